This is an optimization exercise on Yosys and OpenROAD, whose aim is small area, not a production implementation. RTL that was checked went through simulation tests only; none was proved equivalent to the original. Order is by start time. A run may have started before the one above it ended, and the first run may already hold edits. The series may have gaps, and a smaller design here may also do less where the tests do not look. Function not checked in runs 7, 8, 10, 11, 16, 17 and 39: the RTL went through the layout flow alone. The flow treats the clock pin as an ideal source, which a real chip does not have.

### design/flow/config.mk
export PLATFORM = sky130hd
export DESIGN_NAME = canny_top
export DESIGN_NICKNAME = canny_top
export VERILOG_FILES = /design/flow/design.v
export SDC_FILE = /design/flow/constraint.sdc
export NUM_CORES = 8
export LEC_CHECK = 0
export CAP_MARGIN = 60
export CORE_MARGIN = 2
export CORE_UTILIZATION = 40
export SLEW_MARGIN = 60
### design/flow/constraint.sdc
create_clock -name core_clock -period 12.0 [get_ports {clk}]
set_input_delay 2.4000 -clock core_clock [delete_from_list [all_inputs] [get_ports {clk}]]
set_output_delay 2.4000 -clock core_clock [all_outputs]
set_load 0.01 [all_outputs]
### design/flow/design.v
`timescale 1ns / 1ps
module canny_top #(
    parameter IMG_W = 256
)(
    input  wire        clk,
    input  wire        rst,
    input  wire [7:0]  pixel_in,
    output wire        out_valid,
    output wire [7:0]  pixel_out
);
    reg  [7:0] col;
    reg  [2:0] row;
    wire [10:0] cnt = {row, col};
    always @(posedge clk) begin
        if (rst) begin
            col <= 8'd0;
            row <= 3'd0;
        end else begin
            col <= col + 8'd1;
            if (col == 8'd255 && row != 3'd7)
                row <= row + 3'd1;
        end
    end
    reg [8*513-1:0] xc;
    always @(posedge clk)
        xc <= {xc[8*512-1:0], pixel_in};
    wire [7:0] x_bot = xc[7:0];
    wire [7:0] x_mid = xc[8*257-1 -: 8];
    wire [7:0] x_top = (cnt <= 11'd512) ? 8'd0 : xc[8*513-1 -: 8];
    wire [9:0]        a_new = {2'b0, x_top} + {1'b0, x_mid, 1'b0} + {2'b0, x_bot};
    wire [8:0] b_new = {1'b0, x_bot} - {1'b0, x_top};    
    reg [9:0]        a1, a2;
    reg [8:0]        b1, b2;
    always @(posedge clk) begin
        a1 <= a_new; a2 <= a1;
        b1 <= b_new; b2 <= b1;
    end
    wire [10:0] fx = {1'b0, a_new} - {1'b0, a2};
    wire [10:0] fy = {{2{b2[8]}}, b2} + {b1[8], b1, 1'b0} + {{2{b_new[8]}}, b_new};
    wire [9:0]  ax = fx[10] ? -fx[9:0] : fx[9:0];
    wire [9:0]  ay = fy[10] ? -fy[9:0] : fy[9:0];
    wire [10:0] mag = {1'b0, ax} + {1'b0, ay};
    wire        quad = fx[10] ^ fy[10];
    wire [9:0]  tan22 = (ax >> 2) + (ax >> 3) + (ax >> 5) + (ax >> 7);
    wire [10:0] tan67 = {1'b0, ax} + {1'b0, tan22};
    localparam [2:0] C_NONE = 3'd0,    
                     C_H    = 3'd1,    
                     C_D    = 3'd2,    
                     C_V    = 3'd3,    
                     C_W    = 3'd4;    
    wire [2:0] cls = (ay < tan22)             ? C_H :
                     ({1'b0, ay} < tan67)     ? (quad ? C_V : C_D) :
                                                C_W;
    wire valid_s = (cnt >= 11'd514) && (col >= 8'd2);
    reg [10:0] ms;       
    reg [2:0]  zc;       
    reg [2:0]  zc_d;
    always @(posedge clk) begin
        if (rst) begin
            ms <= 11'd0;
            zc <= C_NONE;
        end else if (valid_s) begin
            ms <= mag;
            zc <= cls;
        end
        zc_d <= zc;
    end
    reg [11*257-1:0] mc;
    always @(posedge clk)
        mc <= {mc[11*256-1:0], ms};
    wire [10:0] mc1   = mc[10:0];
    wire [10:0] mc255 = mc[11*255-1 -: 11];
    wire [10:0] mc256 = mc[11*256-1 -: 11];
    wire [10:0] mc257 = mc[11*257-1 -: 11];
    wire ge1   = ms >= mc1;      
    wire le1   = mc1 >= ms;      
    wire le255 = mc255 >= ms;    
    wire ge256 = ms >= mc256;    
    wire le256 = mc256 >= ms;    
    wire ge257 = ms >= mc257;    
    wire le257 = mc257 >= ms;    
    localparam [1:0] P_NONE = 2'd0, P_DL = 2'd1, P_D = 2'd2, P_DR = 2'd3;
    reg [3:0] st0;
    always @* begin
        case (zc_d)
            C_H:     st0 = {1'b1, ge1,   P_NONE};
            C_W:     st0 = {1'b1, 1'b1,  P_DL};
            C_V:     st0 = {1'b0, ge256, P_D};
            C_D:     st0 = {1'b0, ge257, P_DR};
            default: st0 = {1'b0, 1'b1,  P_NONE};
        endcase
    end
    reg [3:0]         st1;
    reg [3*256-1:0]   st;     
    wire       st1_alive = st1[2] & (~st1[3] | le1);
    wire [2:0] st255 = st[3*254-1 -: 3];
    wire [2:0] st256 = st[3*255-1 -: 3];
    wire [2:0] st257 = st[3*256-1 -: 3];
    wire st255_alive = st255[2] & ~(st255[1:0] == P_DL & ~le255);
    wire st256_alive = st256[2] & ~(st256[1:0] == P_D  & ~le256);
    wire st257_alive = st257[2] & ~(st257[1:0] == P_DR & ~le257);
    always @(posedge clk) begin
        st1 <= st0;
        st  <= {st256_alive, st256[1:0],
                st255_alive, st255[1:0],
                st[3*253-1:0],
                st1_alive, st1[1:0]};
    end
    wire       valid_n = (col != 8'd254) && (col != 8'd255);
    wire [7:0] clip257 = (mc257[10:8] != 3'd0) ? 8'hFF : mc257[7:0];
    wire [7:0] ns_new  = (valid_n && st257_alive) ? clip257 : 8'd0;
    reg [7:0] ns;
    always @(posedge clk)
        ns <= ns_new;
    reg [8*257-1:0] nc_a;       
    reg [8*255-1:0] nc_b;       
    always @(posedge clk) begin
        nc_a <= {nc_a[8*256-1:0], ns};
        nc_b <= {nc_b[8*254-1:0], nc_a[8*257-1 -: 8]};
    end
    wire [7:0] n_bot = (cnt >= 11'd768)  ? ns : 8'd0;
    wire [7:0] n_mid = (cnt >= 11'd1024) ? nc_a[8*256-1 -: 8] : 8'd0;
    wire [7:0] n_top = (cnt >= 11'd1280) ? nc_b[8*255-1 -: 8] : 8'd0;
    wire [7:0] din   = (cnt >= 11'd1024) ? nc_a[8*257-1 -: 8] : 8'd0;
    wire [9:0] s_new = {2'b0, n_top} + {2'b0, n_mid} + {2'b0, n_bot};
    reg  [9:0] s1, s2;
    always @(posedge clk) begin
        s1 <= s_new;
        s2 <= s1;
    end
    wire [11:0] sum9 = {2'b0, s_new} + {2'b0, s1} + {2'b0, s2};
    reg  [11:0] s_prev;
    wire [11:0] din9   = {din, 3'b000} + {4'b0, din} + 12'd8;
    wire        ge_mean = (s_prev <= din9);
    wire        is_strong  = (din >= 8'd155) && ge_mean;
    wire        is_weak    = (din >= 8'd130) && ge_mean;    
    wire valid_l = (col != 8'd252) && (col != 8'd253) && (cnt >= 11'd510);
    reg [259:0] hc;             
    reg [7:0]   hcol;
    reg         wrapped;
    reg         connected;
    reg         dout;
    wire r_col  = (col < 8'd252)  ? hc[257] : hc[259];
    wire r_col1 = (col == 8'd254) ? hc[258] : hc[256];
    wire e_new  = is_strong | (is_weak & connected);
    always @(posedge clk) begin
        hc <= {hc[258:0], e_new};
        if (valid_l)
            s_prev <= sum9;
        if (rst) begin
            hcol    <= 8'd0;
            wrapped <= 1'b0;
        end else if (valid_l) begin
            connected <= ((hcol != 8'd0) & dout) |
                         (wrapped & r_col) |
                         (wrapped & (hcol != 8'd255) & r_col1);
            dout <= e_new;
            hcol <= hcol + 8'd1;
            if (hcol == 8'd255)
                wrapped <= 1'b1;
        end
    end
    reg [5:0] od;
    reg       ov;
    always @(posedge clk) begin
        od <= {od[4:0], dout};
        if (rst)
            ov <= 1'b0;
        else
            ov <= (cnt >= 11'd514) && (col != 8'd2) && (col != 8'd3);
    end
    assign out_valid = ov;
    assign pixel_out = {8{od[5]}};
endmodule
### design/flow/run.sh
#!/bin/bash
# synth_recipe.tcl (not shown) runs the flow's synth.tcl, then flattens the netlist and writes it again
# the make line also repeats each setting of config.mk as NAME=value (left out here)
make -C /OpenROAD-flow-scripts/flow DESIGN_CONFIG=/design/flow/config.mk WORK_HOME=/design/flow/orfs CLKGATE_MAP_FILE= SYNTH_SCRIPT=/design/flow/synth_recipe.tcl finish
==> metrics.yaml, run 1 <==
floorplan:
  fp-row-count: 291
  initial_core_util_pct: 40.2
  pin_count: 19
  coreArea_um2: 628000
  die_area_um2: 637000
  die_x_um: 798
  die_h_um: 798
placed_design:
  portBuffers: 18
  gp_congestion: 0.684
  hpwlAfterDp_um: 119000
detailed_routing:
  wl_per_cell_um: 11.1
  drc: 0
  first_iter_violations: 3128
  postRouteAntennaNets: 0
  vias: 85100
  avgViaCountPerCell: 3.60
  drt-pass1-iter-count: 4
  routed_wl_um: 263000
worst_setup_path:
  worstSetupStartpointType: "flop"
  slowest_stage: "dfxtp_1"
  slowest_delay_ns: 0.54
  worstPathArrival_ns: 11.30
  cp-end-kind: "flop"
  critPathMaxFanout: 11
  cp_common_cell: "ha_1"
  path_class: "reg -> reg"
  worstPathRequired_ns: 13.06
  reg2reg_depth: 45
clocking:
  numCtsBuffers: 1177
  clk_path_buf_depth: 5
  holdBufCountCts: 0
  cts.sinks: 12200
  insertion_delay_ns: 1.15
  root_buffer: "clkbuf_16"
  clk_pin_slew_worst_paths_ns: 0.06
  cts_setup_buffers: 0
  ctsResizeCount: 0
  htreeDepth: 7
  cts_tree: "built"
synth:
  ys_types: 75
  syn-cell-area_um2: 252000
  synth_edf_count: 14
  synth_warnings: 1
  syn_nets: 13500
  syn-mean-instance-area_um2: 19.0
  syn_inst: 13300
  ys.flop_type: "dfxtp_1"
  synthArstFlopShare_pct: 0
  ys_seq_area_share_pct: 96.7
  yosys_register_bits: 12200
sta:
  hold_viol: 0
  slew_headroom_pct: 62.7
  drv_slew: 0
  clock.fmax_ghz: 0.0977
  tightest_slew_ns: 0.554
  worst_clock_skew_ns: 0.0803
  post-route-period-util_pct: 85.3
  setup_violations: 0
  post-route-min-period_ns: 10.23
  finalSetupTns_ns: 0
  rsz0062_at_grt: "no"
final_layout:
  synthToLayoutAreaGrowth_pct: 19.4
  nNetsFinal: 14700
  drive_gt1_share_pct: 11.8
  n_fill_cell: 51900
global_routing:
  grt_max_degree: 38
  antenna_found_initial: 7
  grt_pass1_vias: 86400
  overflow: 0
  grt_use_total_pct: 8.53
  grt_first_pass_wirelength_um: 442000
worst_hold_path:
  hold_class: "reg -> reg"
  holdPathStages: 0
outcome:
  outcome: "complete, no violations"
job:
  drv_cap: 0
area by class of cell:
type	instances	area, um^2	area share (%)
multi-input combinational	895	7430	2.47
clock buffer	1658	34100	11.3
clock inverter	335	4180	1.39
antenna	12	30.0	0.00997
tap	8350	10400	3.47
sequential	12200	244000	81.0
timing repair buffer	31	278	0.0922
inverter	190	713	0.237
state kept, by name, summed over array words and instances, names as in the netlist, 3 cells and up:
name    cells
ns          8
s_prev     12
st1         4
row         3
od          6
nc_a     2056
s2         10
a2          9
nc_b     2040
xc       4104
zc          3
zc_d        3
mc       2827
b2          9
b1          9
a1          9
ms         11
s1         10
hc        260
hcol        8
col         8
st        768
cell families (layout without fill, tap and decap cells):
| logic type | after synthesis | count (layout) | share of synthesized area [%] |
|---|---|---|---|
| DFF | 12200 | 12200 | 96.7 |
| and+or+nand+nor | 289 | 289 | 0.554 |
| AOI/OAI and AO/OA | 256 | 256 | 0.678 |
| adders and majority gates | 228 | 228 | 1.26 |
| buffers and inverters | 214 | 2214 | 0.334 |
| xor gates and xnor gates | 116 | 116 | 0.412 |
| muxes | 6 | 6 | 0.0243 |
| other | 0 | 12 | 0 |
final timing paths:
kind / start / endpoint / slack (ns)
worst min register to register: xc[92] / xc[100] / 0.24
worst max-delay path: col[1] / zc[0] / 1.77
worst min-delay path: xc[92] / xc[100] / 0.24
worst max register to register: col[1] / zc[0] / 1.77
through the flow:
step / instances / area (um^2) / setup WS, ns / util, % / hold slack [ns]
after floorplan: 13300 / 252000 / 3.00 / - / 0.310
after global placement: 21600 / 263000 / 1.30 / 41.8 / 0.310
after detailed placement: 21600 / 263000 / 1.67 / 41.9 / 0.312
after CTS: 23600 / 301000 / 1.58 / 48.0 / 0.244
after global routing: 23600 / 301000 / 0.962 / 48.0 / 0.257
final: 23700 / 301000 / 1.77 / 48.0 / 0.244
cell usage in the layout (no fill, tap or decap), types with 7 or more instances in the layout:
| master | count |
|---|---|
| a211oi_1 | 9 |
| a21o_1 | 30 |
| a21oi_1 | 76 |
| and2_1 | 22 |
| buf_4 | 13 |
| bufinv_16 | 88 |
| clkbuf_1 | 227 |
| clkbuf_16 | 1207 |
| clkbuf_8 | 224 |
| clkdlybuf4s50_1 | 18 |
| clkinv_2 | 175 |
| clkinv_8 | 8 |
| clkinvlp_4 | 32 |
| dfxtp_1 | 12200 |
| diode_2 | 12 |
| edfxtp_1 | 14 |
| fa_1 | 45 |
| ha_1 | 175 |
| inv_1 | 189 |
| inv_6 | 22 |
| maj3_1 | 7 |
| nand2_1 | 73 |
| nand2b_1 | 19 |
| nand3_1 | 16 |
| nand4_1 | 14 |
| nor2_1 | 84 |
| nor2b_1 | 17 |
| nor3_1 | 16 |
| o21a_1 | 32 |
| o21ai_0 | 34 |
| o21bai_1 | 21 |
| xnor2_1 | 68 |
| xor2_1 | 42 |
synth_stat cells (3+ instances only):
| cell | instances | area share [%] |
|---|---|---|
| and3_1 | 6 | 0.015 |
| edfxtp_1 | 14 | 0.17 |
| nor2b_1 | 17 | 0.042 |
| nor4_1 | 3 | 0.0074 |
| nor2_1 | 84 | 0.13 |
| a21boi_0 | 3 | 0.0089 |
| xor2_1 | 43 | 0.15 |
| or3_1 | 4 | 0.0099 |
| clkbuf_1 | 12 | 0.018 |
| or2_2 | 3 | 0.0074 |
| nand2_1 | 73 | 0.11 |
| a211oi_1 | 9 | 0.027 |
| ha_1 | 175 | 0.87 |
| a21oi_1 | 78 | 0.15 |
| and2_1 | 22 | 0.055 |
| maj3_1 | 7 | 0.028 |
| mux2i_1 | 5 | 0.020 |
| nand4_1 | 14 | 0.035 |
| dfxtp_1 | 12200 | 97 |
| xnor2_1 | 70 | 0.24 |
| a31oi_1 | 6 | 0.015 |
| nand3_1 | 16 | 0.032 |
| buf_4 | 8 | 0.024 |
| fa_1 | 45 | 0.36 |
| o211ai_1 | 4 | 0.012 |
| nor3b_1 | 3 | 0.0089 |
| a211o_1 | 3 | 0.010 |
| o31ai_1 | 3 | 0.0089 |
| o21a_1 | 32 | 0.095 |
| o21ai_0 | 34 | 0.067 |
| nand2b_1 | 19 | 0.047 |
| o21bai_1 | 21 | 0.063 |
| a21o_1 | 31 | 0.092 |
| nor3_1 | 16 | 0.032 |
| inv_1 | 189 | 0.28 |
critical path, delay by kind of cell (launching register included):
| kind | cells | cell delay (ns) |
|---|---|---|
| fa+ha+maj | 12 | 3.88 |
| simple gates | 10 | 1.53 |
| compound gates | 18 | 3.54 |
| buf+inv | 2 | 0.17 |
| xor+xnor | 3 | 0.46 |
| flops | 1 | 0.54 |
metal layers:
layer	up-vias	track usage, %	part of all wire (%)
met5	-	0	0
met4	0	4.64	3.7
met1	39000	12.9	56
met2	1415	10.0	34
met3	866	3.40	6.1
li1	43800	-	-
Power of run 1 is not shown: the default activity estimate is doubtful for this run.
==> run 2: changes to the inputs <==
--- a/design/flow/design.v
+++ b/design/flow/design.v
@@ -24,8 +24,8 @@
     reg [8*513-1:0] xc;
     always @(posedge clk)
-        xc <= {xc[8*512-1:0], pixel_in};
+        xc <= {xc[8*512-1:0], rst ? 8'd0 : pixel_in};    
     wire [7:0] x_bot = xc[7:0];
     wire [7:0] x_mid = xc[8*257-1 -: 8];
-    wire [7:0] x_top = (cnt <= 11'd512) ? 8'd0 : xc[8*513-1 -: 8];
+    wire [7:0] x_top = xc[8*513-1 -: 8];
     wire [9:0]        a_new = {2'b0, x_top} + {1'b0, x_mid, 1'b0} + {2'b0, x_bot};
     wire [8:0] b_new = {1'b0, x_bot} - {1'b0, x_top};    
@@ -44,24 +44,22 @@
     wire [9:0]  tan22 = (ax >> 2) + (ax >> 3) + (ax >> 5) + (ax >> 7);
     wire [10:0] tan67 = {1'b0, ax} + {1'b0, tan22};
-    localparam [2:0] C_NONE = 3'd0,    
-                     C_H    = 3'd1,    
-                     C_D    = 3'd2,    
-                     C_V    = 3'd3,    
-                     C_W    = 3'd4;    
-    wire [2:0] cls = (ay < tan22)             ? C_H :
+    localparam [1:0] C_H    = 2'd0,    
+                     C_D    = 2'd1,    
+                     C_V    = 2'd2,    
+                     C_W    = 2'd3;    
+    wire [1:0] cls = (ay < tan22)             ? C_H :
                      ({1'b0, ay} < tan67)     ? (quad ? C_V : C_D) :
                                                 C_W;
     wire valid_s = (cnt >= 11'd514) && (col >= 8'd2);
     reg [10:0] ms;       
-    reg [2:0]  zc;       
-    reg [2:0]  zc_d;
+    reg [1:0]  zc;       
+    reg [1:0]  zc_d;
     always @(posedge clk) begin
-        if (rst) begin
+        if (rst)
             ms <= 11'd0;
-            zc <= C_NONE;
-        end else if (valid_s) begin
+        else if (valid_s)
             ms <= mag;
+        if (valid_s)
             zc <= cls;
-        end
         zc_d <= zc;
     end
@@ -83,10 +81,11 @@
     reg [3:0] st0;
     always @* begin
-        case (zc_d)
+        if (cnt == 11'd515)
+            st0 = {1'b0, 1'b1, P_NONE};
+        else case (zc_d)
             C_H:     st0 = {1'b1, ge1,   P_NONE};
             C_W:     st0 = {1'b1, 1'b1,  P_DL};
             C_V:     st0 = {1'b0, ge256, P_D};
-            C_D:     st0 = {1'b0, ge257, P_DR};
-            default: st0 = {1'b0, 1'b1,  P_NONE};
+            default: st0 = {1'b0, ge257, P_DR};
         endcase
     end
@@ -107,20 +106,17 @@
                 st1_alive, st1[1:0]};
     end
-    wire       valid_n = (col != 8'd254) && (col != 8'd255);
+    wire       valid_n = (col != 8'd254) && (col != 8'd255) && (cnt >= 11'd772);
     wire [7:0] clip257 = (mc257[10:8] != 3'd0) ? 8'hFF : mc257[7:0];
     wire [7:0] ns_new  = (valid_n && st257_alive) ? clip257 : 8'd0;
-    reg [7:0] ns;
-    always @(posedge clk)
-        ns <= ns_new;
     reg [8*257-1:0] nc_a;       
     reg [8*255-1:0] nc_b;       
     always @(posedge clk) begin
-        nc_a <= {nc_a[8*256-1:0], ns};
+        nc_a <= {nc_a[8*256-1:0], ns_new};
         nc_b <= {nc_b[8*254-1:0], nc_a[8*257-1 -: 8]};
     end
-    wire [7:0] n_bot = (cnt >= 11'd768)  ? ns : 8'd0;
-    wire [7:0] n_mid = (cnt >= 11'd1024) ? nc_a[8*256-1 -: 8] : 8'd0;
-    wire [7:0] n_top = (cnt >= 11'd1280) ? nc_b[8*255-1 -: 8] : 8'd0;
-    wire [7:0] din   = (cnt >= 11'd1024) ? nc_a[8*257-1 -: 8] : 8'd0;
+    wire [7:0] n_bot = ns_new;
+    wire [7:0] n_mid = nc_a[8*256-1 -: 8];
+    wire [7:0] n_top = nc_b[8*255-1 -: 8];
+    wire [7:0] din   = nc_a[8*257-1 -: 8];
     wire [9:0] s_new = {2'b0, n_top} + {2'b0, n_mid} + {2'b0, n_bot};
     reg  [9:0] s1, s2;
@@ -135,5 +131,5 @@
     wire        is_strong  = (din >= 8'd155) && ge_mean;
     wire        is_weak    = (din >= 8'd130) && ge_mean;    
-    wire valid_l = (col != 8'd252) && (col != 8'd253) && (cnt >= 11'd510);
+    wire valid_l = (col != 8'd251) && (col != 8'd252) && (cnt >= 11'd509);
     reg [259:0] hc;             
     reg [7:0]   hcol;
@@ -141,6 +137,6 @@
     reg         connected;
     reg         dout;
-    wire r_col  = (col < 8'd252)  ? hc[257] : hc[259];
-    wire r_col1 = (col == 8'd254) ? hc[258] : hc[256];
+    wire r_col  = (col == 8'd253 || col == 8'd254) ? hc[259] : hc[257];
+    wire r_col1 = (col == 8'd253) ? hc[258] : hc[256];
     wire e_new  = is_strong | (is_weak & connected);
     always @(posedge clk) begin
@@ -161,8 +157,8 @@
         end
     end
-    reg [5:0] od;
+    reg [6:0] od;
     reg       ov;
     always @(posedge clk) begin
-        od <= {od[4:0], dout};
+        od <= {od[5:0], dout};
         if (rst)
             ov <= 1'b0;
@@ -171,4 +167,4 @@
     end
     assign out_valid = ov;
-    assign pixel_out = {8{od[5]}};
+    assign pixel_out = {8{od[6]}};
 endmodule
--- a/design/flow/config.mk
+++ b/design/flow/config.mk
@@ -9,3 +9,5 @@
 export CORE_MARGIN = 2
 export CORE_UTILIZATION = 40
+export CTS_CLUSTER_DIAMETER = 80
+export CTS_CLUSTER_SIZE = 30
 export SLEW_MARGIN = 60
==> run 2 against run 1 <==
  * Largest cell class unchanged
  * Clock skew decreased by 0.018 ns
  * Final cell count decreased by 6.2%
  * Critical path depth decreased by 1
  * Flip-flop and latch count decreased by 9
  * Still clean on timing, DRC and antenna
  * Worst hold slack improved by 0.034 ns
  * Final area decreased by 8.2%
  * Synthesized cell count decreased by 0.28%
  * Register-to-register slack improved by 0.76 ns
  * Die area about the same
  * Area after synthesis about the same
  * Non-clock buffer count decreased by 7
==> metrics.yaml, run 2 <==
synth:
  synthArstFlopShare_pct: 0  # unchanged
  syn_inst: 13300  # -0.28%
  synth_edf_count: 16  # +2
  syn-mean-instance-area_um2: 19.0  # +0.22%
  synth_mux_area_share_pct: 0.0288  # +0.0045 points
  synth.largest_area_cell: "dfxtp_1"
  synth-simple-area-share_pct: 0.495  # -0.059 points
  ys_types: 80  # +6.7%
  synth_warnings: 1  # unchanged
  yosysTopAreaCellShare_pct: 96.5  # about the same
  ys_seq_area_share_pct: 96.7  # about the same
  synth-compound-area-share_pct: 0.698  # +0.020 points
  synth-xor-area-share_pct: 0.410  # -0.0017 points
  syn-cell-area_um2: 252000  # about the same
  synth_top_family_by_area: "adder cells"
  yosysMostFrequentCell: "dfxtp_1"
  ys_top_cells_by_area: "dfxtp_1 97%, ha_1 0.89%, fa_1 0.36%, inv_1 0.29%, xnor2_1 0.24%"
  yosys_register_bits: 12200  # -0.074%
  synthAdderAreaFrac_pct: 1.28  # +0.021 points
  yosys-top-cells-count: "12200 x dfxtp_1, 198 x inv_1, 179 x ha_1"
  syn_nets: 13500  # -0.24%
  ys.flop_type: "dfxtp_1"
detailed_routing:
  vias: 79500  # -6.6%
  drt-pass1-iter-count: 6  # +2
  postRouteAntennaNets: 0  # unchanged
  first_iter_violations: 3802  # +22%
  drc: 0  # unchanged
  avgViaCountPerCell: 3.58  # -0.41%
  wl_per_cell_um: 11.0  # -1.2%
  routed_wl_um: 244000  # -7.3%
floorplan:
  fp-row-count: 291  # unchanged
  coreArea_um2: 628000  # unchanged
  initial_core_util_pct: 40.1  # about the same
  die_h_um: 798  # about the same
  die_x_um: 798  # about the same
  die_area_um2: 637000  # about the same
  pin_count: 19  # unchanged
clocking:
  cts.sinks: 12200  # -0.074%
  htreeDepth: 5  # -2
  insertion_delay_ns: 1.05  # -0.10 ns
  cts_setup_buffers: 0  # unchanged
  root_buffer: "clkbuf_16"
  cts_tree: "built"
  ctsResizeCount: 0  # unchanged
  holdBufCountCts: 0  # unchanged
  clk_path_buf_depth: 4  # -1
  clk_pin_slew_worst_paths_ns: 0.10  # +0.04 ns
  numCtsBuffers: 472  # -60%
sta:
  worst_hold_slack_ns: 0.278  # +0.0336 ns
  tightest_slew_ns: 0.554  # +0.0000929 ns
  setup_ws_ns: 2.53  # +0.759 ns
  setup_violations: 0  # unchanged
  clock.fmax_ghz: 0.106  # +8.0%
  slew_headroom_pct: 62.8  # +0.16 points
  rsz0062_at_grt: "no"
  worst_clock_skew_ns: 0.0621  # -0.0182 ns
  post-route-min-period_ns: 9.47  # -0.759 ns
  post-route-period-util_pct: 78.9  # -6.3 points
  drv_slew: 0  # unchanged
  finalSetupTns_ns: 0  # unchanged
  hold_viol: 0  # unchanged
placed_design:
  portBuffers: 18  # unchanged
  dp_slack_ns: 2.41  # +0.746 ns
  hpwlAfterDp_um: 120000  # +0.80%
  gp_congestion: 0.702  # +2.6%
worst_setup_path:
  crit_buf_inv: 4  # +2
  path_class: "reg -> reg"
  slowest_stage: "fa_1"
  slowest_delay_ns: 0.53  # about the same
  worstSetupStartpointType: "flop"
  path_delay_family: "compound AO/OA/AOI/OAI gates"
  worstPathRequired_ns: 12.85  # -0.21 ns
  cp_common_cell: "a21oi_1"
  worstPathArrival_ns: 10.32  # -0.98 ns
  critPathMaxFanout: 9  # -2
  cp-end-kind: "flop"
final_layout:
  drive_gt1_share_pct: 4.54  # -7.2 points
  reg_top3: "xc x4104, mc x2827, nc_a x2056"
  n_fill_cell: 53800  # +3.7%
  regMostFlops: "xc"
  mostFrequentLayoutCells: "12200 x dfxtp_1, 474 x clkbuf_16, 197 x inv_1"
  nNetsFinal: 14000  # -5.0%
  largest_register_ffs: 4104  # unchanged
  synthToLayoutAreaGrowth_pct: 9.73
  layout_commonest_cell: "dfxtp_1"
global_routing:
  grt_max_degree: 44  # +16%
  grt_pass1_vias: 77300  # -11%
  grt_use_total_pct: 7.58  # -0.95 points
  antenna_found_initial: 8  # +1
  overflow: 0  # unchanged
  grt_first_pass_wirelength_um: 405000  # -8.3%
job:
  drv_cap: 0  # unchanged
worst_hold_path:
  hold_class: "reg -> reg"
outcome:
  outcome: "complete, no violations"
==> run 2: final timing paths <==
check | startpoint | end | slack, ns | cells after the start
setup / recovery | xc[1] | zc[0] | 2.53 | 44
hold / removal | xc[1570] | xc[1578] | 0.28 | 0
setup reg to reg | xc[1] | zc[0] | 2.53 | 44
hold reg to reg | xc[1570] | xc[1578] | 0.28 | 0
==> run 2: final cells by class <==
class	count	area, um^2	area share (%)
diodes	5	12.5	0.00452
inverters	199	747	0.270
well taps	8350	10400	3.78
clock buffers	491	12000	4.34
flip-flops and latches	12200	244000	88.2
multi-input cells	861	7490	2.71
clock inverters	88	1840	0.665
repair buffers	24	219	0.0792
==> run 2: metrics by stage <==
| step | std cells | instance area (um^2) | util (%) |
|---|---|---|---|
| 5_1_grt | 22200 | 277000 | 44.0 |
| 2_1_floorplan | 13300 | 252000 | - |
| 3_5_place_dp | 21600 | 263000 | 41.8 |
| 6_report | 22200 | 277000 | 44.0 |
| 4_1_cts | 22200 | 277000 | 44.0 |
| 3_3_place_gp | 21600 | 263000 | 41.8 |
==> run 2: logic make-up after synthesis <==
kind of cell / after synthesis
flops: 12200
compound gates: 260
simple gates: 253
fa+ha+maj: 232
buf+inv: 220
xor+xnor: 109
mux: 7
==> run 2: routing by layer <==
metal | track usage, % | up-vias | wire, um
met5 | 0 | - | 0
met4 | 2.40 | 0 | 7260
met2 | 9.43 | 641 | 81800
met1 | 12.6 | 36900 | 145000
met3 | 1.73 | 511 | 10200
li1 | - | 41500 | -
Power of run 2 is not shown: the default activity estimate is doubtful for this run.
==> run 3: changes to the inputs <==
--- a/design/flow/config.mk
+++ b/design/flow/config.mk
@@ -6,7 +6,8 @@
 export NUM_CORES = 8
 export LEC_CHECK = 0
+export ABC_AREA = 1
 export CAP_MARGIN = 60
 export CORE_MARGIN = 2
-export CORE_UTILIZATION = 40
+export CORE_UTILIZATION = 55
 export CTS_CLUSTER_DIAMETER = 80
 export CTS_CLUSTER_SIZE = 30
==> run 3 against run 2 <==
  * Core utilization increased by 16 points
  * Via count is 1.4% higher
  * Clock skew decreased by 0.0044 ns
  * Final area down 1.5%
  * Register-to-register slack better by 0.76 ns
  * Critical path type unchanged
  * Critical endpoint is now zc[1]
==> metrics.yaml, run 3 <==
worst_setup_path:
  worstPathArrival_ns: 9.46  # -0.86 ns
  cp-end-kind: "flop"
  critPathMaxFanout: 15  # +6
  slowest_delay_ns: 0.54  # about the same
  slowest_stage: "fa_1"
  worstSetupStartpointType: "flop"
  path_class: "reg -> reg"
  worstPathRequired_ns: 12.74  # -0.11 ns
  cp_common_cell: "nand2_1"
synth:
  ys.flop_type: "dfxtp_1"
  synth-xor-area-share_pct: 0.263  # -0.15 points
  yosys-top-cells-count: "12200 x dfxtp_1, 309 x inv_1, 225 x nand2_1"
  syn_inst: 13500  # +1.8%
  ys_seq_area_share_pct: 96.6  # -0.11 points
  synth_mux_area_share_pct: 0  # -0.029 points
  synth_edf_count: 16  # unchanged
  yosys_register_bits: 12200  # unchanged
  ys_top_cells_by_area: "dfxtp_1 96%, ha_1 0.89%, inv_1 0.46%, fa_1 0.36%, nand2_1 0.33%"
  synth_warnings: 1  # unchanged
  synthArstFlopShare_pct: 0  # unchanged
  synth_top_family_by_area: "adder cells"
  ys_types: 55  # -31%
  syn_nets: 13700  # +1.7%
  synth-simple-area-share_pct: 0.809  # +0.31 points
  syn-cell-area_um2: 252000  # +0.11%
  yosysMostFrequentCell: "dfxtp_1"
  syn-mean-instance-area_um2: 18.7  # -1.6%
  synth.largest_area_cell: "dfxtp_1"
  yosysTopAreaCellShare_pct: 96.4  # -0.11 points
  synthAdderAreaFrac_pct: 1.24  # -0.034 points
  synth-compound-area-share_pct: 0.533  # -0.17 points
detailed_routing:
  vias: 80700  # +1.4%
  wl_per_cell_um: 13.0  # +18%
  routed_wl_um: 262000  # +7.3%
  postRouteAntennaNets: 0  # unchanged
  drt-pass1-iter-count: 5  # -1
  first_iter_violations: 3406  # -10%
  drc: 0  # unchanged
  avgViaCountPerCell: 4.00  # +12%
global_routing:
  grt_use_total_pct: 11.3  # +3.7 points
  overflow: 0  # unchanged
  grt_first_pass_wirelength_um: 431000  # +6.5%
  antenna_found_initial: 17  # +9
  grt_max_degree: 32  # -27%
  grt_pass1_vias: 82100  # +6.3%
final_layout:
  layout_commonest_cell: "dfxtp_1"
  drive_gt1_share_pct: 4.18  # -0.36 points
  nNetsFinal: 14200  # +1.6%
  utilization_pct: 59.7  # +16 points
  n_fill_cell: 33000  # -39%
  reg_top3: "xc x4104, mc x2827, nc_a x2056"
  multi_input_area_um2: 7260  # -3.1%
  regArea_um2: 244000  # unchanged
  largest_register_ffs: 4104  # unchanged
  synthToLayoutAreaGrowth_pct: 8.01
  mostFrequentLayoutCells: "12200 x dfxtp_1, 460 x clkbuf_16, 308 x inv_1"
  regMostFlops: "xc"
sta:
  hold_viol: 0  # unchanged
  worst_clock_skew_ns: 0.0577  # -0.00440 ns
  tightest_slew_ns: 0.560  # +0.00570 ns
  post-route-period-util_pct: 72.6  # -6.4 points
  post-route-min-period_ns: 8.71  # -0.763 ns
  setup_violations: 0  # unchanged
  slew_headroom_pct: 62.6  # -0.21 points
  setup_ws_ns: 3.29  # +0.763 ns
  drv_slew: 0  # unchanged
  clock.fmax_ghz: 0.115  # +8.8%
  finalSetupTns_ns: 0  # unchanged
  rsz0062_at_grt: "no"
job:
  drv_cap: 0  # unchanged
clocking:
  ctsResizeCount: 0  # unchanged
  htreeDepth: 5  # unchanged
  insertion_delay_ns: 0.99  # -0.06 ns
  root_buffer: "clkbuf_16"
  cts_tree: "built"
  clk_path_buf_depth: 4  # unchanged
  clk_pin_slew_worst_paths_ns: 0.11  # about the same
  cts.sinks: 12200  # unchanged
  cts_setup_buffers: 0  # unchanged
  holdBufCountCts: 0  # unchanged
  numCtsBuffers: 453  # -4.0%
placed_design:
  portBuffers: 18  # unchanged
  hpwlAfterDp_um: 138000  # +15%
  dp_slack_ns: 3.04  # +0.625 ns
  gp_congestion: 0.729  # +3.9%
floorplan:
  pin_count: 19  # unchanged
  initial_core_util_pct: 55.3  # +15 points
  die_x_um: 681  # -15%
  coreArea_um2: 456000  # -27%
  fp-row-count: 248  # -15%
  die_area_um2: 464000  # -27%
  die_h_um: 681  # -15%
worst_hold_path:
  hold_class: "reg -> reg"
outcome:
  outcome: "complete, no violations"
==> run 3: cell count changes after synthesis, sizes merged, moves of 9 or more <==
cell,delta
inv,+118
a21o,-27
nor3,-9
o21a,-25
a21oi,+60
nand2,+198
xor2,+12
nor2b,-26
nand2b,-12
xnor2,-49
nand3,+59
==> run 3: worst paths after layout <==
path	startpoint	to	slack [ns]	depth (start not counted)
worst max-delay path	xc[1]	zc[1]	3.29	45
worst min-delay path	xc[99]	xc[107]	0.30	0
worst max register to register	xc[1]	zc[1]	3.29	45
worst min register to register	xc[99]	xc[107]	0.30	0
==> run 3: per-stage QoR <==
| stage | cells | area (um^2) | hold slack [ns] |
|---|---|---|---|
| after detailed placement | 19600 | 260000 | 0.312 |
| after CTS | 20100 | 273000 | 0.281 |
| after global placement | 19600 | 260000 | 0.309 |
| final | 20100 | 273000 | 0.297 |
| after floorplan | 13500 | 252000 | 0.310 |
| after global routing | 20100 | 273000 | 0.289 |
==> run 3: per-layer routing <==
layer / GRT usage [%] / vias to the layer above / share of wire, %
met5: 0 / - / 0.012
met4: 3.47 / 4 / 2.9
met3: 1.82 / 508 / 3.1
met2: 15.1 / 604 / 37
met1: 18.4 / 37600 / 57
li1: - / 42000 / -
==> run 3: cell families after synthesis <==
family                   count (synthesis)
AO/OA/AOI/OAI                          235
XOR/XNOR                                72
buffers and inverters                  334
adder cells (fa/ha/maj)                224
AND/OR/NAND/NOR                        450
flip-flops                           12200
==> run 3: critical path, delay by kind of cell (launching register included) <==
kind,cells,cell delay (ns)
AO/OA/AOI/OAI,10,1.68
XOR/XNOR,4,0.78
adder cells (fa/ha/maj),10,3.38
buffers and inverters,6,0.80
flip-flops,1,0.42
AND/OR/NAND/NOR,15,1.40
==> run 3: layout make-up <==
type | instances | share of cell area [%]
clock buffers | 468 | 4.24
clock inverters | 44 | 0.283
repair buffers | 27 | 0.0900
multi-input cells | 981 | 2.66
flip-flops and latches | 12200 | 89.5
well taps | 6125 | 2.81
diodes | 15 | 0.0138
inverters | 317 | 0.438
Power of run 3 is not shown: the default activity estimate is doubtful for this run.
==> run 4: changes to the inputs <==
--- a/design/flow/config.mk
+++ b/design/flow/config.mk
@@ -9,5 +9,5 @@
 export CAP_MARGIN = 60
 export CORE_MARGIN = 2
-export CORE_UTILIZATION = 55
+export CORE_UTILIZATION = 75
 export CTS_CLUSTER_DIAMETER = 80
 export CTS_CLUSTER_SIZE = 30
==> run 4 against run 3 <==
  * The flow now stops in 3_5_place_dp
  * Area after synthesis is the same
  * Synthesized cell count is the same
==> metrics.yaml, run 4 <==
outcome:
  outcome: "did not finish"
  haltStage: "3_5_place_dp"
  first-error: "[ERROR DPL-0033] detailed placement checks failed during check placement."
synth:
  syn-cell-area_um2: 252000  # unchanged
  syn_nets: 13700  # unchanged
  synth_top_family_by_area: "adder cells"
  yosysMostFrequentCell: "dfxtp_1"
  ys_types: 55  # unchanged
  yosysTopAreaCellShare_pct: 96.4  # unchanged
  synth-xor-area-share_pct: 0.263  # unchanged
  syn_inst: 13500  # unchanged
  synth_mux_area_share_pct: 0  # unchanged
  synth.largest_area_cell: "dfxtp_1"
  synthAdderAreaFrac_pct: 1.24  # unchanged
  syn-mean-instance-area_um2: 18.7  # unchanged
  synth-simple-area-share_pct: 0.809  # unchanged
  ys.flop_type: "dfxtp_1"
  synth_warnings: 1  # unchanged
  yosys-top-cells-count: "12200 x dfxtp_1, 309 x inv_1, 225 x nand2_1"
  synth_edf_count: 16  # unchanged
  yosys_register_bits: 12200  # unchanged
  ys_seq_area_share_pct: 96.6  # unchanged
  synthArstFlopShare_pct: 0  # unchanged
  ys_top_cells_by_area: "dfxtp_1 96%, ha_1 0.89%, inv_1 0.46%, fa_1 0.36%, nand2_1 0.33%"
  synth-compound-area-share_pct: 0.533  # unchanged
floorplan:
  initial_core_util_pct: 75.5  # +20 points
  die_x_um: 584  # -14%
  pin_count: 19  # unchanged
  die_h_um: 584  # -14%
  fp-row-count: 212  # -15%
placed_design:
  hpwlAfterDp_um: 272000  # +98%
  portBuffers: 18  # unchanged
  gp_congestion: 0.750  # +2.8%
==> run 4: cell counts after synthesis <==
Identical to the previous run, type by type.
==> run 4: kinds of logic after synthesis <==
group,count (synthesis)
AOI/OAI and AO/OA,235
and+or+nand+nor,450
xor gates and xnor gates,72
adders and majority gates,224
buffers and inverters,334
DFF,12200
==> run 4: worst max path at each step <==
stage                   endpoint  start
after floorplan            zc[1]  xc[1]
after global placement     zc[1]  xc[1]
==> run 4: through the flow <==
step           cell area (um^2)  hold slack (ns)  setup WS, ns
2_1_floorplan            252000            0.310          4.60
3_3_place_gp             258000            0.309          2.38
==> run 5: changes to the inputs <==
--- a/design/flow/config.mk
+++ b/design/flow/config.mk
@@ -9,5 +9,5 @@
 export CAP_MARGIN = 60
 export CORE_MARGIN = 2
-export CORE_UTILIZATION = 75
+export CORE_UTILIZATION = 70
 export CTS_CLUSTER_DIAMETER = 80
 export CTS_CLUSTER_SIZE = 30
==> run 5 against run 4 <==
  * The flow again stops in 3_5_place_dp
  * Synthesized cell count stayed put
  * Area after synthesis stayed put
==> metrics.yaml, run 5 <==
outcome:
  outcome: "did not finish"
  haltStage: "3_5_place_dp"
  first-error: "[ERROR DPL-0033] detailed placement checks failed during check placement."
synth:
  synthArstFlopShare_pct: 0  # unchanged
  yosys_register_bits: 12200  # unchanged
  ys_types: 55  # unchanged
  synth_warnings: 1  # unchanged
  syn_nets: 13700  # unchanged
  yosysMostFrequentCell: "dfxtp_1"
  syn-mean-instance-area_um2: 18.7  # unchanged
  synth.largest_area_cell: "dfxtp_1"
  syn_inst: 13500  # unchanged
  yosysTopAreaCellShare_pct: 96.4  # unchanged
  ys.flop_type: "dfxtp_1"
  ys_seq_area_share_pct: 96.6  # unchanged
  synth_edf_count: 16  # unchanged
  syn-cell-area_um2: 252000  # unchanged
  ys_top_cells_by_area: "dfxtp_1 96%, ha_1 0.89%, inv_1 0.46%, fa_1 0.36%, nand2_1 0.33%"
  yosys-top-cells-count: "12200 x dfxtp_1, 309 x inv_1, 225 x nand2_1"
placed_design:
  gp_congestion: 0.735  # -2.0%
  hpwlAfterDp_um: 183000  # -33%
  portBuffers: 18  # unchanged
floorplan:
  die_x_um: 604  # +3.5%
  pin_count: 19  # unchanged
  die_h_um: 604  # +3.5%
  initial_core_util_pct: 70.3  # -5.2 points
  fp-row-count: 220  # +3.8%
run 5: cell counts after synthesis:
Identical to the previous run, type by type.
run 5: worst max-delay path by stage:
stage / startpoint / endpoint / slack [ns] / cells past startpoint
after global placement: xc[1] / zc[1] / 2.35 / 44
after floorplan: xc[1] / zc[1] / 4.60 / 47
run 5: logic make-up after synthesis:
logic type,synth area share (%)
compound gates,0.533
xor+xnor,0.263
fa+ha+maj,1.24
buf+inv,0.524
flops,96.6
simple gates,0.809
run 5: through the flow:
step	cells	cell area (um^2)	setup slack [ns]
after global placement	18300	258000	2.35
after floorplan	13500	252000	4.60
==> run 6: changes to the inputs <==
--- a/design/flow/config.mk
+++ b/design/flow/config.mk
@@ -9,5 +9,5 @@
 export CAP_MARGIN = 60
 export CORE_MARGIN = 2
-export CORE_UTILIZATION = 70
+export CORE_UTILIZATION = 65
 export CTS_CLUSTER_DIAMETER = 80
 export CTS_CLUSTER_SIZE = 30
==> run 6 against run 5 <==
  * The run now finishes clean
  * Synthesized cell count did not move
  * Area after synthesis did not move
==> metrics.yaml, run 6 <==
clocking:
  root_buffer: "clkbuf_16"
  numCtsBuffers: 449
  cts.sinks: 12200
  cts_tree: "built"
  clk_path_buf_depth: 4
  htreeDepth: 5
  cts_setup_buffers: 0
  clk_pin_slew_worst_paths_ns: 0.11
  holdBufCountCts: 0
  ctsResizeCount: 0
  insertion_delay_ns: 1.00
sta:
  drv_slew: 0
  finalSetupTns_ns: 0
  worst_clock_skew_ns: 0.0874
  rsz0062_at_grt: "no"
  setup_violations: 0
  post-route-period-util_pct: 72.5
  slew_headroom_pct: 64.6
  tightest_slew_ns: 0.528
  setup_ws_ns: 3.30
  clock.fmax_ghz: 0.115
  hold_viol: 0
  post-route-min-period_ns: 8.70
detailed_routing:
  drc: 0
  avgViaCountPerCell: 4.20
  routed_wl_um: 279000
  vias: 80500
  first_iter_violations: 3762
  postRouteAntennaNets: 0
  drt-pass1-iter-count: 5
  wl_per_cell_um: 14.5
final_layout:
  synthToLayoutAreaGrowth_pct: 7.42
  nNetsFinal: 14200
  largest_register_ffs: 4104
  mostFrequentLayoutCells: "12200 x dfxtp_1, 456 x clkbuf_16, 308 x inv_1"
  n_fill_cell: 23100
  drive_gt1_share_pct: 4.03
  reg_top3: "xc x4104, mc x2827, nc_a x2056"
  regMostFlops: "xc"
  layout_commonest_cell: "dfxtp_1"
worst_setup_path:
  path_class: "reg -> reg"
  path_delay_family: "adder cells"
  critPathMaxFanout: 15
  worstPathRequired_ns: 12.71
  slowest_delay_ns: 0.55
  worstSetupStartpointType: "flop"
  slowest_stage: "fa_1"
  cp-end-kind: "flop"
  worstPathArrival_ns: 9.41
  crit_buf_inv: 6
floorplan:
  initial_core_util_pct: 65.4  # -4.9 points
  die_area_um2: 393000
  pin_count: 19  # unchanged
  die_x_um: 627  # +3.7%
  die_h_um: 627  # +3.7%
  fp-row-count: 228  # +3.6%
  coreArea_um2: 386000
global_routing:
  overflow: 0
  antenna_found_initial: 15
  grt_use_total_pct: 14.2
  grt_pass1_vias: 83700
  grt_max_degree: 32
  grt_first_pass_wirelength_um: 451000
synth:
  synth_warnings: 1  # unchanged
  yosysTopAreaCellShare_pct: 96.4  # unchanged
  yosysMostFrequentCell: "dfxtp_1"
  synth.largest_area_cell: "dfxtp_1"
  yosys_register_bits: 12200  # unchanged
  syn-cell-area_um2: 252000  # unchanged
  synth_edf_count: 16  # unchanged
  ys_types: 55  # unchanged
  ys_top_cells_by_area: "dfxtp_1 96%, ha_1 0.89%, inv_1 0.46%, fa_1 0.36%, nand2_1 0.33%"
  syn_nets: 13700  # unchanged
  yosys-top-cells-count: "12200 x dfxtp_1, 309 x inv_1, 225 x nand2_1"
  ys_seq_area_share_pct: 96.6  # unchanged
  syn-mean-instance-area_um2: 18.7  # unchanged
  ys.flop_type: "dfxtp_1"
  synthArstFlopShare_pct: 0  # unchanged
  syn_inst: 13500  # unchanged
placed_design:
  portBuffers: 18  # unchanged
  hpwlAfterDp_um: 137000  # -25%
  gp_congestion: 0.731  # -0.45%
  dp_slack_ns: 3.10
worst_hold_path:
  hold_class: "reg -> reg"
job:
  drv_cap: 0
outcome:
  outcome: "complete, no violations"
-- run 6: path summary, 6_finish.rpt --
kind | startpoint | endpoint | slack (ns) | depth (start not counted)
hold / removal | nc_b[1899] | nc_b[1907] | 0.27 | 0
setup / recovery | xc[1] | zc[1] | 3.30 | 45
hold reg to reg | nc_b[1899] | nc_b[1907] | 0.27 | 0
setup reg to reg | xc[1] | zc[1] | 3.30 | 45
-- run 6: final cells by class --
class,instances,area [um^2],share of cell area [%]
timing repair buffer,24,223,0.0822
sequential,12200,244000,90.0
antenna,3,7.51,0.00277
inverter,317,1190,0.441
clock inverter,34,623,0.230
tap,5175,6470,2.39
multi-input combinational,981,7260,2.68
clock buffer,462,11400,4.22
-- run 6: through the flow --
step | instances | instance area, um^2 | util (%) | hold slack, ns
floorplan | 13500 | 252000 | - | 0.310
global placement | 18700 | 259000 | 67.1 | 0.309
detailed placement | 18700 | 259000 | 67.1 | 0.312
CTS | 19200 | 271000 | 70.2 | 0.271
global route | 19200 | 271000 | 70.2 | 0.282
finish | 19200 | 271000 | 70.2 | 0.270
-- run 6: layer usage --
metal  wire [um]  track usage, %
met3        7970            2.06
met5           0               0
met4        7030            3.89
met2      113000            20.7
met1      151000            22.3
-- run 6: logic make-up (layout without fill, tap and decap cells) --
group,count (synthesis),count (layout),synth area share [%]
other cells,0,3,0
flops,12200,12200,96.6
compound gates,235,235,0.533
simple gates,450,450,0.809
xor+xnor,72,72,0.263
buf+inv,334,837,0.524
fa+ha+maj,224,224,1.24
-- run 6: worst reg2reg max path: cells and delay by family (launching register included) --
family | cells | cell delay [ns]
simple gates | 16 | 1.72
buf+inv | 6 | 0.62
fa+ha+maj | 10 | 3.38
compound gates | 9 | 1.34
flops | 1 | 0.44
xor+xnor | 4 | 0.97
Power of run 6 is not shown: the default activity estimate is doubtful for this run.
==> run 7: changes to the inputs <==
--- a/design/flow/design.v
+++ b/design/flow/design.v
@@ -14,5 +14,5 @@
     always @(posedge clk) begin
         if (rst) begin
-            col <= 8'd0;
+            col <= 8'd1;
             row <= 3'd0;
         end else begin
@@ -22,10 +22,10 @@
         end
     end
-    reg [8*513-1:0] xc;
+    reg [8*512-1:0] xc;
     always @(posedge clk)
-        xc <= {xc[8*512-1:0], rst ? 8'd0 : pixel_in};    
-    wire [7:0] x_bot = xc[7:0];
-    wire [7:0] x_mid = xc[8*257-1 -: 8];
-    wire [7:0] x_top = xc[8*513-1 -: 8];
+        xc <= {xc[8*511-1:0], rst ? 8'd0 : pixel_in};    
+    wire [7:0] x_bot = pixel_in;
+    wire [7:0] x_mid = xc[8*256-1 -: 8];
+    wire [7:0] x_top = xc[8*512-1 -: 8];
     wire [9:0]        a_new = {2'b0, x_top} + {1'b0, x_mid, 1'b0} + {2'b0, x_bot};
     wire [8:0] b_new = {1'b0, x_bot} - {1'b0, x_top};    
@@ -43,11 +43,11 @@
     wire        quad = fx[10] ^ fy[10];
     wire [9:0]  tan22 = (ax >> 2) + (ax >> 3) + (ax >> 5) + (ax >> 7);
-    wire [10:0] tan67 = {1'b0, ax} + {1'b0, tan22};
+    wire [10:0] d22   = {1'b0, ay} - {1'b0, tan22};    
     localparam [1:0] C_H    = 2'd0,    
                      C_D    = 2'd1,    
                      C_V    = 2'd2,    
                      C_W    = 2'd3;    
-    wire [1:0] cls = (ay < tan22)             ? C_H :
-                     ({1'b0, ay} < tan67)     ? (quad ? C_V : C_D) :
+    wire [1:0] cls = d22[10]                  ? C_H :
+                     (d22[9:0] < ax)          ? (quad ? C_V : C_D) :
                                                 C_W;
     wire valid_s = (cnt >= 11'd514) && (col >= 8'd2);
@@ -126,7 +126,8 @@
     end
     wire [11:0] sum9 = {2'b0, s_new} + {2'b0, s1} + {2'b0, s2};
-    reg  [11:0] s_prev;
-    wire [11:0] din9   = {din, 3'b000} + {4'b0, din} + 12'd8;
-    wire        ge_mean = (s_prev <= din9);
+    wire [7:0]  din_nx  = (col == 8'd250) ? nc_a[8*254-1 -: 8] : n_mid;
+    wire [11:0] din9_nx = {1'b0, din_nx, 3'b000} + {4'b0, din_nx} + 12'd8;
+    wire        ge_nx   = (sum9 <= din9_nx);
+    reg         ge_mean;
     wire        is_strong  = (din >= 8'd155) && ge_mean;
     wire        is_weak    = (din >= 8'd130) && ge_mean;    
@@ -143,5 +144,5 @@
         hc <= {hc[258:0], e_new};
         if (valid_l)
-            s_prev <= sum9;
+            ge_mean <= ge_nx;
         if (rst) begin
             hcol    <= 8'd0;
@@ -157,14 +158,14 @@
         end
     end
-    reg [6:0] od;
+    reg [7:0] od;
     reg       ov;
     always @(posedge clk) begin
-        od <= {od[5:0], dout};
+        od <= {od[6:0], dout};
         if (rst)
             ov <= 1'b0;
         else
-            ov <= (cnt >= 11'd514) && (col != 8'd2) && (col != 8'd3);
+            ov <= (cnt >= 11'd515) && (col != 8'd3) && (col != 8'd4);
     end
     assign out_valid = ov;
-    assign pixel_out = {8{od[6]}};
+    assign pixel_out = {8{od[7]}};
 endmodule
==> design/flow/flow/run.sh (new file) <==
#!/bin/bash
# Standard layout (standard.sh), with clock tree synthesis told not to
# add dummy balancing loads and to cluster up to 32 flip-flops per leaf buffer.
set -euo pipefail
export CTS_ARGS="-sink_clustering_enable -repair_clock_nets -dont_use_dummy_load -sink_clustering_size 32 -sink_clustering_max_diameter 80"
bash standard.sh > standard.log 2>&1
==> design/flow/standard.sh (new file) <==
#!/bin/bash
# synth_recipe.tcl (not shown) runs the flow's synth.tcl, then flattens the netlist and writes it again
# the make line also repeats each setting of config.mk as NAME=value (left out here)
make -C /OpenROAD-flow-scripts/flow DESIGN_CONFIG=/design/flow/config.mk WORK_HOME=/design/flow/orfs CLKGATE_MAP_FILE= SYNTH_SCRIPT=/design/flow/synth_recipe.tcl "${@:-finish}"
--- a/design/flow/config.mk
+++ b/design/flow/config.mk
@@ -10,5 +10,3 @@
 export CORE_MARGIN = 2
 export CORE_UTILIZATION = 65
-export CTS_CLUSTER_DIAMETER = 80
-export CTS_CLUSTER_SIZE = 30
 export SLEW_MARGIN = 60
removed: design/flow/run.sh
==> run 7 against run 6 <==
  * Still clean
  * Sequential share of layout area grew 0.61 points
  * Worst setup slack got worse by 1.7 ns
  * Worst hold slack about the same
  * Largest cell class unchanged
==> metrics.yaml, run 7 <==
global_routing:
  grt_pass1_vias: 80100  # -4.3%
  grt_max_degree: 33  # +3.1%
  grt_use_total_pct: 13.2  # -1.0 points
  grt_first_pass_wirelength_um: 426000  # -5.6%
  antenna_found_initial: 3  # -12
  overflow: 0  # unchanged
final_layout:
  nNetsFinal: 14100  # -0.79%
  regArea_um2: 243000  # -0.19%
  reg_top3: "xc x4096, mc x2827, nc_a x2056"
  synthToLayoutAreaGrowth_pct: 6.85
  largest_register_ffs: 4096  # -0.19%
  final_cell_area_um2: 269000  # -0.87%
  n_fill_cell: 23900  # +3.2%
  mostFrequentLayoutCells: "12100 x dfxtp_1, 422 x clkbuf_16, 315 x inv_1"
  multi_input_area_um2: 6840  # -5.8%
  stdcell_count: 19000  # -0.83%
  layout_commonest_cell: "dfxtp_1"
  drive_gt1_share_pct: 3.37  # -0.66 points
  regMostFlops: "xc"
placed_design:
  placed_cell_area_um2: 258000  # -0.33%
  hpwlAfterDp_um: 126000  # -8.4%
  gp_congestion: 0.773  # +5.6%
  dp.cells: 18600  # -0.46%
  portBuffers: 18  # unchanged
floorplan:
  die_h_um: 626  # -0.17%
  initial_core_util_pct: 65.3  # -0.13 points
  die_area_um2: 392000  # -0.34%
  pin_count: 19  # unchanged
  die_x_um: 626  # -0.17%
  fp-row-count: 228  # unchanged
  coreArea_um2: 385000  # -0.15%
worst_setup_path:
  r2r_slack_ns: 3.26  # -0.04 ns
  crit_buf_inv: 9  # +3
  slowest_delay_ns: 0.52  # -0.03 ns
  path_class: "in -> reg"
  cp_common_cell: "inv_1"
  critPathMaxFanout: 9  # -6
  worstSetupStartpointType: "primary input"
  worstPathRequired_ns: 12.61  # -0.10 ns
  cp-end-kind: "flop"
  worstPathArrival_ns: 11.03  # +1.62 ns
  path_delay_family: "adder cells"
  slowest_stage: "fa_1"
synth:
  synth.largest_area_cell: "dfxtp_1"
  yosysMostFrequentCell: "dfxtp_1"
  yosys-top-cells-count: "12100 x dfxtp_1, 316 x inv_1, 204 x nand2_1"
  ys_types: 49  # -11%
  synth_edf_count: 5  # -11
  syn_nets: 13600  # -0.63%
  syn-mean-instance-area_um2: 18.8  # +0.31%
  ys_seq_area_share_pct: 96.8  # +0.14 points
  synthArstFlopShare_pct: 0  # unchanged
  synth_warnings: 1  # unchanged
  syn_inst: 13400  # -0.65%
  syn-cell-area_um2: 251000  # -0.34%
  yosysTopAreaCellShare_pct: 96.7  # +0.27 points
  ys.flop_type: "dfxtp_1"
  yosys_register_bits: 12200  # -0.15%
  ys_top_cells_by_area: "dfxtp_1 97%, ha_1 0.84%, inv_1 0.47%, fa_1 0.45%, nand2_1 0.30%"
job:
  drv_cap: 0  # unchanged
sta:
  post-route-period-util_pct: 86.8  # +14 points
  finalSetupTns_ns: 0  # unchanged
  tightest_slew_ns: 0.611  # +0.0830 ns
  clock.fmax_ghz: 0.0960  # -16%
  hold_viol: 0  # unchanged
  rsz0062_at_grt: "no"
  setup_violations: 0  # unchanged
  post-route-min-period_ns: 10.42  # +1.72 ns
  drv_slew: 0  # unchanged
  slew_headroom_pct: 59.0  # -5.6 points
  worst_clock_skew_ns: 0.0930  # +0.00558 ns
clocking:
  clk_path_buf_depth: 4  # unchanged
  cts_setup_buffers: 0  # unchanged
  holdBufCountCts: 0  # unchanged
  numCtsBuffers: 422  # -6.0%
  htreeDepth: 5  # unchanged
  ctsResizeCount: 0  # unchanged
  root_buffer: "clkbuf_16"
  cts_tree: "built"
  cts.sinks: 12200  # -0.15%
  insertion_delay_ns: 0.92  # -0.08 ns
  clk_pin_slew_worst_paths_ns: 0.10  # about the same
detailed_routing:
  avgViaCountPerCell: 4.15  # -1.1%
  drc: 0  # unchanged
  vias: 79000  # -1.9%
  wl_per_cell_um: 13.6  # -6.4%
  routed_wl_um: 259000  # -7.1%
  postRouteAntennaNets: 0  # unchanged
  first_iter_violations: 3825  # +1.7%
  drt-pass1-iter-count: 5  # unchanged
worst_hold_path:
  hold_class: "reg -> reg"
outcome:
  outcome: "complete, no violations"
[run 7: stage by stage]
stage	hold slack (ns)	setup WS, ns	utilization, %
global route	0.280	0.926	69.7
floorplan	0.310	2.59	-
detailed placement	0.312	0.585	67.0
CTS	0.276	1.56	69.7
global placement	0.309	0.400	67.0
finish	0.271	1.58	69.7
[run 7: final timing paths]
check,startpoint,to,cells past startpoint
setup / recovery,pixel_in[1],zc[0],45
hold reg to reg,xc[231],xc[239],0
hold / removal,xc[231],xc[239],0
setup reg to reg,xc[2040],zc[0],44
[run 7: cells by family after synthesis]
group	count (synthesis)	synth area share, %
compound gates	226	0.504
xor+xnor	63	0.236
fa+ha+maj	224	1.28
buf+inv	342	0.525
flops	12200	96.8
mux	2	0.00895
simple gates	389	0.674
[run 7: area by class of cell]
cell class / count / share of cell area, %
Inverter: 326 / 0.456
Sequential cell: 12200 / 90.6
Multi-Input combinational cell: 904 / 2.55
Antenna cell: 2 / 0.00186
Clock buffer: 422 / 3.93
Timing Repair Buffer: 25 / 0.0866
Tap cell: 5175 / 2.41
[run 7: layer usage]
layer	GRT usage [%]	vias to the layer above	part of all wire, %
met5	0	-	0
met4	3.97	0	2.8
met3	1.83	506	2.8
met2	18.2	647	38
met1	21.6	36300	57
li1	-	41500	-
Power of run 7 is not shown: the default activity estimate is doubtful for this run.
==> run 8: changes to the inputs <==
==> design/flow/flow/run.sh (replaced) <==
#!/bin/bash
# Standard layout (standard.sh), with clock tree synthesis told not to
# add dummy balancing loads and to cluster up to 30 flip-flops per leaf buffer.
set -euo pipefail
export CTS_ARGS="-sink_clustering_enable -repair_clock_nets -dont_use_dummy_load -sink_clustering_size 30 -sink_clustering_max_diameter 80"
bash standard.sh > standard.log 2>&1
==> run 8 against run 7 <==
  * Still clean on timing, DRC and antenna
  * Final cell count grew 0.13%
  * Maximum frequency rose by 0.51%
  * First-iteration DRC count is 0.47% lower
  * Global-route usage rose by 0.11 points
  * Area after synthesis did not move
  * Clock skew is 0.014 ns lower
  * Via count up 0.23%
  * Core utilization rose by 0.17 points
  * Sequential share of layout area is 0.22 points lower
  * Worst setup slack improved by 0.053 ns
  * Largest cell class unchanged
==> metrics.yaml, run 8 <==
sta:
  slew_headroom_pct: 61.2  # +2.3 points
  worst_hold_slack_ns: 0.262  # -0.00899 ns
  setup_ws_ns: 1.63  # +0.0527 ns
  finalSetupTns_ns: 0  # unchanged
  post-route-period-util_pct: 86.4  # -0.44 points
  worst_clock_skew_ns: 0.0786  # -0.0145 ns
  post-route-min-period_ns: 10.37  # -0.0527 ns
  hold_viol: 0  # unchanged
  setup_violations: 0  # unchanged
  clock.fmax_ghz: 0.0965  # +0.51%
  drv_slew: 0  # unchanged
  tightest_slew_ns: 0.577  # -0.0339 ns
  rsz0062_at_grt: "no"
final_layout:
  reg_top3: "xc x4096, mc x2827, nc_a x2056"
  nNetsFinal: 14100  # +0.18%
  synthToLayoutAreaGrowth_pct: 7.10
  layout_commonest_cell: "dfxtp_1"
  mostFrequentLayoutCells: "12100 x dfxtp_1, 448 x clkbuf_16, 315 x inv_1"
  drive_gt1_share_pct: 3.55  # +0.18 points
  final_cell_area_um2: 269000  # +0.24%
  largest_register_ffs: 4096  # unchanged
  regMostFlops: "xc"
global_routing:
  grt_use_total_pct: 13.3  # +0.11 points
  antenna_found_initial: 4  # +1
  grt_max_degree: 31  # -6.1%
  overflow: 0  # unchanged
  grt_pass1_vias: 80700  # +0.80%
  grt_first_pass_wirelength_um: 429000  # +0.67%
synth:
  syn_inst: 13400  # unchanged
  yosysMostFrequentCell: "dfxtp_1"
  ys_top_cells_by_area: "dfxtp_1 97%, ha_1 0.84%, inv_1 0.47%, fa_1 0.45%, nand2_1 0.30%"
  syn-mean-instance-area_um2: 18.8  # unchanged
  ys_types: 49  # unchanged
  yosys-top-cells-count: "12100 x dfxtp_1, 316 x inv_1, 204 x nand2_1"
  syn-cell-area_um2: 251000  # unchanged
  yosys_register_bits: 12200  # unchanged
  synth.largest_area_cell: "dfxtp_1"
  ys.flop_type: "dfxtp_1"
  synth_warnings: 1  # unchanged
  synthArstFlopShare_pct: 0  # unchanged
  syn_nets: 13600  # unchanged
  yosysTopAreaCellShare_pct: 96.7  # unchanged
  synth_edf_count: 5  # unchanged
  ys_seq_area_share_pct: 96.8  # unchanged
worst_hold_path:
  hold_class: "reg -> reg"
  holdPathStages: 0  # unchanged
floorplan:
  pin_count: 19  # unchanged
  coreArea_um2: 385000  # unchanged
  die_area_um2: 392000  # unchanged
  initial_core_util_pct: 65.3  # unchanged
  die_x_um: 626  # unchanged
  die_h_um: 626  # unchanged
  fp-row-count: 228  # unchanged
placed_design:
  gp_congestion: 0.773  # unchanged
  portBuffers: 18  # unchanged
  placed_cell_area_um2: 258000  # unchanged
  dp_slack_ns: 0.585  # unchanged
  hpwlAfterDp_um: 126000  # unchanged
clocking:
  cts.sinks: 12200  # unchanged
  cts_setup_buffers: 0  # unchanged
  clk_path_buf_depth: 4  # unchanged
  numCtsBuffers: 448  # +6.2%
  insertion_delay_ns: 0.94  # +0.02 ns
  clk_pin_slew_worst_paths_ns: 0.10  # about the same
  root_buffer: "clkbuf_16"
  ctsResizeCount: 0  # unchanged
  holdBufCountCts: 0  # unchanged
  htreeDepth: 5  # unchanged
  cts_tree: "built"
worst_setup_path:
  worstPathArrival_ns: 11.01  # -0.02 ns
  worstPathRequired_ns: 12.65  # +0.04 ns
  path_depth: 45  # unchanged
  reg2reg_depth: 44  # unchanged
  path_delay_family: "adder cells"
  cp-end-kind: "flop"
  r2r_slack_ns: 3.30  # +0.04 ns
  worstSetupStartpointType: "primary input"
  crit_buf_inv: 9  # unchanged
  path_class: "in -> reg"
  cp_common_cell: "inv_1"
  slowest_stage: "fa_1"
  critPathMaxFanout: 9  # unchanged
  slowest_delay_ns: 0.52  # about the same
outcome:
  outcome: "complete, no violations"
detailed_routing:
  postRouteAntennaNets: 0  # unchanged
  wl_per_cell_um: 13.7  # +0.35%
  avgViaCountPerCell: 4.16  # +0.10%
  routed_wl_um: 260000  # +0.48%
  first_iter_violations: 3807  # -0.47%
  drc: 0  # unchanged
  drt-pass1-iter-count: 5  # unchanged
  vias: 79200  # +0.23%
job:
  drv_cap: 0  # unchanged
==> run 8: final cells by class <==
cell class	instances	area, um^2
Antenna cell	1	2.50
Clock buffer	448	11200
Fill cell	23800	116000
Inverter	326	1230
Multi-Input combinational cell	904	6840
Sequential cell	12200	243000
Tap cell	5175	6470
Timing Repair Buffer	25	233
==> run 8: layer usage <==
| layer | vias up | wire length [um] | track usage, % |
|---|---|---|---|
| li1 | 41500 | - | - |
| met1 | 36400 | 147000 | 21.7 |
| met2 | 674 | 98100 | 18.3 |
| met3 | 515 | 7520 | 1.95 |
| met4 | 0 | 7500 | 4.07 |
| met5 | - | 0 | 0 |
==> run 8: worst paths after layout <==
kind	from	to
worst max register to register	xc[2040]	zc[0]
worst min register to register	nc_a[2034]	nc_a[2042]
worst max-delay path	pixel_in[1]	zc[0]
worst min-delay path	nc_a[2034]	nc_a[2042]
==> run 8: metrics by stage <==
step | utilization (%) | std cells
finish | 69.9 | 19000
global route | 69.9 | 19000
CTS | 69.9 | 19000
detailed placement | 67.0 | 18600
global placement | 67.0 | 18600
floorplan | - | 13400
==> run 8: worst reg2reg max path, delay by kind of cell (launching register included) <==
family	cells	cell delay (ns)
AND/OR/NAND/NOR	12	1.34
buffers and inverters	8	0.66
AO/OA/AOI/OAI	13	2.24
XOR/XNOR	2	0.45
adder cells (fa/ha/maj)	9	3.35
flip-flops	1	0.37
==> run 8: kinds of logic (layout without fill, tap and decap cells) <==
kind of cell | count (synthesis) | after routing | synth area share [%]
xor gates and xnor gates | 63 | 63 | 0.236
buffers and inverters | 342 | 799 | 0.525
and+or+nand+nor | 389 | 389 | 0.674
muxes | 2 | 2 | 0.00895
DFF | 12200 | 12200 | 96.8
AOI/OAI and AO/OA | 226 | 226 | 0.504
other | 0 | 1 | 0
adders and majority gates | 224 | 224 | 1.28
Power of run 8 is not shown: the default activity estimate is doubtful for this run.
==> run 9: changes to the inputs <==
--- a/design/flow/design.v
+++ b/design/flow/design.v
@@ -31,14 +31,17 @@
     wire [8:0] b_new = {1'b0, x_bot} - {1'b0, x_top};    
     reg [9:0]        a1, a2;
-    reg [8:0]        b1, b2;
+    reg [8:1]        b1h, b2h;
     always @(posedge clk) begin
         a1 <= a_new; a2 <= a1;
-        b1 <= b_new; b2 <= b1;
+        b1h <= b_new[8:1]; b2h <= b1h;
     end
+    wire [8:0] b1 = {b1h, a1[0]};
+    wire [8:0] b2 = {b2h, a2[0]};
     wire [10:0] fx = {1'b0, a_new} - {1'b0, a2};
     wire [10:0] fy = {{2{b2[8]}}, b2} + {b1[8], b1, 1'b0} + {{2{b_new[8]}}, b_new};
     wire [9:0]  ax = fx[10] ? -fx[9:0] : fx[9:0];
     wire [9:0]  ay = fy[10] ? -fy[9:0] : fy[9:0];
-    wire [10:0] mag = {1'b0, ax} + {1'b0, ay};
+    wire [10:0] mag = {1'b0, ax} + {1'b0, ay};    
+    wire [9:0]  mh  = mag[10:1];
     wire        quad = fx[10] ^ fy[10];
     wire [9:0]  tan22 = (ax >> 2) + (ax >> 3) + (ax >> 5) + (ax >> 7);
@@ -52,23 +55,23 @@
                                                 C_W;
     wire valid_s = (cnt >= 11'd514) && (col >= 8'd2);
-    reg [10:0] ms;       
+    reg [9:0]  ms;       
     reg [1:0]  zc;       
     reg [1:0]  zc_d;
     always @(posedge clk) begin
         if (rst)
-            ms <= 11'd0;
+            ms <= 10'd0;
         else if (valid_s)
-            ms <= mag;
+            ms <= mh;
         if (valid_s)
             zc <= cls;
         zc_d <= zc;
     end
-    reg [11*257-1:0] mc;
+    reg [10*257-1:0] mc;
     always @(posedge clk)
-        mc <= {mc[11*256-1:0], ms};
-    wire [10:0] mc1   = mc[10:0];
-    wire [10:0] mc255 = mc[11*255-1 -: 11];
-    wire [10:0] mc256 = mc[11*256-1 -: 11];
-    wire [10:0] mc257 = mc[11*257-1 -: 11];
+        mc <= {mc[10*256-1:0], ms};
+    wire [9:0] mc1   = mc[9:0];
+    wire [9:0] mc255 = mc[10*255-1 -: 10];
+    wire [9:0] mc256 = mc[10*256-1 -: 10];
+    wire [9:0] mc257 = mc[10*257-1 -: 10];
     wire ge1   = ms >= mc1;      
     wire le1   = mc1 >= ms;      
@@ -107,5 +110,5 @@
     end
     wire       valid_n = (col != 8'd254) && (col != 8'd255) && (cnt >= 11'd772);
-    wire [7:0] clip257 = (mc257[10:8] != 3'd0) ? 8'hFF : mc257[7:0];
+    wire [7:0] clip257 = (mc257[9:7] != 3'd0) ? 8'hFF : {mc257[6:0], 1'b0};
     wire [7:0] ns_new  = (valid_n && st257_alive) ? clip257 : 8'd0;
     reg [8*257-1:0] nc_a;       
==> design/flow/flow/run.sh (replaced) <==
#!/bin/bash
# Standard layout (standard.sh), with clock tree synthesis told not to
# add dummy balancing loads and to cluster up to 32 flip-flops per leaf buffer.
set -euo pipefail
export CTS_ARGS="-sink_clustering_enable -repair_clock_nets -dont_use_dummy_load -sink_clustering_size 32 -sink_clustering_max_diameter 80"
bash standard.sh > standard.log 2>&1
==> run 9 against run 8 <==
  * Clock skew grew 0.025 ns
  * Sequential share of layout area increased by 0.18 points
  * Flip-flop and latch count shrank 258
  * Final cell count decreased by 2.4%
  * Maximum frequency increased by 2.1%
  * Worst hold slack got worse by 0.029 ns
  * Wire length is 2.6% lower
  * Largest cell class unchanged
  * Highest routed layer unchanged
  * Register-to-register slack improved by 0.22 ns
  * Non-clock buffer count rose by 9
==> metrics.yaml, run 9 <==
outcome:
  outcome: "complete, no violations"
synth:
  synthArstFlopShare_pct: 0  # unchanged
  yosysMostFrequentCell: "dfxtp_1"
  ys_seq_area_share_pct: 96.7  # about the same
  syn-mean-instance-area_um2: 18.8  # about the same
  syn_inst: 13100  # -2.1%
  synth_edf_count: 5  # unchanged
  yosys_register_bits: 11900  # -2.1%
  yosysTopAreaCellShare_pct: 96.7  # about the same
  yosys-top-cells-count: "11900 x dfxtp_1, 314 x inv_1, 207 x nand2_1"
  ys.flop_type: "dfxtp_1"
  ys_top_cells_by_area: "dfxtp_1 97%, ha_1 0.82%, inv_1 0.48%, fa_1 0.45%, nand2_1 0.32%"
  synth.largest_area_cell: "dfxtp_1"
  syn-cell-area_um2: 246000  # -2.1%
  ys_types: 53  # +8.2%
  synth_warnings: 1  # unchanged
  syn_nets: 13300  # -2.1%
worst_setup_path:
  worstSetupStartpointType: "primary input"
  cp-end-kind: "flop"
  startpoint: "pixel_in[1]"
  path_class: "in -> reg"
  r2r_end: "zc[0]"
  reg2reg_from: "xc[2040]"
  worstPathArrival_ns: 10.82  # -0.19 ns
  reg2reg_depth: 43  # -2.3%
  cp_common_cell: "nand2_1"
  slowest_delay_ns: 0.57  # +0.05 ns
  critPathMaxFanout: 4  # -5
  slowest_stage: "fa_1"
  worstPathRequired_ns: 12.67  # +0.02 ns
  r2r_slack_ns: 3.52  # +0.22 ns
sta:
  rsz0062_at_grt: "no"
  tightest_slew_ns: 0.505  # -0.0717 ns
  hold_viol: 0  # unchanged
  setup_ws_ns: 1.85  # +0.212 ns
  post-route-min-period_ns: 10.15  # -0.212 ns
  setup_violations: 0  # unchanged
  slew_headroom_pct: 66.1  # +4.8 points
  post-route-period-util_pct: 84.6  # -1.8 points
  clock.fmax_ghz: 0.0985  # +2.1%
  finalSetupTns_ns: 0  # unchanged
  drv_slew: 0  # unchanged
  worst_clock_skew_ns: 0.103  # +0.0247 ns
placed_design:
  portBuffers: 18  # unchanged
  placed_cell_area_um2: 253000  # -2.1%
  dp_slack_ns: 0.789  # +0.204 ns
  gp_congestion: 0.736  # -4.7%
  hpwlAfterDp_um: 128000  # +1.7%
clocking:
  clk_path_buf_depth: 4  # unchanged
  root_buffer: "clkbuf_16"
  insertion_delay_ns: 0.94  # about the same
  htreeDepth: 5  # unchanged
  holdBufCountCts: 0  # unchanged
  cts.sinks: 11900  # -2.1%
  clk_pin_slew_worst_paths_ns: 0.10  # about the same
  cts_setup_buffers: 0  # unchanged
  numCtsBuffers: 414  # -7.6%
  cts_tree: "built"
  ctsResizeCount: 0  # unchanged
global_routing:
  grt_pass1_vias: 79200  # -1.9%
  met1_usage_pct: 21.5  # -0.13 points
  overflow: 0  # unchanged
  grt_first_pass_wirelength_um: 416000  # -3.1%
  grt_max_degree: 33  # +6.5%
  grt_use_total_pct: 13.2  # -0.12 points
  grt_use_met2_pct: 18.1  # -0.18 points
  grt_util_met3_pct: 1.82  # -0.12 points
  top_usage_layer: "met1"
  antenna_found_initial: 5  # +1
final_layout:
  nNetsFinal: 13800  # -2.2%
  layout_commonest_cell: "dfxtp_1"
  synthToLayoutAreaGrowth_pct: 6.86
  mostFrequentLayoutCells: "11900 x dfxtp_1, 414 x clkbuf_16, 313 x inv_1"
  reg_top3: "xc x4096, mc x2570, nc_a x2056"
  largest_register_ffs: 4096  # unchanged
  regMostFlops: "xc"
  drive_gt1_share_pct: 3.49  # -0.061 points
  final_cell_area_um2: 263000  # -2.3%
detailed_routing:
  first_iter_violations: 3552  # -6.7%
  drc: 0  # unchanged
  avgViaCountPerCell: 4.16  # about the same
  drt-pass1-iter-count: 5  # unchanged
  routed_wl_um: 253000  # -2.6%
  postRouteAntennaNets: 0  # unchanged
  vias: 77300  # -2.4%
  wl_per_cell_um: 13.6  # -0.19%
floorplan:
  coreArea_um2: 378000  # -1.9%
  fp-row-count: 226  # -0.88%
  die_area_um2: 384000  # -2.1%
  pin_count: 19  # unchanged
  initial_core_util_pct: 65.1  # -0.13 points
  die_h_um: 619  # -1.0%
  die_x_um: 619  # -1.0%
job:
  drv_cap: 0  # unchanged
worst_hold_path:
  hold_class: "reg -> reg"
  hp-start: "mc[96]"
  holdPathStages: 0  # unchanged
  holdPathEnd: "mc[106]"
## run 9: cell type report
| class | instances | area (um^2) |
|---|---|---|
| diodes | 1 | 2.50 |
| multi-input cells | 891 | 6770 |
| well taps | 5016 | 6280 |
| flip-flops and latches | 11900 | 238000 |
| fillers | 23500 | 115000 |
| repair buffers | 34 | 304 |
| inverters | 318 | 1200 |
| clock buffers | 414 | 10400 |
## run 9: kinds of logic after synthesis
kind of cell / Yosys count / synth area share, %
simple gates: 389 / 0.720
flops: 11900 / 96.7
compound gates: 216 / 0.497
xor+xnor: 69 / 0.245
fa+ha+maj: 216 / 1.27
buf+inv: 334 / 0.527
mux: 1 / 0.00457
## run 9: worst max-delay path by stage
stage / cells past startpoint / slack (ns) / to
after floorplan: 43 / 2.20 / zc[0]
after global placement: 44 / 0.72 / zc[0]
after detailed placement: 38 / 0.79 / zc[0]
after CTS: 38 / 1.75 / zc[0]
after global routing: 38 / 1.22 / zc[0]
final: 44 / 1.85 / zc[0]
## run 9: per-layer routing
layer | vias to the layer above | share of wire, % | wire length [um]
met5 | - | 0 | 0
met4 | 0 | 2.9 | 7380
met3 | 484 | 2.8 | 7000
met2 | 577 | 38 | 95000
met1 | 35500 | 57 | 144000
li1 | 40700 | - | -
## run 9: critical path, delay by kind of cell
family          cells  cell delay (ns)
fa+ha+maj           9             3.43
xor+xnor            3             0.72
simple gates       16             1.57
buf+inv             8             0.91
compound gates      8             1.76
## run 9: through the flow
step           std cells  utilization, %  hold slack, ns
6_report           18600            69.6           0.233
5_1_grt            18600            69.6           0.229
4_1_cts            18600            69.6           0.245
3_5_place_dp       18200            66.9           0.312
3_3_place_gp       18200            66.8           0.310
2_1_floorplan      13100               -           0.310
Power of run 9 is not shown: the default activity estimate is doubtful for this run.
==> run 10: changes to the inputs <==
--- a/design/flow/design.v
+++ b/design/flow/design.v
@@ -9,4 +9,17 @@
     output wire [7:0]  pixel_out
 );
+    function [11:0] rca;
+        input [11:0] a, b;
+        input        cin;
+        integer i;
+        reg c;
+        begin
+            c = cin;
+            for (i = 0; i < 12; i = i + 1) begin
+                rca[i] = a[i] ^ b[i] ^ c;
+                c = (a[i] & b[i]) | (a[i] & c) | (b[i] & c);
+            end
+        end
+    endfunction
     reg  [7:0] col;
     reg  [2:0] row;
@@ -28,6 +41,9 @@
     wire [7:0] x_mid = xc[8*256-1 -: 8];
     wire [7:0] x_top = xc[8*512-1 -: 8];
-    wire [9:0]        a_new = {2'b0, x_top} + {1'b0, x_mid, 1'b0} + {2'b0, x_bot};
-    wire [8:0] b_new = {1'b0, x_bot} - {1'b0, x_top};    
+    wire [11:0] tb_w  = rca({4'b0, x_top}, {4'b0, x_bot}, 1'b0);
+    wire [11:0] an_w  = rca(tb_w, {3'b0, x_mid, 1'b0}, 1'b0);
+    wire [9:0]  a_new = an_w[9:0];
+    wire [11:0] bn_w  = rca({4'b0, x_bot}, ~{4'b0, x_top}, 1'b1);
+    wire [8:0]  b_new = bn_w[8:0];    
     reg [9:0]        a1, a2;
     reg [8:1]        b1h, b2h;
@@ -38,9 +54,13 @@
     wire [8:0] b1 = {b1h, a1[0]};
     wire [8:0] b2 = {b2h, a2[0]};
-    wire [10:0] fx = {1'b0, a_new} - {1'b0, a2};
-    wire [10:0] fy = {{2{b2[8]}}, b2} + {b1[8], b1, 1'b0} + {{2{b_new[8]}}, b_new};
+    wire [11:0] fx_w = rca({2'b0, a_new}, ~{2'b0, a2}, 1'b1);
+    wire [10:0] fx = fx_w[10:0];
+    wire [11:0] fy_1 = rca({{3{b2[8]}}, b2}, {{3{b_new[8]}}, b_new}, 1'b0);
+    wire [11:0] fy_w = rca(fy_1, {{2{b1[8]}}, b1, 1'b0}, 1'b0);
+    wire [10:0] fy = fy_w[10:0];
     wire [9:0]  ax = fx[10] ? -fx[9:0] : fx[9:0];
     wire [9:0]  ay = fy[10] ? -fy[9:0] : fy[9:0];
-    wire [10:0] mag = {1'b0, ax} + {1'b0, ay};    
+    wire [11:0] mag_w = rca({2'b0, ax}, {2'b0, ay}, 1'b0);
+    wire [10:0] mag = mag_w[10:0];    
     wire [9:0]  mh  = mag[10:1];
     wire        quad = fx[10] ^ fy[10];
@@ -122,5 +142,7 @@
     wire [7:0] n_top = nc_b[8*255-1 -: 8];
     wire [7:0] din   = nc_a[8*257-1 -: 8];
-    wire [9:0] s_new = {2'b0, n_top} + {2'b0, n_mid} + {2'b0, n_bot};
+    wire [11:0] s_1 = rca({4'b0, n_top}, {4'b0, n_mid}, 1'b0);
+    wire [11:0] s_w = rca(s_1, {4'b0, n_bot}, 1'b0);
+    wire [9:0] s_new = s_w[9:0];
     reg  [9:0] s1, s2;
     always @(posedge clk) begin
@@ -128,7 +150,8 @@
         s2 <= s1;
     end
-    wire [11:0] sum9 = {2'b0, s_new} + {2'b0, s1} + {2'b0, s2};
+    wire [11:0] sum_1 = rca({2'b0, s_new}, {2'b0, s1}, 1'b0);
+    wire [11:0] sum9 = rca(sum_1, {2'b0, s2}, 1'b0);
     wire [7:0]  din_nx  = (col == 8'd250) ? nc_a[8*254-1 -: 8] : n_mid;
-    wire [11:0] din9_nx = {1'b0, din_nx, 3'b000} + {4'b0, din_nx} + 12'd8;
+    wire [11:0] din9_nx = rca({1'b0, din_nx, 3'b000}, {4'b0, din_nx}, 1'b0) + 12'd8;
     wire        ge_nx   = (sum9 <= din9_nx);
     reg         ge_mean;
==> run 10 against run 9 <==
  * Die area decreased by 0.45%
  * First-iteration DRC count increased by 3.9%
  * Final area decreased by 0.41%
  * Register-to-register slack got worse by 1.5 ns
  * Core utilization increased by 0.18 points
  * Count of clock-buffer cells in the layout decreased by 2
  * Maximum frequency decreased by 12%
  * Worst setup slack got worse by 1.4 ns
  * Global-route usage decreased by 0.86 points
  * Flip-flop and latch count unchanged
==> metrics.yaml, run 10 <==
outcome:
  outcome: "complete, no violations"
final_layout:
  n_fill_cell: 23700  # +1.1%
  mostFrequentLayoutCells: "11900 x dfxtp_1, 412 x clkbuf_16, 197 x inv_1"
  reg_top3: "xc x4096, mc x2570, nc_a x2056"
  synthToLayoutAreaGrowth_pct: 6.90  # about the same
  regArea_um2: 238000  # about the same
  drive_gt1_share_pct: 3.73  # +0.24 points
  layout_commonest_cell: "dfxtp_1"
  nNetsFinal: 13500  # -2.0%
  regMostFlops: "xc"
  largest_register_ffs: 4096  # unchanged
  multi_input_area_um2: 6000  # -11%
global_routing:
  grt_max_degree: 33  # unchanged
  grt_first_pass_wirelength_um: 393000  # -5.6%
  grt_use_total_pct: 12.3  # -0.86 points
  antenna_found_initial: 4  # -1
  grt_pass1_vias: 76200  # -3.8%
  overflow: 0  # unchanged
sta:
  post-route-min-period_ns: 11.56  # +1.41 ns
  slew_headroom_pct: 62.6  # -3.4 points
  post-route-period-util_pct: 96.4  # +12 points
  drv_slew: 0  # unchanged
  hold_viol: 0  # unchanged
  setup_ws_ns: 0.437  # -1.41 ns
  setup_violations: 0  # unchanged
  tightest_slew_ns: 0.556  # +0.0511 ns
  rsz0062_at_grt: "no"
  worst_clock_skew_ns: 0.0954  # -0.00783 ns
  clock.fmax_ghz: 0.0865  # -12%
synth:
  synth-xor-area-share_pct: 0.125  # -0.12 points
  syn-cell-area_um2: 245000  # -0.45%
  synthAdderAreaFrac_pct: 1.44  # +0.17 points
  synth_mux_area_share_pct: 0  # -0.0046 points
  syn-mean-instance-area_um2: 19.1  # +1.8%
  synth-simple-area-share_pct: 0.614  # -0.11 points
  synth_top_family_by_area: "adder cells"
  yosysMostFrequentCell: "dfxtp_1"
  yosys_register_bits: 11900  # unchanged
  ys_types: 42  # -21%
  synthArstFlopShare_pct: 0  # unchanged
  yosys-top-cells-count: "11900 x dfxtp_1, 198 x inv_1, 147 x nand2_1"
  synth.largest_area_cell: "dfxtp_1"
  synth_warnings: 1  # unchanged
  synth_edf_count: 5  # unchanged
  ys_top_cells_by_area: "dfxtp_1 97%, fa_1 0.89%, ha_1 0.55%, inv_1 0.30%, nand2_1 0.23%"
  yosysTopAreaCellShare_pct: 97.1  # +0.44 points
  ys_seq_area_share_pct: 97.2  # +0.44 points
  synth-compound-area-share_pct: 0.265  # -0.23 points
  syn_inst: 12800  # -2.2%
  syn_nets: 13100  # -2.2%
  ys.flop_type: "dfxtp_1"
detailed_routing:
  avgViaCountPerCell: 4.13  # -0.69%
  drc: 0  # unchanged
  routed_wl_um: 236000  # -6.9%
  vias: 75500  # -2.3%
  first_iter_violations: 3689  # +3.9%
  postRouteAntennaNets: 0  # unchanged
  drt-pass1-iter-count: 5  # unchanged
  wl_per_cell_um: 12.9  # -5.4%
floorplan:
  die_area_um2: 382000  # -0.45%
  fp-row-count: 225  # -0.44%
  die_h_um: 618  # -0.22%
  die_x_um: 618  # -0.22%
  pin_count: 19  # unchanged
  initial_core_util_pct: 65.3  # +0.14 points
  coreArea_um2: 376000  # -0.67%
clocking:
  clk_path_buf_depth: 4  # unchanged
  insertion_delay_ns: 0.96  # +0.02 ns
  cts.sinks: 11900  # unchanged
  cts_tree: "built"
  holdBufCountCts: 0  # unchanged
  cts_setup_buffers: 0  # unchanged
  root_buffer: "clkbuf_16"
  numCtsBuffers: 412  # -0.48%
  htreeDepth: 5  # unchanged
  clk_pin_slew_worst_paths_ns: 0.11  # about the same
worst_setup_path:
  worstPathArrival_ns: 12.19  # +1.37 ns
  worstPathRequired_ns: 12.63  # -0.04 ns
  cp-end-kind: "flop"
  cp_common_cell: "fa_1"
  slowest_stage: "fa_1"
  worstSetupStartpointType: "primary input"
  slowest_delay_ns: 0.56  # about the same
  critPathMaxFanout: 7  # +3
  path_class: "in -> reg"
job:
  drv_cap: 0  # unchanged
placed_design:
  gp_congestion: 0.802  # +8.9%
  dp_slack_ns: -0.519  # -1.31 ns
  portBuffers: 18  # unchanged
  hpwlAfterDp_um: 114000  # -11%
worst_hold_path:
  hold_class: "reg -> reg"
==> run 10: cell types whose count changed after synthesis, sizes merged, moves of 13 or more <==
cell,delta
nor2,+36
inv,-108
nand3,-16
fa,+54
o21bai,-13
a21oi,-60
nand2,-61
xor2,-21
o21ai,-22
ha,-54
xnor2,-13
==> run 10: through the flow <==
stage / cell area [um^2] / hold slack (ns) / cells / TNS, ns / util [%]
after floorplan: 245000 / 0.310 / 12800 / 0 / -
after global placement: 252000 / 0.309 / 17900 / -1.55 / 67.0
after detailed placement: 252000 / 0.312 / 17900 / -1.42 / 67.0
after CTS: 262000 / 0.240 / 18300 / 0 / 69.8
after global routing: 262000 / 0.238 / 18300 / 0 / 69.8
final: 262000 / 0.246 / 18300 / 0 / 69.8
==> run 10: critical path, delay by kind of cell <==
kind	cells	cell delay, ns
AO/OA/AOI/OAI	1	0.13
XOR/XNOR	2	0.47
AND/OR/NAND/NOR	10	1.18
buffers and inverters	8	1.09
adder cells (fa/ha/maj)	17	6.90
==> run 10: logic make-up after synthesis <==
group                      after synthesis
AOI/OAI and AO/OA                      111
xor gates and xnor gates                35
adders and majority gates              216
and+or+nand+nor                        340
DFF                                  11900
buffers and inverters                  228
==> run 10: worst paths after layout <==
check | from | to | slack, ns | depth (start not counted)
max | pixel_in[0] | zc[0] | 0.44 | 38
min | nc_a[2032] | nc_a[2040] | 0.25 | 0
max reg2reg | xc[4088] | zc[0] | 2.05 | 37
min reg2reg | nc_a[2032] | nc_a[2040] | 0.25 | 0
==> run 10: timing repair <==
item / in CTS / in global routing
hold endpoints to repair: 0 / 0
endpoints found under the setup margin: 0 / 1
gates resized for setup: 0 / 1
==> run 10: area by class of cell <==
type	instances	share of cell area (%)
repair buffers	55	0.174
well taps	4994	2.38
clock buffers	412	3.93
flip-flops and latches	11900	90.9
diodes	1	0.000955
inverters	212	0.309
multi-input cells	702	2.29
==> run 10: per-layer routing <==
metal | wire length (um) | up-vias | track usage [%]
li1 | - | 39700 | -
met1 | 137000 | 34700 | 20.8
met2 | 84400 | 618 | 16.0
met3 | 7030 | 495 | 1.91
met4 | 7210 | 0 | 4.01
met5 | 0 | - | 0
Power of run 10 is not shown: the default activity estimate is doubtful for this run.
==> run 11: changes to the inputs <==
--- a/design/flow/design.v
+++ b/design/flow/design.v
@@ -41,9 +41,6 @@
     wire [7:0] x_mid = xc[8*256-1 -: 8];
     wire [7:0] x_top = xc[8*512-1 -: 8];
-    wire [11:0] tb_w  = rca({4'b0, x_top}, {4'b0, x_bot}, 1'b0);
-    wire [11:0] an_w  = rca(tb_w, {3'b0, x_mid, 1'b0}, 1'b0);
-    wire [9:0]  a_new = an_w[9:0];
-    wire [11:0] bn_w  = rca({4'b0, x_bot}, ~{4'b0, x_top}, 1'b1);
-    wire [8:0]  b_new = bn_w[8:0];    
+    wire [9:0]  a_new = {2'b0, x_top} + {1'b0, x_mid, 1'b0} + {2'b0, x_bot};
+    wire [8:0]  b_new = {1'b0, x_bot} - {1'b0, x_top};    
     reg [9:0]        a1, a2;
     reg [8:1]        b1h, b2h;
@@ -163,5 +160,5 @@
     reg         wrapped;
     reg         connected;
-    reg         dout;
+    wire dout = (col == 8'd253) ? hc[2] : hc[0];
     wire r_col  = (col == 8'd253 || col == 8'd254) ? hc[259] : hc[257];
     wire r_col1 = (col == 8'd253) ? hc[258] : hc[256];
@@ -178,5 +175,4 @@
                          (wrapped & r_col) |
                          (wrapped & (hcol != 8'd255) & r_col1);
-            dout <= e_new;
             hcol <= hcol + 8'd1;
             if (hcol == 8'd255)
@@ -184,14 +180,5 @@
         end
     end
-    reg [7:0] od;
-    reg       ov;
-    always @(posedge clk) begin
-        od <= {od[6:0], dout};
-        if (rst)
-            ov <= 1'b0;
-        else
-            ov <= (cnt >= 11'd515) && (col != 8'd3) && (col != 8'd4);
-    end
-    assign out_valid = ov;
-    assign pixel_out = {8{od[7]}};
+    assign out_valid = (cnt >= 11'd516) && (col != 8'd4) && (col != 8'd5);
+    assign pixel_out = {8{hc[8]}};
 endmodule
==> run 11 against run 10 <==
  * Core utilization is 0.080 points higher
  * Worst hold slack better by 0.017 ns
  * Count of clock-buffer cells in the layout is 5 higher
  * Register-to-register slack better by 0.21 ns
  * Maximum frequency is 0.13% higher
  * First-iteration DRC count is 3.2% lower
  * Sequential share of layout area is 0.18 points lower
  * Final cell count is 0.45% higher
  * Wire length is 10% higher
  * Area after synthesis hardly changed
  * Clock skew is 0.043 ns higher
  * Highest routed layer unchanged
==> metrics.yaml, run 11 <==
outcome:
  outcome: "complete, no violations"
synth:
  synth_warnings: 1  # unchanged
  syn-cell-area_um2: 245000  # about the same
  ys_seq_area_share_pct: 97.1  # about the same
  synth.largest_area_cell: "dfxtp_1"
  ys_types: 45  # +7.1%
  ys_top_cells_by_area: "dfxtp_1 97%, fa_1 0.79%, ha_1 0.62%, inv_1 0.31%, nand2_1 0.24%"
  yosysTopAreaCellShare_pct: 97.1  # about the same
  syn_inst: 12900  # +0.32%
  yosys_register_bits: 11900  # -0.084%
  synthArstFlopShare_pct: 0  # unchanged
  syn-mean-instance-area_um2: 19.0  # -0.35%
  yosysMostFrequentCell: "dfxtp_1"
  synth_edf_count: 4  # -1
  yosys-top-cells-count: "11900 x dfxtp_1, 205 x inv_1, 158 x nand2_1"
  syn_nets: 13100  # +0.33%
  ys.flop_type: "dfxtp_1"
sta:
  worst_clock_skew_ns: 0.139  # +0.0435 ns
  hold_viol: 0  # unchanged
  clock.fmax_ghz: 0.0866  # +0.13%
  finalSetupTns_ns: 0  # unchanged
  tightest_slew_ns: 0.538  # -0.0188 ns
  setup_ws_ns: 0.451  # +0.0145 ns
  rsz0062_at_grt: "no"
  setup_violations: 0  # unchanged
  slew_headroom_pct: 63.9  # +1.2 points
  drv_slew: 0  # unchanged
  post-route-period-util_pct: 96.2  # -0.12 points
  worst_hold_slack_ns: 0.263  # +0.0167 ns
  post-route-min-period_ns: 11.55  # -0.0145 ns
worst_setup_path:
  worstPathArrival_ns: 12.40  # +0.21 ns
  reg2reg_depth: 30  # -19%
  r2r_end: "ms[8]"
  path_class: "in -> reg"
  worstSetupStartpointType: "primary input"
  slowest_stage: "clkdlybuf4s50_1"
  cp_common_cell: "fa_1"
  worstPathRequired_ns: 12.85  # +0.22 ns
  slowest_delay_ns: 0.51  # -0.05 ns
  reg2reg_from: "xc[4088]"
  critPathMaxFanout: 4  # -3
  cp-end-kind: "flop"
  r2r_slack_ns: 2.26  # +0.21 ns
placed_design:
  portBuffers: 18  # unchanged
  dp_slack_ns: -0.629  # -0.110 ns
  gp_congestion: 0.766  # -4.5%
  hpwlAfterDp_um: 134000  # +18%
global_routing:
  grt_use_total_pct: 13.6  # +1.3 points
  overflow: 0  # unchanged
  grt_max_degree: 33  # unchanged
  antenna_found_initial: 7  # +3
  grt_pass1_vias: 79700  # +4.6%
  grt_first_pass_wirelength_um: 424000  # +7.9%
clocking:
  cts.sinks: 11900  # -0.084%
  htreeDepth: 5  # unchanged
  clk_pin_slew_worst_paths_ns: 0.11  # about the same
  holdBufCountCts: 0  # unchanged
  numCtsBuffers: 417  # +1.2%
  insertion_delay_ns: 0.95  # about the same
  root_buffer: "clkbuf_16"
  ctsResizeCount: 0  # unchanged
  clk_path_buf_depth: 4  # unchanged
  cts_setup_buffers: 0  # unchanged
  cts_tree: "built"
job:
  drv_cap: 0  # unchanged
final_layout:
  nNetsFinal: 13600  # +0.57%
  drive_gt1_share_pct: 3.75  # +0.024 points
  layout_commonest_cell: "dfxtp_1"
  reg_top3: "xc x4096, mc x2570, nc_a x2056"
  regMostFlops: "xc"
  mostFrequentLayoutCells: "11900 x dfxtp_1, 417 x clkbuf_16, 204 x inv_1"
  largest_register_ffs: 4096  # unchanged
  synthToLayoutAreaGrowth_pct: 7.05
worst_hold_path:
  holdPathStages: 0  # unchanged
  hold_class: "reg -> reg"
  hp-start: "mc[2391]"
  holdPathEnd: "mc[2401]"
detailed_routing:
  drc: 0  # unchanged
  first_iter_violations: 3572  # -3.2%
  routed_wl_um: 260000  # +10%
  vias: 77000  # +2.0%
  avgViaCountPerCell: 4.19  # +1.5%
  drt-pass1-iter-count: 5  # unchanged
  wl_per_cell_um: 14.2  # +9.9%
  postRouteAntennaNets: 0  # unchanged
floorplan:
  die_x_um: 618  # about the same
  die_area_um2: 382000  # about the same
  initial_core_util_pct: 65.3  # about the same
  die_h_um: 618  # about the same
  fp-row-count: 225  # unchanged
  pin_count: 19  # unchanged
  coreArea_um2: 376000  # unchanged
-- run 11: changes by cell type after synthesis, moves of 4 or more --
cell     before    now
nand2_2      11      1
o21ai_0      19     42
fa_1        109     97
xnor2_1       4      8
inv_2        11      1
nor2_1       97    105
o21ai_1       8      1
a21oi_1      53     63
nand2_1     147    158
dfxtp_1   11891  11882
ha_1        107    121
xor2_1       31     37
inv_1       198    205
a31oi_1       2      9
-- run 11: per-stage QoR --
stage | instance area (um^2) | std cells | utilization (%)
6_report | 262000 | 18400 | 69.9
5_1_grt | 262000 | 18300 | 69.8
4_1_cts | 262000 | 18300 | 69.8
3_5_place_dp | 252000 | 17900 | 67.1
3_3_place_gp | 252000 | 17900 | 67.1
2_1_floorplan | 245000 | 12900 | -
-- run 11: cell type report --
class	instances	area [um^2]
Inverter	208	782
Fill cell	23100	113000
Clock buffer	417	10400
Timing Repair Buffer	81	653
Multi-Input combinational cell	760	6200
Tap cell	4994	6250
Sequential cell	11900	238000
Antenna cell	8	20.0
-- run 11: worst max path at each step --
stage | startpoint | end | slack [ns]
global placement | pixel_in[0] | ms[8] | -0.66
finish | pixel_in[0] | ms[8] | 0.45
global route | pixel_in[0] | ms[8] | 0.05
detailed placement | pixel_in[0] | ms[8] | -0.63
CTS | pixel_in[0] | ms[8] | 0.41
floorplan | pixel_in[0] | ms[8] | 0.58
-- run 11: critical path: cells and delay by family --
kind,cells,cell delay (ns)
compound gates,1,0.17
buf+inv,4,0.74
simple gates,6,0.60
fa+ha+maj,21,8.50
-- run 11: cell families after synthesis --
kind of cell / Yosys count / share of synthesized area (%)
DFF: 11900 / 97.1
and+or+nand+nor: 357 / 0.634
buffers and inverters: 221 / 0.357
adders and majority gates: 218 / 1.41
AOI/OAI and AO/OA: 139 / 0.314
xor gates and xnor gates: 45 / 0.161
muxes: 1 / 0.00460
-- run 11: per-layer routing --
layer  track usage, %  wire length [um]  vias up
met2             19.6            104000      654
met3             2.32              8530      431
met4             3.30              5800        0
li1                 -                 -    40000
met5                0                 0        -
met1             21.4            142000    35900
Power of run 11 is not shown: the default activity estimate is doubtful for this run.
==> run 12: changes to the inputs <==
--- a/design/flow/design.v
+++ b/design/flow/design.v
@@ -41,6 +41,9 @@
     wire [7:0] x_mid = xc[8*256-1 -: 8];
     wire [7:0] x_top = xc[8*512-1 -: 8];
-    wire [9:0]  a_new = {2'b0, x_top} + {1'b0, x_mid, 1'b0} + {2'b0, x_bot};
-    wire [8:0]  b_new = {1'b0, x_bot} - {1'b0, x_top};    
+    wire [11:0] tb_w  = rca({4'b0, x_top}, {4'b0, x_bot}, 1'b0);
+    wire [11:0] an_w  = rca(tb_w, {3'b0, x_mid, 1'b0}, 1'b0);
+    wire [9:0]  a_new = an_w[9:0];
+    wire [11:0] bn_w  = rca({4'b0, x_bot}, ~{4'b0, x_top}, 1'b1);
+    wire [8:0]  b_new = bn_w[8:0];    
     reg [9:0]        a1, a2;
     reg [8:1]        b1h, b2h;
==> run 12 against run 11 <==
  * Still clean
  * Via count fell by 0.50%
  * Final area fell by 0.20%
  * Clock skew fell by 0.054 ns
  * Die area shrank 0.12%
  * Final cell count fell by 0.49%
  * Global-route usage fell by 0.55 points
==> metrics.yaml, run 12 <==
outcome:
  outcome: "complete, no violations"
global_routing:
  grt_pass1_vias: 78800  # -1.2%
  grt_max_degree: 33  # unchanged
  grt_first_pass_wirelength_um: 412000  # -2.8%
  overflow: 0  # unchanged
  grt_use_total_pct: 13.0  # -0.55 points
  antenna_found_initial: 2  # -5
floorplan:
  pin_count: 19  # unchanged
  fp-row-count: 225  # unchanged
  die_area_um2: 381000  # -0.12%
  initial_core_util_pct: 65.2  # about the same
  coreArea_um2: 375000  # about the same
  die_x_um: 618  # about the same
  die_h_um: 618  # about the same
sta:
  post-route-period-util_pct: 96.1  # -0.17 points
  drv_slew: 0  # unchanged
  slew_headroom_pct: 67.8  # +4.0 points
  rsz0062_at_grt: "no"
  clock.fmax_ghz: 0.0867  # +0.17%
  setup_ws_ns: 0.471  # +0.0201 ns
  hold_viol: 0  # unchanged
  setup_violations: 0  # unchanged
  worst_hold_slack_ns: 0.275  # +0.0117 ns
  worst_clock_skew_ns: 0.0851  # -0.0538 ns
  tightest_slew_ns: 0.477  # -0.0603 ns
  post-route-min-period_ns: 11.53  # -0.0201 ns
final_layout:
  layout_commonest_cell: "dfxtp_1"
  regMostFlops: "xc"
  drive_gt1_share_pct: 3.61  # -0.14 points
  mostFrequentLayoutCells: "11900 x dfxtp_1, 413 x clkbuf_16, 216 x inv_1"
  largest_register_ffs: 4096  # unchanged
  utilization_pct: 69.8  # -0.086 points
  n_fill_cell: 23500  # +1.5%
  nNetsFinal: 13500  # -0.66%
  synthToLayoutAreaGrowth_pct: 6.96  # about the same
  reg_top3: "xc x4096, mc x2570, nc_a x2056"
synth:
  synth.largest_area_cell: "dfxtp_1"
  synthArstFlopShare_pct: 0  # unchanged
  syn-cell-area_um2: 245000  # -0.12%
  ys_top_cells_by_area: "dfxtp_1 97%, fa_1 0.89%, ha_1 0.55%, inv_1 0.33%, nand2_1 0.22%"
  synth-compound-area-share_pct: 0.270  # -0.043 points
  synth_warnings: 1  # unchanged
  syn-mean-instance-area_um2: 19.1  # +0.37%
  syn_nets: 13000  # -0.49%
  ys_seq_area_share_pct: 97.2  # +0.11 points
  synth_top_family_by_area: "adder cells"
  synth-xor-area-share_pct: 0.129  # -0.032 points
  ys.flop_type: "dfxtp_1"
  synth-simple-area-share_pct: 0.552  # -0.082 points
  synth_edf_count: 4  # unchanged
  synth_mux_area_share_pct: 0.00460  # +0.0000054 points
  yosysTopAreaCellShare_pct: 97.2  # +0.11 points
  ys_types: 37  # -18%
  synthAdderAreaFrac_pct: 1.44  # +0.028 points
  yosys-top-cells-count: "11900 x dfxtp_1, 217 x inv_1, 141 x nand2_1"
  yosys_register_bits: 11900  # unchanged
  yosysMostFrequentCell: "dfxtp_1"
  syn_inst: 12800  # -0.48%
clocking:
  cts_tree: "built"
  clk_pin_slew_worst_paths_ns: 0.11  # about the same
  cts.sinks: 11900  # unchanged
  numCtsBuffers: 413  # -0.96%
  clk_path_buf_depth: 4  # unchanged
  insertion_delay_ns: 0.96  # about the same
  root_buffer: "clkbuf_16"
  htreeDepth: 5  # unchanged
  holdBufCountCts: 0  # unchanged
job:
  drv_cap: 0  # unchanged
worst_setup_path:
  path_delay_family: "adder cells"
  slowest_delay_ns: 0.55  # +0.04 ns
  critPathMaxFanout: 5  # +1
  crit_buf_inv: 7  # +3
  path_class: "in -> reg"
  worstPathRequired_ns: 12.62  # -0.23 ns
  worstPathArrival_ns: 12.15  # -0.25 ns
  cp_common_cell: "fa_1"
  worstSetupStartpointType: "primary input"
  cp-end-kind: "flop"
  slowest_stage: "fa_1"
worst_hold_path:
  hold_class: "reg -> reg"
detailed_routing:
  drt-pass1-iter-count: 4  # -1
  avgViaCountPerCell: 4.19  # about the same
  drc: 0  # unchanged
  vias: 76600  # -0.50%
  first_iter_violations: 3584  # +0.34%
  routed_wl_um: 248000  # -4.9%
  postRouteAntennaNets: 0  # unchanged
  wl_per_cell_um: 13.6  # -4.4%
placed_design:
  portBuffers: 18  # unchanged
  dp_slack_ns: -0.502  # +0.128 ns
  gp_congestion: 0.764  # -0.21%
  hpwlAfterDp_um: 123000  # -8.2%
## run 12: kinds of logic (layout without fill, tap and decap cells)
family,Yosys count,after routing
DFF,11900,11900
and+or+nand+nor,313,313
buffers and inverters,234,693
adders and majority gates,216,216
AOI/OAI and AO/OA,119,119
xor gates and xnor gates,36,36
muxes,1,1
other,0,6
## run 12: final cells by class
type / count / area, um^2 / share of cell area [%]
Inverter: 220 / 826 / 0.315
Clock buffer: 413 / 10300 / 3.95
Timing Repair Buffer: 60 / 495 / 0.189
Sequential cell: 11900 / 238000 / 90.9
Tap cell: 4994 / 6250 / 2.39
Multi-Input combinational cell: 685 / 5890 / 2.25
Antenna cell: 6 / 15.0 / 0.00574
## run 12: worst paths after layout
check,from,to,slack [ns],cells past startpoint
max,pixel_in[0],zc[0],0.47,37
min,nc_a[5],nc_a[13],0.27,0
max reg2reg,xc[4088],zc[0],2.16,36
min reg2reg,nc_a[5],nc_a[13],0.27,0
## run 12: timing repair
action / in CTS / in global routing
setup endpoints to repair: 0 / 1
setup buffers: 0 / 0
hold endpoints to repair: 0 / 0
resized for setup: 0 / 1
## run 12: worst reg2reg max path: cells and delay by family (launching register included)
family                   cells  cell delay [ns]
AND/OR/NAND/NOR              7             0.91
adder cells (fa/ha/maj)     17             6.60
buffers and inverters        6             0.52
AO/OA/AOI/OAI                5             0.91
flip-flops                   1             0.35
XOR/XNOR                     1             0.32
## run 12: metrics by stage
stage	area (um^2)	TNS, ns	cells
final	262000	0	18300
after global routing	262000	0	18300
after CTS	262000	0	18300
after detailed placement	251000	-1.42	17800
after global placement	251000	-1.75	17800
after floorplan	245000	0	12800
## run 12: routing by layer
metal	global-route usage, %	up-vias	routed length (um)
li1	-	39700	-
met1	20.8	35800	136000
met2	18.4	600	96700
met3	1.89	499	7100
met4	4.09	0	7290
met5	0	-	0
Power of run 12 is not shown: the default activity estimate is doubtful for this run.
==> run 13: changes to the inputs <==
==> design/flow/design.v (replaced) <==
`timescale 1ns / 1ps
module sobel_unit (
    input  wire       clk,
    input  wire [7:0] x_top,
    input  wire [7:0] x_mid,
    input  wire [7:0] x_bot,
    output wire [9:0] mh,
    output wire [1:0] cls
);
    function [11:0] rca;
        input [11:0] a, b;
        input        cin;
        integer i;
        reg c;
        begin
            c = cin;
            for (i = 0; i < 12; i = i + 1) begin
                rca[i] = a[i] ^ b[i] ^ c;
                c = (a[i] & b[i]) | (a[i] & c) | (b[i] & c);
            end
        end
    endfunction
    wire [11:0] tb_w  = rca({4'b0, x_top}, {4'b0, x_bot}, 1'b0);
    wire [11:0] an_w  = rca(tb_w, {3'b0, x_mid, 1'b0}, 1'b0);
    wire [9:0]  a_new = an_w[9:0];
    wire [11:0] bn_w  = rca({4'b0, x_bot}, ~{4'b0, x_top}, 1'b1);
    wire [8:0]  b_new = bn_w[8:0];    
    reg [9:0] a1, a2;
    reg [8:1] b1h, b2h;
    always @(posedge clk) begin
        a1 <= a_new; a2 <= a1;
        b1h <= b_new[8:1]; b2h <= b1h;
    end
    wire [8:0] b1 = {b1h, a1[0]};
    wire [8:0] b2 = {b2h, a2[0]};
    wire [11:0] fx_w = rca({2'b0, a_new}, ~{2'b0, a2}, 1'b1);
    wire [10:0] fx   = fx_w[10:0];
    wire [11:0] fy_1 = rca({{3{b2[8]}}, b2}, {{3{b_new[8]}}, b_new}, 1'b0);
    wire [11:0] fy_w = rca(fy_1, {{2{b1[8]}}, b1, 1'b0}, 1'b0);
    wire [10:0] fy   = fy_w[10:0];
    wire [9:0]  ax   = fx[10] ? -fx[9:0] : fx[9:0];
    wire [9:0]  ay   = fy[10] ? -fy[9:0] : fy[9:0];
    wire [11:0] mag_w = rca({2'b0, ax}, {2'b0, ay}, 1'b0);
    assign mh = mag_w[10:1];
    wire        quad = fx[10] ^ fy[10];
    wire [9:0]  tan22 = (ax >> 2) + (ax >> 3) + (ax >> 5) + (ax >> 7);
    wire [10:0] d22   = {1'b0, ay} - {1'b0, tan22};    
    assign cls = d22[10]         ? 2'd0 :
                 (d22[9:0] < ax) ? (quad ? 2'd2 : 2'd1) :
                                   2'd3;
endmodule
`timescale 1ns / 1ps
module canny_top #(
    parameter IMG_W = 256
)(
    input  wire        clk,
    input  wire        rst,
    input  wire [7:0]  pixel_in,
    output wire        out_valid,
    output wire [7:0]  pixel_out
);
    function [11:0] rca;
        input [11:0] a, b;
        input        cin;
        integer i;
        reg c;
        begin
            c = cin;
            for (i = 0; i < 12; i = i + 1) begin
                rca[i] = a[i] ^ b[i] ^ c;
                c = (a[i] & b[i]) | (a[i] & c) | (b[i] & c);
            end
        end
    endfunction
    reg  [7:0] col;
    reg  [2:0] row;
    wire [10:0] cnt = {row, col};
    always @(posedge clk) begin
        if (rst) begin
            col <= 8'd1;
            row <= 3'd0;
        end else begin
            col <= col + 8'd1;
            if (col == 8'd255 && row != 3'd7)
                row <= row + 3'd1;
        end
    end
    reg [8*767-1:0] xc;
    always @(posedge clk)
        xc <= {xc[8*766-1:0], rst ? 8'd0 : pixel_in};    
    localparam [1:0] C_H = 2'd0,    
                     C_D = 2'd1,    
                     C_V = 2'd2,    
                     C_W = 2'd3;    
    wire [9:0] mh_l;
    wire [1:0] cls_l;
    sobel_unit sob_l (
        .clk(clk),
        .x_top(xc[8*512-1 -: 8]), .x_mid(xc[8*256-1 -: 8]), .x_bot(pixel_in),
        .mh(mh_l), .cls(cls_l)
    );
    wire [9:0] mh_u;
    wire [1:0] cls_u;
    sobel_unit sob_u (
        .clk(clk),
        .x_top(xc[8*767-1 -: 8]), .x_mid(xc[8*511-1 -: 8]), .x_bot(xc[8*255-1 -: 8]),
        .mh(mh_u), .cls(cls_u)
    );
    wire valid_l_s = (cnt >= 11'd514) && (col != 8'd0) && (col != 8'd1);
    wire valid_u_s = (cnt >= 11'd769) && (col != 8'd255) && (col != 8'd0);
    reg [9:0] hl0, hl1, hl2;
    reg [9:0] hu0, hu1, hu2, hu3;
    reg [1:0] zl0, zl1;
    reg [1:0] zu0, zu1, zu2, zu3;
    always @(posedge clk) begin
        if (rst)
            hl0 <= 10'd0;
        else if (valid_l_s)
            hl0 <= mh_l;
        if (rst)
            hu0 <= 10'd0;
        else if (valid_u_s)
            hu0 <= mh_u;
        if (valid_l_s)
            zl0 <= cls_l;
        if (valid_u_s)
            zu0 <= cls_u;
        hl1 <= hl0; hl2 <= hl1;
        hu1 <= hu0; hu2 <= hu1; hu3 <= hu2;
        zl1 <= zl0;
        zu1 <= zu0; zu2 <= zu1; zu3 <= zu2;
    end
    wire up_chk = (zl1 == C_V) ? (hl0 >= hu1) :
                  (zl1 == C_D) ? (hl0 >= hu2) : 1'b1;
    reg [256:0] up_ok;          
    always @(posedge clk)
        up_ok <= {up_ok[255:0], up_chk};
    wire [9:0] hq = hu2;        
    reg  [9:0] nb1;             
    always @* begin
        case (zu3)              
            C_H:     nb1 = hu3;    
            C_W:     nb1 = hl2;    
            C_V:     nb1 = hl1;    
            default: nb1 = hl0;    
        endcase
    end
    wire chk2  = (zu3 == C_H || zu3 == C_W) ? (hq >= hu1) : up_ok[256];
    wire alive = (cnt == 11'd772) || ((hq >= nb1) && chk2);
    wire       valid_n = (col != 8'd254) && (col != 8'd255) && (cnt >= 11'd772);
    wire [7:0] clip_q  = (hq[9:7] != 3'd0) ? 8'hFF : {hq[6:0], 1'b0};
    wire [7:0] ns_new  = (valid_n && alive) ? clip_q : 8'd0;
    reg [8*257-1:0] nc_a;       
    reg [8*255-1:0] nc_b;       
    always @(posedge clk) begin
        nc_a <= {nc_a[8*256-1:0], ns_new};
        nc_b <= {nc_b[8*254-1:0], nc_a[8*257-1 -: 8]};
    end
    wire [7:0] n_bot = ns_new;
    wire [7:0] n_mid = nc_a[8*256-1 -: 8];
    wire [7:0] n_top = nc_b[8*255-1 -: 8];
    wire [7:0] din   = nc_a[8*257-1 -: 8];
    wire [11:0] s_1 = rca({4'b0, n_top}, {4'b0, n_mid}, 1'b0);
    wire [11:0] s_w = rca(s_1, {4'b0, n_bot}, 1'b0);
    wire [9:0] s_new = s_w[9:0];
    reg  [9:0] s1, s2;
    always @(posedge clk) begin
        s1 <= s_new;
        s2 <= s1;
    end
    wire [11:0] sum_1 = rca({2'b0, s_new}, {2'b0, s1}, 1'b0);
    wire [11:0] sum9 = rca(sum_1, {2'b0, s2}, 1'b0);
    wire [7:0]  din_nx  = (col == 8'd250) ? nc_a[8*254-1 -: 8] : n_mid;
    wire [11:0] din9_nx = rca({1'b0, din_nx, 3'b000}, {4'b0, din_nx}, 1'b0) + 12'd8;
    wire        ge_nx   = (sum9 <= din9_nx);
    reg         ge_mean;
    wire        is_strong  = (din >= 8'd155) && ge_mean;
    wire        is_weak    = (din >= 8'd130) && ge_mean;    
    wire valid_l = (col != 8'd251) && (col != 8'd252) && (cnt >= 11'd509);
    reg [259:0] hc;             
    reg [7:0]   hcol;
    reg         wrapped;
    reg         connected;
    wire dout = (col == 8'd253) ? hc[2] : hc[0];
    wire r_col  = (col == 8'd253 || col == 8'd254) ? hc[259] : hc[257];
    wire r_col1 = (col == 8'd253) ? hc[258] : hc[256];
    wire e_new  = is_strong | (is_weak & connected);
    always @(posedge clk) begin
        hc <= {hc[258:0], e_new};
        if (valid_l)
            ge_mean <= ge_nx;
        if (rst) begin
            hcol    <= 8'd0;
            wrapped <= 1'b0;
        end else if (valid_l) begin
            connected <= ((hcol != 8'd0) & dout) |
                         (wrapped & r_col) |
                         (wrapped & (hcol != 8'd255) & r_col1);
            hcol <= hcol + 8'd1;
            if (hcol == 8'd255)
                wrapped <= 1'b1;
        end
    end
    assign out_valid = (cnt >= 11'd516) && (col != 8'd4) && (col != 8'd5);
    assign pixel_out = {8{hc[8]}};
endmodule
==> run 13 against run 12 <==
  * Sequential share of layout area down 2.1 points
  * Wire length increased by 3.4%
  * Flip-flop and latch count down 941
  * Worst setup slack better by 0.076 ns
  * First-iteration DRC count up 10%
  * Final cell count down 3.2%
  * Die area shrank 6.0%
  * Synthesized cell count down 2.8%
  * Count of clock-buffer cells in the layout fell by 27
  * Maximum frequency grew 0.66%
  * Critical path type unchanged
  * Still clean on timing, DRC and antenna
  * Final area down 5.8%
  * Critical path depth rose by 8
==> metrics.yaml, run 13 <==
outcome:
  outcome: "complete, no violations"
sta:
  tightest_slew_ns: 0.586  # +0.109 ns
  worst_clock_skew_ns: 0.127  # +0.0424 ns
  rsz0062_at_grt: "yes"
  post-route-period-util_pct: 95.4  # -0.63 points
  finalSetupTns_ns: 0  # unchanged
  setup_violations: 0  # unchanged
  drv_slew: 0  # unchanged
  post-route-min-period_ns: 11.45  # -0.0757 ns
  clock.fmax_ghz: 0.0873  # +0.66%
  slew_headroom_pct: 60.9  # -6.9 points
  hold_viol: 0  # unchanged
job:
  drv_cap: 0  # unchanged
placed_design:
  portBuffers: 18  # unchanged
  gp_congestion: 0.730  # -4.4%
  hpwlAfterDp_um: 132000  # +7.0%
synth:
  syn-mean-instance-area_um2: 18.5  # -3.4%
  yosys-top-cells-count: "10900 x dfxtp_1, 344 x inv_1, 277 x nand2_1"
  synth_warnings: 2  # +1
  ys_seq_area_share_pct: 95.3  # -1.9 points
  syn_inst: 12400  # -2.8%
  ys.flop_type: "dfxtp_1"
  syn_nets: 12800  # -2.0%
  synthArstFlopShare_pct: 0  # unchanged
  syn-cell-area_um2: 230000  # -6.1%
  yosys_register_bits: 10900  # -7.9%
  synth.largest_area_cell: "dfxtp_1"
  yosysTopAreaCellShare_pct: 95.2  # -1.9 points
  ys_top_cells_by_area: "dfxtp_1 95%, fa_1 1.3%, ha_1 0.87%, inv_1 0.56%, nand2_1 0.45%"
  yosysMostFrequentCell: "dfxtp_1"
  ys_types: 55  # +49%
  synth_edf_count: 6  # +2
final_layout:
  drive_gt1_share_pct: 4.73  # +1.1 points
  regArea_um2: 219000  # -7.9%
  regMostFlops: "xc"
  synthToLayoutAreaGrowth_pct: 7.30
  mostFrequentLayoutCells: "10900 x dfxtp_1, 386 x clkbuf_16, 340 x inv_1"
  n_fill_cell: 21600  # -8.2%
  nNetsFinal: 13300  # -1.7%
  largest_register_ffs: 6136  # +50%
  multi_input_area_um2: 9610  # +63%
  reg_top3: "xc x6136, nc_a x2056, nc_b x2040"
  layout_commonest_cell: "dfxtp_1"
clocking:
  cts.sinks: 10900  # -7.9%
  root_buffer: "clkbuf_16"
  numCtsBuffers: 386  # -6.5%
  clk_path_buf_depth: 4  # unchanged
  clk_pin_slew_worst_paths_ns: 0.11  # about the same
  cts_tree: "built"
  htreeDepth: 5  # unchanged
  insertion_delay_ns: 0.94  # -0.02 ns
worst_setup_path:
  worstPathArrival_ns: 12.08  # -0.07 ns
  worstSetupStartpointType: "primary input"
  cp-end-kind: "flop"
  cp_common_cell: "fa_2"
  startpoint: "pixel_in[0]"
  slowest_stage: "fa_2"
  slowest_delay_ns: 0.58  # +0.03 ns
  r2r_slack_ns: 0.81  # -1.35 ns
  worstPathRequired_ns: 12.63  # about the same
  reg2reg_from: "xc[2032]"
  path_class: "in -> reg"
  critPathMaxFanout: 11  # +6
detailed_routing:
  wl_per_cell_um: 14.5  # +6.8%
  postRouteAntennaNets: 0  # unchanged
  drt-pass1-iter-count: 6  # +2
  drc: 0  # unchanged
  routed_wl_um: 256000  # +3.4%
  avgViaCountPerCell: 4.20  # +0.13%
  vias: 74200  # -3.1%
  first_iter_violations: 3950  # +10%
global_routing:
  grt_pass1_vias: 77000  # -2.2%
  overflow: 0  # unchanged
  grt_first_pass_wirelength_um: 414000  # +0.59%
  grt_max_degree: 36  # +9.1%
  antenna_found_initial: 8  # +6
  grt_use_total_pct: 14.3  # +1.3 points
floorplan:
  fp-row-count: 218  # -3.1%
  die_h_um: 599  # -3.1%
  die_x_um: 599  # -3.1%
  die_area_um2: 359000  # -6.0%
  coreArea_um2: 352000  # -6.1%
  initial_core_util_pct: 65.2  # about the same
  pin_count: 19  # unchanged
worst_hold_path:
  hold_class: "reg -> reg"
  hp-start: "xc[5912]"
==> run 13: per-stage QoR <==
step	instances	setup slack (ns)	cell area (um^2)	hold slack (ns)	util, %
2_1_floorplan	12400	0.473	230000	0.310	-
3_3_place_gp	17300	-1.10	237000	0.309	67.2
3_5_place_dp	17300	-0.895	237000	0.312	67.2
4_1_cts	17700	0.0763	246000	0.224	69.9
5_1_grt	17700	-0.0131	247000	0.218	70.0
6_report	17700	0.547	247000	0.230	70.0
==> run 13: path summary, 6_finish.rpt <==
kind / end / cells after the start
max: zl0[1] / 45
min: xc[5920] / 0
max reg2reg: zu0[0] / 48
min reg2reg: xc[5920] / 0
==> run 13: critical path, delay by kind of cell <==
kind / cells / cell delay, ns
buffers and inverters: 9 / 1.03
AO/OA/AOI/OAI: 9 / 1.25
AND/OR/NAND/NOR: 7 / 0.67
adder cells (fa/ha/maj): 19 / 6.62
XOR/XNOR: 1 / 0.12
==> run 13: cell type report <==
| class | instances | share of cell area [%] |
|---|---|---|
| flip-flops and latches | 10900 | 88.8 |
| multi-input cells | 1126 | 3.90 |
| well taps | 4730 | 2.40 |
| repair buffers | 128 | 0.405 |
| clock buffers | 386 | 3.92 |
| inverters | 356 | 0.545 |
| diodes | 6 | 0.00609 |
==> run 13: logic make-up (layout without fill, tap and decap cells) <==
group	count (synthesis)	in the layout	share of synthesized area (%)
AOI/OAI and AO/OA	222	222	0.562
and+or+nand+nor	521	521	1.02
muxes	1	1	0.00490
adders and majority gates	310	310	2.18
other	0	6	0
DFF	10900	10900	95.3
buffers and inverters	378	870	0.638
xor gates and xnor gates	72	72	0.274
==> run 13: per-layer routing <==
layer	track usage (%)	up-vias	wire [um]
li1	-	38800	-
met1	22.4	34500	138000
met2	21.0	564	104000
met3	1.97	460	6900
met4	4.08	0	6810
met5	0	-	0
==> run 13: timing repair <==
action                                  4_1_cts  5_1_grt
buffers inserted                              0        8
endpoints found under the setup margin        0        4
hold buffers                                  0        0
resized for setup                             0       51
Power of run 13 is not shown: the default activity estimate is doubtful for this run.
==> run 14: changes to the inputs <==
--- a/design/flow/config.mk
+++ b/design/flow/config.mk
@@ -7,6 +7,6 @@
 export LEC_CHECK = 0
 export ABC_AREA = 1
-export CAP_MARGIN = 60
+export CAP_MARGIN = 5
 export CORE_MARGIN = 2
 export CORE_UTILIZATION = 65
-export SLEW_MARGIN = 60
+export SLEW_MARGIN = 5
==> run 14 against run 13 <==
  * Still clean
  * Flip-flop and latch count did not move
  * Via count barely moved
  * Global-route usage barely moved
  * Sequential share of layout area rose by 0.079 points
  * Critical path type unchanged
  * Critical endpoint unchanged
  * Highest routed layer unchanged
==> metrics.yaml, run 14 <==
synth:
  syn-mean-instance-area_um2: 18.5  # unchanged
  syn-cell-area_um2: 230000  # unchanged
  ys_seq_area_share_pct: 95.3  # unchanged
  synthArstFlopShare_pct: 0  # unchanged
  ys_types: 55  # unchanged
  yosys-top-cells-count: "10900 x dfxtp_1, 344 x inv_1, 277 x nand2_1"
  synth.largest_area_cell: "dfxtp_1"
  ys_top_cells_by_area: "dfxtp_1 95%, fa_1 1.3%, ha_1 0.87%, inv_1 0.56%, nand2_1 0.45%"
  synth_warnings: 2  # unchanged
  syn_inst: 12400  # unchanged
  yosys_register_bits: 10900  # unchanged
  syn_nets: 12800  # unchanged
  ys.flop_type: "dfxtp_1"
  yosysTopAreaCellShare_pct: 95.2  # unchanged
  synth_edf_count: 6  # unchanged
  yosysMostFrequentCell: "dfxtp_1"
placed_design:
  portBuffers: 18  # unchanged
  gp_congestion: 0.730  # unchanged
  dp_slack_ns: -0.985  # -0.0905 ns
  placed_cell_area_um2: 237000  # about the same
  dp.cells: 17300  # -0.012%
  hpwlAfterDp_um: 132000  # +0.25%
worst_setup_path:
  path_class: "in -> reg"
  cp-end-kind: "flop"
  worstPathRequired_ns: 12.64  # about the same
  slowest_delay_ns: 0.54  # -0.04 ns
  worstSetupStartpointType: "primary input"
  crit_buf_inv: 12  # +3
  worstPathArrival_ns: 12.20  # +0.12 ns
  path_delay_family: "adder cells"
  slowest_stage: "fa_2"
  critPathMaxFanout: 11  # unchanged
clocking:
  cts_tree: "built"
  holdBufCountCts: 0  # unchanged
  numCtsBuffers: 386  # unchanged
  htreeDepth: 5  # unchanged
  cts.sinks: 10900  # unchanged
  clk_path_buf_depth: 4  # unchanged
  insertion_delay_ns: 0.96  # +0.02 ns
  root_buffer: "clkbuf_16"
  clk_pin_slew_worst_paths_ns: 0.10  # about the same
sta:
  post-route-min-period_ns: 11.56  # +0.104 ns
  tightest_slew_ns: 1.04  # +0.458 ns
  worst_hold_slack_ns: 0.254  # +0.0242 ns
  hold_viol: 0  # unchanged
  drv_slew: 0  # unchanged
  setup_ws_ns: 0.443  # -0.104 ns
  clock.fmax_ghz: 0.0865  # -0.90%
  slew_headroom_pct: 30.3  # -31 points
  setup_violations: 0  # unchanged
  worst_clock_skew_ns: 0.116  # -0.0116 ns
  post-route-period-util_pct: 96.3  # +0.87 points
detailed_routing:
  wl_per_cell_um: 14.6  # +0.58%
  drc: 0  # unchanged
  postRouteAntennaNets: 0  # unchanged
  drt-pass1-iter-count: 5  # -1
  avgViaCountPerCell: 4.20  # about the same
  first_iter_violations: 3681  # -6.8%
  routed_wl_um: 257000  # +0.52%
  vias: 74200  # -0.066%
floorplan:
  die_x_um: 599  # unchanged
  pin_count: 19  # unchanged
  die_area_um2: 359000  # unchanged
  fp-row-count: 218  # unchanged
  initial_core_util_pct: 65.2  # unchanged
  die_h_um: 599  # unchanged
  coreArea_um2: 352000  # unchanged
final_layout:
  drive_gt1_share_pct: 4.45  # -0.28 points
  layout_commonest_cell: "dfxtp_1"
  synthToLayoutAreaGrowth_pct: 7.21  # about the same
  final_cell_area_um2: 246000  # about the same
  largest_register_ffs: 6136  # unchanged
  nNetsFinal: 13300  # -0.060%
  mostFrequentLayoutCells: "10900 x dfxtp_1, 386 x clkbuf_16, 341 x inv_1"
  reg_top3: "xc x6136, nc_a x2056, nc_b x2040"
  stdcell_count: 17700  # -0.062%
  regMostFlops: "xc"
global_routing:
  overflow: 0  # unchanged
  antenna_found_initial: 10  # +2
  grt_first_pass_wirelength_um: 414000  # about the same
  grt_max_degree: 36  # unchanged
  grt_use_total_pct: 14.3  # +0.028 points
  grt_pass1_vias: 76400  # -0.77%
job:
  drv_cap: 0  # unchanged
worst_hold_path:
  hold_class: "reg -> reg"
outcome:
  outcome: "complete, no violations"
run 14: what timing repair did:
item | 4_1_cts | 5_1_grt
setup buffers | 0 | 2
endpoints found under the hold margin | 0 | 0
resized for setup | 0 | 39
endpoints found under the setup margin | 0 | 2
run 14: final timing paths:
kind                    start  endpoint  slack, ns  cells after the start
setup / recovery  pixel_in[1]    zl0[1]       0.44                     49
hold / removal       xc[2126]  xc[2134]       0.25                      0
setup reg to reg     xc[2032]    zu0[0]       0.81                     48
hold reg to reg      xc[2126]  xc[2134]       0.25                      0
run 14: final cells by class:
class | count | area [um^2]
clock buffers | 386 | 9660
diodes | 3 | 7.51
fillers | 21600 | 106000
inverters | 356 | 1340
repair buffers | 120 | 948
multi-input cells | 1126 | 9460
flip-flops and latches | 10900 | 219000
well taps | 4730 | 5920
run 14: cell families after synthesis:
group	Yosys count	share of synthesized area [%]
buf+inv	378	0.638
simple gates	521	1.02
mux	1	0.00490
xor+xnor	72	0.274
compound gates	222	0.562
flops	10900	95.3
fa+ha+maj	310	2.18
run 14: layer usage:
layer  part of all wire, %  vias up  GRT usage [%]
li1                      -    38700              -
met5                     0        -              0
met2                    41      577           21.0
met1                    54    34500           22.5
met3                   2.6      430           1.85
met4                   2.5        0           3.96
run 14: metrics by stage:
step / TNS [ns] / utilization, %
finish: 0 / 69.9
global route: -0.0146 / 69.9
CTS: 0 / 69.9
detailed placement: -1.96 / 67.2
global placement: -2.19 / 67.2
floorplan: 0 / -
Power of run 14 is not shown: the default activity estimate is doubtful for this run.
==> run 15: changes to the inputs <==
--- a/design/flow/config.mk
+++ b/design/flow/config.mk
@@ -7,6 +7,6 @@
 export LEC_CHECK = 0
 export ABC_AREA = 1
-export CAP_MARGIN = 5
+export CAP_MARGIN = 20
 export CORE_MARGIN = 2
 export CORE_UTILIZATION = 65
-export SLEW_MARGIN = 5
+export SLEW_MARGIN = 20
==> run 15 against run 14 <==
  * First-iteration DRC count stayed put
  * Synthesized cell count stayed put
  * Core utilization stayed put
  * Critical path depth stayed put
  * Non-clock buffer count stayed put
  * Critical path type unchanged
  * Critical endpoint unchanged
==> metrics.yaml, run 15 <==
final_layout:
  drive_gt1_share_pct: 4.45  # unchanged
  regMostFlops: "xc"
  largest_register_ffs: 6136  # unchanged
  nNetsFinal: 13300  # unchanged
  reg_top3: "xc x6136, nc_a x2056, nc_b x2040"
  synthToLayoutAreaGrowth_pct: 7.21  # unchanged
  mostFrequentLayoutCells: "10900 x dfxtp_1, 386 x clkbuf_16, 341 x inv_1"
  utilization_pct: 69.9  # unchanged
  layout_commonest_cell: "dfxtp_1"
detailed_routing:
  vias: 74200  # unchanged
  wl_per_cell_um: 14.6  # unchanged
  routed_wl_um: 257000  # unchanged
  first_iter_violations: 3681  # unchanged
  avgViaCountPerCell: 4.20  # unchanged
  drt-pass1-iter-count: 5  # unchanged
  postRouteAntennaNets: 0  # unchanged
  drc: 0  # unchanged
synth:
  syn_nets: 12800  # unchanged
  synth_edf_count: 6  # unchanged
  yosys_register_bits: 10900  # unchanged
  syn-mean-instance-area_um2: 18.5  # unchanged
  synth_warnings: 2  # unchanged
  yosys-top-cells-count: "10900 x dfxtp_1, 344 x inv_1, 277 x nand2_1"
  ys_seq_area_share_pct: 95.3  # unchanged
  synth.largest_area_cell: "dfxtp_1"
  syn_inst: 12400  # unchanged
  yosysMostFrequentCell: "dfxtp_1"
  ys_top_cells_by_area: "dfxtp_1 95%, fa_1 1.3%, ha_1 0.87%, inv_1 0.56%, nand2_1 0.45%"
  yosysTopAreaCellShare_pct: 95.2  # unchanged
  syn-cell-area_um2: 230000  # unchanged
  ys.flop_type: "dfxtp_1"
  synthArstFlopShare_pct: 0  # unchanged
  ys_types: 55  # unchanged
worst_setup_path:
  crit_buf_inv: 12  # unchanged
  worstPathArrival_ns: 12.20  # about the same
  worstSetupStartpointType: "primary input"
  cp-end-kind: "flop"
  path_delay_family: "adder cells"
  slowest_delay_ns: 0.54  # about the same
  path_class: "in -> reg"
  critPathMaxFanout: 11  # unchanged
  slowest_stage: "fa_2"
  worstPathRequired_ns: 12.64  # about the same
clocking:
  htreeDepth: 5  # unchanged
  holdBufCountCts: 0  # unchanged
  insertion_delay_ns: 0.96  # about the same
  cts_tree: "built"
  cts.sinks: 10900  # unchanged
  numCtsBuffers: 386  # unchanged
  clk_path_buf_depth: 4  # unchanged
  root_buffer: "clkbuf_16"
  clk_pin_slew_worst_paths_ns: 0.10  # about the same
floorplan:
  die_h_um: 599  # unchanged
  fp-row-count: 218  # unchanged
  initial_core_util_pct: 65.2  # unchanged
  die_area_um2: 359000  # unchanged
  coreArea_um2: 352000  # unchanged
  die_x_um: 599  # unchanged
  pin_count: 19  # unchanged
global_routing:
  top_usage_layer: "met1"
  grt_use_total_pct: 14.3  # unchanged
  grt_pass1_vias: 76400  # unchanged
  overflow: 0  # unchanged
  grt_max_degree: 36  # unchanged
  grt_util_met3_pct: 1.85  # unchanged
  antenna_found_initial: 10  # unchanged
  grt_use_met2_pct: 21.0  # unchanged
  grt_first_pass_wirelength_um: 414000  # unchanged
  met1_usage_pct: 22.5  # unchanged
sta:
  post-route-min-period_ns: 11.56  # unchanged
  drv_slew: 0  # unchanged
  worst_clock_skew_ns: 0.116  # unchanged
  hold_viol: 0  # unchanged
  slew_headroom_pct: 30.3  # unchanged
  tightest_slew_ns: 1.04  # unchanged
  post-route-period-util_pct: 96.3  # unchanged
  worst_hold_slack_ns: 0.254  # unchanged
  finalSetupTns_ns: 0  # unchanged
  setup_violations: 0  # unchanged
  clock.fmax_ghz: 0.0865  # unchanged
placed_design:
  hpwlAfterDp_um: 132000  # unchanged
  gp_congestion: 0.730  # unchanged
  portBuffers: 18  # unchanged
outcome:
  outcome: "complete, no violations"
worst_hold_path:
  hold_class: "reg -> reg"
job:
  drv_cap: 0  # unchanged
-- run 15: kinds of logic after synthesis --
kind of cell	Yosys count	synth area share, %
buffers and inverters	378	0.638
AOI/OAI and AO/OA	222	0.562
xor gates and xnor gates	72	0.274
DFF	10900	95.3
and+or+nand+nor	521	1.02
muxes	1	0.00490
adders and majority gates	310	2.18
-- run 15: final cells by class --
cell class	count	area, um^2
inverter	356	1340
antenna	3	7.51
fill	21600	106000
multi-input combinational	1126	9460
tap	4730	5920
timing repair buffer	120	948
clock buffer	386	9660
sequential	10900	219000
-- run 15: what timing repair did --
item / in CTS / in global routing
setup buffers: 0 / 2
endpoints found under the setup margin: 0 / 2
gates resized for setup: 0 / 39
-- run 15: layer usage --
metal	vias up	part of all wire [%]
li1	38700	-
met1	34500	54
met2	577	41
met3	430	2.6
met4	0	2.5
met5	-	0
-- run 15: path summary, 6_finish.rpt --
path                    start        to  slack [ns]  depth (start not counted)
hold / removal       xc[2126]  xc[2134]        0.25                          0
setup / recovery  pixel_in[1]    zl0[1]        0.44                         49
hold reg to reg      xc[2126]  xc[2134]        0.25                          0
setup reg to reg     xc[2032]    zu0[0]        0.81                         48
-- run 15: stage by stage --
stage                     setup WS [ns]  std cells  area [um^2]
after floorplan                   0.473      12400       230000
after global placement            -1.10      17300       237000
after detailed placement         -0.985      17300       237000
after CTS                        0.0214      17700       246000
after global routing           -0.00736      17700       246000
final                             0.443      17700       246000
-- run 15: worst register-to-register path, delay by kind of cell (launching register included) --
family / cells / cell delay, ns
AO/OA/AOI/OAI: 7 / 1.27
XOR/XNOR: 3 / 0.52
adder cells (fa/ha/maj): 18 / 7.01
buffers and inverters: 11 / 0.86
flip-flops: 1 / 0.37
AND/OR/NAND/NOR: 9 / 0.94
Power of run 15 is not shown: the default activity estimate is doubtful for this run.
==> run 16: changes to the inputs <==
--- a/design/flow/design.v
+++ b/design/flow/design.v
@@ -109,6 +109,6 @@
     wire valid_l_s = (cnt >= 11'd514) && (col != 8'd0) && (col != 8'd1);
     wire valid_u_s = (cnt >= 11'd769) && (col != 8'd255) && (col != 8'd0);
-    reg [9:0] hl0, hl1, hl2;
-    reg [9:0] hu0, hu1, hu2, hu3;
+    reg [9:0] hl0;
+    reg [9:0] hu0, hu1, hu2;
     reg [1:0] zl0, zl1;
     reg [1:0] zu0, zu1, zu2, zu3;
@@ -126,26 +126,41 @@
         if (valid_u_s)
             zu0 <= cls_u;
-        hl1 <= hl0; hl2 <= hl1;
-        hu1 <= hu0; hu2 <= hu1; hu3 <= hu2;
+        hu1 <= hu0; hu2 <= hu1;
         zl1 <= zl0;
         zu1 <= zu0; zu2 <= zu1; zu3 <= zu2;
     end
-    wire up_chk = (zl1 == C_V) ? (hl0 >= hu1) :
-                  (zl1 == C_D) ? (hl0 >= hu2) : 1'b1;
+    wire l_ge_u1 = hl0 >= hu1;      
+    wire u1_ge_l = hu1 >= hl0;
+    wire l_ge_u2 = hl0 >= hu2;      
+    wire u2_ge_l = hu2 >= hl0;
+    wire u0_ge_l = hu0 >= hl0;      
+    wire u0_ge_u1 = hu0 >= hu1;     
+    wire u1_ge_u0 = hu1 >= hu0;
+    reg [1:0] dl_ok;     
+    reg       dn_ok;     
+    reg       rt_ok;     
+    reg [1:0] lt_ok;     
+    always @(posedge clk) begin
+        dl_ok <= {dl_ok[0], u0_ge_l};
+        dn_ok <= u1_ge_l;
+        rt_ok <= u1_ge_u0;
+        lt_ok <= {lt_ok[0], u0_ge_u1};
+    end
+    wire up_chk = (zl1 == C_V) ? l_ge_u1 :
+                  (zl1 == C_D) ? l_ge_u2 : 1'b1;
     reg [256:0] up_ok;          
     always @(posedge clk)
         up_ok <= {up_ok[255:0], up_chk};
     wire [9:0] hq = hu2;        
-    reg  [9:0] nb1;             
+    reg        chk;
     always @* begin
         case (zu3)              
-            C_H:     nb1 = hu3;    
-            C_W:     nb1 = hl2;    
-            C_V:     nb1 = hl1;    
-            default: nb1 = hl0;    
+            C_H:     chk = lt_ok[1] & rt_ok;       
+            C_W:     chk = rt_ok & dl_ok[1];       
+            C_V:     chk = up_ok[256] & dn_ok;     
+            default: chk = up_ok[256] & u2_ge_l;   
         endcase
     end
-    wire chk2  = (zu3 == C_H || zu3 == C_W) ? (hq >= hu1) : up_ok[256];
-    wire alive = (cnt == 11'd772) || ((hq >= nb1) && chk2);
+    wire alive = (cnt == 11'd772) || chk;
     wire       valid_n = (col != 8'd254) && (col != 8'd255) && (cnt >= 11'd772);
     wire [7:0] clip_q  = (hq[9:7] != 3'd0) ? 8'hFF : {hq[6:0], 1'b0};
--- a/design/flow/config.mk
+++ b/design/flow/config.mk
@@ -7,6 +7,6 @@
 export LEC_CHECK = 0
 export ABC_AREA = 1
-export CAP_MARGIN = 20
+export CAP_MARGIN = 60
 export CORE_MARGIN = 2
 export CORE_UTILIZATION = 65
-export SLEW_MARGIN = 20
+export SLEW_MARGIN = 60
==> run 16 against run 15 <==
  * Non-clock buffer count fell by 5
  * Area after synthesis fell by 0.35%
  * Largest cell class unchanged
  * Die area fell by 0.34%
  * Maximum frequency rose by 0.87%
  * Highest routed layer unchanged
  * Final cell count fell by 1.0%
  * Synthesized cell count fell by 0.55%
  * Wire length fell by 5.6%
  * Flip-flop and latch count fell by 24
  * Global-route usage fell by 0.71 points
  * Worst hold slack got worse by 0.066 ns
==> metrics.yaml, run 16 <==
final_layout:
  utilization_pct: 69.8  # -0.14 points
  n_fill_cell: 21700  # +0.25%
  largest_register_ffs: 6136  # unchanged
  regMostFlops: "xc"
  mostFrequentLayoutCells: "10900 x dfxtp_1, 388 x clkbuf_16, 347 x inv_1"
  layout_commonest_cell: "dfxtp_1"
  nNetsFinal: 13200  # -0.51%
  synthToLayoutAreaGrowth_pct: 7.20  # about the same
  stdcell_count: 17500  # -1.0%
  reg_top3: "xc x6136, nc_a x2056, nc_b x2040"
  drive_gt1_share_pct: 4.49  # +0.038 points
worst_hold_path:
  holdPathStages: 0  # unchanged
  hp-start: "xc[2367]"
  holdPathEnd: "xc[2375]"
  hold_class: "reg -> reg"
clocking:
  numCtsBuffers: 388  # +0.52%
  insertion_delay_ns: 0.96  # about the same
  cts_setup_buffers: 0  # unchanged
  cts_tree: "built"
  cts.sinks: 10900  # -0.22%
  root_buffer: "clkbuf_16"
  clk_path_buf_depth: 4  # unchanged
  clk_pin_slew_worst_paths_ns: 0.11  # about the same
  htreeDepth: 5  # unchanged
  holdBufCountCts: 0  # unchanged
synth:
  ys.flop_type: "dfxtp_1"
  yosys-top-cells-count: "10900 x dfxtp_1, 351 x inv_1, 240 x nand2_1"
  synth_edf_count: 6  # unchanged
  synthArstFlopShare_pct: 0  # unchanged
  yosysTopAreaCellShare_pct: 95.4  # +0.12 points
  syn-cell-area_um2: 229000  # -0.35%
  ys_top_cells_by_area: "dfxtp_1 95%, fa_1 1.3%, ha_1 0.86%, inv_1 0.58%, nand2_1 0.39%"
  syn_nets: 12700  # -0.55%
  syn-mean-instance-area_um2: 18.5  # +0.20%
  syn_inst: 12400  # -0.55%
  yosys_register_bits: 10900  # -0.22%
  ys_seq_area_share_pct: 95.4  # +0.12 points
  yosysMostFrequentCell: "dfxtp_1"
  synth.largest_area_cell: "dfxtp_1"
  ys_types: 49  # -11%
  synth_warnings: 2  # unchanged
sta:
  post-route-period-util_pct: 95.5  # -0.83 points
  drv_slew: 0  # unchanged
  tightest_slew_ns: 0.557  # -0.488 ns
  setup_ws_ns: 0.542  # +0.0993 ns
  slew_headroom_pct: 62.7  # +32 points
  setup_violations: 0  # unchanged
  clock.fmax_ghz: 0.0873  # +0.87%
  hold_viol: 0  # unchanged
  finalSetupTns_ns: 0  # unchanged
  post-route-min-period_ns: 11.46  # -0.0993 ns
  worst_clock_skew_ns: 0.127  # +0.0114 ns
  rsz0062_at_grt: "no"
floorplan:
  die_area_um2: 357000  # -0.34%
  initial_core_util_pct: 65.1  # -0.13 points
  fp-row-count: 218  # unchanged
  die_x_um: 598  # -0.17%
  coreArea_um2: 352000  # -0.15%
  die_h_um: 598  # -0.17%
  pin_count: 19  # unchanged
worst_setup_path:
  worstSetupStartpointType: "primary input"
  r2r_slack_ns: 0.85  # +0.04 ns
  path_class: "in -> reg"
  reg2reg_from: "xc[2032]"
  critPathMaxFanout: 11  # unchanged
  r2r_end: "zu0[0]"
  worstPathArrival_ns: 12.06  # -0.14 ns
  reg2reg_depth: 50  # +4.2%
  worstPathRequired_ns: 12.60  # -0.04 ns
  slowest_delay_ns: 0.57  # +0.03 ns
  cp-end-kind: "flop"
  slowest_stage: "fa_1"
detailed_routing:
  avgViaCountPerCell: 4.20  # about the same
  wl_per_cell_um: 13.9  # -4.6%
  routed_wl_um: 243000  # -5.6%
  first_iter_violations: 3746  # +1.8%
  postRouteAntennaNets: 0  # unchanged
  vias: 73500  # -0.97%
  drt-pass1-iter-count: 5  # unchanged
  drc: 0  # unchanged
placed_design:
  gp_congestion: 0.728  # -0.31%
  dp.cells: 17100  # -1.0%
  dp_slack_ns: -1.12  # -0.139 ns
  hpwlAfterDp_um: 124000  # -6.2%
  portBuffers: 18  # unchanged
global_routing:
  antenna_found_initial: 11  # +1
  grt_first_pass_wirelength_um: 398000  # -3.9%
  grt_pass1_vias: 75000  # -1.8%
  grt_max_degree: 33  # -8.3%
  overflow: 0  # unchanged
  grt_use_total_pct: 13.6  # -0.71 points
job:
  drv_cap: 0  # unchanged
outcome:
  outcome: "complete, no violations"
## run 16: changes by cell type in the layout (fill, tap and decap cells not counted), sizes merged, moves of 6 or more
cell,delta
nand2,-40
dfxtp,-24
a21oi,+15
o21ai,+10
o22ai,-10
a22o,-9
nor3,+7
inv,+6
## run 16: worst max path at each step
stage / from / to / slack [ns] / cells past startpoint
global route: pixel_in[0] / zl0[0] / 0.03 / 53
global placement: pixel_in[0] / zl0[0] / -1.15 / 53
floorplan: pixel_in[0] / zl0[0] / 0.48 / 52
detailed placement: pixel_in[0] / zl0[0] / -1.12 / 53
CTS: pixel_in[0] / zl0[0] / 0.03 / 54
finish: pixel_in[0] / zl0[0] / 0.54 / 53
## run 16: critical path: cells and delay by family
kind,cells,cell delay (ns)
adders and majority gates,18,6.03
and+or+nand+nor,15,1.23
xor gates and xnor gates,2,0.29
AOI/OAI and AO/OA,5,0.61
buffers and inverters,13,1.43
## run 16: cells by family (layout without fill, tap and decap cells)
family	after synthesis	count (layout)	synth area share (%)
compound gates	216	216	0.519
xor+xnor	74	74	0.283
fa+ha+maj	308	308	2.17
buf+inv	379	865	0.638
flops	10900	10900	95.4
mux	1	1	0.00491
other cells	0	2	0
simple gates	482	482	0.939
## run 16: layer usage
metal  up-vias  GRT usage (%)  wire length (um)  share of wire, %
li1      38500              -                 -                 -
met1     34000           22.0            135000                56
met2       567           19.1             94000                39
met3       444           1.88              6680               2.8
met4         0           4.20              6970               2.9
met5         -              0                 0                 0
## run 16: area by class of cell
class | instances | area [um^2] | share of cell area [%]
timing repair buffer | 115 | 910 | 0.370
multi-input combinational | 1081 | 9170 | 3.73
inverter | 362 | 1370 | 0.556
tap | 4620 | 5780 | 2.35
clock buffer | 388 | 9710 | 3.95
antenna | 2 | 5.00 | 0.00204
sequential | 10900 | 219000 | 89.0
## run 16: what timing repair did
| action | in CTS | in global routing |
|---|---|---|
| setup endpoints to repair | 2 | 2 |
| pin swaps | 0 | 12 |
| resized for setup | 5 | 36 |
## run 16: metrics by stage
stage               hold WS, ns  area, um^2
CTS                       0.177      245000
floorplan                 0.310      229000
detailed placement        0.312      236000
global placement          0.309      236000
global route              0.187      246000
finish                    0.188      246000
Power of run 16 is not shown: the default activity estimate is doubtful for this run.
==> run 17: changes to the inputs <==
--- a/design/flow/config.mk
+++ b/design/flow/config.mk
@@ -7,6 +7,7 @@
 export LEC_CHECK = 0
 export ABC_AREA = 1
-export CAP_MARGIN = 60
+export CAP_MARGIN = 20
 export CORE_MARGIN = 2
 export CORE_UTILIZATION = 65
-export SLEW_MARGIN = 60
+export GPL_TIMING_DRIVEN = 0
+export SLEW_MARGIN = 20
==> run 17 against run 16 <==
  * Still clean on timing, DRC and antenna
  * Non-clock buffer count shrank 67
  * Global-route usage grew 0.80 points
  * Worst hold slack improved by 0.061 ns
  * Highest routed layer unchanged
==> metrics.yaml, run 17 <==
outcome:
  outcome: "complete, no violations"
detailed_routing:
  drc: 0  # unchanged
  routed_wl_um: 256000  # +5.3%
  avgViaCountPerCell: 4.23  # +0.61%
  first_iter_violations: 3753  # +0.19%
  drt-pass1-iter-count: 8  # +3
  wl_per_cell_um: 14.7  # +5.7%
  vias: 73600  # +0.22%
  postRouteAntennaNets: 0  # unchanged
worst_setup_path:
  worstPathRequired_ns: 12.61  # about the same
  slowest_delay_ns: 0.61  # +0.04 ns
  slowest_stage: "fa_2"
  cp-end-kind: "flop"
  cp_common_cell: "fa_2"
  critPathMaxFanout: 10  # -1
  worstSetupStartpointType: "primary input"
  worstPathArrival_ns: 12.28  # +0.22 ns
  path_class: "in -> reg"
clocking:
  holdBufCountCts: 0  # unchanged
  cts.sinks: 10900  # unchanged
  cts_tree: "built"
  root_buffer: "clkbuf_16"
  clk_pin_slew_worst_paths_ns: 0.10  # about the same
  numCtsBuffers: 388  # unchanged
  clk_path_buf_depth: 4  # unchanged
  insertion_delay_ns: 0.94  # -0.02 ns
  htreeDepth: 5  # unchanged
floorplan:
  die_area_um2: 357000  # unchanged
  die_x_um: 598  # unchanged
  initial_core_util_pct: 65.1  # unchanged
  coreArea_um2: 352000  # unchanged
  die_h_um: 598  # unchanged
  pin_count: 19  # unchanged
  fp-row-count: 218  # unchanged
final_layout:
  final_cell_area_um2: 245000  # -0.14%
  reg_top3: "xc x6136, nc_a x2056, nc_b x2040"
  layout_commonest_cell: "dfxtp_1"
  regMostFlops: "xc"
  mostFrequentLayoutCells: "10900 x dfxtp_1, 388 x clkbuf_16, 340 x inv_1"
  nNetsFinal: 13100  # -0.51%
  utilization_pct: 69.7  # -0.094 points
  drive_gt1_share_pct: 4.22  # -0.27 points
  synthToLayoutAreaGrowth_pct: 7.06
  largest_register_ffs: 6136  # unchanged
sta:
  hold_viol: 0  # unchanged
  clock.fmax_ghz: 0.0857  # -1.8%
  worst_clock_skew_ns: 0.127  # -0.000690 ns
  tightest_slew_ns: 0.908  # +0.351 ns
  slew_headroom_pct: 39.3  # -23 points
  post-route-period-util_pct: 97.2  # +1.7 points
  drv_slew: 0  # unchanged
  post-route-min-period_ns: 11.67  # +0.209 ns
  setup_violations: 0  # unchanged
global_routing:
  antenna_found_initial: 8  # -3
  grt_first_pass_wirelength_um: 417000  # +4.7%
  grt_pass1_vias: 77400  # +3.1%
  grt_max_degree: 33  # unchanged
  overflow: 0  # unchanged
  grt_use_total_pct: 14.4  # +0.80 points
synth:
  yosys_register_bits: 10900  # unchanged
  ys.flop_type: "dfxtp_1"
  ys_top_cells_by_area: "dfxtp_1 95%, fa_1 1.3%, ha_1 0.86%, inv_1 0.58%, nand2_1 0.39%"
  yosysTopAreaCellShare_pct: 95.4  # unchanged
  synthArstFlopShare_pct: 0  # unchanged
  yosys-top-cells-count: "10900 x dfxtp_1, 351 x inv_1, 240 x nand2_1"
  syn-mean-instance-area_um2: 18.5  # unchanged
  synthAdderAreaFrac_pct: 2.17  # unchanged
  syn-cell-area_um2: 229000  # unchanged
  synth-compound-area-share_pct: 0.519  # unchanged
  ys_seq_area_share_pct: 95.4  # unchanged
  syn_nets: 12700  # unchanged
  synth-xor-area-share_pct: 0.283  # unchanged
  synth_mux_area_share_pct: 0.00491  # unchanged
  syn_inst: 12400  # unchanged
  synth-simple-area-share_pct: 0.939  # unchanged
  synth_top_family_by_area: "adder cells"
  synth_warnings: 2  # unchanged
  synth.largest_area_cell: "dfxtp_1"
  yosysMostFrequentCell: "dfxtp_1"
  ys_types: 49  # unchanged
  synth_edf_count: 6  # unchanged
worst_hold_path:
  hold_class: "reg -> reg"
placed_design:
  hpwlAfterDp_um: 131000  # +5.7%
  gp_congestion: 0.734  # +0.85%
  portBuffers: 18  # unchanged
  placed_cell_area_um2: 235000  # -0.29%
job:
  drv_cap: 0  # unchanged
## run 17: stage by stage
step | std cells | worst slack, ns | hold WS (ns) | setup TNS [ns]
after global placement | 17000 | -1.61 | 0.309 | -3.21
after detailed placement | 17000 | -1.62 | 0.312 | -3.23
after floorplan | 12400 | 0.483 | 0.310 | 0
after global routing | 17400 | -0.0377 | 0.245 | -0.0404
final | 17400 | 0.333 | 0.249 | 0
after CTS | 17400 | 0.0327 | 0.245 | 0
## run 17: layout make-up
| cell class | count | area (um^2) |
|---|---|---|
| flip-flops and latches | 10900 | 219000 |
| fillers | 21300 | 107000 |
| clock buffers | 388 | 9710 |
| inverters | 362 | 1370 |
| well taps | 4620 | 5780 |
| plain buffers | 16 | 100 |
| multi-input cells | 1081 | 9350 |
| repair buffers | 32 | 288 |
| diodes | 2 | 5.00 |
## run 17: per-layer routing
metal,wire length [um],track usage [%]
met1,138000,22.4
met2,105000,21.4
met3,6740,1.90
met4,6450,3.93
met5,0,0
## run 17: kinds of logic (layout without fill, tap and decap cells)
group / count (synthesis) / after routing
xor gates and xnor gates: 74 / 74
and+or+nand+nor: 482 / 482
muxes: 1 / 1
AOI/OAI and AO/OA: 216 / 216
buffers and inverters: 379 / 798
DFF: 10900 / 10900
other: 0 / 2
adders and majority gates: 308 / 308
## run 17: what timing repair did
action,CTS,global route
pin swaps,7,43
gates cloned,0,0
gates resized for setup,29,70
endpoints found under the hold margin,0,0
endpoints found under the setup margin,4,4
setup buffers,3,11
## run 17: worst paths after layout
check / to / slack (ns) / startpoint / cells after the start
max: zl0[0] / 0.33 / pixel_in[1] / 51
min: nc_a[8] / 0.25 / nc_a[0] / 0
max reg2reg: zu0[1] / 0.94 / xc[2032] / 50
min reg2reg: nc_a[8] / 0.25 / nc_a[0] / 0
## run 17: critical path, delay by kind of cell
family	cells	cell delay, ns
buffers and inverters	13	1.39
XOR/XNOR	2	0.48
AO/OA/AOI/OAI	5	0.81
adder cells (fa/ha/maj)	17	6.03
AND/OR/NAND/NOR	14	1.15
Power of run 17 is not shown: the default activity estimate is doubtful for this run.
==> run 18: changes to the inputs <==
--- a/design/flow/design.v
+++ b/design/flow/design.v
@@ -166,14 +166,30 @@
     wire [7:0] clip_q  = (hq[9:7] != 3'd0) ? 8'hFF : {hq[6:0], 1'b0};
     wire [7:0] ns_new  = (valid_n && alive) ? clip_q : 8'd0;
-    reg [8*257-1:0] nc_a;       
-    reg [8*255-1:0] nc_b;       
-    always @(posedge clk) begin
-        nc_a <= {nc_a[8*256-1:0], ns_new};
-        nc_b <= {nc_b[8*254-1:0], nc_a[8*257-1 -: 8]};
-    end
-    wire [7:0] n_bot = ns_new;
-    wire [7:0] n_mid = nc_a[8*256-1 -: 8];
-    wire [7:0] n_top = nc_b[8*255-1 -: 8];
-    wire [7:0] din   = nc_a[8*257-1 -: 8];
+    function [14:0] pair_code;
+        input [7:0] m, t;
+        begin
+            if (m[0])
+                pair_code = {2'b11, 5'b0, t};
+            else if (t[0])
+                pair_code = {2'b10, 6'b0, m[7:1]};
+            else
+                pair_code = {1'b0, m[7:1], t[7:1]};
+        end
+    endfunction
+    function [7:0] pair_mid;
+        input [14:0] c;
+        pair_mid = c[14] ? (c[13] ? 8'hFF : {c[6:0], 1'b0}) : {c[13:7], 1'b0};
+    endfunction
+    function [7:0] pair_top;
+        input [14:0] c;
+        pair_top = c[14] ? (c[13] ? c[7:0] : 8'hFF) : {c[6:0], 1'b0};
+    endfunction
+    reg [15*256-1:0] ncc;       
+    wire [14:0] code_j = ncc[15*256-1 -: 15];
+    wire [7:0]  n_mid  = pair_mid(code_j);       
+    wire [7:0]  n_top  = pair_top(code_j);       
+    wire [7:0]  n_bot  = ns_new;                 
+    always @(posedge clk)
+        ncc <= {ncc[15*255-1:0], pair_code(n_bot, n_mid)};
     wire [11:0] s_1 = rca({4'b0, n_top}, {4'b0, n_mid}, 1'b0);
     wire [11:0] s_w = rca(s_1, {4'b0, n_bot}, 1'b0);
@@ -186,10 +202,8 @@
     wire [11:0] sum_1 = rca({2'b0, s_new}, {2'b0, s1}, 1'b0);
     wire [11:0] sum9 = rca(sum_1, {2'b0, s2}, 1'b0);
-    wire [7:0]  din_nx  = (col == 8'd250) ? nc_a[8*254-1 -: 8] : n_mid;
+    wire [7:0]  din_nx  = (col == 8'd250) ? pair_mid(ncc[15*254-1 -: 15]) : n_mid;
     wire [11:0] din9_nx = rca({1'b0, din_nx, 3'b000}, {4'b0, din_nx}, 1'b0) + 12'd8;
     wire        ge_nx   = (sum9 <= din9_nx);
-    reg         ge_mean;
-    wire        is_strong  = (din >= 8'd155) && ge_mean;
-    wire        is_weak    = (din >= 8'd130) && ge_mean;    
+    reg         is_strong, is_weak;     
     wire valid_l = (col != 8'd251) && (col != 8'd252) && (cnt >= 11'd509);
     reg [259:0] hc;             
@@ -203,6 +217,11 @@
     always @(posedge clk) begin
         hc <= {hc[258:0], e_new};
-        if (valid_l)
-            ge_mean <= ge_nx;
+        if (rst) begin
+            is_strong <= 1'b0;
+            is_weak   <= 1'b0;
+        end else if (valid_l) begin
+            is_strong <= (din_nx >= 8'd155) && ge_nx;
+            is_weak   <= (din_nx >= 8'd130) && ge_nx;
+        end
         if (rst) begin
             hcol    <= 8'd0;
==> run 18 against run 17 <==
  * Clock skew rose by 0.0048 ns
  * Register-to-register slack worse by 0.12 ns
  * Flip-flop and latch count is 255 lower
  * Synthesized cell count is 1.5% lower
  * Sequential share of layout area is 0.25 points lower
  * Die area shrank 2.0%
  * Final cell count shrank 1.5%
  * First-iteration DRC count fell by 4.7%
  * Critical path depth decreased by 1
  * Critical endpoint unchanged
==> metrics.yaml, run 18 <==
synth:
  ys_types: 63  # +29%
  ys_seq_area_share_pct: 95.1  # -0.35 points
  yosys-top-cells-count: "10700 x dfxtp_1, 346 x inv_1, 247 x nand2_1"
  synthArstFlopShare_pct: 0  # unchanged
  ys.flop_type: "dfxtp_1"
  yosys_register_bits: 10700  # -2.3%
  syn_inst: 12200  # -1.5%
  ys_top_cells_by_area: "dfxtp_1 95%, fa_1 1.3%, ha_1 0.88%, inv_1 0.58%, nand2_1 0.41%"
  syn_nets: 12500  # -1.5%
  yosysMostFrequentCell: "dfxtp_1"
  syn-mean-instance-area_um2: 18.4  # -0.46%
  synth_warnings: 2  # unchanged
  synth_edf_count: 5  # -1
  synth.largest_area_cell: "dfxtp_1"
  yosysTopAreaCellShare_pct: 95.0  # -0.34 points
  syn-cell-area_um2: 225000  # -2.0%
sta:
  hold_viol: 0  # unchanged
  clock.fmax_ghz: 0.0864  # +0.84%
  post-route-period-util_pct: 96.4  # -0.81 points
  slew_headroom_pct: 39.6  # +0.33 points
  worst_clock_skew_ns: 0.131  # +0.00484 ns
  tightest_slew_ns: 0.899  # -0.00876 ns
  rsz0062_at_grt: "no"
  setup_violations: 0  # unchanged
  post-route-min-period_ns: 11.57  # -0.0977 ns
  drv_slew: 0  # unchanged
placed_design:
  hpwlAfterDp_um: 126000  # -3.4%
  gp_congestion: 0.732  # -0.33%
  dp.cells: 16800  # -1.5%
  portBuffers: 17  # -1
floorplan:
  coreArea_um2: 344000  # -2.4%
  initial_core_util_pct: 65.4  # +0.26 points
  die_h_um: 592  # -0.99%
  die_area_um2: 350000  # -2.0%
  fp-row-count: 215  # -1.4%
  die_x_um: 592  # -0.99%
  pin_count: 19  # unchanged
final_layout:
  drive_gt1_share_pct: 4.29  # +0.070 points
  stdcell_count: 17200  # -1.5%
  layout_commonest_cell: "dfxtp_1"
  synthToLayoutAreaGrowth_pct: 6.96  # about the same
  largest_register_ffs: 6136  # unchanged
  reg_top3: "xc x6136, ncc x3840, hc x260"
  mostFrequentLayoutCells: "10700 x dfxtp_1, 379 x clkbuf_16, 342 x inv_1"
  utilization_pct: 69.9  # +0.22 points
  nNetsFinal: 12900  # -1.6%
  regMostFlops: "xc"
detailed_routing:
  wl_per_cell_um: 14.0  # -4.4%
  drt-pass1-iter-count: 5  # -3
  postRouteAntennaNets: 0  # unchanged
  drc: 0  # unchanged
  first_iter_violations: 3576  # -4.7%
  vias: 72800  # -1.1%
  avgViaCountPerCell: 4.25  # +0.47%
  routed_wl_um: 241000  # -5.9%
worst_setup_path:
  critPathMaxFanout: 10  # unchanged
  worstPathRequired_ns: 12.58  # -0.03 ns
  cp_common_cell: "fa_2"
  slowest_stage: "fa_1"
  worstPathArrival_ns: 12.15  # -0.13 ns
  slowest_delay_ns: 0.58  # -0.03 ns
  path_class: "in -> reg"
  cp-end-kind: "flop"
  worstSetupStartpointType: "primary input"
clocking:
  numCtsBuffers: 379  # -2.3%
  root_buffer: "clkbuf_16"
  clk_pin_slew_worst_paths_ns: 0.11  # about the same
  clk_path_buf_depth: 4  # unchanged
  cts_tree: "built"
  insertion_delay_ns: 0.94  # about the same
  htreeDepth: 5  # unchanged
  cts.sinks: 10700  # -2.3%
outcome:
  outcome: "complete, no violations"
global_routing:
  grt_use_total_pct: 13.8  # -0.64 points
  overflow: 0  # unchanged
  grt_pass1_vias: 74800  # -3.3%
  grt_first_pass_wirelength_um: 394000  # -5.6%
  grt_max_degree: 33  # unchanged
  antenna_found_initial: 12  # +4
job:
  drv_cap: 0  # unchanged
worst_hold_path:
  hold_class: "reg -> reg"
-- run 18: worst paths after layout --
kind	start	endpoint	slack (ns)	depth (start not counted)
setup reg to reg	xc[2032]	zu0[1]	0.82	49
hold / removal	xc[6009]	xc[6017]	0.25	0
hold reg to reg	xc[6009]	xc[6017]	0.25	0
setup / recovery	pixel_in[0]	zl0[0]	0.43	50
-- run 18: repair_timing --
item | CTS | global route
resized for setup | 23 | 43
setup buffers | 1 | 3
endpoints found under the setup margin | 2 | 4
hold buffers | 0 | 0
pin swaps | 4 | 18
-- run 18: logic make-up (layout without fill, tap and decap cells) --
family          Yosys count  count (layout)  synth area share [%]
buf+inv                 393             793                 0.688
other cells               0               5                     0
compound gates          246             246                 0.644
flops                 10700           10700                  95.1
xor+xnor                 78              78                 0.304
fa+ha+maj               308             308                  2.22
simple gates            500             500                  1.05
mux                       1               1               0.00501
-- run 18: worst max-delay path: cells and delay by family --
family / cells / cell delay, ns
adders and majority gates: 18 / 6.39
AOI/OAI and AO/OA: 4 / 0.68
xor gates and xnor gates: 3 / 0.59
and+or+nand+nor: 12 / 1.03
buffers and inverters: 13 / 1.04
-- run 18: metrics by stage --
stage	instance area, um^2	setup TNS (ns)	hold WS, ns	worst slack, ns
after global placement	230000	-2.94	0.309	-1.47
after detailed placement	230000	-3.14	0.312	-1.58
final	240000	0	0.254	0.431
after CTS	240000	0	0.248	0.0151
after global routing	240000	0	0.261	0.00453
after floorplan	225000	0	0.310	0.485
-- run 18: cell type report --
type / count / area (um^2)
Tap cell: 4557 / 5700
Inverter: 367 / 1380
Multi-Input combinational cell: 1133 / 9710
Antenna cell: 5 / 12.5
Clock buffer: 379 / 9480
Fill cell: 21200 / 103000
Sequential cell: 10700 / 214000
Timing Repair Buffer: 21 / 203
Buffer: 26 / 169
-- run 18: routing by layer --
layer / GRT usage (%) / routed length [um]
met1: 21.9 / 132000
met2: 19.7 / 95000
met3: 2.32 / 8340
met4: 3.50 / 5430
met5: 0 / 0
Power of run 18 is not shown: the default activity estimate is doubtful for this run.
==> run 19: changes to the inputs <==
--- a/design/flow/config.mk
+++ b/design/flow/config.mk
@@ -7,7 +7,6 @@
 export LEC_CHECK = 0
 export ABC_AREA = 1
-export CAP_MARGIN = 20
+export CAP_MARGIN = 60
 export CORE_MARGIN = 2
 export CORE_UTILIZATION = 65
-export GPL_TIMING_DRIVEN = 0
-export SLEW_MARGIN = 20
+export SLEW_MARGIN = 60
==> run 19 against run 18 <==
  * Still clean on timing, DRC and antenna
  * Maximum frequency rose by 3.6%
  * Die area did not move
  * Area after synthesis did not move
  * Synthesized cell count did not move
  * Non-clock buffer count rose by 72
  * Worst setup slack improved by 0.40 ns
  * Critical path depth fell by 1
  * Final area rose by 0.25%
  * Clock skew fell by 0.0062 ns
  * Register-to-register slack improved by 0.21 ns
  * Flip-flop and latch count did not move
  * Critical path type unchanged
  * Largest cell class unchanged
==> metrics.yaml, run 19 <==
clocking:
  cts.sinks: 10700  # unchanged
  clk_path_buf_depth: 4  # unchanged
  cts_tree: "built"
  numCtsBuffers: 379  # unchanged
  holdBufCountCts: 0  # unchanged
  insertion_delay_ns: 0.94  # about the same
  clk_pin_slew_worst_paths_ns: 0.10  # about the same
  htreeDepth: 5  # unchanged
  root_buffer: "clkbuf_16"
synth:
  ys_types: 63  # unchanged
  synth_warnings: 2  # unchanged
  ys_seq_area_share_pct: 95.1  # unchanged
  yosysMostFrequentCell: "dfxtp_1"
  synth.largest_area_cell: "dfxtp_1"
  yosys_register_bits: 10700  # unchanged
  ys.flop_type: "dfxtp_1"
  synth_edf_count: 5  # unchanged
  yosysTopAreaCellShare_pct: 95.0  # unchanged
  syn_nets: 12500  # unchanged
  syn_inst: 12200  # unchanged
  syn-mean-instance-area_um2: 18.4  # unchanged
  yosys-top-cells-count: "10700 x dfxtp_1, 346 x inv_1, 247 x nand2_1"
  syn-cell-area_um2: 225000  # unchanged
  ys_top_cells_by_area: "dfxtp_1 95%, fa_1 1.3%, ha_1 0.88%, inv_1 0.58%, nand2_1 0.41%"
  synthArstFlopShare_pct: 0  # unchanged
worst_setup_path:
  cp_common_cell: "fa_2"
  slowest_delay_ns: 0.55  # -0.03 ns
  worstPathArrival_ns: 11.77  # -0.38 ns
  cp-end-kind: "flop"
  slowest_stage: "fa_1"
  r2r_slack_ns: 1.03  # +0.21 ns
  path_class: "in -> reg"
  worstPathRequired_ns: 12.61  # +0.03 ns
  worstSetupStartpointType: "primary input"
  critPathMaxFanout: 6  # -4
final_layout:
  synthToLayoutAreaGrowth_pct: 7.24
  nNetsFinal: 13000  # +0.56%
  largest_register_ffs: 6136  # unchanged
  final_cell_area_um2: 241000  # +0.25%
  drive_gt1_share_pct: 4.86  # +0.58 points
  layout_commonest_cell: "dfxtp_1"
  mostFrequentLayoutCells: "10700 x dfxtp_1, 379 x clkbuf_16, 344 x inv_1"
  n_fill_cell: 20500  # -3.2%
  regMostFlops: "xc"
  reg_top3: "xc x6136, ncc x3840, hc x260"
global_routing:
  met1_usage_pct: 22.8  # +0.88 points
  top_usage_layer: "met2"
  grt_use_met2_pct: 23.0  # +3.3 points
  overflow: 0  # unchanged
  grt_first_pass_wirelength_um: 423000  # +7.4%
  grt_max_degree: 33  # unchanged
  antenna_found_initial: 5  # -7
  grt_use_total_pct: 15.0  # +1.2 points
  grt_pass1_vias: 77500  # +3.6%
  grt_util_met3_pct: 2.02  # -0.31 points
detailed_routing:
  postRouteAntennaNets: 0  # unchanged
  routed_wl_um: 261000  # +8.3%
  drt-pass1-iter-count: 4  # -1
  first_iter_violations: 3567  # -0.25%
  vias: 73100  # +0.39%
  drc: 0  # unchanged
  wl_per_cell_um: 15.1  # +7.8%
  avgViaCountPerCell: 4.25  # about the same
job:
  drv_cap: 0  # unchanged
placed_design:
  portBuffers: 18  # +1
  hpwlAfterDp_um: 127000  # +0.86%
  placed_cell_area_um2: 231000  # +0.31%
  gp_congestion: 0.733  # +0.19%
sta:
  worst_hold_slack_ns: 0.246  # -0.00794 ns
  post-route-period-util_pct: 93.0  # -3.4 points
  worst_clock_skew_ns: 0.125  # -0.00619 ns
  setup_violations: 0  # unchanged
  hold_viol: 0  # unchanged
  post-route-min-period_ns: 11.17  # -0.403 ns
  clock.fmax_ghz: 0.0896  # +3.6%
  drv_slew: 0  # unchanged
  rsz0062_at_grt: "no"
  tightest_slew_ns: 0.512  # -0.387 ns
  slew_headroom_pct: 65.4  # +26 points
floorplan:
  initial_core_util_pct: 65.4  # unchanged
  die_h_um: 592  # unchanged
  coreArea_um2: 344000  # unchanged
  die_x_um: 592  # unchanged
  pin_count: 19  # unchanged
  fp-row-count: 215  # unchanged
  die_area_um2: 350000  # unchanged
outcome:
  outcome: "complete, no violations"
worst_hold_path:
  hold_class: "reg -> reg"
-- run 19: worst max-delay path: cells and delay by family --
family                     cells  cell delay [ns]
and+or+nand+nor               12             0.98
xor gates and xnor gates       3             0.47
buffers and inverters         10             0.65
adders and majority gates     18             6.20
AOI/OAI and AO/OA              6             1.03
-- run 19: area by class of cell --
type	count	area, um^2	share of cell area, %
Antenna cell	4	10.0	0.00416
Clock buffer	379	9480	3.94
Inverter	367	1380	0.575
Multi-Input combinational cell	1133	9720	4.03
Sequential cell	10700	214000	88.7
Tap cell	4557	5700	2.37
Timing Repair Buffer	119	977	0.406
-- run 19: cell families (layout without fill, tap and decap cells) --
| family | Yosys count | in the layout | synth area share [%] |
|---|---|---|---|
| multiplexers | 1 | 1 | 0.00501 |
| AO/OA/AOI/OAI | 246 | 246 | 0.644 |
| XOR/XNOR | 78 | 78 | 0.304 |
| buffers and inverters | 393 | 865 | 0.688 |
| AND/OR/NAND/NOR | 500 | 500 | 1.05 |
| adder cells (fa/ha/maj) | 308 | 308 | 2.22 |
| flip-flops | 10700 | 10700 | 95.1 |
| other | 0 | 4 | 0 |
-- run 19: metrics by stage --
stage | std cells | setup TNS, ns | setup WS (ns) | utilization, %
2_1_floorplan | 12200 | 0 | 0.485 | -
3_3_place_gp | 16800 | -2.47 | -1.26 | 67.2
3_5_place_dp | 16800 | -2.21 | -1.12 | 67.3
4_1_cts | 17200 | 0 | 0.00188 | 70.1
5_1_grt | 17200 | 0 | 0.177 | 70.1
6_report | 17200 | 0 | 0.834 | 70.1
-- run 19: path summary, 6_finish.rpt --
kind | from | to | depth (start not counted)
max | pixel_in[0] | zl0[0] | 49
min | ncc[506] | ncc[521] | 0
min reg2reg | ncc[506] | ncc[521] | 0
max reg2reg | xc[6128] | zu0[0] | 48
-- run 19: what timing repair did --
item / 4_1_cts / 5_1_grt
setup endpoints to repair: 2 / 3
pin swaps: 1 / 15
setup buffers: 0 / 2
gates resized for setup: 4 / 41
-- run 19: per-layer routing --
layer | wire length [um] | vias to the layer above
met4 | 6230 | 0
met5 | 0 | -
li1 | - | 38000
met1 | 136000 | 34200
met2 | 111000 | 554
met3 | 7470 | 403
Power of run 19 is not shown: the default activity estimate is doubtful for this run.
==> run 20: changes to the inputs <==
--- a/design/flow/design.v
+++ b/design/flow/design.v
@@ -78,5 +78,5 @@
     always @(posedge clk) begin
         if (rst) begin
-            col <= 8'd1;
+            col <= 8'd0;
             row <= 3'd0;
         end else begin
@@ -86,7 +86,7 @@
         end
     end
-    reg [8*767-1:0] xc;
+    reg [8*768-1:0] xc;
     always @(posedge clk)
-        xc <= {xc[8*766-1:0], rst ? 8'd0 : pixel_in};    
+        xc <= {xc[8*767-1:0], rst ? 8'd0 : pixel_in};    
     localparam [1:0] C_H = 2'd0,    
                      C_D = 2'd1,    
@@ -97,5 +97,5 @@
     sobel_unit sob_l (
         .clk(clk),
-        .x_top(xc[8*512-1 -: 8]), .x_mid(xc[8*256-1 -: 8]), .x_bot(pixel_in),
+        .x_top(xc[8*513-1 -: 8]), .x_mid(xc[8*257-1 -: 8]), .x_bot(xc[7:0]),
         .mh(mh_l), .cls(cls_l)
     );
@@ -104,5 +104,5 @@
     sobel_unit sob_u (
         .clk(clk),
-        .x_top(xc[8*767-1 -: 8]), .x_mid(xc[8*511-1 -: 8]), .x_bot(xc[8*255-1 -: 8]),
+        .x_top(xc[8*768-1 -: 8]), .x_mid(xc[8*512-1 -: 8]), .x_bot(xc[8*256-1 -: 8]),
         .mh(mh_u), .cls(cls_u)
     );
@@ -236,5 +236,5 @@
         end
     end
-    assign out_valid = (cnt >= 11'd516) && (col != 8'd4) && (col != 8'd5);
-    assign pixel_out = {8{hc[8]}};
+    assign out_valid = (cnt >= 11'd515) && (col != 8'd3) && (col != 8'd4);
+    assign pixel_out = {8{hc[7]}};
 endmodule
--- a/design/flow/config.mk
+++ b/design/flow/config.mk
@@ -7,6 +7,7 @@
 export LEC_CHECK = 0
 export ABC_AREA = 1
-export CAP_MARGIN = 60
+export CAP_MARGIN = 20
 export CORE_MARGIN = 2
 export CORE_UTILIZATION = 65
-export SLEW_MARGIN = 60
+export GPL_TIMING_DRIVEN = 0
+export SLEW_MARGIN = 20
==> run 20 against run 19 <==
  * Synthesized cell count is essentially flat
  * Clock skew shrank 0.0072 ns
  * Highest routed layer unchanged
  * Wire length shrank 9.0%
  * Final cell count shrank 0.38%
==> metrics.yaml, run 20 <==
outcome:
  outcome: "complete, no violations"
final_layout:
  synthToLayoutAreaGrowth_pct: 6.90
  nNetsFinal: 12900  # -0.52%
  mostFrequentLayoutCells: "10700 x dfxtp_1, 381 x clkbuf_16, 349 x inv_1"
  reg_top3: "xc x6144, ncc x3840, hc x260"
  regMostFlops: "xc"
  largest_register_ffs: 6144  # +0.13%
  drive_gt1_share_pct: 3.83  # -1.0 points
  layout_commonest_cell: "dfxtp_1"
floorplan:
  coreArea_um2: 344000  # unchanged
  die_area_um2: 350000  # about the same
  initial_core_util_pct: 65.4  # about the same
  fp-row-count: 215  # unchanged
  die_h_um: 592  # about the same
  die_x_um: 592  # about the same
  pin_count: 19  # unchanged
sta:
  drv_slew: 0  # unchanged
  slew_headroom_pct: 42.0  # -23 points
  setup_violations: 0  # unchanged
  finalSetupTns_ns: 0  # unchanged
  tightest_slew_ns: 0.863  # +0.351 ns
  hold_viol: 0  # unchanged
  post-route-period-util_pct: 92.5  # -0.59 points
  post-route-min-period_ns: 11.10  # -0.0707 ns
  worst_clock_skew_ns: 0.118  # -0.00722 ns
  clock.fmax_ghz: 0.0901  # +0.64%
synth:
  synth_edf_count: 5  # unchanged
  ys_seq_area_share_pct: 95.1  # about the same
  yosysTopAreaCellShare_pct: 95.1  # about the same
  syn_inst: 12200  # +0.025%
  syn-mean-instance-area_um2: 18.4  # about the same
  synthArstFlopShare_pct: 0  # unchanged
  yosysMostFrequentCell: "dfxtp_1"
  ys_types: 54  # -14%
  syn_nets: 12500  # +0.024%
  synth_warnings: 2  # unchanged
  ys_top_cells_by_area: "dfxtp_1 95%, fa_1 1.3%, ha_1 0.88%, inv_1 0.58%, nand2_1 0.43%"
  yosys-top-cells-count: "10700 x dfxtp_1, 349 x inv_1, 255 x nand2_1"
  syn-cell-area_um2: 225000  # about the same
  yosys_register_bits: 10700  # +0.075%
  synth.largest_area_cell: "dfxtp_1"
  ys.flop_type: "dfxtp_1"
worst_hold_path:
  hp-start: "up_ok[232]"
  hold_class: "reg -> reg"
clocking:
  htreeDepth: 5  # unchanged
  cts_tree: "built"
  clk_path_buf_depth: 4  # unchanged
  insertion_delay_ns: 0.94  # about the same
  numCtsBuffers: 381  # +0.53%
  holdBufCountCts: 0  # unchanged
  root_buffer: "clkbuf_16"
  clk_pin_slew_worst_paths_ns: 0.10  # about the same
  cts.sinks: 10700  # +0.075%
worst_setup_path:
  cp-end-kind: "flop"
  critPathMaxFanout: 10  # +4
  slowest_delay_ns: 0.56  # about the same
  startpoint: "xc[6137]"
  slowest_stage: "fa_1"
  path_class: "reg -> reg"
  reg2reg_from: "xc[6137]"
  cp_common_cell: "fa_1"
  r2r_slack_ns: 0.90  # -0.13 ns
  crit_end: "zu0[0]"
  worstPathRequired_ns: 12.63  # +0.02 ns
  r2r_end: "zu0[0]"
  reg2reg_depth: 48  # unchanged
  worstPathArrival_ns: 11.73  # -0.04 ns
  worstSetupStartpointType: "flop"
global_routing:
  grt_pass1_vias: 74400  # -4.0%
  grt_use_total_pct: 13.6  # -1.4 points
  grt_max_degree: 33  # unchanged
  overflow: 0  # unchanged
  antenna_found_initial: 9  # +4
  grt_first_pass_wirelength_um: 389000  # -8.0%
detailed_routing:
  first_iter_violations: 3933  # +10%
  drt-pass1-iter-count: 5  # +1
  drc: 0  # unchanged
  routed_wl_um: 237000  # -9.0%
  vias: 72800  # -0.41%
  wl_per_cell_um: 13.8  # -8.7%
  postRouteAntennaNets: 0  # unchanged
  avgViaCountPerCell: 4.24  # about the same
placed_design:
  portBuffers: 18  # unchanged
  hpwlAfterDp_um: 126000  # -1.0%
  gp_congestion: 0.757  # +3.3%
job:
  drv_cap: 0  # unchanged
## run 20: cell count changes after synthesis, moves of 3 or more
cell / before / now
a211oi_1: 2 / 6
buf_2: 9 / 6
dfxtp_1: 10661 / 10669
inv_1: 346 / 349
inv_2: 19 / 15
nand2_1: 247 / 255
nand3_1: 73 / 68
nor2_1: 79 / 83
nor3_1: 17 / 12
o211ai_1: 10 / 5
o21ai_2: 4 / 1
## run 20: worst min path at each step
stage | slack (ns) | to | depth (start not counted)
after floorplan | 0.31 | dl_ok[1] | 0
final | 0.23 | up_ok[233] | 0
after global placement | 0.31 | ncc[828] | 0
after detailed placement | 0.31 | hc[236] | 0
after CTS | 0.23 | up_ok[233] | 0
after global routing | 0.23 | up_ok[233] | 0
## run 20: metrics by stage
step | worst slack [ns] | util (%) | instances | hold slack [ns] | area [um^2]
finish | 0.905 | 69.9 | 17200 | 0.233 | 240000
global route | -0.000572 | 69.9 | 17200 | 0.228 | 240000
detailed placement | 0.405 | 67.1 | 16800 | 0.312 | 231000
global placement | 0.433 | 67.1 | 16800 | 0.309 | 231000
floorplan | 1.80 | - | 12200 | 0.310 | 225000
CTS | 0.334 | 69.9 | 17200 | 0.229 | 240000
## run 20: logic make-up (layout without fill, tap and decap cells)
family                     after synthesis  count (layout)  share of synthesized area, %
buffers and inverters                  389             790                         0.670
and+or+nand+nor                        499             499                          1.02
adders and majority gates              308             308                          2.22
xor gates and xnor gates                77              77                         0.300
AOI/OAI and AO/OA                      246             246                         0.628
DFF                                  10700           10700                          95.1
other                                    0               6                             0
muxes                                    2               2                        0.0100
## run 20: critical path: cells and delay by family (launching register included)
family,cells,cell delay (ns)
flops,1,0.54
buf+inv,12,0.98
fa+ha+maj,17,6.86
simple gates,9,0.79
xor+xnor,3,0.56
compound gates,7,1.08
## run 20: final cells by class
type,instances,area [um^2]
antenna,6,15.0
buffer,24,135
clock buffer,381,9530
fill,21300,103000
inverter,365,1370
multi-input combinational,1132,9440
sequential,10700,214000
tap,4557,5700
timing repair buffer,20,199
## run 20: metal layers
layer / global-route usage, % / up-vias / wire [um] / part of all wire [%]
li1: - / 37800 / - / -
met4: 3.94 / 0 / 6430 / 2.7
met3: 2.06 / 441 / 7530 / 3.2
met2: 19.4 / 607 / 92600 / 39
met5: 0 / - / 0 / 0
met1: 21.5 / 34000 / 131000 / 55
## run 20: repair_timing
action,4_1_cts,5_1_grt
endpoints found under the setup margin,0,2
gates resized for setup,0,11
buffers inserted,0,1
Power of run 20 is not shown: the default activity estimate is doubtful for this run.
==> run 21: changes to the inputs <==
--- a/design/flow/design.v
+++ b/design/flow/design.v
@@ -44,8 +44,11 @@
     assign mh = mag_w[10:1];
     wire        quad = fx[10] ^ fy[10];
-    wire [9:0]  tan22 = (ax >> 2) + (ax >> 3) + (ax >> 5) + (ax >> 7);
-    wire [10:0] d22   = {1'b0, ay} - {1'b0, tan22};    
-    assign cls = d22[10]         ? 2'd0 :
-                 (d22[9:0] < ax) ? (quad ? 2'd2 : 2'd1) :
+    wire [11:0] t1 = rca({4'b0, ax[9:2]}, {5'b0, ax[9:3]}, 1'b0);
+    wire [11:0] t2 = rca({7'b0, ax[9:5]}, {9'b0, ax[9:7]}, 1'b0);
+    wire [11:0] t3 = rca(t1, t2, 1'b0);
+    wire [11:0] d22w = rca({2'b0, ay}, ~t3, 1'b1);            
+    wire [11:0] d67w = rca(d22w, ~{2'b0, ax}, 1'b1);          
+    assign cls = d22w[11]         ? 2'd0 :
+                 d67w[11] ? (quad ? 2'd2 : 2'd1) :
                                    2'd3;
 endmodule
==> run 21 against run 20 <==
  * Die area down 0.29%
  * Synthesized cell count down 0.73%
  * First-iteration DRC count down 14%
  * Critical path depth down 7
  * Flip-flop and latch count unchanged
  * Non-clock buffer count down 1
  * Count of clock-buffer cells in the layout down 1
  * Final area down 0.25%
  * Clock skew up 0.0079 ns
  * Global-route usage up 0.28 points
  * Sequential share of layout area up 0.22 points
  * Maximum frequency down 3.6%
==> metrics.yaml, run 21 <==
sta:
  tightest_slew_ns: 0.897  # +0.0335 ns
  post-route-period-util_pct: 95.9  # +3.4 points
  worst_hold_slack_ns: 0.221  # -0.0120 ns
  worst_clock_skew_ns: 0.126  # +0.00789 ns
  drv_slew: 0  # unchanged
  post-route-min-period_ns: 11.51  # +0.412 ns
  clock.fmax_ghz: 0.0869  # -3.6%
  setup_violations: 0  # unchanged
  hold_viol: 0  # unchanged
  rsz0062_at_grt: "no"
  slew_headroom_pct: 40.2  # -1.8 points
worst_setup_path:
  worstPathArrival_ns: 12.08  # +0.35 ns
  critPathMaxFanout: 4  # -6
  path_class: "reg -> reg"
  cp-end-kind: "flop"
  cp_common_cell: "fa_1"
  worstSetupStartpointType: "flop"
  slowest_stage: "fa_2"
  slowest_delay_ns: 0.57  # about the same
  worstPathRequired_ns: 12.57  # -0.06 ns
placed_design:
  hpwlAfterDp_um: 126000  # -0.42%
  gp_congestion: 0.748  # -1.2%
  portBuffers: 17  # -1
  placed_cell_area_um2: 230000  # -0.28%
outcome:
  outcome: "complete, no violations"
final_layout:
  nNetsFinal: 12800  # -0.89%
  regMostFlops: "xc"
  layout_commonest_cell: "dfxtp_1"
  synthToLayoutAreaGrowth_pct: 6.95  # about the same
  largest_register_ffs: 6144  # unchanged
  mostFrequentLayoutCells: "10700 x dfxtp_1, 380 x clkbuf_16, 320 x inv_1"
  reg_top3: "xc x6144, ncc x3840, hc x260"
  n_fill_cell: 21000  # -1.4%
  drive_gt1_share_pct: 4.05  # +0.22 points
  final_cell_area_um2: 240000  # -0.25%
global_routing:
  grt_first_pass_wirelength_um: 394000  # +1.2%
  grt_max_degree: 33  # unchanged
  antenna_found_initial: 5  # -4
  grt_use_total_pct: 13.8  # +0.28 points
  overflow: 0  # unchanged
  grt_pass1_vias: 74100  # -0.38%
synth:
  yosys-top-cells-count: "10700 x dfxtp_1, 321 x inv_1, 318 x nand2_1"
  yosysMostFrequentCell: "dfxtp_1"
  syn_nets: 12400  # -0.92%
  synth.largest_area_cell: "dfxtp_1"
  yosys_register_bits: 10700  # unchanged
  ys.flop_type: "dfxtp_1"
  yosysTopAreaCellShare_pct: 95.4  # +0.28 points
  syn-mean-instance-area_um2: 18.5  # +0.44%
  ys_types: 56  # +3.7%
  ys_seq_area_share_pct: 95.4  # +0.28 points
  synth_edf_count: 5  # unchanged
  ys_top_cells_by_area: "dfxtp_1 95%, fa_1 1.5%, ha_1 0.64%, inv_1 0.54%, nand2_1 0.53%"
  synthArstFlopShare_pct: 0  # unchanged
  syn_inst: 12100  # -0.73%
  syn-cell-area_um2: 224000  # -0.29%
  synth_warnings: 2  # unchanged
detailed_routing:
  drc: 0  # unchanged
  avgViaCountPerCell: 4.23  # -0.32%
  vias: 72200  # -0.85%
  drt-pass1-iter-count: 5  # unchanged
  postRouteAntennaNets: 0  # unchanged
  routed_wl_um: 241000  # +1.4%
  first_iter_violations: 3387  # -14%
  wl_per_cell_um: 14.1  # +2.0%
clocking:
  holdBufCountCts: 0  # unchanged
  root_buffer: "clkbuf_16"
  cts_tree: "built"
  clk_path_buf_depth: 4  # unchanged
  numCtsBuffers: 380  # -0.26%
  cts.sinks: 10700  # unchanged
  htreeDepth: 5  # unchanged
  insertion_delay_ns: 0.95  # about the same
  clk_pin_slew_worst_paths_ns: 0.10  # about the same
floorplan:
  pin_count: 19  # unchanged
  coreArea_um2: 343000  # -0.16%
  die_h_um: 591  # -0.14%
  die_x_um: 591  # -0.14%
  fp-row-count: 215  # unchanged
  initial_core_util_pct: 65.3  # -0.087 points
  die_area_um2: 349000  # -0.29%
worst_hold_path:
  hold_class: "reg -> reg"
job:
  drv_cap: 0  # unchanged
run 21: repair_timing:
item,4_1_cts,5_1_grt
gates resized for setup,13,27
setup endpoints to repair,4,4
gates cloned,0,0
endpoints found under the hold margin,0,0
setup buffers,2,1
pin swaps,1,4
run 21: cell type report:
cell class,count,area [um^2],area share [%]
buffer,22,139,0.0580
tap,4557,5700,2.38
clock buffer,380,9510,3.97
inverter,339,1270,0.532
timing repair buffer,21,216,0.0904
multi-input combinational,1071,8940,3.73
sequential,10700,214000,89.2
antenna,4,10.0,0.00418
run 21: worst paths after layout:
path / start / endpoint / slack (ns) / depth (start not counted)
setup / recovery: xc[6136] / zu0[1] / 0.49 / 41
hold reg to reg: xc[597] / xc[605] / 0.22 / 0
setup reg to reg: xc[6136] / zu0[1] / 0.49 / 41
hold / removal: xc[597] / xc[605] / 0.22 / 0
run 21: kinds of logic after synthesis:
group / share of synthesized area (%)
compound gates: 0.485
buf+inv: 0.631
flops: 95.4
fa+ha+maj: 2.14
xor+xnor: 0.234
simple gates: 1.09
run 21: per-stage QoR:
step	setup WS [ns]	setup TNS [ns]	cells	util, %
floorplan	0.892	0	12100	-
global placement	-0.370	-1.17	16700	67.0
detailed placement	-0.310	-0.883	16700	67.0
CTS	0.0147	0	17100	69.8
global route	0.00815	0	17100	69.8
finish	0.493	0	17100	69.8
run 21: layer usage:
layer | vias to the layer above | wire (um) | global-route usage, %
li1 | 37400 | - | -
met1 | 33800 | 131000 | 21.9
met2 | 557 | 96000 | 19.9
met3 | 425 | 7030 | 2.00
met4 | 0 | 6220 | 4.06
met5 | - | 0 | 0
run 21: worst max-delay path: cells and delay by family, from the launching register on:
family / cells / cell delay, ns
AND/OR/NAND/NOR: 6 / 0.42
buffers and inverters: 10 / 0.73
flip-flops: 1 / 0.38
adder cells (fa/ha/maj): 24 / 9.36
XOR/XNOR: 1 / 0.22
Power of run 21 is not shown: the default activity estimate is doubtful for this run.
==> run 22: changes to the inputs <==
--- a/design/flow/config.mk
+++ b/design/flow/config.mk
@@ -9,5 +9,5 @@
 export CAP_MARGIN = 20
 export CORE_MARGIN = 2
-export CORE_UTILIZATION = 65
+export CORE_UTILIZATION = 72
 export GPL_TIMING_DRIVEN = 0
 export SLEW_MARGIN = 20
==> run 22 against run 21 <==
  * The run now fails in 3_5_place_dp
  * Synthesized cell count unchanged
  * Area after synthesis unchanged
==> metrics.yaml, run 22 <==
placed_design:
  gp_congestion: 0.785  # +5.0%
  portBuffers: 17  # unchanged
  hpwlAfterDp_um: 183000  # +46%
synth:
  ys.flop_type: "dfxtp_1"
  syn_inst: 12100  # unchanged
  syn_nets: 12400  # unchanged
  synth.largest_area_cell: "dfxtp_1"
  ys_top_cells_by_area: "dfxtp_1 95%, fa_1 1.5%, ha_1 0.64%, inv_1 0.54%, nand2_1 0.53%"
  syn-mean-instance-area_um2: 18.5  # unchanged
  yosys_register_bits: 10700  # unchanged
  yosys-top-cells-count: "10700 x dfxtp_1, 321 x inv_1, 318 x nand2_1"
  ys_seq_area_share_pct: 95.4  # unchanged
  syn-cell-area_um2: 224000  # unchanged
  yosysMostFrequentCell: "dfxtp_1"
  synthArstFlopShare_pct: 0  # unchanged
  synth_edf_count: 5  # unchanged
  synth_warnings: 2  # unchanged
  yosysTopAreaCellShare_pct: 95.4  # unchanged
  ys_types: 56  # unchanged
outcome:
  haltStage: "3_5_place_dp"
  outcome: "did not finish"
  first-error: "[ERROR DPL-0033] detailed placement checks failed during check placement."
floorplan:
  die_x_um: 562  # -5.0%
  pin_count: 19  # unchanged
  initial_core_util_pct: 72.5  # +7.2 points
  die_h_um: 562  # -5.0%
  fp-row-count: 204  # -5.1%
run 22: cell counts after synthesis:
No cell type changed its count.
run 22: how the worst max path moves through the flow:
stage | to | slack [ns] | cells after the start
after global placement | zl0[1] | -0.28 | 43
after floorplan | zl0[0] | 0.89 | 43
run 22: logic make-up after synthesis:
logic type,share of synthesized area (%)
flops,95.4
simple gates,1.09
buf+inv,0.631
fa+ha+maj,2.14
compound gates,0.485
xor+xnor,0.234
run 22: stage by stage:
| stage | setup slack [ns] | area (um^2) | instances | TNS (ns) | hold slack, ns |
|---|---|---|---|---|---|
| after floorplan | 0.892 | 224000 | 12100 | 0 | 0.310 |
| after global placement | -0.284 | 229000 | 16200 | -0.842 | 0.310 |
==> run 23: changes to the inputs <==
==> design/flow/flow/run.sh (replaced) <==
#!/bin/bash
# Standard layout (standard.sh), with clock tree synthesis told not to
# add dummy balancing loads and to cluster up to 34 flip-flops per leaf buffer,
# and the port buffers made with the smallest buffer cell.
set -euo pipefail
export CTS_ARGS="-sink_clustering_enable -repair_clock_nets -dont_use_dummy_load -sink_clustering_size 34 -sink_clustering_max_diameter 80"
export BUFFER_PORTS_ARGS="-buffer_cell sky130_fd_sc_hd__buf_1"
bash standard.sh > standard.log 2>&1
--- a/design/flow/config.mk
+++ b/design/flow/config.mk
@@ -9,5 +9,5 @@
 export CAP_MARGIN = 20
 export CORE_MARGIN = 2
-export CORE_UTILIZATION = 72
+export CORE_UTILIZATION = 65
 export GPL_TIMING_DRIVEN = 0
 export SLEW_MARGIN = 20
==> run 23 against run 22 <==
  * The run now finishes clean
  * Area after synthesis stayed put
  * Synthesized cell count unchanged
==> metrics.yaml, run 23 <==
clocking:
  clk_path_buf_depth: 4
  cts.sinks: 10700
  root_buffer: "clkbuf_16"
  numCtsBuffers: 362
  clk_pin_slew_worst_paths_ns: 0.11
  cts_tree: "built"
  insertion_delay_ns: 0.94
  holdBufCountCts: 0
  htreeDepth: 5
job:
  drv_cap: 0
synth:
  syn_nets: 12400  # unchanged
  ys_types: 56  # unchanged
  ys_seq_area_share_pct: 95.4  # unchanged
  syn-mean-instance-area_um2: 18.5  # unchanged
  synth_edf_count: 5  # unchanged
  yosysMostFrequentCell: "dfxtp_1"
  yosys_register_bits: 10700  # unchanged
  yosysTopAreaCellShare_pct: 95.4  # unchanged
  yosys-top-cells-count: "10700 x dfxtp_1, 321 x inv_1, 318 x nand2_1"
  ys_top_cells_by_area: "dfxtp_1 95%, fa_1 1.5%, ha_1 0.64%, inv_1 0.54%, nand2_1 0.53%"
  syn_inst: 12100  # unchanged
  synthArstFlopShare_pct: 0  # unchanged
  syn-cell-area_um2: 224000  # unchanged
  ys.flop_type: "dfxtp_1"
  synth_warnings: 2  # unchanged
  synth.largest_area_cell: "dfxtp_1"
global_routing:
  antenna_found_initial: 10
  grt_pass1_vias: 75300
  overflow: 0
  grt_first_pass_wirelength_um: 402000
  grt_use_total_pct: 14.2
  grt_max_degree: 35
floorplan:
  fp-row-count: 215  # +5.4%
  coreArea_um2: 343000
  pin_count: 19  # unchanged
  initial_core_util_pct: 65.3  # -7.2 points
  die_h_um: 591  # +5.2%
  die_x_um: 591  # +5.2%
  die_area_um2: 349000
final_layout:
  layout_commonest_cell: "dfxtp_1"
  synthToLayoutAreaGrowth_pct: 6.70
  nNetsFinal: 12800
  mostFrequentLayoutCells: "10700 x dfxtp_1, 362 x clkbuf_16, 319 x inv_1"
  reg_top3: "xc x6144, ncc x3840, hc x260"
  drive_gt1_share_pct: 3.96
  regMostFlops: "xc"
  final_cell_area_um2: 239000
  largest_register_ffs: 6144
worst_setup_path:
  cp-end-kind: "flop"
  slowest_delay_ns: 0.56
  cp_common_cell: "fa_1"
  r2r_end: "zl0[0]"
  r2r_slack_ns: 0.47
  worstPathArrival_ns: 12.14
  path_class: "reg -> reg"
  worstSetupStartpointType: "flop"
  slowest_stage: "fa_1"
  worstPathRequired_ns: 12.61
  reg2reg_from: "xc[0]"
  reg2reg_depth: 42
  crit_end: "zl0[0]"
  startpoint: "xc[0]"
  critPathMaxFanout: 10
outcome:
  outcome: "complete, no violations"
sta:
  tightest_slew_ns: 1.01
  hold_viol: 0
  drv_slew: 0
  setup_violations: 0
  worst_clock_skew_ns: 0.124
  post-route-min-period_ns: 11.53
  clock.fmax_ghz: 0.0867
  post-route-period-util_pct: 96.1
  slew_headroom_pct: 32.2
detailed_routing:
  first_iter_violations: 3508
  vias: 72400
  wl_per_cell_um: 14.5
  routed_wl_um: 247000
  avgViaCountPerCell: 4.25
  drc: 0
  drt-pass1-iter-count: 5
  postRouteAntennaNets: 0
placed_design:
  portBuffers: 17  # unchanged
  placed_cell_area_um2: 230000
  hpwlAfterDp_um: 128000  # -30%
  gp_congestion: 0.759  # -3.3%
worst_hold_path:
  hp-start: "xc[3867]"
  hold_class: "reg -> reg"
  holdPathStages: 0
run 23: cell counts after synthesis:
No cell type changed its count.
run 23: layout make-up:
class                      count  area [um^2]
timing repair buffer          22          101
buffer                        22          139
antenna                        5         12.5
multi-input combinational   1071         8950
fill                       20900       104000
tap                         4557         5700
inverter                     339         1280
clock buffer                 362         9060
sequential                 10700       214000
run 23: per-layer routing:
metal	GRT usage, %	vias up	routed length [um]
met4	4.18	0	6630
met5	0	-	0
met2	21.0	565	101000
met3	1.99	430	7150
li1	-	37400	-
met1	22.1	34000	132000
run 23: worst min path at each step:
stage / endpoint / slack, ns
after global placement: xc[4937] / 0.31
after detailed placement: ncc[192] / 0.31
after global routing: xc[1921] / 0.26
final: xc[3875] / 0.25
after CTS: xc[3859] / 0.25
after floorplan: dl_ok[1] / 0.31
run 23: logic make-up after synthesis:
kind of cell	count (synthesis)	synth area share, %
AO/OA/AOI/OAI	188	0.485
buffers and inverters	361	0.631
AND/OR/NAND/NOR	543	1.09
adder cells (fa/ha/maj)	282	2.14
flip-flops	10700	95.4
XOR/XNOR	58	0.234
run 23: through the flow:
step	setup TNS, ns	utilization (%)	hold WS, ns	instances	setup WS [ns]
detailed placement	-0.788	67.0	0.312	16700	-0.305
finish	0	69.7	0.251	17100	0.469
global route	-0.000725	69.7	0.262	17000	-0.000725
CTS	0	69.6	0.254	17000	0.000399
floorplan	0	-	0.310	12100	0.892
global placement	-0.792	67.0	0.309	16700	-0.243
run 23: what timing repair did:
item,4_1_cts,5_1_grt
setup endpoints to repair,4,4
pin swaps,0,4
buffers inserted,0,5
resized for setup,15,32
run 23: critical path: cells and delay by family (launching register included):
| kind | cells | cell delay (ns) |
|---|---|---|
| and+or+nand+nor | 7 | 0.52 |
| DFF | 1 | 0.38 |
| buffers and inverters | 10 | 0.80 |
| adders and majority gates | 23 | 9.30 |
| AOI/OAI and AO/OA | 1 | 0.08 |
| xor gates and xnor gates | 1 | 0.15 |
Power of run 23 is not shown: the default activity estimate is doubtful for this run.
==> run 24: changes to the inputs <==
--- a/design/flow/design.v
+++ b/design/flow/design.v
@@ -152,7 +152,4 @@
     wire up_chk = (zl1 == C_V) ? l_ge_u1 :
                   (zl1 == C_D) ? l_ge_u2 : 1'b1;
-    reg [256:0] up_ok;          
-    always @(posedge clk)
-        up_ok <= {up_ok[255:0], up_chk};
     wire [9:0] hq = hu2;        
     reg        chk;
@@ -161,6 +158,6 @@
             C_H:     chk = lt_ok[1] & rt_ok;       
             C_W:     chk = rt_ok & dl_ok[1];       
-            C_V:     chk = up_ok[256] & dn_ok;     
-            default: chk = up_ok[256] & u2_ge_l;   
+            C_V:     chk = up_ok & dn_ok;          
+            default: chk = up_ok & u2_ge_l;        
         endcase
     end
@@ -169,30 +166,49 @@
     wire [7:0] clip_q  = (hq[9:7] != 3'd0) ? 8'hFF : {hq[6:0], 1'b0};
     wire [7:0] ns_new  = (valid_n && alive) ? clip_q : 8'd0;
-    function [14:0] pair_code;
+    function [15:0] nc_code;
         input [7:0] m, t;
+        input       e, u;
+        reg   [7:0] te;
+        reg         eh;
         begin
+            eh = e & t[7] & (t[6:1] != 6'd0);      
+            if (t[0])
+                te = eh ? 8'hFF : 8'h80;
+            else
+                te = eh ? {1'b1, t[6:0]} : {1'b0, t[7:1]};
             if (m[0])
-                pair_code = {2'b11, 5'b0, t};
-            else if (t[0])
-                pair_code = {2'b10, 6'b0, m[7:1]};
+                nc_code = {te, 6'b100000, u, 1'b1};
             else
-                pair_code = {1'b0, m[7:1], t[7:1]};
-        end
-    endfunction
-    function [7:0] pair_mid;
-        input [14:0] c;
-        pair_mid = c[14] ? (c[13] ? 8'hFF : {c[6:0], 1'b0}) : {c[13:7], 1'b0};
-    endfunction
-    function [7:0] pair_top;
-        input [14:0] c;
-        pair_top = c[14] ? (c[13] ? c[7:0] : 8'hFF) : {c[6:0], 1'b0};
-    endfunction
-    reg [15*256-1:0] ncc;       
-    wire [14:0] code_j = ncc[15*256-1 -: 15];
-    wire [7:0]  n_mid  = pair_mid(code_j);       
-    wire [7:0]  n_top  = pair_top(code_j);       
-    wire [7:0]  n_bot  = ns_new;                 
-    always @(posedge clk)
-        ncc <= {ncc[15*255-1:0], pair_code(n_bot, n_mid)};
+                nc_code = {u, m[7:1], te};
+        end
+    endfunction
+    function nc_sp;                  
+        input [15:0] c;
+        nc_sp = c[7] & c[0] & (c[6:2] == 5'd0);
+    endfunction
+    function [7:0] nc_mid;
+        input [15:0] c;
+        nc_mid = nc_sp(c) ? 8'hFF : {c[14:8], 1'b0};
+    endfunction
+    reg [7:0] m_r, t_r;
+    reg       u_r;
+    reg  [16*255-1:0] ncj;
+    wire [15:0] ent  = ncj[16*255-1 -: 16];       
+    wire        sp   = nc_sp(ent);
+    wire [7:0]  te_j = sp ? ent[15:8] : ent[7:0];
+    wire [7:0]  n_mid = nc_mid(ent);              
+    wire [7:0]  n_top = te_j[7] ? (((te_j[6:0] == 7'd0) || (te_j[6:0] == 7'h7F)) ?
+                                   8'hFF : {1'b1, te_j[6:0]}) :
+                                  {te_j[6:0], 1'b0};    
+    wire        e_j   = te_j[7] & (te_j[6:0] != 7'd0);  
+    wire        u_j   = sp ? ent[1] : ent[15];          
+    wire [7:0]  n_bot = ns_new;                         
+    reg         up_ok;           
+    always @(posedge clk) begin
+        m_r <= n_bot;
+        t_r <= n_mid;
+        u_r <= up_chk;
+        up_ok <= u_j;
+    end
     wire [11:0] s_1 = rca({4'b0, n_top}, {4'b0, n_mid}, 1'b0);
     wire [11:0] s_w = rca(s_1, {4'b0, n_bot}, 1'b0);
@@ -205,19 +221,22 @@
     wire [11:0] sum_1 = rca({2'b0, s_new}, {2'b0, s1}, 1'b0);
     wire [11:0] sum9 = rca(sum_1, {2'b0, s2}, 1'b0);
-    wire [7:0]  din_nx  = (col == 8'd250) ? pair_mid(ncc[15*254-1 -: 15]) : n_mid;
+    wire [7:0]  din_nx  = (col == 8'd250) ? nc_mid(ncj[16*253-1 -: 16]) : n_mid;
     wire [11:0] din9_nx = rca({1'b0, din_nx, 3'b000}, {4'b0, din_nx}, 1'b0) + 12'd8;
     wire        ge_nx   = (sum9 <= din9_nx);
     reg         is_strong, is_weak;     
     wire valid_l = (col != 8'd251) && (col != 8'd252) && (cnt >= 11'd509);
-    reg [259:0] hc;             
+    reg [7:0]   hc;             
+    reg [4:0]   hd;             
     reg [7:0]   hcol;
     reg         wrapped;
     reg         connected;
     wire dout = (col == 8'd253) ? hc[2] : hc[0];
-    wire r_col  = (col == 8'd253 || col == 8'd254) ? hc[259] : hc[257];
-    wire r_col1 = (col == 8'd253) ? hc[258] : hc[256];
+    wire r_col  = (col == 8'd253 || col == 8'd254) ? hd[4] : hd[2];
+    wire r_col1 = (col == 8'd253) ? hd[3] : hd[1];
     wire e_new  = is_strong | (is_weak & connected);
     always @(posedge clk) begin
-        hc <= {hc[258:0], e_new};
+        hc <= {hc[6:0], e_new};
+        hd <= {hd[3:0], e_j};
+        ncj <= {ncj[16*254-1:0], nc_code(m_r, t_r, e_new, u_r)};
         if (rst) begin
             is_strong <= 1'b0;
==> design/flow/flow/run.sh (replaced) <==
#!/bin/bash
# Standard layout (standard.sh), with clock tree synthesis told not to
# add dummy balancing loads and to cluster up to 32 flip-flops per leaf buffer,
# and the port buffers made with the smallest buffer cell.
set -euo pipefail
export CTS_ARGS="-sink_clustering_enable -repair_clock_nets -dont_use_dummy_load -sink_clustering_size 32 -sink_clustering_max_diameter 80"
export BUFFER_PORTS_ARGS="-buffer_cell sky130_fd_sc_hd__buf_1"
bash standard.sh > standard.log 2>&1
==> run 24 against run 23 <==
  * Final cell count fell by 1.4%
  * Count of clock-buffer cells in the layout rose by 10
  * Global-route usage fell by 0.90 points
  * Non-clock buffer count fell by 1
  * Die area fell by 2.1%
  * Critical endpoint is now zu0[0]
  * Worst setup slack improved by 0.14 ns
  * Area after synthesis fell by 2.2%
  * Still clean
  * Critical path type unchanged
  * Final area fell by 1.9%
  * Core utilization rose by 0.055 points
  * First-iteration DRC count fell by 8.4%
  * Flip-flop and latch count fell by 246
  * Maximum frequency rose by 1.2%
==> metrics.yaml, run 24 <==
sta:
  post-route-min-period_ns: 11.39  # -0.140 ns
  slew_headroom_pct: 35.7  # +3.4 points
  setup_violations: 0  # unchanged
  tightest_slew_ns: 0.965  # -0.0440 ns
  post-route-period-util_pct: 94.9  # -1.2 points
  hold_viol: 0  # unchanged
  drv_slew: 0  # unchanged
  worst_clock_skew_ns: 0.145  # +0.0215 ns
  rsz0062_at_grt: "no"
  finalSetupTns_ns: 0  # unchanged
  setup_ws_ns: 0.610  # +0.140 ns
  clock.fmax_ghz: 0.0878  # +1.2%
synth:
  syn-mean-instance-area_um2: 18.4  # -0.48%
  syn-cell-area_um2: 219000  # -2.2%
  ys_top_cells_by_area: "dfxtp_1 95%, fa_1 1.5%, ha_1 0.65%, inv_1 0.58%, nand2_1 0.53%"
  syn_nets: 12200  # -1.6%
  ys_types: 59  # +5.4%
  yosysTopAreaCellShare_pct: 95.2  # -0.15 points
  yosys-top-cells-count: "10400 x dfxtp_1, 340 x inv_1, 309 x nand2_1"
  synth_edf_count: 5  # unchanged
  yosys_register_bits: 10400  # -2.3%
  synthArstFlopShare_pct: 0  # unchanged
  ys.flop_type: "dfxtp_1"
  synth_warnings: 2  # unchanged
  synth.largest_area_cell: "dfxtp_1"
  syn_inst: 11900  # -1.7%
  ys_seq_area_share_pct: 95.3  # -0.15 points
  yosysMostFrequentCell: "dfxtp_1"
clocking:
  clk_pin_slew_worst_paths_ns: 0.11  # about the same
  cts_tree: "built"
  holdBufCountCts: 0  # unchanged
  cts.sinks: 10400  # -2.3%
  clk_path_buf_depth: 4  # unchanged
  numCtsBuffers: 372  # +2.8%
  root_buffer: "clkbuf_16"
  insertion_delay_ns: 0.96  # +0.02 ns
  htreeDepth: 5  # unchanged
worst_setup_path:
  worstPathArrival_ns: 12.00  # -0.14 ns
  slowest_delay_ns: 0.56  # about the same
  path_delay_family: "adder cells"
  cp_common_cell: "fa_1"
  critPathMaxFanout: 10  # unchanged
  crit_buf_inv: 10  # unchanged
  worstPathRequired_ns: 12.61  # about the same
  slowest_stage: "fa_2"
  path_class: "reg -> reg"
  cp-end-kind: "flop"
  worstSetupStartpointType: "flop"
final_layout:
  n_fill_cell: 21000  # +0.70%
  synthToLayoutAreaGrowth_pct: 6.93
  mostFrequentLayoutCells: "10400 x dfxtp_1, 372 x clkbuf_16, 339 x inv_1"
  final_cell_area_um2: 234000  # -1.9%
  layout_commonest_cell: "dfxtp_1"
  multi_input_area_um2: 9030  # +0.84%
  largest_register_ffs: 6144  # unchanged
  stdcell_count: 16800  # -1.4%
  reg_top3: "xc x6144, ncj x4080"
  drive_gt1_share_pct: 3.90  # -0.051 points
  regArea_um2: 209000  # -2.3%
  nNetsFinal: 12600  # -1.5%
  regMostFlops: "xc"
global_routing:
  antenna_found_initial: 10  # unchanged
  grt_use_total_pct: 13.3  # -0.90 points
  grt_pass1_vias: 71900  # -4.5%
  overflow: 0  # unchanged
  grt_max_degree: 33  # -5.7%
  grt_first_pass_wirelength_um: 375000  # -6.9%
detailed_routing:
  postRouteAntennaNets: 0  # unchanged
  first_iter_violations: 3215  # -8.4%
  avgViaCountPerCell: 4.22  # -0.61%
  drt-pass1-iter-count: 5  # unchanged
  vias: 71000  # -2.0%
  drc: 0  # unchanged
  routed_wl_um: 228000  # -7.7%
  wl_per_cell_um: 13.5  # -6.4%
placed_design:
  gp_congestion: 0.734  # -3.3%
  portBuffers: 18  # +1
  hpwlAfterDp_um: 120000  # -6.2%
  dp.cells: 16400  # -1.5%
  placed_cell_area_um2: 225000  # -2.1%
  dp_slack_ns: -0.213  # +0.0914 ns
floorplan:
  initial_core_util_pct: 65.2  # -0.088 points
  die_h_um: 585  # -1.1%
  pin_count: 19  # unchanged
  die_x_um: 585  # -1.1%
  coreArea_um2: 336000  # -2.0%
  die_area_um2: 342000  # -2.1%
  fp-row-count: 213  # -0.93%
worst_hold_path:
  hold_class: "reg -> reg"
outcome:
  outcome: "complete, no violations"
job:
  drv_cap: 0  # unchanged
-- run 24: final cells by class --
type | count | share of cell area, %
diodes | 4 | 0.00427
plain buffers | 22 | 0.0561
clock buffers | 372 | 3.97
inverters | 350 | 0.562
multi-input cells | 1103 | 3.85
flip-flops and latches | 10400 | 89.1
well taps | 4515 | 2.41
repair buffers | 21 | 0.0384
-- run 24: path summary, 6_finish.rpt --
check                           endpoint  cells after the start      from  slack, ns
worst max-delay path              zu0[0]                     42  xc[2040]       0.61
worst min-delay path            xc[2327]                      0  xc[2319]       0.25
worst max register to register    zu0[0]                     42  xc[2040]       0.61
worst min register to register  xc[2327]                      0  xc[2319]       0.25
-- run 24: layer usage --
layer | global-route usage [%] | wire (um) | up-vias
met5 | 0 | 0 | -
met4 | 4.16 | 6520 | 0
met3 | 1.95 | 6830 | 418
met2 | 18.6 | 88100 | 560
met1 | 21.4 | 126000 | 33200
li1 | - | - | 36800
-- run 24: logic make-up (layout without fill, tap and decap cells) --
| group | after synthesis | count (layout) | share of synthesized area [%] |
|---|---|---|---|
| DFF | 10400 | 10400 | 95.3 |
| and+or+nand+nor | 566 | 566 | 1.13 |
| buffers and inverters | 372 | 765 | 0.658 |
| adders and majority gates | 282 | 282 | 2.19 |
| AOI/OAI and AO/OA | 196 | 196 | 0.503 |
| xor gates and xnor gates | 59 | 59 | 0.248 |
| other | 0 | 4 | 0 |
-- run 24: worst register-to-register path, delay by kind of cell (launching register included) --
family / cells / cell delay (ns)
compound gates: 1 / 0.07
xor+xnor: 1 / 0.16
simple gates: 7 / 0.53
fa+ha+maj: 23 / 9.18
buf+inv: 10 / 0.80
flops: 1 / 0.37
-- run 24: repair_timing --
item / 4_1_cts / 5_1_grt
gates resized for setup: 8 / 38
setup buffers: 2 / 1
pin swaps: 2 / 3
setup endpoints to repair: 4 / 4
-- run 24: metrics by stage --
step / hold slack (ns) / util [%]
after floorplan: 0.310 / -
after global placement: 0.310 / 66.9
after detailed placement: 0.312 / 66.9
after CTS: 0.240 / 69.7
after global routing: 0.237 / 69.7
final: 0.249 / 69.7
Power of run 24 is not shown: the default activity estimate is doubtful for this run.
==> run 25: changes to the inputs <==
==> design/flow/flow/run.sh (replaced) <==
#!/bin/bash
# Standard layout (standard.sh), with clock tree synthesis told not to
# add dummy balancing loads and to cluster up to 34 flip-flops per leaf buffer,
# and the port buffers made with the smallest buffer cell.
set -euo pipefail
export CTS_ARGS="-sink_clustering_enable -repair_clock_nets -dont_use_dummy_load -sink_clustering_size 34 -sink_clustering_max_diameter 80"
export BUFFER_PORTS_ARGS="-buffer_cell sky130_fd_sc_hd__buf_1"
bash standard.sh > standard.log 2>&1
==> run 25 against run 24 <==
  * Synthesized cell count unchanged
  * Count of clock-buffer cells in the layout down 19
  * Global-route usage about the same
  * Final cell count down 0.11%
  * Area after synthesis unchanged
  * Core utilization down 0.14 points
  * Sequential share of layout area up 0.18 points
  * Critical path depth unchanged
  * Non-clock buffer count unchanged
  * Register-to-register slack about the same
  * Largest cell class unchanged
==> metrics.yaml, run 25 <==
synth:
  ys_types: 59  # unchanged
  synth_warnings: 2  # unchanged
  yosysTopAreaCellShare_pct: 95.2  # unchanged
  yosysMostFrequentCell: "dfxtp_1"
  synth_edf_count: 5  # unchanged
  syn_nets: 12200  # unchanged
  ys_top_cells_by_area: "dfxtp_1 95%, fa_1 1.5%, ha_1 0.65%, inv_1 0.58%, nand2_1 0.53%"
  syn-mean-instance-area_um2: 18.4  # unchanged
  yosys-top-cells-count: "10400 x dfxtp_1, 340 x inv_1, 309 x nand2_1"
  syn_inst: 11900  # unchanged
  synthArstFlopShare_pct: 0  # unchanged
  syn-cell-area_um2: 219000  # unchanged
  ys_seq_area_share_pct: 95.3  # unchanged
  yosys_register_bits: 10400  # unchanged
  ys.flop_type: "dfxtp_1"
  synth.largest_area_cell: "dfxtp_1"
worst_setup_path:
  cp-end-kind: "flop"
  worstPathRequired_ns: 12.59  # -0.02 ns
  path_class: "reg -> reg"
  slowest_delay_ns: 0.56  # about the same
  critPathMaxFanout: 10  # unchanged
  cp_common_cell: "fa_1"
  worstSetupStartpointType: "flop"
  crit_buf_inv: 10  # unchanged
  worstPathArrival_ns: 11.99  # about the same
  path_delay_family: "adder cells"
  slowest_stage: "fa_2"
detailed_routing:
  first_iter_violations: 3273  # +1.8%
  routed_wl_um: 227000  # -0.18%
  drc: 0  # unchanged
  wl_per_cell_um: 13.5  # about the same
  drt-pass1-iter-count: 5  # unchanged
  avgViaCountPerCell: 4.22  # -0.11%
  vias: 70800  # -0.21%
  postRouteAntennaNets: 0  # unchanged
clocking:
  cts_tree: "built"
  root_buffer: "clkbuf_16"
  numCtsBuffers: 353  # -5.1%
  cts.sinks: 10400  # unchanged
  clk_path_buf_depth: 4  # unchanged
  insertion_delay_ns: 0.95  # about the same
  htreeDepth: 5  # unchanged
  clk_pin_slew_worst_paths_ns: 0.12  # about the same
worst_hold_path:
  hold_class: "reg -> reg"
final_layout:
  reg_top3: "xc x6144, ncj x4080"
  layout_commonest_cell: "dfxtp_1"
  regMostFlops: "xc"
  utilization_pct: 69.6  # -0.14 points
  nNetsFinal: 12600  # -0.15%
  largest_register_ffs: 6144  # unchanged
  synthToLayoutAreaGrowth_pct: 6.72
  drive_gt1_share_pct: 3.78  # -0.12 points
  mostFrequentLayoutCells: "10400 x dfxtp_1, 353 x clkbuf_16, 339 x inv_1"
floorplan:
  initial_core_util_pct: 65.2  # unchanged
  die_h_um: 585  # unchanged
  die_area_um2: 342000  # unchanged
  pin_count: 19  # unchanged
  coreArea_um2: 336000  # unchanged
  fp-row-count: 213  # unchanged
  die_x_um: 585  # unchanged
sta:
  post-route-min-period_ns: 11.39  # +0.00373 ns
  setup_ws_ns: 0.606  # -0.00373 ns
  hold_viol: 0  # unchanged
  setup_violations: 0  # unchanged
  tightest_slew_ns: 0.953  # -0.0117 ns
  post-route-period-util_pct: 95.0  # about the same
  slew_headroom_pct: 36.4  # +0.78 points
  worst_hold_slack_ns: 0.272  # +0.0231 ns
  drv_slew: 0  # unchanged
  finalSetupTns_ns: 0  # unchanged
  worst_clock_skew_ns: 0.142  # -0.00252 ns
  clock.fmax_ghz: 0.0878  # about the same
placed_design:
  dp_slack_ns: -0.213  # unchanged
  hpwlAfterDp_um: 120000  # unchanged
  portBuffers: 18  # unchanged
  gp_congestion: 0.734  # unchanged
global_routing:
  grt_pass1_vias: 71600  # -0.39%
  antenna_found_initial: 10  # unchanged
  overflow: 0  # unchanged
  grt_max_degree: 35  # +6.1%
  grt_use_total_pct: 13.3  # -0.044 points
  grt_first_pass_wirelength_um: 374000  # -0.24%
outcome:
  outcome: "complete, no violations"
job:
  drv_cap: 0  # unchanged
-- run 25: cell count changes in the layout (fill, tap and decap cells not counted) --
cell | before | now
clkbuf_16 | 372 | 353
diode_2 | 4 | 5
fa_1 | 143 | 141
fa_2 | 25 | 27
xor2_1 | 41 | 40
xor2_2 | 0 | 1
-- run 25: layout make-up --
type                    count  area [um^2]
plain buffers              22          131
fillers                 21100       102000
diodes                      5         12.5
repair buffers             21         90.1
well taps                4515         5650
clock buffers             353         8830
flip-flops and latches  10400       209000
multi-input cells        1103         9040
inverters                 350         1320
-- run 25: stage by stage --
stage,std cells,cell area (um^2)
2_1_floorplan,11900,219000
5_1_grt,16800,234000
6_report,16800,234000
3_5_place_dp,16400,225000
4_1_cts,16800,234000
3_3_place_gp,16400,225000
-- run 25: kinds of logic (layout without fill, tap and decap cells) --
| logic type | Yosys count | after routing | share of synthesized area [%] |
|---|---|---|---|
| buf+inv | 372 | 746 | 0.658 |
| simple gates | 566 | 566 | 1.13 |
| fa+ha+maj | 282 | 282 | 2.19 |
| xor+xnor | 59 | 59 | 0.248 |
| flops | 10400 | 10400 | 95.3 |
| other cells | 0 | 5 | 0 |
| compound gates | 196 | 196 | 0.503 |
-- run 25: final timing paths --
check | startpoint | end | slack, ns | depth (start not counted)
hold / removal | ncj[12] | ncj[28] | 0.27 | 0
setup reg to reg | xc[2040] | zu0[0] | 0.61 | 42
hold reg to reg | ncj[12] | ncj[28] | 0.27 | 0
setup / recovery | xc[2040] | zu0[0] | 0.61 | 42
-- run 25: routing by layer --
metal | track usage (%) | part of all wire (%)
met5 | 0 | 0
met4 | 4.18 | 3.0
met3 | 1.88 | 2.8
met2 | 18.5 | 38
met1 | 21.4 | 56
-- run 25: timing repair --
item	4_1_cts	5_1_grt
resized for setup	9	40
setup buffers	2	1
endpoints found under the setup margin	4	4
pin swaps	2	3
hold buffers	0	0
Power of run 25 is not shown: the default activity estimate is doubtful for this run.
==> run 26: changes to the inputs <==
==> design/flow/flow/run.sh (replaced) <==
#!/bin/bash
# Standard layout (standard.sh), with clock tree synthesis told not to
# add dummy balancing loads and to cluster up to 36 flip-flops per leaf buffer,
# and the port buffers made with the smallest buffer cell.
set -euo pipefail
export CTS_ARGS="-sink_clustering_enable -repair_clock_nets -dont_use_dummy_load -sink_clustering_size 36 -sink_clustering_max_diameter 80"
export BUFFER_PORTS_ARGS="-buffer_cell sky130_fd_sc_hd__buf_1"
bash standard.sh > standard.log 2>&1
==> run 26 against run 25 <==
  * Worst hold slack lost 0.041 ns
  * Wire length shrank 0.39%
  * Non-clock buffer count is the same
  * Via count is essentially flat
  * Clock skew grew 0.0019 ns
  * Count of clock-buffer cells in the layout shrank 17
  * Synthesized cell count is the same
  * Maximum frequency shrank 0.10%
  * Global-route usage shrank 0.055 points
  * Final cell count shrank 0.10%
  * Critical path depth is the same
  * Die area is the same
==> metrics.yaml, run 26 <==
placed_design:
  hpwlAfterDp_um: 120000  # unchanged
  dp.cells: 16400  # unchanged
  portBuffers: 18  # unchanged
  dp_slack_ns: -0.213  # unchanged
  gp_congestion: 0.734  # unchanged
synth:
  syn_inst: 11900  # unchanged
  ys_top_cells_by_area: "dfxtp_1 95%, fa_1 1.5%, ha_1 0.65%, inv_1 0.58%, nand2_1 0.53%"
  ys_seq_area_share_pct: 95.3  # unchanged
  yosys-top-cells-count: "10400 x dfxtp_1, 340 x inv_1, 309 x nand2_1"
  yosys_register_bits: 10400  # unchanged
  syn_nets: 12200  # unchanged
  yosysTopAreaCellShare_pct: 95.2  # unchanged
  syn-cell-area_um2: 219000  # unchanged
  synth_warnings: 2  # unchanged
  synthArstFlopShare_pct: 0  # unchanged
  synth_edf_count: 5  # unchanged
  ys_types: 59  # unchanged
  yosysMostFrequentCell: "dfxtp_1"
  ys.flop_type: "dfxtp_1"
  syn-mean-instance-area_um2: 18.4  # unchanged
  synth.largest_area_cell: "dfxtp_1"
final_layout:
  nNetsFinal: 12600  # -0.14%
  reg_top3: "xc x6144, ncj x4080"
  synthToLayoutAreaGrowth_pct: 6.52
  mostFrequentLayoutCells: "10400 x dfxtp_1, 339 x inv_1, 336 x clkbuf_16"
  largest_register_ffs: 6144  # unchanged
  layout_commonest_cell: "dfxtp_1"
  n_fill_cell: 21200  # +0.35%
  drive_gt1_share_pct: 3.62  # -0.16 points
  stdcell_count: 16800  # -0.10%
  regMostFlops: "xc"
worst_setup_path:
  slowest_delay_ns: 0.61  # +0.05 ns
  cp-end-kind: "flop"
  slowest_stage: "fa_2"
  worstPathRequired_ns: 12.57  # -0.02 ns
  worstPathArrival_ns: 11.98  # about the same
  cp_common_cell: "fa_1"
  worstSetupStartpointType: "flop"
  critPathMaxFanout: 10  # unchanged
  path_class: "reg -> reg"
global_routing:
  grt_use_total_pct: 13.2  # -0.055 points
  grt_pass1_vias: 71400  # -0.35%
  grt_max_degree: 37  # +5.7%
  overflow: 0  # unchanged
  grt_first_pass_wirelength_um: 372000  # -0.46%
  antenna_found_initial: 9  # -1
floorplan:
  die_h_um: 585  # unchanged
  fp-row-count: 213  # unchanged
  die_x_um: 585  # unchanged
  initial_core_util_pct: 65.2  # unchanged
  die_area_um2: 342000  # unchanged
  pin_count: 19  # unchanged
  coreArea_um2: 336000  # unchanged
clocking:
  cts.sinks: 10400  # unchanged
  htreeDepth: 5  # unchanged
  root_buffer: "clkbuf_16"
  numCtsBuffers: 336  # -4.8%
  clk_pin_slew_worst_paths_ns: 0.12  # about the same
  cts_tree: "built"
  insertion_delay_ns: 0.94  # about the same
  clk_path_buf_depth: 4  # unchanged
worst_hold_path:
  hold_class: "reg -> reg"
sta:
  drv_slew: 0  # unchanged
  post-route-min-period_ns: 11.41  # +0.0118 ns
  clock.fmax_ghz: 0.0877  # -0.10%
  worst_clock_skew_ns: 0.144  # +0.00190 ns
  post-route-period-util_pct: 95.0  # +0.098 points
  setup_violations: 0  # unchanged
  slew_headroom_pct: 36.0  # -0.44 points
  hold_viol: 0  # unchanged
  tightest_slew_ns: 0.960  # +0.00657 ns
  setup_ws_ns: 0.594  # -0.0118 ns
job:
  drv_cap: 0  # unchanged
detailed_routing:
  first_iter_violations: 3303  # +0.92%
  vias: 70800  # +0.044%
  wl_per_cell_um: 13.5  # -0.29%
  drt-pass1-iter-count: 5  # unchanged
  drc: 0  # unchanged
  avgViaCountPerCell: 4.22  # +0.15%
  postRouteAntennaNets: 0  # unchanged
  routed_wl_um: 226000  # -0.39%
outcome:
  outcome: "complete, no violations"
==> run 26: cell counts after synthesis <==
No cell type changed its count.
==> run 26: routing by layer <==
metal	global-route usage (%)	vias up	share of wire [%]
met5	0	-	0
met4	4.01	0	2.8
met3	1.94	390	3.2
met2	18.4	543	38
met1	21.4	33200	56
li1	-	36700	-
==> run 26: final cells by class <==
class	instances	area (um^2)	area share [%]
well taps	4515	5650	2.42
multi-input cells	1103	9030	3.87
diodes	5	12.5	0.00536
plain buffers	22	131	0.0563
inverters	350	1320	0.564
clock buffers	336	8410	3.60
flip-flops and latches	10400	209000	89.4
repair buffers	21	90.1	0.0386
==> run 26: worst max-delay path: cells and delay by family, from the launching register on <==
family | cells | cell delay (ns)
AO/OA/AOI/OAI | 1 | 0.06
buffers and inverters | 11 | 0.82
XOR/XNOR | 1 | 0.17
adder cells (fa/ha/maj) | 23 | 9.13
AND/OR/NAND/NOR | 6 | 0.47
flip-flops | 1 | 0.40
==> run 26: timing repair <==
item / in CTS / in global routing
setup buffers: 2 / 1
resized for setup: 10 / 36
hold buffers: 0 / 0
endpoints found under the setup margin: 4 / 4
pin swaps: 2 / 3
==> run 26: kinds of logic after synthesis <==
family | count (synthesis) | share of synthesized area (%)
fa+ha+maj | 282 | 2.19
xor+xnor | 59 | 0.248
buf+inv | 372 | 0.658
compound gates | 196 | 0.503
simple gates | 566 | 1.13
flops | 10400 | 95.3
==> run 26: final timing paths <==
kind              startpoint       to  slack, ns  depth (start not counted)
setup / recovery       xc[0]   zl0[1]       0.59                         42
hold / removal       ncj[12]  ncj[28]       0.23                          0
setup reg to reg       xc[0]   zl0[1]       0.59                         42
hold reg to reg      ncj[12]  ncj[28]       0.23                          0
==> run 26: per-stage QoR <==
stage	hold slack, ns	setup TNS (ns)	area [um^2]	utilization [%]
floorplan	0.310	0	219000	-
global placement	0.310	-0.333	225000	66.9
detailed placement	0.312	-0.427	225000	66.9
CTS	0.231	0	233000	69.4
global route	0.234	-0.0170	233000	69.5
finish	0.231	0	233000	69.5
Power of run 26 is not shown: the default activity estimate is doubtful for this run.
==> run 27: changes to the inputs <==
--- a/design/flow/config.mk
+++ b/design/flow/config.mk
@@ -9,5 +9,5 @@
 export CAP_MARGIN = 20
 export CORE_MARGIN = 2
-export CORE_UTILIZATION = 65
+export CORE_UTILIZATION = 60
 export GPL_TIMING_DRIVEN = 0
 export SLEW_MARGIN = 20
==> run 27 against run 26 <==
  * Still clean on timing, DRC and antenna
  * Maximum frequency down 0.56%
  * Count of clock-buffer cells in the layout rose by 3
  * Wire length fell by 2.0%
  * Largest cell class unchanged
  * Highest routed layer unchanged
==> metrics.yaml, run 27 <==
sta:
  hold_viol: 0  # unchanged
  tightest_slew_ns: 1.02  # +0.0601 ns
  drv_slew: 0  # unchanged
  rsz0062_at_grt: "no"
  setup_violations: 0  # unchanged
  setup_ws_ns: 0.530  # -0.0642 ns
  worst_clock_skew_ns: 0.145  # +0.000205 ns
  post-route-period-util_pct: 95.6  # +0.54 points
  slew_headroom_pct: 32.0  # -4.0 points
  clock.fmax_ghz: 0.0872  # -0.56%
  post-route-min-period_ns: 11.47  # +0.0642 ns
worst_setup_path:
  critPathMaxFanout: 10  # unchanged
  r2r_slack_ns: 0.53  # -0.06 ns
  cp-end-kind: "flop"
  r2r_end: "zl0[0]"
  slowest_delay_ns: 0.59  # -0.02 ns
  cp_common_cell: "fa_2"
  startpoint: "xc[4096]"
  reg2reg_depth: 43  # +2.4%
  worstSetupStartpointType: "flop"
  slowest_stage: "fa_2"
  reg2reg_from: "xc[4096]"
  path_class: "reg -> reg"
  worstPathArrival_ns: 12.05  # +0.07 ns
  worstPathRequired_ns: 12.58  # about the same
clocking:
  numCtsBuffers: 339  # +0.89%
  root_buffer: "clkbuf_16"
  cts_tree: "built"
  clk_pin_slew_worst_paths_ns: 0.12  # about the same
  htreeDepth: 5  # unchanged
  insertion_delay_ns: 0.93  # about the same
  clk_path_buf_depth: 4  # unchanged
  cts.sinks: 10400  # unchanged
synth:
  yosys-top-cells-count: "10400 x dfxtp_1, 340 x inv_1, 309 x nand2_1"
  ys_seq_area_share_pct: 95.3  # unchanged
  ys.flop_type: "dfxtp_1"
  yosysTopAreaCellShare_pct: 95.2  # unchanged
  synthArstFlopShare_pct: 0  # unchanged
  syn_nets: 12200  # unchanged
  yosys_register_bits: 10400  # unchanged
  yosysMostFrequentCell: "dfxtp_1"
  syn-cell-area_um2: 219000  # unchanged
  ys_types: 59  # unchanged
  synth_warnings: 2  # unchanged
  syn-mean-instance-area_um2: 18.4  # unchanged
  synth_edf_count: 5  # unchanged
  ys_top_cells_by_area: "dfxtp_1 95%, fa_1 1.5%, ha_1 0.65%, inv_1 0.58%, nand2_1 0.53%"
  syn_inst: 11900  # unchanged
  synth.largest_area_cell: "dfxtp_1"
global_routing:
  grt_pass1_vias: 71000  # -0.52%
  grt_max_degree: 37  # unchanged
  antenna_found_initial: 11  # +2
  grt_first_pass_wirelength_um: 370000  # -0.64%
  overflow: 0  # unchanged
  grt_use_total_pct: 12.0  # -1.2 points
job:
  drv_cap: 0  # unchanged
detailed_routing:
  postRouteAntennaNets: 0  # unchanged
  avgViaCountPerCell: 4.13  # -2.2%
  first_iter_violations: 3296  # -0.21%
  drc: 0  # unchanged
  vias: 70500  # -0.50%
  routed_wl_um: 222000  # -2.0%
  drt-pass1-iter-count: 5  # unchanged
  wl_per_cell_um: 13.0  # -3.6%
placed_design:
  dp_slack_ns: -0.260  # -0.0464 ns
  portBuffers: 18  # unchanged
  hpwlAfterDp_um: 118000  # -1.5%
  gp_congestion: 0.722  # -1.6%
floorplan:
  die_area_um2: 370000  # +8.3%
  coreArea_um2: 363000  # +8.0%
  die_h_um: 608  # +4.1%
  die_x_um: 608  # +4.1%
  fp-row-count: 221  # +3.8%
  pin_count: 19  # unchanged
  initial_core_util_pct: 60.4  # -4.8 points
worst_hold_path:
  holdPathEnd: "ncj[3966]"
  hold_class: "reg -> reg"
  holdPathStages: 0  # unchanged
  hp-start: "ncj[3950]"
final_layout:
  nNetsFinal: 12600  # +0.040%
  reg_top3: "xc x6144, ncj x4080"
  drive_gt1_share_pct: 3.71  # +0.088 points
  synthToLayoutAreaGrowth_pct: 6.74
  regMostFlops: "xc"
  mostFrequentLayoutCells: "10400 x dfxtp_1, 339 x clkbuf_16, 338 x inv_1"
  layout_commonest_cell: "dfxtp_1"
  largest_register_ffs: 6144  # unchanged
outcome:
  outcome: "complete, no violations"
## run 27: worst max path at each step
| stage | endpoint | slack [ns] |
|---|---|---|
| after detailed placement | zl0[0] | -0.26 |
| after global placement | zl0[0] | -0.25 |
| final | zl0[0] | 0.53 |
| after CTS | zl0[0] | 0.002 |
| after floorplan | zl0[0] | 0.87 |
| after global routing | zl0[0] | 0.01 |
## run 27: timing repair
action | CTS | global route
buffers inserted | 2 | 3
pin swaps | 2 | 4
gates resized for setup | 17 | 37
endpoints found under the setup margin | 4 | 4
hold buffers | 0 | 0
cloned | 0 | 0
## run 27: cell type report
class,instances,area [um^2]
antenna,6,15.0
buffer,22,131
clock buffer,339,8480
fill,25000,129000
inverter,350,1320
multi-input combinational,1103,9060
sequential,10400,209000
tap,4794,6000
timing repair buffer,23,105
## run 27: cells by family after synthesis
family / Yosys count / share of synthesized area (%)
buffers and inverters: 372 / 0.658
adder cells (fa/ha/maj): 282 / 2.19
flip-flops: 10400 / 95.3
AO/OA/AOI/OAI: 196 / 0.503
AND/OR/NAND/NOR: 566 / 1.13
XOR/XNOR: 59 / 0.248
## run 27: worst max-delay path: cells and delay by family, from the launching register on
family	cells	cell delay, ns
buffers and inverters	12	0.89
AND/OR/NAND/NOR	6	0.50
AO/OA/AOI/OAI	1	0.06
flip-flops	1	0.37
adder cells (fa/ha/maj)	24	9.29
## run 27: layer usage
layer / track usage [%] / vias up / part of all wire, %
met5: 0 / - / 0
met4: 3.84 / 0 / 3.0
met3: 1.83 / 423 / 3.0
met2: 16.2 / 523 / 37
met1: 19.6 / 32800 / 57
li1: - / 36700 / -
## run 27: metrics by stage
stage | area, um^2 | util [%] | TNS [ns] | hold slack, ns | cells
after floorplan | 219000 | - | 0 | 0.310 | 11900
after global placement | 225000 | 62.0 | -0.605 | 0.310 | 16700
after detailed placement | 225000 | 62.0 | -0.682 | 0.312 | 16700
after CTS | 234000 | 64.4 | 0 | 0.267 | 17100
after global routing | 234000 | 64.4 | 0 | 0.260 | 17100
final | 234000 | 64.4 | 0 | 0.266 | 17100
Power of run 27 is not shown: the default activity estimate is doubtful for this run.
==> run 28: changes to the inputs <==
==> design/flow/flow/run.sh (replaced) <==
#!/bin/bash
# Standard layout (standard.sh), with clock tree synthesis told not to
# add dummy balancing loads and to cluster up to 38 flip-flops per leaf buffer,
# and the port buffers made with the smallest buffer cell.
set -euo pipefail
export CTS_ARGS="-sink_clustering_enable -repair_clock_nets -dont_use_dummy_load -sink_clustering_size 38 -sink_clustering_max_diameter 80"
export BUFFER_PORTS_ARGS="-buffer_cell sky130_fd_sc_hd__buf_1"
bash standard.sh > standard.log 2>&1
--- a/design/flow/config.mk
+++ b/design/flow/config.mk
@@ -9,5 +9,5 @@
 export CAP_MARGIN = 20
 export CORE_MARGIN = 2
-export CORE_UTILIZATION = 60
+export CORE_UTILIZATION = 65
 export GPL_TIMING_DRIVEN = 0
 export SLEW_MARGIN = 20
==> run 28 against run 27 <==
  * Still clean
  * Area after synthesis is the same
  * Register-to-register slack better by 0.098 ns
  * Maximum frequency up 0.86%
  * Worst hold slack worse by 0.023 ns
  * Flip-flop and latch count unchanged
  * Sequential share of layout area up 0.31 points
  * First-iteration DRC count is 1.8% lower
  * Critical path type unchanged
==> metrics.yaml, run 28 <==
floorplan:
  die_h_um: 585  # -3.9%
  fp-row-count: 213  # -3.6%
  die_area_um2: 342000  # -7.6%
  die_x_um: 585  # -3.9%
  initial_core_util_pct: 65.2  # +4.8 points
  pin_count: 19  # unchanged
  coreArea_um2: 336000  # -7.4%
synth:
  ys_top_cells_by_area: "dfxtp_1 95%, fa_1 1.5%, ha_1 0.65%, inv_1 0.58%, nand2_1 0.53%"
  ys.flop_type: "dfxtp_1"
  synth_warnings: 2  # unchanged
  syn_inst: 11900  # unchanged
  syn-cell-area_um2: 219000  # unchanged
  syn_nets: 12200  # unchanged
  yosys_register_bits: 10400  # unchanged
  synth.largest_area_cell: "dfxtp_1"
  yosysMostFrequentCell: "dfxtp_1"
  ys_types: 59  # unchanged
  ys_seq_area_share_pct: 95.3  # unchanged
  yosysTopAreaCellShare_pct: 95.2  # unchanged
  syn-mean-instance-area_um2: 18.4  # unchanged
  synth_edf_count: 5  # unchanged
  synthArstFlopShare_pct: 0  # unchanged
  yosys-top-cells-count: "10400 x dfxtp_1, 340 x inv_1, 309 x nand2_1"
sta:
  clock.fmax_ghz: 0.0879  # +0.86%
  post-route-period-util_pct: 94.8  # -0.81 points
  drv_slew: 0  # unchanged
  finalSetupTns_ns: 0  # unchanged
  worst_clock_skew_ns: 0.155  # +0.0105 ns
  slew_headroom_pct: 34.9  # +2.9 points
  post-route-min-period_ns: 11.37  # -0.0975 ns
  setup_violations: 0  # unchanged
  hold_viol: 0  # unchanged
  tightest_slew_ns: 0.977  # -0.0429 ns
  rsz0062_at_grt: "no"
detailed_routing:
  postRouteAntennaNets: 0  # unchanged
  avgViaCountPerCell: 4.21  # +1.8%
  routed_wl_um: 226000  # +1.6%
  first_iter_violations: 3237  # -1.8%
  wl_per_cell_um: 13.5  # +3.4%
  drt-pass1-iter-count: 5  # unchanged
  drc: 0  # unchanged
  vias: 70500  # +0.014%
clocking:
  cts_tree: "built"
  root_buffer: "clkbuf_16"
  numCtsBuffers: 322  # -5.0%
  htreeDepth: 5  # unchanged
  holdBufCountCts: 0  # unchanged
  insertion_delay_ns: 0.95  # +0.02 ns
  cts.sinks: 10400  # unchanged
  clk_pin_slew_worst_paths_ns: 0.12  # about the same
  clk_path_buf_depth: 4  # unchanged
worst_setup_path:
  worstSetupStartpointType: "flop"
  path_delay_family: "adder cells"
  critPathMaxFanout: 10  # unchanged
  slowest_stage: "fa_2"
  cp-end-kind: "flop"
  cp_common_cell: "fa_1"
  crit_buf_inv: 10  # -2
  path_class: "reg -> reg"
  worstPathRequired_ns: 12.59  # about the same
  worstPathArrival_ns: 11.97  # -0.08 ns
  slowest_delay_ns: 0.57  # -0.02 ns
final_layout:
  n_fill_cell: 21200  # -15%
  regMostFlops: "xc"
  layout_commonest_cell: "dfxtp_1"
  reg_top3: "xc x6144, ncj x4080"
  synthToLayoutAreaGrowth_pct: 6.36
  largest_register_ffs: 6144  # unchanged
  mostFrequentLayoutCells: "10400 x dfxtp_1, 339 x inv_1, 322 x clkbuf_16"
  nNetsFinal: 12500  # -0.15%
  drive_gt1_share_pct: 3.54  # -0.17 points
global_routing:
  overflow: 0  # unchanged
  grt_pass1_vias: 70900  # -0.11%
  antenna_found_initial: 10  # -1
  grt_first_pass_wirelength_um: 370000  # about the same
  grt_max_degree: 39  # +5.4%
  grt_use_total_pct: 13.1  # +1.1 points
placed_design:
  portBuffers: 18  # unchanged
  hpwlAfterDp_um: 120000  # +1.5%
  gp_congestion: 0.734  # +1.6%
worst_hold_path:
  hold_class: "reg -> reg"
outcome:
  outcome: "complete, no violations"
job:
  drv_cap: 0  # unchanged
run 28: layout make-up:
cell class                      instances  area [um^2]  share of cell area [%]
Antenna cell                            2         5.00                 0.00215
Buffer                                 22          131                  0.0564
Clock buffer                          322         8060                    3.46
Inverter                              350         1320                   0.565
Multi-Input combinational cell       1103         9040                    3.88
Sequential cell                     10400       209000                    89.6
Tap cell                             4515         5650                    2.42
Timing Repair Buffer                   21         90.1                  0.0386
run 28: through the flow:
| stage | instance area, um^2 | std cells | worst slack, ns | util (%) | hold slack (ns) |
|---|---|---|---|---|---|
| floorplan | 219000 | 11900 | 0.873 | - | 0.310 |
| global placement | 225000 | 16400 | -0.130 | 66.9 | 0.310 |
| detailed placement | 225000 | 16400 | -0.213 | 66.9 | 0.312 |
| CTS | 233000 | 16800 | 0.00426 | 69.3 | 0.249 |
| global route | 233000 | 16800 | 0.00751 | 69.4 | 0.250 |
| finish | 233000 | 16800 | 0.627 | 69.4 | 0.242 |
run 28: timing repair:
| action | in CTS | in global routing |
|---|---|---|
| setup endpoints to repair | 4 | 4 |
| pin swaps | 2 | 3 |
| setup buffers | 2 | 1 |
| resized for setup | 8 | 42 |
run 28: worst paths after layout:
path	to	cells past startpoint	startpoint	slack (ns)
max	zu0[0]	42	xc[2040]	0.63
min	ncj[28]	0	ncj[12]	0.24
max reg2reg	zu0[0]	42	xc[2040]	0.63
min reg2reg	ncj[28]	0	ncj[12]	0.24
run 28: per-layer routing:
layer  wire [um]  share of wire, %  track usage, %
met5           0                 0               0
met1      127000                56            21.4
met3        6620               2.9            1.93
met4        6050               2.7            3.87
met2       85900                38            18.2
run 28: cells by family after synthesis:
| logic type | synth area share, % |
|---|---|
| simple gates | 1.13 |
| fa+ha+maj | 2.19 |
| xor+xnor | 0.248 |
| buf+inv | 0.658 |
| flops | 95.3 |
| compound gates | 0.503 |
Power of run 28 is not shown: the default activity estimate is doubtful for this run.
==> run 29: changes to the inputs <==
--- a/design/flow/design.v
+++ b/design/flow/design.v
@@ -110,5 +110,5 @@
         .mh(mh_u), .cls(cls_u)
     );
-    wire valid_l_s = (cnt >= 11'd514) && (col != 8'd0) && (col != 8'd1);
+    wire valid_l_s = (col != 8'd0) && (col != 8'd1);
     wire valid_u_s = (cnt >= 11'd769) && (col != 8'd255) && (col != 8'd0);
     reg [9:0] hl0;
@@ -117,7 +117,5 @@
     reg [1:0] zu0, zu1, zu2, zu3;
     always @(posedge clk) begin
-        if (rst)
-            hl0 <= 10'd0;
-        else if (valid_l_s)
+        if (valid_l_s)
             hl0 <= mh_l;
         if (rst)
==> design/flow/flow/run.sh (replaced) <==
#!/bin/bash
# Standard layout (standard.sh), with clock tree synthesis told not to
# add dummy balancing loads and to cluster up to 36 flip-flops per leaf buffer,
# and the port buffers made with the smallest buffer cell.
set -euo pipefail
export CTS_ARGS="-sink_clustering_enable -repair_clock_nets -dont_use_dummy_load -sink_clustering_size 36 -sink_clustering_max_diameter 80"
export BUFFER_PORTS_ARGS="-buffer_cell sky130_fd_sc_hd__buf_1"
bash standard.sh > standard.log 2>&1
==> run 29 against run 28 <==
  * Clock skew fell by 0.034 ns
  * Core utilization rose by 0.10 points
  * Maximum frequency fell by 1.3%
  * Area after synthesis barely moved
  * Worst setup slack got worse by 0.15 ns
  * Global-route usage rose by 0.38 points
  * Worst hold slack improved by 0.0052 ns
  * Via count rose by 0.80%
  * Count of clock-buffer cells in the layout rose by 15
  * Register-to-register slack got worse by 0.15 ns
  * Largest cell class unchanged
==> metrics.yaml, run 29 <==
floorplan:
  initial_core_util_pct: 65.2  # about the same
  die_area_um2: 342000  # about the same
  die_x_um: 585  # about the same
  pin_count: 19  # unchanged
  fp-row-count: 213  # unchanged
  coreArea_um2: 336000  # unchanged
  die_h_um: 585  # about the same
final_layout:
  nNetsFinal: 12500  # -0.096%
  reg_top3: "xc x6144, ncj x4080"
  layout_commonest_cell: "dfxtp_1"
  mostFrequentLayoutCells: "10400 x dfxtp_1, 346 x inv_1, 337 x clkbuf_16"
  synthToLayoutAreaGrowth_pct: 6.57
  largest_register_ffs: 6144  # unchanged
  stdcell_count: 16800  # -0.036%
  regMostFlops: "xc"
  drive_gt1_share_pct: 3.74  # +0.20 points
  utilization_pct: 69.5  # +0.10 points
  n_fill_cell: 20900  # -1.3%
sta:
  worst_clock_skew_ns: 0.121  # -0.0339 ns
  setup_violations: 0  # unchanged
  drv_slew: 0  # unchanged
  post-route-min-period_ns: 11.53  # +0.154 ns
  tightest_slew_ns: 1.03  # +0.0549 ns
  rsz0062_at_grt: "no"
  hold_viol: 0  # unchanged
  clock.fmax_ghz: 0.0868  # -1.3%
  post-route-period-util_pct: 96.1  # +1.3 points
  finalSetupTns_ns: 0  # unchanged
  slew_headroom_pct: 31.2  # -3.7 points
clocking:
  cts_tree: "built"
  numCtsBuffers: 337  # +4.7%
  htreeDepth: 5  # unchanged
  clk_pin_slew_worst_paths_ns: 0.12  # about the same
  root_buffer: "clkbuf_16"
  clk_path_buf_depth: 4  # unchanged
  cts.sinks: 10400  # unchanged
  insertion_delay_ns: 0.92  # -0.03 ns
  holdBufCountCts: 0  # unchanged
detailed_routing:
  postRouteAntennaNets: 0  # unchanged
  wl_per_cell_um: 13.8  # +2.5%
  avgViaCountPerCell: 4.24  # +0.84%
  vias: 71100  # +0.80%
  routed_wl_um: 231000  # +2.4%
  drc: 0  # unchanged
  first_iter_violations: 2990  # -7.6%
  drt-pass1-iter-count: 5  # unchanged
synth:
  syn_nets: 12200  # -0.25%
  ys_top_cells_by_area: "dfxtp_1 95%, fa_1 1.5%, ha_1 0.65%, inv_1 0.60%, nand2_1 0.52%"
  yosysTopAreaCellShare_pct: 95.2  # about the same
  synth.largest_area_cell: "dfxtp_1"
  syn-cell-area_um2: 219000  # about the same
  ys.flop_type: "dfxtp_1"
  ys_seq_area_share_pct: 95.4  # about the same
  synth_warnings: 2  # unchanged
  yosysMostFrequentCell: "dfxtp_1"
  yosys_register_bits: 10400  # unchanged
  ys_types: 54  # -8.5%
  yosys-top-cells-count: "10400 x dfxtp_1, 348 x inv_1, 302 x nand2_1"
  syn-mean-instance-area_um2: 18.4  # +0.20%
  synthArstFlopShare_pct: 0  # unchanged
  synth_edf_count: 15  # +10
  syn_inst: 11900  # -0.25%
worst_setup_path:
  cp-end-kind: "flop"
  cp_common_cell: "fa_1"
  path_class: "reg -> reg"
  critPathMaxFanout: 10  # unchanged
  worstSetupStartpointType: "flop"
  slowest_stage: "fa_1"
  worstPathRequired_ns: 12.61  # +0.02 ns
  worstPathArrival_ns: 12.14  # +0.17 ns
  slowest_delay_ns: 0.57  # about the same
global_routing:
  grt_use_total_pct: 13.5  # +0.38 points
  grt_first_pass_wirelength_um: 378000  # +2.2%
  overflow: 0  # unchanged
  antenna_found_initial: 13  # +3
  grt_pass1_vias: 72000  # +1.5%
  grt_max_degree: 37  # -5.1%
placed_design:
  gp_congestion: 0.791  # +7.7%
  portBuffers: 17  # -1
  dp.cells: 16400  # -0.18%
  hpwlAfterDp_um: 123000  # +2.5%
job:
  drv_cap: 0  # unchanged
worst_hold_path:
  hold_class: "reg -> reg"
outcome:
  outcome: "complete, no violations"
run 29: logic make-up after synthesis:
kind of cell	synth area share, %
XOR/XNOR	0.235
AND/OR/NAND/NOR	1.09
AO/OA/AOI/OAI	0.448
buffers and inverters	0.667
flip-flops	95.4
adder cells (fa/ha/maj)	2.19
run 29: per-stage QoR:
step / hold slack (ns) / setup slack [ns] / instance area, um^2
final: 0.248 / 0.474 / 233000
after global routing: 0.249 / 0.00613 / 233000
after CTS: 0.254 / 0.00220 / 233000
after detailed placement: 0.312 / -0.849 / 225000
after global placement: 0.309 / -0.994 / 225000
after floorplan: 0.310 / 0.781 / 219000
run 29: critical path, delay by kind of cell (launching register included):
kind            cells  cell delay [ns]
fa+ha+maj          23             9.24
buf+inv            11             0.83
simple gates        6             0.53
flops               1             0.38
xor+xnor            1             0.15
compound gates      1             0.07
run 29: timing repair:
action,4_1_cts,5_1_grt
pin swaps,2,6
endpoints found under the setup margin,4,4
resized for setup,25,37
buffers inserted,3,2
endpoints found under the hold margin,0,0
run 29: routing by layer:
metal	vias to the layer above	global-route usage (%)	part of all wire, %
met5	-	0	0
met4	0	3.23	2.2
met3	357	2.48	3.7
met2	609	19.4	40
met1	33500	21.3	54
li1	36600	-	-
run 29: area by class of cell:
type,instances,area [um^2],area share (%)
flip-flops and latches,10400,209000,89.5
multi-input cells,1068,8840,3.79
clock buffers,337,8430,3.61
well taps,4515,5650,2.42
inverters,356,1340,0.575
plain buffers,21,125,0.0536
repair buffers,24,116,0.0498
diodes,8,20.0,0.00858
run 29: worst paths after layout:
kind / endpoint / cells after the start / slack, ns / startpoint
min: xc[6067] / 0 / 0.25 / xc[6059]
max reg2reg: zl0[0] / 42 / 0.47 / xc[4096]
max: zl0[0] / 42 / 0.47 / xc[4096]
min reg2reg: xc[6067] / 0 / 0.25 / xc[6059]
Power of run 29 is not shown: the default activity estimate is doubtful for this run.
==> run 30: changes to the inputs <==
--- a/design/flow/design.v
+++ b/design/flow/design.v
@@ -110,5 +110,5 @@
         .mh(mh_u), .cls(cls_u)
     );
-    wire valid_l_s = (col != 8'd0) && (col != 8'd1);
+    wire valid_l_s = (cnt >= 11'd514) && (col != 8'd0) && (col != 8'd1);
     wire valid_u_s = (cnt >= 11'd769) && (col != 8'd255) && (col != 8'd0);
     reg [9:0] hl0;
@@ -117,5 +117,7 @@
     reg [1:0] zu0, zu1, zu2, zu3;
     always @(posedge clk) begin
-        if (valid_l_s)
+        if (rst)
+            hl0 <= 10'd0;
+        else if (valid_l_s)
             hl0 <= mh_l;
         if (rst)
==> design/flow/flow/run.sh (replaced) <==
#!/bin/bash
# Standard layout (standard.sh), with clock tree synthesis told not to
# add dummy balancing loads and to cluster up to 37 flip-flops per leaf buffer,
# and the port buffers made with the smallest buffer cell.
set -euo pipefail
export CTS_ARGS="-sink_clustering_enable -repair_clock_nets -dont_use_dummy_load -sink_clustering_size 37 -sink_clustering_max_diameter 80"
export BUFFER_PORTS_ARGS="-buffer_cell sky130_fd_sc_hd__buf_1"
bash standard.sh > standard.log 2>&1
==> run 30 against run 29 <==
  * Count of clock-buffer cells in the layout down 9
  * Non-clock buffer count decreased by 2
  * Still clean on timing, DRC and antenna
  * Largest cell class unchanged
  * Sequential share of layout area about the same
  * Via count shrank 0.58%
  * Clock skew up 0.017 ns
  * First-iteration DRC count rose by 2.9%
==> metrics.yaml, run 30 <==
synth:
  synth_warnings: 2  # unchanged
  syn_nets: 12200  # +0.25%
  yosys_register_bits: 10400  # unchanged
  yosys-top-cells-count: "10400 x dfxtp_1, 340 x inv_1, 309 x nand2_1"
  synthArstFlopShare_pct: 0  # unchanged
  synthAdderAreaFrac_pct: 2.19  # about the same
  synth-xor-area-share_pct: 0.248  # +0.012 points
  ys.flop_type: "dfxtp_1"
  synth_edf_count: 5  # -10
  syn-mean-instance-area_um2: 18.4  # -0.20%
  ys_types: 59  # +9.3%
  synth_top_family_by_area: "adder cells"
  synth_mux_area_share_pct: 0  # unchanged
  yosysTopAreaCellShare_pct: 95.2  # about the same
  ys_seq_area_share_pct: 95.3  # about the same
  ys_top_cells_by_area: "dfxtp_1 95%, fa_1 1.5%, ha_1 0.65%, inv_1 0.58%, nand2_1 0.53%"
  syn_inst: 11900  # +0.25%
  yosysMostFrequentCell: "dfxtp_1"
  synth.largest_area_cell: "dfxtp_1"
  syn-cell-area_um2: 219000  # about the same
  synth-simple-area-share_pct: 1.13  # +0.037 points
  synth-compound-area-share_pct: 0.503  # +0.055 points
sta:
  rsz0062_at_grt: "no"
  drv_slew: 0  # unchanged
  worst_clock_skew_ns: 0.138  # +0.0169 ns
  slew_headroom_pct: 37.0  # +5.8 points
  tightest_slew_ns: 0.945  # -0.0868 ns
  hold_viol: 0  # unchanged
  post-route-min-period_ns: 11.39  # -0.137 ns
  finalSetupTns_ns: 0  # unchanged
  setup_violations: 0  # unchanged
  clock.fmax_ghz: 0.0878  # +1.2%
  post-route-period-util_pct: 94.9  # -1.1 points
final_layout:
  largest_register_ffs: 6144  # unchanged
  mostFrequentLayoutCells: "10400 x dfxtp_1, 339 x inv_1, 328 x clkbuf_16"
  n_fill_cell: 21200  # +1.1%
  synthToLayoutAreaGrowth_pct: 6.43
  layout_commonest_cell: "dfxtp_1"
  reg_top3: "xc x6144, ncj x4080"
  drive_gt1_share_pct: 3.59  # -0.15 points
  regMostFlops: "xc"
  nNetsFinal: 12500  # +0.14%
detailed_routing:
  wl_met1_um: 126000  # +0.48%
  drt-pass1-iter-count: 5  # unchanged
  met2_wirelength_um: 86500  # -6.2%
  highest_layer: "met4"
  drc: 0  # unchanged
  routed-wl-met3_um: 6860  # -19%
  routed_wl_um: 225000  # -2.4%
  avgViaCountPerCell: 4.21  # -0.65%
  first_iter_violations: 3078  # +2.9%
  postRouteAntennaNets: 0  # unchanged
  vias: 70700  # -0.58%
  wl_per_cell_um: 13.4  # -2.5%
placed_design:
  portBuffers: 18  # +1
  gp_congestion: 0.734  # -7.1%
  hpwlAfterDp_um: 120000  # -2.5%
global_routing:
  grt_pass1_vias: 71100  # -1.3%
  grt_first_pass_wirelength_um: 371000  # -1.8%
  grt_max_degree: 38  # +2.7%
  overflow: 0  # unchanged
  antenna_found_initial: 10  # -3
  grt_use_total_pct: 13.2  # -0.33 points
clocking:
  clk_path_buf_depth: 4  # unchanged
  cts_tree: "built"
  holdBufCountCts: 0  # unchanged
  cts.sinks: 10400  # unchanged
  numCtsBuffers: 328  # -2.7%
  clk_pin_slew_worst_paths_ns: 0.12  # about the same
  htreeDepth: 5  # unchanged
  insertion_delay_ns: 0.95  # +0.03 ns
  root_buffer: "clkbuf_16"
floorplan:
  die_area_um2: 342000  # about the same
  coreArea_um2: 336000  # unchanged
  die_h_um: 585  # about the same
  pin_count: 19  # unchanged
  fp-row-count: 213  # unchanged
  initial_core_util_pct: 65.2  # about the same
  die_x_um: 585  # about the same
outcome:
  outcome: "complete, no violations"
worst_setup_path:
  cp-end-kind: "flop"
  slowest_stage: "fa_2"
  worstPathRequired_ns: 12.59  # -0.02 ns
  worstSetupStartpointType: "flop"
  critPathMaxFanout: 10  # unchanged
  path_class: "reg -> reg"
  worstPathArrival_ns: 11.98  # -0.16 ns
  path_delay_family: "adder cells"
  slowest_delay_ns: 0.57  # about the same
  cp_common_cell: "fa_1"
  crit_buf_inv: 10  # -1
  r2r_slack_ns: 0.61  # +0.14 ns
job:
  drv_cap: 0  # unchanged
worst_hold_path:
  hold_class: "reg -> reg"
==> run 30: changes by cell type after synthesis, moves of 3 or more <==
cell,change
inv_1,-8
nand3_1,-7
nand2_2,+6
edfxtp_1,-10
o21ai_0,+12
a211oi_1,+3
dfxtp_1,+10
nand2_1,+7
nor3b_1,+3
o21ai_1,+3
==> run 30: stage by stage <==
step                      worst slack (ns)  instance area, um^2  utilization [%]  std cells  hold slack (ns)
after floorplan                      0.873               219000                -      11900            0.310
after global placement              -0.130               225000             66.9      16400            0.310
after detailed placement            -0.213               225000             66.9      16400            0.312
after CTS                          0.00873               233000             69.4      16800            0.268
after global routing               0.00645               233000             69.4      16800            0.268
final                                0.611               233000             69.4      16800            0.263
==> run 30: routing by layer <==
metal / vias to the layer above / track usage [%]
met4: 0 / 3.98
met1: 33100 / 21.4
met5: - / 0
li1: 36700 / -
met3: 383 / 1.87
met2: 513 / 18.3
==> run 30: final timing paths <==
path,from,end,cells after the start
setup / recovery,xc[2040],zu0[0],42
setup reg to reg,xc[2040],zu0[0],42
hold reg to reg,ncj[239],ncj[255],0
hold / removal,ncj[239],ncj[255],0
==> run 30: cell families after synthesis <==
| group | Yosys count |
|---|---|
| AND/OR/NAND/NOR | 566 |
| buffers and inverters | 372 |
| adder cells (fa/ha/maj) | 282 |
| XOR/XNOR | 59 |
| AO/OA/AOI/OAI | 196 |
| flip-flops | 10400 |
==> run 30: what timing repair did <==
| action | CTS | global route |
|---|---|---|
| setup endpoints to repair | 4 | 4 |
| pin swaps | 2 | 3 |
| buffers inserted | 2 | 1 |
| cloned | 0 | 0 |
| resized for setup | 10 | 40 |
==> run 30: cell type report <==
| type | count | area, um^2 | share of cell area, % |
|---|---|---|---|
| antenna | 3 | 7.51 | 0.00322 |
| buffer | 22 | 131 | 0.0563 |
| clock buffer | 328 | 8210 | 3.52 |
| inverter | 350 | 1320 | 0.564 |
| multi-input combinational | 1103 | 9040 | 3.88 |
| sequential | 10400 | 209000 | 89.5 |
| tap | 4515 | 5650 | 2.42 |
| timing repair buffer | 21 | 90.1 | 0.0386 |
Power of run 30 is not shown: the default activity estimate is doubtful for this run.
==> run 31: changes to the inputs <==
==> design/flow/flow/run.sh (replaced) <==
#!/bin/bash
# Standard layout (standard.sh), with clock tree synthesis told not to
# add dummy balancing loads and to cluster up to 36 flip-flops per leaf buffer,
# and the port buffers made with the smallest buffer cell.
set -euo pipefail
export CTS_ARGS="-sink_clustering_enable -repair_clock_nets -dont_use_dummy_load -sink_clustering_size 36 -sink_clustering_max_diameter 80"
export BUFFER_PORTS_ARGS="-buffer_cell sky130_fd_sc_hd__buf_1"
bash standard.sh > standard.log 2>&1
--- a/design/flow/config.mk
+++ b/design/flow/config.mk
@@ -6,5 +6,5 @@
 export NUM_CORES = 8
 export LEC_CHECK = 0
-export ABC_AREA = 1
+export ABC_AREA = 0
 export CAP_MARGIN = 20
 export CORE_MARGIN = 2
==> run 31 against run 30 <==
  * Maximum frequency shrank 1.2%
  * Via count shrank 0.80%
  * Sequential share of layout area shrank 0.098 points
  * Worst setup slack lost 0.14 ns
  * Clock skew shrank 0.016 ns
  * Count of clock-buffer cells in the layout grew 11
  * Register-to-register slack lost 0.14 ns
  * Worst hold slack lost 0.029 ns
  * Critical path depth shrank 3
  * Critical endpoint is now zl0[0]
==> metrics.yaml, run 31 <==
detailed_routing:
  routed_wl_um: 228000  # +0.98%
  vias: 70100  # -0.80%
  drt-pass1-iter-count: 6  # +1
  postRouteAntennaNets: 0  # unchanged
  drc: 0  # unchanged
  avgViaCountPerCell: 4.27  # +1.4%
  wl_per_cell_um: 13.9  # +3.2%
  first_iter_violations: 3142  # +2.1%
placed_design:
  portBuffers: 17  # -1
  hpwlAfterDp_um: 120000  # about the same
  gp_congestion: 0.755  # +2.9%
sta:
  tightest_slew_ns: 0.830  # -0.115 ns
  post-route-min-period_ns: 11.53  # +0.138 ns
  worst_clock_skew_ns: 0.122  # -0.0164 ns
  drv_slew: 0  # unchanged
  clock.fmax_ghz: 0.0868  # -1.2%
  setup_violations: 0  # unchanged
  hold_viol: 0  # unchanged
  finalSetupTns_ns: 0  # unchanged
  post-route-period-util_pct: 96.1  # +1.2 points
  slew_headroom_pct: 44.7  # +7.7 points
synth:
  ys.flop_type: "dfxtp_1"
  yosys_register_bits: 10400  # unchanged
  yosysTopAreaCellShare_pct: 95.3  # +0.13 points
  synth-xor-area-share_pct: 0.417  # +0.17 points
  synth_edf_count: 5  # unchanged
  yosysMostFrequentCell: "dfxtp_1"
  yosys-top-cells-count: "10400 x dfxtp_1, 223 x inv_1, 168 x fa_1"
  ys_top_cells_by_area: "dfxtp_1 95%, fa_1 1.5%, ha_1 0.65%, inv_1 0.38%, xnor2_1 0.27%"
  syn-cell-area_um2: 219000  # -0.13%
  ys_types: 80  # +36%
  syn_nets: 11900  # -2.4%
  synth_mux_area_share_pct: 0.118  # +0.12 points
  synth-compound-area-share_pct: 0.697  # +0.19 points
  synth_top_family_by_area: "adder cells"
  synthArstFlopShare_pct: 0  # unchanged
  syn_inst: 11600  # -2.5%
  synth.largest_area_cell: "dfxtp_1"
  synth-simple-area-share_pct: 0.616  # -0.51 points
  synth_warnings: 2  # unchanged
  ys_seq_area_share_pct: 95.4  # +0.13 points
  synthAdderAreaFrac_pct: 2.26  # +0.075 points
  syn-mean-instance-area_um2: 18.9  # +2.4%
global_routing:
  grt_first_pass_wirelength_um: 374000  # +0.79%
  antenna_found_initial: 9  # -1
  grt_use_total_pct: 13.3  # +0.15 points
  overflow: 0  # unchanged
  grt_pass1_vias: 71200  # +0.094%
  grt_max_degree: 37  # -2.6%
floorplan:
  die_x_um: 584  # about the same
  die_area_um2: 341000  # -0.13%
  initial_core_util_pct: 65.2  # about the same
  pin_count: 19  # unchanged
  fp-row-count: 213  # unchanged
  die_h_um: 584  # about the same
  coreArea_um2: 336000  # about the same
worst_hold_path:
  hold_class: "reg -> reg"
worst_setup_path:
  critPathMaxFanout: 10  # unchanged
  worstSetupStartpointType: "flop"
  worstPathArrival_ns: 12.10  # +0.12 ns
  slowest_stage: "fa_2"
  path_class: "reg -> reg"
  cp-end-kind: "flop"
  slowest_delay_ns: 0.59  # +0.02 ns
  cp_common_cell: "fa_2"
  worstPathRequired_ns: 12.57  # -0.02 ns
clocking:
  htreeDepth: 5  # unchanged
  cts.sinks: 10400  # unchanged
  clk_pin_slew_worst_paths_ns: 0.12  # about the same
  cts_tree: "built"
  holdBufCountCts: 0  # unchanged
  root_buffer: "clkbuf_16"
  clk_path_buf_depth: 4  # unchanged
  numCtsBuffers: 339  # +3.4%
  insertion_delay_ns: 0.93  # -0.02 ns
final_layout:
  regMostFlops: "xc"
  mostFrequentLayoutCells: "10400 x dfxtp_1, 339 x clkbuf_16, 222 x inv_1"
  nNetsFinal: 12300  # -2.1%
  reg_top3: "xc x6144, ncj x4080"
  utilization_pct: 69.5  # +0.13 points
  drive_gt1_share_pct: 4.24  # +0.65 points
  layout_commonest_cell: "dfxtp_1"
  synthToLayoutAreaGrowth_pct: 6.69
  largest_register_ffs: 6144  # unchanged
job:
  drv_cap: 0  # unchanged
outcome:
  outcome: "complete, no violations"
-- run 31: changes by cell type after synthesis, sizes merged, moves of 19 or more --
| cell | before | now |
|---|---|---|
| nor2b | 0 | 24 |
| xnor2 | 16 | 73 |
| nand3 | 59 | 18 |
| nand2 | 320 | 42 |
| nor2 | 124 | 94 |
| o21ai | 95 | 39 |
| inv | 349 | 225 |
| o21a | 2 | 21 |
-- run 31: routing by layer --
| layer | part of all wire, % | track usage, % | vias up |
|---|---|---|---|
| met5 | 0 | 0 | - |
| li1 | - | - | 36100 |
| met3 | 3.9 | 2.50 | 399 |
| met2 | 39 | 19.0 | 575 |
| met1 | 54 | 21.0 | 33000 |
| met4 | 2.4 | 3.45 | 0 |
-- run 31: final cells by class --
class | instances | area (um^2)
sequential | 10400 | 209000
fill | 21000 | 102000
multi-input combinational | 916 | 9300
clock buffer | 339 | 8480
tap | 4407 | 5510
inverter | 226 | 848
buffer | 39 | 283
timing repair buffer | 44 | 267
antenna | 3 | 7.51
-- run 31: cell families after synthesis --
family          count (synthesis)
fa+ha+maj                     297
simple gates                  267
compound gates                227
mux                            25
buf+inv                       265
flops                       10400
xor+xnor                      100
-- run 31: final timing paths --
path	cells after the start	startpoint	to	slack (ns)
setup reg to reg	39	xc[0]	zl0[0]	0.47
hold / removal	0	xc[2144]	xc[2152]	0.23
setup / recovery	39	xc[0]	zl0[0]	0.47
hold reg to reg	0	xc[2144]	xc[2152]	0.23
-- run 31: critical path, delay by kind of cell, from the launching register on --
kind / cells / cell delay, ns
fa+ha+maj: 23 / 8.67
buf+inv: 8 / 0.79
compound gates: 5 / 0.75
xor+xnor: 2 / 0.45
flops: 1 / 0.39
simple gates: 1 / 0.07
-- run 31: through the flow --
stage	worst slack [ns]	area [um^2]	instances	hold slack, ns
6_report	0.473	234000	16400	0.234
5_1_grt	-0.00380	234000	16400	0.239
4_1_cts	0.00170	233000	16400	0.243
3_5_place_dp	-1.23	224000	16000	0.312
3_3_place_gp	-1.32	224000	16000	0.310
2_1_floorplan	0.278	219000	11600	0.310
-- run 31: what timing repair did --
| item | 4_1_cts | 5_1_grt |
|---|---|---|
| setup buffers | 23 | 4 |
| gates resized for setup | 65 | 37 |
| pin swaps | 19 | 14 |
| setup endpoints to repair | 4 | 4 |
| endpoints found under the hold margin | 0 | 0 |
Power of run 31 is not shown: the default activity estimate is doubtful for this run.
==> run 32: changes to the inputs <==
--- a/design/flow/config.mk
+++ b/design/flow/config.mk
@@ -6,8 +6,9 @@
 export NUM_CORES = 8
 export LEC_CHECK = 0
-export ABC_AREA = 0
+export ABC_AREA = 1
 export CAP_MARGIN = 20
 export CORE_MARGIN = 2
 export CORE_UTILIZATION = 65
+export GPL_ROUTABILITY_DRIVEN = 0
 export GPL_TIMING_DRIVEN = 0
 export SLEW_MARGIN = 20
==> run 32 against run 31 <==
  * Still clean on timing, DRC and antenna
  * Final area hardly changed
  * Non-clock buffer count fell by 42
  * Final cell count is 2.3% higher
  * Clock skew down 0.011 ns
  * Core utilization shrank 0.12 points
  * Flip-flop and latch count is the same
  * Count of clock-buffer cells in the layout shrank 6
  * Worst setup slack got worse by 0.018 ns
  * Critical path depth up 3
  * Die area up 0.13%
  * Critical endpoint is now zu0[1]
==> metrics.yaml, run 32 <==
global_routing:
  overflow: 0  # unchanged
  grt_pass1_vias: 70800  # -0.52%
  grt_first_pass_wirelength_um: 357000  # -4.5%
  grt_use_total_pct: 12.5  # -0.80 points
  antenna_found_initial: 11  # +2
  grt_max_degree: 37  # unchanged
worst_setup_path:
  cp_common_cell: "fa_1"
  cp-end-kind: "flop"
  slowest_stage: "fa_2"
  worstPathArrival_ns: 12.17  # +0.07 ns
  slowest_delay_ns: 0.58  # about the same
  worstSetupStartpointType: "flop"
  path_class: "reg -> reg"
  crit_buf_inv: 10  # +2
  path_delay_family: "adder cells"
  startpoint: "xc[6136]"
  worstPathRequired_ns: 12.63  # +0.06 ns
  critPathMaxFanout: 10  # unchanged
  reg2reg_from: "xc[6136]"
sta:
  hold_viol: 0  # unchanged
  worst_clock_skew_ns: 0.111  # -0.0106 ns
  slew_headroom_pct: 44.3  # -0.33 points
  clock.fmax_ghz: 0.0866  # -0.16%
  post-route-min-period_ns: 11.55  # +0.0181 ns
  post-route-period-util_pct: 96.2  # +0.15 points
  setup_violations: 0  # unchanged
  worst_hold_slack_ns: 0.248  # +0.0144 ns
  drv_slew: 0  # unchanged
  tightest_slew_ns: 0.835  # +0.00493 ns
floorplan:
  die_h_um: 585  # about the same
  initial_core_util_pct: 65.2  # about the same
  die_x_um: 585  # about the same
  coreArea_um2: 336000  # about the same
  pin_count: 19  # unchanged
  fp-row-count: 213  # unchanged
  die_area_um2: 342000  # +0.13%
synth:
  synthArstFlopShare_pct: 0  # unchanged
  yosys-top-cells-count: "10400 x dfxtp_1, 340 x inv_1, 309 x nand2_1"
  yosys_register_bits: 10400  # unchanged
  ys_types: 59  # -26%
  yosysMostFrequentCell: "dfxtp_1"
  syn_nets: 12200  # +2.5%
  ys_seq_area_share_pct: 95.3  # -0.13 points
  yosysTopAreaCellShare_pct: 95.2  # -0.13 points
  syn-cell-area_um2: 219000  # +0.13%
  syn_inst: 11900  # +2.5%
  syn-mean-instance-area_um2: 18.4  # -2.3%
  synth.largest_area_cell: "dfxtp_1"
  synth_warnings: 2  # unchanged
  ys_top_cells_by_area: "dfxtp_1 95%, fa_1 1.5%, ha_1 0.65%, inv_1 0.58%, nand2_1 0.53%"
  synth_edf_count: 5  # unchanged
  ys.flop_type: "dfxtp_1"
clocking:
  cts.sinks: 10400  # unchanged
  clk_pin_slew_worst_paths_ns: 0.12  # about the same
  htreeDepth: 5  # unchanged
  root_buffer: "clkbuf_16"
  clk_path_buf_depth: 4  # unchanged
  cts_tree: "built"
  insertion_delay_ns: 0.93  # about the same
  numCtsBuffers: 333  # -1.8%
detailed_routing:
  drc: 0  # unchanged
  avgViaCountPerCell: 4.25  # -0.65%
  postRouteAntennaNets: 0  # unchanged
  routed_wl_um: 215000  # -5.5%
  wl_per_cell_um: 12.8  # -7.6%
  vias: 71200  # +1.6%
  drt-pass1-iter-count: 5  # -1
  first_iter_violations: 3551  # +13%
placed_design:
  placed_cell_area_um2: 225000  # +0.19%
  portBuffers: 18  # +1
  hpwlAfterDp_um: 114000  # -5.2%
final_layout:
  utilization_pct: 69.4  # -0.12 points
  layout_commonest_cell: "dfxtp_1"
  final_cell_area_um2: 233000  # about the same
  n_fill_cell: 21600  # +2.7%
  regMostFlops: "xc"
  largest_register_ffs: 6144  # unchanged
  synthToLayoutAreaGrowth_pct: 6.45
  mostFrequentLayoutCells: "10400 x dfxtp_1, 339 x inv_1, 333 x clkbuf_16"
  reg_top3: "xc x6144, ncj x4080"
  nNetsFinal: 12500  # +2.1%
  drive_gt1_share_pct: 3.48  # -0.77 points
worst_hold_path:
  hp-start: "xc[2270]"
  hold_class: "reg -> reg"
job:
  drv_cap: 0  # unchanged
outcome:
  outcome: "complete, no violations"
-- run 32: final cells by class --
| type | count | area (um^2) | area share, % |
|---|---|---|---|
| tap | 4515 | 5650 | 2.42 |
| clock buffer | 333 | 8330 | 3.57 |
| sequential | 10400 | 209000 | 89.5 |
| antenna | 2 | 5.00 | 0.00215 |
| timing repair buffer | 19 | 75.1 | 0.0322 |
| multi-input combinational | 1103 | 8970 | 3.85 |
| inverter | 350 | 1320 | 0.564 |
| buffer | 22 | 131 | 0.0563 |
-- run 32: through the flow --
stage                      TNS, ns  instances  setup WS, ns
after floorplan                  0      11900         0.873
after global placement           0      16400         0.138
after detailed placement         0      16400        0.0533
after CTS                        0      16800        0.0264
after global routing      -0.00120      16800      -0.00120
final                            0      16800         0.455
-- run 32: cell families after synthesis --
kind of cell | count (synthesis) | synth area share (%)
and+or+nand+nor | 566 | 1.13
xor gates and xnor gates | 59 | 0.248
DFF | 10400 | 95.3
buffers and inverters | 372 | 0.658
adders and majority gates | 282 | 2.19
AOI/OAI and AO/OA | 196 | 0.503
-- run 32: worst paths after layout --
| kind | cells after the start | endpoint | slack (ns) |
|---|---|---|---|
| hold / removal | 0 | xc[2278] | 0.25 |
| setup / recovery | 42 | zu0[1] | 0.45 |
| setup reg to reg | 42 | zu0[1] | 0.45 |
| hold reg to reg | 0 | xc[2278] | 0.25 |
-- run 32: timing repair --
action,in CTS,in global routing
resized for setup,1,28
pin swaps,0,2
hold buffers,0,0
setup endpoints to repair,1,4
setup buffers,0,1
-- run 32: routing by layer --
layer,up-vias,track usage [%],part of all wire (%),routed length [um]
li1,36700,-,-,-
met1,33400,20.4,56,121000
met2,678,17.0,37,80100
met3,468,1.90,3.2,6870
met4,0,4.22,3.1,6730
met5,-,0,0,0
Power of run 32 is not shown: the default activity estimate is doubtful for this run.
==> run 33: changes to the inputs <==
==> design/flow/flow/run.sh (replaced) <==
#!/bin/bash
# Standard layout (standard.sh), with clock tree synthesis told not to
# add dummy balancing loads and to cluster up to 37 flip-flops per leaf buffer,
# and the port buffers made with the smallest buffer cell.
set -euo pipefail
export CTS_ARGS="-sink_clustering_enable -repair_clock_nets -dont_use_dummy_load -sink_clustering_size 37 -sink_clustering_max_diameter 80"
export BUFFER_PORTS_ARGS="-buffer_cell sky130_fd_sc_hd__buf_1"
bash standard.sh > standard.log 2>&1
==> run 33 against run 32 <==
  * Non-clock buffer count did not move
  * Global-route usage barely moved
  * Final cell count about the same
  * Maximum frequency up 0.41%
  * Clock skew fell by 0.0060 ns
  * Area after synthesis unchanged
==> metrics.yaml, run 33 <==
worst_setup_path:
  crit_buf_inv: 10  # unchanged
  cp-end-kind: "flop"
  worstPathRequired_ns: 12.63  # about the same
  worstPathArrival_ns: 12.13  # -0.04 ns
  reg2reg_from: "xc[6136]"
  reg2reg_depth: 42  # unchanged
  path_class: "reg -> reg"
  slowest_delay_ns: 0.55  # -0.03 ns
  cp_common_cell: "fa_1"
  slowest_stage: "fa_1"
  path_delay_family: "adder cells"
  critPathMaxFanout: 10  # unchanged
  r2r_end: "zu0[1]"
  path_depth: 42  # unchanged
  worstSetupStartpointType: "flop"
  r2r_slack_ns: 0.50  # +0.05 ns
worst_hold_path:
  holdPathEnd: "xc[2064]"
  hp-start: "xc[2056]"
  hold_class: "reg -> reg"
  holdPathStages: 0  # unchanged
synth:
  ys_seq_area_share_pct: 95.3  # unchanged
  synth-xor-area-share_pct: 0.248  # unchanged
  syn_nets: 12200  # unchanged
  synthAdderAreaFrac_pct: 2.19  # unchanged
  syn_inst: 11900  # unchanged
  yosys_register_bits: 10400  # unchanged
  ys.flop_type: "dfxtp_1"
  synth.largest_area_cell: "dfxtp_1"
  synth_top_family_by_area: "adder cells"
  synth-simple-area-share_pct: 1.13  # unchanged
  syn-mean-instance-area_um2: 18.4  # unchanged
  syn-cell-area_um2: 219000  # unchanged
  ys_types: 59  # unchanged
  synth_mux_area_share_pct: 0  # unchanged
  synth-compound-area-share_pct: 0.503  # unchanged
  ys_top_cells_by_area: "dfxtp_1 95%, fa_1 1.5%, ha_1 0.65%, inv_1 0.58%, nand2_1 0.53%"
  synthArstFlopShare_pct: 0  # unchanged
  synth_warnings: 2  # unchanged
  synth_edf_count: 5  # unchanged
  yosysTopAreaCellShare_pct: 95.2  # unchanged
  yosysMostFrequentCell: "dfxtp_1"
  yosys-top-cells-count: "10400 x dfxtp_1, 340 x inv_1, 309 x nand2_1"
detailed_routing:
  wl_per_cell_um: 12.8  # -0.37%
  drt-pass1-iter-count: 5  # unchanged
  vias: 71100  # -0.088%
  first_iter_violations: 3376  # -4.9%
  postRouteAntennaNets: 0  # unchanged
  routed_wl_um: 214000  # -0.41%
  avgViaCountPerCell: 4.24  # about the same
  drc: 0  # unchanged
final_layout:
  drive_gt1_share_pct: 3.44  # -0.039 points
  utilization_pct: 69.4  # about the same
  largest_register_ffs: 6144  # unchanged
  nNetsFinal: 12500  # -0.064%
  layout_commonest_cell: "dfxtp_1"
  n_fill_cell: 21600  # -0.056%
  multi_input_area_um2: 8980  # about the same
  mostFrequentLayoutCells: "10400 x dfxtp_1, 339 x inv_1, 325 x clkbuf_16"
  regArea_um2: 209000  # about the same
  final_cell_area_um2: 233000  # about the same
  regMostFlops: "xc"
  reg_top3: "xc x6144, ncj x4080"
  synthToLayoutAreaGrowth_pct: 6.36  # about the same
clocking:
  numCtsBuffers: 325  # -2.4%
  holdBufCountCts: 0  # unchanged
  cts.sinks: 10400  # unchanged
  root_buffer: "clkbuf_16"
  clk_pin_slew_worst_paths_ns: 0.12  # about the same
  htreeDepth: 5  # unchanged
  clk_path_buf_depth: 4  # unchanged
  insertion_delay_ns: 0.93  # about the same
  cts_tree: "built"
outcome:
  outcome: "complete, no violations"
floorplan:
  fp-row-count: 213  # unchanged
  pin_count: 19  # unchanged
  die_area_um2: 342000  # unchanged
  coreArea_um2: 336000  # unchanged
  initial_core_util_pct: 65.2  # unchanged
  die_x_um: 585  # unchanged
  die_h_um: 585  # unchanged
sta:
  clock.fmax_ghz: 0.0870  # +0.41%
  slew_headroom_pct: 46.4  # +2.1 points
  finalSetupTns_ns: 0  # unchanged
  drv_slew: 0  # unchanged
  post-route-period-util_pct: 95.8  # -0.40 points
  hold_viol: 0  # unchanged
  tightest_slew_ns: 0.804  # -0.0311 ns
  setup_violations: 0  # unchanged
  worst_clock_skew_ns: 0.105  # -0.00599 ns
  post-route-min-period_ns: 11.50  # -0.0476 ns
  rsz0062_at_grt: "no"
  worst_hold_slack_ns: 0.243  # -0.00528 ns
global_routing:
  grt_use_total_pct: 12.5  # -0.039 points
  grt_pass1_vias: 70600  # -0.24%
  grt_first_pass_wirelength_um: 356000  # -0.31%
  grt_max_degree: 38  # +2.7%
  antenna_found_initial: 11  # unchanged
  overflow: 0  # unchanged
placed_design:
  placed_cell_area_um2: 225000  # unchanged
  hpwlAfterDp_um: 114000  # unchanged
  portBuffers: 18  # unchanged
job:
  drv_cap: 0  # unchanged
run 33: changes by cell type in the layout (fill, tap and decap cells not counted):
cell and delta:
dfxtp_2 +1, clkbuf_16 -8, fa_1 -2, dfxtp_1 -1, diode_2 +2, fa_2 +2
run 33: worst max-delay path by stage:
stage	start	end	slack (ns)
after floorplan	xc[0]	zl0[0]	0.87
after global placement	xc[0]	zl0[0]	0.14
after detailed placement	xc[0]	zl0[0]	0.05
after CTS	xc[6136]	zu0[1]	0.03
after global routing	xc[0]	zl0[1]	0.03
final	xc[6136]	zu0[1]	0.50
run 33: repair_timing:
action / in CTS / in global routing
setup endpoints to repair: 2 / 4
resized for setup: 1 / 31
buffers inserted: 0 / 1
pin swaps: 0 / 2
hold endpoints to repair: 0 / 0
run 33: cell families after synthesis:
family	Yosys count
and+or+nand+nor	566
DFF	10400
xor gates and xnor gates	59
adders and majority gates	282
buffers and inverters	372
AOI/OAI and AO/OA	196
run 33: area by class of cell:
type | instances | share of cell area, %
sequential | 10400 | 89.6
timing repair buffer | 19 | 0.0322
multi-input combinational | 1103 | 3.85
inverter | 350 | 0.565
antenna | 4 | 0.00429
buffer | 22 | 0.0564
tap | 4515 | 2.42
clock buffer | 325 | 3.49
run 33: metal layers:
layer / vias to the layer above / track usage (%) / wire length (um)
li1: 36700 / - / -
met2: 663 / 16.9 / 79900
met1: 33400 / 20.4 / 121000
met5: - / 0 / 0
met3: 430 / 1.93 / 7180
met4: 0 / 4.10 / 6360
run 33: metrics by stage:
step           std cells  setup WS [ns]
5_1_grt            16800         0.0300
4_1_cts            16800         0.0310
6_report           16800          0.503
3_3_place_gp       16400          0.138
2_1_floorplan      11900          0.873
3_5_place_dp       16400         0.0533
Power of run 33 is not shown: the default activity estimate is doubtful for this run.
==> run 34: changes to the inputs <==
==> design/flow/flow/run.sh (replaced) <==
#!/bin/bash
# Standard layout (standard.sh), with clock tree synthesis told not to
# add dummy balancing loads and to cluster up to 38 flip-flops per leaf buffer,
# and the port buffers made with the smallest buffer cell.
set -euo pipefail
export CTS_ARGS="-sink_clustering_enable -repair_clock_nets -dont_use_dummy_load -sink_clustering_size 38 -sink_clustering_max_diameter 80"
export BUFFER_PORTS_ARGS="-buffer_cell sky130_fd_sc_hd__buf_1"
bash standard.sh > standard.log 2>&1
==> run 34 against run 33 <==
  * Core utilization is 0.055 points lower
  * First-iteration DRC count fell by 2.5%
  * Critical endpoint unchanged
  * Worst setup slack worse by 0.032 ns
  * Critical path type unchanged
  * Synthesized cell count did not move
==> metrics.yaml, run 34 <==
outcome:
  outcome: "complete, no violations"
synth:
  yosys-top-cells-count: "10400 x dfxtp_1, 340 x inv_1, 309 x nand2_1"
  synth_warnings: 2  # unchanged
  yosysTopAreaCellShare_pct: 95.2  # unchanged
  yosys_register_bits: 10400  # unchanged
  synth-xor-area-share_pct: 0.248  # unchanged
  syn-mean-instance-area_um2: 18.4  # unchanged
  syn_nets: 12200  # unchanged
  yosysMostFrequentCell: "dfxtp_1"
  syn_inst: 11900  # unchanged
  ys_seq_area_share_pct: 95.3  # unchanged
  synth_mux_area_share_pct: 0  # unchanged
  synthAdderAreaFrac_pct: 2.19  # unchanged
  ys_top_cells_by_area: "dfxtp_1 95%, fa_1 1.5%, ha_1 0.65%, inv_1 0.58%, nand2_1 0.53%"
  synth.largest_area_cell: "dfxtp_1"
  syn-cell-area_um2: 219000  # unchanged
  ys_types: 59  # unchanged
  synth_edf_count: 5  # unchanged
  synth_top_family_by_area: "adder cells"
  ys.flop_type: "dfxtp_1"
  synth-compound-area-share_pct: 0.503  # unchanged
  synthArstFlopShare_pct: 0  # unchanged
  synth-simple-area-share_pct: 1.13  # unchanged
worst_setup_path:
  reg2reg_depth: 42  # unchanged
  r2r_slack_ns: 0.47  # -0.03 ns
  critPathMaxFanout: 10  # unchanged
  path_delay_family: "adder cells"
  worstPathArrival_ns: 12.16  # +0.03 ns
  worstSetupStartpointType: "flop"
  cp_common_cell: "fa_1"
  reg2reg_from: "xc[2040]"
  worstPathRequired_ns: 12.63  # about the same
  slowest_stage: "fa_2"
  path_class: "reg -> reg"
  cp-end-kind: "flop"
  slowest_delay_ns: 0.58  # +0.03 ns
  r2r_end: "zu0[1]"
  crit_buf_inv: 10  # unchanged
clocking:
  numCtsBuffers: 318  # -2.2%
  root_buffer: "clkbuf_16"
  holdBufCountCts: 0  # unchanged
  htreeDepth: 5  # unchanged
  clk_path_buf_depth: 4  # unchanged
  cts.sinks: 10400  # unchanged
  clk_pin_slew_worst_paths_ns: 0.12  # about the same
  insertion_delay_ns: 0.93  # about the same
  cts_tree: "built"
sta:
  rsz0062_at_grt: "no"
  drv_slew: 0  # unchanged
  tightest_slew_ns: 0.851  # +0.0472 ns
  worst_clock_skew_ns: 0.105  # +0.000157 ns
  clock.fmax_ghz: 0.0867  # -0.27%
  post-route-min-period_ns: 11.53  # +0.0316 ns
  setup_violations: 0  # unchanged
  hold_viol: 0  # unchanged
  finalSetupTns_ns: 0  # unchanged
  post-route-period-util_pct: 96.1  # +0.26 points
  slew_headroom_pct: 43.3  # -3.1 points
global_routing:
  grt_util_met3_pct: 1.86  # -0.069 points
  grt_first_pass_wirelength_um: 356000  # +0.11%
  top_usage_layer: "met1"
  grt_use_total_pct: 12.5  # +0.025 points
  grt_max_degree: 39  # +2.6%
  grt_pass1_vias: 70600  # -0.013%
  antenna_found_initial: 13  # +2
  overflow: 0  # unchanged
  grt_use_met2_pct: 17.0  # +0.037 points
  met1_usage_pct: 20.4  # +0.032 points
detailed_routing:
  drc: 0  # unchanged
  avgViaCountPerCell: 4.24  # -0.16%
  wl_per_cell_um: 12.8  # +0.36%
  routed_wl_um: 215000  # +0.32%
  drt-pass1-iter-count: 5  # unchanged
  postRouteAntennaNets: 0  # unchanged
  first_iter_violations: 3291  # -2.5%
  vias: 71000  # -0.21%
job:
  drv_cap: 0  # unchanged
worst_hold_path:
  holdPathEnd: "xc[2080]"
  hold_class: "reg -> reg"
  holdPathStages: 0  # unchanged
  hp-start: "xc[2072]"
floorplan:
  die_h_um: 585  # unchanged
  die_area_um2: 342000  # unchanged
  pin_count: 19  # unchanged
  die_x_um: 585  # unchanged
  coreArea_um2: 336000  # unchanged
  initial_core_util_pct: 65.2  # unchanged
  fp-row-count: 213  # unchanged
final_layout:
  layout_commonest_cell: "dfxtp_1"
  mostFrequentLayoutCells: "10400 x dfxtp_1, 339 x inv_1, 318 x clkbuf_16"
  largest_register_ffs: 6144  # unchanged
  synthToLayoutAreaGrowth_pct: 6.28  # about the same
  reg_top3: "xc x6144, ncj x4080"
  drive_gt1_share_pct: 3.36  # -0.080 points
  regMostFlops: "xc"
  nNetsFinal: 12500  # -0.056%
placed_design:
  hpwlAfterDp_um: 114000  # unchanged
  portBuffers: 18  # unchanged
[run 34: cell counts after synthesis]
Identical to the previous run, type by type.
[run 34: worst max-delay path by stage]
stage | from | to | slack [ns] | cells past startpoint
final | xc[2040] | zu0[1] | 0.47 | 42
after global placement | xc[0] | zl0[0] | 0.14 | 43
after floorplan | xc[0] | zl0[0] | 0.87 | 42
after global routing | xc[2040] | zu0[1] | 0.004 | 43
after detailed placement | xc[0] | zl0[0] | 0.05 | 43
after CTS | xc[0] | zl0[0] | 0.02 | 43
[run 34: kinds of logic (layout without fill, tap and decap cells)]
logic type / count (synthesis) / in the layout
xor+xnor: 59 / 59
buf+inv: 372 / 709
fa+ha+maj: 282 / 282
simple gates: 566 / 566
flops: 10400 / 10400
compound gates: 196 / 196
other cells: 0 / 3
[run 34: metrics by stage]
stage	util (%)	hold WS, ns	cells	area [um^2]	setup WS (ns)
after floorplan	-	0.310	11900	219000	0.873
after global placement	66.9	0.309	16400	225000	0.138
after detailed placement	66.9	0.312	16400	225000	0.0533
after CTS	69.3	0.246	16800	233000	0.0212
after global routing	69.3	0.249	16800	233000	0.00436
final	69.3	0.245	16800	233000	0.471
[run 34: repair_timing]
action	CTS	global route
setup endpoints to repair	1	4
resized for setup	1	28
pin swaps	0	2
setup buffers	0	1
[run 34: layer usage]
| metal | share of wire, % | vias to the layer above | wire length, um |
|---|---|---|---|
| met5 | 0 | - | 0 |
| met4 | 3.2 | 0 | 6790 |
| met3 | 3.2 | 446 | 6880 |
| met2 | 37 | 670 | 79600 |
| met1 | 57 | 33200 | 122000 |
| li1 | - | 36700 | - |
[run 34: area by class of cell]
| type | instances | area (um^2) |
|---|---|---|
| Antenna cell | 3 | 7.51 |
| Sequential cell | 10400 | 209000 |
| Inverter | 350 | 1320 |
| Buffer | 22 | 131 |
| Tap cell | 4515 | 5650 |
| Clock buffer | 318 | 7960 |
| Timing Repair Buffer | 19 | 75.1 |
| Fill cell | 21600 | 103000 |
| Multi-Input combinational cell | 1103 | 8970 |
Power of run 34 is not shown: the default activity estimate is doubtful for this run.
==> run 35: changes to the inputs <==
--- a/design/flow/design.v
+++ b/design/flow/design.v
@@ -110,5 +110,5 @@
         .mh(mh_u), .cls(cls_u)
     );
-    wire valid_l_s = (cnt >= 11'd514) && (col != 8'd0) && (col != 8'd1);
+    wire valid_l_s = (col != 8'd0) && (col != 8'd1);
     wire valid_u_s = (cnt >= 11'd769) && (col != 8'd255) && (col != 8'd0);
     reg [9:0] hl0;
@@ -117,7 +117,5 @@
     reg [1:0] zu0, zu1, zu2, zu3;
     always @(posedge clk) begin
-        if (rst)
-            hl0 <= 10'd0;
-        else if (valid_l_s)
+        if (valid_l_s)
             hl0 <= mh_l;
         if (rst)
==> run 35 against run 34 <==
  * Worst setup slack worse by 0.017 ns
  * Die area hardly changed
  * Final cell count is 0.14% lower
  * Global-route usage is 0.10 points higher
  * Count of clock-buffer cells in the layout stayed put
  * Wire length is 0.68% higher
  * Sequential share of layout area is 0.061 points higher
  * Largest cell class unchanged
  * Core utilization hardly changed
==> metrics.yaml, run 35 <==
floorplan:
  die_x_um: 585  # about the same
  initial_core_util_pct: 65.2  # about the same
  coreArea_um2: 336000  # unchanged
  die_h_um: 585  # about the same
  die_area_um2: 342000  # about the same
  pin_count: 19  # unchanged
  fp-row-count: 213  # unchanged
synth:
  ys_top_cells_by_area: "dfxtp_1 95%, fa_1 1.5%, ha_1 0.65%, inv_1 0.60%, nand2_1 0.52%"
  synthArstFlopShare_pct: 0  # unchanged
  syn-cell-area_um2: 219000  # about the same
  yosysMostFrequentCell: "dfxtp_1"
  ys_seq_area_share_pct: 95.4  # about the same
  ys_types: 54  # -8.5%
  yosysTopAreaCellShare_pct: 95.2  # about the same
  syn_nets: 12200  # -0.25%
  syn_inst: 11900  # -0.25%
  syn-mean-instance-area_um2: 18.4  # +0.20%
  synth.largest_area_cell: "dfxtp_1"
  yosys-top-cells-count: "10400 x dfxtp_1, 348 x inv_1, 302 x nand2_1"
  synth_warnings: 2  # unchanged
  ys.flop_type: "dfxtp_1"
  synth_edf_count: 15  # +10
  yosys_register_bits: 10400  # unchanged
sta:
  tightest_slew_ns: 0.937  # +0.0860 ns
  finalSetupTns_ns: 0  # unchanged
  worst_clock_skew_ns: 0.0784  # -0.0269 ns
  clock.fmax_ghz: 0.0866  # -0.14%
  post-route-min-period_ns: 11.55  # +0.0165 ns
  hold_viol: 0  # unchanged
  setup_violations: 0  # unchanged
  drv_slew: 0  # unchanged
  post-route-period-util_pct: 96.2  # +0.14 points
  setup_ws_ns: 0.454  # -0.0165 ns
  slew_headroom_pct: 37.5  # -5.7 points
outcome:
  outcome: "complete, no violations"
final_layout:
  synthToLayoutAreaGrowth_pct: 6.31  # about the same
  multi_input_area_um2: 8790  # -2.1%
  n_fill_cell: 21800  # +0.72%
  layout_commonest_cell: "dfxtp_1"
  largest_register_ffs: 6144  # unchanged
  regMostFlops: "xc"
  nNetsFinal: 12500  # -0.23%
  regArea_um2: 209000  # about the same
  drive_gt1_share_pct: 3.45  # +0.090 points
  final_cell_area_um2: 233000  # about the same
  mostFrequentLayoutCells: "10400 x dfxtp_1, 347 x inv_1, 318 x clkbuf_16"
  reg_top3: "xc x6144, ncj x4080"
global_routing:
  grt_first_pass_wirelength_um: 359000  # +0.73%
  grt_use_total_pct: 12.6  # +0.10 points
  grt_pass1_vias: 71400  # +1.1%
  grt_max_degree: 39  # unchanged
  overflow: 0  # unchanged
  antenna_found_initial: 11  # -2
clocking:
  root_buffer: "clkbuf_16"
  insertion_delay_ns: 0.94  # about the same
  holdBufCountCts: 0  # unchanged
  numCtsBuffers: 318  # unchanged
  cts.sinks: 10400  # unchanged
  clk_pin_slew_worst_paths_ns: 0.12  # about the same
  cts_tree: "built"
  htreeDepth: 5  # unchanged
  clk_path_buf_depth: 4  # unchanged
detailed_routing:
  routed_wl_um: 216000  # +0.68%
  avgViaCountPerCell: 4.27  # +0.78%
  drc: 0  # unchanged
  drt-pass1-iter-count: 6  # +1
  wl_per_cell_um: 12.9  # +0.83%
  first_iter_violations: 3250  # -1.2%
  postRouteAntennaNets: 0  # unchanged
  vias: 71400  # +0.64%
placed_design:
  hpwlAfterDp_um: 116000  # +2.4%
  portBuffers: 17  # -1
  dp_slack_ns: -0.272  # -0.326 ns
  placed_cell_area_um2: 225000  # about the same
worst_setup_path:
  cp-end-kind: "flop"
  worstSetupStartpointType: "flop"
  critPathMaxFanout: 10  # unchanged
  path_class: "reg -> reg"
  worstPathArrival_ns: 12.22  # +0.06 ns
  cp_common_cell: "fa_1"
  worstPathRequired_ns: 12.68  # +0.05 ns
  slowest_delay_ns: 0.58  # about the same
  slowest_stage: "fa_2"
worst_hold_path:
  hold_class: "reg -> reg"
job:
  drv_cap: 0  # unchanged
-- run 35: worst paths after layout --
| check | slack, ns | cells after the start | start | endpoint |
|---|---|---|---|---|
| max | 0.45 | 43 | xc[4096] | zl0[0] |
| min | 0.28 | 0 | xc[6098] | xc[6106] |
| max reg2reg | 0.45 | 43 | xc[4096] | zl0[0] |
| min reg2reg | 0.28 | 0 | xc[6098] | xc[6106] |
-- run 35: timing repair --
item,CTS,global route
setup buffers,1,1
pin swaps,1,4
resized for setup,14,33
endpoints found under the setup margin,4,4
cloned,0,0
-- run 35: logic make-up (layout without fill, tap and decap cells) --
kind of cell               Yosys count  count (layout)  share of synthesized area [%]
buffers and inverters              377             715                          0.667
xor gates and xnor gates            58              58                          0.235
AOI/OAI and AO/OA                  175             175                          0.448
DFF                              10400           10400                           95.4
other                                0               8                              0
and+or+nand+nor                    553             553                           1.09
adders and majority gates          282             282                           2.19
-- run 35: metal layers --
metal	up-vias	global-route usage (%)	share of wire (%)
li1	36600	-	-
met1	33800	20.3	55
met2	685	17.4	38
met3	429	1.99	3.5
met4	0	4.11	3.0
met5	-	0	0
-- run 35: cell type report --
| cell class | count | area share, % |
|---|---|---|
| sequential | 10400 | 89.7 |
| multi-input combinational | 1068 | 3.77 |
| clock buffer | 318 | 3.42 |
| tap | 4515 | 2.43 |
| inverter | 356 | 0.575 |
| buffer | 21 | 0.0537 |
| timing repair buffer | 20 | 0.0371 |
| antenna | 8 | 0.00860 |
-- run 35: critical path: cells and delay by family, from the launching register on --
family	cells	cell delay, ns
adders and majority gates	24	9.30
buffers and inverters	12	0.92
and+or+nand+nor	6	0.59
DFF	1	0.38
AOI/OAI and AO/OA	1	0.07
-- run 35: per-stage QoR --
step,hold slack [ns],cells,utilization (%)
2_1_floorplan,0.310,11900,-
3_3_place_gp,0.309,16400,66.9
3_5_place_dp,0.312,16400,66.9
4_1_cts,0.280,16700,69.3
5_1_grt,0.279,16700,69.3
6_report,0.280,16700,69.3
Power of run 35 is not shown: the default activity estimate is doubtful for this run.
==> run 36: changes to the inputs <==
==> design/flow/flow/run.sh (replaced) <==
#!/bin/bash
# Standard layout (standard.sh), with clock tree synthesis told not to
# add dummy balancing loads and to cluster up to 36 flip-flops per leaf buffer,
# and the port buffers made with the smallest buffer cell.
set -euo pipefail
export CTS_ARGS="-sink_clustering_enable -repair_clock_nets -dont_use_dummy_load -sink_clustering_size 36 -sink_clustering_max_diameter 80"
export BUFFER_PORTS_ARGS="-buffer_cell sky130_fd_sc_hd__buf_1"
bash standard.sh > standard.log 2>&1
==> run 36 against run 35 <==
  * Clock skew down 0.011 ns
  * First-iteration DRC count grew 5.7%
  * Final cell count barely moved
  * Area after synthesis is the same
  * Final area is 0.15% higher
  * Global-route usage about the same
==> metrics.yaml, run 36 <==
outcome:
  outcome: "complete, no violations"
worst_setup_path:
  reg2reg_from: "xc[0]"
  critPathMaxFanout: 10  # unchanged
  worstPathRequired_ns: 12.69  # about the same
  path_class: "reg -> reg"
  slowest_delay_ns: 0.58  # about the same
  worstSetupStartpointType: "flop"
  slowest_stage: "fa_2"
  cp_common_cell: "fa_1"
  r2r_end: "zl0[0]"
  cp-end-kind: "flop"
  worstPathArrival_ns: 12.26  # +0.04 ns
  r2r_slack_ns: 0.43  # -0.02 ns
  reg2reg_depth: 43  # unchanged
final_layout:
  drive_gt1_share_pct: 3.53  # +0.086 points
  largest_register_ffs: 6144  # unchanged
  utilization_pct: 69.4  # +0.10 points
  regMostFlops: "xc"
  mostFrequentLayoutCells: "10400 x dfxtp_1, 347 x inv_1, 332 x clkbuf_16"
  nNetsFinal: 12500  # +0.11%
  n_fill_cell: 21700  # -0.37%
  layout_commonest_cell: "dfxtp_1"
  reg_top3: "xc x6144, ncj x4080"
  synthToLayoutAreaGrowth_pct: 6.47
synth:
  synth-compound-area-share_pct: 0.448  # unchanged
  synth_top_family_by_area: "adder cells"
  syn_nets: 12200  # unchanged
  synth_edf_count: 15  # unchanged
  yosys_register_bits: 10400  # unchanged
  yosysTopAreaCellShare_pct: 95.2  # unchanged
  synthArstFlopShare_pct: 0  # unchanged
  ys.flop_type: "dfxtp_1"
  synth_mux_area_share_pct: 0  # unchanged
  syn-cell-area_um2: 219000  # unchanged
  synth.largest_area_cell: "dfxtp_1"
  ys_top_cells_by_area: "dfxtp_1 95%, fa_1 1.5%, ha_1 0.65%, inv_1 0.60%, nand2_1 0.52%"
  yosysMostFrequentCell: "dfxtp_1"
  syn_inst: 11900  # unchanged
  yosys-top-cells-count: "10400 x dfxtp_1, 348 x inv_1, 302 x nand2_1"
  ys_types: 54  # unchanged
  synth-simple-area-share_pct: 1.09  # unchanged
  synthAdderAreaFrac_pct: 2.19  # unchanged
  syn-mean-instance-area_um2: 18.4  # unchanged
  synth-xor-area-share_pct: 0.235  # unchanged
  ys_seq_area_share_pct: 95.4  # unchanged
  synth_warnings: 2  # unchanged
worst_hold_path:
  hold_class: "reg -> reg"
  holdPathEnd: "xc[175]"
  hp-start: "xc[167]"
  holdPathStages: 0  # unchanged
global_routing:
  grt_pass1_vias: 71500  # +0.19%
  antenna_found_initial: 13  # +2
  overflow: 0  # unchanged
  grt_max_degree: 37  # -5.1%
  grt_use_total_pct: 12.6  # +0.030 points
  grt_first_pass_wirelength_um: 360000  # +0.24%
floorplan:
  fp-row-count: 213  # unchanged
  pin_count: 19  # unchanged
  die_area_um2: 342000  # unchanged
  die_h_um: 585  # unchanged
  initial_core_util_pct: 65.2  # unchanged
  die_x_um: 585  # unchanged
  coreArea_um2: 336000  # unchanged
job:
  drv_cap: 0  # unchanged
clocking:
  holdBufCountCts: 0  # unchanged
  root_buffer: "clkbuf_16"
  clk_path_buf_depth: 4  # unchanged
  htreeDepth: 5  # unchanged
  cts.sinks: 10400  # unchanged
  cts_tree: "built"
  clk_pin_slew_worst_paths_ns: 0.12  # about the same
  numCtsBuffers: 332  # +4.4%
  insertion_delay_ns: 0.92  # -0.02 ns
detailed_routing:
  drc: 0  # unchanged
  drt-pass1-iter-count: 6  # unchanged
  vias: 71600  # +0.15%
  postRouteAntennaNets: 0  # unchanged
  first_iter_violations: 3434  # +5.7%
  avgViaCountPerCell: 4.27  # about the same
  routed_wl_um: 216000  # about the same
  wl_per_cell_um: 12.9  # -0.19%
sta:
  worst_clock_skew_ns: 0.0674  # -0.0110 ns
  finalSetupTns_ns: 0  # unchanged
  setup_violations: 0  # unchanged
  tightest_slew_ns: 0.945  # +0.00736 ns
  clock.fmax_ghz: 0.0865  # -0.17%
  slew_headroom_pct: 37.0  # -0.49 points
  hold_viol: 0  # unchanged
  drv_slew: 0  # unchanged
  post-route-period-util_pct: 96.4  # +0.16 points
  rsz0062_at_grt: "no"
  post-route-min-period_ns: 11.57  # +0.0195 ns
placed_design:
  hpwlAfterDp_um: 116000  # unchanged
  portBuffers: 17  # unchanged
## run 36: changes by cell type in the layout (fill, tap and decap cells not counted), sizes merged
cell / previous run / this run
clkbuf: 325 / 339
diode: 8 / 9
## run 36: logic make-up (layout without fill, tap and decap cells)
family,count (synthesis),count (layout)
simple gates,553,553
fa+ha+maj,282,282
compound gates,175,175
flops,10400,10400
buf+inv,377,729
xor+xnor,58,58
other cells,0,9
## run 36: area by class of cell
cell class	instances	area, um^2	share of cell area (%)
Sequential cell	10400	209000	89.6
Inverter	356	1340	0.574
Multi-Input combinational cell	1068	8780	3.76
Clock buffer	332	8310	3.56
Timing Repair Buffer	20	86.3	0.0370
Antenna cell	9	22.5	0.00966
Tap cell	4515	5650	2.42
Buffer	21	125	0.0536
## run 36: timing repair
action / CTS / global route
setup buffers: 1 / 1
endpoints found under the setup margin: 4 / 4
gates resized for setup: 10 / 34
pin swaps: 1 / 4
## run 36: worst max path at each step
stage,from,to,depth (start not counted)
floorplan,xc[2040],zu0[0],42
global placement,xc[2040],zu0[0],44
detailed placement,xc[2040],zu0[0],44
CTS,xc[0],zl0[0],43
global route,xc[0],zl0[0],42
finish,xc[0],zl0[0],43
## run 36: worst max-delay path: cells and delay by family (launching register included)
family,cells,cell delay [ns]
buf+inv,12,0.92
simple gates,6,0.59
flops,1,0.38
compound gates,1,0.07
fa+ha+maj,24,9.36
## run 36: routing by layer
metal | wire length (um) | global-route usage [%]
met5 | 0 | 0
met2 | 83600 | 17.6
met1 | 118000 | 20.2
met4 | 6600 | 4.13
met3 | 7660 | 1.99
## run 36: stage by stage
step / cells / worst slack (ns) / hold slack (ns) / area, um^2
floorplan: 11900 / 0.781 / 0.310 / 219000
global placement: 16400 / -0.0144 / 0.309 / 225000
detailed placement: 16400 / -0.272 / 0.312 / 225000
CTS: 16700 / 0.00816 / 0.267 / 233000
global route: 16700 / 0.000434 / 0.259 / 233000
finish: 16700 / 0.435 / 0.262 / 233000
Power of run 36 is not shown: the default activity estimate is doubtful for this run.
==> run 37: changes to the inputs <==
--- a/design/flow/design.v
+++ b/design/flow/design.v
@@ -6,5 +6,6 @@
     input  wire [7:0] x_bot,
     output wire [9:0] mh,
-    output wire [1:0] cls
+    output wire [1:0] cls,
+    output wire       quad
 );
     function [11:0] rca;
@@ -43,5 +44,5 @@
     wire [11:0] mag_w = rca({2'b0, ax}, {2'b0, ay}, 1'b0);
     assign mh = mag_w[10:1];
-    wire        quad = fx[10] ^ fy[10];
+    assign quad = fx[10] ^ fy[10];
     wire [11:0] t1 = rca({4'b0, ax[9:2]}, {5'b0, ax[9:3]}, 1'b0);
     wire [11:0] t2 = rca({7'b0, ax[9:5]}, {9'b0, ax[9:7]}, 1'b0);
@@ -97,9 +98,9 @@
                      C_W = 2'd3;    
     wire [9:0] mh_l;
-    wire [1:0] cls_l;
+    wire       quad_l;
     sobel_unit sob_l (
         .clk(clk),
         .x_top(xc[8*513-1 -: 8]), .x_mid(xc[8*257-1 -: 8]), .x_bot(xc[7:0]),
-        .mh(mh_l), .cls(cls_l)
+        .mh(mh_l), .cls(), .quad(quad_l)
     );
     wire [9:0] mh_u;
@@ -108,5 +109,5 @@
         .clk(clk),
         .x_top(xc[8*768-1 -: 8]), .x_mid(xc[8*512-1 -: 8]), .x_bot(xc[8*256-1 -: 8]),
-        .mh(mh_u), .cls(cls_u)
+        .mh(mh_u), .cls(cls_u), .quad()
     );
     wire valid_l_s = (col != 8'd0) && (col != 8'd1);
@@ -114,5 +115,5 @@
     reg [9:0] hl0;
     reg [9:0] hu0, hu1, hu2;
-    reg [1:0] zl0, zl1;
+    reg       ql0, ql1;
     reg [1:0] zu0, zu1, zu2, zu3;
     always @(posedge clk) begin
@@ -124,9 +125,9 @@
             hu0 <= mh_u;
         if (valid_l_s)
-            zl0 <= cls_l;
+            ql0 <= quad_l;
         if (valid_u_s)
             zu0 <= cls_u;
         hu1 <= hu0; hu2 <= hu1;
-        zl1 <= zl0;
+        ql1 <= ql0;
         zu1 <= zu0; zu2 <= zu1; zu3 <= zu2;
     end
@@ -148,6 +149,5 @@
         lt_ok <= {lt_ok[0], u0_ge_u1};
     end
-    wire up_chk = (zl1 == C_V) ? l_ge_u1 :
-                  (zl1 == C_D) ? l_ge_u2 : 1'b1;
+    wire up_chk = ql1 ? l_ge_u1 : l_ge_u2;
     wire [9:0] hq = hu2;        
     reg        chk;
==> design/flow/flow/run.sh (replaced) <==
#!/bin/bash
# Standard layout (standard.sh), with clock tree synthesis told not to
# add dummy balancing loads and to cluster up to 38 flip-flops per leaf buffer,
# and the port buffers made with the smallest buffer cell.
set -euo pipefail
export CTS_ARGS="-sink_clustering_enable -repair_clock_nets -dont_use_dummy_load -sink_clustering_size 38 -sink_clustering_max_diameter 80"
export BUFFER_PORTS_ARGS="-buffer_cell sky130_fd_sc_hd__buf_1"
bash standard.sh > standard.log 2>&1
==> run 37 against run 36 <==
  * Clock skew rose by 0.0094 ns
  * Wire length fell by 2.3%
  * Area after synthesis fell by 0.51%
  * Worst hold slack got worse by 0.0024 ns
  * Via count fell by 2.8%
  * Global-route usage fell by 0.30 points
  * First-iteration DRC count rose by 0.84%
  * Largest cell class unchanged
  * Register-to-register slack improved by 0.06 ns
  * Critical endpoint is now zu0[0]
  * Core utilization barely moved
  * Critical path depth fell by 1
==> metrics.yaml, run 37 <==
outcome:
  outcome: "complete, no violations"
final_layout:
  mostFrequentLayoutCells: "10400 x dfxtp_1, 316 x clkbuf_16, 299 x inv_1"
  synthToLayoutAreaGrowth_pct: 6.23
  nNetsFinal: 12300  # -2.0%
  utilization_pct: 69.4  # about the same
  regMostFlops: "xc"
  layout_commonest_cell: "dfxtp_1"
  reg_top3: "xc x6144, ncj x4080"
  largest_register_ffs: 6144  # unchanged
  drive_gt1_share_pct: 3.22  # -0.32 points
sta:
  worst_clock_skew_ns: 0.0768  # +0.00941 ns
  finalSetupTns_ns: 0  # unchanged
  tightest_slew_ns: 0.801  # -0.144 ns
  post-route-min-period_ns: 11.50  # -0.0606 ns
  hold_viol: 0  # unchanged
  rsz0062_at_grt: "no"
  slew_headroom_pct: 46.6  # +9.6 points
  drv_slew: 0  # unchanged
  clock.fmax_ghz: 0.0869  # +0.53%
  setup_violations: 0  # unchanged
  post-route-period-util_pct: 95.9  # -0.51 points
worst_setup_path:
  worstPathArrival_ns: 12.12  # -0.14 ns
  critPathMaxFanout: 10  # unchanged
  cp_common_cell: "fa_1"
  worstPathRequired_ns: 12.61  # -0.08 ns
  slowest_delay_ns: 0.58  # about the same
  cp-end-kind: "flop"
  worstSetupStartpointType: "flop"
  slowest_stage: "fa_2"
  path_class: "reg -> reg"
detailed_routing:
  drt-pass1-iter-count: 6  # unchanged
  first_iter_violations: 3463  # +0.84%
  avgViaCountPerCell: 4.24  # -0.70%
  routed_wl_um: 211000  # -2.3%
  postRouteAntennaNets: 0  # unchanged
  wl_per_cell_um: 12.9  # -0.22%
  vias: 69500  # -2.8%
  drc: 0  # unchanged
global_routing:
  grt_pass1_vias: 68800  # -3.8%
  overflow: 0  # unchanged
  grt_first_pass_wirelength_um: 349000  # -2.8%
  antenna_found_initial: 8  # -5
  grt_max_degree: 39  # +5.4%
  grt_use_total_pct: 12.3  # -0.30 points
synth:
  yosys_register_bits: 10400  # -0.019%
  synth_edf_count: 14  # -1
  syn-mean-instance-area_um2: 18.7  # +1.3%
  ys.flop_type: "dfxtp_1"
  ys_seq_area_share_pct: 95.8  # +0.47 points
  yosysTopAreaCellShare_pct: 95.6  # +0.48 points
  yosys-top-cells-count: "10400 x dfxtp_1, 299 x inv_1, 210 x nand2_1"
  syn-cell-area_um2: 218000  # -0.51%
  synth.largest_area_cell: "dfxtp_1"
  synth_warnings: 2  # unchanged
  synthArstFlopShare_pct: 0  # unchanged
  syn_inst: 11700  # -1.8%
  syn_nets: 11900  # -1.9%
  yosysMostFrequentCell: "dfxtp_1"
  ys_types: 56  # +3.7%
  ys_top_cells_by_area: "dfxtp_1 96%, fa_1 1.5%, ha_1 0.60%, inv_1 0.52%, nand2_1 0.36%"
floorplan:
  die_area_um2: 340000  # -0.51%
  fp-row-count: 212  # -0.47%
  die_h_um: 583  # -0.26%
  pin_count: 19  # unchanged
  die_x_um: 583  # -0.26%
  coreArea_um2: 334000  # -0.71%
  initial_core_util_pct: 65.3  # +0.13 points
clocking:
  insertion_delay_ns: 0.93  # about the same
  holdBufCountCts: 0  # unchanged
  clk_pin_slew_worst_paths_ns: 0.12  # about the same
  root_buffer: "clkbuf_16"
  clk_path_buf_depth: 4  # unchanged
  htreeDepth: 5  # unchanged
  numCtsBuffers: 316  # -4.8%
  cts.sinks: 10400  # -0.019%
  cts_tree: "built"
placed_design:
  portBuffers: 18  # +1
  hpwlAfterDp_um: 111000  # -5.1%
worst_hold_path:
  hold_class: "reg -> reg"
job:
  drv_cap: 0  # unchanged
run 37: cell count changes after synthesis, sizes merged, moves of 4 or more:
| cell | before | now |
|---|---|---|
| nand2 | 307 | 217 |
| inv | 355 | 308 |
| nor2 | 123 | 96 |
| nand3 | 65 | 54 |
| ha | 114 | 104 |
| fa | 168 | 159 |
| o21ai | 79 | 71 |
| nand4 | 18 | 11 |
| or2 | 14 | 9 |
| xor2 | 40 | 36 |
run 37: final timing paths:
check | slack (ns) | start | to | depth (start not counted)
max | 0.50 | xc[2040] | zu0[0] | 42
min | 0.26 | xc[2153] | xc[2161] | 0
max reg2reg | 0.50 | xc[2040] | zu0[0] | 42
min reg2reg | 0.26 | xc[2153] | xc[2161] | 0
run 37: cells by family (layout without fill, tap and decap cells):
family | count (synthesis) | in the layout | synth area share (%)
xor gates and xnor gates | 54 | 54 | 0.220
other | 0 | 14 | 0
AOI/OAI and AO/OA | 172 | 172 | 0.452
buffers and inverters | 328 | 664 | 0.588
and+or+nand+nor | 415 | 415 | 0.842
adders and majority gates | 263 | 263 | 2.06
DFF | 10400 | 10400 | 95.8
run 37: area by class of cell:
type / instances / area (um^2)
Timing Repair Buffer: 20 / 82.6
Antenna cell: 14 / 35.0
Fill cell: 21500 / 102000
Multi-Input combinational cell: 904 / 7840
Buffer: 20 / 129
Clock buffer: 316 / 7910
Inverter: 308 / 1160
Tap cell: 4387 / 5490
Sequential cell: 10400 / 209000
run 37: metal layers:
| layer | GRT usage, % | part of all wire [%] | vias up | routed length (um) |
|---|---|---|---|---|
| li1 | - | - | 36000 | - |
| met4 | 4.05 | 3.0 | 0 | 6370 |
| met2 | 16.6 | 37 | 603 | 77700 |
| met5 | 0 | 0 | - | 0 |
| met1 | 20.3 | 57 | 32600 | 120000 |
| met3 | 1.88 | 3.3 | 432 | 7020 |
run 37: worst max-delay path: cells and delay by family, from the launching register on:
| kind | cells | cell delay [ns] |
|---|---|---|
| AOI/OAI and AO/OA | 1 | 0.08 |
| DFF | 1 | 0.37 |
| xor gates and xnor gates | 1 | 0.15 |
| adders and majority gates | 23 | 9.31 |
| and+or+nand+nor | 6 | 0.48 |
| buffers and inverters | 11 | 0.79 |
run 37: timing repair:
| action | in CTS | in global routing |
|---|---|---|
| hold endpoints to repair | 0 | 0 |
| setup endpoints to repair | 2 | 2 |
| buffers inserted | 0 | 1 |
| resized for setup | 2 | 13 |
| pin swaps | 0 | 3 |
run 37: metrics by stage:
stage / hold WS [ns] / instance area (um^2) / setup WS (ns) / cells
final: 0.260 / 231000 / 0.496 / 16400
after global placement: 0.309 / 223000 / 0.0959 / 16100
after CTS: 0.263 / 231000 / 0.0619 / 16400
after global routing: 0.258 / 231000 / 0.0348 / 16400
after floorplan: 0.310 / 218000 / 0.831 / 11700
after detailed placement: 0.312 / 224000 / 0.0200 / 16100
Power of run 37 is not shown: the default activity estimate is doubtful for this run.
==> run 38: changes to the inputs <==
==> design/flow/flow/run.sh (replaced) <==
#!/bin/bash
# Standard layout (standard.sh), with clock tree synthesis told not to
# add dummy balancing loads and to cluster up to 36 flip-flops per leaf buffer,
# and the port buffers made with the smallest buffer cell.
set -euo pipefail
export CTS_ARGS="-sink_clustering_enable -repair_clock_nets -dont_use_dummy_load -sink_clustering_size 36 -sink_clustering_max_diameter 80"
export BUFFER_PORTS_ARGS="-buffer_cell sky130_fd_sc_hd__buf_1"
bash standard.sh > standard.log 2>&1
==> run 38 against run 37 <==
  * Still clean
  * Die area stayed put
  * Count of clock-buffer cells in the layout is 15 higher
  * Flip-flop and latch count stayed put
  * Worst setup slack improved by 0.0017 ns
  * Critical endpoint is now zu0[1]
==> metrics.yaml, run 38 <==
sta:
  tightest_slew_ns: 0.807  # +0.00639 ns
  worst_clock_skew_ns: 0.0781  # +0.00125 ns
  setup_violations: 0  # unchanged
  worst_hold_slack_ns: 0.254  # -0.00598 ns
  rsz0062_at_grt: "no"
  hold_viol: 0  # unchanged
  slew_headroom_pct: 46.2  # -0.43 points
  clock.fmax_ghz: 0.0869  # about the same
  drv_slew: 0  # unchanged
  post-route-min-period_ns: 11.50  # -0.00174 ns
  finalSetupTns_ns: 0  # unchanged
  post-route-period-util_pct: 95.9  # about the same
synth:
  ys.flop_type: "dfxtp_1"
  yosys-top-cells-count: "10400 x dfxtp_1, 299 x inv_1, 210 x nand2_1"
  syn-mean-instance-area_um2: 18.7  # unchanged
  yosysMostFrequentCell: "dfxtp_1"
  synth.largest_area_cell: "dfxtp_1"
  ys_top_cells_by_area: "dfxtp_1 96%, fa_1 1.5%, ha_1 0.60%, inv_1 0.52%, nand2_1 0.36%"
  ys_types: 56  # unchanged
  syn_inst: 11700  # unchanged
  synth_edf_count: 14  # unchanged
  synthArstFlopShare_pct: 0  # unchanged
  synth_warnings: 2  # unchanged
  ys_seq_area_share_pct: 95.8  # unchanged
  syn_nets: 11900  # unchanged
  syn-cell-area_um2: 218000  # unchanged
  yosys_register_bits: 10400  # unchanged
  yosysTopAreaCellShare_pct: 95.6  # unchanged
detailed_routing:
  first_iter_violations: 3253  # -6.1%
  drc: 0  # unchanged
  wl_per_cell_um: 12.9  # about the same
  postRouteAntennaNets: 0  # unchanged
  avgViaCountPerCell: 4.25  # +0.10%
  routed_wl_um: 212000  # +0.17%
  drt-pass1-iter-count: 8  # +2
  vias: 69700  # +0.18%
global_routing:
  antenna_found_initial: 7  # -1
  grt_max_degree: 37  # -5.1%
  overflow: 0  # unchanged
  grt_pass1_vias: 69100  # +0.42%
  grt_use_total_pct: 12.4  # +0.042 points
  grt_first_pass_wirelength_um: 350000  # +0.28%
placed_design:
  portBuffers: 18  # unchanged
  hpwlAfterDp_um: 111000  # unchanged
floorplan:
  die_area_um2: 340000  # unchanged
  die_h_um: 583  # unchanged
  fp-row-count: 212  # unchanged
  coreArea_um2: 334000  # unchanged
  initial_core_util_pct: 65.3  # unchanged
  die_x_um: 583  # unchanged
  pin_count: 19  # unchanged
clocking:
  clk_path_buf_depth: 4  # unchanged
  clk_pin_slew_worst_paths_ns: 0.12  # about the same
  cts.sinks: 10400  # unchanged
  htreeDepth: 5  # unchanged
  insertion_delay_ns: 0.93  # about the same
  numCtsBuffers: 331  # +4.7%
  cts_tree: "built"
  root_buffer: "clkbuf_16"
worst_setup_path:
  reg2reg_from: "xc[2040]"
  slowest_delay_ns: 0.58  # about the same
  reg2reg_depth: 42  # unchanged
  path_class: "reg -> reg"
  worstPathArrival_ns: 12.12  # about the same
  cp_common_cell: "fa_1"
  worstSetupStartpointType: "flop"
  r2r_end: "zu0[1]"
  r2r_slack_ns: 0.50  # about the same
  critPathMaxFanout: 10  # unchanged
  cp-end-kind: "flop"
  slowest_stage: "fa_2"
  worstPathRequired_ns: 12.61  # about the same
final_layout:
  reg_top3: "xc x6144, ncj x4080"
  regMostFlops: "xc"
  layout_commonest_cell: "dfxtp_1"
  largest_register_ffs: 6144  # unchanged
  mostFrequentLayoutCells: "10400 x dfxtp_1, 331 x clkbuf_16, 299 x inv_1"
  drive_gt1_share_pct: 3.34  # +0.12 points
  synthToLayoutAreaGrowth_pct: 6.40
  nNetsFinal: 12300  # +0.12%
worst_hold_path:
  holdPathEnd: "xc[2161]"
  hold_class: "reg -> reg"
  holdPathStages: 0  # unchanged
  hp-start: "xc[2153]"
outcome:
  outcome: "complete, no violations"
job:
  drv_cap: 0  # unchanged
[run 38: per-layer routing]
| metal | vias to the layer above | track usage (%) | wire length, um |
|---|---|---|---|
| met3 | 431 | 1.88 | 6710 |
| met1 | 32600 | 20.3 | 120000 |
| met5 | - | 0 | 0 |
| li1 | 36000 | - | - |
| met4 | 0 | 4.19 | 6620 |
| met2 | 634 | 16.6 | 78100 |
[run 38: area by class of cell]
type | instances | area [um^2]
Sequential cell | 10400 | 209000
Multi-Input combinational cell | 904 | 7840
Buffer | 20 | 129
Tap cell | 4387 | 5490
Inverter | 308 | 1160
Clock buffer | 331 | 8280
Antenna cell | 12 | 30.0
Timing Repair Buffer | 20 | 82.6
Fill cell | 21500 | 102000
[run 38: cell families (layout without fill, tap and decap cells)]
logic type                 Yosys count  in the layout  synth area share, %
DFF                              10400          10400                 95.8
and+or+nand+nor                    415            415                0.842
buffers and inverters              328            679                0.588
AOI/OAI and AO/OA                  172            172                0.452
xor gates and xnor gates            54             54                0.220
adders and majority gates          263            263                 2.06
other                                0             12                    0
[run 38: repair_timing]
| action | 4_1_cts | 5_1_grt |
|---|---|---|
| hold buffers | 0 | 0 |
| resized for setup | 2 | 13 |
| endpoints found under the setup margin | 2 | 2 |
| pin swaps | 0 | 3 |
| setup buffers | 0 | 1 |
[run 38: stage by stage]
step                cells  instance area, um^2  worst slack [ns]  util [%]
global route        16400               232000            0.0316      69.5
global placement    16100               223000            0.0959      67.0
floorplan           11700               218000             0.831         -
detailed placement  16100               224000            0.0200      67.0
CTS                 16400               232000            0.0589      69.5
finish              16400               232000             0.497      69.5
[run 38: worst max path at each step]
stage              from      to  slack [ns]  cells after the start
2_1_floorplan  xc[2040]  zu0[0]        0.83                     42
3_3_place_gp   xc[2040]  zu0[0]         0.1                     40
3_5_place_dp   xc[2040]  zu0[1]        0.02                     40
4_1_cts        xc[2040]  zu0[1]        0.06                     42
5_1_grt        xc[2040]  zu0[1]        0.03                     42
6_report       xc[2040]  zu0[1]        0.50                     42
[run 38: worst max-delay path: cells and delay by family (launching register included)]
kind	cells	cell delay, ns
adder cells (fa/ha/maj)	23	9.31
AO/OA/AOI/OAI	1	0.08
buffers and inverters	11	0.79
XOR/XNOR	1	0.15
flip-flops	1	0.37
AND/OR/NAND/NOR	6	0.49
Power of run 38 is not shown: the default activity estimate is doubtful for this run.
==> run 39: changes to the inputs <==
--- a/design/flow/design.v
+++ b/design/flow/design.v
@@ -82,5 +82,5 @@
     always @(posedge clk) begin
         if (rst) begin
-            col <= 8'd0;
+            col <= 8'd1;
             row <= 3'd0;
         end else begin
@@ -90,7 +90,7 @@
         end
     end
-    reg [8*768-1:0] xc;
+    reg [8*767-1:0] xc;
     always @(posedge clk)
-        xc <= {xc[8*767-1:0], rst ? 8'd0 : pixel_in};    
+        xc <= {xc[8*766-1:0], rst ? 8'd0 : pixel_in};    
     localparam [1:0] C_H = 2'd0,    
                      C_D = 2'd1,    
@@ -101,5 +101,5 @@
     sobel_unit sob_l (
         .clk(clk),
-        .x_top(xc[8*513-1 -: 8]), .x_mid(xc[8*257-1 -: 8]), .x_bot(xc[7:0]),
+        .x_top(xc[8*512-1 -: 8]), .x_mid(xc[8*256-1 -: 8]), .x_bot(pixel_in),
         .mh(mh_l), .cls(), .quad(quad_l)
     );
@@ -108,5 +108,5 @@
     sobel_unit sob_u (
         .clk(clk),
-        .x_top(xc[8*768-1 -: 8]), .x_mid(xc[8*512-1 -: 8]), .x_bot(xc[8*256-1 -: 8]),
+        .x_top(xc[8*767-1 -: 8]), .x_mid(xc[8*511-1 -: 8]), .x_bot(xc[8*255-1 -: 8]),
         .mh(mh_u), .cls(cls_u), .quad()
     );
@@ -224,5 +224,5 @@
     reg         is_strong, is_weak;     
     wire valid_l = (col != 8'd251) && (col != 8'd252) && (cnt >= 11'd509);
-    reg [7:0]   hc;             
+    reg [8:0]   hc;             
     reg [4:0]   hd;             
     reg [7:0]   hcol;
@@ -234,5 +234,5 @@
     wire e_new  = is_strong | (is_weak & connected);
     always @(posedge clk) begin
-        hc <= {hc[6:0], e_new};
+        hc <= {hc[7:0], e_new};
         hd <= {hd[3:0], e_j};
         ncj <= {ncj[16*254-1:0], nc_code(m_r, t_r, e_new, u_r)};
@@ -256,5 +256,5 @@
         end
     end
-    assign out_valid = (cnt >= 11'd515) && (col != 8'd3) && (col != 8'd4);
-    assign pixel_out = {8{hc[7]}};
+    assign out_valid = (cnt >= 11'd516) && (col != 8'd4) && (col != 8'd5);
+    assign pixel_out = {8{hc[8]}};
 endmodule
==> design/flow/flow/run.sh (replaced) <==
#!/bin/bash
# Standard layout (standard.sh), with clock tree synthesis told not to
# add dummy balancing loads and to cluster up to 38 flip-flops per leaf buffer,
# and the port buffers made with the smallest buffer cell.
set -euo pipefail
export CTS_ARGS="-sink_clustering_enable -repair_clock_nets -dont_use_dummy_load -sink_clustering_size 38 -sink_clustering_max_diameter 80"
export BUFFER_PORTS_ARGS="-buffer_cell sky130_fd_sc_hd__buf_1"
bash standard.sh > standard.log 2>&1
==> run 39 against run 38 <==
  * Clock skew down 0.0055 ns
  * Area after synthesis about the same
  * Maximum frequency down 0.55%
  * Via count up 0.60%
  * Worst setup slack worse by 0.063 ns
  * Count of clock-buffer cells in the layout down 15
  * Critical path depth down 13
  * Non-clock buffer count down 2
  * Wire length up 2.1%
==> metrics.yaml, run 39 <==
global_routing:
  overflow: 0  # unchanged
  grt_first_pass_wirelength_um: 356000  # +1.6%
  antenna_found_initial: 17  # +10
  grt_pass1_vias: 69600  # +0.66%
  grt_use_total_pct: 12.7  # +0.31 points
  grt_max_degree: 39  # +5.4%
worst_hold_path:
  hp-start: "ncj[1248]"
  holdPathEnd: "ncj[1264]"
  holdPathStages: 0  # unchanged
  hold_class: "reg -> reg"
final_layout:
  largest_register_ffs: 6136  # -0.13%
  stdcell_count: 16400  # +0.049%
  nNetsFinal: 12300  # +0.090%
  drive_gt1_share_pct: 3.19  # -0.14 points
  regMostFlops: "xc"
  mostFrequentLayoutCells: "10400 x dfxtp_1, 322 x inv_1, 316 x clkbuf_16"
  synthToLayoutAreaGrowth_pct: 6.22
  reg_top3: "xc x6136, ncj x4080"
  layout_commonest_cell: "dfxtp_1"
clocking:
  clk_path_buf_depth: 4  # unchanged
  numCtsBuffers: 316  # -4.5%
  insertion_delay_ns: 0.95  # +0.02 ns
  root_buffer: "clkbuf_16"
  cts.sinks: 10400  # -0.067%
  cts_tree: "built"
  holdBufCountCts: 0  # unchanged
  htreeDepth: 5  # unchanged
  clk_pin_slew_worst_paths_ns: 0.12  # about the same
synth:
  ys_seq_area_share_pct: 95.8  # about the same
  synth_edf_count: 14  # unchanged
  synthArstFlopShare_pct: 0  # unchanged
  syn-cell-area_um2: 218000  # about the same
  ys_top_cells_by_area: "dfxtp_1 96%, fa_1 1.5%, ha_1 0.60%, inv_1 0.56%, nand2_1 0.35%"
  yosysTopAreaCellShare_pct: 95.6  # about the same
  ys_types: 52  # -7.1%
  syn_inst: 11700  # +0.23%
  ys.flop_type: "dfxtp_1"
  synth.largest_area_cell: "dfxtp_1"
  syn_nets: 12000  # +0.23%
  yosysMostFrequentCell: "dfxtp_1"
  yosys-top-cells-count: "10400 x dfxtp_1, 323 x inv_1, 203 x nand2_1"
  synth_warnings: 2  # unchanged
  syn-mean-instance-area_um2: 18.6  # -0.25%
  yosys_register_bits: 10400  # -0.067%
sta:
  hold_viol: 0  # unchanged
  post-route-period-util_pct: 96.4  # +0.53 points
  clock.fmax_ghz: 0.0865  # -0.55%
  worst_clock_skew_ns: 0.0726  # -0.00549 ns
  slew_headroom_pct: 41.6  # -4.6 points
  post-route-min-period_ns: 11.57  # +0.0634 ns
  setup_violations: 0  # unchanged
  drv_slew: 0  # unchanged
  tightest_slew_ns: 0.876  # +0.0688 ns
worst_setup_path:
  path_class: "in -> reg"
  slowest_stage: "fa_1"
  critPathMaxFanout: 9  # -1
  r2r_end: "zu0[0]"
  worstPathRequired_ns: 12.63  # +0.02 ns
  worstPathArrival_ns: 12.20  # +0.08 ns
  reg2reg_from: "xc[2032]"
  worstSetupStartpointType: "primary input"
  slowest_delay_ns: 0.56  # -0.02 ns
  reg2reg_depth: 42  # unchanged
  cp-end-kind: "flop"
  r2r_slack_ns: 0.48  # -0.02 ns
  cp_common_cell: "fa_1"
detailed_routing:
  first_iter_violations: 3404  # +4.6%
  postRouteAntennaNets: 0  # unchanged
  routed_wl_um: 216000  # +2.1%
  drt-pass1-iter-count: 5  # -3
  wl_per_cell_um: 13.2  # +2.0%
  vias: 70100  # +0.60%
  avgViaCountPerCell: 4.27  # +0.55%
  drc: 0  # unchanged
placed_design:
  portBuffers: 17  # -1
  hpwlAfterDp_um: 117000  # +5.5%
  dp.cells: 16100  # +0.16%
floorplan:
  initial_core_util_pct: 65.3  # about the same
  pin_count: 19  # unchanged
  die_h_um: 583  # about the same
  fp-row-count: 212  # unchanged
  coreArea_um2: 333000  # about the same
  die_x_um: 583  # about the same
  die_area_um2: 340000  # about the same
job:
  drv_cap: 0  # unchanged
outcome:
  outcome: "complete, no violations"
-- run 39: layout make-up --
cell class	instances	area, um^2
fill	21500	102000
clock buffer	316	7910
inverter	330	1240
sequential	10400	209000
multi-input combinational	917	7850
buffer	19	120
antenna	9	22.5
timing repair buffer	19	78.8
tap	4387	5490
-- run 39: layer usage --
metal  wire, um  part of all wire [%]  global-route usage [%]
met1     120000                    56                    20.6
met2      82900                    38                    17.5
met3       6950                   3.2                    2.06
met4       6210                   2.9                    3.74
met5          0                     0                       0
-- run 39: logic make-up after synthesis --
logic type      share of synthesized area [%]
fa+ha+maj                                2.06
buf+inv                                 0.623
xor+xnor                                0.208
compound gates                          0.438
simple gates                            0.876
flops                                    95.8
-- run 39: metrics by stage --
step | TNS, ns | instance area, um^2 | utilization (%) | hold WS (ns) | setup WS (ns)
2_1_floorplan | 0 | 218000 | - | 0.310 | 0.0901
3_3_place_gp | -0.952 | 223000 | 67.0 | 0.309 | -0.479
3_5_place_dp | -1.48 | 223000 | 67.0 | 0.312 | -0.533
4_1_cts | 0 | 231000 | 69.4 | 0.286 | 0.0503
5_1_grt | -0.0633 | 231000 | 69.4 | 0.287 | -0.0339
6_report | 0 | 231000 | 69.4 | 0.290 | 0.434
-- run 39: worst max path at each step --
stage,startpoint,depth (start not counted),end
2_1_floorplan,pixel_in[0],28,hl0[8]
3_3_place_gp,pixel_in[0],29,hl0[8]
3_5_place_dp,pixel_in[0],29,hl0[8]
4_1_cts,xc[2032],41,zu0[0]
5_1_grt,xc[2032],43,zu0[0]
6_report,pixel_in[0],29,hl0[8]
-- run 39: worst max-delay path: cells and delay by family --
family	cells	cell delay, ns
adders and majority gates	21	8.69
AOI/OAI and AO/OA	1	0.11
and+or+nand+nor	3	0.61
buffers and inverters	4	0.35
-- run 39: repair_timing --
item | in CTS | in global routing
pin swaps | 0 | 1
endpoints found under the setup margin | 2 | 2
setup buffers | 1 | 1
gates resized for setup | 5 | 13
endpoints found under the hold margin | 0 | 0
cloned | 0 | 0
Power of run 39 is not shown: the default activity estimate is doubtful for this run.

[what the ideal ports hide]
No port has a modelled driver above. Below, the same layouts with a new extraction and two added sets of constraints.
Step 1 (the two cells are an assumption about what drives the block):
set clk [get_ports {clk}]
set_driving_cell -lib_cell sky130_fd_sc_hd__clkbuf_16 $clk
set_driving_cell -lib_cell sky130_fd_sc_hd__buf_2 [delete_from_list [all_inputs] $clk]
Step 2 times the ports against the registers' clock, not the clock port: input delays grow and output delays shrink by t, the midpoint of the rising clock arrivals with the driver on.
Slacks: no drivers / after step 1 / after step 2; pairs: no drivers / after step 1.
run | t (ns) | slack for setup (ns) | hold WS [ns]
run 1 | 1.250 | 1.768 / 1.768 / 1.768 | 0.244 / 0.244 / 0.244
run 2 | 1.141 | 2.527 / 2.527 / 2.527 | 0.278 / 0.278 / 0.278
run 3 | 1.072 | 3.289 / 3.289 / 3.289 | 0.297 / 0.297 / 0.297
run 6 | 1.062 | 3.300 / 3.300 / 3.300 | 0.270 / 0.270 / 0.270
run 7 | 0.997 | 1.582 / 1.640 / 0.643 | 0.271 / 0.271 / 0.271
run 8 | 1.020 | 1.635 / 1.690 / 0.670 | 0.262 / 0.262 / 0.262
run 9 | 1.016 | 1.847 / 1.864 / 0.848 | 0.233 / 0.233 / 0.233
run 10 | 1.016 | 0.437 / 0.504 / -0.513 | 0.246 / 0.246 / 0.246
run 11 | 1.001 | 0.451 / 0.524 / -0.477 | 0.263 / 0.263 / 0.263
run 12 | 1.011 | 0.471 / 0.530 / -0.482 | 0.274 / 0.274 / 0.274
run 13 | 0.987 | 0.547 / 0.610 / -0.377 | 0.230 / 0.230 / 0.230
run 14 | 0.988 | 0.443 / 0.513 / -0.475 | 0.254 / 0.254 / 0.254
run 15 | 0.988 | 0.443 / 0.513 / -0.475 | 0.254 / 0.254 / 0.254
run 16 | 0.984 | 0.542 / 0.607 / -0.377 | 0.188 / 0.188 / 0.188
run 17 | 0.988 | 0.333 / 0.386 / -0.602 | 0.249 / 0.249 / 0.249
run 18 | 0.982 | 0.431 / 0.483 / -0.498 | 0.254 / 0.254 / 0.254
run 19 | 0.989 | 0.834 / 0.864 / -0.125 | 0.246 / 0.246 / 0.246
run 20 | 0.988 | 0.905 / 0.905 / 0.905 | 0.233 / 0.233 / 0.233
run 21 | 0.996 | 0.493 / 0.493 / 0.493 | 0.221 / 0.221 / 0.221
run 23 | 0.987 | 0.469 / 0.469 / 0.469 | 0.251 / 0.251 / 0.251
run 24 | 0.981 | 0.610 / 0.610 / 0.610 | 0.249 / 0.249 / 0.249
run 25 | 0.982 | 0.606 / 0.606 / 0.606 | 0.272 / 0.272 / 0.272
run 26 | 0.973 | 0.594 / 0.594 / 0.594 | 0.231 / 0.231 / 0.231
run 27 | 0.977 | 0.530 / 0.530 / 0.530 | 0.266 / 0.266 / 0.266
run 28 | 0.972 | 0.627 / 0.627 / 0.627 | 0.242 / 0.242 / 0.242
run 29 | 0.975 | 0.474 / 0.474 / 0.474 | 0.248 / 0.248 / 0.248
run 30 | 0.982 | 0.611 / 0.611 / 0.611 | 0.263 / 0.263 / 0.263
run 31 | 0.976 | 0.473 / 0.473 / 0.473 | 0.234 / 0.234 / 0.234
run 32 | 0.978 | 0.455 / 0.455 / 0.455 | 0.248 / 0.248 / 0.248
run 33 | 0.976 | 0.503 / 0.503 / 0.503 | 0.243 / 0.243 / 0.243
run 34 | 0.978 | 0.471 / 0.471 / 0.471 | 0.245 / 0.245 / 0.245
run 35 | 0.994 | 0.454 / 0.454 / 0.454 | 0.280 / 0.280 / 0.280
run 36 | 0.988 | 0.435 / 0.435 / 0.435 | 0.262 / 0.262 / 0.262
run 37 | 0.997 | 0.496 / 0.496 / 0.496 | 0.260 / 0.260 / 0.260
run 38 | 0.994 | 0.497 / 0.497 / 0.497 | 0.254 / 0.254 / 0.254
run 39 | 1.006 | 0.434 / 0.481 / -0.501 | 0.290 / 0.290 / 0.290
Met with ideal ports but missed after step 2: setup timing in 11 of these runs. The setup slack of run 9, which loses most, moves by +0.017 ns with the drivers and by -0.999 ns with both steps.
